What follows belongs to an exercise in optimizing a design on an open flow for small area; a production flow would make more cautious choices. At most, simulation tests tie the RTL to the original design; equivalence was not proved. The runs stand in the order in which they began. Some may have run side by side, so a run need not build on the results above it, and the first need not be the original design. The series may have gaps, and a smaller design here may also do less where the tests do not look. For runs 8 to 12, 14 and 15, only the layout was checked, not whether the RTL still works.

==> flow/run.sh <==
#!/bin/bash
# synth_recipe.tcl (not shown) runs the flow's synth.tcl, then flattens the netlist and writes it again
# the make line also repeats each setting of config.mk as NAME=value (left out here)
make -C /OpenROAD-flow-scripts/flow DESIGN_CONFIG=/design/flow/config.mk WORK_HOME=/design/flow/orfs CLKGATE_MAP_FILE= SYNTH_SCRIPT=/design/flow/synth_recipe.tcl finish
==> flow/config.mk <==
export PLATFORM = sky130hd
export DESIGN_NAME = apb_spi_master
export DESIGN_NICKNAME = apb_spi_master
export VERILOG_FILES = /design/flow/design.v
export SDC_FILE = /design/flow/constraint.sdc
export NUM_CORES = 4
export LEC_CHECK = 0
export CAP_MARGIN = 20
export CORE_MARGIN = 2
export CORE_UTILIZATION = 40
export SLEW_MARGIN = 20
==> flow/constraint.sdc <==
create_clock -name core_clock -period 5.0 [get_ports {pclk_i}]
set_input_delay 1.0000 -clock core_clock [delete_from_list [all_inputs] [get_ports {pclk_i}]]
set_output_delay 1.0000 -clock core_clock [all_outputs]
set_load 0.01 [all_outputs]
==> flow/design.v <==
module spi_clkgen #(
    parameter CNT_WIDTH = 8
) (
    input  wire                 clk_i,
    input  wire                 rst_n_i,
    input  wire                 spi_clk_en_i,
    input  wire [CNT_WIDTH-1:0] spi_clk_div_i,       
    input  wire                 spi_clk_div_vld_i,
    output reg                  spi_clk_o,           
    output wire                 spi_fall_edge_o,
    output wire                 spi_rise_edge_o
);
    reg                  d_q;
    reg  [CNT_WIDTH-1:0] counter;
    wire [CNT_WIDTH-1:0] counter_next;   
    wire                 counter_disable;   
    wire                 counter_full;   
    assign counter_next    = counter + 'h1;
    assign counter_disable = !(spi_clk_en_i && spi_clk_div_vld_i);
    assign counter_full    = counter_next == spi_clk_div_i;
    assign spi_rise_edge_o = d_q & (~spi_clk_o);     
    assign spi_fall_edge_o = (~d_q) & spi_clk_o;     
    always @(posedge clk_i or negedge rst_n_i) begin
        if (!rst_n_i) begin
            counter <= 1'b0;
        end else begin
            if (counter_full || counter_disable) begin
                counter <= 'h0;
            end else begin
                counter <= counter_next;
            end
        end
    end
    always @(posedge clk_i or negedge rst_n_i) begin
        if (!rst_n_i) begin
            d_q <= 1'b0;
        end else begin
            if (counter_disable) begin
                d_q <= 1'b0;
            end else if (counter_full) begin
                d_q <= ~d_q;
            end
        end
    end
    always @(posedge clk_i or negedge rst_n_i) begin
        if (!rst_n_i) begin
            spi_clk_o <= 'h0;
        end else begin
            spi_clk_o <= d_q;
        end
    end
endmodule
module spi_tx (
    input  wire        clk_i,                  
    input  wire        rst_n_i,                
    input  wire        en_i,
    input  wire        tx_edge_i,              
    output wire        tx_done_o,              
    output wire        sdo,                    
    input  wire [15:0] tx_bits_len_i,
    input  wire        tx_bits_len_update_i,
    input  wire [31:0] tx_data_i,
    input  wire        tx_data_vld_i,
    output wire        tx_data_rdy_o
);
    localparam IDLE = 1'b0, TRANSMIT = 1'b1;
    reg         state;   
    reg  [15:0] tx_bits_len;   
    reg  [31:0] tx_data;   
    reg  [15:0] tx_counter;   
    wire [15:0] tx_counter_next;   
    wire        state_next;   
    wire        state_go_idle;   
    wire        state_go_transmit;   
    wire        state_is_idle;   
    wire        state_is_transmit;   
    wire        word_done;   
    wire        tx_active;   
    assign tx_counter_next   = tx_counter + 16'h1;
    assign sdo               = tx_data[31];
    assign state_is_idle     = state == IDLE;
    assign state_is_transmit = state == TRANSMIT;
    assign tx_data_rdy_o     = state_is_idle;
    assign word_done         = (tx_counter[4:0] == 5'b11111) && tx_edge_i;
    assign tx_done_o         = (tx_counter_next == tx_bits_len) && tx_edge_i;
    assign tx_active         = state_is_transmit && tx_edge_i && (!tx_done_o);
    assign state_go_idle     = state_is_transmit && (word_done && !tx_data_vld_i) || tx_done_o;
    assign state_go_transmit = state_is_idle && en_i && tx_data_vld_i;
    assign state_next        = state_go_transmit ? TRANSMIT : (state_go_idle ? IDLE : state);
    always @(posedge clk_i or negedge rst_n_i) begin
        if (!rst_n_i) begin
            tx_bits_len <= 16'h0;
        end else begin
            if (tx_bits_len_update_i) begin
                tx_bits_len <= tx_bits_len_i;
            end
        end
    end
    always @(posedge clk_i or negedge rst_n_i) begin
        if (!rst_n_i) begin
            tx_counter <= 16'h0;
        end else begin
            if (state_go_transmit) begin
                tx_counter <= 16'h0;
            end else if (tx_active) begin
                tx_counter <= tx_counter_next;
            end
        end
    end
    always @(posedge clk_i or negedge rst_n_i) begin
        if (!rst_n_i) begin
            tx_data <= 32'h0;
        end else begin
            if (state_go_transmit || (word_done && tx_data_vld_i)) begin
                tx_data <= tx_data_i;
            end else if (tx_active) begin
                tx_data <= {tx_data[30:0], tx_data[31]};
            end
        end
    end
    always @(posedge clk_i or negedge rst_n_i) begin
        if (!rst_n_i) begin
            state <= IDLE;
        end else begin
            state <= state_next;
        end
    end
endmodule
module spi_rx (
    input  wire        clk_i,                  
    input  wire        rst_n_i,                
    input  wire        en_i,                   
    input  wire        sdi,                    
    output wire        rx_done_o,              
    input  wire        rx_edge_i,              
    input  wire [15:0] rx_bits_len_i,
    input  wire        rx_bits_len_update_i,
    output wire [31:0] rx_data_o,
    output wire        rx_data_vld_o,
    input  wire        rx_data_rdy_i
);
    localparam IDLE = 0, RECEIVE = 1;
    reg         state;   
    reg  [15:0] rx_bits_len;   
    reg  [31:0] rx_data;   
    reg  [15:0] rx_counter;   
    wire [15:0] rx_counter_next;   
    wire        state_next;   
    wire        state_go_idle;   
    wire        state_go_receive;   
    wire        state_is_idle;   
    wire        state_is_receive;   
    wire        word_done;   
    wire        rx_active;   
    assign rx_counter_next  = rx_counter + 16'h1;
    assign rx_data_o        = rx_data;
    assign state_is_idle    = state == IDLE;
    assign state_is_receive = state == RECEIVE;
    assign rx_data_vld_o    = state_is_idle;
    assign word_done        = (rx_counter == 5'b11111) && rx_edge_i;
    assign rx_done_o        = (rx_counter_next == rx_bits_len) && rx_edge_i;
    assign rx_active        = state_is_receive && rx_edge_i;
    assign state_go_idle    = state_is_receive && (word_done && !rx_data_rdy_i) || rx_done_o;
    assign state_go_receive = state_is_idle && en_i && rx_data_rdy_i;
    assign state_next       = state_go_receive ? RECEIVE : (state_go_idle ? IDLE : state);
    always @(posedge clk_i or negedge rst_n_i) begin
        if (!rst_n_i) begin
            rx_bits_len <= 16'h0;
        end else begin
            if (rx_bits_len_update_i) begin
                rx_bits_len <= rx_bits_len_i;
            end
        end
    end
    always @(posedge clk_i or negedge rst_n_i) begin
        if (!rst_n_i) begin
            rx_counter <= 16'h0;
        end else begin
            if (state_go_receive) begin
                rx_counter <= 16'h0;
            end else if (rx_active) begin
                rx_counter <= rx_counter_next;
            end
        end
    end
    always @(posedge clk_i or negedge rst_n_i) begin
        if (!rst_n_i) begin
            rx_data <= 32'h0;
        end else begin
            if (rx_active) begin
                rx_data <= {rx_data[30:0], sdi};
            end
        end
    end
    always @(posedge clk_i or negedge rst_n_i) begin
        if (!rst_n_i) begin
            state <= IDLE;
        end else begin
            state <= state_next;
        end
    end
endmodule
module spi_master_controller (
    input  wire        clk_i,                  
    input  wire        rst_n_i,                
    input  wire [15:0] spi_clk_div_i,          
    input  wire        spi_clk_div_vld_i,      
    input  wire [31:0] stream_data_tx_i,       
    input  wire        stream_data_tx_vld_i,   
    output wire        stream_data_tx_rdy_o,   
    output wire [31:0] stream_data_rx_o,       
    output wire        stream_data_rx_vld_o,   
    input  wire        stream_data_rx_rdy_i,   
    output wire        spi_clk_o,              
    output reg         spi_cs_n_o,             
    output wire        spi_sdo_o,              
    input  wire        spi_sdi_i,              
    output reg         eot_o                   
);
    localparam ReadReq = 4'b1010, WriteReq = 4'b1011;
    localparam IDLE = 3'd0, CMD = 1, ADDR = 2, DUMMY = 3, TX = 4, RX = 5, EOT = 6;
    reg  [ 2:0] state;
    reg  [ 2:0] state_next;
    wire        state_is_idle;
    wire        state_is_cmd;
    wire        state_is_addr;
    wire        state_is_dummy;
    wire        state_is_tx;
    wire        state_is_rx;
    wire        state_is_eot;
    wire        state_go_idle;
    wire        state_go_cmd;
    wire        state_go_addr;
    wire        state_go_dummy;
    wire        state_go_tx;
    wire        state_go_rx;
    wire        state_go_eot;
    reg         spi_clk_en;
    wire        spi_clk_rise_edge;
    wire        spi_clk_fall_edge;
    reg         spi_tx_en;
    reg         spi_rx_en;
    reg  [ 3:0] cmd;   
    reg  [ 3:0] addr;   
    reg  [ 7:0] wr_rd_len;   
    reg  [15:0] wr_data;   
    reg  [31:0] tx_data;
    reg         tx_data_vld;
    wire        tx_data_rdy;
    reg  [15:0] tx_len;
    reg         tx_len_vld;
    reg  [15:0] rx_len;
    reg         rx_len_vld;
    reg         rx_wait;
    wire        tx_done;
    wire        rx_done;
    wire        spi_rd_seq;   
    wire        spi_wr_seq;   
    reg  [ 7:0] dummy_cnt;
    wire        dummy_cnt_is_2;   
    assign spi_rd_seq     = cmd == ReadReq;
    assign spi_wr_seq     = cmd == WriteReq;
    assign dummy_cnt_is_2 = dummy_cnt == 2;
    assign state_is_idle  = state == IDLE;
    assign state_is_cmd   = state == CMD;
    assign state_is_addr  = state == ADDR;
    assign state_is_dummy = state == DUMMY;
    assign state_is_tx    = state == TX;
    assign state_is_rx    = state == RX;
    assign state_is_eot   = state == EOT;
    assign state_go_cmd   = state_is_idle & stream_data_tx_vld_i & (spi_rd_seq | spi_wr_seq);
    assign state_go_addr  = state_is_cmd & tx_done;
    assign state_go_dummy = state_is_addr & tx_done;
    assign state_go_rx    = state_is_dummy & dummy_cnt_is_2 & spi_rd_seq;
    assign state_go_tx    = state_is_dummy & dummy_cnt_is_2 & spi_wr_seq;
    assign state_go_eot   = (state_is_rx & rx_wait & spi_clk_fall_edge) | (state_is_tx & tx_done);
    assign state_go_idle  = state_is_eot;
    spi_clkgen #(
        .CNT_WIDTH(16)
    ) clk_gen (
        .clk_i            (clk_i),
        .rst_n_i          (rst_n_i),
        .spi_clk_en_i     (spi_clk_en),
        .spi_clk_div_i    (spi_clk_div_i),
        .spi_clk_div_vld_i(spi_clk_div_vld_i),
        .spi_clk_o        (spi_clk_o),
        .spi_fall_edge_o  (spi_clk_fall_edge),
        .spi_rise_edge_o  (spi_clk_rise_edge)
    );
    spi_tx spi_transfer (
        .clk_i               (clk_i),
        .rst_n_i             (rst_n_i),
        .en_i                (spi_tx_en),
        .tx_edge_i           (spi_clk_fall_edge),
        .tx_done_o           (tx_done),
        .sdo                 (spi_sdo_o),
        .tx_bits_len_i       (tx_len),
        .tx_bits_len_update_i(tx_len_vld),
        .tx_data_i           (tx_data),
        .tx_data_vld_i       (tx_data_vld),
        .tx_data_rdy_o       (tx_data_rdy)
    );
    spi_rx spi_receiver (
        .clk_i               (clk_i),
        .rst_n_i             (rst_n_i),
        .en_i                (spi_rx_en),
        .rx_edge_i           (spi_clk_rise_edge),
        .rx_done_o           (rx_done),
        .sdi                 (spi_sdi_i),
        .rx_bits_len_i       (rx_len),
        .rx_bits_len_update_i(rx_len_vld),
        .rx_data_o           (stream_data_rx_o),
        .rx_data_vld_o       (stream_data_rx_vld_o),
        .rx_data_rdy_i       (stream_data_rx_rdy_i)
    );
    always @(posedge clk_i or negedge rst_n_i) begin
        if (!rst_n_i) begin
            {cmd, addr, wr_rd_len, wr_data} <= 32'h0;
        end else begin
            if (eot_o) begin
                {cmd, addr, wr_rd_len, wr_data} <= 32'h0;
            end else if ((state == IDLE) && stream_data_tx_vld_i) begin
                {cmd, addr, wr_rd_len, wr_data} <= stream_data_tx_i;
            end
        end
    end
    always @(posedge clk_i or negedge rst_n_i) begin
        if (!rst_n_i) begin
            state <= IDLE;
        end else begin
            state <= state_next;
        end
    end
    always @(*) begin
        if (state_go_cmd) begin
            state_next = CMD;
        end else if (state_go_addr) begin
            state_next = ADDR;
        end else if (state_go_dummy) begin
            state_next = DUMMY;
        end else if (state_go_rx) begin
            state_next = RX;
        end else if (state_go_tx) begin
            state_next = TX;
        end else if (state_go_eot) begin
            state_next = EOT;
        end else if (state_go_idle) begin
            state_next = IDLE;
        end else begin
            state_next = state;
        end
    end
    always @(posedge clk_i or negedge rst_n_i) begin
        if (!rst_n_i) begin
            spi_clk_en <= 1'b0;
        end else begin
            if (state_go_cmd) begin
                spi_clk_en <= 1'b1;
            end else if (state_go_eot) begin
                spi_clk_en <= 1'b0;
            end
        end
    end
    always @(posedge clk_i or negedge rst_n_i) begin
        if (!rst_n_i) begin
            dummy_cnt <= 8'd0;
        end else begin
            if (state_go_dummy) begin
                dummy_cnt <= 8'd0;
            end else if (state_is_dummy && spi_clk_fall_edge) begin
                dummy_cnt <= dummy_cnt + 8'd1;
            end
        end
    end
    always @(posedge clk_i or negedge rst_n_i) begin
        if (!rst_n_i) begin
            spi_tx_en   <= 1'b0;
            tx_len      <= 16'h0;
            tx_len_vld  <= 1'b0;
            tx_data     <= 32'b0;
            tx_data_vld <= 1'b0;
        end else begin
            if (state_go_dummy || state_go_eot || state_go_idle) begin
                spi_tx_en   <= 1'b0;
                tx_len      <= 16'h0;
                tx_len_vld  <= 1'b0;
                tx_data     <= 32'h0;
                tx_data_vld <= 1'b1;
            end else if (state_go_cmd) begin
                spi_tx_en   <= 1'b1;
                tx_len      <= 16'h4;
                tx_len_vld  <= 1'b1;
                tx_data     <= {cmd, 28'h0};
                tx_data_vld <= 1'b1;
            end else if (state_go_addr) begin
                spi_tx_en   <= 1'b1;
                tx_len      <= 16'h4;
                tx_len_vld  <= 1'b1;
                tx_data     <= {addr, 28'h0};
                tx_data_vld <= 1'b1;
            end else if (state_go_tx) begin
                spi_tx_en   <= 1'b1;
                tx_len      <= wr_rd_len;
                tx_len_vld  <= 1'b1;
                tx_data     <= {wr_data, 16'h0};
                tx_data_vld <= 1'b1;
            end
        end
    end
    always @(posedge clk_i or negedge rst_n_i) begin
        if (!rst_n_i) begin
            spi_rx_en  <= 1'b0;
            rx_len     <= 16'h0;
            rx_len_vld <= 1'b0;
        end else begin
            if (state_go_eot) begin
                spi_rx_en  <= 1'b0;
                rx_len     <= 16'h0;
                rx_len_vld <= 1'b0;
            end else if (state_go_rx) begin
                spi_rx_en  <= 1'b1;
                rx_len     <= wr_rd_len;
                rx_len_vld <= 1'b1;
            end
        end
    end
    always @(posedge clk_i or negedge rst_n_i) begin
        if (!rst_n_i) begin
            rx_wait <= 1'b0;
        end else begin
            if (spi_clk_fall_edge) begin
                rx_wait <= 1'b0;
            end else if (rx_done) begin
                rx_wait <= 1'b1;
            end
        end
    end
    always @(posedge clk_i or negedge rst_n_i) begin
        if (!rst_n_i) begin
            spi_cs_n_o <= 1'b1;
        end else begin
            if (state_go_cmd) begin
                spi_cs_n_o <= 1'b0;
            end else if (state_go_eot) begin
                spi_cs_n_o <= 1'b1;
            end
        end
    end
    always @(posedge clk_i or negedge rst_n_i) begin
        if (!rst_n_i) begin
            eot_o <= 1'b0;
        end else begin
            eot_o <= state_go_eot;
        end
    end
    assign stream_data_tx_rdy_o = state_is_idle;
endmodule
module apb_spi_rf (
    input  wire        pclk_i,
    input  wire        rst_n_i,
    input  wire        psel_i,
    input  wire        penable_i,
    input  wire [ 3:0] paddr_i,
    input  wire        pwrite_i,
    input  wire [31:0] pwdata_i,
    output wire [31:0] prdata_o,
    output wire        pready_o,
    output wire        spi_clk_div_vld_o,
    output wire [15:0] spi_clk_div_o,
    input  wire        eot_i,                  
    output wire [31:0] stream_data_tx_o,       
    output wire        stream_data_tx_vld_o,   
    input  wire        stream_data_tx_rdy_i,   
    input  wire [31:0] stream_data_rx_i,       
    input  wire        stream_data_rx_vld_i,   
    output wire        stream_data_rx_rdy_o    
);
    reg  [31:0] regs             [0:5];
    reg  [31:0] reg_data_out;
    wire [31:0] reg_ctrl_next;
    wire [ 3:0] cmd;
    wire [ 3:0] addr;
    wire [ 7:0] len;
    wire [15:0] wdata;
    wire        rd_en;
    wire        wr_en;
    wire        reg_ctrl_tx_flag;
    wire        reg_ctrl_rx_flag;
    assign pready_o             = 1'b1;
    assign wr_en                = psel_i & penable_i & pwrite_i;
    assign rd_en                = psel_i & penable_i & (~pwrite_i);
    assign stream_data_tx_vld_o = regs[4'd5][0];
    assign stream_data_rx_rdy_o = regs[4'd5][1];
    assign spi_clk_div_vld_o    = 1'b1;
    assign spi_clk_div_o        = regs[4'd5][31:16];
    assign reg_ctrl_tx_flag     = eot_i ? 1'b0 : regs[4'd5][0];   
    assign reg_ctrl_rx_flag     = eot_i ? 1'b0 : regs[4'd5][1];   
    assign reg_ctrl_next        = {spi_clk_div_o, 14'd0, reg_ctrl_rx_flag, reg_ctrl_tx_flag};
    assign cmd                  = regs[4'd0][3:0];
    assign addr                 = regs[4'd1][3:0];
    assign len                  = regs[4'd2][7:0];
    assign wdata                = regs[4'd3][15:0];
    assign stream_data_tx_o     = {cmd, addr, len, wdata};
    assign prdata_o             = reg_data_out;
    always @(posedge pclk_i or negedge rst_n_i) begin
        if (!rst_n_i) begin
            regs[4'd0]   <= 32'h0;
            regs[4'd1]  <= 32'h0;
            regs[4'd2]   <= 32'h0;
            regs[4'd3] <= 32'h0;
            regs[4'd5]  <= 32'h0;
        end else begin
            if (wr_en) begin
                case (paddr_i)
                    4'd0: begin
                        regs[4'd0] <= pwdata_i;
                    end
                    4'd1: begin
                        regs[4'd1] <= pwdata_i;
                    end
                    4'd2: begin
                        regs[4'd2] <= pwdata_i;
                    end
                    4'd3: begin
                        regs[4'd3] <= pwdata_i;
                    end
                    4'd5: begin
                        regs[4'd5] <= {
                            pwdata_i[31:16] < 4 ? 16'd4 : pwdata_i[31:16], pwdata_i[15:0]
                        };
                    end
                    default: begin
                        regs[4'd0]   <= regs[4'd0];
                        regs[4'd1]  <= regs[4'd1];
                        regs[4'd2]   <= regs[4'd2];
                        regs[4'd3] <= regs[4'd3];
                        regs[4'd5]  <= reg_ctrl_next;
                    end
                endcase
            end else begin
                regs[4'd0]   <= regs[4'd0];
                regs[4'd1]  <= regs[4'd1];
                regs[4'd2]   <= regs[4'd2];
                regs[4'd3] <= regs[4'd3];
                regs[4'd5]  <= reg_ctrl_next;
            end
        end
    end
    always @(posedge pclk_i or negedge rst_n_i) begin
        if (!rst_n_i) begin
            regs[4'd4] <= 32'h0;
        end else begin
            if (stream_data_rx_vld_i) begin
                regs[4'd4] <= stream_data_rx_i;
            end
        end
    end
    always @(posedge pclk_i or negedge rst_n_i) begin
        if (!rst_n_i) begin
            reg_data_out <= 32'h0;
        end else begin
            if (psel_i & (~pwrite_i)) begin
                case (paddr_i)
                    4'd0: begin
                        reg_data_out <= regs[4'd0];
                    end
                    4'd1: begin
                        reg_data_out <= regs[4'd1];
                    end
                    4'd2: begin
                        reg_data_out <= regs[4'd2];
                    end
                    4'd3: begin
                        reg_data_out <= regs[4'd3];
                    end
                    4'd4: begin
                        reg_data_out <= regs[4'd4];
                    end
                    4'd5: begin
                        reg_data_out <= regs[4'd5];
                    end
                    default: begin
                        reg_data_out <= 32'h0;
                    end
                endcase
            end
        end
    end
endmodule
module apb_spi_master (
    input  wire        pclk_i,
    input  wire        rst_n_i,
    input  wire        psel_i,
    input  wire        penable_i,
    input  wire [ 3:0] paddr_i,
    input  wire        pwrite_i,
    input  wire [31:0] pwdata_i,
    output wire [31:0] prdata_o,
    output wire        pready_o,
    output wire        spi_clk_o,
    output wire        spi_sdo_o,
    output wire        spi_cs_n_o,
    input  wire        spi_sdi_i
);
    wire        eot;
    wire [31:0] stream_data_tx;
    wire        stream_data_tx_vld;
    wire        stream_data_tx_rdy;
    wire [31:0] spi_stream_rx;
    wire        spi_stream_rx_rdy;
    wire        spi_stream_rx_vld;
    wire        spi_clk_div_vld;
    wire [15:0] spi_clk_div;
    spi_master_controller spi_master (
        .clk_i               (pclk_i),
        .rst_n_i             (rst_n_i),
        .spi_clk_div_i       (spi_clk_div),
        .spi_clk_div_vld_i   (spi_clk_div_vld),
        .stream_data_tx_i    (stream_data_tx),
        .stream_data_tx_vld_i(stream_data_tx_vld),
        .stream_data_tx_rdy_o(stream_data_tx_rdy),
        .stream_data_rx_o    (spi_stream_rx),
        .stream_data_rx_vld_o(spi_stream_rx_vld),
        .stream_data_rx_rdy_i(spi_stream_rx_rdy),
        .spi_clk_o           (spi_clk_o),
        .spi_cs_n_o          (spi_cs_n_o),
        .spi_sdo_o           (spi_sdo_o),
        .spi_sdi_i           (spi_sdi_i),
        .eot_o               (eot)
    );
    apb_spi_rf apb_registers (
        .pclk_i              (pclk_i),
        .rst_n_i             (rst_n_i),
        .psel_i              (psel_i),
        .penable_i           (penable_i),
        .paddr_i             (paddr_i),
        .pwrite_i            (pwrite_i),
        .pwdata_i            (pwdata_i),
        .prdata_o            (prdata_o),
        .pready_o            (pready_o),
        .spi_clk_div_vld_o   (spi_clk_div_vld),
        .spi_clk_div_o       (spi_clk_div),
        .eot_i               (eot),                  
        .stream_data_tx_o    (stream_data_tx),       
        .stream_data_tx_vld_o(stream_data_tx_vld),   
        .stream_data_tx_rdy_i(stream_data_tx_rdy),   
        .stream_data_rx_i    (spi_stream_rx),        
        .stream_data_rx_vld_i(spi_stream_rx_vld),    
        .stream_data_rx_rdy_o(spi_stream_rx_rdy)     
    );
endmodule
==> results_dict.tcl, run 1 <==
set metrics [dict create \
    ff2ff_path_depth 11 \
    worst-path-buf-inv 1 \
    cts_resized 0 \
    drv_cap 0 \
    cts_tree "done" \
    die_w_um 225.2 \
    drc_errors 0 \
    ys_warn_count 6 \
    r2r_end "spi_master.spi_transfer.tx_counter[12]$_DFFE_PN0P_" \
    cts_sinks 438 \
    startpoint_type "flip-flop" \
    yosysSeqAreaShare_pct 56.00 \
    cp_slowest_cell "o31ai_4" \
    fin_crit_ns 3.629 \
    period_share_pct 72.58 \
    grt_start_max_net_pins 114 \
    clkTransAtPathRegs_ns 0.06 \
    syn_inst 1773 \
    path_class "reg2reg" \
    initial_core_util_pct 40.24 \
    coreArea_um2 48650 \
    clock_path_buffers 3 \
    via_per_inst 5.574 \
    skew_ns 0.02308 \
    cts_setup_buffers 0 \
    gp_congestion 0.8121 \
    grt_first_pass_wirelength_mm 77.62 \
    grt_overflow 0 \
    crit_chain "ha_1 -> and3_1 -> ha_1 -> xor2_1 -> nor4_1 -> and3_1 -> nand4_1 -> o31ai_4 -> buf_12 -> nor2_1 -> a211o_1" \
    die-area_um2 50730 \
    vias 13750 \
    numCtsBuffers 49 \
    syn_area_um2 19580 \
    run_status "timing/DRC/antenna clean" \
    crit_path_max_fanout 42 \
    cp_top_family "compound AO/OA/AOI/OAI gates" \
    cp.required_ns 5.46 \
    wire_per_inst_um 19.11 \
    reg2reg_slack_ns 1.37 \
    crit_path_max_incr_delay_ns 0.76 \
    synthFlopType "dfrtp_1" \
    antenna_found_initial 0 \
    syn_avg_cell_area_um2 11.04 \
    cp-end-kind "flip-flop" \
    cts-root-buf "clkbuf_16" \
    fin_setup_tns_ns 0 \
    hold_violations 0 \
    slew_viol_final 0 \
    synth_edf_count 0 \
    setup_viol_count_final 0 \
    drive_above_1_share_pct 17.25 \
    worst_slew_pin_slew_ns 1.053 \
    arrival_ns 4.09 \
    hpwlAfterDp_mm 30.44 \
    grtUsageTotal_pct 19.15 \
    slew_headroom_pct 29.83 \
    rows 81 \
    htree_levels 2 \
    layout-area-overhead-vs-synth_pct 14.97 \
    drt_first_iter_violations 965 \
    port_buffers 76 \
    diodes 0 \
    async_flop_share_pct 100.0 \
    synth.distinct_cells 78 \
    first_pass_iters 6 \
    ant_nets 0 \
    nNetsFinal 1859 \
    clkLatencyLatePin_ns 0.59 \
    max_freq_ghz 0.2756 \
    fp.dieH_um 225.2 \
    ios 78 \
    wl_mm 47.12 \
    fillers 4485 \
    holdCritPathClass "in2async" \
    synth-seq-cells 438 \
    grt_pass1_vias 13930 \
    rr_startpoint "spi_master.spi_transfer.tx_counter[0]$_DFFE_PN0P_" \
    grt_setup_unrepaired "false" \
    ctsHoldBuffers 0 \
]
## stage by stage
step	cell area, um2	util (%)	hold WS (ns)	worst slack, ns	std cells
floorplan	19580	-	0.4111	1.967	1773
global placement	20980	43.13	0.4587	1.439	2381
detailed placement	20990	43.15	0.4627	1.345	2382
CTS	22510	46.27	0.3908	1.321	2466
global route	22510	46.27	0.4223	1.026	2466
finish	22510	46.27	0.3654	1.371	2466
## state kept, by name, summed over array words and instances, names as in the netlist, 3 cells and up
signal and count:
spi_master.tx_len 8, spi_master.state 3, spi_master.spi_transfer.tx_bits_len 8, spi_master.spi_transfer.tx_counter 16
apb_registers.regs 192, spi_master.wr_data 16, spi_master.addr 4, spi_master.spi_receiver.rx_counter 16
apb_registers.reg_data_out 32, spi_master.spi_transfer.tx_data 32, spi_master.cmd 4, spi_master.dummy_cnt 8
spi_master.tx_data 16, spi_master.wr_rd_len 8, spi_master.spi_receiver.rx_bits_len 8, spi_master.clk_gen.counter 16
spi_master.rx_len 8, spi_master.spi_receiver.rx_data 32
## worst max path at each step
| stage | end | startpoint | slack (ns) | cells past startpoint |
|---|---|---|---|---|
| finish | spi_master.spi_transfer.tx_counter[12]$_DFFE_PN0P_ | spi_master.spi_transfer.tx_counter[0]$_DFFE_PN0P_ | 1.37 | 11 |
| global route | spi_master.spi_transfer.tx_data[20]$_DFFE_PN0P_ | spi_master.spi_transfer.tx_counter[0]$_DFFE_PN0P_ | 1.03 | 11 |
| CTS | spi_master.spi_transfer.tx_counter[8]$_DFFE_PN0P_ | spi_master.spi_transfer.tx_counter[0]$_DFFE_PN0P_ | 1.32 | 11 |
| detailed placement | spi_master.spi_transfer.tx_data[16]$_DFFE_PN0P_ | spi_master.spi_transfer.tx_counter[0]$_DFFE_PN0P_ | 1.34 | 11 |
| global placement | spi_master.spi_transfer.tx_data[21]$_DFFE_PN0P_ | spi_master.spi_transfer.tx_counter[0]$_DFFE_PN0P_ | 1.44 | 11 |
| floorplan | spi_master.tx_data[29]$_DFFE_PN0P_ | spi_master.spi_transfer.tx_counter[0]$_DFFE_PN0P_ | 1.97 | 11 |
## synthesized netlist by cell type (all sizes together) (3+ instances only)
cell type    n  share of area [%]
a21o         4               0.15
a22oi       64                2.5
nor3        25               0.64
buf         28               0.68
a31oi        4               0.13
a21oi       65                1.7
o21a         4               0.15
nand2      285                5.5
or3          7               0.22
nor2       100                1.9
clkbuf      91                1.8
a2111o       4               0.23
nand4       19               0.61
nor3b        3               0.12
a22o        39                1.7
a221oi      32                1.4
nor2b        8               0.26
nand3       31               0.79
o21bai       3               0.12
o31ai       12               0.56
inv         16               0.31
nor4        13               0.42
xor2        28                1.3
dfrtp      437                 56
o22ai        5               0.16
xnor2       30                1.3
and4         9               0.40
or4          7               0.29
ha           6               0.38
a211o        9               0.40
mux2i       36                1.8
and2        11               0.35
and3        25               0.82
o21ai       80                2.0
mux2       187                 11
nand2b      10               0.32
nor4b        3               0.13
## layer usage
layer | track usage [%] | wire length [um] | part of all wire, % | vias up
met1 | 27.40 | 22590 | 48 | 7020
li1 | - | - | - | 6417
met4 | 6.003 | 1122 | 2.4 | 0
met3 | 2.568 | 1537 | 3.3 | 83
met2 | 30.30 | 21870 | 46 | 226
met5 | 0 | 0 | 0 | -
## cell type report
class	count	area, um2	share of cell area, %
Sequential cell	438	10960	48.70
Multi-Input combinational cell	1200	8147	36.20
Clock buffer	71	1419	6.304
Timing Repair Buffer	106	1045	4.642
Tap cell	622	778.2	3.458
Clock inverter	13	96.34	0.4281
Inverter	16	60.06	0.2668
## logic make-up (layout without fill, tap and decap cells)
family	after synthesis	after routing	synth area share [%]
mux	223	223	12.60
buf+inv	135	206	2.761
simple gates	564	564	13.12
flops	438	438	56.00
compound gates	346	346	12.30
xor+xnor	60	60	2.831
other cells	1	1	0.01916
fa+ha+maj	6	6	0.3835
## placed cells by master, fill, tap and decap left out, types with 8 or more instances in the layout
cell type / count
xnor2_1: 30
and2_1: 9
buf_4: 25
and3_1: 24
dfrtp_1: 437
a211o_1: 9
nand2_1: 284
nor3_1: 19
clkdlybuf4s50_1: 75
mux2i_1: 36
mux2_2: 187
a22oi_1: 64
a21oi_1: 64
inv_1: 16
a221oi_1: 32
clkbuf_8: 11
o31ai_1: 10
nand4_1: 19
nor4_1: 12
nand3_1: 31
clkbuf_16: 49
xor2_1: 28
nand2b_1: 8
nor2_1: 97
and4_1: 9
clkbuf_1: 11
a22o_1: 39
o21ai_0: 79
Power of run 1 is not shown: the default activity estimate is doubtful for this run.
==> run 2: changes to the inputs <==
--- a/flow/config.mk
+++ b/flow/config.mk
@@ -5,6 +5,7 @@
 export SDC_FILE = /design/flow/constraint.sdc
 export NUM_CORES = 4
 export LEC_CHECK = 0
+export ABC_AREA = 1
 export CAP_MARGIN = 20
 export CORE_MARGIN = 2
 export CORE_UTILIZATION = 40
==> run 2 against run 1 <==
  * Still clean on timing, DRC and antenna
  * Critical path type unchanged
  * Core utilization grew 0.40 points
  * Largest cell class unchanged
  * Die area grew 0.93%
  * Hold slack gained 0.038 ns
  * Critical path depth grew 7
  * Synthesized cell count grew 31%
  * Non-clock buffer count shrank 6
  * First-iteration DRC count grew 16%
==> results_dict.tcl, run 2 <==
set metrics [dict create \
    synth_most_common_cell "nand2_1" \
    grt_first_pass_wirelength_mm 85.56 \
    period_share_pct 68.92 \
    yosys.area.top_type_share_pct 55.34 \
    layout-area-overhead-vs-synth_pct 15.35 \
    max_freq_ghz 0.2902 \
    vias 15990 \
    crit_path_max_incr_delay_ns 0.46 \
    skew_ns 0.02233 \
    grt_pass1_vias 15850 \
    synthTopCellsByCount "nand2_1 (586), dfrtp_1 (437), o21ai_0 (294)" \
    cp_slowest_cell "dfrtp_1" \
    hold_violations 0 \
    startpoint_type "flip-flop" \
    first_pass_iters 5 \
    clock_path_buffers 3 \
    synth-seq-cells 438 \
    synth.distinct_cells 42 \
    grt_overflow 0 \
    final-seq-area_um2 10960 \
    die-area_um2 51200 \
    ant_nets 0 \
    cp-end-kind "flip-flop" \
    gp_congestion 0.8737 \
    final_cell_mix "nand2_1 (583), dfrtp_1 (437), o21ai_0 (294), inv_1 (260), nand3_1 (240)" \
    rows 81 \
    cp_top_family "simple AND/OR/NAND/NOR gates" \
    ctsHoldBuffers 0 \
    worst_slew_pin_slew_ns 1.108 \
    slew_viol_final 0 \
    syn_area_um2 19760 \
    synth_area_leaders "dfrtp_1 (55%), nand2_1 (11%), o21ai_0 (7.4%)" \
    final_core_util_pct 46.66 \
    synthFlopType "dfrtp_1" \
    fin_cells 3065 \
    syn_inst 2315 \
    run_status "timing/DRC/antenna clean" \
    cp.required_ns 5.45 \
    grtUsageTotal_pct 20.91 \
    crit_path_max_fanout 38 \
    htree_levels 2 \
    cts_tree "done" \
    die_w_um 226.3 \
    wl_mm 51.63 \
    via_per_inst 5.217 \
    ios 78 \
    dp.cells 2979 \
    wire_per_inst_um 16.84 \
    yosysSeqAreaShare_pct 55.47 \
    nNetsFinal 2414 \
    holdCritPathClass "reg2reg" \
    cts-root-buf "clkbuf_16" \
    worst-path-buf-inv 1 \
    clkTransAtPathRegs_ns 0.06 \
    arrival_ns 3.89 \
    hpwlAfterDp_mm 34.47 \
    cts_sinks 438 \
    holdWs_ns 0.4037 \
    fin_crit_ns 3.446 \
    grt_start_max_net_pins 105 \
    ys_warn_count 6 \
    fillers 4804 \
    crit_chain "ha_1 -> nand2_1 -> nor2_2 -> ha_1 -> nand2_1 -> nand2_1 -> nor2_1 -> nand2_1 -> nor2_1 -> nand2_1 -> nor2_1 -> nand2_1 -> nor2_4 -> nand2_2 -> nand3_2 -> inv_2 -> nand3_1 -> nand3_1" \
    drc_errors 0 \
    async_flop_share_pct 100.0 \
    path_class "reg2reg" \
    drive_above_1_share_pct 6.789 \
    drt_first_iter_violations 1119 \
    port_buffers 76 \
    layout_commonest_cell "nand2_1" \
    diodes 0 \
    fin_setup_tns_ns 0 \
    antenna_found_initial 0 \
    fp.dieH_um 226.3 \
    cts_setup_buffers 0 \
    coreArea_um2 48850 \
    regMostFlops "apb_registers.regs" \
    largest_register_ff_count 192 \
    path_common_cell "nand2_1" \
    numCtsBuffers 49 \
    initial_core_util_pct 40.45 \
    drv_cap 0 \
    cts_resized 0 \
    synth_edf_count 0 \
    setup_viol_count_final 0 \
    synth_largest_area_cell "dfrtp_1" \
    slew_headroom_pct 25.75 \
    clkLatencyLatePin_ns 0.58 \
    syn_avg_cell_area_um2 8.536 \
    grt_setup_unrepaired "false" \
    multiInputGateArea_um2 7398 \
]
-- run 2: changes by cell type after synthesis, moves of 19 or more --
cell / previous run / this run
nand2_1: 284 / 586
inv_1: 16 / 260
o21ai_0: 79 / 294
nand3_1: 31 / 240
mux2_2: 187 / 26
a22oi_1: 64 / 0
a21oi_1: 64 / 10
a22o_1: 39 / 0
o22ai_1: 5 / 43
mux2i_1: 36 / 0
o21ai_1: 1 / 31
xnor2_1: 30 / 3
and3_1: 24 / 0
o211ai_1: 1 / 20
-- run 2: layout make-up --
cell class / instances / area share, %
Sequential cell: 438 / 48.09
Clock inverter: 19 / 0.8343
Multi-Input combinational cell: 1510 / 32.46
Inverter: 267 / 4.397
Tap cell: 664 / 3.645
Clock buffer: 67 / 6.208
Timing Repair Buffer: 100 / 4.369
-- run 2: per-layer routing --
layer	track usage, %	vias up	share of wire, %
met5	0	-	0
met4	6.218	0	2.5
met3	3.486	79	5.2
met2	34.34	403	47
met1	28.51	7782	45
li1	-	7727	-
-- run 2: path summary, 6_finish.rpt --
path | from | end | slack [ns] | cells past startpoint
worst max register to register | spi_master.spi_transfer.tx_counter[0]$_DFFE_PN0P_ | spi_master.spi_transfer.tx_data[28]$_DFFE_PN0P_ | 1.55 | 18
worst min register to register | spi_master.clk_gen.d_q$_DFFE_PN0P_ | spi_master.clk_gen.spi_clk_o$_DFF_PN0_ | 0.40 | 0
min in group asynchronous | rst_n_i | spi_master.spi_receiver.rx_counter[9]$_DFFE_PN0P_ | 0.53 | 1
worst min-delay path | spi_master.clk_gen.d_q$_DFFE_PN0P_ | spi_master.clk_gen.spi_clk_o$_DFF_PN0_ | 0.40 | 0
worst max-delay path | spi_master.spi_transfer.tx_counter[0]$_DFFE_PN0P_ | spi_master.spi_transfer.tx_data[28]$_DFFE_PN0P_ | 1.55 | 18
max in group asynchronous | rst_n_i | spi_master.spi_receiver.rx_data[18]$_DFFE_PN0P_ | 3.34 | 2
-- run 2: kinds of logic after synthesis --
family,after synthesis,synth area share (%)
buffers and inverters,367,7.319
other,1,0.01898
DFF,438,55.47
AOI/OAI and AO/OA,437,12.26
xor gates and xnor gates,24,1.064
adders and majority gates,6,0.3799
and+or+nand+nor,1016,22.01
muxes,26,1.482
-- run 2: per-stage QoR --
| stage | cell area [um2] | setup WS, ns |
|---|---|---|
| 2_1_floorplan | 19760 | 2.394 |
| 3_3_place_gp | 21170 | 0.9921 |
| 3_5_place_dp | 21190 | 1.003 |
| 4_1_cts | 22790 | 1.538 |
| 5_1_grt | 22790 | 1.236 |
| 6_report | 22790 | 1.554 |
Power of run 2 is not shown: the default activity estimate is doubtful for this run.
==> run 3: changes to the inputs <==
==> flow/design.v (replaced) <==
module apb_spi_master (
    input  wire        pclk_i,
    input  wire        rst_n_i,
    input  wire        psel_i,
    input  wire        penable_i,
    input  wire [ 3:0] paddr_i,
    input  wire        pwrite_i,
    input  wire [31:0] pwdata_i,
    output reg  [31:0] prdata_o,
    output wire        pready_o,
    output reg         spi_clk_o,
    output reg         spi_sdo_o,
    output wire        spi_cs_n_o,
    input  wire        spi_sdi_i
);
    localparam [2:0] S_IDLE = 3'd0, S_CMD = 3'd1, S_ADDR = 3'd2, S_DUMMY = 3'd3,
                     S_TX = 3'd4, S_RX = 3'd5, S_EOT = 3'd6;
    reg  [ 2:0] state;
    reg  [31:0] reg_cmd;
    reg  [31:0] reg_addr;
    reg  [31:0] reg_len;
    reg  [31:0] reg_wdata;
    reg  [31:0] reg_rdata;
    reg  [15:0] ctrl_div;    
    reg  [13:0] ctrl_mid;    
    reg         ctrl_rx;     
    reg         ctrl_tx;     
    reg         req_rd;      
    reg         req_wr;      
    reg         cmd_b;       
    reg  [ 3:0] req_addr;
    reg  [ 7:0] req_len;
    reg  [15:0] req_wdata;
    reg         tx_busy;
    reg  [15:0] tx_cnt;
    reg         rx_busy;
    reg  [ 7:0] rx_len;
    reg  [15:0] rx_cnt;
    reg  [31:0] rx_data;
    reg         rx_wait;
    reg  [15:0] clk_cnt;
    reg         clk_q;
    wire        st_idle  = state == S_IDLE;
    wire        st_cmd   = state == S_CMD;
    wire        st_addr  = state == S_ADDR;
    wire        st_dummy = state == S_DUMMY;
    wire        st_tx    = state == S_TX;
    wire        st_rx    = state == S_RX;
    wire        st_eot   = state == S_EOT;
    wire        active   = !(st_idle || st_eot);
    wire        tx_phase = st_cmd || st_addr || st_tx;
    assign pready_o   = 1'b1;
    assign spi_cs_n_o = !active;
    wire [15:0] clk_cnt_next = clk_cnt + 16'd1;
    wire        clk_full     = clk_cnt_next == ctrl_div;
    wire        rise         = clk_q & ~spi_clk_o;
    wire        fall         = ~clk_q & spi_clk_o;
    always @(posedge pclk_i or negedge rst_n_i) begin
        if (!rst_n_i) begin
            clk_cnt   <= 16'd0;
            clk_q     <= 1'b0;
            spi_clk_o <= 1'b0;
        end else begin
            clk_cnt   <= (clk_full || !active) ? 16'd0 : clk_cnt_next;
            clk_q     <= active && (clk_q ^ clk_full);
            spi_clk_o <= clk_q;
        end
    end
    wire [15:0] tx_cnt_next = tx_cnt + 16'd1;
    wire [15:0] tx_len      = st_tx ? {8'd0, req_len} : 16'd4;
    wire        tx_done     = fall && (tx_cnt_next == tx_len);
    wire        tx_start    = tx_phase && !tx_busy;
    wire        tx_word     = tx_cnt[4:0] == 5'b11111;
    wire        tx_shift    = fall && tx_busy && (!tx_done || tx_word);
    wire        dummy_two   = tx_cnt[2] && tx_cnt[0];   
    wire        dummy_step  = st_dummy && fall && !dummy_two;
    wire [ 4:0] bit_idx     = tx_start ? 5'd0 : tx_cnt_next[4:0];
    reg         bit_val;
    always @(*) begin
        case (state)
            S_CMD:   bit_val = !bit_idx[0] || (bit_idx[1] && cmd_b);
            S_ADDR:  bit_val = req_addr[~bit_idx[1:0]];
            default: bit_val = !bit_idx[4] && req_wdata[~bit_idx[3:0]];
        endcase
    end
    always @(posedge pclk_i or negedge rst_n_i) begin
        if (!rst_n_i) begin
            tx_busy   <= 1'b0;
            tx_cnt    <= 16'd0;
            spi_sdo_o <= 1'b0;
        end else begin
            tx_busy <= tx_start || (tx_busy && !tx_done);
            if (tx_start) tx_cnt <= 16'd0;
            else if ((tx_busy && fall && !tx_done) || dummy_step) tx_cnt <= tx_cnt_next;
            if (tx_start || tx_shift) spi_sdo_o <= bit_val;
        end
    end
    wire [15:0] rx_cnt_next = rx_cnt + 16'd1;
    wire        rx_done     = rise && (rx_cnt_next == {8'd0, rx_len});
    wire        rx_word     = rise && (rx_cnt == 16'd31);
    wire        rx_start    = !rx_busy && st_rx && ctrl_rx;
    wire        rx_stop     = (rx_busy && rx_word && !ctrl_rx) || rx_done;
    always @(posedge pclk_i or negedge rst_n_i) begin
        if (!rst_n_i) begin
            rx_busy   <= 1'b0;
            rx_len    <= 8'd0;
            rx_cnt    <= 16'd0;
            rx_data   <= 32'd0;
            rx_wait   <= 1'b0;
            reg_rdata <= 32'd0;
        end else begin
            if (rx_start) rx_busy <= 1'b1;
            else if (rx_stop) rx_busy <= 1'b0;
            if (st_rx) rx_len <= req_len;
            if (rx_start) rx_cnt <= 16'd0;
            else if (rx_busy && rise) rx_cnt <= rx_cnt_next;
            if (rx_busy && rise) rx_data <= {rx_data[30:0], spi_sdi_i};
            if (fall) rx_wait <= 1'b0;
            else if (rx_done) rx_wait <= 1'b1;
            if (!rx_busy) reg_rdata <= rx_data;
        end
    end
    wire go_cmd = st_idle && ctrl_tx && (req_rd || req_wr);
    always @(posedge pclk_i or negedge rst_n_i) begin
        if (!rst_n_i) begin
            state     <= S_IDLE;
            req_rd    <= 1'b0;
            req_wr    <= 1'b0;
            cmd_b     <= 1'b0;
            req_addr  <= 4'd0;
            req_len   <= 8'd0;
            req_wdata <= 16'd0;
        end else begin
            case (state)
                S_IDLE:  if (go_cmd) state <= S_CMD;
                S_CMD:   if (tx_done) state <= S_ADDR;
                S_ADDR:  if (tx_done) state <= S_DUMMY;
                S_DUMMY: if (dummy_two) begin
                    if (req_rd) state <= S_RX;
                    else if (req_wr) state <= S_TX;
                end
                S_TX:    if (tx_done) state <= S_EOT;
                S_RX:    if (rx_wait && fall) state <= S_EOT;
                default: state <= S_IDLE;
            endcase
            if (st_idle) cmd_b <= req_wr;
            if (st_eot) begin
                req_rd <= 1'b0;
                req_wr <= 1'b0;
            end else if (st_idle && ctrl_tx) begin
                req_rd    <= reg_cmd[3:0] == 4'hA;
                req_wr    <= reg_cmd[3:0] == 4'hB;
                req_addr  <= reg_addr[3:0];
                req_len   <= reg_len[7:0];
                req_wdata <= reg_wdata[15:0];
            end
        end
    end
    wire wr_en   = psel_i && penable_i && pwrite_i;
    wire wr_low  = wr_en && (paddr_i[3:2] == 2'b00);
    wire wr_ctrl = wr_en && (paddr_i == 4'd5);
    always @(posedge pclk_i or negedge rst_n_i) begin
        if (!rst_n_i) begin
            reg_cmd   <= 32'd0;
            reg_addr  <= 32'd0;
            reg_len   <= 32'd0;
            reg_wdata <= 32'd0;
            ctrl_div  <= 16'd0;
            ctrl_mid  <= 14'd0;
            ctrl_rx   <= 1'b0;
            ctrl_tx   <= 1'b0;
        end else begin
            if (wr_en && paddr_i == 4'd0) reg_cmd <= pwdata_i;
            if (wr_en && paddr_i == 4'd1) reg_addr <= pwdata_i;
            if (wr_en && paddr_i == 4'd2) reg_len <= pwdata_i;
            if (wr_en && paddr_i == 4'd3) reg_wdata <= pwdata_i;
            if (wr_ctrl) begin
                ctrl_div <= (pwdata_i[31:16] < 16'd4) ? 16'd4 : pwdata_i[31:16];
                ctrl_mid <= pwdata_i[15:2];
                ctrl_rx  <= pwdata_i[1];
                ctrl_tx  <= pwdata_i[0];
            end else if (!wr_low) begin
                ctrl_mid <= 14'd0;
                ctrl_rx  <= ctrl_rx && !st_eot;
                ctrl_tx  <= ctrl_tx && !st_eot;
            end
        end
    end
    always @(posedge pclk_i or negedge rst_n_i) begin
        if (!rst_n_i) begin
            prdata_o <= 32'd0;
        end else if (psel_i && !pwrite_i) begin
            case (paddr_i)
                4'd0:    prdata_o <= reg_cmd;
                4'd1:    prdata_o <= reg_addr;
                4'd2:    prdata_o <= reg_len;
                4'd3:    prdata_o <= reg_wdata;
                4'd4:    prdata_o <= reg_rdata;
                4'd5:    prdata_o <= {ctrl_div, ctrl_mid, ctrl_rx, ctrl_tx};
                default: prdata_o <= 32'd0;
            endcase
        end
    end
endmodule
--- a/flow/config.mk
+++ b/flow/config.mk
@@ -5,7 +5,6 @@
 export SDC_FILE = /design/flow/constraint.sdc
 export NUM_CORES = 4
 export LEC_CHECK = 0
-export ABC_AREA = 1
 export CAP_MARGIN = 20
 export CORE_MARGIN = 2
 export CORE_UTILIZATION = 40
==> run 3 against run 2 <==
  * Still clean
  * Setup slack got worse by 0.26 ns
  * Routed wire length is 17% lower
  * First-iteration DRC count is 17% lower
  * Via count is 25% lower
  * Non-clock buffer count increased by 4
  * Critical endpoint is now state[0]$_DFFE_PN0P_
  * Largest cell class unchanged
  * Highest routed layer unchanged
==> results_dict.tcl, run 3 <==
set metrics [dict create \
    cts_setup_buffers 0 \
    synthTopCellsByCount "dfrtp_1 (352), nand2_1 (294), mux2_2 (185)" \
    place_area_um2 17770 \
    synthFlopType "dfrtp_1" \
    synth_largest_area_cell "dfrtp_1" \
    grt_first_pass_wirelength_mm 68.70 \
    synth-seq-cells 352 \
    wl_mm 42.72 \
    grt_util_met3_pct 3.815 \
    dp.cells 2052 \
    gp_congestion 0.8285 \
    slew_headroom_pct 29.53 \
    clkLatencyLatePin_ns 0.54 \
    initial_core_util_pct 40.41 \
    fin_crit_ns 3.707 \
    synth_area_leaders "dfrtp_1 (54%), mux2_2 (13%), nand2_1 (6.7%)" \
    cp_slowest_cell "or4b_4" \
    antenna_found_initial 0 \
    path_class "reg2reg" \
    async_flop_share_pct 100.0 \
    die_w_um 206.9 \
    ios 78 \
    synth_edf_count 0 \
    syn_area_um2 16460 \
    period_share_pct 74.14 \
    hpwlAfterDp_mm 27.05 \
    yosysSeqAreaShare_pct 53.50 \
    setup_ws_ns 1.293 \
    rows 74 \
    ctsHoldBuffers 0 \
    syn_inst 1513 \
    cp-end-kind "flip-flop" \
    hold_violations 0 \
    holdCritPathClass "reg2reg" \
    diodes 0 \
    final_cell_mix "dfrtp_1 (352), nand2_1 (294), mux2_2 (185), o21ai_0 (81), clkdlybuf4s50_1 (75)" \
    drive_above_1_share_pct 19.16 \
    slew_viol_final 0 \
    port_buffers 76 \
    coreArea_um2 40740 \
    post-place-ws_ns 1.362 \
    wire_per_inst_um 20.16 \
    htree_levels 2 \
    via_per_inst 5.678 \
    yosys.area.top_type_share_pct 53.50 \
    fin_cells 2119 \
    syn_avg_cell_area_um2 10.88 \
    cts_resized 0 \
    design_area_um2 19030 \
    top_usage_layer "met2" \
    skew_ns 0.01625 \
    first_pass_iters 4 \
    path_common_cell "ha_1" \
    fillers 3793 \
    drc_errors 0 \
    use_met2_pct 31.62 \
    grtUsageTotal_pct 20.49 \
    drv_cap 0 \
    grt_start_max_net_pins 92 \
    crit_chain "buf_4 -> ha_1 -> nand3_1 -> inv_1 -> ha_1 -> nor4bb_1 -> a31oi_1 -> o32ai_1 -> o211ai_2 -> or4b_4 -> mux2_2 -> a221o_1" \
    layout-area-overhead-vs-synth_pct 15.60 \
    cts_tree "done" \
    max_freq_ghz 0.2698 \
    startpoint_type "flip-flop" \
    fp.dieH_um 206.9 \
    ys_warn_count 1 \
    grt_overflow 0 \
    clock_path_buffers 3 \
    cp.required_ns 5.42 \
    ant_nets 0 \
    nNetsFinal 1606 \
    synth_most_common_cell "dfrtp_1" \
    drt_first_iter_violations 924 \
    arrival_ns 4.13 \
    crit_path_max_fanout 18 \
    cts-root-buf "clkbuf_16" \
    synth.distinct_cells 85 \
    final-seq-area_um2 8808 \
    clkTransAtPathRegs_ns 0.06 \
    die-area_um2 42800 \
    grt_setup_unrepaired "false" \
    gr-usage-met1_pct 29.55 \
    fin_setup_tns_ns 0 \
    grt_pass1_vias 12000 \
    setup_viol_count_final 0 \
    cts_sinks 352 \
    worst_slew_pin_slew_ns 1.057 \
    crit_path_max_incr_delay_ns 0.67 \
    layout_commonest_cell "dfrtp_1" \
    numCtsBuffers 38 \
    run_status "timing/DRC/antenna clean" \
    vias 12030 \
    multiInputGateArea_um2 7244 \
]
## run 3: cell count changes in the layout (fill, tap and decap cells not counted), moves of 26 or more
cell,previous run,this run
o22ai_1,43,8
dfrtp_1,437,352
inv_1,260,18
xnor2_1,3,29
nand4_1,35,9
nand3_1,240,24
nand2_1,583,294
mux2_2,26,185
o21ai_1,31,0
o21ai_0,294,81
a22oi_1,0,65
nor2_1,103,45
## run 3: worst paths after layout
kind | from | to | slack [ns] | cells after the start
setup / recovery | tx_cnt[0]$_DFFE_PN0P_ | state[0]$_DFFE_PN0P_ | 1.29 | 12
hold / removal | req_wdata[2]$_DFFE_PN0P_ | req_wdata[2]$_DFFE_PN0P_ | 0.47 | 2
setup reg to reg | tx_cnt[0]$_DFFE_PN0P_ | state[0]$_DFFE_PN0P_ | 1.29 | 12
hold reg to reg | req_wdata[2]$_DFFE_PN0P_ | req_wdata[2]$_DFFE_PN0P_ | 0.47 | 2
max in group asynchronous | rst_n_i | rx_data[30]$_DFFE_PN0P_ | 3.37 | 2
min in group asynchronous | rst_n_i | tx_cnt[5]$_DFFE_PN0P_ | 0.48 | 1
## run 3: kinds of logic (layout without fill, tap and decap cells)
kind of cell,after synthesis,count (layout),share of synthesized area (%)
AO/OA/AOI/OAI,292,292,12.59
XOR/XNOR,46,46,2.706
adder cells (fa/ha/maj),4,4,0.3040
buffers and inverters,115,189,2.911
flip-flops,352,352,53.50
multiplexers,203,203,13.90
other,1,1,0.02278
AND/OR/NAND/NOR,500,500,14.07
## run 3: final cells by class
cell class / instances / share of cell area, %
sequential: 352 / 46.29
inverter: 18 / 0.3550
clock inverter: 13 / 0.8678
tap: 532 / 3.498
multi-input combinational: 1046 / 38.07
clock buffer: 54 / 5.733
timing repair buffer: 104 / 5.194
## run 3: per-stage QoR
stage | hold WS [ns] | util [%]
2_1_floorplan | 0.4119 | -
3_3_place_gp | 0.4534 | 43.57
3_5_place_dp | 0.4567 | 43.61
4_1_cts | 0.4769 | 46.69
5_1_grt | 0.5032 | 46.71
6_report | 0.4728 | 46.71
## run 3: worst max-delay path, delay by kind of cell (launching register included)
family / cells / cell delay, ns
buf+inv: 2 / 0.31
fa+ha+maj: 2 / 0.61
mux: 1 / 0.31
flops: 1 / 0.35
simple gates: 3 / 1.24
compound gates: 4 / 0.77
## run 3: layer usage
layer / vias to the layer above / part of all wire [%]
met1: 6122 / 47
met5: - / 0
met4: 0 / 2.3
met3: 66 / 5.1
li1: 5536 / -
met2: 307 / 46
Power of run 3 is not shown: the default activity estimate is doubtful for this run.
==> run 4: changes to the inputs <==
--- a/flow/config.mk
+++ b/flow/config.mk
@@ -8,4 +8,5 @@
 export CAP_MARGIN = 20
 export CORE_MARGIN = 2
 export CORE_UTILIZATION = 40
+export CTS_BUF_LIST = sky130_fd_sc_hd__clkbuf_4
 export SLEW_MARGIN = 20
==> run 4 against run 3 <==
  * Cell count increased by 4.1%
  * Non-clock buffer count unchanged
  * Count of clock-buffer cells in the layout is 77 higher
  * Via count increased by 2.4%
  * Setup slack better by 0.077 ns
  * Die area is the same
  * Critical path type unchanged
  * Critical endpoint unchanged
  * Largest cell class unchanged
==> results_dict.tcl, run 4 <==
set metrics [dict create \
    synth_most_common_cell "dfrtp_1" \
    hold_violations 0 \
    yosysSeqAreaShare_pct 53.50 \
    coreArea_um2 40740 \
    startpoint_type "flip-flop" \
    clkTransAtPathRegs_ns 0.07 \
    setup_ws_ns 1.370 \
    ctsHoldBuffers 0 \
    cts_resized 0 \
    skew_ns 0.05140 \
    cts_tree "done" \
    port_buffers 76 \
    fin_setup_tns_ns 0 \
    synth_largest_area_cell "dfrtp_1" \
    async_flop_share_pct 100.0 \
    ys_warn_count 1 \
    place_area_um2 17770 \
    grt_overflow 0 \
    fp.dieH_um 206.9 \
    first_pass_iters 5 \
    period_share_pct 72.60 \
    rr_startpoint "tx_cnt[0]$_DFFE_PN0P_" \
    via_per_inst 5.587 \
    hpwlAfterDp_mm 27.05 \
    synth.distinct_cells 85 \
    slew_viol_final 0 \
    grtUsageTotal_pct 20.86 \
    clock_path_buffers 3 \
    cp-end-kind "flip-flop" \
    crit_path_max_fanout 18 \
    path_class "reg2reg" \
    drive_above_1_share_pct 22.75 \
    cp-startpoint "tx_cnt[0]$_DFFE_PN0P_" \
    layout_commonest_cell "dfrtp_1" \
    synthTopCellsByCount "dfrtp_1 (352), nand2_1 (294), mux2_2 (185)" \
    vias 12320 \
    antenna_found_initial 2 \
    clkLatencyLatePin_ns 0.74 \
    ios 78 \
    cp.required_ns 5.63 \
    fin_crit_ns 3.630 \
    syn_avg_cell_area_um2 10.88 \
    wire_per_inst_um 19.69 \
    synth_edf_count 0 \
    grt_pass1_vias 12310 \
    htree_levels 3 \
    ant_nets 0 \
    gp_congestion 0.8285 \
    setup_viol_count_final 0 \
    numCtsBuffers 91 \
    post-place-ws_ns 1.362 \
    synth-seq-cells 352 \
    grt_setup_unrepaired "false" \
    die_w_um 206.9 \
    drv_cap 0 \
    synth_area_leaders "dfrtp_1 (54%), mux2_2 (13%), nand2_1 (6.7%)" \
    yosys.area.top_type_share_pct 53.50 \
    ff2ff_path_depth 12 \
    design_area_um2 18840 \
    holdWs_ns 0.2701 \
    die-area_um2 42800 \
    cts_setup_buffers 0 \
    holdCritPathClass "in2async" \
    grt_first_pass_wirelength_mm 69.41 \
    rows 74 \
    cts-root-buf "clkbuf_4" \
    slew_headroom_pct 27.34 \
    syn_area_um2 16460 \
    arrival_ns 4.26 \
    initial_core_util_pct 40.41 \
    layout-area-overhead-vs-synth_pct 14.46 \
    worst_slew_pin_slew_ns 1.090 \
    drc_errors 0 \
    grt_start_max_net_pins 92 \
    syn_inst 1513 \
    max_freq_ghz 0.2755 \
    final_cell_mix "dfrtp_1 (352), nand2_1 (294), mux2_2 (185), clkbuf_4 (131), o21ai_0 (81)" \
    drt_first_iter_violations 978 \
    reg2reg_slack_ns 1.37 \
    nNetsFinal 1659 \
    synthFlopType "dfrtp_1" \
    run_status "timing/DRC/antenna clean" \
    wl_mm 43.41 \
    cts_sinks 352 \
]
==> run 4: cell type report <==
type | instances | area (um2)
tap | 532 | 665.6
timing repair buffer | 104 | 988.4
inverter | 18 | 67.56
fill | 3854 | 21900
multi-input combinational | 1046 | 7244
antenna | 3 | 7.507
sequential | 352 | 8808
clock inverter | 19 | 77.57
clock buffer | 131 | 983.4
==> run 4: per-stage QoR <==
stage          utilization [%]  cells
2_1_floorplan                -   1513
3_3_place_gp             43.57   2052
3_5_place_dp             43.61   2052
4_1_cts                  46.21   2202
5_1_grt                  46.25   2204
6_report                 46.25   2205
==> run 4: final timing paths <==
path                                      endpoint
setup / recovery              state[0]$_DFFE_PN0P_
hold / removal               rx_len[3]$_DFFE_PN0N_
setup reg to reg              state[0]$_DFFE_PN0P_
hold reg to reg             rx_data[1]$_DFFE_PN0P_
max in group asynchronous  rx_data[30]$_DFFE_PN0P_
min in group core_clock     rx_data[1]$_DFFE_PN0P_
==> run 4: kinds of logic after synthesis <==
logic type	synth area share [%]
other	0.02278
and+or+nand+nor	14.07
xor gates and xnor gates	2.706
adders and majority gates	0.3040
DFF	53.50
muxes	13.90
AOI/OAI and AO/OA	12.59
buffers and inverters	2.911
==> run 4: layer usage <==
layer  wire (um)  global-route usage [%]  share of wire [%]
met5           0                       0                  0
met4        1064                   6.864                2.5
met3        2302                   4.537                5.3
met2       19630                   31.55                 45
met1       20410                   29.81                 47
==> run 4: critical path, cell delays in order, from the launching register on <==
cell and delay, ns:
dfrtp_1 0.36, buf_4 0.20, ha_1 0.26, nand3_1 0.25
inv_1 0.10, ha_1 0.35, nor4bb_1 0.29, a31oi_1 0.06
o32ai_1 0.22, o211ai_2 0.20, or4b_4 0.67, mux2_2 0.31
a221o_1 0.28
Power of run 4 is not shown: the default activity estimate is doubtful for this run.
==> run 5: changes to the inputs <==
--- a/flow/config.mk
+++ b/flow/config.mk
@@ -8,5 +8,7 @@
 export CAP_MARGIN = 20
 export CORE_MARGIN = 2
 export CORE_UTILIZATION = 40
-export CTS_BUF_LIST = sky130_fd_sc_hd__clkbuf_4
+export CTS_BUF_LIST = sky130_fd_sc_hd__clkbuf_2 sky130_fd_sc_hd__clkbuf_4 sky130_fd_sc_hd__clkbuf_8
+export CTS_CLUSTER_DIAMETER = 60
+export CTS_CLUSTER_SIZE = 20
 export SLEW_MARGIN = 20
==> run 5 against run 4 <==
  * Non-clock buffer count stayed put
  * Maximum frequency fell by 0.70%
  * Sequential share of layout area is 1.2 points higher
  * Critical endpoint unchanged
  * Die area unchanged
  * Clock skew is 0.0083 ns higher
  * Register-to-register slack got worse by 0.03 ns
  * Global-route usage down 0.69 points
  * First-iteration DRC count grew 8.0%
  * Sequential cell count unchanged
==> results_dict.tcl, run 5 <==
set metrics [dict create \
    htree_levels 1 \
    clock_path_buffers 3 \
    gp_congestion 0.8285 \
    slew_viol_final 0 \
    synth_area_leaders "dfrtp_1 (54%), mux2_2 (13%), nand2_1 (6.7%)" \
    grt_setup_unrepaired "false" \
    cp.required_ns 5.50 \
    grt_start_max_net_pins 92 \
    worst_slew_pin_slew_ns 1.083 \
    coreArea_um2 40740 \
    async_flop_share_pct 100.0 \
    fin_setup_tns_ns 0 \
    cp-endpoint "state[0]$_DFFE_PN0P_" \
    grtUsageTotal_pct 20.17 \
    ys_warn_count 1 \
    first_pass_iters 5 \
    drv_cap 0 \
    cts_resized 0 \
    ant_nets 0 \
    drc_errors 0 \
    setup_viol_count_final 0 \
    crit_path_max_fanout 18 \
    ff2ff_path_depth 12 \
    syn_inst 1513 \
    cts_setup_buffers 0 \
    synthTopCellsByCount "dfrtp_1 (352), nand2_1 (294), mux2_2 (185)" \
    final-seq-area_um2 8808 \
    cts-root-buf "clkbuf_8" \
    synth_edf_count 0 \
    r2r_end "state[0]$_DFFE_PN0P_" \
    rows 74 \
    drive_above_1_share_pct 18.37 \
    hold_violations 0 \
    multiInputGateArea_um2 7244 \
    syn_area_um2 16460 \
    arrival_ns 4.15 \
    reg2reg_slack_ns 1.34 \
    die-area_um2 42800 \
    cp-end-kind "flip-flop" \
    wire_per_inst_um 20.19 \
    rr_startpoint "tx_cnt[0]$_DFFE_PN0P_" \
    clkTransAtPathRegs_ns 0.12 \
    ios 78 \
    fin_crit_ns 3.656 \
    grt_overflow 0 \
    yosysSeqAreaShare_pct 53.50 \
    fp.dieH_um 206.9 \
    die_w_um 206.9 \
    ctsHoldBuffers 0 \
    startpoint_type "flip-flop" \
    numCtsBuffers 27 \
    synth_most_common_cell "dfrtp_1" \
    cts_sinks 352 \
    via_per_inst 5.673 \
    grt_pass1_vias 11750 \
    nNetsFinal 1595 \
    skew_ns 0.05970 \
    yosys.area.top_type_share_pct 53.50 \
    antenna_found_initial 0 \
    vias 11880 \
    grt_first_pass_wirelength_mm 67.72 \
    period_share_pct 73.11 \
    synth.distinct_cells 85 \
    port_buffers 76 \
    layout_commonest_cell "dfrtp_1" \
    cp-startpoint "tx_cnt[0]$_DFFE_PN0P_" \
    final_cell_mix "dfrtp_1 (352), nand2_1 (294), mux2_2 (185), o21ai_0 (81), clkdlybuf4s50_1 (75)" \
    hpwlAfterDp_mm 27.05 \
    synth-seq-cells 352 \
    syn_avg_cell_area_um2 10.88 \
    clkLatencyLatePin_ns 0.65 \
    layout-area-overhead-vs-synth_pct 11.48 \
    slew_headroom_pct 27.81 \
    cts_tree "done" \
    drt_first_iter_violations 1056 \
    max_freq_ghz 0.2736 \
    initial_core_util_pct 40.41 \
    holdCritPathClass "in2async" \
    synthFlopType "dfrtp_1" \
    path_class "reg2reg" \
    run_status "timing/DRC/antenna clean" \
    wl_mm 42.30 \
    fillers 3852 \
    synth_largest_area_cell "dfrtp_1" \
]
run 5: cell count changes in the layout (fill, tap and decap cells not counted), sizes merged:
cell | before | now
inv | 19 | 24
diode | 3 | 1
clkinvlp | 1 | 2
clkbuf | 131 | 28
clkinv | 17 | 5
bufinv | 0 | 1
run 5: final cells by class:
| cell class | instances | share of cell area (%) |
|---|---|---|
| sequential | 352 | 47.99 |
| multi-input combinational | 1046 | 39.47 |
| timing repair buffer | 104 | 5.385 |
| tap | 532 | 3.627 |
| clock buffer | 28 | 2.100 |
| clock inverter | 14 | 1.043 |
| inverter | 18 | 0.3681 |
| antenna | 1 | 0.01363 |
run 5: worst min path at each step:
stage | from | endpoint | slack, ns | depth (start not counted)
floorplan | clk_q$_DFF_PN0_ | spi_clk_o$_DFF_PN0_ | 0.41 | 0
global placement | clk_q$_DFF_PN0_ | spi_clk_o$_DFF_PN0_ | 0.45 | 0
detailed placement | clk_q$_DFF_PN0_ | spi_clk_o$_DFF_PN0_ | 0.46 | 0
CTS | rst_n_i | reg_rdata[2]$_DFFE_PN0N_ | 0.38 | 1
global route | rst_n_i | reg_cmd[2]$_DFFE_PN0P_ | 0.41 | 1
finish | rst_n_i | rx_data[1]$_DFFE_PN0P_ | 0.38 | 1
run 5: logic make-up after synthesis:
kind of cell	count (synthesis)	share of synthesized area [%]
AOI/OAI and AO/OA	292	12.59
adders and majority gates	4	0.3040
and+or+nand+nor	500	14.07
xor gates and xnor gates	46	2.706
buffers and inverters	115	2.911
DFF	352	53.50
muxes	203	13.90
other	1	0.02278
run 5: metal layers:
metal | global-route usage [%] | wire length, um | part of all wire [%]
met4 | 4.078 | 801 | 1.9
met1 | 29.69 | 20300 | 48
met3 | 3.297 | 1808 | 4.3
met2 | 31.54 | 19390 | 46
met5 | 0 | 0 | 0
run 5: worst max-delay path, cell delays in order, from the launching register on:
cell and delay, ns:
dfrtp_1 0.37, buf_4 0.20, ha_1 0.26, nand3_1 0.24
inv_1 0.10, ha_1 0.35, nor4bb_1 0.28, a31oi_1 0.06
o32ai_1 0.22, o211ai_2 0.19, or4b_4 0.67, mux2_2 0.31
a221o_1 0.29
run 5: metrics by stage:
stage	setup slack (ns)	hold slack [ns]	utilization [%]	area, um2	cells
after floorplan	1.886	0.4119	-	16460	1513
after global placement	1.311	0.4534	43.57	17750	2052
after detailed placement	1.362	0.4567	43.61	17770	2052
after CTS	1.363	0.3785	45.02	18340	2094
after global routing	1.066	0.4125	45.05	18350	2094
final	1.344	0.3834	45.05	18350	2095
Power of run 5 is not shown: the default activity estimate is doubtful for this run.
==> run 6: changes to the inputs <==
--- a/flow/config.mk
+++ b/flow/config.mk
@@ -11,4 +11,5 @@
 export CTS_BUF_LIST = sky130_fd_sc_hd__clkbuf_2 sky130_fd_sc_hd__clkbuf_4 sky130_fd_sc_hd__clkbuf_8
 export CTS_CLUSTER_DIAMETER = 60
 export CTS_CLUSTER_SIZE = 20
+export GPL_TIMING_DRIVEN = 0
 export SLEW_MARGIN = 20
==> run 6 against run 5 <==
  * First-iteration DRC count fell by 17%
  * Clock skew fell by 0.031 ns
  * Critical path depth fell by 8
  * Setup slack got worse by 0.44 ns
  * Non-clock buffer count rose by 72
  * Count of clock-buffer cells in the layout rose by 2
  * Largest cell class unchanged
  * Hold slack got worse by 0.047 ns
  * Maximum frequency fell by 11%
  * Still clean on timing, DRC and antenna
==> results_dict.tcl, run 6 <==
set metrics [dict create \
    drive_above_1_share_pct 16.83 \
    synth.distinct_cells 85 \
    cts_resized 0 \
    async_flop_share_pct 100.0 \
    grt_start_max_net_pins 100 \
    numCtsBuffers 29 \
    drv_cap 0 \
    use_met2_pct 31.52 \
    path_class "reg2out" \
    skew_ns 0.02860 \
    worst-path-buf-inv 2 \
    synth_largest_area_cell "dfrtp_1" \
    grt_first_pass_wirelength_mm 68.29 \
    gr-usage-met1_pct 28.84 \
    ios 78 \
    crit_chain "clkbuf_1 -> nor2_1 -> nor3_1 -> clkdlybuf4s50_1" \
    htree_levels 1 \
    ys_warn_count 1 \
    synthFlopType "dfrtp_1" \
    cts_tree "done" \
    worst_slew_pin_slew_ns 1.120 \
    wire_per_inst_um 19.85 \
    synth_most_common_cell "dfrtp_1" \
    cts_setup_buffers 0 \
    final_cell_mix "dfrtp_1 (352), nand2_1 (294), mux2_2 (185), o21ai_0 (81), clkdlybuf4s50_1 (75)" \
    layout-area-overhead-vs-synth_pct 13.29 \
    hpwlAfterDp_mm 30.48 \
    diodes 0 \
    drc_errors 0 \
    grt_overflow 0 \
    rows 74 \
    syn_area_um2 16460 \
    setup_viol_count_final 0 \
    synth-seq-cells 352 \
    syn_inst 1513 \
    cp_top_family "buffers and inverters" \
    run_status "timing/DRC/antenna clean" \
    coreArea_um2 40740 \
    slew_viol_final 0 \
    cts-root-buf "clkbuf_8" \
    fin_crit_ns 4.099 \
    r2r_end "tx_cnt[10]$_DFFE_PN0P_" \
    synth_area_leaders "dfrtp_1 (54%), mux2_2 (13%), nand2_1 (6.7%)" \
    fp.dieH_um 206.9 \
    dp.cells 2124 \
    yosys.area.top_type_share_pct 53.50 \
    slew_headroom_pct 24.73 \
    max_freq_ghz 0.2440 \
    cp.required_ns 4.00 \
    holdCritPathClass "in2async" \
    antenna_found_initial 3 \
    first_pass_iters 5 \
    cp-end-kind "primary output" \
    clkTransAtPathRegs_ns 0.12 \
    gp_congestion 0.8394 \
    grt_util_met3_pct 4.741 \
    period_share_pct 81.98 \
    wl_mm 43.24 \
    via_per_inst 5.581 \
    synth_edf_count 0 \
    ff2ff_path_depth 12 \
    initial_core_util_pct 40.41 \
    hold_violations 0 \
    drt_first_iter_violations 874 \
    cts_sinks 352 \
    vias 12160 \
    yosysSeqAreaShare_pct 53.50 \
    grtUsageTotal_pct 20.41 \
    grt_pass1_vias 11950 \
    crit_path_max_fanout 10 \
    top_usage_layer "met2" \
    clkLatencyLatePin_ns 0.65 \
    nNetsFinal 1669 \
    grt_setup_unrepaired "false" \
    syn_avg_cell_area_um2 10.88 \
    port_buffers 76 \
    synthTopCellsByCount "dfrtp_1 (352), nand2_1 (294), mux2_2 (185)" \
    layout_commonest_cell "dfrtp_1" \
    reg2reg_slack_ns 1.22 \
    startpoint_type "flip-flop" \
    ant_nets 0 \
    die_w_um 206.9 \
    fin_cells 2178 \
    crit_path_max_incr_delay_ns 0.71 \
    ctsHoldBuffers 0 \
    cp_slowest_cell "nor3_1" \
    arrival_ns 3.10 \
    clock_path_buffers 3 \
    rr_startpoint "tx_cnt[1]$_DFFE_PN0P_" \
    die-area_um2 42800 \
]
[run 6: cell counts after synthesis]
No cell type changed its count.
[run 6: layer usage]
metal | wire, um | part of all wire (%)
met5 | 48 | 0.11
met4 | 1147 | 2.7
met3 | 2817 | 6.5
met2 | 19460 | 45
met1 | 19770 | 46
[run 6: layout make-up]
class	count	area, um2
buffer	97	411.6
clock buffer	30	412.9
clock inverter	24	250.2
fill	3848	22090
inverter	18	67.56
multi-input combinational	1046	7187
sequential	352	8808
tap	532	665.6
timing repair buffer	79	848.3
[run 6: worst register-to-register path: cells and delay by family (launching register included)]
kind                       cells  cell delay (ns)
and+or+nand+nor                4             1.26
AOI/OAI and AO/OA              4             0.76
buffers and inverters          2             0.64
adders and majority gates      2             0.57
DFF                            1             0.46
[run 6: metrics by stage]
step                      worst slack [ns]  utilization [%]  TNS [ns]  hold WS, ns  instance area (um2)
after floorplan                      1.886                -         0       0.4119                16460
after global placement              -12.64            43.91  -4437.11       0.4549                17890
after detailed placement            0.9840            44.14         0       0.4551                17980
after CTS                           0.7459            45.77         0       0.3327                18650
after global routing                0.6760            45.78         0       0.3679                18650
final                               0.9009            45.78         0       0.3360                18650
[run 6: cell families (layout without fill, tap and decap cells)]
| kind of cell | count (synthesis) | in the layout | synth area share [%] |
|---|---|---|---|
| XOR/XNOR | 46 | 46 | 2.706 |
| AND/OR/NAND/NOR | 500 | 500 | 14.07 |
| multiplexers | 203 | 203 | 13.90 |
| adder cells (fa/ha/maj) | 4 | 4 | 0.3040 |
| other | 1 | 1 | 0.02278 |
| flip-flops | 352 | 352 | 53.50 |
| buffers and inverters | 115 | 248 | 2.911 |
| AO/OA/AOI/OAI | 292 | 292 | 12.59 |
[run 6: worst max path at each step]
stage                                      from                        to  cells past startpoint
after global routing       state[1]$_DFFE_PN0P_                spi_cs_n_o                      4
after global placement                  rst_n_i  prdata_o[18]$_DFFE_PN0P_                      1
after detailed placement                 psel_i   reg_cmd[15]$_DFFE_PN0P_                      6
after CTS                  state[1]$_DFFE_PN0P_                spi_cs_n_o                      4
after floorplan           tx_cnt[1]$_DFFE_PN0P_      state[0]$_DFFE_PN0P_                     11
final                      state[1]$_DFFE_PN0P_                spi_cs_n_o                      4
Power of run 6 is not shown: the default activity estimate is doubtful for this run.
==> run 7: changes to the inputs <==
==> flow/config.mk (replaced) <==
export PLATFORM = sky130hd
export DESIGN_NAME = apb_spi_master
export DESIGN_NICKNAME = apb_spi_master
export VERILOG_FILES = /design/flow/design.v
export SDC_FILE = /design/flow/constraint.sdc
export NUM_CORES = 4
export LEC_CHECK = 0
export CAP_MARGIN = 20
export CORE_MARGIN = 2
export CORE_UTILIZATION = 40
export CTS_BUF_LIST = sky130_fd_sc_hd__clkbuf_4 sky130_fd_sc_hd__clkbuf_8
export CTS_CLUSTER_DIAMETER = 50
export CTS_CLUSTER_SIZE = 16
export SLEW_MARGIN = 20
==> run 7 against run 6 <==
  * Global-route usage shrank 0.083 points
  * First-iteration DRC count grew 17%
  * Cell count shrank 2.9%
  * Routed wire length shrank 1.8%
  * Sequential share of layout area grew 0.13 points
  * Synthesized cell count is the same
  * Setup slack gained 0.47 ns
  * Critical path type is now reg2reg
==> results_dict.tcl, run 7 <==
set metrics [dict create \
    run_status "timing/DRC/antenna clean" \
    synth_largest_area_cell "dfrtp_1" \
    wl_mm 42.47 \
    syn_inst 1513 \
    layout-area-overhead-vs-synth_pct 12.99 \
    clkTransAtPathRegs_ns 0.08 \
    initial_core_util_pct 40.41 \
    holdCritPathClass "in2async" \
    fin_setup_tns_ns 0 \
    drive_above_1_share_pct 19.35 \
    die-area_um2 42800 \
    layout_commonest_cell "dfrtp_1" \
    ff2ff_path_depth 12 \
    nNetsFinal 1603 \
    wire_per_inst_um 20.09 \
    cts_tree "done" \
    async_flop_share_pct 100.0 \
    synthTopCellsByCount "dfrtp_1 (352), nand2_1 (294), mux2_2 (185)" \
    grtUsageTotal_pct 20.32 \
    htree_levels 2 \
    yosysSeqAreaShare_pct 53.50 \
    cts_setup_buffers 0 \
    skew_ns 0.03540 \
    final_cell_mix "dfrtp_1 (352), nand2_1 (294), mux2_2 (185), o21ai_0 (81), clkdlybuf4s50_1 (75)" \
    first_pass_iters 5 \
    synth_area_leaders "dfrtp_1 (54%), mux2_2 (13%), nand2_1 (6.7%)" \
    clock_path_buffers 3 \
    grt_start_max_net_pins 92 \
    synth_edf_count 0 \
    yosys.area.top_type_share_pct 53.50 \
    syn_area_um2 16460 \
    cp.required_ns 5.46 \
    arrival_ns 4.09 \
    cts_sinks 352 \
    period_share_pct 72.65 \
    clkLatencyLatePin_ns 0.59 \
    drt_first_iter_violations 1021 \
    port_buffers 76 \
    hpwlAfterDp_mm 27.05 \
    setup_viol_count_final 0 \
    synth_most_common_cell "dfrtp_1" \
    grt_setup_unrepaired "false" \
    ant_nets 0 \
    path_class "reg2reg" \
    die_w_um 206.9 \
    gp_congestion 0.8285 \
    grt_first_pass_wirelength_mm 68.11 \
    grt_overflow 0 \
    rows 74 \
    vias 11910 \
    synthFlopType "dfrtp_1" \
    via_per_inst 5.636 \
    numCtsBuffers 35 \
    grt_pass1_vias 11860 \
    cts_resized 0 \
    crit_path_max_fanout 18 \
    drc_errors 0 \
    worst_slew_pin_slew_ns 1.072 \
    syn_avg_cell_area_um2 10.88 \
    ctsHoldBuffers 0 \
    max_freq_ghz 0.2753 \
    synth.distinct_cells 85 \
    synth-seq-cells 352 \
    fin_crit_ns 3.633 \
    ios 78 \
    drv_cap 0 \
    ys_warn_count 1 \
    antenna_found_initial 0 \
    coreArea_um2 40740 \
    fp.dieH_um 206.9 \
    slew_viol_final 0 \
    startpoint_type "flip-flop" \
    hold_violations 0 \
    cts-root-buf "clkbuf_8" \
    cp-end-kind "flip-flop" \
    slew_headroom_pct 28.52 \
]
-- run 7: kinds of logic after synthesis --
family,Yosys count,share of synthesized area [%]
xor+xnor,46,2.706
compound gates,292,12.59
buf+inv,115,2.911
fa+ha+maj,4,0.3040
flops,352,53.50
other cells,1,0.02278
simple gates,500,14.07
mux,203,13.90
-- run 7: through the flow --
stage | std cells | util, % | instance area (um2) | setup slack [ns] | hold WS, ns
after floorplan | 1513 | - | 16460 | 1.886 | 0.4119
after global placement | 2052 | 43.57 | 17750 | 1.311 | 0.4534
after detailed placement | 2052 | 43.61 | 17770 | 1.362 | 0.4567
after CTS | 2113 | 45.63 | 18590 | 1.381 | 0.4418
after global routing | 2113 | 45.65 | 18600 | 1.099 | 0.4673
final | 2114 | 45.66 | 18600 | 1.367 | 0.4490
-- run 7: path summary, 6_finish.rpt --
check	slack, ns	endpoint	startpoint
max	1.37	state[0]$_DFFE_PN0P_	tx_cnt[0]$_DFFE_PN0P_
min reg2reg	0.48	req_wdata[2]$_DFFE_PN0P_	req_wdata[2]$_DFFE_PN0P_
min	0.45	rx_cnt[11]$_DFFE_PN0P_	rst_n_i
min in group core_clock	0.48	req_wdata[2]$_DFFE_PN0P_	req_wdata[2]$_DFFE_PN0P_
max in group asynchronous	3.42	rx_data[30]$_DFFE_PN0P_	rst_n_i
max reg2reg	1.37	state[0]$_DFFE_PN0P_	tx_cnt[0]$_DFFE_PN0P_
-- run 7: routing by layer --
metal | part of all wire, % | wire, um | GRT usage, % | vias up
li1 | - | - | - | 5516
met1 | 47 | 20110 | 29.96 | 6020
met2 | 45 | 19120 | 31.07 | 311
met3 | 5.4 | 2283 | 3.375 | 67
met4 | 2.3 | 957 | 5.420 | 0
met5 | 0 | 0 | 0 | -
-- run 7: layout make-up --
type	instances	area (um2)
diodes	1	2.502
clock buffers	41	558.0
clock inverters	20	266.5
fillers	3838	22140
inverters	18	67.56
multi-input cells	1046	7244
flip-flops and latches	352	8808
well taps	532	665.6
repair buffers	104	988.4
-- run 7: worst max-delay path, stage by stage (launching register included) --
cell and delay, ns:
dfrtp_1 0.36, buf_4 0.20, ha_1 0.26, nand3_1 0.24, inv_1 0.10, ha_1 0.35
nor4bb_1 0.29, a31oi_1 0.06, o32ai_1 0.22, o211ai_2 0.19, or4b_4 0.66, mux2_2 0.31
a221o_1 0.29
Power of run 7 is not shown: the default activity estimate is doubtful for this run.
==> run 8: changes to the inputs <==
--- a/flow/design.v
+++ b/flow/design.v
@@ -13,6 +13,10 @@
     output wire        spi_cs_n_o,
     input  wire        spi_sdi_i
 );
+    always @(posedge pclk_i) begin
+        if (fall) rx_wait <= 1'b0;
+        else if (rx_done) rx_wait <= 1'b1;
+    end
     localparam [2:0] S_IDLE = 3'd0, S_CMD = 3'd1, S_ADDR = 3'd2, S_DUMMY = 3'd3,
                      S_TX = 3'd4, S_RX = 3'd5, S_EOT = 3'd6;
     reg  [ 2:0] state;
@@ -51,22 +55,35 @@
     wire        tx_phase = st_cmd || st_addr || st_tx;
     assign pready_o   = 1'b1;
     assign spi_cs_n_o = !active;
-    wire [15:0] clk_cnt_next = clk_cnt + 16'd1;
+    function [15:0] inc16;
+        input [15:0] x;
+        integer i;
+        reg c;
+        begin
+            c = 1'b1;
+            for (i = 0; i < 16; i = i + 1) begin
+                inc16[i] = x[i] ^ c;
+                c = c & x[i];
+            end
+        end
+    endfunction
+    wire [15:0] clk_cnt_next = inc16(clk_cnt);
     wire        clk_full     = clk_cnt_next == ctrl_div;
     wire        rise         = clk_q & ~spi_clk_o;
     wire        fall         = ~clk_q & spi_clk_o;
-    always @(posedge pclk_i or negedge rst_n_i) begin
-        if (!rst_n_i) begin
-            clk_cnt   <= 16'd0;
+    always @(posedge pclk_i) begin
+        clk_cnt <= (clk_full || !active) ? 16'd0 : clk_cnt_next;
+    end
+    always @(posedge pclk_i or negedge rst_n_i) begin
+        if (!rst_n_i) begin
             clk_q     <= 1'b0;
             spi_clk_o <= 1'b0;
         end else begin
-            clk_cnt   <= (clk_full || !active) ? 16'd0 : clk_cnt_next;
             clk_q     <= active && (clk_q ^ clk_full);
             spi_clk_o <= clk_q;
         end
     end
-    wire [15:0] tx_cnt_next = tx_cnt + 16'd1;
+    wire [15:0] tx_cnt_next = inc16(tx_cnt);
     wire [15:0] tx_len      = st_tx ? {8'd0, req_len} : 16'd4;
     wire        tx_done     = fall && (tx_cnt_next == tx_len);
     wire        tx_start    = tx_phase && !tx_busy;
@@ -83,19 +100,20 @@
             default: bit_val = !bit_idx[4] && req_wdata[~bit_idx[3:0]];
         endcase
     end
+    always @(posedge pclk_i) begin
+        if (tx_start) tx_cnt <= 16'd0;
+        else if ((tx_busy && fall && !tx_done) || dummy_step) tx_cnt <= tx_cnt_next;
+    end
     always @(posedge pclk_i or negedge rst_n_i) begin
         if (!rst_n_i) begin
             tx_busy   <= 1'b0;
-            tx_cnt    <= 16'd0;
             spi_sdo_o <= 1'b0;
         end else begin
             tx_busy <= tx_start || (tx_busy && !tx_done);
-            if (tx_start) tx_cnt <= 16'd0;
-            else if ((tx_busy && fall && !tx_done) || dummy_step) tx_cnt <= tx_cnt_next;
             if (tx_start || tx_shift) spi_sdo_o <= bit_val;
         end
     end
-    wire [15:0] rx_cnt_next = rx_cnt + 16'd1;
+    wire [15:0] rx_cnt_next = inc16(rx_cnt);
     wire        rx_done     = rise && (rx_cnt_next == {8'd0, rx_len});
     wire        rx_word     = rise && (rx_cnt == 16'd31);
     wire        rx_start    = !rx_busy && st_rx && ctrl_rx;
@@ -106,7 +124,6 @@
             rx_len    <= 8'd0;
             rx_cnt    <= 16'd0;
             rx_data   <= 32'd0;
-            rx_wait   <= 1'b0;
             reg_rdata <= 32'd0;
         end else begin
             if (rx_start) rx_busy <= 1'b1;
@@ -115,10 +132,12 @@
             if (rx_start) rx_cnt <= 16'd0;
             else if (rx_busy && rise) rx_cnt <= rx_cnt_next;
             if (rx_busy && rise) rx_data <= {rx_data[30:0], spi_sdi_i};
-            if (fall) rx_wait <= 1'b0;
-            else if (rx_done) rx_wait <= 1'b1;
             if (!rx_busy) reg_rdata <= rx_data;
         end
+    end
+    always @(posedge pclk_i) begin
+        if (fall) rx_wait <= 1'b0;
+        else if (rx_done) rx_wait <= 1'b1;
     end
     wire go_cmd = st_idle && ctrl_tx && (req_rd || req_wr);
     always @(posedge pclk_i or negedge rst_n_i) begin
@@ -126,10 +145,6 @@
             state     <= S_IDLE;
             req_rd    <= 1'b0;
             req_wr    <= 1'b0;
-            cmd_b     <= 1'b0;
-            req_addr  <= 4'd0;
-            req_len   <= 8'd0;
-            req_wdata <= 16'd0;
         end else begin
             case (state)
                 S_IDLE:  if (go_cmd) state <= S_CMD;
@@ -143,17 +158,21 @@
                 S_RX:    if (rx_wait && fall) state <= S_EOT;
                 default: state <= S_IDLE;
             endcase
-            if (st_idle) cmd_b <= req_wr;
             if (st_eot) begin
                 req_rd <= 1'b0;
                 req_wr <= 1'b0;
             end else if (st_idle && ctrl_tx) begin
                 req_rd    <= reg_cmd[3:0] == 4'hA;
                 req_wr    <= reg_cmd[3:0] == 4'hB;
-                req_addr  <= reg_addr[3:0];
-                req_len   <= reg_len[7:0];
-                req_wdata <= reg_wdata[15:0];
             end
+        end
+    end
+    always @(posedge pclk_i) begin
+        if (st_idle) cmd_b <= req_wr;
+        if (st_idle && ctrl_tx) begin
+            req_addr  <= reg_addr[3:0];
+            req_len   <= reg_len[7:0];
+            req_wdata <= reg_wdata[15:0];
         end
     end
     wire wr_en   = psel_i && penable_i && pwrite_i;
--- a/flow/config.mk
+++ b/flow/config.mk
@@ -8,7 +8,7 @@
 export CAP_MARGIN = 20
 export CORE_MARGIN = 2
 export CORE_UTILIZATION = 40
-export CTS_BUF_LIST = sky130_fd_sc_hd__clkbuf_4 sky130_fd_sc_hd__clkbuf_8
-export CTS_CLUSTER_DIAMETER = 50
-export CTS_CLUSTER_SIZE = 16
+export CTS_BUF_LIST = sky130_fd_sc_hd__clkbuf_2 sky130_fd_sc_hd__clkbuf_4 sky130_fd_sc_hd__clkbuf_8
+export CTS_CLUSTER_DIAMETER = 60
+export CTS_CLUSTER_SIZE = 20
 export SLEW_MARGIN = 20
==> run 8 against run 7 <==
  * Area after synthesis is 7.4% lower
  * Hold slack lost 0.14 ns
  * Die area fell by 7.2%
  * Via count decreased by 14%
  * Sequential share of layout area up 3.3 points
  * First-iteration DRC count fell by 27%
  * Synthesized cell count fell by 17%
  * Sequential cell count unchanged
  * Largest cell class unchanged
  * Highest routed layer unchanged
==> results_dict.tcl, run 8 <==
set metrics [dict create \
    drv_cap 0 \
    synth_fa_ha_area_share_pct 3.447 \
    run_status "timing/DRC/antenna clean" \
    layout_commonest_cell "dfrtp_1" \
    cts_sinks 352 \
    syn_area_um2 15250 \
    drt_first_iter_violations 749 \
    wl_mm 37.24 \
    synth_top_family_by_area "multiplexers" \
    arrival_ns 5.15 \
    yosysSeqAreaShare_pct 57.64 \
    grtUsageTotal_pct 19.50 \
    ant_nets 0 \
    final_cell_mix "dfrtp_1 (290), nand2_1 (207), mux2_2 (180), clkdlybuf4s50_1 (75), a22oi_1 (64)" \
    synth_simple_gate_area_share_pct 9.634 \
    fp.dieH_um 199.2 \
    synth_largest_area_cell "dfrtp_1" \
    syn_avg_cell_area_um2 12.13 \
    grt_start_max_net_pins 119 \
    period_share_pct 92.59 \
    hold_violations 0 \
    yosys.area.top_type_share_pct 47.60 \
    synth_area_leaders "dfrtp_1 (48%), mux2_2 (13%), edfxtp_1 (5.7%)" \
    cp.required_ns 5.52 \
    synthFlopType "dfrtp_1" \
    antenna_found_initial 0 \
    grt_first_pass_wirelength_mm 60.26 \
    synth_most_common_cell "dfrtp_1" \
    synth-xor-area-share_pct 2.068 \
    layout-area-overhead-vs-synth_pct 13.79 \
    max_freq_ghz 0.2160 \
    setup_viol_count_final 0 \
    synth-seq-cells 352 \
    wire_per_inst_um 20.08 \
    nNetsFinal 1403 \
    initial_core_util_pct 40.58 \
    holdCritPathClass "in2async" \
    slew_headroom_pct 32.69 \
    clock_path_buffers 3 \
    via_per_inst 5.500 \
    coreArea_um2 37580 \
    synth_edf_count 29 \
    vias 10200 \
    syn_inst 1257 \
    startpoint_type "flip-flop" \
    crit_path_max_fanout 5 \
    drive_above_1_share_pct 21.44 \
    port_buffers 76 \
    ys_warn_count 2 \
    diodes 0 \
    synthTopCellsByCount "dfrtp_1 (290), nand2_1 (207), mux2_2 (180)" \
    first_pass_iters 5 \
    slew_viol_final 0 \
    die-area_um2 39690 \
    fin_cells 1854 \
    cts-root-buf "clkbuf_8" \
    ios 78 \
    grt_overflow 0 \
    worst_slew_pin_slew_ns 1.006 \
    synth_mux_area_share_pct 13.79 \
    async_flop_share_pct 82.39 \
    synth_compound_area_share_pct 10.97 \
    synth.distinct_cells 67 \
    drc_errors 0 \
    numCtsBuffers 30 \
    htree_levels 1 \
    clkLatencyLatePin_ns 0.65 \
    rows 71 \
    ctsHoldBuffers 0 \
    fillers 3477 \
    gp_congestion 0.7908 \
    fin_crit_ns 4.630 \
    cts_tree "done" \
    die_w_um 199.2 \
    hpwlAfterDp_mm 23.89 \
    dp.cells 1796 \
    skew_ns 0.03904 \
    path_class "reg2reg" \
    cp-end-kind "flip-flop" \
    clkTransAtPathRegs_ns 0.12 \
    grt_pass1_vias 10360 \
]
==> run 8: cell count changes after synthesis, sizes merged, moves of 14 or more <==
cell / before / now
nand3: 24 / 6
mux2i: 16 / 2
o21ai: 81 / 64
dfrtp: 352 / 290
edfxtp: 0 / 29
nor2: 48 / 21
dfxtp: 0 / 33
clkbuf: 71 / 50
ha: 4 / 42
nand2: 294 / 207
==> run 8: worst paths after layout <==
kind | startpoint | end | slack, ns | depth (start not counted)
min in group core_clock | tx_cnt[13]$_SDFFE_PP0P_ | tx_cnt[13]$_SDFFE_PP0P_ | 0.46 | 2
max in group asynchronous | rst_n_i | reg_len[30]$_DFFE_PN0P_ | 3.63 | 2
hold reg to reg | tx_cnt[13]$_SDFFE_PP0P_ | tx_cnt[13]$_SDFFE_PP0P_ | 0.46 | 2
setup / recovery | tx_cnt[0]$_SDFFE_PP0P_ | spi_sdo_o$_DFFE_PN0P_ | 0.37 | 21
hold / removal | rst_n_i | reg_cmd[13]$_DFFE_PN0P_ | 0.31 | 1
setup reg to reg | tx_cnt[0]$_SDFFE_PP0P_ | spi_sdo_o$_DFFE_PN0P_ | 0.37 | 21
==> run 8: logic make-up (layout without fill, tap and decap cells) <==
family          count (synthesis)  count (layout)
compound gates                236             236
xor+xnor                       36              36
fa+ha+maj                      42              42
buf+inv                        86             172
flops                         352             352
mux                           185             185
other cells                     1               1
simple gates                  319             319
==> run 8: metal layers <==
layer	part of all wire [%]	wire, um	up-vias	GRT usage (%)
li1	-	-	4675	-
met5	0	0	-	0
met3	4.4	1637	55	2.464
met1	47	17630	5253	28.66
met4	1.7	635	0	4.146
met2	47	17340	214	30.97
==> run 8: cell type report <==
cell class / count / area (um2) / area share [%]
inverters: 11 / 41.29 / 0.2380
repair buffers: 105 / 1012 / 5.834
flip-flops and latches: 352 / 8788 / 50.65
multi-input cells: 819 / 6161 / 35.51
well taps: 511 / 639.4 / 3.685
clock inverters: 20 / 225.2 / 1.298
clock buffers: 36 / 483.0 / 2.784
==> run 8: critical path: stages, from the launching register on <==
cell	delay (ns)
dfxtp_1	0.33
ha_1	0.21
ha_1	0.18
ha_1	0.18
ha_1	0.17
ha_1	0.18
ha_1	0.18
ha_1	0.19
ha_1	0.18
ha_1	0.18
ha_1	0.19
ha_1	0.19
ha_1	0.19
ha_1	0.19
ha_1	0.30
nor4_2	0.15
nand4_1	0.18
nor4_2	0.30
and4b_4	0.33
a21oi_1	0.08
nor2_1	0.12
mux2_2	0.35
==> run 8: through the flow <==
stage	instance area, um2	TNS [ns]	setup slack, ns	hold slack, ns	utilization (%)
final	17350	0	0.3704	0.3091	46.17
after CTS	17320	0	0.1976	0.2779	46.09
after floorplan	15250	0	0.5812	0.4058	-
after detailed placement	16610	0	0.2283	0.4448	44.20
after global placement	16610	0	0.3637	0.4439	44.20
after global routing	17350	-0.009453	-0.009453	0.3112	46.17
==> run 8: timing repair <==
item | CTS | global route
setup buffers | 0 | 1
setup endpoints to repair | 0 | 17
resized for setup | 0 | 2
Power of run 8 is not shown: the default activity estimate is doubtful for this run.
==> run 9: changes to the inputs <==
--- a/flow/config.mk
+++ b/flow/config.mk
@@ -8,7 +8,4 @@
 export CAP_MARGIN = 20
 export CORE_MARGIN = 2
 export CORE_UTILIZATION = 40
-export CTS_BUF_LIST = sky130_fd_sc_hd__clkbuf_2 sky130_fd_sc_hd__clkbuf_4 sky130_fd_sc_hd__clkbuf_8
-export CTS_CLUSTER_DIAMETER = 60
-export CTS_CLUSTER_SIZE = 20
 export SLEW_MARGIN = 20
==> run 9 against run 8 <==
  * Critical path type unchanged
  * Final area increased by 3.3%
  * Non-clock buffer count decreased by 1
  * Die area unchanged
  * First-iteration DRC count decreased by 3.5%
  * Clock skew decreased by 0.016 ns
  * Global-route usage increased by 0.22 points
  * Cell count increased by 0.81%
  * Setup slack got worse by 0.021 ns
  * Largest cell class unchanged
  * Highest routed layer unchanged
  * Register-to-register slack got worse by 0.02 ns
  * Count of clock-buffer cells in the layout increased by 26
  * Synthesized cell count unchanged
  * Core utilization increased by 1.5 points
==> results_dict.tcl, run 9 <==
set metrics [dict create \
    ios 78 \
    setup_viol_count_final 0 \
    cts-root-buf "clkbuf_16" \
    layout_commonest_cell "dfrtp_1" \
    run_status "timing/DRC/antenna clean" \
    async_flop_share_pct 82.39 \
    fin_crit_ns 4.650 \
    clkLatencyLatePin_ns 0.53 \
    max_freq_ghz 0.2150 \
    gp_congestion 0.7908 \
    synth_edf_count 29 \
    synth_most_common_cell "dfrtp_1" \
    arrival_ns 5.04 \
    syn_area_um2 15250 \
    clock_path_buffers 3 \
    via_per_inst 5.452 \
    synthFlopType "dfrtp_1" \
    drt_first_iter_violations 723 \
    grt_start_max_net_pins 119 \
    numCtsBuffers 39 \
    wire_per_inst_um 20.05 \
    fp.dieH_um 199.2 \
    hpwlAfterDp_mm 23.89 \
    layout-area-overhead-vs-synth_pct 17.59 \
    grt_overflow 0 \
    nNetsFinal 1411 \
    cp-end-kind "flip-flop" \
    crit_chain "ha_1 -> ha_1 -> ha_1 -> ha_1 -> ha_1 -> ha_1 -> ha_1 -> ha_1 -> ha_1 -> ha_1 -> ha_1 -> ha_1 -> ha_1 -> ha_1 -> nor4_2 -> nand4_1 -> nor4_2 -> and4b_4 -> a21oi_1 -> nor2_1 -> mux2_2" \
    period_share_pct 93.00 \
    holdCritPathClass "in2async" \
    rows 71 \
    ant_nets 0 \
    crit_path_max_incr_delay_ns 0.35 \
    synth_largest_area_cell "dfrtp_1" \
    coreArea_um2 37580 \
    crit_path_max_fanout 5 \
    startpoint_type "flip-flop" \
    htree_levels 2 \
    cts_resized 0 \
    path_common_cell "ha_1" \
    drv_cap 0 \
    port_buffers 76 \
    drc_errors 0 \
    cp_slowest_cell "mux2_2" \
    synth.distinct_cells 67 \
    syn_avg_cell_area_um2 12.13 \
    grt_setup_unrepaired "false" \
    final_cell_mix "dfrtp_1 (290), nand2_1 (207), mux2_2 (180), clkdlybuf4s50_1 (75), a22oi_1 (64)" \
    wl_mm 37.47 \
    cts_sinks 352 \
    yosys.area.top_type_share_pct 47.60 \
    slew_viol_final 0 \
    clkTransAtPathRegs_ns 0.06 \
    grt_pass1_vias 10570 \
    grtUsageTotal_pct 19.72 \
    cts_setup_buffers 0 \
    worst_slew_pin_slew_ns 1.006 \
    synthTopCellsByCount "dfrtp_1 (290), nand2_1 (207), mux2_2 (180)" \
    hold_violations 0 \
    drive_above_1_share_pct 21.50 \
    cp.required_ns 5.39 \
    syn_inst 1257 \
    antenna_found_initial 0 \
    die-area_um2 39690 \
    ctsHoldBuffers 0 \
    diodes 0 \
    initial_core_util_pct 40.58 \
    synth_area_leaders "dfrtp_1 (48%), mux2_2 (13%), edfxtp_1 (5.7%)" \
    slew_headroom_pct 32.68 \
    die_w_um 199.2 \
    skew_ns 0.02279 \
    vias 10190 \
    yosysSeqAreaShare_pct 57.64 \
    ys_warn_count 2 \
    synth-seq-cells 352 \
    grt_first_pass_wirelength_mm 60.89 \
    fin_setup_tns_ns 0 \
    path_class "reg2reg" \
    cts_tree "done" \
    first_pass_iters 5 \
]
## run 9: cell types whose count changed in the layout (fill, tap and decap cells not counted), moves of 2 or more
cell and change:
clkbuf_16 +41, clkinv_4 -6, clkinv_8 -2, inv_8 -5, clkbuf_8 -24, clkbuf_4 -2
clkbuf_1 +11, inv_6 -2, clkinv_2 +6
## run 9: per-layer routing
metal	up-vias	track usage, %	share of wire, %
li1	4717	-	-
met1	5222	28.63	48
met2	205	31.32	47
met3	46	3.004	4.0
met4	0	4.256	1.6
met5	-	0	0
## run 9: logic make-up after synthesis
| kind of cell | after synthesis | share of synthesized area [%] |
|---|---|---|
| compound gates | 236 | 10.97 |
| xor+xnor | 36 | 2.068 |
| fa+ha+maj | 42 | 3.447 |
| buf+inv | 86 | 2.421 |
| flops | 352 | 57.64 |
| mux | 185 | 13.79 |
| other cells | 1 | 0.02459 |
| simple gates | 319 | 9.634 |
## run 9: layout make-up
cell class / instances / area, um2
clock buffers: 62 / 1205
multi-input cells: 819 / 6161
flip-flops and latches: 352 / 8788
clock inverters: 10 / 90.09
well taps: 511 / 639.4
inverters: 11 / 41.29
fillers: 3396 / 19650
repair buffers: 104 / 1005
## run 9: stage by stage
step,setup WS (ns),area (um2),hold slack [ns],cells,utilization (%)
6_report,0.3499,17930,0.4367,1869,47.71
5_1_grt,0.01812,17930,0.4629,1869,47.71
4_1_cts,0.2117,17900,0.4384,1868,47.65
3_5_place_dp,0.2283,16610,0.4448,1796,44.20
3_3_place_gp,0.3637,16610,0.4439,1796,44.20
2_1_floorplan,0.5812,15250,0.4058,1257,-
## run 9: critical path: cells and delay by family, from the launching register on
family                     cells  cell delay, ns
adders and majority gates     14            2.71
AOI/OAI and AO/OA              1            0.08
and+or+nand+nor                5            1.10
muxes                          1            0.35
DFF                            1            0.32
## run 9: path summary, 6_finish.rpt
check	start	endpoint	slack (ns)	depth (start not counted)
worst min-delay path	rst_n_i	prdata_o[7]$_DFFE_PN0P_	0.44	1
min in group core_clock	tx_cnt[12]$_SDFFE_PP0P_	tx_cnt[12]$_SDFFE_PP0P_	0.45	2
worst min register to register	tx_cnt[12]$_SDFFE_PP0P_	tx_cnt[12]$_SDFFE_PP0P_	0.45	2
worst max-delay path	tx_cnt[0]$_SDFFE_PP0P_	spi_sdo_o$_DFFE_PN0P_	0.35	21
max in group asynchronous	rst_n_i	prdata_o[30]$_DFFE_PN0P_	3.52	2
worst max register to register	tx_cnt[0]$_SDFFE_PP0P_	spi_sdo_o$_DFFE_PN0P_	0.35	21
Power of run 9 is not shown: the default activity estimate is doubtful for this run.
==> run 10: changes to the inputs <==
--- a/flow/config.mk
+++ b/flow/config.mk
@@ -5,7 +5,10 @@
 export SDC_FILE = /design/flow/constraint.sdc
 export NUM_CORES = 4
 export LEC_CHECK = 0
-export CAP_MARGIN = 20
+export CAP_MARGIN = 0
 export CORE_MARGIN = 2
 export CORE_UTILIZATION = 40
-export SLEW_MARGIN = 20
+export CTS_BUF_LIST = sky130_fd_sc_hd__clkbuf_2 sky130_fd_sc_hd__clkbuf_4 sky130_fd_sc_hd__clkbuf_8
+export CTS_CLUSTER_DIAMETER = 60
+export CTS_CLUSTER_SIZE = 20
+export SLEW_MARGIN = 0
==> run 10 against run 9 <==
  * Still clean on timing, DRC and antenna
  * Hold slack worse by 0.13 ns
  * Core utilization down 1.6 points
  * Synthesized cell count stayed put
  * Global-route usage is 0.22 points lower
  * Non-clock buffer count unchanged
  * Via count shrank 0.31%
  * Sequential cell count unchanged
  * Setup slack improved by 0.0078 ns
  * Count of clock-buffer cells in the layout shrank 26
  * Final area fell by 3.3%
  * Critical path depth unchanged
  * Routed wire length fell by 0.57%
  * Highest routed layer unchanged
==> results_dict.tcl, run 10 <==
set metrics [dict create \
    arrival_ns 5.16 \
    antenna_found_initial 0 \
    design_area_um2 17340 \
    drv_cap 0 \
    holdCritPathClass "in2async" \
    drt_first_iter_violations 709 \
    nNetsFinal 1402 \
    grtUsageTotal_pct 19.50 \
    startpoint_type "flip-flop" \
    yosysSeqAreaShare_pct 57.64 \
    grt_first_pass_wirelength_mm 60.26 \
    coreArea_um2 37580 \
    clock_path_buffers 3 \
    synth.distinct_cells 67 \
    drc_errors 0 \
    wire_per_inst_um 20.11 \
    grt_start_max_net_pins 119 \
    fp.dieH_um 199.2 \
    layout_commonest_cell "dfrtp_1" \
    crit_path_max_fanout 5 \
    async_flop_share_pct 82.39 \
    cp-startpoint "tx_cnt[0]$_SDFFE_PP0P_" \
    cp_top_family "adder cells" \
    synth_most_common_cell "dfrtp_1" \
    die_w_um 199.2 \
    cp-end-kind "flip-flop" \
    die-area_um2 39690 \
    gp_congestion 0.7908 \
    ios 78 \
    clkLatencyLatePin_ns 0.65 \
    fin_crit_ns 4.642 \
    place_area_um2 16610 \
    post-place-ws_ns 0.2283 \
    numCtsBuffers 30 \
    ys_warn_count 2 \
    fin_cells 1853 \
    initial_core_util_pct 40.58 \
    cp.required_ns 5.52 \
    grt_overflow 0 \
    path_class "reg2reg" \
    cp_slowest_cell "mux2_2" \
    cts-root-buf "clkbuf_8" \
    crit_path_max_incr_delay_ns 0.35 \
    synthFlopType "dfrtp_1" \
    via_per_inst 5.482 \
    worst_slew_pin_slew_ns 1.132 \
    grt_pass1_vias 10360 \
    cts_sinks 352 \
    synth_area_leaders "dfrtp_1 (48%), mux2_2 (13%), edfxtp_1 (5.7%)" \
    layout-area-overhead-vs-synth_pct 13.72 \
    max_freq_ghz 0.2154 \
    first_pass_iters 5 \
    rr_startpoint "tx_cnt[0]$_SDFFE_PP0P_" \
    htree_levels 1 \
    setup_ws_ns 0.3577 \
    ctsHoldBuffers 0 \
    vias 10160 \
    run_status "timing/DRC/antenna clean" \
    rows 71 \
    syn_area_um2 15250 \
    skew_ns 0.03653 \
    dp.cells 1796 \
    holdWs_ns 0.3095 \
    period_share_pct 92.85 \
    syn_inst 1257 \
    synth_largest_area_cell "dfrtp_1" \
    slew_headroom_pct 24.28 \
    path_common_cell "ha_1" \
    hpwlAfterDp_mm 23.89 \
    ant_nets 0 \
    hold_violations 0 \
    multiInputGateArea_um2 6161 \
    final-seq-area_um2 8788 \
    crit_chain "ha_1 -> ha_1 -> ha_1 -> ha_1 -> ha_1 -> ha_1 -> ha_1 -> ha_1 -> ha_1 -> ha_1 -> ha_1 -> ha_1 -> ha_1 -> ha_1 -> nor4_2 -> nand4_1 -> nor4_2 -> and4b_4 -> a21oi_1 -> nor2_1 -> mux2_2" \
    worst-path-buf-inv 0 \
    synth_edf_count 29 \
    diodes 0 \
    yosys.area.top_type_share_pct 47.60 \
    syn_avg_cell_area_um2 12.13 \
    wl_mm 37.26 \
    fillers 3476 \
    clkTransAtPathRegs_ns 0.12 \
    slew_viol_final 0 \
    port_buffers 76 \
    setup_viol_count_final 0 \
    final_cell_mix "dfrtp_1 (290), nand2_1 (207), mux2_2 (180), clkdlybuf4s50_1 (75), a22oi_1 (64)" \
    synthTopCellsByCount "dfrtp_1 (290), nand2_1 (207), mux2_2 (180)" \
    cts_tree "done" \
    synth-seq-cells 352 \
    drive_above_1_share_pct 21.39 \
]
run 10: cell count changes in the layout (fill, tap and decap cells not counted), sizes merged:
cell,change
inv,+8
clkinv,+2
clkbuf,-26
run 10: path summary, 6_finish.rpt:
kind | endpoint | depth (start not counted) | slack, ns
setup / recovery | spi_sdo_o$_DFFE_PN0P_ | 21 | 0.36
hold / removal | reg_cmd[13]$_DFFE_PN0P_ | 1 | 0.31
setup reg to reg | spi_sdo_o$_DFFE_PN0P_ | 21 | 0.36
hold reg to reg | tx_cnt[13]$_SDFFE_PP0P_ | 2 | 0.46
max in group asynchronous | reg_len[30]$_DFFE_PN0P_ | 2 | 3.63
min in group core_clock | tx_cnt[13]$_SDFFE_PP0P_ | 2 | 0.46
run 10: logic make-up (layout without fill, tap and decap cells):
family / count (synthesis) / count (layout) / synth area share [%]
other: 1 / 1 / 0.02459
flip-flops: 352 / 352 / 57.64
XOR/XNOR: 36 / 36 / 2.068
AND/OR/NAND/NOR: 319 / 319 / 9.634
adder cells (fa/ha/maj): 42 / 42 / 3.447
AO/OA/AOI/OAI: 236 / 236 / 10.97
multiplexers: 185 / 185 / 13.79
buffers and inverters: 86 / 171 / 2.421
run 10: final cells by class:
| class | count | area share [%] |
|---|---|---|
| clock inverters | 20 | 1.299 |
| repair buffers | 104 | 5.773 |
| flip-flops and latches | 352 | 50.69 |
| multi-input cells | 819 | 35.53 |
| clock buffers | 36 | 2.785 |
| well taps | 511 | 3.687 |
| inverters | 11 | 0.2381 |
run 10: per-stage QoR:
stage / TNS [ns] / util, %
2_1_floorplan: 0 / -
3_3_place_gp: 0 / 44.20
3_5_place_dp: 0 / 44.20
4_1_cts: 0 / 46.09
5_1_grt: -0.009453 / 46.14
6_report: 0 / 46.14
run 10: repair_timing:
| action | 4_1_cts | 5_1_grt |
|---|---|---|
| setup buffers | 0 | 1 |
| endpoints found under the setup margin | 0 | 17 |
| gates resized for setup | 0 | 2 |
run 10: metal layers:
metal | track usage (%) | part of all wire, % | vias to the layer above | routed length (um)
met2 | 30.97 | 46 | 223 | 17290
met5 | 0 | 0 | - | 0
met1 | 28.66 | 48 | 5205 | 17750
met3 | 2.464 | 4.2 | 58 | 1580
li1 | - | - | 4672 | -
met4 | 4.146 | 1.7 | 0 | 641
run 10: worst reg2reg max path, cell delays in order (launching register included):
cell and delay [ns]:
dfxtp_1 0.33, ha_1 0.21, ha_1 0.19, ha_1 0.18
ha_1 0.17, ha_1 0.18, ha_1 0.18, ha_1 0.19
ha_1 0.18, ha_1 0.18, ha_1 0.19, ha_1 0.19
ha_1 0.19, ha_1 0.19, ha_1 0.30, nor4_2 0.15
nand4_1 0.18, nor4_2 0.30, and4b_4 0.33, a21oi_1 0.08
nor2_1 0.12, mux2_2 0.35
Power of run 10 is not shown: the default activity estimate is doubtful for this run.
==> run 11: changes to the inputs <==
==> flow/flow/run.sh (new file) <==
#!/bin/bash
# Standard layout, with the port buffers made of the smallest buffer cell
# (the default picks a much larger delay cell).
set -euo pipefail
export BUFFER_PORTS_ARGS="-buffer_cell sky130_fd_sc_hd__buf_1"
bash standard.sh > standard_flow.log 2>&1
==> flow/standard.sh (new file) <==
#!/bin/bash
# synth_recipe.tcl (not shown) runs the flow's synth.tcl, then flattens the netlist and writes it again
# the make line also repeats each setting of config.mk as NAME=value (left out here)
make -C /OpenROAD-flow-scripts/flow DESIGN_CONFIG=/design/flow/config.mk WORK_HOME=/design/flow/orfs CLKGATE_MAP_FILE= SYNTH_SCRIPT=/design/flow/synth_recipe.tcl "${@:-finish}"
--- a/flow/config.mk
+++ b/flow/config.mk
@@ -5,10 +5,10 @@
 export SDC_FILE = /design/flow/constraint.sdc
 export NUM_CORES = 4
 export LEC_CHECK = 0
-export CAP_MARGIN = 0
+export CAP_MARGIN = 20
 export CORE_MARGIN = 2
 export CORE_UTILIZATION = 40
 export CTS_BUF_LIST = sky130_fd_sc_hd__clkbuf_2 sky130_fd_sc_hd__clkbuf_4 sky130_fd_sc_hd__clkbuf_8
 export CTS_CLUSTER_DIAMETER = 60
 export CTS_CLUSTER_SIZE = 20
-export SLEW_MARGIN = 0
+export SLEW_MARGIN = 20
removed: flow/run.sh
==> run 11 against run 10 <==
  * First-iteration DRC count up 17%
  * Die area unchanged
  * Maximum frequency up 1.4%
  * Synthesized cell count unchanged
  * Still clean on timing, DRC and antenna
  * Global-route usage down 0.46 points
  * Hold slack worse by 0.059 ns
  * Core utilization down 1.4 points
  * Setup slack better by 0.064 ns
  * Via count about the same
  * Cell count down 0.11%
==> results_dict.tcl, run 11 <==
set metrics [dict create \
    antenna_found_initial 1 \
    syn_inst 1257 \
    syn_avg_cell_area_um2 12.13 \
    cts_tree "done" \
    clock_path_buffers 3 \
    grtUsageTotal_pct 19.04 \
    synth_top_family_by_area "multiplexers" \
    worst_slew_pin_slew_ns 1.128 \
    rows 71 \
    arrival_ns 5.06 \
    synth_most_common_cell "dfrtp_1" \
    cp-startpoint "tx_cnt[0]$_SDFFE_PP0P_" \
    synth_largest_area_cell "dfrtp_1" \
    via_per_inst 5.493 \
    max_freq_ghz 0.2184 \
    synth_simple_gate_area_share_pct 9.634 \
    synth_compound_area_share_pct 10.97 \
    reg2reg_slack_ns 0.42 \
    r2r_end "spi_sdo_o$_DFFE_PN0P_" \
    synth-seq-cells 352 \
    cts_sinks 352 \
    crit_path_max_fanout 5 \
    initial_core_util_pct 40.58 \
    diodes 0 \
    wire_per_inst_um 19.97 \
    grt_setup_unrepaired "false" \
    skew_ns 0.06358 \
    final_cell_mix "dfrtp_1 (290), nand2_1 (207), mux2_2 (180), buf_1 (75), a22oi_1 (64)" \
    startpoint_type "flip-flop" \
    slew_viol_final 0 \
    synthFlopType "dfrtp_1" \
    ys_warn_count 2 \
    ff2ff_path_depth 21 \
    grt_overflow 0 \
    synth_area_leaders "dfrtp_1 (48%), mux2_2 (13%), edfxtp_1 (5.7%)" \
    synth-xor-area-share_pct 2.068 \
    drc_errors 0 \
    layout_commonest_cell "dfrtp_1" \
    wl_mm 36.97 \
    fin_crit_ns 4.578 \
    drt_first_iter_violations 831 \
    holdCritPathClass "in2async" \
    synthTopCellsByCount "dfrtp_1 (290), nand2_1 (207), mux2_2 (180)" \
    rr_startpoint "tx_cnt[0]$_SDFFE_PP0P_" \
    gp_congestion 0.7963 \
    run_status "timing/DRC/antenna clean" \
    first_pass_iters 5 \
    syn_area_um2 15250 \
    cp.required_ns 5.49 \
    synth_edf_count 29 \
    ctsHoldBuffers 0 \
    fp.dieH_um 199.2 \
    ant_nets 0 \
    path_class "reg2reg" \
    hpwlAfterDp_mm 23.59 \
    hold_violations 0 \
    ios 78 \
    grt_first_pass_wirelength_mm 58.81 \
    coreArea_um2 37580 \
    die_w_um 199.2 \
    die-area_um2 39690 \
    synth_mux_area_share_pct 13.79 \
    clkLatencyLatePin_ns 0.64 \
    cts-root-buf "clkbuf_8" \
    nNetsFinal 1402 \
    grt_start_max_net_pins 158 \
    setup_viol_count_final 0 \
    yosysSeqAreaShare_pct 57.64 \
    synth_fa_ha_area_share_pct 3.447 \
    fin_setup_tns_ns 0 \
    slew_headroom_pct 24.71 \
    numCtsBuffers 29 \
    clkTransAtPathRegs_ns 0.11 \
    htree_levels 1 \
    cp-end-kind "flip-flop" \
    drv_cap 0 \
    vias 10170 \
    yosys.area.top_type_share_pct 47.60 \
    async_flop_share_pct 82.39 \
    synth.distinct_cells 67 \
    drive_above_1_share_pct 21.27 \
    port_buffers 76 \
    grt_pass1_vias 10350 \
    layout-area-overhead-vs-synth_pct 10.24 \
    period_share_pct 91.56 \
]
==> run 11: cell counts after synthesis <==
No cell type changed its count.
==> run 11: repair_timing <==
action | in CTS | in global routing
buffers inserted | 0 | 0
setup endpoints to repair | 0 | 17
gates resized for setup | 0 | 1
hold endpoints to repair | 0 | 0
==> run 11: worst max path at each step <==
stage,to,slack (ns)
after floorplan,spi_sdo_o$_DFFE_PN0P_,0.58
after global placement,tx_cnt[0]$_SDFFE_PP0P_,0.39
after detailed placement,tx_cnt[10]$_SDFFE_PP0P_,0.31
after CTS,tx_cnt[10]$_SDFFE_PP0P_,0.27
after global routing,spi_sdo_o$_DFFE_PN0P_,0.02
final,spi_sdo_o$_DFFE_PN0P_,0.42
==> run 11: final cells by class <==
| cell class | instances | area (um2) |
|---|---|---|
| clock buffers | 31 | 414.1 |
| multi-input cells | 819 | 6157 |
| flip-flops and latches | 352 | 8788 |
| fillers | 3472 | 20770 |
| clock inverters | 22 | 229.0 |
| inverters | 11 | 41.29 |
| repair buffers | 105 | 539.3 |
| well taps | 511 | 639.4 |
==> run 11: metrics by stage <==
step	hold slack, ns	std cells	util [%]	cell area, um2	worst slack (ns)
floorplan	0.4058	1257	-	15250	0.5812
global placement	0.4437	1797	42.95	16140	0.3937
detailed placement	0.4509	1797	42.95	16140	0.3063
CTS	0.2091	1850	44.66	16780	0.2733
global route	0.2072	1851	44.73	16810	0.02055
finish	0.2509	1851	44.73	16810	0.4218
==> run 11: cell families (layout without fill, tap and decap cells) <==
kind of cell               after synthesis  after routing
other                                    1              1
buffers and inverters                   86            169
adders and majority gates               42             42
and+or+nand+nor                        319            319
DFF                                    352            352
AOI/OAI and AO/OA                      236            236
muxes                                  185            185
xor gates and xnor gates                36             36
==> run 11: critical path: stages, from the launching register on <==
cell and delay (ns):
dfxtp_1 0.33, ha_1 0.21, ha_1 0.18, ha_1 0.17, ha_1 0.18, ha_1 0.17
ha_1 0.18, ha_1 0.18, ha_1 0.18, ha_1 0.19, ha_1 0.18, ha_1 0.18
ha_1 0.18, ha_1 0.19, ha_1 0.29, nor4_1 0.19, nand4_1 0.18, nor4_2 0.28
and4b_4 0.32, a21oi_1 0.08, nor2_1 0.10, mux2_2 0.33
==> run 11: routing by layer <==
metal | up-vias | GRT usage (%) | routed length (um)
li1 | 4668 | - | -
met1 | 5260 | 27.77 | 17590
met5 | - | 0 | 13
met3 | 44 | 2.734 | 1588
met2 | 194 | 30.30 | 17200
met4 | 2 | 3.925 | 572
Power of run 11 is not shown: the default activity estimate is doubtful for this run.
==> run 12: changes to the inputs <==
==> flow/flow/run.sh (replaced) <==
#!/bin/bash
# Standard layout, with the port buffers made of the smallest buffer cell
# (the default picks a much larger delay cell) and a clock tree without
# dummy balancing loads.
set -euo pipefail
export BUFFER_PORTS_ARGS="-buffer_cell sky130_fd_sc_hd__buf_1"
export CTS_ARGS="-sink_clustering_enable -repair_clock_nets -sink_clustering_size 20 -sink_clustering_max_diameter 60 -buf_list {sky130_fd_sc_hd__clkbuf_2 sky130_fd_sc_hd__clkbuf_4 sky130_fd_sc_hd__clkbuf_8} -dont_use_dummy_load"
bash standard.sh > standard_flow.log 2>&1
==> run 12 against run 11 <==
  * Die area stayed put
  * Final area shrank 1.5%
  * Still clean
  * Maximum frequency fell by 0.16%
  * Via count decreased by 0.89%
  * Critical endpoint unchanged
  * Count of clock-buffer cells in the layout decreased by 2
==> results_dict.tcl, run 12 <==
set metrics [dict create \
    path_class "reg2reg" \
    startpoint_type "flip-flop" \
    synth_compound_area_share_pct 10.97 \
    hpwlAfterDp_mm 23.59 \
    cp_top_family "adder cells" \
    drv_cap 0 \
    synth_most_common_cell "dfrtp_1" \
    synth_edf_count 29 \
    drc_errors 0 \
    htree_levels 1 \
    grt_overflow 0 \
    yosys.area.top_type_share_pct 47.60 \
    die_w_um 199.2 \
    diodes 0 \
    rr_startpoint "tx_cnt[0]$_SDFFE_PP0P_" \
    port_buffers 76 \
    ant_nets 0 \
    synth_fa_ha_area_share_pct 3.447 \
    layout-area-overhead-vs-synth_pct 8.641 \
    synth-xor-area-share_pct 2.068 \
    fin_setup_tns_ns 0 \
    arrival_ns 5.01 \
    setup_viol_count_final 0 \
    worst-path-buf-inv 0 \
    reg2reg_slack_ns 0.41 \
    synth-seq-cells 352 \
    cp-end-kind "flip-flop" \
    synth_simple_gate_area_share_pct 9.634 \
    slew_headroom_pct 24.87 \
    crit_path_max_fanout 5 \
    wire_per_inst_um 20.17 \
    cp.required_ns 5.43 \
    synth_largest_area_cell "dfrtp_1" \
    final_cell_mix "dfrtp_1 (290), nand2_1 (207), mux2_2 (180), buf_1 (75), a22oi_1 (64)" \
    synthTopCellsByCount "dfrtp_1 (290), nand2_1 (207), mux2_2 (180)" \
    multiInputGateArea_um2 6157 \
    path_common_cell "ha_1" \
    max_freq_ghz 0.2181 \
    synthFlopType "dfrtp_1" \
    synth_area_leaders "dfrtp_1 (48%), mux2_2 (13%), edfxtp_1 (5.7%)" \
    drt_first_iter_violations 732 \
    fp.dieH_um 199.2 \
    die-area_um2 39690 \
    cp_slowest_cell "dfxtp_1" \
    post-place-ws_ns 0.3063 \
    slew_viol_final 0 \
    synth_mux_area_share_pct 13.79 \
    wl_mm 36.85 \
    grtUsageTotal_pct 19.02 \
    clkLatencyLatePin_ns 0.63 \
    holdCritPathClass "in2async" \
    syn_avg_cell_area_um2 12.13 \
    crit_chain "ha_1 -> ha_1 -> ha_1 -> ha_1 -> ha_1 -> ha_1 -> ha_1 -> ha_1 -> ha_1 -> ha_1 -> ha_1 -> ha_1 -> ha_1 -> ha_1 -> nor4_1 -> nand4_1 -> nor4_2 -> and4b_4 -> a21oi_1 -> nor2_1 -> mux2_2" \
    fillers 3497 \
    gp_congestion 0.7963 \
    synth_top_family_by_area "multiplexers" \
    coreArea_um2 37580 \
    first_pass_iters 5 \
    grt_first_pass_wirelength_mm 58.73 \
    syn_area_um2 15250 \
    async_flop_share_pct 82.39 \
    run_status "timing/DRC/antenna clean" \
    grt_start_max_net_pins 158 \
    cts_sinks 352 \
    grt_pass1_vias 10310 \
    routed-wl-met2_mm 17.04 \
    initial_core_util_pct 40.58 \
    drive_above_1_share_pct 19.83 \
    met3_length_mm 1.621 \
    fin_crit_ns 4.586 \
    nNetsFinal 1402 \
    cts-root-buf "clkbuf_8" \
    ctsHoldBuffers 0 \
    antenna_found_initial 1 \
    rows 71 \
    syn_inst 1257 \
    period_share_pct 91.71 \
    drt-met1-wl_mm 17.56 \
    synth.distinct_cells 67 \
    final_core_util_pct 44.08 \
    place_area_um2 16140 \
    design_area_um2 16560 \
    maxUsedRoutingLayer "met5" \
    layout_commonest_cell "dfrtp_1" \
    setup_ws_ns 0.4143 \
    yosysSeqAreaShare_pct 57.64 \
    numCtsBuffers 29 \
    cp-startpoint "tx_cnt[0]$_SDFFE_PP0P_" \
    r2r_end "spi_sdo_o$_DFFE_PN0P_" \
    final-seq-area_um2 8788 \
    clkTransAtPathRegs_ns 0.09 \
    clock_path_buffers 3 \
    via_per_inst 5.516 \
    crit_path_max_incr_delay_ns 0.33 \
    ys_warn_count 2 \
    worst_slew_pin_slew_ns 1.126 \
    ios 78 \
    skew_ns 0.1040 \
    cts_tree "done" \
    vias 10080 \
    hold_violations 0 \
    ff2ff_path_depth 21 \
]
-- run 12: changes by cell type in the layout (fill, tap and decap cells not counted), sizes merged --
cell,previous run,this run
clkinv,9,1
inv,20,10
clkbuf,32,30
clkinvlp,4,0
-- run 12: metal layers --
metal / track usage [%] / up-vias
met4: 4.035 / 2
met1: 27.90 / 5191
met2: 30.13 / 203
met3: 2.599 / 42
li1: - / 4639
met5: 0 / -
-- run 12: through the flow --
step | hold slack [ns] | std cells
final | 0.2996 | 1827
after global routing | 0.2639 | 1827
after CTS | 0.2643 | 1826
after detailed placement | 0.4509 | 1797
after global placement | 0.4437 | 1797
after floorplan | 0.4058 | 1257
-- run 12: layout make-up --
type                            count  share of cell area [%]
Timing Repair Buffer              105                   3.256
Multi-Input combinational cell    819                   37.17
Inverter                           11                  0.2493
Sequential cell                   352                   53.06
Tap cell                          511                   3.860
Clock buffer                       29                   2.410
-- run 12: kinds of logic after synthesis --
| logic type | after synthesis |
|---|---|
| adder cells (fa/ha/maj) | 42 |
| AND/OR/NAND/NOR | 319 |
| buffers and inverters | 86 |
| XOR/XNOR | 36 |
| other | 1 |
| AO/OA/AOI/OAI | 236 |
| flip-flops | 352 |
| multiplexers | 185 |
-- run 12: what timing repair did --
item | CTS | global route
endpoints found under the setup margin | 0 | 17
setup buffers | 0 | 0
resized for setup | 0 | 1
endpoints found under the hold margin | 0 | 0
-- run 12: worst max path at each step --
stage	to	slack, ns	cells after the start
after floorplan	spi_sdo_o$_DFFE_PN0P_	0.58	21
after global placement	tx_cnt[0]$_SDFFE_PP0P_	0.39	21
after detailed placement	tx_cnt[10]$_SDFFE_PP0P_	0.31	21
after CTS	tx_cnt[10]$_SDFFE_PP0P_	0.27	21
after global routing	spi_sdo_o$_DFFE_PN0P_	-0.0009	21
final	spi_sdo_o$_DFFE_PN0P_	0.41	21
Power of run 12 is not shown: the default activity estimate is doubtful for this run.
==> run 13: changes to the inputs <==
--- a/flow/design.v
+++ b/flow/design.v
@@ -13,10 +13,6 @@
     output wire        spi_cs_n_o,
     input  wire        spi_sdi_i
 );
-    always @(posedge pclk_i) begin
-        if (fall) rx_wait <= 1'b0;
-        else if (rx_done) rx_wait <= 1'b1;
-    end
     localparam [2:0] S_IDLE = 3'd0, S_CMD = 3'd1, S_ADDR = 3'd2, S_DUMMY = 3'd3,
                      S_TX = 3'd4, S_RX = 3'd5, S_EOT = 3'd6;
     reg  [ 2:0] state;
==> run 13 against run 12 <==
  * First-iteration DRC count decreased by 26%
  * Hold slack worse by 0.069 ns
  * Synthesized cell count grew 1.1%
  * Global-route usage is 0.11 points higher
  * Area after synthesis up 0.45%
  * Sequential cell count is the same
  * Final area is 0.59% higher
  * Sequential share of layout area decreased by 0.31 points
  * Routed wire length up 0.13%
==> results_dict.tcl, run 13 <==
set metrics [dict create \
    run_status "timing/DRC/antenna clean" \
    synth_largest_area_cell "dfrtp_1" \
    initial_core_util_pct 40.66 \
    place_area_um2 16240 \
    synth_area_leaders "dfrtp_1 (47%), mux2_2 (12%), edfxtp_1 (5.7%)" \
    cp_slowest_cell "nor3_1" \
    setup_ws_ns 0.6407 \
    via_per_inst 5.476 \
    yosys.area.top_type_share_pct 47.38 \
    wire_per_inst_um 19.98 \
    coreArea_um2 37670 \
    cp-end-kind "flip-flop" \
    final-seq-area_um2 8788 \
    wl_mm 36.90 \
    gp_congestion 0.8223 \
    design_area_um2 16660 \
    hold_violations 0 \
    first_pass_iters 7 \
    fillers 3569 \
    clock_path_buffers 3 \
    grtUsageTotal_pct 19.13 \
    syn_avg_cell_area_um2 12.05 \
    arrival_ns 4.84 \
    async_flop_share_pct 82.39 \
    startpoint_type "flip-flop" \
    crit_chain "ha_1 -> ha_1 -> ha_1 -> ha_1 -> ha_1 -> ha_1 -> ha_1 -> ha_1 -> ha_1 -> ha_1 -> ha_1 -> ha_1 -> ha_1 -> ha_1 -> xor2_1 -> xnor2_1 -> nand3_1 -> nor3_1 -> nor2_1 -> and2_1" \
    worst_slew_pin_slew_ns 0.8706 \
    layout_commonest_cell "dfrtp_1" \
    drive_above_1_share_pct 18.65 \
    die_w_um 199.7 \
    synth-seq-cells 352 \
    grt_overflow 0 \
    holdCritPathClass "in2async" \
    cp-startpoint "clk_cnt[0]$_SDFF_PP0_" \
    fp.dieH_um 199.7 \
    path_class "reg2reg" \
    path_common_cell "ha_1" \
    ios 78 \
    cp_top_family "adder cells" \
    rows 71 \
    worst-path-buf-inv 0 \
    die-area_um2 39870 \
    numCtsBuffers 29 \
    synthFlopType "dfrtp_1" \
    cts-root-buf "clkbuf_8" \
    post-place-ws_ns 0.6252 \
    setup_viol_count_final 0 \
    clkTransAtPathRegs_ns 0.11 \
    hpwlAfterDp_mm 24.68 \
    antenna_found_initial 2 \
    clkLatencyLatePin_ns 0.64 \
    syn_inst 1271 \
    nNetsFinal 1421 \
    period_share_pct 87.19 \
    crit_path_max_incr_delay_ns 0.37 \
    yosysSeqAreaShare_pct 57.38 \
    synth.distinct_cells 60 \
    drt_first_iter_violations 542 \
    crit_path_max_fanout 15 \
    layout-area-overhead-vs-synth_pct 8.790 \
    fin_setup_tns_ns 0 \
    cts_setup_buffers 0 \
    synth_edf_count 29 \
    cp_num_cells 20 \
    final_cell_mix "dfrtp_1 (290), nand2_1 (219), mux2_2 (163), buf_1 (75), a22oi_1 (68)" \
    ctsHoldBuffers 0 \
    htree_levels 1 \
    slew_headroom_pct 41.96 \
    vias 10110 \
    grt_start_max_net_pins 141 \
    skew_ns 0.1068 \
    grt_setup_unrepaired "false" \
    cts_resized 0 \
    max_freq_ghz 0.2294 \
    port_buffers 76 \
    cts_sinks 352 \
    cp.required_ns 5.48 \
    drc_errors 0 \
    slew_viol_final 0 \
    syn_area_um2 15320 \
    ys_warn_count 1 \
    drv_cap 0 \
    ant_nets 0 \
    cts_tree "done" \
    fin_crit_ns 4.359 \
    synth_most_common_cell "dfrtp_1" \
    synthTopCellsByCount "dfrtp_1 (290), nand2_1 (219), mux2_2 (163)" \
    multiInputGateArea_um2 6153 \
    grt_pass1_vias 10310 \
    ff2ff_path_depth 20 \
    rr_startpoint "clk_cnt[0]$_SDFF_PP0_" \
    grt_first_pass_wirelength_mm 58.96 \
]
-- run 13: cell types whose count changed in the layout (fill, tap and decap cells not counted), sizes merged, moves of 8 or more --
cell,change
inv,+13
mux2i,+16
o21ai,-19
mux2,-8
nand2,+12
-- run 13: final timing paths --
check	slack, ns	end
setup / recovery	0.64	clk_cnt[4]$_SDFF_PP0_
hold / removal	0.23	reg_addr[0]$_DFFE_PN0P_
setup reg to reg	0.64	clk_cnt[4]$_SDFF_PP0_
hold reg to reg	0.42	req_addr[1]$_DFFE_PP_
max in group asynchronous	3.61	ctrl_div[2]$_DFFE_PN0P_
min in group core_clock	0.42	req_addr[1]$_DFFE_PP_
-- run 13: layer usage --
| metal | vias up | part of all wire [%] | track usage [%] |
|---|---|---|---|
| met5 | - | 0.060 | 0 |
| met4 | 4 | 2.8 | 6.036 |
| met3 | 66 | 3.5 | 2.228 |
| met2 | 201 | 48 | 31.43 |
| met1 | 5178 | 46 | 26.50 |
| li1 | 4665 | - | - |
-- run 13: logic make-up (layout without fill, tap and decap cells) --
group	count (synthesis)	after routing	share of synthesized area (%)
flops	352	352	57.38
fa+ha+maj	42	42	3.431
compound gates	212	212	10.20
simple gates	335	335	9.803
mux	194	194	14.34
xor+xnor	36	36	2.059
buf+inv	99	163	2.761
other cells	1	2	0.02448
-- run 13: metrics by stage --
stage          util, %  hold slack (ns)  std cells
2_1_floorplan        -           0.4058       1271
3_3_place_gp     43.06           0.4503       1814
3_5_place_dp     43.11           0.4572       1815
4_1_cts          44.17           0.1709       1844
5_1_grt          44.23           0.1950       1846
6_report         44.24           0.2305       1847
-- run 13: cell type report --
| cell class | instances | share of cell area, % |
|---|---|---|
| clock buffers | 29 | 2.395 |
| well taps | 511 | 3.837 |
| multi-input cells | 820 | 36.93 |
| inverters | 24 | 0.5407 |
| diodes | 1 | 0.01502 |
| flip-flops and latches | 352 | 52.74 |
| repair buffers | 110 | 3.537 |
Power of run 13 is not shown: the default activity estimate is doubtful for this run.
==> run 14: changes to the inputs <==
--- a/flow/design.v
+++ b/flow/design.v
@@ -201,19 +201,33 @@
             end
         end
     end
-    always @(posedge pclk_i or negedge rst_n_i) begin
-        if (!rst_n_i) begin
-            prdata_o <= 32'd0;
-        end else if (psel_i && !pwrite_i) begin
-            case (paddr_i)
-                4'd0:    prdata_o <= reg_cmd;
-                4'd1:    prdata_o <= reg_addr;
-                4'd2:    prdata_o <= reg_len;
-                4'd3:    prdata_o <= reg_wdata;
-                4'd4:    prdata_o <= reg_rdata;
-                4'd5:    prdata_o <= {ctrl_div, ctrl_mid, ctrl_rx, ctrl_tx};
-                default: prdata_o <= 32'd0;
-            endcase
-        end
+    wire       rd_en  = psel_i && !pwrite_i;
+    wire [6:0] rd_sel = {!rd_en,
+                         rd_en && paddr_i == 4'd5, rd_en && paddr_i == 4'd4,
+                         rd_en && paddr_i == 4'd3, rd_en && paddr_i == 4'd2,
+                         rd_en && paddr_i == 4'd1, rd_en && paddr_i == 4'd0};
+    wire [31:0] reg_ctrl = {ctrl_div, ctrl_mid, ctrl_rx, ctrl_tx};
+    wire [31:0] rd_next;
+    genvar gi;
+    generate
+        for (gi = 0; gi < 32; gi = gi + 1) begin : g_rd
+            apb_spi_rd_bit u_bit (
+                .sel (rd_sel),
+                .din ({prdata_o[gi], reg_ctrl[gi], reg_rdata[gi], reg_wdata[gi],
+                       reg_len[gi], reg_addr[gi], reg_cmd[gi]}),
+                .dout(rd_next[gi])
+            );
+        end
+    endgenerate
+    always @(posedge pclk_i or negedge rst_n_i) begin
+        if (!rst_n_i) prdata_o <= 32'd0;
+        else prdata_o <= rd_next;
     end
 endmodule
+module apb_spi_rd_bit (
+    input  wire [6:0] sel,
+    input  wire [6:0] din,
+    output wire       dout
+);
+    assign dout = |(sel & din);
+endmodule
==> flow/flow/run.sh (replaced) <==
#!/bin/bash
# Standard layout, with the port buffers made of the smallest buffer cell
# (the default picks a much larger delay cell) and a clock tree without
# dummy balancing loads.
set -euo pipefail
export BUFFER_PORTS_ARGS="-buffer_cell sky130_fd_sc_hd__buf_1"
export CTS_ARGS="-sink_clustering_enable -repair_clock_nets -sink_clustering_size 20 -sink_clustering_max_diameter 60 -buf_list {sky130_fd_sc_hd__clkbuf_4 sky130_fd_sc_hd__clkbuf_8 sky130_fd_sc_hd__clkbuf_16} -dont_use_dummy_load"
bash standard.sh > standard_flow.log 2>&1
--- a/flow/config.mk
+++ b/flow/config.mk
@@ -8,7 +8,6 @@
 export CAP_MARGIN = 20
 export CORE_MARGIN = 2
 export CORE_UTILIZATION = 40
-export CTS_BUF_LIST = sky130_fd_sc_hd__clkbuf_2 sky130_fd_sc_hd__clkbuf_4 sky130_fd_sc_hd__clkbuf_8
-export CTS_CLUSTER_DIAMETER = 60
-export CTS_CLUSTER_SIZE = 20
 export SLEW_MARGIN = 20
+export SYNTH_HIERARCHICAL = 1
+export SYNTH_MINIMUM_KEEP_SIZE = 0
==> run 14 against run 13 <==
  * Largest cell class unchanged
  * Maximum frequency shrank 7.4%
  * Setup slack worse by 0.35 ns
  * Die area fell by 2.2%
  * Clock skew shrank 0.080 ns
  * First-iteration DRC count rose by 59%
  * Sequential cell count unchanged
  * Register-to-register slack got worse by 0.35 ns
  * Critical path type unchanged
  * Non-clock buffer count is 9 lower
==> results_dict.tcl, run 14 <==
set metrics [dict create \
    hpwlAfterDp_mm 23.65 \
    period_share_pct 94.18 \
    cts_resized 0 \
    synthFlopType "dfrtp_1" \
    layout-area-overhead-vs-synth_pct 10.78 \
    coreArea_um2 36700 \
    cts_tree "done" \
    cts_sinks 352 \
    gp_congestion 0.8371 \
    async_flop_share_pct 82.39 \
    crit_path_max_fanout 15 \
    slew_headroom_pct 24.37 \
    synth_edf_count 29 \
    synth-seq-cells 352 \
    cts-root-buf "clkbuf_16" \
    multiInputGateArea_um2 5979 \
    layout_commonest_cell "dfrtp_1" \
    initial_core_util_pct 40.80 \
    port_buffers 76 \
    synth_largest_area_cell "dfrtp_1" \
    final_core_util_pct 45.20 \
    ctsHoldBuffers 0 \
    cp.required_ns 5.48 \
    via_per_inst 5.753 \
    syn_avg_cell_area_um2 12.92 \
    fillers 3342 \
    startpoint_type "flip-flop" \
    drt_first_iter_violations 862 \
    grt_first_pass_wirelength_mm 57.96 \
    final_cell_mix "dfrtp_1 (290), mux2_2 (182), nand2_1 (121), buf_1 (75), a22oi_1 (64)" \
    fin_crit_ns 4.709 \
    path_common_cell "ha_1" \
    hold_violations 0 \
    drv_cap 0 \
    cp_top_family "adder cells" \
    vias 9826 \
    clock_path_buffers 3 \
    numCtsBuffers 27 \
    arrival_ns 5.18 \
    final-seq-area_um2 8788 \
    die-area_um2 39000 \
    grt_pass1_vias 10020 \
    worst_slew_pin_slew_ns 1.133 \
    synth.distinct_cells 61 \
    slew_viol_final 0 \
    synth_most_common_cell "dfrtp_1" \
    crit_chain "ha_1 -> ha_1 -> ha_1 -> ha_1 -> ha_1 -> ha_1 -> ha_1 -> ha_1 -> ha_1 -> ha_1 -> ha_1 -> ha_1 -> ha_1 -> ha_1 -> nor3_1 -> and4_1 -> nand4_1 -> or4_4 -> nand2_1 -> a31o_1" \
    antenna_found_initial 0 \
    grt_setup_unrepaired "false" \
    cts_setup_buffers 0 \
    die_w_um 197.5 \
    run_status "timing/DRC/antenna clean" \
    drive_above_1_share_pct 20.82 \
    skew_ns 0.02646 \
    ys_warn_count 7 \
    ios 78 \
    syn_inst 1159 \
    grt_overflow 0 \
    fp.dieH_um 197.5 \
    max_freq_ghz 0.2124 \
    htree_levels 1 \
    crit_path_max_incr_delay_ns 0.52 \
    rows 70 \
    fin_setup_tns_ns 0 \
    synth_area_leaders "dfrtp_1 (48%), mux2_2 (14%), edfxtp_1 (5.8%)" \
    path_class "reg2reg" \
    cp-end-kind "flip-flop" \
    dp.cells 1680 \
    grt_start_max_net_pins 91 \
    holdCritPathClass "reg2reg" \
    syn_area_um2 14970 \
    yosys.area.top_type_share_pct 48.47 \
    cp_slowest_cell "or4_4" \
    worst-path-buf-inv 0 \
    clkTransAtPathRegs_ns 0.08 \
    grtUsageTotal_pct 18.98 \
    nNetsFinal 1325 \
    clkLatencyLatePin_ns 0.54 \
    first_pass_iters 5 \
    setup_viol_count_final 0 \
    wire_per_inst_um 21.33 \
    drc_errors 0 \
    fin_cells 1708 \
    wl_mm 36.43 \
    ant_nets 0 \
    synthTopCellsByCount "dfrtp_1 (290), mux2_2 (182), nand2_1 (121)" \
    yosysSeqAreaShare_pct 58.69 \
]
==> run 14: cell types whose count changed after synthesis, sizes merged, moves of 10 or more <==
| cell | change |
|---|---|
| o21ai | -16 |
| a221oi | -34 |
| mux2i | -15 |
| a222oi | +32 |
| inv | -15 |
| nand3 | +31 |
| mux2 | +10 |
| nand2 | -98 |
| clkbuf | -31 |
==> run 14: logic make-up (layout without fill, tap and decap cells) <==
kind of cell               after synthesis  in the layout  share of synthesized area [%]
muxes                                  188            188                          14.26
buffers and inverters                   59            139                          1.763
AOI/OAI and AO/OA                      203            203                          10.44
DFF                                    352            352                          58.69
xor gates and xnor gates                33             33                          1.930
other                                    1              2                        0.02504
and+or+nand+nor                        281            281                          9.376
adders and majority gates               42             42                          3.510
==> run 14: modules after synthesis, one instance, submodules excluded <==
module,times used,cells,flops+latches
apb_spi_master,1,1031,352
apb_spi_rd_bit,32,4,0
==> run 14: metrics by stage <==
| step | setup slack [ns] | instance area (um2) | hold WS [ns] |
|---|---|---|---|
| detailed placement | 0.3146 | 15910 | 0.4610 |
| CTS | 0.2880 | 16580 | 0.4557 |
| finish | 0.2910 | 16590 | 0.4605 |
| global route | 0.03631 | 16580 | 0.4678 |
| global placement | 0.3990 | 15910 | 0.4554 |
| floorplan | 0.7165 | 14970 | 0.4058 |
==> run 14: final cells by class <==
class / instances / area share (%)
diodes: 1 / 0.01509
well taps: 468 / 3.530
flip-flops and latches: 352 / 52.98
repair buffers: 101 / 3.100
clock buffers: 27 / 4.073
inverters: 11 / 0.2489
multi-input cells: 748 / 36.05
==> run 14: layer usage <==
layer	wire, um	part of all wire [%]	GRT usage (%)	vias to the layer above
met4	614	1.7	4.288	0
met5	0	0	0	-
met1	16810	46	26.68	5089
met3	1583	4.3	2.202	41
li1	-	-	-	4490
met2	17430	48	31.61	206
==> run 14: worst register-to-register path, delay by kind of cell, from the launching register on <==
kind | cells | cell delay (ns)
compound gates | 1 | 0.22
flops | 1 | 0.32
fa+ha+maj | 14 | 2.63
simple gates | 5 | 1.46
==> run 14: path summary, 6_finish.rpt <==
path,to,cells past startpoint,start,slack [ns]
worst max-delay path,tx_cnt[12]$_SDFFE_PP0P_,20,tx_cnt[0]$_SDFFE_PP0P_,0.29
worst min-delay path,req_wdata[7]$_DFFE_PP_,0,reg_wdata[7]$_DFFE_PN0P_,0.46
worst max register to register,tx_cnt[12]$_SDFFE_PP0P_,20,tx_cnt[0]$_SDFFE_PP0P_,0.29
worst min register to register,req_wdata[7]$_DFFE_PP_,0,reg_wdata[7]$_DFFE_PN0P_,0.46
max in group asynchronous,ctrl_div[5]$_DFFE_PN0P_,2,rst_n_i,3.44
min in group asynchronous,rx_len[0]$_DFFE_PN0N_,1,rst_n_i,0.60
Power of run 14 is not shown: the default activity estimate is doubtful for this run.
==> run 15: changes to the inputs <==
==> flow/flow/run.sh (replaced) <==
#!/bin/bash
# Standard layout, with the port buffers made of the smallest buffer cell
# (the default picks a much larger delay cell) and a clock tree without
# dummy balancing loads.
set -euo pipefail
export BUFFER_PORTS_ARGS="-buffer_cell sky130_fd_sc_hd__buf_1"
export CTS_ARGS="-sink_clustering_enable -repair_clock_nets -sink_clustering_size 16 -sink_clustering_max_diameter 50 -buf_list {sky130_fd_sc_hd__clkbuf_2 sky130_fd_sc_hd__clkbuf_4 sky130_fd_sc_hd__clkbuf_8} -dont_use_dummy_load"
bash standard.sh > standard_flow.log 2>&1
==> run 15 against run 14 <==
  * Register-to-register slack got worse by 0.03 ns
  * Critical path depth stayed put
  * Still clean on timing, DRC and antenna
  * Cell count up 0.64%
  * Clock skew is 0.042 ns higher
  * Non-clock buffer count is the same
  * Die area is the same
  * First-iteration DRC count rose by 5.5%
  * Critical path type unchanged
  * Routed wire length increased by 0.67%
  * Setup slack lost 0.028 ns
  * Maximum frequency fell by 0.59%
  * Final area decreased by 0.85%
  * Count of clock-buffer cells in the layout rose by 12
==> results_dict.tcl, run 15 <==
set metrics [dict create \
    run_status "timing/DRC/antenna clean" \
    ctsHoldBuffers 0 \
    wire_per_inst_um 21.33 \
    slew_viol_final 0 \
    grt_overflow 0 \
    coreArea_um2 36700 \
    crit_chain "ha_1 -> ha_1 -> ha_1 -> ha_1 -> ha_1 -> ha_1 -> ha_1 -> ha_1 -> ha_1 -> ha_1 -> ha_1 -> ha_1 -> ha_1 -> ha_1 -> nor3_1 -> and4_1 -> nand4_1 -> or4_4 -> nand2_1 -> a31o_1" \
    synth_most_common_cell "dfrtp_1" \
    grt_pass1_vias 10100 \
    yosys.area.top_type_share_pct 48.47 \
    cts_setup_buffers 0 \
    cts_sinks 352 \
    cts_resized 0 \
    async_flop_share_pct 82.39 \
    ant_nets 0 \
    holdCritPathClass "reg2reg" \
    drt_first_iter_violations 909 \
    crit_path_max_incr_delay_ns 0.52 \
    ios 78 \
    syn_avg_cell_area_um2 12.92 \
    initial_core_util_pct 40.80 \
    first_pass_iters 5 \
    dp.cells 1680 \
    yosysSeqAreaShare_pct 58.69 \
    cp.required_ns 5.48 \
    final_cell_mix "dfrtp_1 (290), mux2_2 (182), nand2_1 (121), buf_1 (75), a22oi_1 (64)" \
    grt_first_pass_wirelength_mm 58.14 \
    synthFlopType "dfrtp_1" \
    die-area_um2 39000 \
    cp_slowest_cell "or4_4" \
    diodes 0 \
    vias 9811 \
    cp-end-kind "flip-flop" \
    grtUsageTotal_pct 19.22 \
    slew_headroom_pct 21.89 \
    fin_setup_tns_ns 0 \
    drc_errors 0 \
    setup_viol_count_final 0 \
    worst_slew_pin_slew_ns 1.170 \
    fin_crit_ns 4.737 \
    syn_area_um2 14970 \
    layout_commonest_cell "dfrtp_1" \
    synthTopCellsByCount "dfrtp_1 (290), mux2_2 (182), nand2_1 (121)" \
    via_per_inst 5.707 \
    startpoint_type "flip-flop" \
    cts-root-buf "clkbuf_8" \
    wl_mm 36.67 \
    clkLatencyLatePin_ns 0.58 \
    grt_setup_unrepaired "false" \
    numCtsBuffers 39 \
    worst-path-buf-inv 0 \
    antenna_found_initial 0 \
    port_buffers 76 \
    arrival_ns 5.22 \
    path_class "reg2reg" \
    synth.distinct_cells 61 \
    cp_top_family "adder cells" \
    clkTransAtPathRegs_ns 0.10 \
    nNetsFinal 1337 \
    ys_warn_count 7 \
    path_common_cell "ha_1" \
    hold_violations 0 \
    synth_edf_count 29 \
    die_w_um 197.5 \
    syn_inst 1159 \
    synth-seq-cells 352 \
    drive_above_1_share_pct 21.58 \
    htree_levels 2 \
    max_freq_ghz 0.2111 \
    fp.dieH_um 197.5 \
    skew_ns 0.06864 \
    gp_congestion 0.8371 \
    fin_cells 1719 \
    crit_path_max_fanout 15 \
    synth_area_leaders "dfrtp_1 (48%), mux2_2 (14%), edfxtp_1 (5.8%)" \
    cts_tree "done" \
    hpwlAfterDp_mm 23.65 \
    synth_largest_area_cell "dfrtp_1" \
    drv_cap 0 \
    period_share_pct 94.74 \
    rows 70 \
    layout-area-overhead-vs-synth_pct 9.836 \
    clock_path_buffers 3 \
    grt_start_max_net_pins 91 \
]
[run 15: worst reg2reg max path, stage by stage (launching register included)]
cell and delay [ns]:
dfxtp_1 0.33, ha_1 0.20, ha_1 0.19, ha_1 0.18
ha_1 0.17, ha_1 0.18, ha_1 0.17, ha_1 0.18
ha_1 0.18, ha_1 0.18, ha_1 0.17, ha_1 0.18
ha_1 0.19, ha_1 0.18, ha_1 0.28, nor3_1 0.11
and4_1 0.27, nand4_1 0.13, or4_4 0.52, nand2_1 0.44
a31o_1 0.22
[run 15: cell families (layout without fill, tap and decap cells)]
family                     Yosys count  in the layout  share of synthesized area (%)
AOI/OAI and AO/OA                  203            203                          10.44
buffers and inverters               59            151                          1.763
and+or+nand+nor                    281            281                          9.376
DFF                                352            352                          58.69
adders and majority gates           42             42                          3.510
muxes                              188            188                          14.26
xor gates and xnor gates            33             33                          1.930
other                                1              1                        0.02504
[run 15: metrics by stage]
step           worst slack (ns)  hold WS (ns)  util, %  cell area (um2)
4_1_cts                  0.2616        0.4722    44.81            16450
6_report                 0.2630        0.4699    44.81            16450
5_1_grt                0.005707        0.4831    44.81            16450
2_1_floorplan            0.7165        0.4058        -            14970
3_3_place_gp             0.3990        0.4554    43.35            15910
3_5_place_dp             0.3146        0.4610    43.35            15910
[run 15: worst paths after layout]
kind | startpoint | to | slack [ns] | depth (start not counted)
worst max-delay path | tx_cnt[0]$_SDFFE_PP0P_ | tx_cnt[12]$_SDFFE_PP0P_ | 0.26 | 20
worst min-delay path | reg_addr[26]$_DFFE_PN0P_ | prdata_o[26]$_DFF_PN0_ | 0.47 | 2
min in group asynchronous | rst_n_i | reg_addr[0]$_DFFE_PN0P_ | 0.56 | 1
worst min register to register | reg_addr[26]$_DFFE_PN0P_ | prdata_o[26]$_DFF_PN0_ | 0.47 | 2
max in group asynchronous | rst_n_i | reg_cmd[29]$_DFFE_PN0P_ | 3.46 | 2
worst max register to register | tx_cnt[0]$_SDFFE_PP0P_ | tx_cnt[12]$_SDFFE_PP0P_ | 0.26 | 20
[run 15: modules after synthesis (local to each module, per instance)]
module,flops+latches,copies in the design,cell area [um2]
apb_spi_rd_bit,0,32,30.03
apb_spi_master,352,1,14010
[run 15: layout make-up]
type                       count  area (um2)
tap                          468       585.6
inverter                      11       41.29
fill                        3375       20250
multi-input combinational    748        5979
sequential                   352        8788
clock buffer                  39       536.8
timing repair buffer         101       514.2
[run 15: routing by layer]
metal | global-route usage [%] | routed length [um]
met5 | 0 | 0
met4 | 5.375 | 710
met3 | 2.817 | 1397
met2 | 31.68 | 17430
met1 | 26.52 | 17130
Power of run 15 is not shown: the default activity estimate is doubtful for this run.
==> run 16: changes to the inputs <==
--- a/flow/design.v
+++ b/flow/design.v
@@ -13,21 +13,28 @@
     output wire        spi_cs_n_o,
     input  wire        spi_sdi_i
 );
-    localparam [2:0] S_IDLE = 3'd0, S_CMD = 3'd1, S_ADDR = 3'd2, S_DUMMY = 3'd3,
-                     S_TX = 3'd4, S_RX = 3'd5, S_EOT = 3'd6;
+    localparam [2:0] S_IDLE = 3'b000, S_CMD = 3'b001, S_ADDR = 3'b011, S_DUMMY = 3'b010,
+                     S_TX = 3'b101, S_RX = 3'b110, S_EOT = 3'b100;
     reg  [ 2:0] state;
-    reg  [31:0] reg_cmd;
-    reg  [31:0] reg_addr;
-    reg  [31:0] reg_len;
-    reg  [31:0] reg_wdata;
-    reg  [31:0] reg_rdata;
-    reg  [15:0] ctrl_div;    
-    reg  [13:0] ctrl_mid;    
-    reg         ctrl_rx;     
-    reg         ctrl_tx;     
-    reg         req_rd;      
-    reg         req_wr;      
-    reg         cmd_b;       
+    reg  [31:0] reg_cmd;      
+    reg  [ 3:0] reg_addr_lo;    
+    reg  [31:4] reg_addr_hi;    
+    reg  [ 7:0] reg_len_lo;     
+    reg  [31:8] reg_len_hi;     
+    reg  [15:0] reg_wdata_lo;   
+    reg  [31:16] reg_wdata_hi;  
+    wire [31:0] reg_addr  = {reg_addr_hi, reg_addr_lo};
+    wire [31:0] reg_len   = {reg_len_hi, reg_len_lo};
+    wire [31:0] reg_wdata = {reg_wdata_hi, reg_wdata_lo};
+    reg  [31:0] reg_rdata;    
+    reg  [15:0] ctrl_div;     
+    reg  [13:0] ctrl_mid;     
+    reg         ctrl_rx;      
+    reg         ctrl_tx;      
+    reg         cmd_v, addr_v, len_v, wdata_v, rdata_v, div_v, mid_v;
+    reg         req_rd;       
+    reg         req_wr;       
+    reg         cmd_b;        
     reg  [ 3:0] req_addr;
     reg  [ 7:0] req_len;
     reg  [15:0] req_wdata;
@@ -44,11 +51,11 @@
     wire        st_cmd   = state == S_CMD;
     wire        st_addr  = state == S_ADDR;
     wire        st_dummy = state == S_DUMMY;
-    wire        st_tx    = state == S_TX;
-    wire        st_rx    = state == S_RX;
+    wire        st_tx    = state[2] && state[0];
+    wire        st_rx    = state[2] && state[1];
     wire        st_eot   = state == S_EOT;
-    wire        active   = !(st_idle || st_eot);
-    wire        tx_phase = st_cmd || st_addr || st_tx;
+    wire        active   = state[1] || state[0];
+    wire        tx_phase = state[0];
     assign pready_o   = 1'b1;
     assign spi_cs_n_o = !active;
     function [15:0] inc16;
@@ -80,8 +87,8 @@
         end
     end
     wire [15:0] tx_cnt_next = inc16(tx_cnt);
-    wire [15:0] tx_len      = st_tx ? {8'd0, req_len} : 16'd4;
-    wire        tx_done     = fall && (tx_cnt_next == tx_len);
+    wire        tx_last     = st_tx ? (tx_cnt_next == {8'd0, req_len}) : (tx_cnt[1] && tx_cnt[0]);
+    wire        tx_done     = fall && tx_last;
     wire        tx_start    = tx_phase && !tx_busy;
     wire        tx_word     = tx_cnt[4:0] == 5'b11111;
     wire        tx_shift    = fall && tx_busy && (!tx_done || tx_word);
@@ -116,31 +123,31 @@
     wire        rx_stop     = (rx_busy && rx_word && !ctrl_rx) || rx_done;
     always @(posedge pclk_i or negedge rst_n_i) begin
         if (!rst_n_i) begin
-            rx_busy   <= 1'b0;
-            rx_len    <= 8'd0;
-            rx_cnt    <= 16'd0;
-            rx_data   <= 32'd0;
-            reg_rdata <= 32'd0;
+            rx_busy <= 1'b0;
+            rx_cnt  <= 16'd0;
+            rx_data <= 32'd0;
+            rdata_v <= 1'b0;
         end else begin
             if (rx_start) rx_busy <= 1'b1;
             else if (rx_stop) rx_busy <= 1'b0;
-            if (st_rx) rx_len <= req_len;
             if (rx_start) rx_cnt <= 16'd0;
             else if (rx_busy && rise) rx_cnt <= rx_cnt_next;
             if (rx_busy && rise) rx_data <= {rx_data[30:0], spi_sdi_i};
-            if (!rx_busy) reg_rdata <= rx_data;
-        end
-    end
-    always @(posedge pclk_i) begin
+            rdata_v <= 1'b1;
+        end
+    end
+    always @(posedge pclk_i) begin
+        if (!rx_busy) reg_rdata <= rx_data;
+        if (st_rx) rx_len <= req_len;
         if (fall) rx_wait <= 1'b0;
         else if (rx_done) rx_wait <= 1'b1;
     end
     wire go_cmd = st_idle && ctrl_tx && (req_rd || req_wr);
     always @(posedge pclk_i or negedge rst_n_i) begin
         if (!rst_n_i) begin
-            state     <= S_IDLE;
-            req_rd    <= 1'b0;
-            req_wr    <= 1'b0;
+            state  <= S_IDLE;
+            req_rd <= 1'b0;
+            req_wr <= 1'b0;
         end else begin
             case (state)
                 S_IDLE:  if (go_cmd) state <= S_CMD;
@@ -158,61 +165,84 @@
                 req_rd <= 1'b0;
                 req_wr <= 1'b0;
             end else if (st_idle && ctrl_tx) begin
-                req_rd    <= reg_cmd[3:0] == 4'hA;
-                req_wr    <= reg_cmd[3:0] == 4'hB;
+                req_rd <= cmd_v && (reg_cmd[3:0] == 4'hA);
+                req_wr <= cmd_v && (reg_cmd[3:0] == 4'hB);
             end
         end
     end
     always @(posedge pclk_i) begin
         if (st_idle) cmd_b <= req_wr;
         if (st_idle && ctrl_tx) begin
-            req_addr  <= reg_addr[3:0];
-            req_len   <= reg_len[7:0];
-            req_wdata <= reg_wdata[15:0];
+            req_addr  <= reg_addr_lo;
+            req_len   <= reg_len_lo;
+            req_wdata <= reg_wdata_lo;
         end
     end
     wire wr_en   = psel_i && penable_i && pwrite_i;
     wire wr_low  = wr_en && (paddr_i[3:2] == 2'b00);
+    wire wr_cmd  = wr_en && (paddr_i == 4'd0);
+    wire wr_addr = wr_en && (paddr_i == 4'd1);
+    wire wr_len  = wr_en && (paddr_i == 4'd2);
+    wire wr_wd   = wr_en && (paddr_i == 4'd3);
     wire wr_ctrl = wr_en && (paddr_i == 4'd5);
     always @(posedge pclk_i or negedge rst_n_i) begin
         if (!rst_n_i) begin
-            reg_cmd   <= 32'd0;
-            reg_addr  <= 32'd0;
-            reg_len   <= 32'd0;
-            reg_wdata <= 32'd0;
-            ctrl_div  <= 16'd0;
-            ctrl_mid  <= 14'd0;
-            ctrl_rx   <= 1'b0;
-            ctrl_tx   <= 1'b0;
-        end else begin
-            if (wr_en && paddr_i == 4'd0) reg_cmd <= pwdata_i;
-            if (wr_en && paddr_i == 4'd1) reg_addr <= pwdata_i;
-            if (wr_en && paddr_i == 4'd2) reg_len <= pwdata_i;
-            if (wr_en && paddr_i == 4'd3) reg_wdata <= pwdata_i;
+            reg_addr_lo     <= 4'd0;
+            reg_len_lo      <= 8'd0;
+            reg_wdata_lo    <= 16'd0;
+            ctrl_rx         <= 1'b0;
+            ctrl_tx         <= 1'b0;
+            cmd_v           <= 1'b0;
+            addr_v          <= 1'b0;
+            len_v           <= 1'b0;
+            wdata_v         <= 1'b0;
+            div_v           <= 1'b0;
+            mid_v           <= 1'b0;
+        end else begin
+            if (wr_addr) reg_addr_lo <= pwdata_i[3:0];
+            if (wr_len) reg_len_lo <= pwdata_i[7:0];
+            if (wr_wd) reg_wdata_lo <= pwdata_i[15:0];
+            if (wr_cmd) cmd_v <= 1'b1;
+            if (wr_addr) addr_v <= 1'b1;
+            if (wr_len) len_v <= 1'b1;
+            if (wr_wd) wdata_v <= 1'b1;
+            if (wr_ctrl) div_v <= 1'b1;
             if (wr_ctrl) begin
-                ctrl_div <= (pwdata_i[31:16] < 16'd4) ? 16'd4 : pwdata_i[31:16];
-                ctrl_mid <= pwdata_i[15:2];
-                ctrl_rx  <= pwdata_i[1];
-                ctrl_tx  <= pwdata_i[0];
+                mid_v   <= 1'b1;
+                ctrl_rx <= pwdata_i[1];
+                ctrl_tx <= pwdata_i[0];
             end else if (!wr_low) begin
-                ctrl_mid <= 14'd0;
-                ctrl_rx  <= ctrl_rx && !st_eot;
-                ctrl_tx  <= ctrl_tx && !st_eot;
+                mid_v   <= 1'b0;
+                ctrl_rx <= ctrl_rx && !st_eot;
+                ctrl_tx <= ctrl_tx && !st_eot;
             end
         end
     end
-    wire       rd_en  = psel_i && !pwrite_i;
-    wire [6:0] rd_sel = {!rd_en,
-                         rd_en && paddr_i == 4'd5, rd_en && paddr_i == 4'd4,
-                         rd_en && paddr_i == 4'd3, rd_en && paddr_i == 4'd2,
-                         rd_en && paddr_i == 4'd1, rd_en && paddr_i == 4'd0};
+    always @(posedge pclk_i) begin
+        if (wr_cmd) reg_cmd <= pwdata_i;
+        if (wr_addr) reg_addr_hi <= pwdata_i[31:4];
+        if (wr_len) reg_len_hi <= pwdata_i[31:8];
+        if (wr_wd) reg_wdata_hi <= pwdata_i[31:16];
+        if (wr_ctrl) begin
+            ctrl_div <= (pwdata_i[31:16] < 16'd4) ? 16'd4 : pwdata_i[31:16];
+            ctrl_mid <= pwdata_i[15:2];
+        end
+    end
+    wire        rd_en  = psel_i && !pwrite_i;
+    wire        rd_cmd = rd_en && cmd_v && paddr_i == 4'd0;
+    wire        rd_adr = rd_en && addr_v && paddr_i == 4'd1;
+    wire        rd_len = rd_en && len_v && paddr_i == 4'd2;
+    wire        rd_wd  = rd_en && wdata_v && paddr_i == 4'd3;
+    wire        rd_rd  = rd_en && rdata_v && paddr_i == 4'd4;
+    wire        rd_ct  = rd_en && paddr_i == 4'd5;
+    wire [31:0] rd_ctv = {{16{rd_ct && div_v}}, {14{rd_ct && mid_v}}, rd_ct, rd_ct};
     wire [31:0] reg_ctrl = {ctrl_div, ctrl_mid, ctrl_rx, ctrl_tx};
     wire [31:0] rd_next;
     genvar gi;
     generate
         for (gi = 0; gi < 32; gi = gi + 1) begin : g_rd
             apb_spi_rd_bit u_bit (
-                .sel (rd_sel),
+                .sel ({!rd_en, rd_ctv[gi], rd_rd, rd_wd, rd_len, rd_adr, rd_cmd}),
                 .din ({prdata_o[gi], reg_ctrl[gi], reg_rdata[gi], reg_wdata[gi],
                        reg_len[gi], reg_addr[gi], reg_cmd[gi]}),
                 .dout(rd_next[gi])
==> run 16 against run 15 <==
  * Still clean
  * Core utilization fell by 0.24 points
  * Hold slack got worse by 0.027 ns
  * Register-to-register slack improved by 0.05 ns
  * Sequential share of layout area rose by 10 points
  * Critical path type unchanged
==> results_dict.tcl, run 16 <==
set metrics [dict create \
    worst-path-buf-inv 0 \
    wl_mm 33.15 \
    period_share_pct 93.80 \
    crit_path_max_fanout 17 \
    fin_crit_ns 4.690 \
    port_buffers 76 \
    synth_most_common_cell "edfxtp_1" \
    final_cell_mix "edfxtp_1 (199), nand2_1 (147), dfrtp_1 (127), buf_1 (75), a22oi_1 (65)" \
    holdCritPathClass "reg2reg" \
    grt_pass1_vias 8783 \
    place_area_um2 14930 \
    initial_core_util_pct 40.68 \
    ctsHoldBuffers 0 \
    synthTopCellsByCount "edfxtp_1 (199), nand2_1 (147), dfrtp_1 (127)" \
    run_status "timing/DRC/antenna clean" \
    syn_avg_cell_area_um2 13.98 \
    drc_errors 0 \
    setup_viol_count_final 0 \
    cts_sinks 359 \
    die-area_um2 36740 \
    setup_ws_ns 0.3099 \
    yosys.area.top_type_share_pct 42.42 \
    fin_setup_tns_ns 0 \
    fp.dieH_um 191.7 \
    async_flop_share_pct 35.38 \
    worst_slew_pin_slew_ns 1.125 \
    grt_start_max_net_pins 71 \
    synth-seq-cells 359 \
    via_per_inst 5.510 \
    post-place-ws_ns 0.3032 \
    hold_violations 0 \
    max_freq_ghz 0.2132 \
    cp_top_family "adder cells" \
    clkLatencyLatePin_ns 0.57 \
    ios 78 \
    grt_first_pass_wirelength_mm 51.74 \
    hpwlAfterDp_mm 20.45 \
    synthFlopType "edfxtp_1" \
    ys_warn_count 7 \
    drv_cap 0 \
    slew_headroom_pct 24.99 \
    synth_edf_count 199 \
    ff2ff_path_depth 20 \
    syn_inst 1008 \
    coreArea_um2 34630 \
    cts_resized 0 \
    grt_overflow 0 \
    startpoint_type "flip-flop" \
    clock_path_buffers 3 \
    grt_setup_unrepaired "false" \
    antenna_found_initial 2 \
    cts_tree "done" \
    rr_startpoint "tx_cnt[0]$_SDFFE_PP0P_" \
    cp_num_cells 20 \
    rows 68 \
    cts_setup_buffers 0 \
    synth_largest_area_cell "edfxtp_1" \
    clkTransAtPathRegs_ns 0.08 \
    path_common_cell "ha_1" \
    grtUsageTotal_pct 18.48 \
    min_path_cells 0 \
    first_pass_iters 5 \
    htree_levels 2 \
    wire_per_inst_um 21.36 \
    cp.required_ns 5.39 \
    skew_ns 0.09097 \
    design_area_um2 15440 \
    layout-area-overhead-vs-synth_pct 9.575 \
    path_class "reg2reg" \
    nNetsFinal 1183 \
    numCtsBuffers 37 \
    die_w_um 191.7 \
    ant_nets 0 \
    syn_area_um2 14090 \
    cp-end-kind "flip-flop" \
    arrival_ns 5.08 \
    layout_commonest_cell "edfxtp_1" \
    min-delay-start "reg_wdata_lo[4]$_DFFE_PN0P_" \
    vias 8552 \
    cp_slowest_cell "or4_4" \
    cts-root-buf "clkbuf_8" \
    synth_area_leaders "edfxtp_1 (42%), dfrtp_1 (23%), dfxtp_1 (4.7%)" \
    slew_viol_final 0 \
    cp-startpoint "tx_cnt[0]$_SDFFE_PP0P_" \
    synth.distinct_cells 56 \
    drive_above_1_share_pct 9.663 \
    yosysSeqAreaShare_pct 69.67 \
    gp_congestion 0.7692 \
    crit_chain "ha_1 -> ha_1 -> ha_1 -> ha_1 -> ha_1 -> ha_1 -> ha_1 -> ha_1 -> ha_1 -> ha_1 -> ha_1 -> ha_1 -> ha_1 -> ha_1 -> or4_4 -> nor4_4 -> nand4_4 -> nand2_4 -> xor2_1 -> nor2_1" \
    diodes 0 \
    drt_first_iter_violations 682 \
    crit_path_max_incr_delay_ns 0.46 \
]
## run 16: cell types whose count changed in the layout (fill, tap and decap cells not counted), sizes merged, moves of 7 or more
cell    before  now
nand3       42   62
and2        16   23
a22o        30    0
dfrtp      290  127
edfxtp      29  199
o211ai       8    0
mux2       183   28
a31o        10    1
a21oi       10   29
o21ai       29   10
buf        100   92
nand2      121  148
xor2        10   21
## run 16: layout make-up
class	count	area, um2
inverter	5	18.77
clock buffer	37	509.2
sequential	359	9814
timing repair buffer	93	429.2
tap	455	569.3
multi-input combinational	603	4095
fill	3133	19190
## run 16: worst paths after layout
path                            slack, ns                     endpoint
worst min register to register       0.44       req_wdata[4]$_DFFE_PP_
worst min-delay path                 0.44       req_wdata[4]$_DFFE_PP_
max in group asynchronous            3.39  reg_wdata_lo[4]$_DFFE_PN0P_
min in group asynchronous            0.62       prdata_o[27]$_DFF_PN0_
worst max-delay path                 0.31       tx_cnt[0]$_SDFFE_PP0P_
worst max register to register       0.31       tx_cnt[0]$_SDFFE_PP0P_
## run 16: modules after synthesis, one instance, submodules excluded
module          flops+latches  cell area, um2  cells inside
apb_spi_master            359           13130           880
apb_spi_rd_bit              0           30.03             4
## run 16: metal layers
layer  up-vias  part of all wire (%)  track usage, %  wire (um)
li1       3953                     -               -          -
met3        53                   4.8           3.033       1593
met1      4361                    45           25.52      14860
met2       181                    48           30.69      16070
met4         4                   1.8           4.231        598
met5         -                 0.069               0         23
## run 16: kinds of logic (layout without fill, tap and decap cells)
group                      after synthesis  after routing  synth area share [%]
AOI/OAI and AO/OA                      155            155                 8.242
xor gates and xnor gates                40             40                 2.487
adders and majority gates               42             42                 3.730
buffers and inverters                   47            135                 1.448
DFF                                    359            359                 69.67
muxes                                   36             36                 2.984
other                                    1              2               0.02662
and+or+nand+nor                        328            328                 11.41
## run 16: through the flow
stage                     cells  hold WS [ns]  utilization (%)
after floorplan            1009        0.4169                -
after global placement     1515        0.4399            43.10
after detailed placement   1515        0.4460            43.10
after CTS                  1552        0.4450            44.57
after global routing       1552        0.4532            44.58
final                      1552        0.4433            44.58
Power of run 16 is not shown: the default activity estimate is doubtful for this run.
==> run 17: changes to the inputs <==
--- a/flow/config.mk
+++ b/flow/config.mk
@@ -7,7 +7,7 @@
 export LEC_CHECK = 0
 export CAP_MARGIN = 20
 export CORE_MARGIN = 2
-export CORE_UTILIZATION = 40
+export CORE_UTILIZATION = 65
 export SLEW_MARGIN = 20
 export SYNTH_HIERARCHICAL = 1
 export SYNTH_MINIMUM_KEEP_SIZE = 0
==> run 17 against run 16 <==
  * Count of clock-buffer cells in the layout is 1 lower
  * Clock skew is 0.031 ns lower
  * Cell count is 11% lower
  * Global-route usage is 9.2 points higher
  * Maximum frequency is 0.72% lower
  * Routed wire length is 6.9% lower
  * Die area is 38% lower
  * Setup slack worse by 0.034 ns
  * Area after synthesis stayed put
  * Highest routed layer is now met4
  * Non-clock buffer count is 4 higher
  * Via count is 0.41% higher
==> results_dict.tcl, run 17 <==
set metrics [dict create \
    run_status "timing/DRC/antenna clean" \
    max_freq_ghz 0.2117 \
    via_per_inst 6.241 \
    first_pass_iters 5 \
    rr_startpoint "tx_cnt[0]$_SDFFE_PP0P_" \
    min-delay-start "rx_data[31]$_DFFE_PN0P_" \
    path_class "reg2reg" \
    synth-xor-area-share_pct 2.487 \
    slew_viol_final 0 \
    grt_setup_unrepaired "true" \
    cts_tree "done" \
    synth_mux_area_share_pct 2.984 \
    synth_largest_area_cell "edfxtp_1" \
    synth_edf_count 199 \
    synth-seq-cells 359 \
    nNetsFinal 1186 \
    cts-root-buf "clkbuf_8" \
    period_share_pct 94.48 \
    ff2ff_path_depth 20 \
    post-place-ws_ns 0.2710 \
    synth_simple_gate_area_share_pct 11.41 \
    hpwlAfterDp_mm 19.51 \
    final_cell_mix "edfxtp_1 (199), nand2_1 (147), dfrtp_1 (127), buf_1 (75), a22oi_1 (65)" \
    setup_ws_ns 0.2760 \
    arrival_ns 5.11 \
    ios 78 \
    yosys.area.top_type_share_pct 42.42 \
    grtUsageTotal_pct 27.70 \
    skew_ns 0.05948 \
    grt_start_max_net_pins 71 \
    cp.required_ns 5.38 \
    rows 53 \
    fin_cells 1376 \
    wire_per_inst_um 22.43 \
    startpoint_type "flip-flop" \
    htree_levels 2 \
    initial_core_util_pct 66.59 \
    ant_nets 0 \
    holdPathEnd "reg_rdata[31]$_DFFE_PN_" \
    dp.cells 1339 \
    synth_compound_area_share_pct 8.242 \
    cts_setup_buffers 0 \
    holdCritPathClass "reg2reg" \
    setup_viol_count_final 0 \
    fin_crit_ns 4.724 \
    ctsHoldBuffers 0 \
    drv_cap 0 \
    fin_setup_tns_ns 0 \
    grt_pass1_vias 8491 \
    cts_sinks 359 \
    fp.dieH_um 151.2 \
    layout-area-overhead-vs-synth_pct 8.162 \
    syn_avg_cell_area_um2 13.98 \
    clkTransAtPathRegs_ns 0.08 \
    hold_violations 0 \
    slew_headroom_pct 18.64 \
    clkLatencyLatePin_ns 0.55 \
    worst_slew_pin_slew_ns 1.220 \
    synthFlopType "edfxtp_1" \
    die-area_um2 22870 \
    synth_area_leaders "edfxtp_1 (42%), dfrtp_1 (23%), dfxtp_1 (4.7%)" \
    die_w_um 151.2 \
    reg2reg_slack_ns 0.28 \
    cp-end-kind "flip-flop" \
    synth_most_common_cell "edfxtp_1" \
    yosysSeqAreaShare_pct 69.67 \
    r2r_end "tx_cnt[0]$_SDFFE_PP0P_" \
    crit_path_max_fanout 17 \
    syn_inst 1008 \
    vias 8587 \
    grt_first_pass_wirelength_mm 47.33 \
    grt_overflow 0 \
    antenna_found_initial 1 \
    wl_mm 30.87 \
    layout_commonest_cell "edfxtp_1" \
    drive_above_1_share_pct 9.909 \
    synth_top_family_by_area "simple AND/OR/NAND/NOR gates" \
    synth.distinct_cells 56 \
    numCtsBuffers 36 \
    drt_first_iter_violations 793 \
    ys_warn_count 7 \
    synthTopCellsByCount "edfxtp_1 (199), nand2_1 (147), dfrtp_1 (127)" \
    drc_errors 0 \
    gp_congestion 0.8294 \
    port_buffers 76 \
    coreArea_um2 21150 \
    async_flop_share_pct 35.38 \
    synth_fa_ha_area_share_pct 3.730 \
    min_path_cells 0 \
    clock_path_buffers 3 \
    syn_area_um2 14090 \
    cts_resized 0 \
]
-- run 17: per-stage QoR --
stage / hold WS (ns) / instance area (um2) / utilization, %
after global routing: 0.4683 / 15230 / 72.02
after floorplan: 0.4169 / 14090 / -
after CTS: 0.4478 / 15230 / 71.98
after detailed placement: 0.4322 / 14730 / 69.63
after global placement: 0.4308 / 14730 / 69.63
final: 0.4552 / 15240 / 72.03
-- run 17: per-module statistics from Yosys (local to each module, per instance) --
module          times used  flops+latches
apb_spi_master           1            359
apb_spi_rd_bit          32              0
-- run 17: worst max path at each step --
| stage | cells after the start | endpoint | start |
|---|---|---|---|
| 3_5_place_dp | 20 | tx_cnt[0]$_SDFFE_PP0P_ | tx_cnt[0]$_SDFFE_PP0P_ |
| 2_1_floorplan | 20 | spi_sdo_o$_DFFE_PN0P_ | tx_cnt[0]$_SDFFE_PP0P_ |
| 4_1_cts | 20 | tx_cnt[0]$_SDFFE_PP0P_ | tx_cnt[0]$_SDFFE_PP0P_ |
| 3_3_place_gp | 20 | tx_cnt[0]$_SDFFE_PP0P_ | tx_cnt[0]$_SDFFE_PP0P_ |
| 5_1_grt | 20 | tx_cnt[15]$_SDFFE_PP0P_ | tx_cnt[1]$_SDFFE_PP0P_ |
| 6_report | 20 | tx_cnt[0]$_SDFFE_PP0P_ | tx_cnt[0]$_SDFFE_PP0P_ |
-- run 17: cell families (layout without fill, tap and decap cells) --
family / after synthesis / after routing
DFF: 359 / 359
xor gates and xnor gates: 40 / 40
buffers and inverters: 47 / 138
other: 1 / 3
and+or+nand+nor: 328 / 328
adders and majority gates: 42 / 42
muxes: 36 / 36
AOI/OAI and AO/OA: 155 / 155
-- run 17: worst max-delay path, cell delays in order (launching register included) --
cell	delay, ns
dfxtp_1	0.31
ha_1	0.25
ha_1	0.20
ha_1	0.18
ha_1	0.19
ha_1	0.18
ha_1	0.18
ha_1	0.18
ha_1	0.18
ha_1	0.18
ha_1	0.17
ha_1	0.18
ha_1	0.18
ha_1	0.18
ha_1	0.30
or4_4	0.47
nor4_4	0.28
nand4_4	0.34
nand2_8	0.24
xor2_1	0.16
nor2_1	0.05
-- run 17: metal layers --
layer	vias to the layer above	routed length [um]	GRT usage, %
li1	3964	-	-
met1	4305	13460	39.76
met2	274	14960	45.09
met3	44	1904	4.548
met4	0	547	6.869
met5	-	0	0
-- run 17: area by class of cell --
cell class / count / area, um2
well taps: 275 / 344.1
inverters: 5 / 18.77
multi-input cells: 603 / 4103
clock buffers: 36 / 495.5
fillers: 1454 / 5917
flip-flops and latches: 359 / 9814
diodes: 1 / 2.502
repair buffers: 97 / 459.2
Power of run 17 is not shown: the default activity estimate is doubtful for this run.
==> run 18: changes to the inputs <==
==> flow/design.v (replaced) <==
module apb_spi_master (
    input  wire        pclk_i,
    input  wire        rst_n_i,
    input  wire        psel_i,
    input  wire        penable_i,
    input  wire [ 3:0] paddr_i,
    input  wire        pwrite_i,
    input  wire [31:0] pwdata_i,
    output reg  [31:0] prdata_o,
    output wire        pready_o,
    output reg         spi_clk_o,
    output reg         spi_sdo_o,
    output wire        spi_cs_n_o,
    input  wire        spi_sdi_i
);
    localparam [2:0] S_IDLE = 3'b000, S_CMD = 3'b001, S_ADDR = 3'b011, S_DUMMY = 3'b010,
                     S_TX = 3'b101, S_RX = 3'b110, S_EOT = 3'b100;
    reg  [ 2:0] state;
    reg  [31:0] reg_cmd;
    reg  [31:0] reg_addr;
    reg  [31:0] reg_len;
    reg  [31:0] reg_wdata;
    reg  [31:0] reg_rdata;
    reg  [15:0] ctrl_div;    
    reg  [13:0] ctrl_mid;    
    reg         ctrl_rx;     
    reg         ctrl_tx;     
    reg         req_rd;      
    reg         req_wr;      
    reg         cmd_b;       
    reg  [ 3:0] req_addr;
    reg  [ 7:0] req_len;
    reg  [15:0] req_wdata;
    reg         tx_busy;
    reg  [15:0] tx_cnt;
    reg         rx_busy;
    reg  [ 7:0] rx_len;
    reg  [15:0] rx_cnt;
    reg  [31:0] rx_data;
    reg         rx_wait;
    reg  [15:0] clk_cnt;
    reg         clk_q;
    wire        st_idle  = state == S_IDLE;
    wire        st_cmd   = state == S_CMD;
    wire        st_addr  = state == S_ADDR;
    wire        st_dummy = state == S_DUMMY;
    wire        st_tx    = state[2] && state[0];
    wire        st_rx    = state[2] && state[1];
    wire        st_eot   = state == S_EOT;
    wire        active   = state[1] || state[0];
    wire        tx_phase = state[0];
    assign pready_o   = 1'b1;
    assign spi_cs_n_o = !active;
    function [15:0] inc16;
        input [15:0] x;
        integer i;
        reg c;
        begin
            c = 1'b1;
            for (i = 0; i < 16; i = i + 1) begin
                inc16[i] = x[i] ^ c;
                c = c & x[i];
            end
        end
    endfunction
    wire [15:0] clk_cnt_next = inc16(clk_cnt);
    wire        clk_full     = clk_cnt_next == ctrl_div;
    wire        rise         = clk_q & ~spi_clk_o;
    wire        fall         = ~clk_q & spi_clk_o;
    always @(posedge pclk_i or negedge rst_n_i) begin
        if (!rst_n_i) begin
            clk_cnt   <= 16'd0;
            clk_q     <= 1'b0;
            spi_clk_o <= 1'b0;
        end else begin
            clk_cnt   <= (clk_full || !active) ? 16'd0 : clk_cnt_next;
            clk_q     <= active && (clk_q ^ clk_full);
            spi_clk_o <= clk_q;
        end
    end
    wire [15:0] tx_cnt_next = inc16(tx_cnt);
    wire        tx_last     = st_tx ? (tx_cnt_next == {8'd0, req_len}) : (tx_cnt[1] && tx_cnt[0]);
    wire        tx_done     = fall && tx_last;
    wire        tx_start    = tx_phase && !tx_busy;
    wire        tx_word     = tx_cnt[4:0] == 5'b11111;
    wire        tx_shift    = fall && tx_busy && (!tx_done || tx_word);
    wire        dummy_two   = tx_cnt[2] && tx_cnt[0];   
    wire        dummy_step  = st_dummy && fall && !dummy_two;
    wire [ 4:0] bit_idx     = tx_start ? 5'd0 : tx_cnt_next[4:0];
    reg         bit_val;
    always @(*) begin
        case (state)
            S_CMD:   bit_val = !bit_idx[0] || (bit_idx[1] && cmd_b);
            S_ADDR:  bit_val = req_addr[~bit_idx[1:0]];
            default: bit_val = !bit_idx[4] && req_wdata[~bit_idx[3:0]];
        endcase
    end
    always @(posedge pclk_i or negedge rst_n_i) begin
        if (!rst_n_i) begin
            tx_cnt    <= 16'd0;
            tx_busy   <= 1'b0;
            spi_sdo_o <= 1'b0;
        end else begin
            if (tx_start) tx_cnt <= 16'd0;
            else if ((tx_busy && fall && !tx_done) || dummy_step) tx_cnt <= tx_cnt_next;
            tx_busy <= tx_start || (tx_busy && !tx_done);
            if (tx_start || tx_shift) spi_sdo_o <= bit_val;
        end
    end
    wire [15:0] rx_cnt_next = inc16(rx_cnt);
    wire        rx_done     = rise && (rx_cnt_next == {8'd0, rx_len});
    wire        rx_word     = rise && (rx_cnt == 16'd31);
    wire        rx_start    = !rx_busy && st_rx && ctrl_rx;
    wire        rx_stop     = (rx_busy && rx_word && !ctrl_rx) || rx_done;
    always @(posedge pclk_i or negedge rst_n_i) begin
        if (!rst_n_i) begin
            rx_busy   <= 1'b0;
            rx_len    <= 8'd0;
            rx_cnt    <= 16'd0;
            rx_data   <= 32'd0;
            reg_rdata <= 32'd0;
        end else begin
            if (rx_start) rx_busy <= 1'b1;
            else if (rx_stop) rx_busy <= 1'b0;
            if (st_rx) rx_len <= req_len;
            if (rx_start) rx_cnt <= 16'd0;
            else if (rx_busy && rise) rx_cnt <= rx_cnt_next;
            if (rx_busy && rise) rx_data <= {rx_data[30:0], spi_sdi_i};
            if (!rx_busy) reg_rdata <= rx_data;
        end
    end
    always @(posedge pclk_i or negedge rst_n_i) begin
        if (!rst_n_i) begin
            rx_wait <= 1'b0;
        end else begin
            if (fall) rx_wait <= 1'b0;
            else if (rx_done) rx_wait <= 1'b1;
        end
    end
    wire go_cmd = st_idle && ctrl_tx && (req_rd || req_wr);
    always @(posedge pclk_i or negedge rst_n_i) begin
        if (!rst_n_i) begin
            state     <= S_IDLE;
            req_rd    <= 1'b0;
            req_wr    <= 1'b0;
        end else begin
            case (state)
                S_IDLE:  if (go_cmd) state <= S_CMD;
                S_CMD:   if (tx_done) state <= S_ADDR;
                S_ADDR:  if (tx_done) state <= S_DUMMY;
                S_DUMMY: if (dummy_two) begin
                    if (req_rd) state <= S_RX;
                    else if (req_wr) state <= S_TX;
                end
                S_TX:    if (tx_done) state <= S_EOT;
                S_RX:    if (rx_wait && fall) state <= S_EOT;
                default: state <= S_IDLE;
            endcase
            if (st_eot) begin
                req_rd <= 1'b0;
                req_wr <= 1'b0;
            end else if (st_idle && ctrl_tx) begin
                req_rd    <= reg_cmd[3:0] == 4'hA;
                req_wr    <= reg_cmd[3:0] == 4'hB;
            end
        end
    end
    always @(posedge pclk_i or negedge rst_n_i) begin
        if (!rst_n_i) begin
            cmd_b     <= 1'b0;
            req_addr  <= 4'd0;
            req_len   <= 8'd0;
            req_wdata <= 16'd0;
        end else begin
        if (st_idle) cmd_b <= req_wr;
        if (st_idle && ctrl_tx) begin
            req_addr  <= reg_addr[3:0];
            req_len   <= reg_len[7:0];
            req_wdata <= reg_wdata[15:0];
        end
        end
    end
    wire wr_en   = psel_i && penable_i && pwrite_i;
    wire wr_low  = wr_en && (paddr_i[3:2] == 2'b00);
    wire wr_ctrl = wr_en && (paddr_i == 4'd5);
    always @(posedge pclk_i or negedge rst_n_i) begin
        if (!rst_n_i) begin
            reg_cmd   <= 32'd0;
            reg_addr  <= 32'd0;
            reg_len   <= 32'd0;
            reg_wdata <= 32'd0;
            ctrl_div  <= 16'd0;
            ctrl_mid  <= 14'd0;
            ctrl_rx   <= 1'b0;
            ctrl_tx   <= 1'b0;
        end else begin
            if (wr_en && paddr_i == 4'd0) reg_cmd <= pwdata_i;
            if (wr_en && paddr_i == 4'd1) reg_addr <= pwdata_i;
            if (wr_en && paddr_i == 4'd2) reg_len <= pwdata_i;
            if (wr_en && paddr_i == 4'd3) reg_wdata <= pwdata_i;
            if (wr_ctrl) begin
                ctrl_div <= (pwdata_i[31:16] < 16'd4) ? 16'd4 : pwdata_i[31:16];
                ctrl_mid <= pwdata_i[15:2];
                ctrl_rx  <= pwdata_i[1];
                ctrl_tx  <= pwdata_i[0];
            end else if (!wr_low) begin
                ctrl_mid <= 14'd0;
                ctrl_rx  <= ctrl_rx && !st_eot;
                ctrl_tx  <= ctrl_tx && !st_eot;
            end
        end
    end
    wire       rd_en  = psel_i && !pwrite_i;
    wire [6:0] rd_sel = {!rd_en,
                         rd_en && paddr_i == 4'd5, rd_en && paddr_i == 4'd4,
                         rd_en && paddr_i == 4'd3, rd_en && paddr_i == 4'd2,
                         rd_en && paddr_i == 4'd1, rd_en && paddr_i == 4'd0};
    wire [31:0] reg_ctrl = {ctrl_div, ctrl_mid, ctrl_rx, ctrl_tx};
    wire [31:0] rd_next;
    genvar gi;
    generate
        for (gi = 0; gi < 32; gi = gi + 1) begin : g_rd
            apb_spi_rd_bit u_bit (
                .sel (rd_sel),
                .din ({prdata_o[gi], reg_ctrl[gi], reg_rdata[gi], reg_wdata[gi],
                       reg_len[gi], reg_addr[gi], reg_cmd[gi]}),
                .dout(rd_next[gi])
            );
        end
    endgenerate
    always @(posedge pclk_i or negedge rst_n_i) begin
        if (!rst_n_i) prdata_o <= 32'd0;
        else prdata_o <= rd_next;
    end
endmodule
module apb_spi_rd_bit (
    input  wire [6:0] sel,
    input  wire [6:0] din,
    output wire       dout
);
    assign dout = |(sel & din);
endmodule
--- a/flow/config.mk
+++ b/flow/config.mk
@@ -7,7 +7,7 @@
 export LEC_CHECK = 0
 export CAP_MARGIN = 20
 export CORE_MARGIN = 2
-export CORE_UTILIZATION = 65
+export CORE_UTILIZATION = 40
 export SLEW_MARGIN = 20
 export SYNTH_HIERARCHICAL = 1
 export SYNTH_MINIMUM_KEEP_SIZE = 0
==> run 18 against run 17 <==
  * Area after synthesis rose by 7.8%
  * Final area rose by 9.8%
  * Maximum frequency grew 0.88%
  * Cell count increased by 28%
  * Still clean
  * Count of clock-buffer cells in the layout increased by 1
  * Highest routed layer unchanged
  * Via count grew 17%
  * Clock skew grew 0.026 ns
  * Sequential share of layout area fell by 12 points
  * Global-route usage decreased by 8.7 points
==> results_dict.tcl, run 18 <==
set metrics [dict create \
    cts-root-buf "clkbuf_8" \
    cts_tree "done" \
    synth_mux_area_share_pct 15.79 \
    rows 71 \
    gp_congestion 0.8129 \
    clock_path_buffers 3 \
    cp-startpoint "tx_cnt[0]$_DFFE_PN0P_" \
    port_buffers 76 \
    synth_edf_count 0 \
    path_common_cell "ha_1" \
    crit_path_max_fanout 14 \
    ant_nets 0 \
    fp.dieH_um 198.9 \
    holdWs_ns 0.4383 \
    worst-path-buf-inv 1 \
    path_class "reg2reg" \
    drt_first_iter_violations 762 \
    grt_first_pass_wirelength_mm 58.90 \
    rr_startpoint "tx_cnt[0]$_DFFE_PN0P_" \
    synth-xor-area-share_pct 2.076 \
    slew_viol_final 0 \
    synth_most_common_cell "dfrtp_1" \
    drv_cap 0 \
    ios 78 \
    coreArea_um2 37490 \
    post-place-ws_ns 0.2221 \
    drive_above_1_share_pct 11.91 \
    slew_headroom_pct 28.98 \
    synth_simple_gate_area_share_pct 8.624 \
    worst_slew_pin_slew_ns 1.061 \
    synth-seq-cells 352 \
    holdCritPathClass "in2async" \
    cts_sinks 352 \
    layout_commonest_cell "dfrtp_1" \
    syn_avg_cell_area_um2 13.10 \
    layout-area-overhead-vs-synth_pct 10.10 \
    syn_area_um2 15190 \
    reg2reg_slack_ns 0.32 \
    synth_largest_area_cell "dfrtp_1" \
    synth.distinct_cells 60 \
    fin_crit_ns 4.683 \
    run_status "timing/DRC/antenna clean" \
    grt_start_max_net_pins 119 \
    r2r_end "tx_cnt[7]$_DFFE_PN0P_" \
    clkTransAtPathRegs_ns 0.10 \
    wl_mm 36.22 \
    grtUsageTotal_pct 19.02 \
    synth_top_family_by_area "multiplexers" \
    via_per_inst 5.680 \
    ctsHoldBuffers 0 \
    synthFlopType "dfrtp_1" \
    setup_viol_count_final 0 \
    crit_chain "ha_1 -> ha_1 -> ha_1 -> ha_1 -> ha_1 -> ha_1 -> ha_1 -> ha_1 -> ha_1 -> ha_1 -> ha_1 -> ha_1 -> ha_1 -> ha_1 -> nor4_2 -> nand4_2 -> nor4_4 -> buf_4 -> o21ai_4 -> a22o_1" \
    place_area_um2 16190 \
    cp_top_family "adder cells" \
    grt_overflow 0 \
    yosysSeqAreaShare_pct 57.99 \
    first_pass_iters 6 \
    die-area_um2 39550 \
    hold_violations 0 \
    synthTopCellsByCount "dfrtp_1 (352), mux2_1 (147), nand2_1 (119)" \
    drc_errors 0 \
    numCtsBuffers 37 \
    diodes 0 \
    fin_setup_tns_ns 0 \
    vias 10010 \
    antenna_found_initial 0 \
    final_cell_mix "dfrtp_1 (352), mux2_1 (147), nand2_1 (119), buf_1 (75), a22oi_1 (67)" \
    hpwlAfterDp_mm 23.46 \
    design_area_um2 16720 \
    synth_fa_ha_area_share_pct 3.459 \
    fillers 3564 \
    yosys.area.top_type_share_pct 57.99 \
    synth_compound_area_share_pct 10.46 \
    die_w_um 198.9 \
    nNetsFinal 1337 \
    initial_core_util_pct 40.52 \
    ys_warn_count 7 \
    arrival_ns 5.08 \
    skew_ns 0.08536 \
    period_share_pct 93.65 \
    cp-end-kind "flip-flop" \
    clkLatencyLatePin_ns 0.60 \
    ff2ff_path_depth 20 \
    cp.required_ns 5.39 \
    setup_ws_ns 0.3175 \
    max_freq_ghz 0.2136 \
    htree_levels 2 \
    grt_setup_unrepaired "false" \
    synth_area_leaders "dfrtp_1 (58%), mux2_1 (11%), mux2_2 (4.7%)" \
    async_flop_share_pct 100.0 \
    cp_slowest_cell "nor4_2" \
    grt_pass1_vias 10270 \
    syn_inst 1160 \
    wire_per_inst_um 20.55 \
    crit_path_max_incr_delay_ns 0.39 \
    startpoint_type "flip-flop" \
]
run 18: cell types whose count changed after synthesis, sizes merged, moves of 17 or more:
cell / before / now
edfxtp: 199 / 0
a21oi: 29 / 10
a22o: 0 / 43
nand3: 62 / 39
dfxtp: 33 / 0
dfrtp: 127 / 352
nand2: 148 / 119
buf: 11 / 28
mux2: 28 / 211
run 18: kinds of logic after synthesis:
| group | Yosys count |
|---|---|
| flops | 352 |
| xor+xnor | 36 |
| buf+inv | 51 |
| other cells | 1 |
| fa+ha+maj | 42 |
| compound gates | 199 |
| simple gates | 267 |
| mux | 212 |
run 18: per-module statistics from Yosys, one instance, submodules excluded:
module	copies in the design	area, um2
apb_spi_rd_bit	32	30.03
apb_spi_master	1	14230
run 18: how the worst max path moves through the flow:
| stage | to | slack [ns] | depth (start not counted) |
|---|---|---|---|
| finish | tx_cnt[7]$_DFFE_PN0P_ | 0.32 | 20 |
| global route | tx_cnt[5]$_DFFE_PN0P_ | 0.11 | 20 |
| global placement | tx_cnt[14]$_DFFE_PN0P_ | 0.27 | 19 |
| detailed placement | tx_cnt[14]$_DFFE_PN0P_ | 0.22 | 19 |
| CTS | tx_cnt[7]$_DFFE_PN0P_ | 0.15 | 19 |
| floorplan | tx_cnt[10]$_DFFE_PN0P_ | 0.48 | 20 |
run 18: repair_timing:
| item | 4_1_cts | 5_1_grt |
|---|---|---|
| endpoints found under the setup margin | 0 | 14 |
| gates resized for setup | 0 | 2 |
| setup buffers | 0 | 1 |
run 18: layer usage:
| layer | share of wire, % | wire [um] | global-route usage, % |
|---|---|---|---|
| met1 | 48 | 17330 | 27.83 |
| met4 | 2.4 | 866 | 5.638 |
| met2 | 45 | 16480 | 29.10 |
| met3 | 4.3 | 1541 | 3.052 |
| met5 | 0 | 0 | 0 |
run 18: worst reg2reg max path, stage by stage, from the launching register on:
cell	delay [ns]
dfrtp_1	0.38
ha_1	0.25
ha_1	0.20
ha_1	0.18
ha_1	0.18
ha_1	0.18
ha_1	0.18
ha_1	0.19
ha_1	0.18
ha_1	0.18
ha_1	0.18
ha_1	0.18
ha_1	0.18
ha_1	0.18
ha_1	0.30
nor4_2	0.39
nand4_2	0.22
nor4_4	0.25
buf_4	0.18
o21ai_4	0.13
a22o_1	0.27
run 18: stage by stage:
stage,util (%),std cells
2_1_floorplan,-,1160
3_3_place_gp,43.20,1724
3_5_place_dp,43.20,1724
4_1_cts,44.56,1761
5_1_grt,44.61,1762
6_report,44.61,1762
run 18: area by class of cell:
cell class,count,area (um2),share of cell area [%]
clock buffers,37,509.2,3.045
inverters,4,15.01,0.08977
multi-input cells,757,6213,37.15
flip-flops and latches,352,8808,52.67
well taps,511,639.4,3.823
repair buffers,101,539.3,3.224
Power of run 18 is not shown: the default activity estimate is doubtful for this run.
==> run 19: changes to the inputs <==
==> flow/design.v: back to that of run 16 <==
==> flow/flow/run.sh (replaced) <==
#!/bin/bash
# Standard layout, with the port buffers made of the smallest buffer cell
# (the default picks a much larger delay cell) and a clock tree without
# dummy balancing loads.
set -euo pipefail
export BUFFER_PORTS_ARGS="-buffer_cell sky130_fd_sc_hd__buf_1"
export CTS_ARGS="-sink_clustering_enable -repair_clock_nets -sink_clustering_size 24 -sink_clustering_max_diameter 60 -buf_list {sky130_fd_sc_hd__clkbuf_16} -dont_use_dummy_load"
bash standard.sh > standard_flow.log 2>&1
==> run 19 against run 18 <==
  * Core utilization up 0.57 points
  * Sequential cell count up 7
  * Global-route usage down 0.63 points
  * Setup slack worse by 0.014 ns
  * Die area down 7.1%
  * Sequential share of layout area up 10 points
  * Critical path depth unchanged
  * Via count down 14%
  * Area after synthesis down 7.3%
  * Critical path type unchanged
  * Routed wire length down 8.6%
  * Still clean on timing, DRC and antenna
  * Final area down 6.4%
  * Non-clock buffer count down 7
==> results_dict.tcl, run 19 <==
set metrics [dict create \
    run_status "timing/DRC/antenna clean" \
    cts_resized 0 \
    yosysSeqAreaShare_pct 69.67 \
    drt_first_iter_violations 649 \
    grtUsageTotal_pct 18.39 \
    skew_ns 0.08875 \
    via_per_inst 5.544 \
    htree_levels 1 \
    wl_mm 33.11 \
    vias 8560 \
    syn_avg_cell_area_um2 13.98 \
    cts_sinks 359 \
    layout_commonest_cell "edfxtp_1" \
    cp.required_ns 5.37 \
    layout-area-overhead-vs-synth_pct 11.07 \
    grt_first_pass_wirelength_mm 51.57 \
    ant_nets 0 \
    grt_start_max_net_pins 71 \
    yosys.area.top_type_share_pct 42.42 \
    coreArea_um2 34630 \
    clkLatencyLatePin_ns 0.58 \
    clock_path_buffers 3 \
    slew_headroom_pct 25.41 \
    antenna_found_initial 2 \
    fin_setup_tns_ns 0 \
    grt_overflow 0 \
    top_usage_layer "met2" \
    synth_edf_count 199 \
    synth_area_leaders "edfxtp_1 (42%), dfrtp_1 (23%), dfxtp_1 (4.7%)" \
    slew_viol_final 0 \
    setup_viol_count_final 0 \
    arrival_ns 5.07 \
    cp-end-kind "flip-flop" \
    async_flop_share_pct 35.38 \
    grt_setup_unrepaired "false" \
    port_buffers 76 \
    path_class "reg2reg" \
    clkTransAtPathRegs_ns 0.07 \
    grt_pass1_vias 8721 \
    synthTopCellsByCount "edfxtp_1 (199), nand2_1 (147), dfrtp_1 (127)" \
    final_cell_mix "edfxtp_1 (199), nand2_1 (147), dfrtp_1 (127), buf_1 (75), a22oi_1 (65)" \
    cts-root-buf "clkbuf_16" \
    use_met2_pct 30.64 \
    rows 68 \
    reg2reg_slack_ns 0.30 \
    drc_errors 0 \
    synth_largest_area_cell "edfxtp_1" \
    gr-usage-met1_pct 25.73 \
    die-area_um2 36740 \
    max_freq_ghz 0.2129 \
    gp_congestion 0.7692 \
    die_w_um 191.7 \
    synth_most_common_cell "edfxtp_1" \
    period_share_pct 93.93 \
    synth.distinct_cells 56 \
    syn_inst 1008 \
    diodes 0 \
    crit_path_max_fanout 17 \
    worst_slew_pin_slew_ns 1.119 \
    ctsHoldBuffers 0 \
    setup_ws_ns 0.3037 \
    synthFlopType "edfxtp_1" \
    ys_warn_count 7 \
    numCtsBuffers 28 \
    post-place-ws_ns 0.3032 \
    syn_area_um2 14090 \
    startpoint_type "flip-flop" \
    synth-seq-cells 359 \
    hpwlAfterDp_mm 20.45 \
    drv_cap 0 \
    holdWs_ns 0.4301 \
    cts_setup_buffers 0 \
    grt_util_met3_pct 2.339 \
    cts_tree "done" \
    fin_crit_ns 4.696 \
    holdCritPathClass "reg2reg" \
    initial_core_util_pct 40.68 \
    first_pass_iters 5 \
    wire_per_inst_um 21.44 \
    hold_violations 0 \
    fp.dieH_um 191.7 \
    nNetsFinal 1175 \
    drive_above_1_share_pct 8.999 \
    ios 78 \
]
[run 19: cells by family after synthesis]
group,count (synthesis),share of synthesized area [%]
flops,359,69.67
simple gates,328,11.41
compound gates,155,8.242
buf+inv,47,1.448
fa+ha+maj,42,3.730
xor+xnor,40,2.487
mux,36,2.984
other cells,1,0.02662
[run 19: worst max-delay path: stages, from the launching register on]
cell	delay, ns
dfxtp_1	0.31
ha_1	0.27
ha_1	0.21
ha_1	0.18
ha_1	0.18
ha_1	0.18
ha_1	0.17
ha_1	0.17
ha_1	0.17
ha_1	0.17
ha_1	0.17
ha_1	0.18
ha_1	0.18
ha_1	0.18
ha_1	0.29
or4_4	0.46
nor4_4	0.27
nand4_4	0.31
nand2_4	0.28
xor2_1	0.16
nor2_1	0.05
[run 19: cell type report]
class                      instances  area (um2)
sequential                       359        9814
tap                              455       569.3
clock buffer                      28       700.7
inverter                           5       18.77
multi-input combinational        603        4094
fill                            3104       18980
timing repair buffer              94       449.2
[run 19: final timing paths]
check	endpoint	depth (start not counted)	from
setup / recovery	tx_cnt[0]$_SDFFE_PP0P_	20	tx_cnt[0]$_SDFFE_PP0P_
hold / removal	reg_rdata[0]$_DFFE_PN_	0	rx_data[0]$_DFFE_PN0P_
max in group asynchronous	prdata_o[4]$_DFF_PN0_	2	rst_n_i
hold reg to reg	reg_rdata[0]$_DFFE_PN_	0	rx_data[0]$_DFFE_PN0P_
setup reg to reg	tx_cnt[0]$_SDFFE_PP0P_	20	tx_cnt[0]$_SDFFE_PP0P_
min in group asynchronous	rx_data[25]$_DFFE_PN0P_	1	rst_n_i
[run 19: per-module statistics from Yosys, one instance, submodules excluded]
module | times used | cell area, um2
apb_spi_master | 1 | 13130
apb_spi_rd_bit | 32 | 30.03
[run 19: per-layer routing]
metal | routed length (um) | share of wire, %
met5 | 23 | 0.069
met4 | 698 | 2.1
met3 | 1475 | 4.5
met2 | 16180 | 49
met1 | 14730 | 44
[run 19: metrics by stage]
stage	instances	area, um2	util [%]
6_report	1544	15650	45.18
5_1_grt	1544	15650	45.18
3_3_place_gp	1515	14930	43.10
2_1_floorplan	1009	14090	-
3_5_place_dp	1515	14930	43.10
4_1_cts	1543	15630	45.13
Power of run 19 is not shown: the default activity estimate is doubtful for this run.
==> run 20: changes to the inputs <==
==> flow/flow/run.sh (replaced) <==
#!/bin/bash
# Standard layout, with the port buffers made of the smallest buffer cell
# (the default picks a much larger delay cell) and a clock tree without
# dummy balancing loads.
set -euo pipefail
export BUFFER_PORTS_ARGS="-buffer_cell sky130_fd_sc_hd__buf_1"
export CTS_ARGS="-sink_clustering_enable -repair_clock_nets -sink_clustering_size 12 -sink_clustering_max_diameter 40 -buf_list {sky130_fd_sc_hd__clkbuf_4 sky130_fd_sc_hd__clkbuf_8} -dont_use_dummy_load"
bash standard.sh > standard_flow.log 2>&1
==> run 20 against run 19 <==
  * Cell count is 1.2% higher
  * Sequential cell count stayed put
  * Critical endpoint unchanged
  * Die area stayed put
==> results_dict.tcl, run 20 <==
set metrics [dict create \
    first_pass_iters 5 \
    use_met2_pct 30.59 \
    grt_first_pass_wirelength_mm 52.12 \
    via_per_inst 5.530 \
    cp_num_cells 20 \
    syn_area_um2 14090 \
    startpoint_type "flip-flop" \
    hpwlAfterDp_mm 20.45 \
    port_buffers 76 \
    synthFlopType "edfxtp_1" \
    path_class "reg2reg" \
    crit_chain "ha_1 -> ha_1 -> ha_1 -> ha_1 -> ha_1 -> ha_1 -> ha_1 -> ha_1 -> ha_1 -> ha_1 -> ha_1 -> ha_1 -> ha_1 -> ha_1 -> or4_4 -> nor4_4 -> nand4_4 -> nand2_4 -> xor2_1 -> nor2_1" \
    wire_per_inst_um 21.28 \
    hold_violations 0 \
    grt_overflow 0 \
    htree_levels 2 \
    die_w_um 191.7 \
    min-delay-start "tx_cnt[8]$_SDFFE_PP0P_" \
    final_cell_mix "edfxtp_1 (199), nand2_1 (147), dfrtp_1 (127), buf_1 (75), a22oi_1 (65)" \
    period_share_pct 93.80 \
    yosysSeqAreaShare_pct 69.67 \
    synth_area_leaders "edfxtp_1 (42%), dfrtp_1 (23%), dfxtp_1 (4.7%)" \
    synth-seq-cells 359 \
    setup_viol_count_final 0 \
    clock_path_buffers 3 \
    r2r_end "tx_cnt[0]$_SDFFE_PP0P_" \
    cts_tree "done" \
    layout-area-overhead-vs-synth_pct 10.65 \
    syn_avg_cell_area_um2 13.98 \
    worst-path-buf-inv 0 \
    cts_sinks 359 \
    grt_start_max_net_pins 71 \
    drc_errors 0 \
    crit_path_max_fanout 17 \
    yosys.area.top_type_share_pct 42.42 \
    holdPathEnd "tx_cnt[8]$_SDFFE_PP0P_" \
    reg2reg_slack_ns 0.31 \
    grt_util_met3_pct 3.198 \
    syn_inst 1008 \
    die-area_um2 36740 \
    cts_resized 0 \
    rows 68 \
    ff2ff_path_depth 20 \
    worst_slew_pin_slew_ns 1.164 \
    synthTopCellsByCount "edfxtp_1 (199), nand2_1 (147), dfrtp_1 (127)" \
    synth.distinct_cells 56 \
    fin_setup_tns_ns 0 \
    diodes 0 \
    slew_headroom_pct 22.43 \
    arrival_ns 5.09 \
    grt_pass1_vias 8877 \
    fp.dieH_um 191.7 \
    grtUsageTotal_pct 18.64 \
    cp_slowest_cell "or4_4" \
    path_common_cell "ha_1" \
    min_path_cells 2 \
    gp_congestion 0.7692 \
    numCtsBuffers 48 \
    cts_setup_buffers 0 \
    ios 78 \
    vias 8644 \
    cts-root-buf "clkbuf_8" \
    rr_startpoint "tx_cnt[0]$_SDFFE_PP0P_" \
    clkLatencyLatePin_ns 0.59 \
    synth_edf_count 199 \
    initial_core_util_pct 40.68 \
    top_usage_layer "met2" \
    wl_mm 33.27 \
    async_flop_share_pct 35.38 \
    drv_cap 0 \
    cp_top_family "adder cells" \
    synth_most_common_cell "edfxtp_1" \
    synth_largest_area_cell "edfxtp_1" \
    crit_path_max_incr_delay_ns 0.46 \
    skew_ns 0.08454 \
    max_freq_ghz 0.2132 \
    cp.required_ns 5.40 \
    antenna_found_initial 2 \
    cp-end-kind "flip-flop" \
    grt_setup_unrepaired "false" \
    ant_nets 0 \
    coreArea_um2 34630 \
    ys_warn_count 7 \
    nNetsFinal 1194 \
    clkTransAtPathRegs_ns 0.06 \
    layout_commonest_cell "edfxtp_1" \
    drt_first_iter_violations 699 \
    ctsHoldBuffers 0 \
    slew_viol_final 0 \
    gr-usage-met1_pct 25.62 \
    drive_above_1_share_pct 10.56 \
    run_status "timing/DRC/antenna clean" \
    holdCritPathClass "reg2reg" \
    fin_crit_ns 4.690 \
]
run 20: cell count changes in the layout (fill, tap and decap cells not counted), sizes merged:
cell	previous run	this run
buf	93	92
clkbuf	29	49
run 20: per-module statistics from Yosys, one instance, submodules excluded:
module,copies in the design,cells inside
apb_spi_master,1,880
apb_spi_rd_bit,32,4
run 20: logic make-up after synthesis:
| kind of cell | after synthesis | share of synthesized area, % |
|---|---|---|
| xor+xnor | 40 | 2.487 |
| buf+inv | 47 | 1.448 |
| compound gates | 155 | 8.242 |
| flops | 359 | 69.67 |
| mux | 36 | 2.984 |
| fa+ha+maj | 42 | 3.730 |
| other cells | 1 | 0.02662 |
| simple gates | 328 | 11.41 |
run 20: worst max path at each step:
stage | start | endpoint | slack (ns)
floorplan | tx_cnt[0]$_SDFFE_PP0P_ | spi_sdo_o$_DFFE_PN0P_ | 0.76
global placement | tx_cnt[0]$_SDFFE_PP0P_ | tx_cnt[0]$_SDFFE_PP0P_ | 0.37
detailed placement | tx_cnt[0]$_SDFFE_PP0P_ | tx_cnt[0]$_SDFFE_PP0P_ | 0.30
CTS | tx_cnt[0]$_SDFFE_PP0P_ | tx_cnt[0]$_SDFFE_PP0P_ | 0.29
global route | tx_cnt[1]$_SDFFE_PP0P_ | tx_cnt[3]$_SDFFE_PP0P_ | 0.07
finish | tx_cnt[0]$_SDFFE_PP0P_ | tx_cnt[0]$_SDFFE_PP0P_ | 0.31
run 20: through the flow:
step	std cells	worst slack, ns	area, um2	utilization [%]	hold slack, ns
after detailed placement	1515	0.3032	14930	43.10	0.4460
after global placement	1515	0.3672	14930	43.10	0.4399
after floorplan	1009	0.7583	14090	-	0.4169
after CTS	1563	0.2897	15590	45.01	0.4614
final	1563	0.3098	15590	45.01	0.4603
after global routing	1563	0.06871	15590	45.01	0.4722
run 20: layout make-up:
cell class / instances / area, um2
well taps: 455 / 569.3
multi-input cells: 603 / 4095
clock buffers: 48 / 660.6
fillers: 3132 / 19040
repair buffers: 93 / 429.2
inverters: 5 / 18.77
flip-flops and latches: 359 / 9814
run 20: per-layer routing:
layer | share of wire (%) | wire [um]
met1 | 44 | 14680
met2 | 48 | 16120
met3 | 5.1 | 1708
met4 | 2.2 | 731
met5 | 0.069 | 23
run 20: worst reg2reg max path, cell delays in order, from the launching register on:
cell	delay [ns]
dfxtp_1	0.31
ha_1	0.27
ha_1	0.21
ha_1	0.18
ha_1	0.18
ha_1	0.18
ha_1	0.17
ha_1	0.17
ha_1	0.17
ha_1	0.17
ha_1	0.17
ha_1	0.18
ha_1	0.18
ha_1	0.18
ha_1	0.29
or4_4	0.46
nor4_4	0.27
nand4_4	0.31
nand2_4	0.28
xor2_1	0.17
nor2_1	0.05
Power of run 20 is not shown: the default activity estimate is doubtful for this run.
==> run 21: changes to the inputs <==
==> flow/flow/run.sh (replaced) <==
#!/bin/bash
# Standard layout, with the port buffers made of the smallest buffer cell
# (the default picks a much larger delay cell) and a clock tree without
# dummy balancing loads.
set -euo pipefail
export BUFFER_PORTS_ARGS="-buffer_cell sky130_fd_sc_hd__buf_1"
export CTS_ARGS="-sink_clustering_enable -repair_clock_nets -sink_clustering_size 9 -sink_clustering_max_diameter 30 -buf_list {sky130_fd_sc_hd__clkbuf_4} -dont_use_dummy_load"
bash standard.sh > standard_flow.log 2>&1
==> run 21 against run 20 <==
  * Clock skew increased by 0.020 ns
  * Setup slack improved by 0.0016 ns
  * Via count increased by 2.0%
  * First-iteration DRC count decreased by 2.3%
  * Die area unchanged
  * Largest cell class unchanged
  * Highest routed layer unchanged
==> results_dict.tcl, run 21 <==
set metrics [dict create \
    layout_commonest_cell "edfxtp_1" \
    via_per_inst 5.521 \
    ios 78 \
    slew_viol_final 0 \
    drv_cap 0 \
    synth-xor-area-share_pct 2.487 \
    run_status "timing/DRC/antenna clean" \
    synth_top_family_by_area "simple AND/OR/NAND/NOR gates" \
    fin_setup_tns_ns 0 \
    drc_errors 0 \
    grt_first_pass_wirelength_mm 52.48 \
    layout-area-overhead-vs-synth_pct 10.29 \
    fillers 3170 \
    cp.required_ns 5.54 \
    rr_startpoint "tx_cnt[0]$_SDFFE_PP0P_" \
    antenna_found_initial 3 \
    drt_first_iter_violations 683 \
    syn_area_um2 14090 \
    vias 8817 \
    setup_viol_count_final 0 \
    initial_core_util_pct 40.68 \
    ant_nets 0 \
    grt_pass1_vias 9202 \
    die_w_um 191.7 \
    final-seq-area_um2 9814 \
    synth_edf_count 199 \
    fin_crit_ns 4.689 \
    syn_inst 1008 \
    rows 68 \
    synth_largest_area_cell "edfxtp_1" \
    synth_area_leaders "edfxtp_1 (42%), dfrtp_1 (23%), dfxtp_1 (4.7%)" \
    clkLatencyLatePin_ns 0.74 \
    clkTransAtPathRegs_ns 0.08 \
    hpwlAfterDp_mm 20.45 \
    gp_congestion 0.7692 \
    grt_overflow 0 \
    ys_warn_count 7 \
    die-area_um2 36740 \
    synth.distinct_cells 56 \
    port_buffers 76 \
    r2r_end "tx_cnt[0]$_SDFFE_PP0P_" \
    wl_mm 33.56 \
    htree_levels 3 \
    cts_tree "done" \
    arrival_ns 5.23 \
    cts_resized 0 \
    final_cell_mix "edfxtp_1 (199), nand2_1 (147), dfrtp_1 (127), clkbuf_4 (82), buf_1 (75)" \
    grt_start_max_net_pins 71 \
    skew_ns 0.1046 \
    grt_setup_unrepaired "false" \
    path_class "reg2reg" \
    synth_most_common_cell "edfxtp_1" \
    crit_path_max_fanout 17 \
    nNetsFinal 1227 \
    async_flop_share_pct 35.38 \
    reg2reg_slack_ns 0.31 \
    synth_fa_ha_area_share_pct 3.730 \
    cts_setup_buffers 0 \
    multiInputGateArea_um2 4095 \
    cts-root-buf "clkbuf_4" \
    max_freq_ghz 0.2133 \
    numCtsBuffers 81 \
    cp-end-kind "flip-flop" \
    synth_compound_area_share_pct 8.242 \
    yosysSeqAreaShare_pct 69.67 \
    first_pass_iters 5 \
    synth_mux_area_share_pct 2.984 \
    drive_above_1_share_pct 13.15 \
    grtUsageTotal_pct 18.96 \
    synth_simple_gate_area_share_pct 11.41 \
    yosys.area.top_type_share_pct 42.42 \
    cts_sinks 359 \
    ff2ff_path_depth 20 \
    synth-seq-cells 359 \
    startpoint_type "flip-flop" \
    ctsHoldBuffers 0 \
    synthFlopType "edfxtp_1" \
    syn_avg_cell_area_um2 13.98 \
    fp.dieH_um 191.7 \
    wire_per_inst_um 21.02 \
    clock_path_buffers 3 \
    worst_slew_pin_slew_ns 1.142 \
    hold_violations 0 \
    slew_headroom_pct 23.87 \
    period_share_pct 93.77 \
    holdCritPathClass "in2async" \
    synthTopCellsByCount "edfxtp_1 (199), nand2_1 (147), dfrtp_1 (127)" \
    coreArea_um2 34630 \
]
==> run 21: changes by cell type in the layout (fill, tap and decap cells not counted), sizes merged <==
cell,change
clkbuf,+33
diode,+1
==> run 21: cell type report <==
cell class | count | share of cell area [%]
Antenna cell | 1 | 0.01611
Sequential cell | 359 | 63.17
Multi-Input combinational cell | 603 | 26.36
Clock buffer | 81 | 3.914
Timing Repair Buffer | 93 | 2.762
Inverter | 5 | 0.1208
Tap cell | 455 | 3.664
==> run 21: per-layer routing <==
metal | GRT usage [%] | share of wire [%] | vias to the layer above
met3 | 4.257 | 5.1 | 63
met4 | 6.716 | 2.1 | 4
met5 | 0 | 0.069 | -
met2 | 30.67 | 48 | 239
li1 | - | - | 4067
met1 | 25.17 | 44 | 4444
==> run 21: worst max path at each step <==
stage                        endpoint              startpoint  cells past startpoint
6_report       tx_cnt[0]$_SDFFE_PP0P_  tx_cnt[0]$_SDFFE_PP0P_                     20
5_1_grt        tx_cnt[0]$_SDFFE_PP0P_  tx_cnt[1]$_SDFFE_PP0P_                     20
4_1_cts        tx_cnt[0]$_SDFFE_PP0P_  tx_cnt[0]$_SDFFE_PP0P_                     20
3_5_place_dp   tx_cnt[0]$_SDFFE_PP0P_  tx_cnt[0]$_SDFFE_PP0P_                     20
3_3_place_gp   tx_cnt[0]$_SDFFE_PP0P_  tx_cnt[0]$_SDFFE_PP0P_                     20
2_1_floorplan   spi_sdo_o$_DFFE_PN0P_  tx_cnt[0]$_SDFFE_PP0P_                     20
==> run 21: cells by family after synthesis <==
logic type,count (synthesis)
adders and majority gates,42
other,1
muxes,36
DFF,359
xor gates and xnor gates,40
buffers and inverters,47
and+or+nand+nor,328
AOI/OAI and AO/OA,155
==> run 21: modules after synthesis (local to each module, per instance) <==
module	times used	flip-flops and latches	cell area, um2	cells inside
apb_spi_master	1	359	13130	880
apb_spi_rd_bit	32	0	30.03	4
==> run 21: through the flow <==
stage	area (um2)	cells	hold slack, ns	setup slack, ns	utilization [%]
2_1_floorplan	14090	1009	0.4169	0.7583	-
3_3_place_gp	14930	1515	0.4399	0.3672	43.10
3_5_place_dp	14930	1515	0.4460	0.3032	43.10
4_1_cts	15530	1596	0.4039	0.2904	44.86
5_1_grt	15540	1597	0.4182	0.06899	44.87
6_report	15540	1597	0.4420	0.3114	44.87
==> run 21: critical path, cell delays in order, from the launching register on <==
cell and delay [ns]:
dfxtp_1 0.31, ha_1 0.27, ha_1 0.21, ha_1 0.18, ha_1 0.18, ha_1 0.18
ha_1 0.17, ha_1 0.17, ha_1 0.17, ha_1 0.17, ha_1 0.17, ha_1 0.18
ha_1 0.18, ha_1 0.18, ha_1 0.29, or4_4 0.46, nor4_4 0.27, nand4_4 0.30
nand2_4 0.28, xor2_1 0.16, nor2_1 0.05
Power of run 21 is not shown: the default activity estimate is doubtful for this run.
==> run 22: changes to the inputs <==
==> flow/flow/run.sh (replaced) <==
#!/bin/bash
# Standard layout, with the port buffers made of the smallest buffer cell
# (the default picks a much larger delay cell) and a clock tree without
# dummy balancing loads.
set -euo pipefail
export BUFFER_PORTS_ARGS="-buffer_cell sky130_fd_sc_hd__buf_1"
export CTS_ARGS="-sink_clustering_enable -repair_clock_nets -sink_clustering_size 20 -sink_clustering_max_diameter 35 -buf_list {sky130_fd_sc_hd__clkbuf_2 sky130_fd_sc_hd__clkbuf_4 sky130_fd_sc_hd__clkbuf_8} -dont_use_dummy_load"
bash standard.sh > standard_flow.log 2>&1
==> run 22 against run 21 <==
  * Still clean
  * Synthesized cell count unchanged
  * Critical endpoint unchanged
  * Hold slack better by 0.0060 ns
  * First-iteration DRC count down 1.0%
  * Via count down 1.4%
  * Cell count down 1.4%
==> results_dict.tcl, run 22 <==
set metrics [dict create \
    cp-end-kind "flip-flop" \
    syn_inst 1008 \
    layout-area-overhead-vs-synth_pct 11.72 \
    cts_setup_buffers 0 \
    r2r_end "tx_cnt[0]$_SDFFE_PP0P_" \
    syn_avg_cell_area_um2 13.98 \
    multiInputGateArea_um2 4095 \
    worst_slew_pin_slew_ns 1.134 \
    grt_util_met3_pct 3.947 \
    skew_ns 0.08203 \
    rr_startpoint "tx_cnt[0]$_SDFFE_PP0P_" \
    holdPathEnd "req_addr[2]$_DFFE_PP_" \
    coreArea_um2 34630 \
    slew_viol_final 0 \
    synth_most_common_cell "edfxtp_1" \
    grtUsageTotal_pct 18.89 \
    max_freq_ghz 0.2135 \
    synth_compound_area_share_pct 8.242 \
    setup_viol_count_final 0 \
    clkLatencyLatePin_ns 0.65 \
    arrival_ns 5.13 \
    wire_per_inst_um 21.21 \
    worst-path-buf-inv 0 \
    first_pass_iters 7 \
    cp_top_family "adder cells" \
    grt_setup_unrepaired "false" \
    ant_nets 0 \
    path_class "reg2reg" \
    die-area_um2 36740 \
    startpoint_type "flip-flop" \
    top_usage_layer "met2" \
    ios 78 \
    via_per_inst 5.522 \
    grt_start_max_net_pins 71 \
    cts_resized 0 \
    drc_errors 0 \
    grt_overflow 0 \
    final_cell_mix "edfxtp_1 (199), nand2_1 (147), dfrtp_1 (127), buf_1 (75), a22oi_1 (65)" \
    crit_chain "ha_1 -> ha_1 -> ha_1 -> ha_1 -> ha_1 -> ha_1 -> ha_1 -> ha_1 -> ha_1 -> ha_1 -> ha_1 -> ha_1 -> ha_1 -> ha_1 -> or4_4 -> nor4_4 -> nand4_4 -> nand2_4 -> xor2_1 -> nor2_1" \
    async_flop_share_pct 35.38 \
    wl_mm 33.39 \
    holdCritPathClass "reg2reg" \
    grt_pass1_vias 9004 \
    port_buffers 76 \
    synthFlopType "edfxtp_1" \
    yosysSeqAreaShare_pct 69.67 \
    synth-seq-cells 359 \
    synthTopCellsByCount "edfxtp_1 (199), nand2_1 (147), dfrtp_1 (127)" \
    reg2reg_slack_ns 0.32 \
    cts-root-buf "clkbuf_8" \
    clock_path_buffers 3 \
    ctsHoldBuffers 0 \
    rows 68 \
    run_status "timing/DRC/antenna clean" \
    synth-xor-area-share_pct 2.487 \
    numCtsBuffers 59 \
    fin_setup_tns_ns 0 \
    min-delay-start "reg_addr_lo[2]$_DFFE_PN0P_" \
    crit_path_max_incr_delay_ns 0.46 \
    synth_simple_gate_area_share_pct 11.41 \
    synth_largest_area_cell "edfxtp_1" \
    die_w_um 191.7 \
    gr-usage-met1_pct 25.51 \
    use_met2_pct 30.60 \
    vias 8692 \
    final-seq-area_um2 9814 \
    synth_top_family_by_area "simple AND/OR/NAND/NOR gates" \
    period_share_pct 93.69 \
    synth.distinct_cells 56 \
    layout_commonest_cell "edfxtp_1" \
    cts_sinks 359 \
    syn_area_um2 14090 \
    initial_core_util_pct 40.68 \
    synth_edf_count 199 \
    cp_slowest_cell "or4_4" \
    grt_first_pass_wirelength_mm 52.41 \
    cp.required_ns 5.45 \
    gp_congestion 0.7692 \
    drv_cap 0 \
    yosys.area.top_type_share_pct 42.42 \
    crit_path_max_fanout 17 \
    antenna_found_initial 2 \
    fin_crit_ns 4.685 \
    nNetsFinal 1205 \
    synth_mux_area_share_pct 2.984 \
    clkTransAtPathRegs_ns 0.06 \
    hpwlAfterDp_mm 20.45 \
    cts_tree "done" \
    fillers 3115 \
    synth_area_leaders "edfxtp_1 (42%), dfrtp_1 (23%), dfxtp_1 (4.7%)" \
    synth_fa_ha_area_share_pct 3.730 \
    drt_first_iter_violations 676 \
    slew_headroom_pct 24.39 \
    diodes 0 \
    drive_above_1_share_pct 11.44 \
    ff2ff_path_depth 20 \
    path_common_cell "ha_1" \
    ys_warn_count 7 \
    hold_violations 0 \
    fp.dieH_um 191.7 \
    htree_levels 2 \
    min_path_cells 0 \
]
[run 22: cell counts after synthesis]
No cell type changed its count.
[run 22: through the flow]
stage | instance area [um2] | std cells | utilization, % | setup WS (ns) | hold slack, ns
after CTS | 15740 | 1574 | 45.45 | 0.2934 | 0.4466
final | 15740 | 1574 | 45.45 | 0.3154 | 0.4480
after floorplan | 14090 | 1009 | - | 0.7583 | 0.4169
after global routing | 15740 | 1574 | 45.45 | 0.07279 | 0.4644
after global placement | 14930 | 1515 | 43.10 | 0.3672 | 0.4399
after detailed placement | 14930 | 1515 | 43.10 | 0.3032 | 0.4460
[run 22: layout make-up]
| type | count | area share [%] |
|---|---|---|
| tap | 455 | 3.617 |
| multi-input combinational | 603 | 26.02 |
| sequential | 359 | 62.36 |
| timing repair buffer | 93 | 2.727 |
| inverter | 5 | 0.1192 |
| clock buffer | 59 | 5.159 |
[run 22: worst max-delay path by stage]
stage | endpoint | cells after the start | slack, ns | from
after global placement | tx_cnt[0]$_SDFFE_PP0P_ | 20 | 0.37 | tx_cnt[0]$_SDFFE_PP0P_
after CTS | tx_cnt[0]$_SDFFE_PP0P_ | 20 | 0.29 | tx_cnt[0]$_SDFFE_PP0P_
final | tx_cnt[0]$_SDFFE_PP0P_ | 20 | 0.32 | tx_cnt[0]$_SDFFE_PP0P_
after global routing | tx_cnt[0]$_SDFFE_PP0P_ | 20 | 0.07 | tx_cnt[1]$_SDFFE_PP0P_
after detailed placement | tx_cnt[0]$_SDFFE_PP0P_ | 20 | 0.30 | tx_cnt[0]$_SDFFE_PP0P_
after floorplan | spi_sdo_o$_DFFE_PN0P_ | 20 | 0.76 | tx_cnt[0]$_SDFFE_PP0P_
[run 22: logic make-up (layout without fill, tap and decap cells)]
kind of cell,Yosys count,count (layout)
fa+ha+maj,42,42
xor+xnor,40,40
buf+inv,47,157
flops,359,359
simple gates,328,328
other cells,1,2
mux,36,36
compound gates,155,155
[run 22: per-module statistics from Yosys (local to each module, per instance)]
module          cells  flip-flops and latches  cell area (um2)  copies in the design
apb_spi_master    880                     359            13130                     1
apb_spi_rd_bit      4                       0            30.03                    32
[run 22: routing by layer]
| layer | up-vias | routed length (um) |
|---|---|---|
| met5 | - | 23 |
| met4 | 4 | 704 |
| met3 | 65 | 1937 |
| met2 | 236 | 16040 |
| met1 | 4397 | 14680 |
| li1 | 3990 | - |
Power of run 22 is not shown: the default activity estimate is doubtful for this run.
==> run 23: changes to the inputs <==
==> flow/flow/run.sh (replaced) <==
#!/bin/bash
# Standard layout, with the port buffers made of the smallest buffer cell
# (the default picks a much larger delay cell) and a clock tree without
# dummy balancing loads.
set -euo pipefail
export BUFFER_PORTS_ARGS="-buffer_cell sky130_fd_sc_hd__buf_1"
export CTS_ARGS="-sink_clustering_enable -repair_clock_nets -sink_clustering_size 18 -sink_clustering_max_diameter 40 -buf_list {sky130_fd_sc_hd__clkbuf_2 sky130_fd_sc_hd__clkbuf_4 sky130_fd_sc_hd__clkbuf_8} -dont_use_dummy_load"
bash standard.sh > standard_flow.log 2>&1
==> run 23 against run 22 <==
  * First-iteration DRC count is 8.6% higher
  * Global-route usage is 0.16 points lower
  * Cell count is 0.76% lower
  * Count of clock-buffer cells in the layout is 12 lower
  * Critical endpoint unchanged
==> results_dict.tcl, run 23 <==
set metrics [dict create \
    run_status "timing/DRC/antenna clean" \
    multiInputGateArea_um2 4095 \
    ios 78 \
    crit_path_max_fanout 17 \
    synthFlopType "edfxtp_1" \
    hpwlAfterDp_mm 20.45 \
    cts_tree "done" \
    clock_path_buffers 3 \
    wl_mm 33.38 \
    setup_viol_count_final 0 \
    rows 68 \
    yosysSeqAreaShare_pct 69.67 \
    fin_crit_ns 4.689 \
    grt_setup_unrepaired "false" \
    async_flop_share_pct 35.38 \
    drv_cap 0 \
    reg2reg_slack_ns 0.31 \
    fp.dieH_um 191.7 \
    synth.distinct_cells 56 \
    synth_edf_count 199 \
    post-place-ws_ns 0.3032 \
    holdCritPathClass "reg2reg" \
    layout-area-overhead-vs-synth_pct 10.55 \
    clkLatencyLatePin_ns 0.62 \
    drc_errors 0 \
    layout_commonest_cell "edfxtp_1" \
    die_w_um 191.7 \
    grtUsageTotal_pct 18.72 \
    wire_per_inst_um 21.37 \
    coreArea_um2 34630 \
    cts_resized 0 \
    final_cell_mix "edfxtp_1 (199), nand2_1 (147), dfrtp_1 (127), buf_1 (75), a22oi_1 (65)" \
    gp_congestion 0.7692 \
    grt_pass1_vias 8819 \
    worst_slew_pin_slew_ns 1.133 \
    synth_most_common_cell "edfxtp_1" \
    numCtsBuffers 47 \
    slew_headroom_pct 24.48 \
    cts-root-buf "clkbuf_8" \
    synth_largest_area_cell "edfxtp_1" \
    syn_avg_cell_area_um2 13.98 \
    skew_ns 0.06603 \
    final-seq-area_um2 9814 \
    htree_levels 2 \
    nNetsFinal 1193 \
    path_class "reg2reg" \
    syn_inst 1008 \
    syn_area_um2 14090 \
    first_pass_iters 7 \
    drive_above_1_share_pct 10.48 \
    yosys.area.top_type_share_pct 42.42 \
    fillers 3125 \
    cp.required_ns 5.43 \
    port_buffers 76 \
    initial_core_util_pct 40.68 \
    ant_nets 0 \
    cts_sinks 359 \
    holdWs_ns 0.4300 \
    ys_warn_count 7 \
    grt_start_max_net_pins 71 \
    synth_area_leaders "edfxtp_1 (42%), dfrtp_1 (23%), dfxtp_1 (4.7%)" \
    drt_first_iter_violations 734 \
    arrival_ns 5.12 \
    startpoint_type "flip-flop" \
    synth-seq-cells 359 \
    grt_first_pass_wirelength_mm 52.01 \
    max_freq_ghz 0.2133 \
    ctsHoldBuffers 0 \
    setup_ws_ns 0.3113 \
    vias 8595 \
    hold_violations 0 \
    cts_setup_buffers 0 \
    period_share_pct 93.77 \
    via_per_inst 5.503 \
    die-area_um2 36740 \
    antenna_found_initial 2 \
    grt_overflow 0 \
    cp-end-kind "flip-flop" \
    fin_setup_tns_ns 0 \
    clkTransAtPathRegs_ns 0.07 \
    synthTopCellsByCount "edfxtp_1 (199), nand2_1 (147), dfrtp_1 (127)" \
    slew_viol_final 0 \
    diodes 0 \
]
run 23: area by class of cell:
type | instances | area share (%)
sequential | 359 | 63.02
multi-input combinational | 603 | 26.30
clock buffer | 47 | 4.154
tap | 455 | 3.655
timing repair buffer | 93 | 2.756
inverter | 5 | 0.1205
run 23: critical path: stages, from the launching register on:
cell and delay (ns):
dfxtp_1 0.31, ha_1 0.27, ha_1 0.21, ha_1 0.18, ha_1 0.18, ha_1 0.18, ha_1 0.17, ha_1 0.17
ha_1 0.17, ha_1 0.17, ha_1 0.17, ha_1 0.18, ha_1 0.18, ha_1 0.18, ha_1 0.29, or4_4 0.46
nor4_4 0.27, nand4_4 0.31, nand2_4 0.27, xor2_1 0.16, nor2_1 0.05
run 23: logic make-up (layout without fill, tap and decap cells):
logic type | after synthesis | after routing | synth area share [%]
flops | 359 | 359 | 69.67
other cells | 1 | 2 | 0.02662
compound gates | 155 | 155 | 8.242
xor+xnor | 40 | 40 | 2.487
fa+ha+maj | 42 | 42 | 3.730
buf+inv | 47 | 145 | 1.448
simple gates | 328 | 328 | 11.41
mux | 36 | 36 | 2.984
run 23: metrics by stage:
stage | cell area [um2] | instances | utilization [%]
2_1_floorplan | 14090 | 1009 | -
5_1_grt | 15570 | 1562 | 44.97
6_report | 15570 | 1562 | 44.97
3_3_place_gp | 14930 | 1515 | 43.10
3_5_place_dp | 14930 | 1515 | 43.10
4_1_cts | 15570 | 1562 | 44.97
run 23: layer usage:
layer  up-vias  share of wire, %  wire length (um)  track usage, %
met2       218                48             15990           30.56
met3        67               5.5              1848           3.325
met1      4333                44             14730           25.65
met5         -             0.069                23               0
li1       3973                 -                 -               -
met4         4               2.3               780           5.503
run 23: final timing paths:
check	depth (start not counted)	to	start
worst max-delay path	20	tx_cnt[0]$_SDFFE_PP0P_	tx_cnt[0]$_SDFFE_PP0P_
worst min-delay path	2	prdata_o[14]$_DFF_PN0_	reg_rdata[14]$_DFFE_PN_
worst max register to register	20	tx_cnt[0]$_SDFFE_PP0P_	tx_cnt[0]$_SDFFE_PP0P_
worst min register to register	2	prdata_o[14]$_DFF_PN0_	reg_rdata[14]$_DFFE_PN_
max in group asynchronous	2	rx_data[11]$_DFFE_PN0P_	rst_n_i
min in group asynchronous	1	prdata_o[22]$_DFF_PN0_	rst_n_i
run 23: per-module statistics from Yosys, one instance, submodules excluded:
module / copies in the design / flip-flops and latches / cell area, um2
apb_spi_master: 1 / 359 / 13130
apb_spi_rd_bit: 32 / 0 / 30.03
Power of run 23 is not shown: the default activity estimate is doubtful for this run.
==> run 24: changes to the inputs <==
==> flow/flow/run.sh (replaced) <==
#!/bin/bash
# Standard layout, with the port buffers made of the smallest buffer cell
# (the default picks a much larger delay cell) and a clock tree without
# dummy balancing loads.
set -euo pipefail
export BUFFER_PORTS_ARGS="-buffer_cell sky130_fd_sc_hd__buf_1"
export CTS_ARGS="-sink_clustering_enable -repair_clock_nets -sink_clustering_size 16 -sink_clustering_max_diameter 60 -buf_list {sky130_fd_sc_hd__clkbuf_2 sky130_fd_sc_hd__clkbuf_4 sky130_fd_sc_hd__clkbuf_8} -dont_use_dummy_load"
bash standard.sh > standard_flow.log 2>&1
==> run 24 against run 23 <==
  * Still clean
  * First-iteration DRC count shrank 8.2%
  * Cell count is 1.2% lower
  * Synthesized cell count is the same
  * Via count is 0.76% lower
  * Sequential cell count is the same
  * Setup slack worse by 0.011 ns
  * Core utilization is 0.72 points lower
  * Critical path depth unchanged
  * Area after synthesis unchanged
  * Routed wire length decreased by 1.1%
  * Hold slack improved by 0.012 ns
  * Count of clock-buffer cells in the layout fell by 18
  * Largest cell class unchanged
  * Highest routed layer unchanged
==> results_dict.tcl, run 24 <==
set metrics [dict create \
    cts_tree "done" \
    startpoint_type "flip-flop" \
    htree_levels 1 \
    cp-endpoint "tx_cnt[0]$_SDFFE_PP0P_" \
    initial_core_util_pct 40.68 \
    grt_overflow 0 \
    async_flop_share_pct 35.38 \
    use_met2_pct 30.77 \
    clkLatencyLatePin_ns 0.61 \
    fillers 3131 \
    ys_warn_count 7 \
    fin_crit_ns 4.700 \
    cts_setup_buffers 0 \
    ios 78 \
    synth-seq-cells 359 \
    skew_ns 0.06386 \
    worst_slew_pin_slew_ns 1.127 \
    cp-startpoint "tx_cnt[0]$_SDFFE_PP0P_" \
    clkTransAtPathRegs_ns 0.10 \
    final_cell_mix "edfxtp_1 (199), nand2_1 (147), dfrtp_1 (127), buf_1 (75), a22oi_1 (65)" \
    run_status "timing/DRC/antenna clean" \
    arrival_ns 5.16 \
    max_freq_ghz 0.2128 \
    yosys.area.top_type_share_pct 42.42 \
    reg2reg_slack_ns 0.30 \
    coreArea_um2 34630 \
    ant_nets 0 \
    layout_commonest_cell "edfxtp_1" \
    grtUsageTotal_pct 18.33 \
    synth.distinct_cells 56 \
    via_per_inst 5.525 \
    die-area_um2 36740 \
    r2r_end "tx_cnt[0]$_SDFFE_PP0P_" \
    cp-end-kind "flip-flop" \
    rr_startpoint "tx_cnt[0]$_SDFFE_PP0P_" \
    grt_start_max_net_pins 71 \
    syn_area_um2 14090 \
    hpwlAfterDp_mm 20.45 \
    syn_avg_cell_area_um2 13.98 \
    cp.required_ns 5.46 \
    synth_largest_area_cell "edfxtp_1" \
    hold_violations 0 \
    grt_pass1_vias 8700 \
    first_pass_iters 5 \
    gr-usage-met1_pct 25.59 \
    drv_cap 0 \
    setup_viol_count_final 0 \
    wire_per_inst_um 21.37 \
    slew_headroom_pct 24.89 \
    cts_resized 0 \
    die_w_um 191.7 \
    slew_viol_final 0 \
    crit_path_max_fanout 17 \
    synthTopCellsByCount "edfxtp_1 (199), nand2_1 (147), dfrtp_1 (127)" \
    nNetsFinal 1175 \
    grt_first_pass_wirelength_mm 51.53 \
    numCtsBuffers 29 \
    cts_sinks 359 \
    drt_first_iter_violations 674 \
    gp_congestion 0.7692 \
    clock_path_buffers 3 \
    rows 68 \
    cts-root-buf "clkbuf_8" \
    layout-area-overhead-vs-synth_pct 8.793 \
    fin_setup_tns_ns 0 \
    holdCritPathClass "reg2reg" \
    path_class "reg2reg" \
    antenna_found_initial 2 \
    synth_edf_count 199 \
    yosysSeqAreaShare_pct 69.67 \
    fp.dieH_um 191.7 \
    syn_inst 1008 \
    grt_setup_unrepaired "false" \
    synth_area_leaders "edfxtp_1 (42%), dfrtp_1 (23%), dfxtp_1 (4.7%)" \
    vias 8530 \
    wl_mm 32.99 \
    diodes 0 \
    drive_above_1_share_pct 8.999 \
    port_buffers 76 \
    ff2ff_path_depth 20 \
    synth_most_common_cell "edfxtp_1" \
    top_usage_layer "met2" \
    ctsHoldBuffers 0 \
    drc_errors 0 \
    grt_util_met3_pct 2.649 \
    period_share_pct 93.99 \
    synthFlopType "edfxtp_1" \
]
## run 24: changes by cell type in the layout (fill, tap and decap cells not counted)
cell,change
clkbuf_8,-18
## run 24: cell families after synthesis
family                     synth area share (%)
DFF                                       69.67
and+or+nand+nor                           11.41
AOI/OAI and AO/OA                         8.242
buffers and inverters                     1.448
adders and majority gates                 3.730
xor gates and xnor gates                  2.487
muxes                                     2.984
other                                   0.02662
## run 24: per-stage QoR
stage | cell area, um2 | setup slack, ns | utilization, % | cells | hold WS (ns)
floorplan | 14090 | 0.7583 | - | 1009 | 0.4169
global placement | 14930 | 0.3672 | 43.10 | 1515 | 0.4399
detailed placement | 14930 | 0.3032 | 43.10 | 1515 | 0.4460
CTS | 15320 | 0.2867 | 44.26 | 1544 | 0.4411
global route | 15330 | 0.04370 | 44.26 | 1544 | 0.4519
finish | 15330 | 0.3003 | 44.26 | 1544 | 0.4421
## run 24: worst min-delay path by stage
stage                                          from                 endpoint  slack [ns]  depth (start not counted)
after floorplan                     clk_q$_DFF_PN0_      spi_clk_o$_DFF_PN0_        0.42                          0
after global placement      rx_data[31]$_DFFE_PN0P_  reg_rdata[31]$_DFFE_PN_        0.44                          0
after detailed placement         addr_v$_DFFE_PN0P_       addr_v$_DFFE_PN0P_        0.45                          1
after CTS                 reg_addr_hi[17]$_DFFE_PP_   prdata_o[17]$_DFF_PN0_        0.44                          2
after global routing        rx_data[31]$_DFFE_PN0P_  reg_rdata[31]$_DFFE_PN_        0.45                          0
final                       rx_data[31]$_DFFE_PN0P_  reg_rdata[31]$_DFFE_PN_        0.44                          0
## run 24: area by class of cell
class	instances	area [um2]	area share (%)
Clock buffer	29	399.1	2.604
Inverter	5	18.77	0.1225
Multi-Input combinational cell	603	4095	26.72
Sequential cell	359	9814	64.04
Tap cell	455	569.3	3.715
Timing Repair Buffer	93	429.2	2.800
## run 24: modules after synthesis, one instance, submodules excluded
module | flops+latches | cells inside
apb_spi_master | 359 | 880
apb_spi_rd_bit | 0 | 4
## run 24: metal layers
layer,up-vias,part of all wire [%]
met5,-,0.070
met4,4,1.5
met3,40,4.9
met2,195,49
met1,4353,45
li1,3938,-
## run 24: critical path: stages (launching register included)
cell     delay, ns
dfxtp_1       0.32
ha_1          0.27
ha_1          0.21
ha_1          0.18
ha_1          0.18
ha_1          0.18
ha_1          0.17
ha_1          0.17
ha_1          0.17
ha_1          0.17
ha_1          0.17
ha_1          0.18
ha_1          0.18
ha_1          0.18
ha_1          0.29
or4_4         0.46
nor4_4        0.27
nand4_4       0.31
nand2_4       0.28
xor2_1        0.16
nor2_1        0.05
Power of run 24 is not shown: the default activity estimate is doubtful for this run.
==> run 25: changes to the inputs <==
==> flow/flow/run.sh (replaced) <==
#!/bin/bash
# Standard layout, with the port buffers made of the smallest buffer cell
# (the default picks a much larger delay cell) and a clock tree without
# dummy balancing loads.
set -euo pipefail
export BUFFER_PORTS_ARGS="-buffer_cell sky130_fd_sc_hd__buf_1"
export CTS_ARGS="-sink_clustering_enable -repair_clock_nets -sink_clustering_size 14 -sink_clustering_max_diameter 50 -buf_list {sky130_fd_sc_hd__clkbuf_2 sky130_fd_sc_hd__clkbuf_4 sky130_fd_sc_hd__clkbuf_8} -dont_use_dummy_load"
bash standard.sh > standard_flow.log 2>&1
==> run 25 against run 24 <==
  * First-iteration DRC count grew 2.4%
  * Non-clock buffer count unchanged
  * Sequential cell count stayed put
==> results_dict.tcl, run 25 <==
set metrics [dict create \
    run_status "timing/DRC/antenna clean" \
    async_flop_share_pct 35.38 \
    dp.cells 1515 \
    via_per_inst 5.497 \
    worst_slew_pin_slew_ns 1.152 \
    cts_tree "done" \
    cp_slowest_cell "or4_4" \
    wire_per_inst_um 21.33 \
    synth_edf_count 199 \
    cts_setup_buffers 0 \
    numCtsBuffers 38 \
    drv_cap 0 \
    synthTopCellsByCount "edfxtp_1 (199), nand2_1 (147), dfrtp_1 (127)" \
    synth_largest_area_cell "edfxtp_1" \
    wl_mm 33.13 \
    cts_sinks 359 \
    path_common_cell "ha_1" \
    period_share_pct 93.86 \
    diodes 0 \
    die_w_um 191.7 \
    holdPathEnd "req_wdata[4]$_DFFE_PP_" \
    first_pass_iters 6 \
    startpoint_type "flip-flop" \
    nNetsFinal 1184 \
    syn_area_um2 14090 \
    layout-area-overhead-vs-synth_pct 9.672 \
    hpwlAfterDp_mm 20.45 \
    fin_setup_tns_ns 0 \
    ctsHoldBuffers 0 \
    drc_errors 0 \
    fp.dieH_um 191.7 \
    initial_core_util_pct 40.68 \
    cp-end-kind "flip-flop" \
    fin_crit_ns 4.693 \
    path_class "reg2reg" \
    r2r_end "tx_cnt[0]$_SDFFE_PP0P_" \
    synth.distinct_cells 56 \
    cp.required_ns 5.39 \
    yosysSeqAreaShare_pct 69.67 \
    synth-seq-cells 359 \
    grt_start_max_net_pins 71 \
    crit_path_max_incr_delay_ns 0.46 \
    grt_overflow 0 \
    place_area_um2 14930 \
    max_freq_ghz 0.2131 \
    synth_most_common_cell "edfxtp_1" \
    ant_nets 0 \
    port_buffers 76 \
    layout_commonest_cell "edfxtp_1" \
    skew_ns 0.07359 \
    arrival_ns 5.08 \
    clkTransAtPathRegs_ns 0.08 \
    coreArea_um2 34630 \
    ff2ff_path_depth 20 \
    grtUsageTotal_pct 18.51 \
    setup_viol_count_final 0 \
    slew_headroom_pct 23.20 \
    post-place-ws_ns 0.3032 \
    cts_resized 0 \
    slew_viol_final 0 \
    synthFlopType "edfxtp_1" \
    die-area_um2 36740 \
    fin_cells 1553 \
    min-delay-start "reg_wdata_lo[4]$_DFFE_PN0P_" \
    htree_levels 2 \
    gp_congestion 0.7692 \
    hold_violations 0 \
    synth_area_leaders "edfxtp_1 (42%), dfrtp_1 (23%), dfxtp_1 (4.7%)" \
    rows 68 \
    syn_avg_cell_area_um2 13.98 \
    design_area_um2 15450 \
    syn_inst 1008 \
    crit_path_max_fanout 17 \
    reg2reg_slack_ns 0.31 \
    clkLatencyLatePin_ns 0.56 \
    ys_warn_count 7 \
    clock_path_buffers 3 \
    yosys.area.top_type_share_pct 42.42 \
    rr_startpoint "tx_cnt[0]$_SDFFE_PP0P_" \
    grt_setup_unrepaired "false" \
    drive_above_1_share_pct 9.745 \
    min_path_cells 0 \
    cts-root-buf "clkbuf_8" \
    drt_first_iter_violations 690 \
    ios 78 \
    grt_first_pass_wirelength_mm 51.79 \
    crit_chain "ha_1 -> ha_1 -> ha_1 -> ha_1 -> ha_1 -> ha_1 -> ha_1 -> ha_1 -> ha_1 -> ha_1 -> ha_1 -> ha_1 -> ha_1 -> ha_1 -> or4_4 -> nor4_4 -> nand4_4 -> nand2_4 -> xor2_1 -> nor2_1" \
    setup_ws_ns 0.3069 \
    vias 8537 \
    holdCritPathClass "reg2reg" \
    final_cell_mix "edfxtp_1 (199), nand2_1 (147), dfrtp_1 (127), buf_1 (75), a22oi_1 (65)" \
    antenna_found_initial 2 \
    grt_pass1_vias 8803 \
]
-- run 25: final cells by class --
cell class / instances / area (um2)
clock buffer: 38 / 523.0
fill: 3130 / 19180
inverter: 5 / 18.77
multi-input combinational: 603 / 4095
sequential: 359 / 9814
tap: 455 / 569.3
timing repair buffer: 93 / 429.2
-- run 25: metal layers --
metal	vias up	track usage [%]	routed length, um
li1	3947	-	-
met1	4348	25.53	14820
met2	187	30.71	16040
met3	51	3.051	1644
met4	4	4.349	601
met5	-	0	23
-- run 25: how the worst max path moves through the flow --
stage	from	to	slack (ns)
3_3_place_gp	tx_cnt[0]$_SDFFE_PP0P_	tx_cnt[0]$_SDFFE_PP0P_	0.37
3_5_place_dp	tx_cnt[0]$_SDFFE_PP0P_	tx_cnt[0]$_SDFFE_PP0P_	0.30
4_1_cts	tx_cnt[0]$_SDFFE_PP0P_	tx_cnt[0]$_SDFFE_PP0P_	0.29
6_report	tx_cnt[0]$_SDFFE_PP0P_	tx_cnt[0]$_SDFFE_PP0P_	0.31
5_1_grt	tx_cnt[1]$_SDFFE_PP0P_	tx_cnt[3]$_SDFFE_PP0P_	0.05
2_1_floorplan	tx_cnt[0]$_SDFFE_PP0P_	spi_sdo_o$_DFFE_PN0P_	0.76
-- run 25: worst max-delay path, delay by kind of cell, from the launching register on --
family	cells	cell delay (ns)
flip-flops	1	0.32
XOR/XNOR	1	0.16
AND/OR/NAND/NOR	5	1.37
adder cells (fa/ha/maj)	14	2.71
-- run 25: modules after synthesis (local to each module, per instance) --
| module | copies in the design | cell area, um2 |
|---|---|---|
| apb_spi_rd_bit | 32 | 30.03 |
| apb_spi_master | 1 | 13130 |
-- run 25: kinds of logic (layout without fill, tap and decap cells) --
| kind of cell | after synthesis | count (layout) | share of synthesized area [%] |
|---|---|---|---|
| xor gates and xnor gates | 40 | 40 | 2.487 |
| buffers and inverters | 47 | 136 | 1.448 |
| muxes | 36 | 36 | 2.984 |
| AOI/OAI and AO/OA | 155 | 155 | 8.242 |
| DFF | 359 | 359 | 69.67 |
| adders and majority gates | 42 | 42 | 3.730 |
| and+or+nand+nor | 328 | 328 | 11.41 |
| other | 1 | 2 | 0.02662 |
-- run 25: per-stage QoR --
stage | hold WS, ns | utilization, %
after floorplan | 0.4169 | -
final | 0.4449 | 44.62
after global placement | 0.4399 | 43.10
after global routing | 0.4531 | 44.62
after CTS | 0.4449 | 44.61
after detailed placement | 0.4460 | 43.10
Power of run 25 is not shown: the default activity estimate is doubtful for this run.
==> run 26: changes to the inputs <==
--- a/flow/design.v
+++ b/flow/design.v
@@ -17,15 +17,9 @@
                      S_TX = 3'b101, S_RX = 3'b110, S_EOT = 3'b100;
     reg  [ 2:0] state;
     reg  [31:0] reg_cmd;      
-    reg  [ 3:0] reg_addr_lo;    
-    reg  [31:4] reg_addr_hi;    
-    reg  [ 7:0] reg_len_lo;     
-    reg  [31:8] reg_len_hi;     
-    reg  [15:0] reg_wdata_lo;   
-    reg  [31:16] reg_wdata_hi;  
-    wire [31:0] reg_addr  = {reg_addr_hi, reg_addr_lo};
-    wire [31:0] reg_len   = {reg_len_hi, reg_len_lo};
-    wire [31:0] reg_wdata = {reg_wdata_hi, reg_wdata_lo};
+    reg  [31:0] reg_addr;     
+    reg  [31:0] reg_len;      
+    reg  [31:0] reg_wdata;    
     reg  [31:0] reg_rdata;    
     reg  [15:0] ctrl_div;     
     reg  [13:0] ctrl_mid;     
@@ -37,7 +31,8 @@
     reg         cmd_b;        
     reg  [ 3:0] req_addr;
     reg  [ 7:0] req_len;
-    reg  [15:0] req_wdata;
+    reg  [15:0] req_wdata;    
+    reg         req_wdata_v;
     reg         tx_busy;
     reg  [15:0] tx_cnt;
     reg         rx_busy;
@@ -100,7 +95,7 @@
         case (state)
             S_CMD:   bit_val = !bit_idx[0] || (bit_idx[1] && cmd_b);
             S_ADDR:  bit_val = req_addr[~bit_idx[1:0]];
-            default: bit_val = !bit_idx[4] && req_wdata[~bit_idx[3:0]];
+            default: bit_val = !bit_idx[4] && req_wdata_v && req_wdata[~bit_idx[3:0]];
         endcase
     end
     always @(posedge pclk_i) begin
@@ -173,9 +168,10 @@
     always @(posedge pclk_i) begin
         if (st_idle) cmd_b <= req_wr;
         if (st_idle && ctrl_tx) begin
-            req_addr  <= reg_addr_lo;
-            req_len   <= reg_len_lo;
-            req_wdata <= reg_wdata_lo;
+            req_addr    <= reg_addr[3:0] & {4{addr_v}};
+            req_len     <= reg_len[7:0] & {8{len_v}};
+            req_wdata   <= reg_wdata[15:0];
+            req_wdata_v <= wdata_v;
         end
     end
     wire wr_en   = psel_i && penable_i && pwrite_i;
@@ -187,9 +183,6 @@
     wire wr_ctrl = wr_en && (paddr_i == 4'd5);
     always @(posedge pclk_i or negedge rst_n_i) begin
         if (!rst_n_i) begin
-            reg_addr_lo     <= 4'd0;
-            reg_len_lo      <= 8'd0;
-            reg_wdata_lo    <= 16'd0;
             ctrl_rx         <= 1'b0;
             ctrl_tx         <= 1'b0;
             cmd_v           <= 1'b0;
@@ -199,9 +192,6 @@
             div_v           <= 1'b0;
             mid_v           <= 1'b0;
         end else begin
-            if (wr_addr) reg_addr_lo <= pwdata_i[3:0];
-            if (wr_len) reg_len_lo <= pwdata_i[7:0];
-            if (wr_wd) reg_wdata_lo <= pwdata_i[15:0];
             if (wr_cmd) cmd_v <= 1'b1;
             if (wr_addr) addr_v <= 1'b1;
             if (wr_len) len_v <= 1'b1;
@@ -220,9 +210,9 @@
     end
     always @(posedge pclk_i) begin
         if (wr_cmd) reg_cmd <= pwdata_i;
-        if (wr_addr) reg_addr_hi <= pwdata_i[31:4];
-        if (wr_len) reg_len_hi <= pwdata_i[31:8];
-        if (wr_wd) reg_wdata_hi <= pwdata_i[31:16];
+        if (wr_addr) reg_addr <= pwdata_i;
+        if (wr_len) reg_len <= pwdata_i;
+        if (wr_wd) reg_wdata <= pwdata_i;
         if (wr_ctrl) begin
             ctrl_div <= (pwdata_i[31:16] < 16'd4) ? 16'd4 : pwdata_i[31:16];
             ctrl_mid <= pwdata_i[15:2];
==> flow/flow/run.sh (replaced) <==
#!/bin/bash
# Standard layout, with the port buffers made of the smallest buffer cell
# (the default picks a much larger delay cell) and a clock tree without
# dummy balancing loads.
set -euo pipefail
export BUFFER_PORTS_ARGS="-buffer_cell sky130_fd_sc_hd__buf_1"
export CTS_ARGS="-sink_clustering_enable -repair_clock_nets -sink_clustering_size 16 -sink_clustering_max_diameter 60 -buf_list {sky130_fd_sc_hd__clkbuf_2 sky130_fd_sc_hd__clkbuf_4 sky130_fd_sc_hd__clkbuf_8} -dont_use_dummy_load"
bash standard.sh > standard_flow.log 2>&1
==> run 26 against run 25 <==
  * Core utilization shrank 0.48 points
  * Still clean on timing, DRC and antenna
  * Synthesized cell count shrank 3.2%
  * First-iteration DRC count grew 3.0%
  * Routed wire length shrank 4.7%
  * Hold slack lost 0.0095 ns
  * Maximum frequency grew 3.2%
  * Clock skew shrank 0.028 ns
  * Sequential share of layout area grew 2.1 points
==> results_dict.tcl, run 26 <==
set metrics [dict create \
    fin_crit_ns 4.548 \
    min-delay-start "reg_addr[11]$_DFFE_PP_" \
    max_freq_ghz 0.2199 \
    vias 8191 \
    drc_errors 0 \
    grt_first_pass_wirelength_mm 49.78 \
    rows 68 \
    die_w_um 190.8 \
    ys_warn_count 7 \
    cp.required_ns 5.49 \
    place_area_um2 14790 \
    path_class "reg2reg" \
    crit_path_max_fanout 15 \
    first_pass_iters 5 \
    r2r_end "tx_cnt[3]$_SDFFE_PP0P_" \
    grt_pass1_vias 8325 \
    ant_nets 0 \
    startpoint_type "flip-flop" \
    clkLatencyLatePin_ns 0.61 \
    synth_edf_count 228 \
    min_path_cells 2 \
    async_flop_share_pct 27.50 \
    drt_first_iter_violations 711 \
    arrival_ns 5.04 \
    synthFlopType "edfxtp_1" \
    initial_core_util_pct 40.50 \
    synth_largest_area_cell "edfxtp_1" \
    syn_inst 976 \
    syn_avg_cell_area_um2 14.30 \
    die-area_um2 36400 \
    holdWs_ns 0.4354 \
    layout_commonest_cell "edfxtp_1" \
    run_status "timing/DRC/antenna clean" \
    htree_levels 1 \
    clkTransAtPathRegs_ns 0.09 \
    wire_per_inst_um 20.77 \
    fin_setup_tns_ns 0 \
    rr_startpoint "tx_cnt[0]$_SDFFE_PP0P_" \
    layout-area-overhead-vs-synth_pct 8.993 \
    skew_ns 0.04597 \
    grt_start_max_net_pins 64 \
    fp.dieH_um 190.8 \
    cts_tree "done" \
    ff2ff_path_depth 20 \
    period_share_pct 90.97 \
    ios 78 \
    port_buffers 76 \
    holdCritPathClass "reg2reg" \
    drv_cap 0 \
    cts_setup_buffers 0 \
    reg2reg_slack_ns 0.45 \
    via_per_inst 5.389 \
    synth.distinct_cells 52 \
    synthTopCellsByCount "edfxtp_1 (228), nand2_1 (139), dfrtp_1 (99)" \
    holdPathEnd "prdata_o[11]$_DFF_PN0_" \
    yosys.area.top_type_share_pct 49.06 \
    hold_violations 0 \
    final_cell_mix "edfxtp_1 (228), nand2_1 (139), dfrtp_1 (99), buf_1 (75), a22oi_1 (64)" \
    clock_path_buffers 3 \
    cts_sinks 360 \
    gp_congestion 0.8046 \
    synth-seq-cells 360 \
    nNetsFinal 1148 \
    synth_area_leaders "edfxtp_1 (49%), dfrtp_1 (18%), dfxtp_1 (4.7%)" \
    grtUsageTotal_pct 17.89 \
    cp-end-kind "flip-flop" \
    grt_setup_unrepaired "false" \
    ctsHoldBuffers 0 \
    fillers 3172 \
    slew_headroom_pct 29.22 \
    wl_mm 31.58 \
    antenna_found_initial 3 \
    grt_overflow 0 \
    numCtsBuffers 30 \
    cp-startpoint "tx_cnt[0]$_SDFFE_PP0P_" \
    hpwlAfterDp_mm 19.84 \
    yosysSeqAreaShare_pct 71.55 \
    final_core_util_pct 44.14 \
    drive_above_1_share_pct 6.215 \
    cts_resized 0 \
    syn_area_um2 13950 \
    design_area_um2 15210 \
    synth_most_common_cell "edfxtp_1" \
    setup_viol_count_final 0 \
    worst_slew_pin_slew_ns 1.062 \
    slew_viol_final 0 \
    cts-root-buf "clkbuf_8" \
    coreArea_um2 34460 \
]
-- run 26: worst max-delay path by stage --
stage / to / slack, ns / cells after the start
2_1_floorplan: reg_len[0]$_DFFE_PP_ / 0.58 / 3
3_3_place_gp: tx_cnt[1]$_SDFFE_PP0P_ / 0.53 / 20
3_5_place_dp: tx_cnt[12]$_SDFFE_PP0P_ / 0.46 / 20
4_1_cts: tx_cnt[12]$_SDFFE_PP0P_ / 0.43 / 20
5_1_grt: tx_cnt[12]$_SDFFE_PP0P_ / 0.16 / 20
6_report: tx_cnt[3]$_SDFFE_PP0P_ / 0.45 / 20
-- run 26: routing by layer --
metal  vias up  global-route usage (%)  wire, um
li1       3826                       -         -
met5         -                       0         0
met2       198                   28.68     14940
met3        39                   2.245      1398
met4         0                   4.800       563
met1      4128                   25.79     14670
-- run 26: logic make-up (layout without fill, tap and decap cells) --
| logic type | count (synthesis) | in the layout | share of synthesized area [%] |
|---|---|---|---|
| mux | 23 | 23 | 1.757 |
| compound gates | 155 | 155 | 8.186 |
| other cells | 1 | 5 | 0.02687 |
| simple gates | 314 | 314 | 10.89 |
| xor+xnor | 39 | 39 | 2.448 |
| fa+ha+maj | 42 | 42 | 3.766 |
| buf+inv | 42 | 127 | 1.381 |
| flops | 360 | 360 | 71.55 |
-- run 26: metrics by stage --
step / setup slack (ns) / instances
3_5_place_dp: 0.4610 / 1487
4_1_cts: 0.4315 / 1517
5_1_grt: 0.1590 / 1520
3_3_place_gp: 0.5322 / 1487
2_1_floorplan: 0.5775 / 977
6_report: 0.4517 / 1520
-- run 26: modules after synthesis, one instance, submodules excluded --
| module | cells | times used | area [um2] | flip-flops and latches |
|---|---|---|---|---|
| apb_spi_rd_bit | 4 | 32 | 30.03 | 0 |
| apb_spi_master | 848 | 1 | 12990 | 360 |
-- run 26: layout make-up --
type	count	area, um2	share of cell area [%]
tap	455	569.3	3.743
clock buffer	30	412.9	2.715
multi-input combinational	575	3804	25.01
sequential	360	9985	65.65
inverter	4	15.01	0.09872
antenna	3	7.507	0.04936
timing repair buffer	93	416.7	2.739
-- run 26: critical path, cell delays in order (launching register included) --
cell and delay (ns):
dfxtp_1 0.32, ha_1 0.26, ha_1 0.21, ha_1 0.18, ha_1 0.17, ha_1 0.17
ha_1 0.17, ha_1 0.17, ha_1 0.17, ha_1 0.17, ha_1 0.18, ha_1 0.18
ha_1 0.18, ha_1 0.18, ha_1 0.29, nor4_1 0.04, and4_1 0.21, nand4b_2 0.11
and2_1 0.73, mux2i_1 0.28, nor2_1 0.05
Power of run 26 is not shown: the default activity estimate is doubtful for this run.
==> run 27: changes to the inputs <==
--- a/flow/config.mk
+++ b/flow/config.mk
@@ -7,7 +7,8 @@
 export LEC_CHECK = 0
 export CAP_MARGIN = 20
 export CORE_MARGIN = 2
-export CORE_UTILIZATION = 40
+export CORE_UTILIZATION = 70
+export PLACE_DENSITY = 0.75
 export SLEW_MARGIN = 20
 export SYNTH_HIERARCHICAL = 1
 export SYNTH_MINIMUM_KEEP_SIZE = 0
==> run 27 against run 26 <==
  * Global-route usage grew 10 points
  * Synthesized cell count stayed put
  * Count of clock-buffer cells in the layout shrank 3
  * Area after synthesis is the same
  * Cell count fell by 12%
  * Non-clock buffer count grew 6
  * Maximum frequency increased by 2.4%
  * Routed wire length shrank 6.4%
  * Via count grew 3.4%
  * Register-to-register slack improved by 0.10 ns
  * First-iteration DRC count rose by 17%
==> results_dict.tcl, run 27 <==
set metrics [dict create \
    ff2ff_path_depth 20 \
    grt_util_met3_pct 3.333 \
    grt_setup_unrepaired "false" \
    die_w_um 145.2 \
    grt_pass1_vias 8317 \
    nNetsFinal 1151 \
    async_flop_share_pct 27.50 \
    worst_slew_pin_slew_ns 0.9305 \
    drv_cap 0 \
    clkTransAtPathRegs_ns 0.10 \
    cts_tree "done" \
    cts-root-buf "clkbuf_8" \
    synth_largest_area_cell "edfxtp_1" \
    dp.cells 1303 \
    synth_most_common_cell "edfxtp_1" \
    design_area_um2 14970 \
    htree_levels 1 \
    cts_setup_buffers 0 \
    ys_warn_count 7 \
    grt_first_pass_wirelength_mm 46.13 \
    synth-seq-cells 360 \
    fp.dieH_um 145.2 \
    final_cell_mix "edfxtp_1 (228), nand2_1 (139), dfrtp_1 (99), buf_1 (75), a22oi_1 (64)" \
    grt_overflow 0 \
    syn_inst 976 \
    antenna_found_initial 1 \
    gp_congestion 0.8715 \
    first_pass_iters 7 \
    rows 51 \
    place_area_um2 14590 \
    max_freq_ghz 0.2250 \
    fin_cells 1331 \
    min_path_cells 0 \
    synthFlopType "edfxtp_1" \
    arrival_ns 4.89 \
    synthTopCellsByCount "edfxtp_1 (228), nand2_1 (139), dfrtp_1 (99)" \
    syn_area_um2 13950 \
    top_usage_layer "met2" \
    fin_crit_ns 4.444 \
    synth_edf_count 228 \
    slew_headroom_pct 37.97 \
    initial_core_util_pct 71.47 \
    use_met2_pct 44.24 \
    syn_avg_cell_area_um2 14.30 \
    yosys.area.top_type_share_pct 49.06 \
    synth.distinct_cells 52 \
    hold_violations 0 \
    setup_ws_ns 0.5564 \
    startpoint_type "flip-flop" \
    holdCritPathClass "reg2reg" \
    synth_area_leaders "edfxtp_1 (49%), dfrtp_1 (18%), dfxtp_1 (4.7%)" \
    grtUsageTotal_pct 28.23 \
    run_status "timing/DRC/antenna clean" \
    yosysSeqAreaShare_pct 71.55 \
    drive_above_1_share_pct 6.291 \
    ctsHoldBuffers 0 \
    vias 8467 \
    die-area_um2 21080 \
    crit_path_max_fanout 15 \
    ant_nets 0 \
    cts_resized 0 \
    drt_first_iter_violations 832 \
    ios 78 \
    post-place-ws_ns 0.5697 \
    cp-end-kind "flip-flop" \
    path_class "reg2reg" \
    numCtsBuffers 27 \
    slew_viol_final 0 \
    grt_start_max_net_pins 51 \
    wire_per_inst_um 22.20 \
    hpwlAfterDp_mm 18.77 \
    cts_sinks 360 \
    setup_viol_count_final 0 \
    port_buffers 76 \
    clkLatencyLatePin_ns 0.57 \
    cp.required_ns 5.45 \
    skew_ns 0.04030 \
    fin_setup_tns_ns 0 \
    clock_path_buffers 3 \
    via_per_inst 6.361 \
    layout-area-overhead-vs-synth_pct 7.254 \
    drc_errors 0 \
    period_share_pct 88.87 \
    coreArea_um2 19530 \
    wl_mm 29.55 \
    layout_commonest_cell "edfxtp_1" \
    gr-usage-met1_pct 43.26 \
]
run 27: cell counts after synthesis:
No cell type changed its count.
run 27: worst max-delay path: stages (launching register included):
cell and delay (ns):
dfxtp_1 0.35, ha_1 0.20, ha_1 0.18, ha_1 0.18, ha_1 0.18, ha_1 0.18, ha_1 0.18, ha_1 0.18
ha_1 0.18, ha_1 0.18, ha_1 0.18, ha_1 0.19, ha_1 0.19, ha_1 0.18, ha_1 0.30, xor2_1 0.16
nor4_1 0.26, nand3_1 0.14, nor3_2 0.28, nor2_1 0.22, and2_1 0.23
run 27: final cells by class:
| class | instances | area (um2) |
|---|---|---|
| tap | 265 | 331.6 |
| clock buffer | 27 | 371.6 |
| sequential | 360 | 9985 |
| timing repair buffer | 99 | 461.7 |
| inverter | 4 | 15.01 |
| fill | 1237 | 4559 |
| multi-input combinational | 575 | 3800 |
| antenna | 1 | 2.502 |
run 27: path summary, 6_finish.rpt:
path / to / start / slack (ns)
worst max-delay path: clk_cnt[8]$_SDFF_PP0_ / clk_cnt[0]$_SDFF_PP0_ / 0.56
worst min register to register: spi_clk_o$_DFF_PN0_ / clk_q$_DFF_PN0_ / 0.45
min in group asynchronous: rx_cnt[13]$_DFFE_PN0P_ / rst_n_i / 0.57
max in group asynchronous: prdata_o[23]$_DFF_PN0_ / rst_n_i / 3.87
worst max register to register: clk_cnt[8]$_SDFF_PP0_ / clk_cnt[0]$_SDFF_PP0_ / 0.56
worst min-delay path: spi_clk_o$_DFF_PN0_ / clk_q$_DFF_PN0_ / 0.45
run 27: metal layers:
layer,wire (um),vias to the layer above
met3,2337,42
met1,12570,4239
met4,540,0
met2,14110,364
li1,-,3822
met5,0,-
run 27: per-module statistics from Yosys (local to each module, per instance):
module,flip-flops and latches,copies in the design
apb_spi_master,360,1
apb_spi_rd_bit,0,32
run 27: cells by family (layout without fill, tap and decap cells):
kind of cell / Yosys count / after routing / share of synthesized area, %
buffers and inverters: 42 / 130 / 1.381
other: 1 / 3 / 0.02687
xor gates and xnor gates: 39 / 39 / 2.448
and+or+nand+nor: 314 / 314 / 10.89
DFF: 360 / 360 / 71.55
AOI/OAI and AO/OA: 155 / 155 / 8.186
adders and majority gates: 42 / 42 / 3.766
muxes: 23 / 23 / 1.757
run 27: metrics by stage:
step	util, %	hold slack [ns]
after floorplan	-	0.4058
after CTS	76.63	0.4546
after global placement	74.73	0.4276
after detailed placement	74.73	0.4314
final	76.65	0.4524
after global routing	76.65	0.4645
Power of run 27 is not shown: the default activity estimate is doubtful for this run.
==> run 28: changes to the inputs <==
==> flow/flow/run.sh (replaced) <==
#!/bin/bash
# Standard layout, with the port buffers made of the smallest buffer cell
# (the default picks a much larger delay cell) and a clock tree without
# dummy balancing loads.
set -euo pipefail
export BUFFER_PORTS_ARGS="-buffer_cell sky130_fd_sc_hd__buf_1"
export CTS_ARGS="-sink_clustering_enable -repair_clock_nets -sink_clustering_size 24 -sink_clustering_max_diameter 50 -buf_list {sky130_fd_sc_hd__clkbuf_2 sky130_fd_sc_hd__clkbuf_4 sky130_fd_sc_hd__clkbuf_8} -dont_use_dummy_load"
bash standard.sh > standard_flow.log 2>&1
==> run 28 against run 27 <==
  * Largest cell class unchanged
  * Critical path depth unchanged
  * Area after synthesis unchanged
  * Via count down 0.15%
  * Sequential share of layout area down 0.18 points
  * Core utilization up 0.21 points
  * Still clean
==> results_dict.tcl, run 28 <==
set metrics [dict create \
    layout-area-overhead-vs-synth_pct 7.549 \
    synth_edf_count 228 \
    clkTransAtPathRegs_ns 0.11 \
    die_w_um 145.2 \
    ant_nets 0 \
    period_share_pct 88.49 \
    final_core_util_pct 76.86 \
    grt_start_max_net_pins 51 \
    grt_pass1_vias 8260 \
    clkLatencyLatePin_ns 0.62 \
    synthFlopType "edfxtp_1" \
    drv_cap 0 \
    synth_area_leaders "edfxtp_1 (49%), dfrtp_1 (18%), dfxtp_1 (4.7%)" \
    synth-xor-area-share_pct 2.448 \
    cts_sinks 360 \
    startpoint_type "flip-flop" \
    die-area_um2 21080 \
    cp_top_family "adder cells" \
    setup_viol_count_final 0 \
    drive_above_1_share_pct 6.554 \
    path_common_cell "ha_1" \
    crit_path_max_fanout 15 \
    yosys.area.top_type_share_pct 49.06 \
    gp_congestion 0.8715 \
    syn_inst 976 \
    worst-path-buf-inv 0 \
    wire_per_inst_um 22.05 \
    synth_compound_area_share_pct 8.186 \
    port_buffers 76 \
    ios 78 \
    hold_violations 0 \
    ctsHoldBuffers 0 \
    wl_mm 29.42 \
    synth_top_family_by_area "simple AND/OR/NAND/NOR gates" \
    nNetsFinal 1154 \
    crit_chain "ha_1 -> ha_1 -> ha_1 -> ha_1 -> ha_1 -> ha_1 -> ha_1 -> ha_1 -> ha_1 -> ha_1 -> ha_1 -> ha_1 -> ha_1 -> ha_1 -> xor2_1 -> nor4_1 -> nand3_1 -> nor3_2 -> nor2_1 -> and2_1" \
    numCtsBuffers 30 \
    holdCritPathClass "reg2reg" \
    via_per_inst 6.337 \
    crit_path_max_incr_delay_ns 0.34 \
    synth_fa_ha_area_share_pct 3.766 \
    cts_resized 0 \
    arrival_ns 4.87 \
    vias 8454 \
    worst_slew_pin_slew_ns 0.9077 \
    run_status "timing/DRC/antenna clean" \
    synth-seq-cells 360 \
    cp.required_ns 5.45 \
    fin_setup_tns_ns 0 \
    hpwlAfterDp_mm 18.77 \
    yosysSeqAreaShare_pct 71.55 \
    first_pass_iters 6 \
    rows 51 \
    synth_most_common_cell "edfxtp_1" \
    grt_overflow 0 \
    cts_setup_buffers 0 \
    slew_viol_final 0 \
    syn_avg_cell_area_um2 14.30 \
    initial_core_util_pct 71.47 \
    synth.distinct_cells 52 \
    slew_headroom_pct 39.48 \
    htree_levels 1 \
    final_cell_mix "edfxtp_1 (228), nand2_1 (139), dfrtp_1 (99), buf_1 (75), a22oi_1 (64)" \
    syn_area_um2 13950 \
    fin_crit_ns 4.424 \
    synth_mux_area_share_pct 1.757 \
    fp.dieH_um 145.2 \
    path_class "reg2reg" \
    cp-end-kind "flip-flop" \
    cts-root-buf "clkbuf_8" \
    grt_first_pass_wirelength_mm 46.02 \
    synth_simple_gate_area_share_pct 10.88 \
    clock_path_buffers 3 \
    cp_slowest_cell "dfxtp_1" \
    skew_ns 0.07242 \
    cts_tree "done" \
    grt_setup_unrepaired "false" \
    synthTopCellsByCount "edfxtp_1 (228), nand2_1 (139), dfrtp_1 (99)" \
    drc_errors 0 \
    async_flop_share_pct 27.50 \
    synth_largest_area_cell "edfxtp_1" \
    ys_warn_count 7 \
    grtUsageTotal_pct 28.23 \
    drt_first_iter_violations 974 \
    antenna_found_initial 1 \
    max_freq_ghz 0.2260 \
    layout_commonest_cell "edfxtp_1" \
    coreArea_um2 19530 \
]
[run 28: cell counts after synthesis]
No cell type changed its count.
[run 28: path summary, 6_finish.rpt]
path                       depth (start not counted)                      end                     from  slack (ns)
max                                               20    clk_cnt[5]$_SDFF_PP0_    clk_cnt[0]$_SDFF_PP0_        0.58
min                                                0  reg_rdata[22]$_DFFE_PN_  rx_data[22]$_DFFE_PN0P_        0.44
max reg2reg                                       20    clk_cnt[5]$_SDFF_PP0_    clk_cnt[0]$_SDFF_PP0_        0.58
min reg2reg                                        0  reg_rdata[22]$_DFFE_PN_  rx_data[22]$_DFFE_PN0P_        0.44
max in group asynchronous                          2  rx_data[27]$_DFFE_PN0P_                  rst_n_i        3.89
min in group asynchronous                          2  rx_data[28]$_DFFE_PN0P_                  rst_n_i        0.56
[run 28: metrics by stage]
stage	std cells	setup WS, ns	cell area (um2)	hold slack (ns)
after floorplan	977	0.5775	13960	0.4058
after global placement	1303	0.6553	14590	0.4276
after detailed placement	1303	0.5697	14590	0.4314
after CTS	1333	0.5259	15000	0.4376
after global routing	1334	0.2710	15010	0.4521
final	1334	0.5756	15010	0.4369
[run 28: layout make-up]
type	instances	area, um2
antenna	1	2.502
clock buffer	30	412.9
sequential	360	9985
inverter	4	15.01
tap	265	331.6
fill	1234	4518
timing repair buffer	99	461.7
multi-input combinational	575	3800
[run 28: worst register-to-register path, stage by stage, from the launching register on]
cell and delay (ns):
dfxtp_1 0.34, ha_1 0.20, ha_1 0.18, ha_1 0.18, ha_1 0.18, ha_1 0.18, ha_1 0.18, ha_1 0.18
ha_1 0.18, ha_1 0.18, ha_1 0.18, ha_1 0.19, ha_1 0.19, ha_1 0.18, ha_1 0.29, xor2_1 0.16
nor4_1 0.26, nand3_1 0.14, nor3_2 0.28, nor2_1 0.22, and2_1 0.24
[run 28: cell families after synthesis]
kind of cell	after synthesis
flip-flops	360
AND/OR/NAND/NOR	314
AO/OA/AOI/OAI	155
adder cells (fa/ha/maj)	42
buffers and inverters	42
XOR/XNOR	39
multiplexers	23
other	1
[run 28: layer usage]
layer / share of wire (%) / routed length (um) / up-vias / global-route usage [%]
met5: 0 / 0 / - / 0
met4: 2.4 / 695 / 0 / 7.941
met3: 7.9 / 2325 / 47 / 3.145
met2: 47 / 13930 / 360 / 43.79
met1: 42 / 12470 / 4220 / 43.62
li1: - / - / 3827 / -
[run 28: per-module statistics from Yosys (local to each module, per instance)]
| module | flops+latches | cells inside | times used |
|---|---|---|---|
| apb_spi_rd_bit | 0 | 4 | 32 |
| apb_spi_master | 360 | 848 | 1 |
Power of run 28 is not shown: the default activity estimate is doubtful for this run.
==> run 29: changes to the inputs <==
==> flow/flow/run.sh (replaced) <==
#!/bin/bash
# Standard layout, with the port buffers made of the smallest buffer cell
# (the default picks a much larger delay cell) and a clock tree without
# dummy balancing loads.
set -euo pipefail
export BUFFER_PORTS_ARGS="-buffer_cell sky130_fd_sc_hd__buf_1"
export CTS_ARGS="-sink_clustering_enable -repair_clock_nets -sink_clustering_size 20 -sink_clustering_max_diameter 60 -buf_list {sky130_fd_sc_hd__clkbuf_2 sky130_fd_sc_hd__clkbuf_4 sky130_fd_sc_hd__clkbuf_8} -dont_use_dummy_load"
bash standard.sh > standard_flow.log 2>&1
--- a/flow/config.mk
+++ b/flow/config.mk
@@ -7,8 +7,7 @@
 export LEC_CHECK = 0
 export CAP_MARGIN = 20
 export CORE_MARGIN = 2
-export CORE_UTILIZATION = 70
-export PLACE_DENSITY = 0.75
+export CORE_UTILIZATION = 40
 export SLEW_MARGIN = 20
 export SYNTH_HIERARCHICAL = 1
 export SYNTH_MINIMUM_KEEP_SIZE = 0
==> run 29 against run 28 <==
  * Final area increased by 1.1%
  * Register-to-register slack lost 0.13 ns
  * Setup slack got worse by 0.13 ns
  * Die area up 73%
  * Sequential cell count unchanged
  * Cell count increased by 14%
  * Sequential share of layout area is 0.70 points lower
  * Core utilization is 33 points lower
  * Via count shrank 3.3%
  * Clock skew is 0.012 ns lower
  * Global-route usage fell by 10 points
  * Critical path type unchanged
==> results_dict.tcl, run 29 <==
set metrics [dict create \
    run_status "timing/DRC/antenna clean" \
    synth-xor-area-share_pct 2.448 \
    grt_setup_unrepaired "false" \
    clkLatencyLatePin_ns 0.60 \
    synth-seq-cells 360 \
    cp.required_ns 5.48 \
    ant_nets 0 \
    top_usage_layer "met2" \
    cts_resized 0 \
    crit_path_max_incr_delay_ns 0.73 \
    cts-root-buf "clkbuf_8" \
    syn_area_um2 13950 \
    grt_overflow 0 \
    cts_tree "done" \
    wl_mm 31.42 \
    crit_chain "ha_1 -> ha_1 -> ha_1 -> ha_1 -> ha_1 -> ha_1 -> ha_1 -> ha_1 -> ha_1 -> ha_1 -> ha_1 -> ha_1 -> ha_1 -> ha_1 -> nor4_1 -> and4_1 -> nand4b_2 -> and2_1 -> mux2i_1 -> nor2_1" \
    period_share_pct 91.13 \
    drt_first_iter_violations 777 \
    async_flop_share_pct 27.50 \
    clkTransAtPathRegs_ns 0.12 \
    grt_start_max_net_pins 64 \
    drv_cap 0 \
    synth_top_family_by_area "simple AND/OR/NAND/NOR gates" \
    grt_first_pass_wirelength_mm 49.56 \
    hpwlAfterDp_mm 19.84 \
    arrival_ns 5.03 \
    cp-end-kind "flip-flop" \
    synth.distinct_cells 52 \
    ys_warn_count 7 \
    holdCritPathClass "reg2reg" \
    cp_slowest_cell "and2_1" \
    die-area_um2 36400 \
    worst_slew_pin_slew_ns 1.061 \
    max_freq_ghz 0.2195 \
    cts_setup_buffers 0 \
    rows 68 \
    htree_levels 1 \
    syn_inst 976 \
    hold_violations 0 \
    coreArea_um2 34460 \
    crit_path_max_fanout 15 \
    path_class "reg2reg" \
    final_cell_mix "edfxtp_1 (228), nand2_1 (139), dfrtp_1 (99), buf_1 (75), a22oi_1 (64)" \
    drive_above_1_share_pct 5.949 \
    fillers 3170 \
    synth_edf_count 228 \
    path_common_cell "ha_1" \
    skew_ns 0.06009 \
    slew_headroom_pct 29.27 \
    initial_core_util_pct 40.50 \
    gp_congestion 0.8046 \
    first_pass_iters 5 \
    synth_most_common_cell "edfxtp_1" \
    synth_largest_area_cell "edfxtp_1" \
    port_buffers 76 \
    synth_compound_area_share_pct 8.186 \
    via_per_inst 5.388 \
    slew_viol_final 0 \
    antenna_found_initial 3 \
    yosysSeqAreaShare_pct 71.55 \
    clock_path_buffers 3 \
    vias 8174 \
    layout_commonest_cell "edfxtp_1" \
    setup_viol_count_final 0 \
    numCtsBuffers 27 \
    fin_crit_ns 4.556 \
    drc_errors 0 \
    nNetsFinal 1145 \
    synth_fa_ha_area_share_pct 3.766 \
    synthFlopType "edfxtp_1" \
    wire_per_inst_um 20.71 \
    fp.dieH_um 190.8 \
    fin_setup_tns_ns 0 \
    ios 78 \
    die_w_um 190.8 \
    startpoint_type "flip-flop" \
    grtUsageTotal_pct 17.80 \
    cts_sinks 360 \
    gr-usage-met1_pct 25.66 \
    synth_mux_area_share_pct 1.757 \
    yosys.area.top_type_share_pct 49.06 \
    ctsHoldBuffers 0 \
    layout-area-overhead-vs-synth_pct 8.697 \
    grt_pass1_vias 8286 \
    syn_avg_cell_area_um2 14.30 \
    synth_simple_gate_area_share_pct 10.88 \
    use_met2_pct 28.64 \
    grt_util_met3_pct 2.190 \
    synth_area_leaders "edfxtp_1 (49%), dfrtp_1 (18%), dfxtp_1 (4.7%)" \
    synthTopCellsByCount "edfxtp_1 (228), nand2_1 (139), dfrtp_1 (99)" \
]
run 29: Yosys stat by module (local to each module, per instance):
module,times used,flip-flops and latches,cells
apb_spi_master,1,360,848
apb_spi_rd_bit,32,0,4
run 29: path summary, 6_finish.rpt:
kind                                             start                endpoint  slack, ns  depth (start not counted)
max in group asynchronous                      rst_n_i   rx_cnt[5]$_DFFE_PN0P_       3.55                          2
worst min-delay path            reg_rdata[0]$_DFFE_PN_   prdata_o[0]$_DFF_PN0_       0.44                          2
worst min register to register  reg_rdata[0]$_DFFE_PN_   prdata_o[0]$_DFF_PN0_       0.44                          2
worst max-delay path            tx_cnt[0]$_SDFFE_PP0P_  tx_cnt[3]$_SDFFE_PP0P_       0.44                         20
min in group asynchronous                      rst_n_i     ctrl_rx$_DFFE_PN0P_       0.54                          1
worst max register to register  tx_cnt[0]$_SDFFE_PP0P_  tx_cnt[3]$_SDFFE_PP0P_       0.44                         20
run 29: cell families after synthesis:
group,count (synthesis)
xor gates and xnor gates,39
DFF,360
other,1
muxes,23
buffers and inverters,42
AOI/OAI and AO/OA,155
adders and majority gates,42
and+or+nand+nor,314
run 29: area by class of cell:
type / count / area (um2) / share of cell area, %
Inverter: 4 / 15.01 / 0.09899
Timing Repair Buffer: 93 / 416.7 / 2.747
Tap cell: 455 / 569.3 / 3.753
Multi-Input combinational cell: 575 / 3804 / 25.08
Clock buffer: 27 / 371.6 / 2.450
Sequential cell: 360 / 9985 / 65.83
Antenna cell: 3 / 7.507 / 0.04949
run 29: metal layers:
layer  vias to the layer above  wire, um  part of all wire, %
met2                       200     14830                   47
met4                         0       544                  1.7
met5                         -         0                    0
met1                      4106     14620                   47
li1                       3827         -                    -
met3                        41      1428                  4.5
run 29: metrics by stage:
| stage | worst slack [ns] | area, um2 | hold slack, ns | std cells | utilization, % |
|---|---|---|---|---|---|
| global placement | 0.5322 | 14790 | 0.4316 | 1487 | 42.92 |
| finish | 0.4436 | 15170 | 0.4364 | 1517 | 44.02 |
| CTS | 0.4221 | 15160 | 0.4352 | 1514 | 43.99 |
| floorplan | 0.5775 | 13960 | 0.4058 | 977 | - |
| detailed placement | 0.4610 | 14790 | 0.4354 | 1487 | 42.92 |
| global route | 0.1496 | 15170 | 0.4658 | 1517 | 44.02 |
run 29: critical path, delay by kind of cell, from the launching register on:
family | cells | cell delay [ns]
mux | 1 | 0.28
fa+ha+maj | 14 | 2.67
simple gates | 5 | 1.14
flops | 1 | 0.32
Power of run 29 is not shown: the default activity estimate is doubtful for this run.
==> run 30: changes to the inputs <==
==> flow/design.v: back to that of run 18 <==
==> flow/flow/run.sh (replaced) <==
#!/bin/bash
# Standard layout, with the port buffers made of the smallest buffer cell
# (the default picks a much larger delay cell) and a clock tree without
# dummy balancing loads.
set -euo pipefail
export BUFFER_PORTS_ARGS="-buffer_cell sky130_fd_sc_hd__buf_1"
export CTS_ARGS="-sink_clustering_enable -repair_clock_nets -sink_clustering_size 16 -sink_clustering_max_diameter 60 -buf_list {sky130_fd_sc_hd__clkbuf_2 sky130_fd_sc_hd__clkbuf_4 sky130_fd_sc_hd__clkbuf_8} -dont_use_dummy_load"
bash standard.sh > standard_flow.log 2>&1
==> run 30 against run 29 <==
  * Still clean on timing, DRC and antenna
  * Setup slack got worse by 0.19 ns
  * Area after synthesis increased by 8.9%
  * Register-to-register slack worse by 0.19 ns
  * Final area up 9.6%
  * Via count grew 21%
  * Critical path type unchanged
==> results_dict.tcl, run 30 <==
set metrics [dict create \
    synth_area_leaders "dfrtp_1 (58%), mux2_1 (11%), mux2_2 (4.7%)" \
    gp_congestion 0.8129 \
    grtUsageTotal_pct 18.78 \
    first_pass_iters 5 \
    reg2reg_slack_ns 0.26 \
    synth_mux_area_share_pct 15.79 \
    syn_area_um2 15190 \
    wire_per_inst_um 20.48 \
    final_cell_mix "dfrtp_1 (352), mux2_1 (147), nand2_1 (119), buf_1 (75), a22oi_1 (67)" \
    slew_viol_final 0 \
    slew_headroom_pct 28.34 \
    synth.distinct_cells 60 \
    max_freq_ghz 0.2109 \
    cts_tree "done" \
    synth_fa_ha_area_share_pct 3.459 \
    rr_startpoint "tx_cnt[0]$_DFFE_PN0P_" \
    diodes 0 \
    synth_top_family_by_area "multiplexers" \
    period_share_pct 94.83 \
    crit_path_max_fanout 14 \
    synthTopCellsByCount "dfrtp_1 (352), mux2_1 (147), nand2_1 (119)" \
    path_class "reg2reg" \
    cp.required_ns 5.51 \
    synth_most_common_cell "dfrtp_1" \
    cts_sinks 352 \
    cp-endpoint "tx_cnt[14]$_DFFE_PN0P_" \
    holdCritPathClass "in2async" \
    fp.dieH_um 198.9 \
    hold_violations 0 \
    skew_ns 0.05963 \
    rows 71 \
    syn_inst 1160 \
    cp-startpoint "tx_cnt[0]$_DFFE_PN0P_" \
    hpwlAfterDp_mm 23.46 \
    via_per_inst 5.651 \
    layout-area-overhead-vs-synth_pct 9.414 \
    grt_first_pass_wirelength_mm 58.39 \
    fillers 3573 \
    drc_errors 0 \
    synth_largest_area_cell "dfrtp_1" \
    grt_overflow 0 \
    async_flop_share_pct 100.0 \
    fin_setup_tns_ns 0 \
    port_buffers 76 \
    yosys.area.top_type_share_pct 57.99 \
    setup_viol_count_final 0 \
    grt_pass1_vias 10170 \
    syn_avg_cell_area_um2 13.10 \
    coreArea_um2 37490 \
    synth_edf_count 0 \
    cts-root-buf "clkbuf_8" \
    drt_first_iter_violations 735 \
    die-area_um2 39550 \
    numCtsBuffers 30 \
    clock_path_buffers 3 \
    antenna_found_initial 0 \
    clkLatencyLatePin_ns 0.64 \
    initial_core_util_pct 40.52 \
    arrival_ns 5.25 \
    cp-end-kind "flip-flop" \
    drive_above_1_share_pct 11.34 \
    yosysSeqAreaShare_pct 57.99 \
    r2r_end "tx_cnt[14]$_DFFE_PN0P_" \
    synthFlopType "dfrtp_1" \
    clkTransAtPathRegs_ns 0.10 \
    nNetsFinal 1329 \
    ff2ff_path_depth 19 \
    startpoint_type "flip-flop" \
    ant_nets 0 \
    wl_mm 35.92 \
    synth-xor-area-share_pct 2.076 \
    htree_levels 1 \
    die_w_um 198.9 \
    synth-seq-cells 352 \
    drv_cap 0 \
    fin_crit_ns 4.741 \
    run_status "timing/DRC/antenna clean" \
    ios 78 \
    vias 9912 \
    grt_setup_unrepaired "false" \
    worst_slew_pin_slew_ns 1.071 \
    layout_commonest_cell "dfrtp_1" \
    synth_compound_area_share_pct 10.46 \
    synth_simple_gate_area_share_pct 8.624 \
    ys_warn_count 7 \
    grt_start_max_net_pins 119 \
]
-- run 30: changes by cell type in the layout (fill, tap and decap cells not counted), sizes merged, moves of 19 or more --
cell	previous run	this run
mux2i	20	0
and2	36	17
a22o	0	43
dfrtp	99	352
mux2	2	211
nand2	139	119
dfxtp	33	0
edfxtp	228	0
-- run 30: cell families (layout without fill, tap and decap cells) --
| family | after synthesis | in the layout |
|---|---|---|
| muxes | 212 | 212 |
| other | 1 | 1 |
| and+or+nand+nor | 267 | 267 |
| AOI/OAI and AO/OA | 199 | 199 |
| DFF | 352 | 352 |
| xor gates and xnor gates | 36 | 36 |
| buffers and inverters | 51 | 134 |
| adders and majority gates | 42 | 42 |
-- run 30: how the worst min path moves through the flow --
| stage | from | endpoint | slack [ns] | cells after the start |
|---|---|---|---|---|
| after CTS | rst_n_i | reg_addr[1]$_DFFE_PN0P_ | 0.35 | 1 |
| after global routing | rst_n_i | reg_addr[1]$_DFFE_PN0P_ | 0.38 | 1 |
| after floorplan | clk_q$_DFF_PN0_ | spi_clk_o$_DFF_PN0_ | 0.40 | 0 |
| after global placement | rx_data[31]$_DFFE_PN0P_ | rx_data[31]$_DFFE_PN0P_ | 0.46 | 2 |
| after detailed placement | rx_data[31]$_DFFE_PN0P_ | rx_data[31]$_DFFE_PN0P_ | 0.46 | 2 |
| final | rst_n_i | reg_addr[1]$_DFFE_PN0P_ | 0.39 | 1 |
-- run 30: timing repair --
item,in CTS,in global routing
hold buffers,0,0
endpoints found under the hold margin,0,0
setup endpoints to repair,0,15
setup buffers,0,0
resized for setup,0,2
-- run 30: worst max-delay path, stage by stage, from the launching register on --
cell	delay, ns
dfrtp_1	0.39
ha_1	0.25
ha_1	0.20
ha_1	0.18
ha_1	0.18
ha_1	0.18
ha_1	0.18
ha_1	0.19
ha_1	0.18
ha_1	0.18
ha_1	0.18
ha_1	0.18
ha_1	0.18
ha_1	0.18
ha_1	0.30
nor4_2	0.38
nand4_2	0.22
nor4_4	0.43
o21ai_4	0.20
a22o_1	0.27
-- run 30: per-module statistics from Yosys, one instance, submodules excluded --
module / cell area [um2] / cells inside / times used
apb_spi_rd_bit: 30.03 / 4 / 32
apb_spi_master: 14230 / 1032 / 1
-- run 30: cell type report --
cell class	count	area, um2	share of cell area [%]
inverters	4	15.01	0.09033
flip-flops and latches	352	8808	53.00
well taps	511	639.4	3.847
clock buffers	30	412.9	2.484
multi-input cells	757	6213	37.38
repair buffers	100	531.8	3.199
-- run 30: metal layers --
layer	vias to the layer above	routed length [um]	GRT usage, %
li1	4475	-	-
met1	5176	17270	27.70
met2	208	16410	29.15
met3	53	1505	2.323
met4	0	743	5.252
met5	-	0	0
-- run 30: stage by stage --
stage	utilization (%)	instances	instance area [um2]	hold slack (ns)	worst slack (ns)
floorplan	-	1160	15190	0.4025	0.4789
global placement	43.20	1724	16190	0.4623	0.2721
detailed placement	43.20	1724	16190	0.4634	0.2221
CTS	44.30	1754	16610	0.3455	0.1724
global route	44.34	1754	16620	0.3831	0.01759
finish	44.34	1754	16620	0.3880	0.2585
Power of run 30 is not shown: the default activity estimate is doubtful for this run.
==> run 31: changes to the inputs <==
==> flow/design.v: back to that of run 26 <==
==> flow/flow/run.sh (replaced) <==
#!/bin/bash
# Standard layout, with the port buffers made of the smallest buffer cell
# (the default picks a much larger delay cell) and a clock tree without
# dummy balancing loads.
set -euo pipefail
export BUFFER_PORTS_ARGS="-buffer_cell sky130_fd_sc_hd__buf_1"
export CTS_ARGS="-sink_clustering_enable -repair_clock_nets -sink_clustering_size 16 -sink_clustering_max_diameter 70 -buf_list {sky130_fd_sc_hd__clkbuf_2 sky130_fd_sc_hd__clkbuf_4 sky130_fd_sc_hd__clkbuf_8} -dont_use_dummy_load"
bash standard.sh > standard_flow.log 2>&1
==> run 31 against run 30 <==
  * Maximum frequency increased by 3.6%
  * Clock skew down 0.021 ns
  * Sequential cell count up 8
  * Cell count fell by 13%
  * Routed wire length decreased by 12%
  * Die area decreased by 8.0%
  * Critical path depth increased by 1
  * Via count fell by 17%
  * Critical path type unchanged
  * Largest cell class unchanged
  * Highest routed layer unchanged
==> results_dict.tcl, run 31 <==
set metrics [dict create \
    run_status "timing/DRC/antenna clean" \
    met3_length_mm 1.355 \
    fillers 3176 \
    ant_nets 0 \
    synth_area_leaders "edfxtp_1 (49%), dfrtp_1 (18%), dfxtp_1 (4.7%)" \
    final-seq-area_um2 9985 \
    cts_tree "done" \
    syn_inst 976 \
    wl_mm 31.71 \
    grt_pass1_vias 8298 \
    ctsHoldBuffers 0 \
    fp.dieH_um 190.8 \
    fin_setup_tns_ns 0 \
    synth_largest_area_cell "edfxtp_1" \
    routed-wl-met2_mm 14.99 \
    slew_viol_final 0 \
    worst_slew_pin_slew_ns 1.047 \
    hold_violations 0 \
    cts_sinks 360 \
    synth_edf_count 228 \
    design_area_um2 15180 \
    grt_start_max_net_pins 64 \
    cp-endpoint "tx_cnt[12]$_SDFFE_PP0P_" \
    maxUsedRoutingLayer "met4" \
    synthTopCellsByCount "edfxtp_1 (228), nand2_1 (139), dfrtp_1 (99)" \
    rows 68 \
    yosysSeqAreaShare_pct 71.55 \
    clock_path_buffers 3 \
    setup_viol_count_final 0 \
    worst-path-buf-inv 0 \
    grt_first_pass_wirelength_mm 49.69 \
    cts_resized 0 \
    synthFlopType "edfxtp_1" \
    place_area_um2 14790 \
    final_core_util_pct 44.06 \
    drc_errors 0 \
    initial_core_util_pct 40.50 \
    nNetsFinal 1146 \
    path_class "reg2reg" \
    async_flop_share_pct 27.50 \
    layout_commonest_cell "edfxtp_1" \
    drive_above_1_share_pct 6.038 \
    cts_setup_buffers 0 \
    final_cell_mix "edfxtp_1 (228), nand2_1 (139), dfrtp_1 (99), buf_1 (75), a22oi_1 (64)" \
    cp_num_cells 20 \
    ys_warn_count 7 \
    gp_congestion 0.8046 \
    holdWs_ns 0.4418 \
    layout-area-overhead-vs-synth_pct 8.796 \
    via_per_inst 5.444 \
    cp-end-kind "flip-flop" \
    ios 78 \
    multiInputGateArea_um2 3804 \
    cp_slowest_cell "and2_1" \
    numCtsBuffers 28 \
    ff2ff_path_depth 20 \
    wire_per_inst_um 20.89 \
    syn_area_um2 13950 \
    grtUsageTotal_pct 17.83 \
    synth_most_common_cell "edfxtp_1" \
    rr_startpoint "tx_cnt[0]$_SDFFE_PP0P_" \
    r2r_end "tx_cnt[12]$_SDFFE_PP0P_" \
    drt-met1-wl_mm 14.80 \
    synth-seq-cells 360 \
    slew_headroom_pct 30.18 \
    skew_ns 0.03869 \
    coreArea_um2 34460 \
    startpoint_type "flip-flop" \
    synth.distinct_cells 52 \
    period_share_pct 91.49 \
    holdCritPathClass "reg2reg" \
    cp-startpoint "tx_cnt[0]$_SDFFE_PP0P_" \
    clkLatencyLatePin_ns 0.59 \
    antenna_found_initial 3 \
    grt_overflow 0 \
    grt_setup_unrepaired "false" \
    first_pass_iters 5 \
    hpwlAfterDp_mm 19.84 \
    die-area_um2 36400 \
    syn_avg_cell_area_um2 14.30 \
    die_w_um 190.8 \
    max_freq_ghz 0.2186 \
    fin_crit_ns 4.575 \
    path_common_cell "ha_1" \
    drt_first_iter_violations 722 \
    vias 8264 \
    drv_cap 0 \
    cp_top_family "adder cells" \
    reg2reg_slack_ns 0.43 \
    crit_path_max_incr_delay_ns 0.74 \
    cts-root-buf "clkbuf_8" \
    cp.required_ns 5.46 \
    crit_chain "ha_1 -> ha_1 -> ha_1 -> ha_1 -> ha_1 -> ha_1 -> ha_1 -> ha_1 -> ha_1 -> ha_1 -> ha_1 -> ha_1 -> ha_1 -> ha_1 -> nor4_1 -> and4_1 -> nand4b_2 -> and2_1 -> mux2i_1 -> nor2_1" \
    port_buffers 76 \
    arrival_ns 5.03 \
    clkTransAtPathRegs_ns 0.10 \
    crit_path_max_fanout 15 \
    yosys.area.top_type_share_pct 49.06 \
    htree_levels 1 \
]
## run 31: cells by family after synthesis
group / synth area share, %
muxes: 1.757
AOI/OAI and AO/OA: 8.186
buffers and inverters: 1.381
xor gates and xnor gates: 2.448
adders and majority gates: 3.766
and+or+nand+nor: 10.89
other: 0.02687
DFF: 71.55
## run 31: worst register-to-register path, cell delays in order (launching register included)
cell and delay, ns:
dfxtp_1 0.32, ha_1 0.25, ha_1 0.21, ha_1 0.18, ha_1 0.17, ha_1 0.17, ha_1 0.17, ha_1 0.17
ha_1 0.17, ha_1 0.17, ha_1 0.18, ha_1 0.18, ha_1 0.18, ha_1 0.19, ha_1 0.29, nor4_1 0.04
and4_1 0.21, nand4b_2 0.11, and2_1 0.74, mux2i_1 0.28, nor2_1 0.05
## run 31: worst min-delay path by stage
| stage | start | end | slack, ns | cells past startpoint |
|---|---|---|---|---|
| 2_1_floorplan | clk_q$_DFF_PN0_ | spi_clk_o$_DFF_PN0_ | 0.41 | 0 |
| 3_3_place_gp | rx_data[31]$_DFFE_PN0P_ | reg_rdata[31]$_DFFE_PN_ | 0.43 | 0 |
| 3_5_place_dp | rx_data[31]$_DFFE_PN0P_ | reg_rdata[31]$_DFFE_PN_ | 0.44 | 0 |
| 4_1_cts | reg_addr[23]$_DFFE_PP_ | prdata_o[23]$_DFF_PN0_ | 0.45 | 2 |
| 5_1_grt | reg_addr[25]$_DFFE_PP_ | prdata_o[25]$_DFF_PN0_ | 0.46 | 2 |
| 6_report | reg_addr[25]$_DFFE_PP_ | prdata_o[25]$_DFF_PN0_ | 0.44 | 2 |
## run 31: routing by layer
layer	up-vias	track usage (%)
li1	3828	-
met2	216	28.58
met4	0	4.532
met3	41	2.190
met1	4179	25.82
met5	-	0
## run 31: per-module statistics from Yosys, one instance, submodules excluded
module,cells inside,cell area (um2)
apb_spi_rd_bit,4,30.03
apb_spi_master,848,12990
## run 31: final cells by class
| class | instances | area share, % |
|---|---|---|
| clock buffers | 28 | 2.538 |
| multi-input cells | 575 | 25.05 |
| inverters | 4 | 0.09890 |
| repair buffers | 93 | 2.744 |
| well taps | 455 | 3.750 |
| flip-flops and latches | 360 | 65.77 |
| diodes | 3 | 0.04945 |
## run 31: per-stage QoR
| step | worst slack (ns) | instances |
|---|---|---|
| finish | 0.4253 | 1518 |
| CTS | 0.4045 | 1515 |
| floorplan | 0.5775 | 977 |
| global route | 0.1285 | 1518 |
| detailed placement | 0.4610 | 1487 |
| global placement | 0.5322 | 1487 |
Power of run 31 is not shown: the default activity estimate is doubtful for this run.
==> run 32: changes to the inputs <==
--- a/flow/config.mk
+++ b/flow/config.mk
@@ -8,6 +8,7 @@
 export CAP_MARGIN = 20
 export CORE_MARGIN = 2
 export CORE_UTILIZATION = 40
+export GPL_TIMING_DRIVEN = 0
 export SLEW_MARGIN = 20
 export SYNTH_HIERARCHICAL = 1
 export SYNTH_MINIMUM_KEEP_SIZE = 0
==> run 32 against run 31 <==
  * Still clean on timing, DRC and antenna
  * Register-to-register slack worse by 0.11 ns
  * Setup slack worse by 0.11 ns
  * Hold slack worse by 0.13 ns
  * Synthesized cell count unchanged
  * Global-route usage is 0.25 points higher
  * Non-clock buffer count up 44
  * Critical path depth rose by 1
  * Count of clock-buffer cells in the layout unchanged
  * Cell count up 2.7%
  * Sequential share of layout area shrank 2.1 points
  * First-iteration DRC count shrank 5.1%
  * Critical path type unchanged
  * Critical endpoint is now clk_cnt[15]$_SDFF_PP0_
==> results_dict.tcl, run 32 <==
set metrics [dict create \
    ys_warn_count 7 \
    cts_setup_buffers 0 \
    rr_startpoint "clk_cnt[0]$_SDFF_PP0_" \
    synth_compound_area_share_pct 8.186 \
    synth_edf_count 228 \
    grt_pass1_vias 8658 \
    layout-area-overhead-vs-synth_pct 12.45 \
    wire_per_inst_um 20.57 \
    fp.dieH_um 190.8 \
    die-area_um2 36400 \
    port_buffers 76 \
    synth_largest_area_cell "edfxtp_1" \
    path_class "reg2reg" \
    cp.required_ns 5.51 \
    cts-root-buf "clkbuf_8" \
    ff2ff_path_depth 21 \
    via_per_inst 5.373 \
    holdWs_ns 0.3121 \
    period_share_pct 93.72 \
    holdCritPathClass "in2async" \
    final_core_util_pct 45.54 \
    nNetsFinal 1190 \
    ant_nets 0 \
    synthTopCellsByCount "edfxtp_1 (228), nand2_1 (139), dfrtp_1 (99)" \
    run_status "timing/DRC/antenna clean" \
    place_area_um2 15300 \
    slew_viol_final 0 \
    wl_mm 32.06 \
    hpwlAfterDp_mm 22.25 \
    fin_crit_ns 4.686 \
    r2r_end "clk_cnt[15]$_SDFF_PP0_" \
    cts_sinks 360 \
    drive_above_1_share_pct 7.699 \
    cp-end-kind "flip-flop" \
    synth.distinct_cells 52 \
    synth-xor-area-share_pct 2.448 \
    grt_first_pass_wirelength_mm 50.37 \
    rows 68 \
    diodes 0 \
    grt_start_max_net_pins 30 \
    setup_viol_count_final 0 \
    syn_avg_cell_area_um2 14.30 \
    yosysSeqAreaShare_pct 71.55 \
    arrival_ns 5.19 \
    drc_errors 0 \
    synth_simple_gate_area_share_pct 10.88 \
    clock_path_buffers 3 \
    syn_area_um2 13950 \
    startpoint_type "flip-flop" \
    ios 78 \
    crit_path_max_fanout 10 \
    worst_slew_pin_slew_ns 0.8908 \
    coreArea_um2 34460 \
    cts_tree "done" \
    drt_first_iter_violations 685 \
    htree_levels 1 \
    synth_mux_area_share_pct 1.757 \
    fin_cells 1559 \
    vias 8377 \
    synth_area_leaders "edfxtp_1 (49%), dfrtp_1 (18%), dfxtp_1 (4.7%)" \
    design_area_um2 15690 \
    yosys.area.top_type_share_pct 49.06 \
    numCtsBuffers 28 \
    gp_congestion 0.8229 \
    initial_core_util_pct 40.50 \
    max_freq_ghz 0.2134 \
    grtUsageTotal_pct 18.07 \
    hold_violations 0 \
    layout_commonest_cell "edfxtp_1" \
    synth_top_family_by_area "simple AND/OR/NAND/NOR gates" \
    first_pass_iters 7 \
    syn_inst 976 \
    fillers 3087 \
    async_flop_share_pct 27.50 \
    cp-endpoint "clk_cnt[15]$_SDFF_PP0_" \
    reg2reg_slack_ns 0.31 \
    synth_fa_ha_area_share_pct 3.766 \
    die_w_um 190.8 \
    synth-seq-cells 360 \
    slew_headroom_pct 40.61 \
    clkLatencyLatePin_ns 0.61 \
    synth_most_common_cell "edfxtp_1" \
    drv_cap 0 \
    antenna_found_initial 3 \
    clkTransAtPathRegs_ns 0.10 \
    cp-startpoint "clk_cnt[0]$_SDFF_PP0_" \
    grt_overflow 0 \
    synthFlopType "edfxtp_1" \
    final_cell_mix "edfxtp_1 (228), nand2_1 (139), dfrtp_1 (99), buf_1 (77), a22oi_1 (64)" \
    skew_ns 0.06452 \
    grt_setup_unrepaired "false" \
    dp.cells 1531 \
]
## run 32: logic make-up (layout without fill, tap and decap cells)
kind of cell	Yosys count	after routing
compound gates	155	155
xor+xnor	39	39
fa+ha+maj	42	42
buf+inv	42	169
flops	360	360
mux	23	23
other cells	1	2
simple gates	314	314
## run 32: stage by stage
step / worst slack (ns) / TNS [ns]
detailed placement: 0.1101 / 0
global placement: -2.260 / -343.81
CTS: 0.08613 / 0
floorplan: 0.5775 / 0
finish: 0.3139 / 0
global route: 0.03823 / 0
## run 32: area by class of cell
type / count / area (um2) / share of cell area (%)
tap: 455 / 569.3 / 3.628
sequential: 360 / 9985 / 63.63
inverter: 4 / 15.01 / 0.09569
buffer: 38 / 178.9 / 1.140
clock buffer: 28 / 385.4 / 2.456
timing repair buffer: 99 / 740.7 / 4.721
multi-input combinational: 575 / 3817 / 24.33
## run 32: timing repair
| item | CTS | global route |
|---|---|---|
| gates resized for setup | 0 | 3 |
| hold buffers | 0 | 0 |
| endpoints found under the setup margin | 0 | 10 |
## run 32: how the worst min path moves through the flow
stage                                        end  depth (start not counted)
after floorplan              spi_clk_o$_DFF_PN0_                          0
after global placement       spi_clk_o$_DFF_PN0_                          0
after detailed placement  req_wdata[3]$_DFFE_PP_                          0
after CTS                 prdata_o[31]$_DFF_PN0_                          1
after global routing      prdata_o[31]$_DFF_PN0_                          1
final                     prdata_o[31]$_DFF_PN0_                          1
## run 32: critical path, cell delays in order, from the launching register on
cell,delay [ns]
dfxtp_1,0.35
ha_1,0.21
ha_1,0.18
ha_1,0.18
ha_1,0.19
ha_1,0.19
ha_1,0.20
ha_1,0.19
ha_1,0.18
ha_1,0.18
ha_1,0.18
ha_1,0.18
ha_1,0.18
ha_1,0.18
ha_1,0.29
xor2_1,0.17
nor4_1,0.27
nand3_1,0.21
nor3_4,0.28
nor2_1,0.16
clkbuf_2,0.24
and2_1,0.19
## run 32: modules after synthesis (local to each module, per instance)
| module | cells inside | flip-flops and latches |
|---|---|---|
| apb_spi_rd_bit | 4 | 0 |
| apb_spi_master | 848 | 360 |
## run 32: layer usage
metal  global-route usage [%]  wire length [um]
met1                    25.50             14620
met2                    29.47             15230
met3                    2.760              1583
met4                    4.264               607
met5                        0                28
Power of run 32 is not shown: the default activity estimate is doubtful for this run.
==> run 33: changes to the inputs <==
--- a/flow/config.mk
+++ b/flow/config.mk
@@ -5,10 +5,10 @@
 export SDC_FILE = /design/flow/constraint.sdc
 export NUM_CORES = 4
 export LEC_CHECK = 0
-export CAP_MARGIN = 20
+export CAP_MARGIN = 0
 export CORE_MARGIN = 2
 export CORE_UTILIZATION = 40
 export GPL_TIMING_DRIVEN = 0
-export SLEW_MARGIN = 20
+export SLEW_MARGIN = 0
 export SYNTH_HIERARCHICAL = 1
 export SYNTH_MINIMUM_KEEP_SIZE = 0
==> run 33 against run 32 <==
  * Still clean
  * Hold slack got worse by 0.0056 ns
  * Clock skew decreased by 0.035 ns
  * First-iteration DRC count decreased by 5.1%
  * Critical endpoint is now tx_cnt[11]$_SDFFE_PP0P_
  * Largest cell class unchanged
  * Highest routed layer unchanged
==> results_dict.tcl, run 33 <==
set metrics [dict create \
    grt_util_met3_pct 3.036 \
    path_common_cell "ha_1" \
    cp.required_ns 5.43 \
    cts-root-buf "clkbuf_8" \
    synth_edf_count 228 \
    grt_overflow 0 \
    drc_errors 0 \
    synth.distinct_cells 52 \
    coreArea_um2 34460 \
    synth_most_common_cell "edfxtp_1" \
    gp_congestion 0.8229 \
    yosysSeqAreaShare_pct 71.55 \
    ys_warn_count 7 \
    r2r_end "tx_cnt[11]$_SDFFE_PP0P_" \
    arrival_ns 4.98 \
    max_freq_ghz 0.2194 \
    vias 8302 \
    layout_commonest_cell "edfxtp_1" \
    syn_avg_cell_area_um2 14.30 \
    yosys.area.top_type_share_pct 49.06 \
    die-area_um2 36400 \
    fin_crit_ns 4.558 \
    cp-endpoint "tx_cnt[11]$_SDFFE_PP0P_" \
    synthTopCellsByCount "edfxtp_1 (228), nand2_1 (139), dfrtp_1 (99)" \
    startpoint_type "flip-flop" \
    top_usage_layer "met2" \
    drv_cap 0 \
    hold_violations 0 \
    fin_cells 1551 \
    wl_mm 31.80 \
    slew_viol_final 0 \
    rows 68 \
    synth_largest_area_cell "edfxtp_1" \
    grt_pass1_vias 8490 \
    diodes 0 \
    wire_per_inst_um 20.50 \
    initial_core_util_pct 40.50 \
    cts_tree "done" \
    use_met2_pct 29.17 \
    ios 78 \
    rr_startpoint "tx_cnt[0]$_SDFFE_PP0P_" \
    port_buffers 76 \
    htree_levels 1 \
    die_w_um 190.8 \
    clkTransAtPathRegs_ns 0.10 \
    nNetsFinal 1182 \
    worst_slew_pin_slew_ns 0.9606 \
    post-place-ws_ns 0.1206 \
    first_pass_iters 5 \
    cp_slowest_cell "dfxtp_1" \
    numCtsBuffers 27 \
    ctsHoldBuffers 0 \
    final_cell_mix "edfxtp_1 (228), nand2_1 (139), dfrtp_1 (99), buf_1 (77), a22oi_1 (64)" \
    ant_nets 0 \
    dp.cells 1522 \
    antenna_found_initial 1 \
    slew_headroom_pct 35.68 \
    skew_ns 0.02953 \
    cp-startpoint "tx_cnt[0]$_SDFFE_PP0P_" \
    clock_path_buffers 3 \
    crit_path_max_incr_delay_ns 0.32 \
    grt_setup_unrepaired "false" \
    clkLatencyLatePin_ns 0.58 \
    cp-end-kind "flip-flop" \
    gr-usage-met1_pct 25.14 \
    crit_path_max_fanout 10 \
    period_share_pct 91.15 \
    drt_first_iter_violations 650 \
    setup_viol_count_final 0 \
    via_per_inst 5.353 \
    grt_start_max_net_pins 34 \
    holdCritPathClass "in2async" \
    layout-area-overhead-vs-synth_pct 10.82 \
    crit_chain "ha_1 -> ha_1 -> ha_1 -> ha_1 -> ha_1 -> ha_1 -> ha_1 -> ha_1 -> ha_1 -> ha_1 -> ha_1 -> ha_1 -> ha_1 -> ha_1 -> nor4_1 -> and4_1 -> nand4b_2 -> and2_1 -> buf_6 -> buf_12 -> mux2i_1 -> nor2_1" \
    synth-seq-cells 360 \
    drive_above_1_share_pct 7.026 \
    synthFlopType "edfxtp_1" \
    fp.dieH_um 190.8 \
    grt_first_pass_wirelength_mm 49.91 \
    syn_inst 976 \
    path_class "reg2reg" \
    synth_area_leaders "edfxtp_1 (49%), dfrtp_1 (18%), dfxtp_1 (4.7%)" \
    reg2reg_slack_ns 0.44 \
    async_flop_share_pct 27.50 \
    run_status "timing/DRC/antenna clean" \
    grtUsageTotal_pct 17.90 \
    hpwlAfterDp_mm 20.97 \
    ff2ff_path_depth 22 \
    syn_area_um2 13950 \
    setup_ws_ns 0.4424 \
    cts_sinks 360 \
]
## run 33: cell counts after synthesis
Identical to the previous run, type by type.
## run 33: layout make-up
| cell class | count | area [um2] |
|---|---|---|
| Buffer | 38 | 178.9 |
| Clock buffer | 27 | 371.6 |
| Fill cell | 3127 | 18990 |
| Inverter | 4 | 15.01 |
| Multi-Input combinational cell | 575 | 3817 |
| Sequential cell | 360 | 9985 |
| Tap cell | 455 | 569.3 |
| Timing Repair Buffer | 92 | 528.0 |
## run 33: what timing repair did
action,in CTS,in global routing
endpoints found under the setup margin,0,10
buffers inserted,0,2
resized for setup,0,3
## run 33: routing by layer
layer / vias to the layer above / wire length, um / part of all wire [%]
met2: 185 / 15030 / 47
met1: 4195 / 14360 / 45
li1: 3885 / - / -
met4: 2 / 552 / 1.7
met3: 35 / 1842 / 5.8
met5: - / 12 / 0.038
## run 33: worst min path at each step
| stage | startpoint | to | slack [ns] | cells past startpoint |
|---|---|---|---|---|
| finish | rst_n_i | prdata_o[31]$_DFF_PN0_ | 0.31 | 1 |
| detailed placement | reg_wdata[3]$_DFFE_PP_ | req_wdata[3]$_DFFE_PP_ | 0.44 | 0 |
| global placement | clk_q$_DFF_PN0_ | spi_clk_o$_DFF_PN0_ | 0.42 | 0 |
| floorplan | clk_q$_DFF_PN0_ | spi_clk_o$_DFF_PN0_ | 0.41 | 0 |
| global route | rst_n_i | prdata_o[31]$_DFF_PN0_ | 0.28 | 1 |
| CTS | rst_n_i | prdata_o[31]$_DFF_PN0_ | 0.28 | 1 |
## run 33: stage by stage
stage / hold slack (ns) / area (um2) / utilization [%] / TNS (ns)
finish: 0.3065 / 15460 / 44.88 / 0
global route: 0.2780 / 15460 / 44.88 / 0
CTS: 0.2795 / 15440 / 44.81 / 0
detailed placement: 0.4377 / 15070 / 43.73 / 0
global placement: 0.4237 / 14810 / 42.99 / -343.81
floorplan: 0.4058 / 13960 / - / 0
## run 33: cells by family (layout without fill, tap and decap cells)
| family | Yosys count | count (layout) | synth area share, % |
|---|---|---|---|
| xor gates and xnor gates | 39 | 39 | 2.448 |
| other | 1 | 2 | 0.02687 |
| adders and majority gates | 42 | 42 | 3.766 |
| muxes | 23 | 23 | 1.757 |
| AOI/OAI and AO/OA | 155 | 155 | 8.186 |
| and+or+nand+nor | 314 | 314 | 10.89 |
| buffers and inverters | 42 | 161 | 1.381 |
| DFF | 360 | 360 | 71.55 |
## run 33: per-module statistics from Yosys, one instance, submodules excluded
module          cells  copies in the design
apb_spi_master    848                     1
apb_spi_rd_bit      4                    32
## run 33: critical path: cells and delay by family (launching register included)
family / cells / cell delay, ns
multiplexers: 1 / 0.14
buffers and inverters: 2 / 0.29
AND/OR/NAND/NOR: 5 / 0.90
adder cells (fa/ha/maj): 14 / 2.77
flip-flops: 1 / 0.32
Power of run 33 is not shown: the default activity estimate is doubtful for this run.
==> run 34: changes to the inputs <==
--- a/flow/config.mk
+++ b/flow/config.mk
@@ -8,7 +8,6 @@
 export CAP_MARGIN = 0
 export CORE_MARGIN = 2
 export CORE_UTILIZATION = 40
-export GPL_TIMING_DRIVEN = 0
 export SLEW_MARGIN = 0
 export SYNTH_HIERARCHICAL = 1
 export SYNTH_MINIMUM_KEEP_SIZE = 0
==> run 34 against run 33 <==
  * Die area did not move
  * Routed wire length fell by 0.32%
  * Sequential cell count did not move
  * Count of clock-buffer cells in the layout rose by 1
  * Hold slack improved by 0.13 ns
  * Cell count fell by 2.1%
  * Clock skew rose by 0.0090 ns
  * Non-clock buffer count fell by 37
  * Via count fell by 0.33%
  * First-iteration DRC count rose by 11%
  * Area after synthesis did not move
  * Synthesized cell count did not move
==> results_dict.tcl, run 34 <==
set metrics [dict create \
    drv_cap 0 \
    final_cell_mix "edfxtp_1 (228), nand2_1 (139), dfrtp_1 (99), buf_1 (75), a22oi_1 (64)" \
    reg2reg_slack_ns 0.42 \
    numCtsBuffers 28 \
    layout-area-overhead-vs-synth_pct 8.787 \
    cp-end-kind "flip-flop" \
    slew_headroom_pct 25.90 \
    holdPathEnd "prdata_o[25]$_DFF_PN0_" \
    antenna_found_initial 3 \
    cts_sinks 360 \
    fp.dieH_um 190.8 \
    fin_crit_ns 4.576 \
    cts-root-buf "clkbuf_8" \
    fillers 3177 \
    ff2ff_path_depth 20 \
    via_per_inst 5.451 \
    skew_ns 0.03848 \
    ant_nets 0 \
    synth_simple_gate_area_share_pct 10.88 \
    synth-xor-area-share_pct 2.448 \
    synth_largest_area_cell "edfxtp_1" \
    ios 78 \
    arrival_ns 5.03 \
    nNetsFinal 1146 \
    syn_inst 976 \
    yosysSeqAreaShare_pct 71.55 \
    yosys.area.top_type_share_pct 49.06 \
    run_status "timing/DRC/antenna clean" \
    cts_resized 0 \
    fin_setup_tns_ns 0 \
    die_w_um 190.8 \
    period_share_pct 91.52 \
    hpwlAfterDp_mm 19.84 \
    grt_pass1_vias 8298 \
    rr_startpoint "tx_cnt[0]$_SDFFE_PP0P_" \
    gp_congestion 0.8046 \
    holdCritPathClass "reg2reg" \
    startpoint_type "flip-flop" \
    first_pass_iters 5 \
    grt_start_max_net_pins 64 \
    clock_path_buffers 3 \
    port_buffers 76 \
    grt_overflow 0 \
    wire_per_inst_um 20.88 \
    hold_violations 0 \
    cp.required_ns 5.46 \
    synth_edf_count 228 \
    path_class "reg2reg" \
    initial_core_util_pct 40.50 \
    cts_tree "done" \
    synth_fa_ha_area_share_pct 3.766 \
    wl_mm 31.70 \
    synth-seq-cells 360 \
    syn_avg_cell_area_um2 14.30 \
    coreArea_um2 34460 \
    slew_viol_final 0 \
    synthFlopType "edfxtp_1" \
    grt_setup_unrepaired "false" \
    async_flop_share_pct 27.50 \
    synth_compound_area_share_pct 8.186 \
    clkLatencyLatePin_ns 0.59 \
    synth.distinct_cells 52 \
    die-area_um2 36400 \
    grt_first_pass_wirelength_mm 49.69 \
    ys_warn_count 7 \
    synth_area_leaders "edfxtp_1 (49%), dfrtp_1 (18%), dfxtp_1 (4.7%)" \
    crit_path_max_fanout 15 \
    worst_slew_pin_slew_ns 1.111 \
    synth_top_family_by_area "simple AND/OR/NAND/NOR gates" \
    drive_above_1_share_pct 6.038 \
    drt_first_iter_violations 723 \
    syn_area_um2 13950 \
    drc_errors 0 \
    layout_commonest_cell "edfxtp_1" \
    ctsHoldBuffers 0 \
    grtUsageTotal_pct 17.83 \
    vias 8275 \
    clkTransAtPathRegs_ns 0.10 \
    max_freq_ghz 0.2185 \
    synth_most_common_cell "edfxtp_1" \
    cts_setup_buffers 0 \
    min-delay-start "reg_addr[25]$_DFFE_PP_" \
    rows 68 \
    setup_viol_count_final 0 \
    htree_levels 1 \
    min_path_cells 2 \
    synth_mux_area_share_pct 1.757 \
    synthTopCellsByCount "edfxtp_1 (228), nand2_1 (139), dfrtp_1 (99)" \
    r2r_end "tx_cnt[12]$_SDFFE_PP0P_" \
]
run 34: routing by layer:
| metal | share of wire (%) | wire length [um] | global-route usage (%) |
|---|---|---|---|
| met3 | 4.4 | 1392 | 2.190 |
| met1 | 47 | 14750 | 25.82 |
| met5 | 0 | 0 | 0 |
| met4 | 1.8 | 565 | 4.532 |
| met2 | 47 | 14990 | 28.58 |
run 34: metrics by stage:
stage          hold WS [ns]  instances  area (um2)  setup slack [ns]  util [%]
3_5_place_dp         0.4354       1487       14790            0.4610     42.92
6_report             0.4401       1518       15180            0.4241     44.06
5_1_grt              0.4599       1518       15180            0.1285     44.06
4_1_cts              0.4466       1515       15170            0.4045     44.03
2_1_floorplan        0.4058        977       13960            0.5775         -
3_3_place_gp         0.4316       1487       14790            0.5322     42.92
run 34: layout make-up:
type	count	area, um2	share of cell area (%)
flip-flops and latches	360	9985	65.77
inverters	4	15.01	0.09890
diodes	3	7.507	0.04945
well taps	455	569.3	3.750
repair buffers	93	416.7	2.745
clock buffers	28	385.4	2.539
multi-input cells	575	3802	25.05
run 34: logic make-up after synthesis:
| logic type | count (synthesis) |
|---|---|
| other | 1 |
| XOR/XNOR | 39 |
| flip-flops | 360 |
| multiplexers | 23 |
| adder cells (fa/ha/maj) | 42 |
| AND/OR/NAND/NOR | 314 |
| buffers and inverters | 42 |
| AO/OA/AOI/OAI | 155 |
run 34: worst max-delay path by stage:
| stage | cells after the start | startpoint | end | slack (ns) |
|---|---|---|---|---|
| 6_report | 20 | tx_cnt[0]$_SDFFE_PP0P_ | tx_cnt[12]$_SDFFE_PP0P_ | 0.42 |
| 5_1_grt | 20 | tx_cnt[0]$_SDFFE_PP0P_ | tx_cnt[12]$_SDFFE_PP0P_ | 0.13 |
| 4_1_cts | 20 | tx_cnt[0]$_SDFFE_PP0P_ | tx_cnt[12]$_SDFFE_PP0P_ | 0.40 |
| 3_5_place_dp | 20 | tx_cnt[0]$_SDFFE_PP0P_ | tx_cnt[12]$_SDFFE_PP0P_ | 0.46 |
| 3_3_place_gp | 20 | tx_cnt[0]$_SDFFE_PP0P_ | tx_cnt[1]$_SDFFE_PP0P_ | 0.53 |
| 2_1_floorplan | 3 | paddr_i[3] | reg_len[0]$_DFFE_PP_ | 0.58 |
run 34: per-module statistics from Yosys (local to each module, per instance):
module          flip-flops and latches  copies in the design
apb_spi_master                     360                     1
apb_spi_rd_bit                       0                    32
run 34: critical path, cell delays in order, from the launching register on:
cell and delay (ns):
dfxtp_1 0.32, ha_1 0.25, ha_1 0.21, ha_1 0.18, ha_1 0.17, ha_1 0.17
ha_1 0.17, ha_1 0.17, ha_1 0.17, ha_1 0.17, ha_1 0.18, ha_1 0.18
ha_1 0.18, ha_1 0.19, ha_1 0.29, nor4_1 0.04, and4_1 0.21, nand4b_2 0.11
and2_1 0.74, mux2i_1 0.28, nor2_1 0.05
Power of run 34 is not shown: the default activity estimate is doubtful for this run.
==> run 35: changes to the inputs <==
--- a/flow/config.mk
+++ b/flow/config.mk
@@ -5,9 +5,10 @@
 export SDC_FILE = /design/flow/constraint.sdc
 export NUM_CORES = 4
 export LEC_CHECK = 0
-export CAP_MARGIN = 0
+export CAP_MARGIN = 20
 export CORE_MARGIN = 2
-export CORE_UTILIZATION = 40
-export SLEW_MARGIN = 0
+export CORE_UTILIZATION = 60
+export PLACE_DENSITY = 0.8
+export SLEW_MARGIN = 20
 export SYNTH_HIERARCHICAL = 1
 export SYNTH_MINIMUM_KEEP_SIZE = 0
==> run 35 against run 34 <==
  * Area after synthesis unchanged
  * Register-to-register slack improved by 0.04 ns
  * Count of clock-buffer cells in the layout decreased by 2
  * Synthesized cell count unchanged
  * Still clean
  * Highest routed layer is now met5
==> results_dict.tcl, run 35 <==
set metrics [dict create \
    synth_area_leaders "edfxtp_1 (49%), dfrtp_1 (18%), dfxtp_1 (4.7%)" \
    synth_edf_count 228 \
    drt_first_iter_violations 1034 \
    clock_path_buffers 3 \
    startpoint_type "flip-flop" \
    arrival_ns 5.00 \
    cp-end-kind "flip-flop" \
    run_status "timing/DRC/antenna clean" \
    rows 55 \
    grtUsageTotal_pct 24.74 \
    slew_viol_final 0 \
    max_freq_ghz 0.2204 \
    hpwlAfterDp_mm 19.57 \
    cts_sinks 360 \
    fp.dieH_um 156.5 \
    final_cell_mix "edfxtp_1 (228), nand2_1 (139), dfrtp_1 (99), buf_1 (75), a22oi_1 (64)" \
    synth-seq-cells 360 \
    coreArea_um2 22710 \
    crit_path_max_fanout 15 \
    ant_nets 0 \
    layout-area-overhead-vs-synth_pct 7.272 \
    grt_pass1_vias 8361 \
    initial_core_util_pct 61.45 \
    drc_errors 0 \
    synthTopCellsByCount "edfxtp_1 (228), nand2_1 (139), dfrtp_1 (99)" \
    final_core_util_pct 65.92 \
    grt_start_max_net_pins 42 \
    cts-root-buf "clkbuf_8" \
    synthFlopType "edfxtp_1" \
    fillers 1614 \
    nNetsFinal 1149 \
    wl_mm 29.73 \
    ys_warn_count 7 \
    place_area_um2 14610 \
    synth.distinct_cells 52 \
    die-area_um2 24490 \
    hold_violations 0 \
    period_share_pct 90.76 \
    gp_congestion 0.8442 \
    cts_setup_buffers 0 \
    ctsHoldBuffers 0 \
    wire_per_inst_um 22.05 \
    cts_resized 0 \
    dp.cells 1322 \
    grt_first_pass_wirelength_mm 46.44 \
    syn_avg_cell_area_um2 14.30 \
    diodes 0 \
    drv_cap 0 \
    grt_overflow 0 \
    clkTransAtPathRegs_ns 0.10 \
    port_buffers 76 \
    cp.required_ns 5.46 \
    die_w_um 156.5 \
    layout_commonest_cell "edfxtp_1" \
    first_pass_iters 8 \
    vias 8464 \
    synth_most_common_cell "edfxtp_1" \
    fin_setup_tns_ns 0 \
    syn_area_um2 13950 \
    ios 78 \
    drive_above_1_share_pct 6.209 \
    yosys.area.top_type_share_pct 49.06 \
    synth_largest_area_cell "edfxtp_1" \
    fin_crit_ns 4.538 \
    path_class "reg2reg" \
    syn_inst 976 \
    htree_levels 1 \
    via_per_inst 6.279 \
    slew_headroom_pct 19.40 \
    antenna_found_initial 1 \
    setup_viol_count_final 0 \
    holdCritPathClass "in2async" \
    clkLatencyLatePin_ns 0.59 \
    skew_ns 0.02776 \
    cts_tree "done" \
    numCtsBuffers 26 \
    fin_cells 1348 \
    worst_slew_pin_slew_ns 1.209 \
    async_flop_share_pct 27.50 \
    yosysSeqAreaShare_pct 71.55 \
    design_area_um2 14970 \
    grt_setup_unrepaired "false" \
]
## run 35: cell counts after synthesis
No cell type changed its count.
## run 35: modules after synthesis, one instance, submodules excluded
module	copies in the design	cell area, um2	cells	flip-flops and latches
apb_spi_master	1	12990	848	360
apb_spi_rd_bit	32	30.03	4	0
## run 35: cell type report
class                           instances  area (um2)  share of cell area, %
Clock buffer                           26       357.8                  2.390
Inverter                                4       15.01                 0.1003
Multi-Input combinational cell        575        3801                  25.39
Sequential cell                       360        9985                  66.70
Tap cell                              285       356.6                  2.382
Timing Repair Buffer                   98       454.2                  3.034
## run 35: per-stage QoR
step / hold WS [ns] / setup slack [ns]
final: 0.4018 / 0.4622
after global routing: 0.4277 / 0.1089
after CTS: 0.4093 / 0.4470
after detailed placement: 0.4360 / 0.4696
after global placement: 0.4304 / 0.5793
after floorplan: 0.4058 / 0.5775
## run 35: critical path: stages, from the launching register on
cell	delay, ns
dfxtp_1	0.33
ha_1	0.26
ha_1	0.20
ha_1	0.17
ha_1	0.17
ha_1	0.18
ha_1	0.18
ha_1	0.18
ha_1	0.17
ha_1	0.18
ha_1	0.18
ha_1	0.18
ha_1	0.18
ha_1	0.18
ha_1	0.29
nor4_1	0.04
and4_1	0.21
nand4b_2	0.11
and2_1	0.71
mux2i_1	0.27
nor2_1	0.05
## run 35: kinds of logic after synthesis
logic type	Yosys count	synth area share, %
adders and majority gates	42	3.766
buffers and inverters	42	1.381
xor gates and xnor gates	39	2.448
DFF	360	71.55
other	1	0.02687
and+or+nand+nor	314	10.89
AOI/OAI and AO/OA	155	8.186
muxes	23	1.757
## run 35: path summary, 6_finish.rpt
path / from / to / slack [ns] / depth (start not counted)
setup reg to reg: tx_cnt[0]$_SDFFE_PP0P_ / tx_cnt[8]$_SDFFE_PP0P_ / 0.46 / 20
max in group asynchronous: rst_n_i / prdata_o[14]$_DFF_PN0_ / 3.68 / 2
hold reg to reg: reg_wdata[12]$_DFFE_PP_ / req_wdata[12]$_DFFE_PP_ / 0.46 / 0
min in group core_clock: reg_wdata[12]$_DFFE_PP_ / req_wdata[12]$_DFFE_PP_ / 0.46 / 0
hold / removal: rst_n_i / prdata_o[31]$_DFF_PN0_ / 0.40 / 1
setup / recovery: tx_cnt[0]$_SDFFE_PP0P_ / tx_cnt[8]$_SDFFE_PP0P_ / 0.46 / 20
## run 35: layer usage
| metal | track usage (%) | share of wire [%] |
|---|---|---|
| met1 | 35.36 | 42 |
| met2 | 40.03 | 48 |
| met3 | 4.265 | 8.4 |
| met4 | 6.553 | 1.7 |
| met5 | 0 | 0.047 |
Power of run 35 is not shown: the default activity estimate is doubtful for this run.

==> port drivers added, routing unchanged <==
The flow's constraints put no driver on any port. The routed layouts listed below were extracted and timed again, unchanged, in two steps.
Step 1 assumes that a clkbuf_16 drives the clock port and a buf_2 every other input.
Step 2 adds t to the input delays and takes it off the output delays; t is the mean of the earliest and latest rising clock arrival at the registers after step 1. Input paths then give back, and output paths get back, about the clock's delay inside the block.
Slacks: ideal / step 1 / step 2; pairs: ideal / step 1.
| run | t, ns | slack for setup (ns) | hold slack, ns | worst setup path at the end | worst register clock-pin slew, ns |
|---|---|---|---|---|---|
| run 1 | 0.639 | 1.371 / 1.371 / 1.371 | 0.365 / 0.364 / 0.480 | register to register | 0.06 / 0.06 |
| run 2 | 0.626 | 1.554 / 1.554 / 0.956 | 0.404 / 0.404 / 0.404 | input to register | 0.06 / 0.06 |
| run 3 | 0.594 | 1.293 / 1.293 / 1.293 | 0.473 / 0.473 / 0.473 | register to register | 0.06 / 0.06 |
| run 4 | 0.768 | 1.370 / 1.343 / 1.359 | 0.270 / 0.268 / 0.469 | input to register | 0.08 / 0.08 |
| run 5 | 0.675 | 1.344 / 1.344 / 1.344 | 0.383 / 0.382 / 0.481 | register to register | 0.12 / 0.12 |
| run 6 | 0.684 | 0.901 / 0.848 / 0.939 | 0.336 / 0.333 / 0.474 | input to register | 0.12 / 0.12 |
| run 7 | 0.623 | 1.367 / 1.367 / 1.358 | 0.449 / 0.449 / 0.481 | input to register | 0.10 / 0.10 |
| run 8 | 0.680 | 0.370 / 0.370 / 0.370 | 0.309 / 0.311 / 0.459 | register to register | 0.12 / 0.12 |
| run 9 | 0.572 | 0.350 / 0.350 / 0.350 | 0.437 / 0.435 / 0.453 | register to register | 0.06 / 0.06 |
| run 10 | 0.681 | 0.358 / 0.358 / 0.358 | 0.310 / 0.311 / 0.459 | register to register | 0.12 / 0.12 |
| run 11 | 0.660 | 0.422 / 0.422 / 0.422 | 0.251 / 0.241 / 0.462 | register to register | 0.12 / 0.12 |
| run 12 | 0.631 | 0.414 / 0.414 / 0.414 | 0.300 / 0.289 / 0.431 | register to register | 0.12 / 0.12 |
| run 13 | 0.634 | 0.641 / 0.641 / 0.641 | 0.230 / 0.269 / 0.415 | register to register | 0.12 / 0.12 |
| run 14 | 0.583 | 0.291 / 0.291 / 0.291 | 0.461 / 0.461 / 0.461 | register to register | 0.08 / 0.08 |
| run 15 | 0.586 | 0.263 / 0.263 / 0.263 | 0.470 / 0.470 / 0.470 | register to register | 0.10 / 0.10 |
| run 16 | 0.571 | 0.310 / 0.310 / 0.310 | 0.443 / 0.443 / 0.443 | register to register | 0.10 / 0.10 |
| run 17 | 0.566 | 0.276 / 0.276 / 0.276 | 0.455 / 0.455 / 0.455 | register to register | 0.10 / 0.10 |
| run 18 | 0.600 | 0.317 / 0.317 / 0.317 | 0.438 / 0.453 / 0.462 | register to register | 0.10 / 0.10 |
| run 19 | 0.590 | 0.304 / 0.304 / 0.304 | 0.430 / 0.430 / 0.430 | register to register | 0.09 / 0.09 |
| run 20 | 0.588 | 0.310 / 0.310 / 0.310 | 0.460 / 0.460 / 0.460 | register to register | 0.08 / 0.08 |
| run 21 | 0.731 | 0.311 / 0.311 / 0.311 | 0.442 / 0.424 / 0.444 | register to register | 0.09 / 0.09 |
| run 22 | 0.651 | 0.315 / 0.315 / 0.315 | 0.448 / 0.448 / 0.448 | register to register | 0.07 / 0.07 |
| run 23 | 0.625 | 0.311 / 0.311 / 0.311 | 0.430 / 0.430 / 0.430 | register to register | 0.09 / 0.09 |
| run 24 | 0.617 | 0.300 / 0.300 / 0.300 | 0.442 / 0.442 / 0.442 | register to register | 0.11 / 0.11 |
| run 25 | 0.575 | 0.307 / 0.307 / 0.307 | 0.445 / 0.445 / 0.445 | register to register | 0.09 / 0.09 |
| run 26 | 0.623 | 0.452 / 0.452 / 0.452 | 0.435 / 0.435 / 0.435 | register to register | 0.10 / 0.10 |
| run 27 | 0.598 | 0.556 / 0.556 / 0.556 | 0.452 / 0.452 / 0.452 | register to register | 0.10 / 0.10 |
| run 28 | 0.615 | 0.576 / 0.576 / 0.576 | 0.437 / 0.437 / 0.437 | register to register | 0.11 / 0.11 |
| run 29 | 0.618 | 0.444 / 0.444 / 0.444 | 0.436 / 0.436 / 0.436 | register to register | 0.12 / 0.12 |
| run 30 | 0.652 | 0.259 / 0.259 / 0.259 | 0.388 / 0.402 / 0.475 | register to register | 0.10 / 0.10 |
| run 31 | 0.618 | 0.425 / 0.425 / 0.425 | 0.442 / 0.442 / 0.442 | register to register | 0.10 / 0.10 |
| run 32 | 0.631 | 0.314 / 0.314 / 0.314 | 0.312 / 0.294 / 0.445 | register to register | 0.11 / 0.11 |
| run 33 | 0.609 | 0.442 / 0.442 / 0.442 | 0.307 / 0.292 / 0.453 | register to register | 0.10 / 0.10 |
| run 34 | 0.615 | 0.424 / 0.424 / 0.424 | 0.440 / 0.440 / 0.440 | register to register | 0.10 / 0.10 |
| run 35 | 0.615 | 0.462 / 0.462 / 0.462 | 0.402 / 0.406 / 0.457 | register to register | 0.10 / 0.10 |
After both steps every run listed still meets setup and hold. For run 2, which loses most, drivers alone change the setup slack by 0.000 ns; drivers and shift together by -0.598 ns.
